From an optimization exercise on the open Yosys and OpenROAD flow, aimed at small area; shortcuts taken in it are not production practice.
Where RTL was checked, it was by simulation tests only, not by an equivalence proof against the original.
The runs stand in the order in which they began. Some may have run side by side, so a run need not build on the results above it, and the first need not be the original design.
The series may have gaps, and a smaller design here may also do less where the tests do not look.
Only the layout flow was run in runs 1, 23 to 25, 27 and 28; the RTL was not checked for function there.

<file path="config.mk">
export PLATFORM = sky130hd
export DESIGN_NAME = FIR_filter
export DESIGN_NICKNAME = FIR_filter
export VERILOG_FILES = /design/flow/design.v
export SDC_FILE = /design/flow/constraint.sdc
export NUM_CORES = 4
export LEC_CHECK = 0
export CAP_MARGIN = 20
export CORE_MARGIN = 2
export CORE_UTILIZATION = 40
export SLEW_MARGIN = 20
</file>
<file path="constraint.sdc">
create_clock -name core_clock -period 8.0 [get_ports {CLK}]
set_input_delay 1.6000 -clock core_clock [delete_from_list [all_inputs] [get_ports {CLK}]]
set_output_delay 1.6000 -clock core_clock [all_outputs]
set_load 0.01 [all_outputs]
</file>
<file path="design.v">
`timescale 1ns / 1ps
module FIR_filter(data_in,data_out,reset,CLK,music);
input wire signed [15:0]data_in;
output reg signed [31:0]data_out;
input reset;
input music;
input CLK;
parameter word_width = 16;
parameter      order =15;
wire signed [15:0] coef [0:15];
reg signed [15:0] delay_pipeline[0:15];          
          assign coef[0]=-58;
          assign coef[1]=15;
          assign coef[2]=601;
          assign coef[3]=223;
          assign coef[4]=-2831;
          assign coef[5]=-2447;
          assign coef[6]=10325;
          assign coef[7]=26941;
          assign coef[8]=26941;
          assign coef[9]=10325;
          assign coef[10]=-2447;
          assign coef[11]=-2831;
          assign coef[12]=223;
          assign coef[13]=601;
          assign coef[14]=15;
          assign coef[15]=-58;
reg signed [31:0]product[0:15];
reg signed [31:0]sum;
reg signed [15:0]data_in_buf;
always@(posedge CLK or negedge reset)
begin 
  if (!reset)
   begin
    data_in_buf<=0;
   end
  else begin
    data_in_buf<=data_in;
   end
end
always@(posedge CLK or negedge reset)
  begin 
    if(!reset) begin
        delay_pipeline[0]<=0;
        delay_pipeline[1]<=0;
        delay_pipeline[2]<=0;
        delay_pipeline[3]<=0;
        delay_pipeline[4]<=0;
        delay_pipeline[5]<=0;
        delay_pipeline[6]<=0;
        delay_pipeline[7]<=0;
        delay_pipeline[8]<=0;
        delay_pipeline[9]<=0;
        delay_pipeline[10]<=0;
        delay_pipeline[11]<=0;
        delay_pipeline[12]<=0;
        delay_pipeline[13]<=0;
        delay_pipeline[14]<=0;
        delay_pipeline[15]<=0;
      end
      else begin
      delay_pipeline[0]<=data_in_buf;
      delay_pipeline[1]<=delay_pipeline[0];
      delay_pipeline[2]<=delay_pipeline[1];
      delay_pipeline[3]<=delay_pipeline[2];
      delay_pipeline[4]<=delay_pipeline[3];
      delay_pipeline[5]<=delay_pipeline[4];
      delay_pipeline[6]<=delay_pipeline[5];
      delay_pipeline[7]<=delay_pipeline[6];
      delay_pipeline[8]<=delay_pipeline[7];
      delay_pipeline[9]<=delay_pipeline[8];
      delay_pipeline[10]<=delay_pipeline[9];
      delay_pipeline[11]<=delay_pipeline[10];
      delay_pipeline[12]<=delay_pipeline[11];
      delay_pipeline[13]<=delay_pipeline[12];
      delay_pipeline[14]<=delay_pipeline[13];
      delay_pipeline[15]<=delay_pipeline[14];
      end 
    end 
always@(posedge CLK or negedge reset)
begin
  if (!reset)begin
  product[0]<=0;
  product[1]<=0;
  product[2]<=0;
  product[3]<=0;
  product[4]<=0;
  product[5]<=0;
  product[6]<=0;
  product[7]<=0;
  product[8]<=0;
  product[9]<=0;
  product[10]<=0;
  product[11]<=0;
  product[12]<=0;
  product[13]<=0;
  product[14]<=0;
  product[15]<=0;
  end
  else begin
  product[0]<=coef[0]*delay_pipeline[0];
  product[1]<=coef[1]*delay_pipeline[1];
  product[2]<=coef[2]*delay_pipeline[2];
  product[3]<=coef[3]*delay_pipeline[3];
  product[4]<=coef[4]*delay_pipeline[4];
  product[5]<=coef[5]*delay_pipeline[5];
  product[6]<=coef[6]*delay_pipeline[6];
  product[7]<=coef[7]*delay_pipeline[7];
  product[8]<=coef[8]*delay_pipeline[8];
  product[9]<=coef[9]*delay_pipeline[9];
  product[10]<=coef[10]*delay_pipeline[10];
  product[11]<=coef[11]*delay_pipeline[11];
  product[12]<=coef[12]*delay_pipeline[12];
  product[13]<=coef[13]*delay_pipeline[13];
  product[14]<=coef[14]*delay_pipeline[14];
  product[15]<=coef[15]*delay_pipeline[15];
  end
end
always@(posedge CLK or negedge reset)
begin
  if(!reset)
  begin
  sum<=0;
  end
  else begin
  sum<=product[0]+product[1]+product[2]+product[3]+product[4]+product[5]+product[6]+product[7]+product[8]+product[9]+product[10]+product[11]+product[12]+product[13]+product[14]+product[15];
  end
end
always@(posedge CLK or negedge reset)
begin
  if(!reset)
  begin
  data_out<=0;
  end
  else begin
  data_out <= sum;
  end
end
endmodule
</file>
<file path="run.sh">
#!/bin/bash
# synth_recipe.tcl (not shown) runs the flow's synth.tcl, then flattens the netlist and writes it again
# the make line also repeats each setting of config.mk as NAME=value (left out here)
make -C /OpenROAD-flow-scripts/flow DESIGN_CONFIG=/design/flow/config.mk WORK_HOME=/design/flow/orfs CLKGATE_MAP_FILE= SYNTH_SCRIPT=/design/flow/synth_recipe.tcl finish
</file>
==> results of run 1 <==
logic make-up after synthesis:
kind of cell / after synthesis / synth area share (%)
fa+ha+maj: 2745 / 52.31
buf+inv: 2382 / 10.65
compound gates: 784 / 6.104
flops: 733 / 21.84
simple gates: 678 / 3.844
xor+xnor: 448 / 4.689
mux: 45 / 0.5677
per-layer routing:
metal  wire length (µm)  up-vias  track usage (%)
li1                   -    24350                -
met1              92040    26560            27.44
met4               5587        6            5.304
met3               5668      182            1.631
met5                 41        -                0
met2              96100      684            32.90
final cells by class:
| class | instances | share of cell area, % |
|---|---|---|
| Multi-Input combinational cell | 4700 | 62.14 |
| Clock inverter | 54 | 0.8640 |
| Clock buffer | 105 | 2.538 |
| Sequential cell | 733 | 20.11 |
| Inverter | 2370 | 9.751 |
| Timing Repair Buffer | 69 | 0.7351 |
| Tap cell | 2805 | 3.847 |
| Antenna cell | 7 | 0.01920 |
placed cells by master (no fill, tap or decap), types with 26 or more instances in the layout:
cell	count
a211oi_1	43
a21o_1	116
a21oi_1	230
clkbuf_16	88
clkdlybuf4s50_1	48
dfrtp_1	733
fa_1	1276
ha_1	1469
inv_1	2369
nand2_1	131
nand2b_1	30
nand3_1	58
nor2_1	232
nor2b_1	26
nor3_1	66
o21a_1	48
o21ai_0	132
o21bai_1	50
xnor2_1	336
xor2_1	111
registers in the layout, summed over array words and instances, names as in the netlist:
signal and cells:
delay_pipeline 256, sum 32, data_in_buf 16, product 397, data_out 32
cell usage after synthesis, types with 21 or more instances:
cell,instances,area (µm²)
nor3_1,66,330.3
xor2_1,111,972.2
o21bai_1,50,375.4
nand2_1,131,491.7
a21oi_1,230,1151
fa_1,1276,25540
a211oi_1,43,322.8
ha_1,1469,18380
a31oi_1,23,143.9
nand2b_1,30,187.7
inv_1,2369,8892
and2_1,23,143.9
and3_1,25,156.4
nand3_1,58,290.3
o21a_1,48,360.4
nor2b_1,26,162.7
xnor2_1,336,2943
mux2_2,21,236.5
o21ai_0,132,660.6
nor2_1,232,870.8
mux2i_1,24,240.2
dfrtp_1,733,18340
a21o_1,116,870.8
stage by stage:
step,instances,setup slack (ps),utilization [%],instance area [µm²]
after CTS,10840,844.0,43.61,91220
after global routing,10840,589.6,43.62,91220
after global placement,10680,927.0,42.13,88110
final,10840,830.7,43.62,91230
after floorplan,7815,2006,-,83980
after detailed placement,10680,864.1,42.13,88110
worst paths after layout:
check / depth (start not counted) / endpoint / from / slack, ps
max: 20 / sum[31]$_DFF_PN0_ / delay_pipeline[11][2]$_DFF_PN0_ / 830
min: 0 / delay_pipeline[0][10]$_DFF_PN0_ / data_in_buf[10]$_DFF_PN0_ / 350
max reg2reg: 20 / sum[31]$_DFF_PN0_ / delay_pipeline[11][2]$_DFF_PN0_ / 830
min reg2reg: 0 / delay_pipeline[0][10]$_DFF_PN0_ / data_in_buf[10]$_DFF_PN0_ / 350
max in group asynchronous: 2 / product[6][26]$_DFF_PN0_ / reset / 5550
min in group asynchronous: 1 / delay_pipeline[0][6]$_DFF_PN0_ / reset / 880
worst register-to-register path: stages (launching register included):
cell and delay [ps]:
dfrtp_1 550, inv_1 240, fa_1 520, fa_1 520, inv_1 60, fa_1 510, fa_1 580, fa_1 440
fa_1 500, ha_1 230, fa_1 270, a211oi_1 100, nor2_1 260, o21ai_0 160, buf_4 180, o31ai_1 660
a211oi_1 320, o41a_1 550, o21bai_1 180, a21oi_1 110, xnor2_1 130
==> qor.yml, run 1 <==
floorplan:
  ioPinCount: 51
  core_um2: 209200
  start_util_pct: 40.15
  rows: 168
  die_x_um: 462.2
  die_h_um: 462.2
  die_area_um2: 213600
logic_synthesis:
  avgSynthCellArea_um2: 10.75
  synth_cell_type_count: 72
  netlist_area_um2: 83980
  synth-edff-count: 0
  synth_warnings: 3
  ys_ff_latch: 733
  syn-num-nets: 10580
  ys.flop_type: "dfrtp_1"
  synthArstFlopShare_pct: 100.0
  synth-seq-area-share_pct: 21.84
  postSynthCellCount: 7815
timing:
  relSlewSlack_pct: 32.23
  holdWs_ps: 345.8
  setup_viol: 0
  min_period_ps: 7169
  period_share_pct: 89.62
  fmaxAchievable_mhz: 139.5
  worstMarginPinSlew_ps: 1009
  slew_violations: 0
  skew_ps: 25.87
  hold_viol: 0
  setup_tns_ps: 0
  rsz0062_at_grt: "false"
finish:
  fill_cells: 19620
  multi_input_area_um2: 56690
  area_delta_synth_final_pct: 8.642
  drive_gt1_share_pct: 2.864
  nets: 10730
  seq_area_um2: 18340
clocking:
  cts_buffers: 87
  cts-root-buf: "clkbuf_16"
  cts.path.max_buffers: 3
  clock_latency_ps: 720
  cts_hold_buf: 0
  clock-sinks: 733
  ctsResizeCount: 0
  cts_tree: "done"
  clk_pin_slew_ps: 60
  htreeDepth: 3
  cts_setup_buffers: 0
global_route:
  antenna_found_initial: 10
  overflow: 0
  track_usage_pct: 19.67
  grt_pass1_wl_mm: 322.8
  grt_pass1_vias: 56550
  grt_max_degree: 165
setup_path:
  crit_type: "reg2reg"
  required_ps: 8600
  cp_top_family: "adder cells"
  cp-start-kind: "register"
  cp_cell_sequence: "inv_1 > fa_1 > fa_1 > inv_1 > fa_1 > fa_1 > fa_1 > fa_1 > ha_1 > fa_1 > a211oi_1 > nor2_1 > o21ai_0 > buf_4 > o31ai_1 > a211oi_1 > o41a_1 > o21bai_1 > a21oi_1 > xnor2_1"
  worstPathMaxFanout: 7
  slowest_delay_ps: 660
  crit_top_cell: "fa_1"
  critPathBufInv: 3
  slowest_stage: "o31ai_1"
  cp-end-kind: "register"
  cp.arrival_ps: 7770
place:
  hpwl_mm: 169.4
  port_buffers: 49
  gp_congestion: 0.8864
detailed_routing:
  num_vias: 51780
  drt_wl_total_mm: 199.4
  wl_per_cell_um: 18.39
  drc: 0
  avgViaCountPerCell: 4.775
  drt_first_iter_violations: 2677
  drt_first_pass_iters: 6
  ant_nets: 0
outcome:
  status: "complete, no violations"
flow_run:
  cap_viol_max_count: 0
worst_hold_path:
  hold_path_class: "reg2reg"
Power of run 1 is left out: the tool's default activity adds up to more than one toggle a clock period on the data nets, which glitch-free logic cannot reach.
## Run 2: large edit since run 1, in outline
design.v: 139 -> 1764 lines; modules unchanged: 0
  FIR_filter: edited, 138 -> 1764 lines, shown in part
  code outside the modules changed too, not shown
==> module FIR_filter as of run 2, first 82 of 1764 lines <==
module FIR_filter(data_in,data_out,reset,CLK,music);
input wire signed [15:0] data_in;
output wire signed [31:0] data_out;
input reset;
input music;
input CLK;
reg [15:0] r0;
reg [15:0] r1;
reg [15:0] r2;
reg [15:0] r3;
reg [15:0] r4;
reg [15:0] r5;
reg [15:0] r6;
reg [15:0] r7;
reg [15:0] r8;
reg [15:0] r9;
reg [15:0] r10;
reg [15:0] r11;
reg [15:0] r12;
reg [15:0] r13;
reg [15:0] r14;
reg [15:0] r15;
reg [15:0] r16;
reg [15:0] r17;
reg [15:0] r18;
always @(posedge CLK or negedge reset)
  if (!reset) begin
    r0 <= 16'd0;
    r1 <= 16'd0;
    r2 <= 16'd0;
    r3 <= 16'd0;
    r4 <= 16'd0;
    r5 <= 16'd0;
    r6 <= 16'd0;
    r7 <= 16'd0;
    r8 <= 16'd0;
    r9 <= 16'd0;
    r10 <= 16'd0;
    r11 <= 16'd0;
    r12 <= 16'd0;
    r13 <= 16'd0;
    r14 <= 16'd0;
    r15 <= 16'd0;
    r16 <= 16'd0;
    r17 <= 16'd0;
    r18 <= 16'd0;
  end else begin
    r0 <= data_in;
    r1 <= r0;
    r2 <= r1;
    r3 <= r2;
    r4 <= r3;
    r5 <= r4;
    r6 <= r5;
    r7 <= r6;
    r8 <= r7;
    r9 <= r8;
    r10 <= r9;
    r11 <= r10;
    r12 <= r11;
    r13 <= r12;
    r14 <= r13;
    r15 <= r14;
    r16 <= r15;
    r17 <= r16;
    r18 <= r17;
  end
wire s1 = r3[0] ^ r18[0];
wire c2 = r3[0] & r18[0];
wire s3 = r3[1] ^ r18[1] ^ c2;
wire c4 = (r3[1] & r18[1]) | (r3[1] & c2) | (r18[1] & c2);
wire s5 = r3[2] ^ r18[2] ^ c4;
wire c6 = (r3[2] & r18[2]) | (r3[2] & c4) | (r18[2] & c4);
wire s7 = r3[3] ^ r18[3] ^ c6;
wire c8 = (r3[3] & r18[3]) | (r3[3] & c6) | (r18[3] & c6);
wire s9 = r3[4] ^ r18[4] ^ c8;
wire c10 = (r3[4] & r18[4]) | (r3[4] & c8) | (r18[4] & c8);
wire s11 = r3[5] ^ r18[5] ^ c10;
wire c12 = (r3[5] & r18[5]) | (r3[5] & c10) | (r18[5] & c10);
wire s13 = r3[6] ^ r18[6] ^ c12;
wire c14 = (r3[6] & r18[6]) | (r3[6] & c12) | (r18[6] & c12);
wire s15 = r3[7] ^ r18[7] ^ c14;
==> qor.yml, run 2 <==
clocking:
  cts_tree: "done"
  cts.path.max_buffers: 3  # unchanged
  cts_hold_buf: 0  # unchanged
  cts_buffers: 39  # -55%
  clock-sinks: 369  # -50%
  clk_pin_slew_ps: 60  # about the same
  clock_latency_ps: 560  # -160 ps
  htreeDepth: 2  # -1
  cts-root-buf: "clkbuf_16"
timing:
  period_share_pct: 96.40  # +6.8 points
  fmaxAchievable_mhz: 129.7  # -7.0%
  slew_violations: 0  # unchanged
  skew_ps: 11.37  # -14.50 ps
  rsz0062_at_grt: "false"
  hold_viol: 0  # unchanged
  worstMarginPinSlew_ps: 962.0  # -47.29 ps
  setup_tns_ps: 0  # unchanged
  setup_viol: 0  # unchanged
  min_period_ps: 7712  # +542.8 ps
  relSlewSlack_pct: 35.86  # +3.6 points
finish:
  top_register: "cs"
  final_cell_mix: "inv_1 (950), fa_1 (705), dfrtp_1 (369), ha_1 (55), clkdlybuf4s50_1 (48)"
  area_delta_synth_final_pct: 10.59
  largest_register_ff_count: 65  # -84%
  final_common_cell: "inv_1"
  drive_gt1_share_pct: 5.069  # +2.2 points
  fill_cells: 6423  # -67%
  antenna_cells: 0  # -7
  nets: 3065  # -71%
logic_synthesis:
  avgSynthCellArea_um2: 13.04  # +21%
  synth-seq-area-share_pct: 32.47  # +11 points
  synth_cell_type_count: 26  # -64%
  synth_warnings: 1  # -2
  ys_ff_latch: 369  # -50%
  synth_most_common_cell: "inv_1"
  synth-edff-count: 0  # unchanged
  synthArstFlopShare_pct: 100.0  # unchanged
  synth_top_area_share_pct: 50.05  # +20 points
  syn-num-nets: 2966  # -72%
  synth_commonest_cells: "inv_1 (950), fa_1 (711), dfrtp_1 (369), ha_1 (55), buf_4 (32)"
  synth_top_cell_by_area: "fa_1"
  netlist_area_um2: 28440  # -66%
  ys.flop_type: "dfrtp_1"
  synthTopCellsByArea: "fa_1 (50%), dfrtp_1 (32%), inv_1 (13%)"
  postSynthCellCount: 2181  # -72%
setup_path:
  crit_type: "reg2reg"
  required_ps: 8430  # -170 ps
  r2r_setup_slack_ps: 290  # -540 ps
  ff2ff_path_depth: 21  # +5.0%
  cp-end-kind: "register"
  cp-start-kind: "register"
  cp.arrival_ps: 8150  # +380 ps
  worstPathMaxFanout: 2  # -5
place:
  gp_congestion: 0.9023  # +1.8%
  port_buffers: 49  # unchanged
  hpwl_mm: 54.72  # -68%
flow_run:
  cap_viol_max_count: 0  # unchanged
floorplan:
  ioPinCount: 51  # unchanged
  die_area_um2: 73250  # -66%
  rows: 97  # -42%
  die_x_um: 270.6  # -41%
  start_util_pct: 40.47  # +0.32 points
  die_h_um: 270.6  # -41%
  core_um2: 70270  # -66%
global_route:
  grt_pass1_wl_mm: 102.6  # -68%
  grt_pass1_vias: 17980  # -68%
  track_usage_pct: 19.01  # -0.66 points
  antenna_found_initial: 0  # -10
  grt_max_degree: 171  # +3.6%
  overflow: 0  # unchanged
detailed_routing:
  ant_nets: 0  # unchanged
  num_vias: 13940  # -73%
  drt_first_iter_violations: 760  # -72%
  avgViaCountPerCell: 4.291  # -10%
  drt_first_pass_iters: 4  # -2
  drc: 0  # unchanged
  wl_per_cell_um: 19.40  # +5.5%
  drt_wl_total_mm: 63.03  # -68%
worst_hold_path:
  hold_path_class: "reg2reg"
  min_path_cells: 0  # unchanged
outcome:
  status: "complete, no violations"
==> run 2: cell count changes after synthesis, sizes merged, moves of 49 or more <==
cell and change:
xor2 -101, xnor2 -319, nor3 -65, ha -1414
fa -565, a21oi -228, inv -1419, o21bai -49
nand3 -57, dfrtp -364, a21o -114, nor2 -226
o21ai -127, nand2 -124
==> run 2: per-layer routing <==
| metal | up-vias | track usage [%] | part of all wire [%] |
|---|---|---|---|
| li1 | 5883 | - | - |
| met1 | 7820 | 25.26 | 43 |
| met2 | 163 | 33.66 | 53 |
| met3 | 70 | 2.476 | 3.0 |
| met4 | 0 | 3.722 | 1.9 |
| met5 | - | 0 | 0 |
==> run 2: per-stage QoR <==
| stage | std cells | setup WS (ps) | hold slack [ps] | cell area [µm²] | util, % |
|---|---|---|---|---|---|
| after floorplan | 2181 | 296.5 | 331.2 | 28440 | - |
| after global placement | 3178 | 117.7 | 332.7 | 30190 | 42.96 |
| after detailed placement | 3178 | 50.11 | 334.7 | 30190 | 42.96 |
| after CTS | 3247 | 29.37 | 347.2 | 31430 | 44.72 |
| after global routing | 3248 | 17.72 | 349.0 | 31450 | 44.76 |
| final | 3248 | 288.0 | 344.5 | 31450 | 44.76 |
==> run 2: cell families after synthesis <==
kind of cell | synth area share, %
fa+ha+maj | 52.50
xor+xnor | 0.8315
flops | 32.47
compound gates | 0.3431
buf+inv | 13.40
simple gates | 0.4532
==> run 2: final timing paths <==
kind / endpoint / start
max: cs[11]$_DFF_PN0_ / r12[0]$_DFF_PN0_
min: r2[10]$_DFF_PN0_ / r1[10]$_DFF_PN0_
max reg2reg: cs[11]$_DFF_PN0_ / r12[0]$_DFF_PN0_
min reg2reg: r2[10]$_DFF_PN0_ / r1[10]$_DFF_PN0_
max in group asynchronous: r0[15]$_DFF_PN0_ / reset
min in group asynchronous: r17[2]$_DFF_PN0_ / reset
==> run 2: critical path, stage by stage (launching register included) <==
cell and delay, ps:
dfrtp_1 390, ha_1 200, fa_1 410, fa_1 370, inv_1 80, fa_1 450, inv_1 130, fa_1 460
fa_2 420, fa_1 440, fa_1 520, fa_2 430, fa_1 470, fa_2 400, fa_1 510, fa_1 530
ha_1 160, inv_1 60, fa_1 440, fa_1 420, inv_1 70, ha_1 220
==> run 2: cell type report <==
| class | count | area [µm²] | area share, % |
|---|---|---|---|
| repair buffers | 91 | 827.0 | 2.629 |
| clock buffers | 51 | 1082 | 3.441 |
| flip-flops and latches | 369 | 9234 | 29.36 |
| inverters | 950 | 3566 | 11.34 |
| well taps | 940 | 1176 | 3.739 |
| clock inverters | 18 | 157.7 | 0.5012 |
| multi-input cells | 829 | 15410 | 48.99 |
==> run 2: repair_timing <==
item | CTS | global route
setup endpoints to repair | 0 | 3
resized for setup | 0 | 6
buffers inserted | 0 | 1
Power of run 2 is left out for the same reason.
==> run 3, diff against run 2 <==
==> flow/run.sh (new file) <==
#!/bin/bash
# Standard ORFS synthesis, then a netlist pass that re-chooses the polarity
# of the full-adder cells (a full adder is self-dual) to drop the inverters
# Yosys' extract_fa leaves between adders, then the standard layout.
set -euo pipefail
W=$(pwd)
R=$W/orfs/results/$FLOW_PLATFORM/FIR_filter/base
bash standard.sh synth > $W/synth.log 2>&1
cp $R/1_2_yosys.v $W/1_2_yosys.std.v
python3 $W/flow/polar.py $W/1_2_yosys.std.v $W/1_2_yosys.pol.v > $W/polar.log 2>&1
cp $W/1_2_yosys.pol.v $R/1_2_yosys.v
rm -f $R/1_synth.odb $R/1_synth.sdc
bash standard.sh finish > $W/layout.log 2>&1
==> flow/polar.py (new file) <==
#!/usr/bin/env python3
"""Re-choose the polarity of full-adder cells in a flat Yosys netlist.

A full adder is self-dual: FA(~a,~b,~c) = (~sum, ~cout).  Yosys' extract_fa
picks each adder's polarity locally, which leaves many inverters between
adders.  This script flips adders (inverting all three inputs and both
outputs) to minimise the number of inverters needed, then rewrites the
netlist with one shared inverter per signal that needs its complement.
The logic function of every net that is used by a non-adder cell, a
register or a port is unchanged.

usage: polar.py in.v out.v
"""
import re, sys, random

INV_TYPES = ('sky130_fd_sc_hd__inv_', 'sky130_fd_sc_hd__clkinv_')
FA_TYPE = 'sky130_fd_sc_hd__fa_'
OUT_PINS = {'X', 'Y', 'Q', 'Q_N', 'SUM', 'COUT', 'HI', 'LO'}

src = open(sys.argv[1]).read()
cell_re = re.compile(r'^(\s*)(sky130_fd_sc_hd__\w+)\s+(\\\S+\s|\S+)\s*\((.*?)\);\n', re.S | re.M)
pin_re = re.compile(r'\.(\w+)\(\s*(\\\S+\s|[^()\s]+)\s*\)')


def norm(n):
    return n.strip()


cells = []   # dict(type,name,pins{pin:net}, span)
for m in cell_re.finditer(src):
    pins = {p: norm(n) for p, n in pin_re.findall(m.group(4))}
    cells.append(dict(type=m.group(2), name=m.group(3).strip(), pins=pins, span=m.span(), indent=m.group(1)))

# ports
ports = set()
mod = re.search(r'module\s+\w+\s*\((.*?)\);', src, re.S)
decl = {}
for kind, rng, names in re.findall(r'^\s*(input|output)\s*(\[[^\]]*\])?\s*([^;]+);', src, re.M):
    for nm in names.split(','):
        nm = nm.strip()
        if rng:
            hi, lo = [int(x) for x in rng[1:-1].split(':')]
            for i in range(min(hi, lo), max(hi, lo) + 1):
                ports.add('%s[%d]' % (nm, i))
        ports.add(nm)

driver = {}
for c in cells:
    for p, n in c['pins'].items():
        if p in OUT_PINS:
            driver[n] = c

is_inv = lambda c: c['type'].startswith(INV_TYPES)
is_fa = lambda c: c['type'].startswith(FA_TYPE)


def root(n):
    par = 0
    seen = 0
    while n in driver and is_inv(driver[n]) and n not in ports:
        n = driver[n]['pins']['A']
        par ^= 1
        seen += 1
        if seen > 50: raise Exception('loop')
    return n, par


# inverters whose output is a port stay as they are (treated as ordinary cells)
removable = [c for c in cells if is_inv(c) and c['pins']['Y'] not in ports]
keep_cells = [c for c in cells if not (is_inv(c) and c['pins']['Y'] not in ports)]

fas = [c for c in keep_cells if is_fa(c)]
fa_idx = {id(c): i for i, c in enumerate(fas)}
# fixed FAs: drive a port directly
fixed = set()
for i, c in enumerate(fas):
    if c['pins']['SUM'] in ports or c['pins']['COUT'] in ports:
        fixed.add(i)

# consumers: (root, parity_needed_relative_to_root_value, fa_index or None, cell, pin)
uses = {}   # root -> list of (fa or -1, parity)
consumers = []
for c in keep_cells:
    for p, n in c['pins'].items():
        if p in OUT_PINS: continue
        if p == 'CLK' or p == 'RESET_B' or p == 'SET_B':
            r, par = root(n)
            consumers.append((c, p, r, par, -1))
            uses.setdefault(r, []).append((-1, par))
            continue
        r, par = root(n)
        f = fa_idx.get(id(c), -1)
        consumers.append((c, p, r, par, f))
        uses.setdefault(r, []).append((f, par))

drv_fa = {}
for i, c in enumerate(fas):
    drv_fa[c['pins']['SUM']] = i
    drv_fa[c['pins']['COUT']] = i

flip = [0] * len(fas)


def root_cost(r):
    d = drv_fa.get(r, -1)
    av = flip[d] if d >= 0 else 0
    for f, par in uses.get(r, []):
        need = par ^ (flip[f] if f >= 0 else 0)
        if need != av:
            return 1
    return 0


fa_roots = []
for i, c in enumerate(fas):
    rs = set()
    rs.add(c['pins']['SUM']); rs.add(c['pins']['COUT'])
    for p in ('A', 'B', 'CIN'):
        rs.add(root(c['pins'][p])[0])
    fa_roots.append(rs)


def total():
    return sum(root_cost(r) for r in uses)


before_inv = len(removable)
best = total()
improved = True
it = 0
while improved and it < 100:
    improved = False
    it += 1
    order = list(range(len(fas)))
    random.Random(it).shuffle(order)
    for i in order:
        if i in fixed: continue
        rs = fa_roots[i]
        c0 = sum(root_cost(r) for r in rs)
        flip[i] ^= 1
        c1 = sum(root_cost(r) for r in rs)
        if c1 < c0:
            improved = True
        elif c1 == c0 and random.Random(i * 7 + it).random() < 0.3:
            pass
        else:
            flip[i] ^= 1
after = total()

# rewrite
inv_net = {}
new_cells = []
ninv = 0


def inv_of(r):
    global ninv
    if r not in inv_net:
        ninv += 1
        nm = 'pol_n%d' % ninv
        inv_net[r] = nm
        new_cells.append('  sky130_fd_sc_hd__inv_1 pol_i%d (\n    .A(%s),\n    .Y(%s)\n  );\n' % (ninv, esc(r), nm))
    return inv_net[r]


def esc(n):
    return n + ' ' if n.startswith('\\') else n


newpins = {}
for (c, p, r, par, f) in consumers:
    d = drv_fa.get(r, -1)
    av = flip[d] if d >= 0 else 0
    need = par ^ (flip[f] if f >= 0 else 0)
    newpins[(id(c), p)] = r if need == av else inv_of(r)

out = []
pos = 0
for c in cells:
    s, e = c['span']
    out.append(src[pos:s])
    pos = e
    if is_inv(c) and c['pins']['Y'] not in ports:
        continue
    pins = []
    for p, n in c['pins'].items():
        if (id(c), p) in newpins:
            n = newpins[(id(c), p)]
        pins.append('    .%s(%s)' % (p, esc(n)))
    out.append('%s%s %s (\n%s\n  );\n' % (c['indent'], c['type'], esc(c['name']), ',\n'.join(pins)))
tail = src[pos:]
i = tail.rfind('endmodule')
decls = ''.join('  wire %s;\n' % nm for nm in inv_net.values())
out.append(tail[:i] + decls + ''.join(new_cells) + tail[i:])
open(sys.argv[2], 'w').write(''.join(out))
print('fa %d fixed %d; inverters %d -> %d (model %d -> %d)' % (len(fas), len(fixed), before_inv, ninv, best, after))
==> standard.sh (new file) <==
#!/bin/bash
# synth_recipe.tcl (not shown) runs the flow's synth.tcl, then flattens the netlist and writes it again
# the make line also repeats each setting of config.mk as NAME=value (left out here)
make -C /OpenROAD-flow-scripts/flow DESIGN_CONFIG=/design/flow/config.mk WORK_HOME=/design/flow/orfs CLKGATE_MAP_FILE= SYNTH_SCRIPT=/design/flow/synth_recipe.tcl "${@:-finish}"
removed: run.sh
==> qor.yml, run 3 <==
floorplan:
  die_x_um: 258.8  # -4.4%
  die_area_um2: 66950  # -8.6%
  start_util_pct: 40.34  # -0.13 points
  core_um2: 64350  # -8.4%
  die_h_um: 258.8  # -4.4%
  ioPinCount: 51  # unchanged
  rows: 93  # -4.1%
clocking:
  cts-root-buf: "clkbuf_16"
  cts_tree: "done"
  cts_buffers: 40  # +2.6%
  clk_pin_slew_ps: 60  # about the same
  clock_latency_ps: 570  # about the same
  htreeDepth: 2  # unchanged
  cts_hold_buf: 0  # unchanged
  cts_setup_buffers: 0  # unchanged
  clock-sinks: 369  # unchanged
  cts.path.max_buffers: 3  # unchanged
detailed_routing:
  drt_first_iter_violations: 839  # +10%
  drt_first_pass_iters: 5  # +1
  drc: 0  # unchanged
  ant_nets: 0  # unchanged
  drt_wl_total_mm: 59.00  # -6.4%
  avgViaCountPerCell: 4.585  # +6.9%
  num_vias: 11520  # -17%
  wl_per_cell_um: 23.48  # +21%
setup_path:
  crit_start: "r7[0]$_DFF_PN0_"
  r2r_start: "r7[0]$_DFF_PN0_"
  r2r_setup_slack_ps: 230  # -60 ps
  slowest_delay_ps: 580  # +50 ps
  crit_top_cell: "fa_1"
  cp-end-kind: "register"
  worstPathMaxFanout: 2  # unchanged
  worst_r2r_endpoint: "cs[11]$_DFF_PN0_"
  cp_cell_sequence: "ha_1 > fa_1 > fa_1 > fa_1 > fa_2 > fa_1 > fa_1 > fa_2 > fa_1 > inv_1 > fa_1 > fa_1 > fa_1 > inv_1 > fa_1 > ha_1 > fa_1 > fa_1 > ha_1"
  cp-start-kind: "register"
  crit_type: "reg2reg"
  ff2ff_path_depth: 19  # -9.5%
  cp.arrival_ps: 8220  # +70 ps
  slowest_stage: "fa_2"
  required_ps: 8450  # +20 ps
  endpoint: "cs[11]$_DFF_PN0_"
global_route:
  grt_max_degree: 169  # -1.2%
  grt_pass1_wl_mm: 91.08  # -11%
  overflow: 0  # unchanged
  grt_pass1_vias: 14690  # -18%
  track_usage_pct: 19.14  # +0.14 points
  antenna_found_initial: 0  # unchanged
timing:
  fmaxAchievable_mhz: 128.7  # -0.72%
  slew_violations: 0  # unchanged
  relSlewSlack_pct: 28.53  # -7.3 points
  rsz0062_at_grt: "false"
  min_period_ps: 7768  # +56.22 ps
  worstMarginPinSlew_ps: 1072  # +109.9 ps
  skew_ps: 18.65  # +7.281 ps
  setup_tns_ps: 0  # unchanged
  period_share_pct: 97.10  # +0.70 points
  hold_viol: 0  # unchanged
  setup_viol: 0  # unchanged
finish:
  drive_gt1_share_pct: 7.901  # +2.8 points
  area_delta_synth_final_pct: 12.24
  final_common_cell: "fa_1"
  largest_register_ff_count: 65  # unchanged
  antenna_cells: 0  # unchanged
  final_cell_mix: "fa_1 (705), dfrtp_1 (369), inv_1 (289), ha_1 (55), clkdlybuf4s50_1 (48)"
  nets: 2412  # -21%
  top_register: "cs"
logic_synthesis:
  postSynthCellCount: 1520  # -30%
  avgSynthCellArea_um2: 17.08  # +31%
  syn-num-nets: 2305  # -22%
  synth_warnings: 1  # unchanged
  netlist_area_um2: 25960  # -8.7%
flow_run:
  cap_viol_max_count: 0  # unchanged
outcome:
  status: "complete, no violations"
place:
  hpwl_mm: 51.55  # -5.8%
  port_buffers: 49  # unchanged
  gp_congestion: 0.8874  # -1.7%
worst_hold_path:
  hold_path_class: "reg2reg"
  worst_hold_startpoint: "r1[13]$_DFF_PN0_"
  min_path_cells: 0  # unchanged
-- run 3: cell type report --
type / instances / area [µm²]
Clock buffer: 55 / 1190
Clock inverter: 18 / 269.0
Fill cell: 5581 / 35210
Inverter: 289 / 1085
Multi-Input combinational cell: 829 / 15410
Sequential cell: 369 / 9234
Tap cell: 855 / 1070
Timing Repair Buffer: 98 / 879.6
-- run 3: critical path: cells and delay by family (launching register included) --
family                     cells  cell delay [ps]
DFF                            1              390
adders and majority gates     17             7110
buffers and inverters          2              140
-- run 3: through the flow --
| stage | util (%) | cells | worst slack [ps] | hold WS (ps) | instance area [µm²] |
|---|---|---|---|---|---|
| after floorplan | - | 1520 | 262.0 | 331.2 | 25960 |
| after global placement | 42.98 | 2440 | -0.9734 | 333.3 | 27660 |
| after detailed placement | 42.98 | 2440 | -9.829 | 334.7 | 27660 |
| after CTS | 45.26 | 2513 | 59.33 | 348.9 | 29120 |
| after global routing | 45.28 | 2513 | 21.91 | 351.0 | 29140 |
| final | 45.28 | 2513 | 231.7 | 342.8 | 29140 |
-- run 3: worst min path at each step --
stage	slack, ps	to
after floorplan	330	r1[0]$_DFF_PN0_
after global placement	330	r2[14]$_DFF_PN0_
after detailed placement	330	r3[12]$_DFF_PN0_
after CTS	350	r2[13]$_DFF_PN0_
after global routing	350	r3[15]$_DFF_PN0_
final	340	r2[13]$_DFF_PN0_
-- run 3: routing by layer --
layer / vias to the layer above / track usage (%) / wire (µm)
li1: 4582 / - / -
met1: 6621 / 26.76 / 24700
met2: 250 / 31.53 / 30240
met3: 68 / 3.208 / 2790
met4: 0 / 4.801 / 1260
met5: - / 0 / 0
-- run 3: repair_timing --
item	in CTS	in global routing
pin swaps	0	2
gates resized for setup	2	4
endpoints found under the setup margin	1	1
Power of run 3 is left out for the same reason.
==> run 4, diff against run 3 <==
--- a/flow/polar.py
+++ b/flow/polar.py
@@ -11,7 +11,7 @@
 
 usage: polar.py in.v out.v
 """
-import re, sys, random
+import re, sys, random, os
 
 INV_TYPES = ('sky130_fd_sc_hd__inv_', 'sky130_fd_sc_hd__clkinv_')
 FA_TYPE = 'sky130_fd_sc_hd__fa_'
@@ -126,25 +126,40 @@
 
 before_inv = len(removable)
 best = total()
+import math
+rng = random.Random(12345)
+cur = best
+best_flip = flip[:]
+free = [i for i in range(len(fas)) if i not in fixed]
+NIT = int(os.environ.get('POLAR_ITERS', '400000'))
+T0 = 1.0
+for it in range(NIT):
+    T = T0 * (1 - it / NIT) + 0.01
+    i = free[rng.randrange(len(free))]
+    rs = fa_roots[i]
+    c0 = sum(root_cost(r) for r in rs)
+    flip[i] ^= 1
+    c1 = sum(root_cost(r) for r in rs)
+    d = c1 - c0
+    if d <= 0 or rng.random() < math.exp(-d / T):
+        cur += d
+        if cur < best:
+            best = cur
+            best_flip = flip[:]
+    else:
+        flip[i] ^= 1
+flip[:] = best_flip
+# final greedy polish
 improved = True
-it = 0
-while improved and it < 100:
+while improved:
     improved = False
-    it += 1
-    order = list(range(len(fas)))
-    random.Random(it).shuffle(order)
-    for i in order:
-        if i in fixed: continue
+    for i in free:
         rs = fa_roots[i]
         c0 = sum(root_cost(r) for r in rs)
         flip[i] ^= 1
         c1 = sum(root_cost(r) for r in rs)
-        if c1 < c0:
-            improved = True
-        elif c1 == c0 and random.Random(i * 7 + it).random() < 0.3:
-            pass
-        else:
-            flip[i] ^= 1
+        if c1 < c0: improved = True
+        else: flip[i] ^= 1
 after = total()
 
 # rewrite
--- a/config.mk
+++ b/config.mk
@@ -8,4 +8,5 @@
 export CAP_MARGIN = 20
 export CORE_MARGIN = 2
 export CORE_UTILIZATION = 40
+export CTS_BUF_LIST = sky130_fd_sc_hd__clkbuf_4
 export SLEW_MARGIN = 20
==> qor.yml, run 4 <==
timing:
  hold_viol: 0  # unchanged
  relSlewSlack_pct: 31.83  # +3.3 points
  setup_slack_ps: 282.8  # +51.06 ps
  skew_ps: 61.06  # +42.41 ps
  min_period_ps: 7717  # -51.06 ps
  slew_violations: 0  # unchanged
  fmaxAchievable_mhz: 129.6  # +0.66%
  period_share_pct: 96.46  # -0.64 points
  worstMarginPinSlew_ps: 1023  # -49.39 ps
  setup_viol: 0  # unchanged
  rsz0062_at_grt: "false"
detailed_routing:
  drt_wl_total_mm: 58.70  # -0.50%
  ant_nets: 0  # unchanged
  avgViaCountPerCell: 4.691  # +2.3%
  wl_per_cell_um: 23.62  # +0.62%
  num_vias: 11660  # +1.2%
  drt_first_pass_iters: 4  # -1
  drt_first_iter_violations: 628  # -25%
  drc: 0  # unchanged
finish:
  drive_gt1_share_pct: 12.58  # +4.7 points
  top_register: "cs"
  largest_register_ff_count: 65  # unchanged
  final_common_cell: "fa_1"
  final_cell_mix: "fa_1 (704), dfrtp_1 (369), inv_1 (185), clkbuf_4 (140), ha_1 (55)"
  area_delta_synth_final_pct: 11.30
  nets: 2357  # -2.3%
worst_hold_path:
  worst_hold_startpoint: "r2[12]$_DFF_PN0_"
  hold_path_class: "reg2reg"
global_route:
  antenna_found_initial: 1  # +1
  grt_max_degree: 168  # -0.59%
  overflow: 0  # unchanged
  grt_pass1_vias: 14880  # +1.3%
  track_usage_pct: 19.47  # +0.32 points
  grt_pass1_wl_mm: 91.09  # about the same
logic_synthesis:
  postSynthCellCount: 1416  # -6.8%
  syn-num-nets: 2201  # -4.5%
  synth_warnings: 1  # unchanged
  netlist_area_um2: 25570  # -1.5%
  avgSynthCellArea_um2: 18.06  # +5.7%
place:
  port_buffers: 49  # unchanged
  place_ws_ps: -29.16  # -19.33 ps
  hpwl_mm: 51.14  # -0.78%
  gp_congestion: 0.8735  # -1.6%
floorplan:
  die_h_um: 256.8  # -0.74%
  rows: 92  # -1.1%
  ioPinCount: 51  # unchanged
  die_area_um2: 65960  # -1.5%
  start_util_pct: 40.53  # +0.19 points
  die_x_um: 256.8  # -0.74%
  core_um2: 63080  # -2.0%
setup_path:
  cp_cell_sequence: "ha_1 > fa_2 > fa_1 > fa_2 > fa_2 > fa_1 > fa_1 > fa_2 > fa_2 > fa_1 > fa_1 > fa_2 > fa_1 > ha_1 > fa_1 > fa_1 > ha_1"
  r2r_start: "r5[0]$_DFF_PN0_"
  cp_top_family: "adder cells"
  cp-start-kind: "register"
  crit_type: "reg2reg"
  slowest_delay_ps: 590  # about the same
  critPathBufInv: 0  # -2
  cp.arrival_ps: 8430  # +210 ps
  cp-end-kind: "register"
  worstPathMaxFanout: 2  # unchanged
  slowest_stage: "fa_2"
  crit_top_cell: "fa_1"
  required_ps: 8710  # +260 ps
  crit_start: "r5[0]$_DFF_PN0_"
flow_run:
  cap_viol_max_count: 0  # unchanged
clocking:
  clock_latency_ps: 850  # +280 ps
  cts.path.max_buffers: 3  # unchanged
  htreeDepth: 3  # +1
  cts-root-buf: "clkbuf_4"
  cts_tree: "done"
  clk_pin_slew_ps: 60  # about the same
  cts_buffers: 95  # +140%
  clock-sinks: 369  # unchanged
outcome:
  status: "complete, no violations"
==> run 4: changes by cell type in the layout (fill, tap and decap cells not counted), sizes merged <==
cell      change
buf           -6
bufinv        -4
clkbuf       +85
clkinv       +10
clkinvlp      -2
diode         +1
inv         -103
==> run 4: cell type report <==
| cell class | count | area [µm²] |
|---|---|---|
| antenna | 1 | 2.502 |
| tap | 846 | 1059 |
| timing repair buffer | 92 | 847.1 |
| clock inverter | 23 | 158.9 |
| multi-input combinational | 829 | 15410 |
| inverter | 185 | 694.4 |
| fill | 5666 | 34620 |
| clock buffer | 140 | 1051 |
| sequential | 369 | 9234 |
==> run 4: what timing repair did <==
item                       CTS  global route
pin swaps                    0             1
gates cloned                 0             0
setup endpoints to repair    1             5
setup buffers                0             1
hold buffers                 0             0
resized for setup            3             4
==> run 4: worst paths after layout <==
kind                       cells after the start  slack (ps)                to
min                                            0         300  r3[12]$_DFF_PN0_
max reg2reg                                   17         280  cs[11]$_DFF_PN0_
max in group asynchronous                      2        5680  r18[8]$_DFF_PN0_
min reg2reg                                    0         300  r3[12]$_DFF_PN0_
min in group asynchronous                      1         830  r18[5]$_DFF_PN0_
max                                           17         280  cs[11]$_DFF_PN0_
==> run 4: worst reg2reg max path, stage by stage, from the launching register on <==
cell and delay [ps]:
dfrtp_1 390, ha_1 230, fa_2 590, fa_1 470, fa_2 390, fa_2 430, fa_1 400, fa_1 440
fa_2 490, fa_2 440, fa_1 520, fa_1 470, fa_2 440, fa_1 490, ha_1 210, fa_1 450
fa_1 430, ha_1 300
==> run 4: metrics by stage <==
| step | instances | area [µm²] | util (%) | setup TNS, ps | hold slack, ps |
|---|---|---|---|---|---|
| floorplan | 1416 | 25570 | - | 0 | 331.2 |
| global placement | 2320 | 27200 | 43.13 | 0 | 332.0 |
| detailed placement | 2320 | 27200 | 43.13 | -29.16 | 334.7 |
| CTS | 2483 | 28420 | 45.06 | 0 | 285.9 |
| global route | 2485 | 28460 | 45.11 | 0 | 304.7 |
| finish | 2485 | 28460 | 45.11 | 0 | 297.3 |
==> run 4: metal layers <==
| metal | vias up | track usage, % | share of wire (%) |
|---|---|---|---|
| met3 | 78 | 5.249 | 5.7 |
| li1 | 4535 | - | - |
| met5 | - | 0 | 0 |
| met2 | 287 | 31.85 | 52 |
| met4 | 0 | 5.749 | 2.2 |
| met1 | 6756 | 25.68 | 40 |
Power of run 4 is left out for the same reason.
==> run 5, diff against run 4 <==
--- a/config.mk
+++ b/config.mk
@@ -8,5 +8,5 @@
 export CAP_MARGIN = 20
 export CORE_MARGIN = 2
 export CORE_UTILIZATION = 40
-export CTS_BUF_LIST = sky130_fd_sc_hd__clkbuf_4
+export CTS_BUF_LIST = sky130_fd_sc_hd__clkbuf_8
 export SLEW_MARGIN = 20
==> qor.yml, run 5 <==
setup_path:
  cp-end-kind: "register"
  r2r_start: "r9[0]$_DFF_PN0_"
  crit_type: "reg2reg"
  worstPathMaxFanout: 2  # unchanged
  cp.arrival_ps: 8250  # -180 ps
  required_ps: 8520  # -190 ps
  endpoint: "cs[11]$_DFF_PN0_"
  worst_r2r_endpoint: "cs[11]$_DFF_PN0_"
  crit_start: "r9[0]$_DFF_PN0_"
  r2r_setup_slack_ps: 270  # about the same
  ff2ff_path_depth: 17  # unchanged
  cp-start-kind: "register"
detailed_routing:
  drt_wl_total_mm: 58.42  # -0.49%
  drt_first_iter_violations: 783  # +25%
  avgViaCountPerCell: 4.667  # -0.51%
  drc: 0  # unchanged
  wl_per_cell_um: 24.07  # +1.9%
  drt_first_pass_iters: 4  # unchanged
  num_vias: 11330  # -2.8%
  ant_nets: 0  # unchanged
floorplan:
  die_area_um2: 65960  # unchanged
  ioPinCount: 51  # unchanged
  die_h_um: 256.8  # unchanged
  die_x_um: 256.8  # unchanged
  start_util_pct: 40.53  # unchanged
  rows: 92  # unchanged
  core_um2: 63080  # unchanged
clocking:
  cts_buffers: 60  # -37%
  clock-sinks: 369  # unchanged
  cts-root-buf: "clkbuf_8"
  clk_pin_slew_ps: 60  # about the same
  clock_latency_ps: 680  # -170 ps
  cts.path.max_buffers: 3  # unchanged
  htreeDepth: 2  # -1
  cts_tree: "done"
logic_synthesis:
  syn-num-nets: 2201  # unchanged
  netlist_area_um2: 25570  # unchanged
  postSynthCellCount: 1416  # unchanged
  avgSynthCellArea_um2: 18.06  # unchanged
  synth_warnings: 1  # unchanged
finish:
  largest_register_ff_count: 65  # unchanged
  top_register: "cs"
  nets: 2321  # -1.5%
  drive_gt1_share_pct: 9.430  # -3.1 points
  final_cell_mix: "fa_1 (703), dfrtp_1 (369), inv_1 (199), clkbuf_8 (75), ha_1 (55)"
  area_delta_synth_final_pct: 11.51
  fin_area_um2: 28510  # +0.18%
  final_common_cell: "fa_1"
timing:
  period_share_pct: 96.62  # +0.15 points
  worstMarginPinSlew_ps: 930.4  # -92.15 ps
  setup_tns_ps: 0  # unchanged
  setup_viol: 0  # unchanged
  slew_violations: 0  # unchanged
  skew_ps: 55.46  # -5.595 ps
  min_period_ps: 7729  # +12.28 ps
  fmaxAchievable_mhz: 129.4  # -0.16%
  relSlewSlack_pct: 37.97  # +6.1 points
  holdWs_ps: 319.6  # +22.29 ps
  hold_viol: 0  # unchanged
global_route:
  track_usage_pct: 19.24  # -0.22 points
  antenna_found_initial: 1  # unchanged
  overflow: 0  # unchanged
  grt_pass1_vias: 14550  # -2.2%
  grt_max_degree: 168  # unchanged
  grt_pass1_wl_mm: 90.41  # -0.74%
place:
  postPlaceCellArea_um2: 27200  # unchanged
  port_buffers: 49  # unchanged
  gp_congestion: 0.8735  # unchanged
  hpwl_mm: 51.14  # unchanged
outcome:
  status: "complete, no violations"
flow_run:
  cap_viol_max_count: 0  # unchanged
worst_hold_path:
  hold_path_class: "reg2reg"
## run 5: worst min-delay path by stage
stage                           from               end  slack [ps]  cells past startpoint
floorplan            r0[0]$_DFF_PN0_   r1[0]$_DFF_PN0_         330                      0
global placement    r1[12]$_DFF_PN0_  r2[12]$_DFF_PN0_         330                      0
detailed placement   r0[8]$_DFF_PN0_   r1[8]$_DFF_PN0_         330                      0
CTS                 r2[12]$_DFF_PN0_  r3[12]$_DFF_PN0_         320                      0
global route        r2[12]$_DFF_PN0_  r3[12]$_DFF_PN0_         330                      0
finish              r2[12]$_DFF_PN0_  r3[12]$_DFF_PN0_         320                      0
## run 5: timing repair
action | CTS | global route
setup endpoints to repair | 1 | 2
buffers inserted | 0 | 0
hold buffers | 0 | 0
gates resized for setup | 2 | 6
pin swaps | 0 | 0
## run 5: critical path, cell delays in order (launching register included)
cell and delay [ps]:
dfrtp_1 390, ha_1 220, fa_1 400, fa_1 410, fa_1 560, fa_1 470
fa_1 460, fa_1 440, fa_2 490, fa_2 440, fa_1 520, fa_1 480
fa_2 440, fa_1 490, ha_1 210, fa_1 450, fa_1 430, ha_1 300
## run 5: per-stage QoR
step	worst slack, ps	utilization, %	instances
after floorplan	230.1	-	1416
after global placement	25.24	43.13	2320
after detailed placement	-29.16	43.13	2320
after CTS	71.60	45.16	2426
after global routing	-6.506	45.20	2427
final	270.5	45.20	2427
## run 5: layout make-up
cell class | instances | area (µm²)
Clock buffer | 75 | 1032
Clock inverter | 31 | 247.7
Antenna cell | 1 | 2.502
Inverter | 185 | 694.4
Fill cell | 5624 | 34570
Timing Repair Buffer | 91 | 827.0
Sequential cell | 369 | 9234
Tap cell | 846 | 1059
Multi-Input combinational cell | 829 | 15410
## run 5: layer usage
layer,vias up,GRT usage [%],part of all wire [%]
met5,-,0,0
met1,6586,26.05,41
met2,258,31.74,52
met3,73,4.478,5.6
li1,4409,-,-
met4,0,4.732,2.1
Power of run 5 is left out for the same reason.
--- run 6: outline of the changes from run 5 ---
design.v: 1764 -> 1758 lines; modules unchanged: 0
  FIR_filter: edited, 1764 -> 1758 lines, shown in part
==> module FIR_filter, changes in run 6, first 43 of 2815 lines <==
@@ -79,10 +79,10 @@
 wire c12 = (r3[5] & r18[5]) | (r3[5] & c10) | (r18[5] & c10);
 wire s13 = r3[6] ^ r18[6] ^ c12;
 wire c14 = (r3[6] & r18[6]) | (r3[6] & c12) | (r18[6] & c12);
-wire s15 = r3[7] ^ r18[7] ^ c14;
-wire c16 = (r3[7] & r18[7]) | (r3[7] & c14) | (r18[7] & c14);
-wire s17 = r3[8] ^ r18[8];
-wire c18 = r3[8] & r18[8];
+wire s15 = r3[7] ^ r18[7];
+wire c16 = r3[7] & r18[7];
+wire s17 = r3[8] ^ r18[8] ^ c16;
+wire c18 = (r3[8] & r18[8]) | (r3[8] & c16) | (r18[8] & c16);
 wire s19 = r3[9] ^ r18[9] ^ c18;
 wire c20 = (r3[9] & r18[9]) | (r3[9] & c18) | (r18[9] & c18);
 wire s21 = r3[10] ^ r18[10] ^ c20;
@@ -111,10 +111,10 @@
 wire c44 = (r4[5] & r17[5]) | (r4[5] & c42) | (r17[5] & c42);
 wire s45 = r4[6] ^ r17[6] ^ c44;
 wire c46 = (r4[6] & r17[6]) | (r4[6] & c44) | (r17[6] & c44);
-wire s47 = r4[7] ^ r17[7] ^ c46;
-wire c48 = (r4[7] & r17[7]) | (r4[7] & c46) | (r17[7] & c46);
-wire s49 = r4[8] ^ r17[8];
-wire c50 = r4[8] & r17[8];
+wire s47 = r4[7] ^ r17[7];
+wire c48 = r4[7] & r17[7];
+wire s49 = r4[8] ^ r17[8] ^ c48;
+wire c50 = (r4[8] & r17[8]) | (r4[8] & c48) | (r17[8] & c48);
 wire s51 = r4[9] ^ r17[9] ^ c50;
 wire c52 = (r4[9] & r17[9]) | (r4[9] & c50) | (r17[9] & c50);
 wire s53 = r4[10] ^ r17[10] ^ c52;
@@ -143,10 +143,10 @@
 wire c76 = (r5[5] & r16[5]) | (r5[5] & c74) | (r16[5] & c74);
 wire s77 = r5[6] ^ r16[6] ^ c76;
 wire c78 = (r5[6] & r16[6]) | (r5[6] & c76) | (r16[6] & c76);
-wire s79 = r5[7] ^ r16[7] ^ c78;
-wire c80 = (r5[7] & r16[7]) | (r5[7] & c78) | (r16[7] & c78);
-wire s81 = r5[8] ^ r16[8];
-wire c82 = r5[8] & r16[8];
+wire s79 = r5[7] ^ r16[7];
+wire c80 = r5[7] & r16[7];
+wire s81 = r5[8] ^ r16[8] ^ c80;
+wire c82 = (r5[8] & r16[8]) | (r5[8] & c80) | (r16[8] & c80);
 wire s83 = r5[9] ^ r16[9] ^ c82;
--- a/config.mk
+++ b/config.mk
@@ -8,5 +8,7 @@
 export CAP_MARGIN = 20
 export CORE_MARGIN = 2
 export CORE_UTILIZATION = 40
-export CTS_BUF_LIST = sky130_fd_sc_hd__clkbuf_8
+export CTS_BUF_LIST = sky130_fd_sc_hd__clkbuf_16
+export CTS_CLUSTER_DIAMETER = 60
+export CTS_CLUSTER_SIZE = 25
 export SLEW_MARGIN = 20
==> qor.yml, run 6 <==
clocking:
  ctsResizeCount: 0  # -2
  cts-root-buf: "clkbuf_16"
  cts_buffers: 25  # -58%
  htreeDepth: 1  # -1
  clk_pin_slew_ps: 90  # +30 ps
  cts_tree: "done"
  clock_latency_ps: 600  # -80 ps
  cts.path.max_buffers: 3  # unchanged
  cts_setup_buffers: 0  # unchanged
  clock-sinks: 354  # -4.1%
  cts_hold_buf: 0  # unchanged
detailed_routing:
  drt_first_pass_iters: 4  # unchanged
  drt_first_iter_violations: 647  # -17%
  drc: 0  # unchanged
  num_vias: 11010  # -2.8%
  avgViaCountPerCell: 4.739  # +1.6%
  drt_wl_total_mm: 58.86  # +0.76%
  ant_nets: 0  # unchanged
  wl_per_cell_um: 25.35  # +5.3%
finish:
  final_common_cell: "fa_1"
  fill_cells: 5472  # -2.7%
  area_delta_synth_final_pct: 9.859
  drive_gt1_share_pct: 5.791  # -3.6 points
  final_cell_mix: "fa_1 (716), dfrtp_1 (354), inv_1 (184), ha_1 (50), clkdlybuf4s50_1 (48)"
  antenna_cells: 0  # -1
  top_register: "cs"
  largest_register_ff_count: 50  # -23%
  nets: 2251  # -3.0%
setup_path:
  crit_type: "reg2reg"
  worst_r2r_endpoint: "cs[28]$_DFF_PN0_"
  worstPathMaxFanout: 6  # +4
  cp-start-kind: "register"
  cp-end-kind: "register"
  ff2ff_path_depth: 15  # -2
  cp.arrival_ps: 8170  # -80 ps
  r2r_setup_slack_ps: 280  # about the same
  r2r_start: "r10[0]$_DFF_PN0_"
  required_ps: 8450  # -70 ps
timing:
  fmaxAchievable_mhz: 129.5  # about the same
  rsz0062_at_grt: "false"
  setup_viol: 0  # unchanged
  relSlewSlack_pct: 39.64  # +1.7 points
  slew_violations: 0  # unchanged
  skew_ps: 30.63  # -24.83 ps
  hold_viol: 0  # unchanged
  min_period_ps: 7724  # -5.835 ps
  worstMarginPinSlew_ps: 905.4  # -25.00 ps
  period_share_pct: 96.55  # about the same
  holdWs_ps: 347.1  # +27.56 ps
  setup_tns_ps: 0  # unchanged
place:
  port_buffers: 49  # unchanged
  gp_congestion: 0.9031  # +3.4%
  hpwl_mm: 52.61  # +2.9%
worst_hold_path:
  worst_hold_startpoint: "r2[6]$_DFF_PN0_"
  hold_path_class: "reg2reg"
  min_path_cells: 0  # unchanged
  worstHoldEndpoint: "r3[6]$_DFF_PN0_"
floorplan:
  core_um2: 61940  # -1.8%
  start_util_pct: 40.55  # about the same
  die_h_um: 254.6  # -0.88%
  ioPinCount: 51  # unchanged
  rows: 91  # -1.1%
  die_x_um: 254.6  # -0.88%
  die_area_um2: 64810  # -1.7%
global_route:
  antenna_found_initial: 0  # -1
  grt_max_degree: 167  # -0.60%
  grt_pass1_wl_mm: 88.53  # -2.1%
  track_usage_pct: 19.63  # +0.38 points
  grt_pass1_vias: 13800  # -5.2%
  overflow: 0  # unchanged
logic_synthesis:
  netlist_area_um2: 25110  # -1.8%
  syn-num-nets: 2170  # -1.4%
  postSynthCellCount: 1385  # -2.2%
  avgSynthCellArea_um2: 18.13  # +0.42%
  synth_warnings: 1  # unchanged
flow_run:
  cap_viol_max_count: 0  # unchanged
outcome:
  status: "complete, no violations"
## run 6: how the worst max path moves through the flow
stage | cells past startpoint | endpoint | start | slack (ps)
after CTS | 15 | cs[28]$_DFF_PN0_ | r10[0]$_DFF_PN0_ | 250
after floorplan | 15 | cs[24]$_DFF_PN0_ | r10[0]$_DFF_PN0_ | 740
final | 15 | cs[28]$_DFF_PN0_ | r10[0]$_DFF_PN0_ | 280
after detailed placement | 15 | cs[28]$_DFF_PN0_ | r10[0]$_DFF_PN0_ | 290
after global routing | 15 | cs[28]$_DFF_PN0_ | r10[0]$_DFF_PN0_ | 110
after global placement | 15 | cs[28]$_DFF_PN0_ | r10[0]$_DFF_PN0_ | 290
## run 6: metal layers
metal	up-vias	wire [µm]	global-route usage (%)
met5	-	0	0
met4	0	1228	3.943
met3	58	2621	3.511
met2	209	29870	32.62
met1	6512	25140	27.46
li1	4226	-	-
## run 6: metrics by stage
step	util, %	cell area [µm²]	setup slack, ps	cells
2_1_floorplan	-	25110	740.1	1385
3_3_place_gp	43.12	26710	288.2	2276
3_5_place_dp	43.12	26710	289.1	2276
4_1_cts	44.54	27590	247.3	2322
5_1_grt	44.54	27590	107.7	2322
6_report	44.54	27590	276.4	2322
## run 6: worst max-delay path, stage by stage (launching register included)
cell and delay [ps]:
dfrtp_1 390, ha_1 210, fa_1 420, fa_1 440
fa_1 430, fa_1 470, fa_1 970, inv_1 310
fa_1 470, fa_1 570, fa_1 460, fa_1 510
fa_1 560, fa_1 450, fa_1 510, fa_1 410
## run 6: cell type report
type	instances	area (µm²)	area share [%]
clock buffer	25	625.6	2.267
clock inverter	21	250.2	0.9070
inverter	182	683.2	2.476
multi-input combinational	816	15330	55.56
sequential	354	8859	32.11
tap	837	1047	3.796
timing repair buffer	87	797.0	2.889
Power of run 6 is left out for the same reason.
==> run 7, diff against run 6 <==
--- a/config.mk
+++ b/config.mk
@@ -8,7 +8,7 @@
 export CAP_MARGIN = 20
 export CORE_MARGIN = 2
 export CORE_UTILIZATION = 40
-export CTS_BUF_LIST = sky130_fd_sc_hd__clkbuf_16
-export CTS_CLUSTER_DIAMETER = 60
-export CTS_CLUSTER_SIZE = 25
+export CTS_BUF_LIST = sky130_fd_sc_hd__clkbuf_8
+export CTS_CLUSTER_DIAMETER = 50
+export CTS_CLUSTER_SIZE = 18
 export SLEW_MARGIN = 20
==> qor.yml, run 7 <==
finish:
  drive_gt1_share_pct: 6.853  # +1.1 points
  largest_register_ff_count: 50  # unchanged
  multi_input_area_um2: 15330  # unchanged
  top_register: "cs"
  seq_area_um2: 8859  # unchanged
  final_cell_mix: "fa_1 (716), dfrtp_1 (354), inv_1 (187), ha_1 (50), clkdlybuf4s50_1 (48)"
  fill_cells: 5500  # +0.51%
  nets: 2262  # +0.49%
  final_common_cell: "fa_1"
  area_delta_synth_final_pct: 9.466
floorplan:
  die_x_um: 254.6  # unchanged
  start_util_pct: 40.55  # unchanged
  die_area_um2: 64810  # unchanged
  core_um2: 61940  # unchanged
  ioPinCount: 51  # unchanged
  rows: 91  # unchanged
  die_h_um: 254.6  # unchanged
place:
  port_buffers: 49  # unchanged
  gp_congestion: 0.9031  # unchanged
  hpwl_mm: 52.61  # unchanged
clocking:
  ctsResizeCount: 0  # unchanged
  clock_latency_ps: 630  # +30 ps
  cts_tree: "done"
  cts_hold_buf: 0  # unchanged
  cts_buffers: 36  # +44%
  clock-sinks: 354  # unchanged
  cts-root-buf: "clkbuf_8"
  clk_pin_slew_ps: 100  # about the same
  cts.path.max_buffers: 3  # unchanged
  cts_setup_buffers: 0  # unchanged
  htreeDepth: 2  # +1
global_route:
  track_usage_pct: 19.85  # +0.22 points
  grt_max_degree: 167  # unchanged
  grt_pass1_vias: 13880  # +0.59%
  antenna_found_initial: 1  # +1
  grt_pass1_wl_mm: 89.06  # +0.59%
  overflow: 0  # unchanged
timing:
  min_period_ps: 7717  # -6.747 ps
  setup_tns_ps: 0  # unchanged
  relSlewSlack_pct: 40.53  # +0.89 points
  skew_ps: 24.92  # -5.707 ps
  period_share_pct: 96.46  # about the same
  fmaxAchievable_mhz: 129.6  # about the same
  slew_violations: 0  # unchanged
  setup_viol: 0  # unchanged
  worstMarginPinSlew_ps: 892.0  # -13.42 ps
  hold_viol: 0  # unchanged
  rsz0062_at_grt: "false"
logic_synthesis:
  netlist_area_um2: 25110  # unchanged
  synth_warnings: 1  # unchanged
  syn-num-nets: 2170  # unchanged
  postSynthCellCount: 1385  # unchanged
  avgSynthCellArea_um2: 18.13  # unchanged
outcome:
  status: "complete, no violations"
detailed_routing:
  drt_wl_total_mm: 59.17  # +0.53%
  ant_nets: 0  # unchanged
  avgViaCountPerCell: 4.736  # about the same
  num_vias: 11090  # +0.75%
  drt_first_iter_violations: 757  # +17%
  wl_per_cell_um: 25.28  # -0.29%
  drt_first_pass_iters: 5  # +1
  drc: 0  # unchanged
setup_path:
  endpoint: "cs[28]$_DFF_PN0_"
  crit_start: "r10[0]$_DFF_PN0_"
  cp-end-kind: "register"
  cp.arrival_ps: 8210  # +40 ps
  required_ps: 8490  # +40 ps
  r2r_start: "r10[0]$_DFF_PN0_"
  worst_r2r_endpoint: "cs[28]$_DFF_PN0_"
  ff2ff_path_depth: 15  # unchanged
  cp-start-kind: "register"
  worstPathMaxFanout: 6  # unchanged
  r2r_setup_slack_ps: 280  # about the same
  crit_type: "reg2reg"
worst_hold_path:
  hold_path_class: "reg2reg"
flow_run:
  cap_viol_max_count: 0  # unchanged
==> run 7: how the worst min path moves through the flow <==
| stage | from | to | slack, ps | depth (start not counted) |
|---|---|---|---|---|
| after floorplan | r0[0]$_DFF_PN0_ | r1[0]$_DFF_PN0_ | 330 | 0 |
| after global placement | r0[15]$_DFF_PN0_ | r1[15]$_DFF_PN0_ | 330 | 0 |
| after detailed placement | r1[9]$_DFF_PN0_ | r2[9]$_DFF_PN0_ | 330 | 0 |
| after CTS | r2[0]$_DFF_PN0_ | r3[0]$_DFF_PN0_ | 350 | 0 |
| after global routing | r2[0]$_DFF_PN0_ | r3[0]$_DFF_PN0_ | 360 | 0 |
| final | r2[0]$_DFF_PN0_ | r3[0]$_DFF_PN0_ | 340 | 0 |
==> run 7: per-stage QoR <==
stage	instance area, µm²	utilization [%]	worst slack, ps	cells	hold WS (ps)
final	27490	44.38	283.1	2341	341.7
after global routing	27490	44.38	113.7	2341	357.3
after CTS	27490	44.37	269.4	2340	348.3
after detailed placement	26710	43.12	289.1	2276	334.7
after global placement	26710	43.12	288.2	2276	331.5
after floorplan	25110	-	740.1	1385	331.2
==> run 7: worst max-delay path, cell delays in order, from the launching register on <==
cell     delay, ps
dfrtp_1        390
ha_1           210
fa_1           420
fa_1           440
fa_1           430
fa_1           480
fa_1           970
inv_1          300
fa_1           470
fa_1           570
fa_1           470
fa_1           510
fa_1           560
fa_1           450
fa_1           510
fa_1           410
==> run 7: area by class of cell <==
cell class / count / share of cell area [%]
diodes: 1 / 0.009102
clock buffers: 37 / 1.852
clock inverters: 27 / 0.9649
inverters: 182 / 2.485
multi-input cells: 816 / 55.76
flip-flops and latches: 354 / 32.22
well taps: 837 / 3.809
repair buffers: 87 / 2.899
==> run 7: layer usage <==
| layer | routed length, µm | share of wire [%] | vias to the layer above | GRT usage (%) |
|---|---|---|---|---|
| met5 | 0 | 0 | - | 0 |
| met2 | 29890 | 51 | 232 | 32.51 |
| li1 | - | - | 4245 | - |
| met1 | 25210 | 43 | 6540 | 27.71 |
| met4 | 1256 | 2.1 | 0 | 4.845 |
| met3 | 2811 | 4.8 | 70 | 3.746 |
Power of run 7 is left out for the same reason.
==> run 8, diff against run 7 <==
--- a/flow/run.sh
+++ b/flow/run.sh
@@ -10,4 +10,5 @@
 python3 $W/flow/polar.py $W/1_2_yosys.std.v $W/1_2_yosys.pol.v > $W/polar.log 2>&1
 cp $W/1_2_yosys.pol.v $R/1_2_yosys.v
 rm -f $R/1_synth.odb $R/1_synth.sdc
+export BUFFER_PORTS_ARGS="-buffer_cell sky130_fd_sc_hd__buf_1"
 bash standard.sh finish > $W/layout.log 2>&1
==> qor.yml, run 8 <==
outcome:
  status: "complete, no violations"
detailed_routing:
  drt_wl_total_mm: 59.40  # +0.39%
  num_vias: 10970  # -1.0%
  wl_per_cell_um: 25.39  # +0.44%
  ant_nets: 0  # unchanged
  drt_first_pass_iters: 5  # unchanged
  avgViaCountPerCell: 4.689  # -0.99%
  drt_first_iter_violations: 730  # -3.6%
  drc: 0  # unchanged
setup_path:
  cp-start-kind: "register"
  r2r_setup_slack_ps: 390  # +110 ps
  required_ps: 8480  # about the same
  cp-end-kind: "register"
  worstPathMaxFanout: 6  # unchanged
  crit_type: "reg2reg"
  cp.arrival_ps: 8090  # -120 ps
clocking:
  cts_setup_buffers: 0  # unchanged
  cts.path.max_buffers: 3  # unchanged
  cts_hold_buf: 0  # unchanged
  clock-sinks: 354  # unchanged
  cts-root-buf: "clkbuf_8"
  cts_tree: "done"
  htreeDepth: 2  # unchanged
  clock_latency_ps: 620  # about the same
  ctsResizeCount: 0  # unchanged
  cts_buffers: 36  # unchanged
  clk_pin_slew_ps: 100  # about the same
finish:
  final_cell_mix: "fa_1 (716), dfrtp_1 (354), inv_1 (185), ha_1 (50), buf_1 (48)"
  area_delta_synth_final_pct: 8.310
  top_register: "cs"
  final_common_cell: "fa_1"
  drive_gt1_share_pct: 6.924  # +0.071 points
  largest_register_ff_count: 50  # unchanged
  final_util_pct: 43.92  # -0.47 points
  fin_area_um2: 27200  # -1.1%
  nets: 2261  # -0.044%
timing:
  min_period_ps: 7609  # -107.8 ps
  slew_violations: 0  # unchanged
  period_share_pct: 95.11  # -1.3 points
  hold_viol: 0  # unchanged
  rsz0062_at_grt: "false"
  setup_viol: 0  # unchanged
  fmaxAchievable_mhz: 131.4  # +1.4%
  relSlewSlack_pct: 36.52  # -4.0 points
  skew_ps: 25.53  # +0.6056 ps
  worstMarginPinSlew_ps: 952.2  # +60.15 ps
  setup_tns_ps: 0  # unchanged
floorplan:
  rows: 91  # unchanged
  die_area_um2: 64810  # unchanged
  ioPinCount: 51  # unchanged
  die_x_um: 254.6  # unchanged
  die_h_um: 254.6  # unchanged
  start_util_pct: 40.55  # unchanged
  core_um2: 61940  # unchanged
global_route:
  grt_pass1_wl_mm: 89.82  # +0.86%
  antenna_found_initial: 1  # unchanged
  grt_max_degree: 168  # +0.60%
  grt_pass1_vias: 13970  # +0.63%
  overflow: 0  # unchanged
  track_usage_pct: 19.97  # +0.12 points
flow_run:
  cap_viol_max_count: 0  # unchanged
logic_synthesis:
  avgSynthCellArea_um2: 18.13  # unchanged
  synth_warnings: 1  # unchanged
  netlist_area_um2: 25110  # unchanged
  postSynthCellCount: 1385  # unchanged
  syn-num-nets: 2170  # unchanged
place:
  hpwl_mm: 53.00  # +0.73%
  postPlaceCellArea_um2: 26410  # -1.1%
  gp_congestion: 0.9195  # +1.8%
  port_buffers: 49  # unchanged
worst_hold_path:
  hold_path_class: "reg2reg"
-- run 8: through the flow --
step | instances | setup slack, ps | hold slack, ps
2_1_floorplan | 1385 | 740.1 | 331.2
3_3_place_gp | 2275 | 343.1 | 333.6
3_5_place_dp | 2275 | 325.9 | 334.7
4_1_cts | 2339 | 311.9 | 347.7
5_1_grt | 2340 | 139.2 | 343.6
6_report | 2340 | 390.9 | 347.0
-- run 8: layout make-up --
type                            instances  area (µm²)
Tap cell                              837        1047
Clock inverter                         27       281.5
Inverter                              182       683.2
Antenna cell                            1       2.502
Fill cell                            5517       34740
Multi-Input combinational cell        816       15330
Sequential cell                       354        8859
Clock buffer                           37       509.2
Timing Repair Buffer                   86       490.5
-- run 8: routing by layer --
layer  GRT usage [%]  wire (µm)  vias to the layer above
li1                -          -                     4249
met1           28.26      25490                     6424
met2           32.95      30070                      234
met3           3.195       2696                       65
met4           4.378       1141                        0
met5               0          0                        -
-- run 8: worst paths after layout --
kind / start / end / cells after the start
max: r10[0]$_DFF_PN0_ / cs[28]$_DFF_PN0_ / 15
min: r1[9]$_DFF_PN0_ / r2[9]$_DFF_PN0_ / 0
max reg2reg: r10[0]$_DFF_PN0_ / cs[28]$_DFF_PN0_ / 15
min reg2reg: r1[9]$_DFF_PN0_ / r2[9]$_DFF_PN0_ / 0
max in group asynchronous: reset / r0[9]$_DFF_PN0_ / 2
min in group asynchronous: reset / r0[6]$_DFF_PN0_ / 1
-- run 8: critical path, stage by stage, from the launching register on --
cell	delay, ps
dfrtp_1	400
ha_1	210
fa_1	410
fa_1	440
fa_1	420
fa_1	450
fa_1	940
inv_1	290
fa_1	470
fa_1	580
fa_1	460
fa_1	500
fa_1	560
fa_1	460
fa_1	500
fa_1	410
Power of run 8 is left out for the same reason.
==> run 9, diff against run 8 <==
--- a/flow/run.sh
+++ b/flow/run.sh
@@ -10,5 +10,4 @@
 python3 $W/flow/polar.py $W/1_2_yosys.std.v $W/1_2_yosys.pol.v > $W/polar.log 2>&1
 cp $W/1_2_yosys.pol.v $R/1_2_yosys.v
 rm -f $R/1_synth.odb $R/1_synth.sdc
-export BUFFER_PORTS_ARGS="-buffer_cell sky130_fd_sc_hd__buf_1"
 bash standard.sh finish > $W/layout.log 2>&1
--- a/config.mk
+++ b/config.mk
@@ -7,7 +7,7 @@
 export LEC_CHECK = 0
 export CAP_MARGIN = 20
 export CORE_MARGIN = 2
-export CORE_UTILIZATION = 40
+export CORE_UTILIZATION = 65
 export CTS_BUF_LIST = sky130_fd_sc_hd__clkbuf_8
 export CTS_CLUSTER_DIAMETER = 50
 export CTS_CLUSTER_SIZE = 18
==> qor.yml, run 9 <==
outcome:
  status: "complete, no violations"
setup_path:
  crit_start: "r11[0]$_DFF_PN0_"
  cp-end-kind: "register"
  cp_cell_sequence: "ha_1 > fa_1 > fa_1 > fa_1 > fa_1 > fa_1 > fa_1 > fa_1 > fa_1 > fa_1 > fa_1 > fa_1 > fa_1 > fa_1 > fa_1"
  cp-start-kind: "register"
  cp_top_family: "adder cells"
  crit_top_cell: "fa_1"
  cp.arrival_ps: 8300  # +210 ps
  worstPathMaxFanout: 6  # unchanged
  slowest_stage: "fa_1"
  r2r_start: "r11[0]$_DFF_PN0_"
  critPathBufInv: 0  # -1
  slowest_delay_ps: 970  # +30 ps
  crit_type: "reg2reg"
  required_ps: 8560  # +80 ps
finish:
  nets: 2251  # -0.44%
  antenna_cells: 0  # -1
  drive_gt1_share_pct: 6.179  # -0.75 points
  top_register: "cs"
  area_delta_synth_final_pct: 7.598
  final_cell_mix: "fa_1 (716), dfrtp_1 (354), inv_1 (184), ha_1 (50), clkdlybuf4s50_1 (48)"
  fill_cells: 2542  # -54%
  largest_register_ff_count: 50  # unchanged
  final_common_cell: "fa_1"
floorplan:
  ioPinCount: 51  # unchanged
  start_util_pct: 65.44  # +25 points
  die_h_um: 200.6  # -21%
  die_area_um2: 40230  # -38%
  rows: 72  # -21%
  core_um2: 38380  # -38%
  die_x_um: 200.6  # -21%
timing:
  skew_ps: 30.87  # +5.340 ps
  fmaxAchievable_mhz: 129.1  # -1.8%
  period_share_pct: 96.83  # +1.7 points
  worstMarginPinSlew_ps: 967.3  # +15.15 ps
  relSlewSlack_pct: 35.51  # -1.0 points
  hold_viol: 0  # unchanged
  setup_tns_ps: 0  # unchanged
  rsz0062_at_grt: "false"
  min_period_ps: 7746  # +136.9 ps
  setup_viol: 0  # unchanged
  slew_violations: 0  # unchanged
clocking:
  cts_setup_buffers: 0  # unchanged
  cts_buffers: 34  # -5.6%
  clk_pin_slew_ps: 100  # about the same
  htreeDepth: 2  # unchanged
  cts.path.max_buffers: 3  # unchanged
  cts_hold_buf: 0  # unchanged
  cts_tree: "done"
  clock-sinks: 354  # unchanged
  clock_latency_ps: 630  # about the same
  ctsResizeCount: 0  # unchanged
  cts-root-buf: "clkbuf_8"
global_route:
  overflow: 0  # unchanged
  track_usage_pct: 31.01  # +11 points
  grt_pass1_wl_mm: 85.86  # -4.4%
  grt_max_degree: 177  # +5.4%
  grt_pass1_vias: 13910  # -0.41%
  antenna_found_initial: 0  # -1
detailed_routing:
  avgViaCountPerCell: 5.524  # +18%
  num_vias: 11090  # +1.0%
  ant_nets: 0  # unchanged
  drt_first_pass_iters: 5  # unchanged
  drt_first_iter_violations: 691  # -5.3%
  drc: 0  # unchanged
  drt_wl_total_mm: 56.31  # -5.2%
  wl_per_cell_um: 28.06  # +11%
place:
  port_buffers: 49  # unchanged
  gp_congestion: 0.9596  # +4.4%
  hpwl_mm: 49.85  # -5.9%
worst_hold_path:
  worst_hold_startpoint: "r2[0]$_DFF_PN0_"
  hold_path_class: "reg2reg"
logic_synthesis:
  netlist_area_um2: 25110  # unchanged
  avgSynthCellArea_um2: 18.13  # unchanged
  synth_warnings: 1  # unchanged
  syn-num-nets: 2170  # unchanged
  postSynthCellCount: 1385  # unchanged
flow_run:
  cap_viol_max_count: 0  # unchanged
[run 9: layout make-up]
cell class | count | area (µm²) | share of cell area (%)
clock inverters | 25 | 306.5 | 1.134
flip-flops and latches | 354 | 8859 | 32.78
inverters | 182 | 683.2 | 2.528
repair buffers | 78 | 729.5 | 2.699
well taps | 518 | 648.1 | 2.398
multi-input cells | 816 | 15330 | 56.73
clock buffers | 34 | 467.9 | 1.732
[run 9: layer usage]
layer  wire length [µm]  part of all wire [%]  vias up  GRT usage [%]
met5                  0                     0        -              0
met4               1567                   2.8        0          8.783
met3               3799                   6.7       83          7.029
met2              29310                    52      349          50.66
met1              21630                    38     6432          43.43
li1                   -                     -     4223              -
[run 9: worst paths after layout]
check,cells past startpoint,end,slack (ps)
setup / recovery,15,cs[22]$_DFF_PN0_,250
hold / removal,0,r3[0]$_DFF_PN0_,330
setup reg to reg,15,cs[22]$_DFF_PN0_,250
hold reg to reg,0,r3[0]$_DFF_PN0_,330
max in group asynchronous,2,r17[10]$_DFF_PN0_,5620
min in group asynchronous,1,r3[6]$_DFF_PN0_,1000
[run 9: through the flow]
stage / setup slack, ps / util, % / hold WS, ps / cell area [µm²] / instances
after floorplan: 740.1 / - / 331.2 / 25110 / 1385
after global placement: 299.2 / 68.38 / 332.1 / 26240 / 1948
after detailed placement: 275.9 / 68.38 / 334.7 / 26240 / 1948
after CTS: 248.6 / 70.40 / 338.0 / 27020 / 2007
after global routing: 50.82 / 70.41 / 342.9 / 27020 / 2007
final: 253.9 / 70.41 / 332.3 / 27020 / 2007
Power of run 9 is left out for the same reason.
==> run 10, diff against run 9 <==
--- a/flow/run.sh
+++ b/flow/run.sh
@@ -10,4 +10,5 @@
 python3 $W/flow/polar.py $W/1_2_yosys.std.v $W/1_2_yosys.pol.v > $W/polar.log 2>&1
 cp $W/1_2_yosys.pol.v $R/1_2_yosys.v
 rm -f $R/1_synth.odb $R/1_synth.sdc
+export BUFFER_PORTS_ARGS="-buffer_cell sky130_fd_sc_hd__buf_1"
 bash standard.sh finish > $W/layout.log 2>&1
--- a/config.mk
+++ b/config.mk
@@ -7,8 +7,9 @@
 export LEC_CHECK = 0
 export CAP_MARGIN = 20
 export CORE_MARGIN = 2
-export CORE_UTILIZATION = 65
+export CORE_UTILIZATION = 40
 export CTS_BUF_LIST = sky130_fd_sc_hd__clkbuf_8
 export CTS_CLUSTER_DIAMETER = 50
 export CTS_CLUSTER_SIZE = 18
+export GPL_TIMING_DRIVEN = 0
 export SLEW_MARGIN = 20
==> qor.yml, run 10 <==
timing:
  min_period_ps: 7710  # -35.91 ps
  rsz0062_at_grt: "false"
  worstMarginPinSlew_ps: 726.1  # -241.2 ps
  period_share_pct: 96.38  # -0.45 points
  hold_viol: 0  # unchanged
  relSlewSlack_pct: 51.45  # +16 points
  fmaxAchievable_mhz: 129.7  # +0.47%
  slew_violations: 0  # unchanged
  setup_viol: 0  # unchanged
  skew_ps: 42.87  # +12.00 ps
detailed_routing:
  num_vias: 10960  # -1.1%
  drc: 0  # unchanged
  wl_per_cell_um: 24.79  # -12%
  ant_nets: 0  # unchanged
  drt_first_pass_iters: 4  # -1
  drt_first_iter_violations: 714  # +3.3%
  drt_wl_total_mm: 58.41  # +3.7%
  avgViaCountPerCell: 4.652  # -16%
clocking:
  cts.path.max_buffers: 3  # unchanged
  clock-sinks: 354  # unchanged
  cts-root-buf: "clkbuf_8"
  clk_pin_slew_ps: 100  # about the same
  cts_tree: "done"
  clock_latency_ps: 660  # +30 ps
  cts_setup_buffers: 0  # unchanged
  cts_buffers: 39  # +15%
  htreeDepth: 2  # unchanged
setup_path:
  worstPathMaxFanout: 6  # unchanged
  crit_type: "reg2reg"
  cp-start-kind: "register"
  required_ps: 8510  # -50 ps
  cp-end-kind: "register"
  cp.arrival_ps: 8220  # -80 ps
logic_synthesis:
  syn-num-nets: 2170  # unchanged
  synth_warnings: 1  # unchanged
  avgSynthCellArea_um2: 18.13  # unchanged
  postSynthCellCount: 1385  # unchanged
  netlist_area_um2: 25110  # unchanged
finish:
  nets: 2271  # +0.89%
  final_common_cell: "fa_1"
  largest_register_ff_count: 50  # unchanged
  top_register: "cs"
  fill_cells: 5512  # +120%
  drive_gt1_share_pct: 8.240  # +2.1 points
  area_delta_synth_final_pct: 9.830
  final_cell_mix: "fa_1 (713), dfrtp_1 (354), inv_1 (182), ha_1 (49), buf_1 (48)"
  final_util_pct: 44.53  # -26 points
outcome:
  status: "complete, no violations"
floorplan:
  die_x_um: 254.6  # +27%
  die_h_um: 254.6  # +27%
  core_um2: 61940  # +61%
  start_util_pct: 40.55  # -25 points
  ioPinCount: 51  # unchanged
  rows: 91  # +26%
  die_area_um2: 64810  # +61%
worst_hold_path:
  hold_path_class: "reg2reg"
flow_run:
  cap_viol_max_count: 0  # unchanged
place:
  port_buffers: 49  # unchanged
  gp_congestion: 0.8852  # -7.8%
  hpwl_mm: 52.07  # +4.4%
global_route:
  grt_max_degree: 37  # -79%
  grt_pass1_wl_mm: 89.60  # +4.4%
  overflow: 0  # unchanged
  track_usage_pct: 19.79  # -11 points
  grt_pass1_vias: 14170  # +1.9%
  antenna_found_initial: 1  # +1
-- run 10: timing repair --
action,4_1_cts,5_1_grt
gates resized for setup,0,4
setup endpoints to repair,0,5
hold buffers,0,0
-- run 10: metrics by stage --
stage	cells	hold WS, ps	setup slack, ps	TNS [ps]	cell area [µm²]
detailed placement	2282	334.7	139.0	0	26570
CTS	2354	341.4	91.48	0	27570
finish	2356	333.8	289.8	0	27580
floorplan	1385	331.2	740.1	0	25110
global placement	2271	332.3	-11930	-4187910	26350
global route	2356	361.1	20.16	0	27580
-- run 10: critical path, cell delays in order (launching register included) --
cell	delay, ps
dfrtp_1	400
ha_1	220
fa_1	860
fa_1	550
fa_1	590
fa_1	460
fa_1	490
fa_1	480
fa_1	650
ha_1	270
xnor2_1	200
fa_1	490
fa_1	580
fa_1	450
fa_1	450
fa_1	460
-- run 10: layout make-up --
type | count | area (µm²) | share of cell area, %
multi-input combinational | 816 | 15340 | 55.61
sequential | 354 | 8859 | 32.12
tap | 837 | 1047 | 3.797
inverter | 182 | 683.2 | 2.477
clock buffer | 41 | 564.3 | 2.046
clock inverter | 31 | 436.7 | 1.583
timing repair buffer | 60 | 405.4 | 1.470
buffer | 33 | 244.0 | 0.8846
antenna | 2 | 5.005 | 0.01814
-- run 10: path summary, 6_finish.rpt --
path,startpoint,end,slack (ps),cells past startpoint
min in group asynchronous,reset,r1[6]$_DFF_PN0_,980,1
max reg2reg,r9[7]$_DFF_PN0_,cs[22]$_DFF_PN0_,290,15
max,r9[7]$_DFF_PN0_,cs[22]$_DFF_PN0_,290,15
min reg2reg,r2[12]$_DFF_PN0_,r3[12]$_DFF_PN0_,330,0
min,r2[12]$_DFF_PN0_,r3[12]$_DFF_PN0_,330,0
max in group asynchronous,reset,r4[7]$_DFF_PN0_,5420,6
-- run 10: routing by layer --
metal	vias up	share of wire, %	global-route usage, %
li1	4273	-	-
met1	6376	41	27.47
met2	256	51	32.86
met3	55	6.4	3.695
met4	0	1.6	4.294
met5	-	0	0
Power of run 10 is left out for the same reason.
==> run 11, diff against run 10 <==
--- a/flow/run.sh
+++ b/flow/run.sh
@@ -11,4 +11,5 @@
 cp $W/1_2_yosys.pol.v $R/1_2_yosys.v
 rm -f $R/1_synth.odb $R/1_synth.sdc
 export BUFFER_PORTS_ARGS="-buffer_cell sky130_fd_sc_hd__buf_1"
+export CTS_ARGS="-sink_clustering_enable -repair_clock_nets -dont_use_dummy_load -buf_list sky130_fd_sc_hd__clkbuf_8 -sink_clustering_size 18 -sink_clustering_max_diameter 50"
 bash standard.sh finish > $W/layout.log 2>&1
--- a/config.mk
+++ b/config.mk
@@ -11,5 +11,4 @@
 export CTS_BUF_LIST = sky130_fd_sc_hd__clkbuf_8
 export CTS_CLUSTER_DIAMETER = 50
 export CTS_CLUSTER_SIZE = 18
-export GPL_TIMING_DRIVEN = 0
 export SLEW_MARGIN = 20
==> qor.yml, run 11 <==
clocking:
  cts_setup_buffers: 0  # unchanged
  cts_buffers: 36  # -7.7%
  clock_latency_ps: 630  # -30 ps
  clk_pin_slew_ps: 100  # about the same
  cts.path.max_buffers: 3  # unchanged
  htreeDepth: 2  # unchanged
  clock-sinks: 354  # unchanged
  cts_hold_buf: 0  # unchanged
  cts-root-buf: "clkbuf_8"
  cts_tree: "done"
  ctsResizeCount: 0  # unchanged
place:
  hpwl_mm: 53.00  # +1.8%
  place_ws_ps: 325.9  # +186.9 ps
  gp_congestion: 0.9195  # +3.9%
  port_buffers: 49  # unchanged
logic_synthesis:
  postSynthCellCount: 1385  # unchanged
  synth_warnings: 1  # unchanged
  netlist_area_um2: 25110  # unchanged
  syn-num-nets: 2170  # unchanged
  avgSynthCellArea_um2: 18.13  # unchanged
setup_path:
  cp.arrival_ps: 8110  # -110 ps
  cp_cell_sequence: "ha_1 > inv_1 > ha_1 > inv_1 > fa_1 > fa_1 > fa_1 > fa_1 > fa_1 > fa_1 > fa_1 > fa_1 > fa_1 > fa_1 > fa_1 > fa_1"
  cp-start-kind: "register"
  slowest_delay_ps: 630  # -230 ps
  slowest_stage: "fa_1"
  critPathBufInv: 2  # +2
  required_ps: 8440  # -70 ps
  crit_type: "reg2reg"
  crit_top_cell: "fa_1"
  cp-end-kind: "register"
  cp_top_family: "adder cells"
  worstPathMaxFanout: 3  # -3
global_route:
  overflow: 0  # unchanged
  track_usage_pct: 19.90  # +0.11 points
  antenna_found_initial: 1  # unchanged
  grt_pass1_wl_mm: 89.45  # -0.17%
  grt_pass1_vias: 13890  # -2.0%
  grt_max_degree: 168  # +350%
finish:
  nets: 2261  # -0.44%
  largest_register_ff_count: 50  # unchanged
  fill_cells: 5529  # +0.31%
  area_delta_synth_final_pct: 7.134
  final_cell_mix: "fa_1 (716), dfrtp_1 (354), inv_1 (182), ha_1 (50), buf_1 (48)"
  final_common_cell: "fa_1"
  drive_gt1_share_pct: 5.360  # -2.9 points
  top_register: "cs"
timing:
  relSlewSlack_pct: 37.76  # -14 points
  setup_tns_ps: 0  # unchanged
  setup_slack_ps: 333.1  # +43.27 ps
  hold_viol: 0  # unchanged
  setup_viol: 0  # unchanged
  fmaxAchievable_mhz: 130.4  # +0.56%
  min_period_ps: 7667  # -43.27 ps
  period_share_pct: 95.84  # -0.54 points
  worstMarginPinSlew_ps: 933.6  # +207.5 ps
  rsz0062_at_grt: "false"
  slew_violations: 0  # unchanged
  holdWs_ps: 305.6  # -28.21 ps
  skew_ps: 62.99  # +20.12 ps
worst_hold_path:
  hold_path_class: "reg2reg"
detailed_routing:
  ant_nets: 0  # unchanged
  drt_first_iter_violations: 742  # +3.9%
  wl_per_cell_um: 25.60  # +3.3%
  num_vias: 10830  # -1.2%
  drc: 0  # unchanged
  avgViaCountPerCell: 4.686  # +0.72%
  drt_wl_total_mm: 59.18  # +1.3%
  drt_first_pass_iters: 5  # +1
floorplan:
  core_um2: 61940  # unchanged
  die_x_um: 254.6  # unchanged
  rows: 91  # unchanged
  die_h_um: 254.6  # unchanged
  start_util_pct: 40.55  # unchanged
  die_area_um2: 64810  # unchanged
  ioPinCount: 51  # unchanged
outcome:
  status: "complete, no violations"
flow_run:
  cap_viol_max_count: 0  # unchanged
-- run 11: cell count changes in the layout (fill, tap and decap cells not counted), moves of 4 or more --
| cell | previous run | this run |
|---|---|---|
| buf_12 | 11 | 2 |
| clkinv_8 | 7 | 0 |
| bufinv_16 | 4 | 0 |
| inv_12 | 5 | 0 |
| inv_6 | 5 | 0 |
| clkbuf_8 | 41 | 36 |
-- run 11: layer usage --
layer,vias up,wire [µm],global-route usage [%]
met2,197,29900,32.85
met3,62,2405,3.154
li1,4209,-,-
met1,6365,25740,28.18
met4,0,1145,4.294
met5,-,0,0
-- run 11: final timing paths --
kind	depth (start not counted)	to	start	slack (ps)
max	16	cs[24]$_DFF_PN0_	r7[7]$_DFF_PN0_	330
min	0	r2[9]$_DFF_PN0_	r1[9]$_DFF_PN0_	310
max reg2reg	16	cs[24]$_DFF_PN0_	r7[7]$_DFF_PN0_	330
min reg2reg	0	r2[9]$_DFF_PN0_	r1[9]$_DFF_PN0_	310
max in group asynchronous	2	r0[9]$_DFF_PN0_	reset	5540
min in group asynchronous	1	cs[28]$_DFF_PN0_	reset	1090
-- run 11: through the flow --
| step | instance area [µm²] | util [%] | instances |
|---|---|---|---|
| floorplan | 25110 | - | 1385 |
| global placement | 26410 | 42.63 | 2275 |
| detailed placement | 26410 | 42.63 | 2275 |
| CTS | 26900 | 43.43 | 2311 |
| global route | 26910 | 43.44 | 2312 |
| finish | 26910 | 43.44 | 2312 |
-- run 11: area by class of cell --
class	instances	area, µm²	area share (%)
clock buffers	36	495.5	1.842
inverters	182	683.2	2.539
diodes	1	2.502	0.009301
multi-input cells	816	15330	56.97
repair buffers	86	490.5	1.823
well taps	837	1047	3.892
flip-flops and latches	354	8859	32.92
Power of run 11 is left out for the same reason.
==> run 12, diff against run 11 <==
--- a/config.mk
+++ b/config.mk
@@ -7,7 +7,7 @@
 export LEC_CHECK = 0
 export CAP_MARGIN = 20
 export CORE_MARGIN = 2
-export CORE_UTILIZATION = 40
+export CORE_UTILIZATION = 65
 export CTS_BUF_LIST = sky130_fd_sc_hd__clkbuf_8
 export CTS_CLUSTER_DIAMETER = 50
 export CTS_CLUSTER_SIZE = 18
==> qor.yml, run 12 <==
outcome:
  status: "complete, no violations"
detailed_routing:
  drt_first_pass_iters: 5  # unchanged
  num_vias: 11090  # +2.4%
  drc: 0  # unchanged
  ant_nets: 0  # unchanged
  avgViaCountPerCell: 5.611  # +20%
  drt_first_iter_violations: 824  # +11%
  drt_wl_total_mm: 56.54  # -4.5%
  wl_per_cell_um: 28.60  # +12%
finish:
  final_cell_mix: "fa_1 (716), dfrtp_1 (354), inv_1 (182), ha_1 (50), buf_1 (48)"
  area_delta_synth_final_pct: 4.962
  drive_gt1_share_pct: 4.387  # -0.97 points
  nets: 2246  # -0.66%
  top_register: "cs"
  antenna_cells: 0  # -1
  largest_register_ff_count: 50  # unchanged
  final_common_cell: "fa_1"
logic_synthesis:
  syn-num-nets: 2170  # unchanged
  netlist_area_um2: 25110  # unchanged
  avgSynthCellArea_um2: 18.13  # unchanged
  synth_warnings: 1  # unchanged
  postSynthCellCount: 1385  # unchanged
timing:
  slew_violations: 0  # unchanged
  hold_viol: 0  # unchanged
  setup_slack_ps: 149.0  # -184.1 ps
  min_period_ps: 7851  # +184.1 ps
  setup_tns_ps: 0  # unchanged
  rsz0062_at_grt: "false"
  worstMarginPinSlew_ps: 1006  # +72.32 ps
  relSlewSlack_pct: 32.94  # -4.8 points
  skew_ps: 81.92  # +18.93 ps
  period_share_pct: 98.14  # +2.3 points
  fmaxAchievable_mhz: 127.4  # -2.3%
  setup_viol: 0  # unchanged
clocking:
  cts_tree: "done"
  cts_hold_buf: 0  # unchanged
  clk_pin_slew_ps: 90  # about the same
  clock-sinks: 354  # unchanged
  clock_latency_ps: 680  # +50 ps
  cts_buffers: 31  # -14%
  cts.path.max_buffers: 3  # unchanged
  cts-root-buf: "clkbuf_8"
  htreeDepth: 1  # -1
  cts_setup_buffers: 0  # unchanged
  ctsResizeCount: 0  # unchanged
setup_path:
  crit_start: "r10[0]$_DFF_PN0_"
  worstPathMaxFanout: 6  # +3
  r2r_start: "r10[0]$_DFF_PN0_"
  cp.arrival_ps: 8330  # +220 ps
  cp-end-kind: "register"
  required_ps: 8480  # +40 ps
  cp-start-kind: "register"
  crit_type: "reg2reg"
global_route:
  antenna_found_initial: 0  # -1
  grt_max_degree: 170  # +1.2%
  track_usage_pct: 30.81  # +11 points
  grt_pass1_wl_mm: 85.68  # -4.2%
  grt_pass1_vias: 13760  # -0.95%
  overflow: 0  # unchanged
floorplan:
  die_x_um: 200.6  # -21%
  ioPinCount: 51  # unchanged
  rows: 72  # -21%
  die_area_um2: 40230  # -38%
  start_util_pct: 65.44  # +25 points
  die_h_um: 200.6  # -21%
  core_um2: 38380  # -38%
worst_hold_path:
  hold_path_class: "reg2reg"
  worst_hold_startpoint: "r11[0]$_DFF_PN0_"
flow_run:
  cap_viol_max_count: 0  # unchanged
place:
  gp_congestion: 0.9669  # +5.2%
  port_buffers: 49  # unchanged
  hpwl_mm: 50.26  # -5.2%
  place_ws_ps: 262.6  # -63.31 ps
-- run 12: critical path, cell delays in order (launching register included) --
cell     delay (ps)
dfrtp_1         370
ha_1            220
fa_1            470
fa_1            450
fa_1            430
fa_1            490
fa_1           1010
inv_1           290
fa_1            490
fa_1            580
fa_1            470
fa_1            510
fa_1            550
fa_1            450
fa_1            510
fa_1            410
-- run 12: layout make-up --
class	instances	area, µm²
inverters	182	683.2
fillers	2631	12020
clock buffers	31	426.7
repair buffers	76	415.4
multi-input cells	816	15330
well taps	518	648.1
flip-flops and latches	354	8859
-- run 12: path summary, 6_finish.rpt --
check,to,slack (ps),cells past startpoint
max,cs[28]$_DFF_PN0_,150,15
min,r12[0]$_DFF_PN0_,330,0
max reg2reg,cs[28]$_DFF_PN0_,150,15
min reg2reg,r12[0]$_DFF_PN0_,330,0
max in group asynchronous,r18[13]$_DFF_PN0_,5760,2
min in group asynchronous,r0[5]$_DFF_PN0_,930,1
-- run 12: per-layer routing --
layer | track usage [%] | part of all wire [%]
met1 | 44.46 | 39
met3 | 4.935 | 5.9
met2 | 50.33 | 52
met5 | 0 | 0
met4 | 9.365 | 3.2
-- run 12: through the flow --
| stage | instance area (µm²) | hold WS [ps] | util, % | instances |
|---|---|---|---|---|
| 5_1_grt | 26360 | 343.2 | 68.69 | 1977 |
| 6_report | 26360 | 331.9 | 68.69 | 1977 |
| 4_1_cts | 26360 | 328.3 | 68.69 | 1977 |
| 3_5_place_dp | 25930 | 335.5 | 67.58 | 1946 |
| 2_1_floorplan | 25110 | 331.2 | - | 1385 |
| 3_3_place_gp | 25930 | 332.0 | 67.58 | 1946 |
Power of run 12 is left out for the same reason.
==> run 13, diff against run 12 <==
==> config.mk (replaced) <==
export PLATFORM = sky130hd
export DESIGN_NAME = FIR_filter
export DESIGN_NICKNAME = FIR_filter
export VERILOG_FILES = /design/flow/design.v
export SDC_FILE = /design/flow/constraint.sdc
export NUM_CORES = 4
export LEC_CHECK = 0
export CAP_MARGIN = 5
export CORE_MARGIN = 2
export CORE_UTILIZATION = 65
export SLEW_MARGIN = 5
==> qor.yml, run 13 <==
timing:
  min_period_ps: 7851  # unchanged
  skew_ps: 81.92  # unchanged
  slew_violations: 0  # unchanged
  fmaxAchievable_mhz: 127.4  # unchanged
  setup_viol: 0  # unchanged
  rsz0062_at_grt: "false"
  worstMarginPinSlew_ps: 1006  # unchanged
  setup_tns_ps: 0  # unchanged
  holdWs_ps: 331.9  # unchanged
  period_share_pct: 98.14  # unchanged
  hold_viol: 0  # unchanged
  relSlewSlack_pct: 32.94  # unchanged
setup_path:
  ff2ff_path_depth: 15  # unchanged
  slowest_stage: "fa_1"
  required_ps: 8480  # about the same
  worst_r2r_endpoint: "cs[28]$_DFF_PN0_"
  crit_top_cell: "fa_1"
  endpoint: "cs[28]$_DFF_PN0_"
  crit_type: "reg2reg"
  cp.arrival_ps: 8330  # about the same
  slowest_delay_ps: 1010  # about the same
  cp_cell_sequence: "ha_1 > fa_1 > fa_1 > fa_1 > fa_1 > fa_1 > inv_1 > fa_1 > fa_1 > fa_1 > fa_1 > fa_1 > fa_1 > fa_1 > fa_1"
  r2r_setup_slack_ps: 150  # about the same
  cp-end-kind: "register"
  crit_start: "r10[0]$_DFF_PN0_"
  worstPathMaxFanout: 6  # unchanged
  cp-start-kind: "register"
  r2r_start: "r10[0]$_DFF_PN0_"
outcome:
  status: "complete, no violations"
finish:
  final_common_cell: "fa_1"
  area_delta_synth_final_pct: 4.962  # unchanged
  largest_register_ff_count: 50  # unchanged
  nets: 2246  # unchanged
  antenna_cells: 0  # unchanged
  drive_gt1_share_pct: 4.387  # unchanged
  final_cell_mix: "fa_1 (716), dfrtp_1 (354), inv_1 (182), ha_1 (50), buf_1 (48)"
  top_register: "cs"
  fin_area_um2: 26360  # unchanged
  fill_cells: 2631  # unchanged
clocking:
  htreeDepth: 1  # unchanged
  cts_tree: "done"
  ctsResizeCount: 0  # unchanged
  cts_setup_buffers: 0  # unchanged
  clock_latency_ps: 680  # about the same
  clk_pin_slew_ps: 90  # about the same
  cts_buffers: 31  # unchanged
  clock-sinks: 354  # unchanged
  cts_hold_buf: 0  # unchanged
  cts.path.max_buffers: 3  # unchanged
  cts-root-buf: "clkbuf_8"
flow_run:
  cap_viol_max_count: 0  # unchanged
floorplan:
  ioPinCount: 51  # unchanged
  die_x_um: 200.6  # unchanged
  start_util_pct: 65.44  # unchanged
  core_um2: 38380  # unchanged
  die_area_um2: 40230  # unchanged
  die_h_um: 200.6  # unchanged
  rows: 72  # unchanged
global_route:
  grt_pass1_wl_mm: 85.68  # unchanged
  track_usage_pct: 30.81  # unchanged
  overflow: 0  # unchanged
  grt_max_degree: 170  # unchanged
  grt_pass1_vias: 13760  # unchanged
  antenna_found_initial: 0  # unchanged
detailed_routing:
  avgViaCountPerCell: 5.611  # unchanged
  drt_first_iter_violations: 824  # unchanged
  wl_per_cell_um: 28.60  # unchanged
  num_vias: 11090  # unchanged
  drc: 0  # unchanged
  ant_nets: 0  # unchanged
  drt_wl_total_mm: 56.54  # unchanged
  drt_first_pass_iters: 5  # unchanged
worst_hold_path:
  hold_path_class: "reg2reg"
  worst_hold_startpoint: "r11[0]$_DFF_PN0_"
logic_synthesis:
  synth_warnings: 1  # unchanged
  postSynthCellCount: 1385  # unchanged
  syn-num-nets: 2170  # unchanged
  netlist_area_um2: 25110  # unchanged
  avgSynthCellArea_um2: 18.13  # unchanged
place:
  gp_congestion: 0.9669  # unchanged
  hpwl_mm: 50.26  # unchanged
  postPlaceCellArea_um2: 25930  # unchanged
  port_buffers: 49  # unchanged
==> run 13: worst max-delay path, delay by kind of cell, from the launching register on <==
family	cells	cell delay, ps
adder cells (fa/ha/maj)	14	7040
flip-flops	1	370
buffers and inverters	1	290
==> run 13: stage by stage <==
step | setup WS [ps] | util [%] | cells
final | 149.0 | 68.69 | 1977
after global routing | 1.655 | 68.69 | 1977
after CTS | 223.9 | 68.69 | 1977
after detailed placement | 262.6 | 67.58 | 1946
after global placement | 280.6 | 67.58 | 1946
after floorplan | 740.1 | - | 1385
==> run 13: worst min-delay path by stage <==
| stage | to | slack (ps) | cells after the start |
|---|---|---|---|
| global placement | r1[2]$_DFF_PN0_ | 330 | 0 |
| global route | r12[0]$_DFF_PN0_ | 340 | 0 |
| finish | r12[0]$_DFF_PN0_ | 330 | 0 |
| detailed placement | r1[0]$_DFF_PN0_ | 340 | 0 |
| CTS | r12[0]$_DFF_PN0_ | 330 | 0 |
| floorplan | r1[0]$_DFF_PN0_ | 330 | 0 |
==> run 13: area by class of cell <==
class | count | area, µm² | area share [%]
Tap cell | 518 | 648.1 | 2.459
Clock buffer | 31 | 426.7 | 1.619
Timing Repair Buffer | 76 | 415.4 | 1.576
Sequential cell | 354 | 8859 | 33.61
Inverter | 182 | 683.2 | 2.592
Multi-Input combinational cell | 816 | 15330 | 58.15
==> run 13: metal layers <==
metal / track usage (%) / wire [µm] / part of all wire (%)
met3: 4.935 / 3360 / 5.9
met5: 0 / 0 / 0
met2: 50.33 / 29340 / 52
met4: 9.365 / 1825 / 3.2
met1: 44.46 / 22010 / 39
Power of run 13 is left out for the same reason.
==> run 14: too many edits to list; what changed since run 13 <==
design.v: 1758 -> 1590 lines; modules unchanged: 0
  FIR_filter: edited, 1758 -> 1590 lines, shown in part
==> module FIR_filter, changes in run 14, first 75 of 2695 lines <==
@@ -321,60 +321,60 @@
 wire c254 = (r10[14] & r11[14]) | (r10[14] & c252) | (r11[14] & c252);
 wire s255 = ~r10[15] ^ ~r11[15] ^ c254;
 wire c256 = (~r10[15] & ~r11[15]) | (~r10[15] & c254) | (~r11[15] & c254);
-wire n257 = ~s1;
-wire n258 = ~s3;
-wire n259 = ~s5;
-wire n260 = ~s7;
-wire n261 = ~s9;
-wire n262 = ~s11;
-wire n263 = ~s13;
-wire n264 = ~c14;
-wire n265 = ~s15;
-wire n266 = ~s17;
-wire n267 = ~s19;
-wire n268 = ~s21;
-wire n269 = ~s23;
-wire n270 = ~s25;
-wire n271 = ~s27;
-wire n272 = ~s29;
-wire n273 = ~s31;
-wire n274 = ~c32;
-wire n275 = ~s33;
-wire n276 = ~s35;
-wire n277 = ~s37;
-wire n278 = ~s39;
-wire n279 = ~s41;
-wire n280 = ~s43;
-wire n281 = ~s45;
-wire n282 = ~c46;
-wire n283 = ~s47;
-wire n284 = ~s49;
-wire n285 = ~s51;
-wire n286 = ~s53;
-wire n287 = ~s55;
-wire n288 = ~s57;
-wire n289 = ~s59;
-wire n290 = ~s61;
-wire n291 = ~s63;
-wire n292 = ~c64;
-wire n293 = ~s65;
-wire n294 = ~s67;
-wire n295 = ~s69;
-wire n296 = ~s71;
-wire n297 = ~s73;
-wire n298 = ~s75;
-wire n299 = ~s77;
-wire n300 = ~c78;
-wire n301 = ~s79;
-wire n302 = ~s81;
-wire n303 = ~s83;
-wire n304 = ~s85;
-wire n305 = ~s87;
-wire n306 = ~s89;
-wire n307 = ~s91;
-wire n308 = ~s93;
-wire n309 = ~s95;
-wire n310 = ~c96;
+wire n257 = ~s65;
+wire n258 = ~s67;
+wire n259 = ~s69;
+wire n260 = ~s71;
+wire n261 = ~s73;
+wire n262 = ~s75;
+wire n263 = ~s77;
+wire n264 = ~c78;
+wire s265 = s1 ^ n257 ^ 1'b1;
+wire c266 = (s1 & n257) | (s1 & 1'b1) | (n257 & 1'b1);
+wire s267 = s3 ^ n258 ^ c266;
+wire c268 = (s3 & n258) | (s3 & c266) | (n258 & c266);
+wire s269 = s5 ^ n259 ^ c268;
+wire c270 = (s5 & n259) | (s5 & c268) | (n259 & c268);
+wire s271 = s7 ^ n260 ^ c270;
+wire c272 = (s7 & n260) | (s7 & c270) | (n260 & c270);
+wire s273 = s9 ^ n261 ^ c272;
--- a/config.mk
+++ b/config.mk
@@ -5,7 +5,7 @@
 export SDC_FILE = /design/flow/constraint.sdc
 export NUM_CORES = 4
 export LEC_CHECK = 0
-export CAP_MARGIN = 5
+export CAP_MARGIN = 20
 export CORE_MARGIN = 2
-export CORE_UTILIZATION = 65
-export SLEW_MARGIN = 5
+export CORE_UTILIZATION = 40
+export SLEW_MARGIN = 20
==> qor.yml, run 14 <==
clocking:
  clk_pin_slew_ps: 100  # about the same
  cts-root-buf: "clkbuf_8"
  cts.path.max_buffers: 3  # unchanged
  clock_latency_ps: 620  # -60 ps
  cts_buffers: 36  # +16%
  cts_hold_buf: 0  # unchanged
  clock-sinks: 352  # -0.56%
  htreeDepth: 2  # +1
  cts_tree: "done"
finish:
  final_common_cell: "fa_1"
  nets: 2100  # -6.5%
  drive_gt1_share_pct: 8.216  # +3.8 points
  fill_cells: 5011  # +90%
  area_delta_synth_final_pct: 8.219
  final_cell_mix: "fa_1 (573), dfrtp_1 (352), inv_1 (209), ha_1 (65), buf_4 (58)"
  top_register: "cs"
  antenna_cells: 0  # unchanged
  largest_register_ff_count: 48  # -4.0%
  fin_area_um2: 24790  # -5.9%
place:
  hpwl_mm: 42.17  # -16%
  gp_congestion: 0.8698  # -10%
  postPlaceCellArea_um2: 24230  # -6.6%
  port_buffers: 49  # unchanged
floorplan:
  rows: 87  # +21%
  ioPinCount: 51  # unchanged
  die_h_um: 243.3  # +21%
  core_um2: 56500  # +47%
  die_x_um: 243.3  # +21%
  die_area_um2: 59210  # +47%
  start_util_pct: 40.55  # -25 points
setup_path:
  cp-start-kind: "register"
  required_ps: 8450  # -30 ps
  cp.arrival_ps: 8240  # -90 ps
  crit_type: "reg2reg"
  r2r_setup_slack_ps: 210  # +60 ps
  cp-end-kind: "register"
  worstPathMaxFanout: 3  # -3
flow_run:
  cap_viol_max_count: 0  # unchanged
timing:
  fmaxAchievable_mhz: 128.4  # +0.80%
  slew_violations: 0  # unchanged
  setup_tns_ps: 0  # unchanged
  rsz0062_at_grt: "false"
  hold_viol: 0  # unchanged
  skew_ps: 75.07  # -6.851 ps
  min_period_ps: 7789  # -62.23 ps
  worstMarginPinSlew_ps: 979.8  # -26.16 ps
  setup_viol: 0  # unchanged
  relSlewSlack_pct: 33.99  # +1.1 points
  period_share_pct: 97.36  # -0.78 points
detailed_routing:
  wl_per_cell_um: 22.11  # -23%
  avgViaCountPerCell: 4.617  # -18%
  drt_first_iter_violations: 550  # -33%
  num_vias: 10060  # -9.3%
  ant_nets: 0  # unchanged
  drt_first_pass_iters: 4  # -1
  drc: 0  # unchanged
  drt_wl_total_mm: 48.20  # -15%
global_route:
  grt_max_degree: 141  # -17%
  track_usage_pct: 17.73  # -13 points
  grt_pass1_wl_mm: 76.06  # -11%
  overflow: 0  # unchanged
  grt_pass1_vias: 12750  # -7.3%
  antenna_found_initial: 0  # unchanged
logic_synthesis:
  syn-num-nets: 1987  # -8.4%
  synth_warnings: 1  # unchanged
  postSynthCellCount: 1313  # -5.2%
  avgSynthCellArea_um2: 17.45  # -3.8%
  netlist_area_um2: 22910  # -8.8%
outcome:
  status: "complete, no violations"
worst_hold_path:
  hold_path_class: "reg2reg"
run 14: per-layer routing:
metal	routed length (µm)	part of all wire [%]	track usage (%)
met5	0	0	0
met1	20760	43	25.51
met3	2386	5.0	3.283
met2	24250	50	28.39
met4	810	1.7	3.970
run 14: final cells by class:
class                   count  area (µm²)  share of cell area (%)
multi-input cells         718       13110                   52.89
flip-flops and latches    352        8808                   35.53
well taps                 756       945.9                   3.815
inverters                 210       788.3                   3.179
repair buffers            108       643.1                   2.594
clock buffers              36       495.5                   1.998
run 14: what timing repair did:
action / in CTS / in global routing
endpoints found under the setup margin: 1 / 5
buffers inserted: 0 / 3
gates resized for setup: 3 / 15
pin swaps: 1 / 8
run 14: critical path: stages, from the launching register on:
cell and delay [ps]:
dfrtp_1 400, ha_1 210, fa_1 520, inv_1 80, fa_1 420, fa_2 430
fa_1 460, fa_2 430, fa_2 420, fa_2 680, fa_1 470, fa_1 500
fa_1 410, fa_1 420, fa_1 380, fa_1 470, fa_1 390, fa_1 490
inv_1 40
run 14: through the flow:
| step | worst slack, ps | instances | hold WS (ps) | util [%] |
|---|---|---|---|---|
| after floorplan | 339.2 | 1313 | 331.2 | - |
| after global placement | 51.57 | 2141 | 331.6 | 42.89 |
| after detailed placement | 6.431 | 2141 | 334.7 | 42.89 |
| after CTS | 15.36 | 2177 | 341.0 | 43.78 |
| after global routing | 1.104 | 2180 | 352.3 | 43.89 |
| final | 211.3 | 2180 | 342.3 | 43.89 |
run 14: worst paths after layout:
path / end / cells past startpoint / startpoint
max: cs[33]$_DFF_PN0_ / 18 / r10[0]$_DFF_PN0_
min: r18[2]$_DFF_PN0_ / 0 / r17[2]$_DFF_PN0_
max reg2reg: cs[33]$_DFF_PN0_ / 18 / r10[0]$_DFF_PN0_
min reg2reg: r18[2]$_DFF_PN0_ / 0 / r17[2]$_DFF_PN0_
max in group asynchronous: r16[2]$_DFF_PN0_ / 2 / reset
min in group asynchronous: r17[4]$_DFF_PN0_ / 1 / reset
Power of run 14 is left out for the same reason.
==> run 15, diff against run 14 <==
--- a/config.mk
+++ b/config.mk
@@ -7,5 +7,8 @@
 export LEC_CHECK = 0
 export CAP_MARGIN = 20
 export CORE_MARGIN = 2
-export CORE_UTILIZATION = 40
+export CORE_UTILIZATION = 65
+export CTS_BUF_LIST = sky130_fd_sc_hd__clkbuf_8
+export CTS_CLUSTER_DIAMETER = 50
+export CTS_CLUSTER_SIZE = 18
 export SLEW_MARGIN = 20
==> qor.yml, run 15 <==
timing:
  relSlewSlack_pct: 31.36  # -2.6 points
  hold_viol: 0  # unchanged
  setup_tns_ps: 0  # unchanged
  fmaxAchievable_mhz: 128.4  # about the same
  rsz0062_at_grt: "false"
  period_share_pct: 97.36  # about the same
  setup_viol: 0  # unchanged
  skew_ps: 53.89  # -21.18 ps
  slew_violations: 0  # unchanged
  min_period_ps: 7789  # -0.1720 ps
  worstMarginPinSlew_ps: 1019  # +39.10 ps
setup_path:
  critPathBufInv: 1  # -1
  required_ps: 8450  # about the same
  cp.arrival_ps: 8240  # about the same
  worst_r2r_endpoint: "cs[33]$_DFF_PN0_"
  ff2ff_path_depth: 17  # -1
  cp-start-kind: "register"
  r2r_setup_slack_ps: 210  # about the same
  crit_type: "reg2reg"
  crit_top_cell: "fa_1"
  endpoint: "cs[33]$_DFF_PN0_"
  cp-end-kind: "register"
  r2r_start: "r13[0]$_DFF_PN0_"
  path_depth: 17  # -1
  slowest_delay_ps: 560  # -120 ps
  worstPathMaxFanout: 3  # unchanged
  cp_top_family: "adder cells"
  cp_cell_sequence: "ha_1 > fa_1 > fa_1 > fa_1 > fa_1 > fa_1 > fa_2 > fa_1 > fa_1 > fa_1 > fa_1 > fa_1 > fa_1 > fa_1 > fa_1 > fa_1 > inv_1"
  crit_start: "r13[0]$_DFF_PN0_"
  slowest_stage: "fa_2"
place:
  gp_congestion: 0.9012  # +3.6%
  port_buffers: 49  # unchanged
  hpwl_mm: 40.40  # -4.2%
floorplan:
  die_x_um: 191.7  # -21%
  start_util_pct: 66.16  # +26 points
  rows: 68  # -22%
  core_um2: 34630  # -39%
  ioPinCount: 51  # unchanged
  die_h_um: 191.7  # -21%
  die_area_um2: 36760  # -38%
clocking:
  htreeDepth: 2  # unchanged
  clock-sinks: 352  # unchanged
  clock_latency_ps: 580  # -40 ps
  cts.path.max_buffers: 3  # unchanged
  clk_pin_slew_ps: 100  # about the same
  cts_tree: "done"
  cts_hold_buf: 0  # unchanged
  cts_buffers: 35  # -2.8%
  cts-root-buf: "clkbuf_8"
detailed_routing:
  num_vias: 10140  # +0.78%
  drt_first_pass_iters: 5  # +1
  avgViaCountPerCell: 5.444  # +18%
  drt_wl_total_mm: 45.93  # -4.7%
  ant_nets: 0  # unchanged
  drt_first_iter_violations: 634  # +15%
  drc: 0  # unchanged
  wl_per_cell_um: 24.65  # +11%
global_route:
  antenna_found_initial: 0  # unchanged
  grt_pass1_vias: 12420  # -2.6%
  grt_pass1_wl_mm: 71.98  # -5.4%
  overflow: 0  # unchanged
  track_usage_pct: 28.33  # +11 points
  grt_max_degree: 154  # +9.2%
logic_synthesis:
  postSynthCellCount: 1313  # unchanged
  syn-num-nets: 1987  # unchanged
  synth_warnings: 1  # unchanged
  netlist_area_um2: 22910  # unchanged
  avgSynthCellArea_um2: 17.45  # unchanged
finish:
  largest_register_ff_count: 48  # unchanged
  final_common_cell: "fa_1"
  final_cell_mix: "fa_1 (572), dfrtp_1 (352), inv_1 (210), ha_1 (65), buf_1 (48)"
  top_register: "cs"
  antenna_cells: 0  # unchanged
  drive_gt1_share_pct: 7.173  # -1.0 points
  nets: 2084  # -0.76%
  area_delta_synth_final_pct: 6.089
  fill_cells: 2286  # -54%
outcome:
  status: "complete, no violations"
worst_hold_path:
  hold_path_class: "reg2reg"
  worst_hold_startpoint: "r10[7]$_DFF_PN0_"
flow_run:
  cap_viol_max_count: 0  # unchanged
-- run 15: cell types whose count changed in the layout (fill, tap and decap cells not counted), sizes merged --
cell / previous run / this run
buf: 107 / 92
clkbuf: 37 / 36
-- run 15: cell type report --
class	count	area [µm²]	area share, %
clock buffers	35	481.7	1.982
inverters	210	788.3	3.243
well taps	455	569.3	2.342
flip-flops and latches	352	8808	36.24
repair buffers	93	543.0	2.234
multi-input cells	718	13120	53.96
-- run 15: per-layer routing --
| layer | track usage [%] | wire length (µm) | up-vias |
|---|---|---|---|
| li1 | - | - | 4040 |
| met1 | 40.28 | 18290 | 5785 |
| met2 | 46.97 | 24100 | 243 |
| met3 | 4.221 | 2343 | 75 |
| met4 | 8.166 | 1193 | 0 |
| met5 | 0 | 0 | - |
-- run 15: worst register-to-register path, delay by kind of cell, from the launching register on --
family                     cells  cell delay [ps]
buffers and inverters          1               40
adders and majority gates     16             7200
DFF                            1              420
-- run 15: worst min path at each step --
stage	to	slack, ps	cells after the start
6_report	r11[7]$_DFF_PN0_	340	0
3_3_place_gp	r1[1]$_DFF_PN0_	330	0
5_1_grt	r11[7]$_DFF_PN0_	350	0
4_1_cts	r11[7]$_DFF_PN0_	350	0
3_5_place_dp	r2[1]$_DFF_PN0_	330	0
2_1_floorplan	r1[0]$_DFF_PN0_	330	0
-- run 15: metrics by stage --
stage | utilization [%] | instance area [µm²] | hold slack, ps | setup slack (ps) | instances
2_1_floorplan | - | 22910 | 331.2 | 339.2 | 1313
3_3_place_gp | 68.67 | 23780 | 331.5 | 91.56 | 1828
3_5_place_dp | 68.67 | 23780 | 334.7 | 27.24 | 1828
4_1_cts | 70.07 | 24260 | 345.2 | 33.97 | 1863
5_1_grt | 70.19 | 24310 | 347.4 | 7.410 | 1863
6_report | 70.19 | 24310 | 341.4 | 211.4 | 1863
-- run 15: timing repair --
| action | in CTS | in global routing |
|---|---|---|
| buffers inserted | 0 | 0 |
| cloned | 0 | 0 |
| setup endpoints to repair | 1 | 9 |
| endpoints found under the hold margin | 0 | 0 |
| pin swaps | 0 | 7 |
| gates resized for setup | 1 | 17 |
Power of run 15 is left out for the same reason.
## Run 16: large edit since run 15, in outline
design.v: 1590 -> 1550 lines; modules unchanged: 0
  FIR_filter: edited, 1590 -> 1550 lines, shown in part
==> module FIR_filter, changes in run 16, first 43 of 2594 lines <==
@@ -79,10 +79,10 @@
 wire c12 = (r3[5] & r18[5]) | (r3[5] & c10) | (r18[5] & c10);
 wire s13 = r3[6] ^ r18[6] ^ c12;
 wire c14 = (r3[6] & r18[6]) | (r3[6] & c12) | (r18[6] & c12);
-wire s15 = r3[7] ^ r18[7];
-wire c16 = r3[7] & r18[7];
-wire s17 = r3[8] ^ r18[8] ^ c16;
-wire c18 = (r3[8] & r18[8]) | (r3[8] & c16) | (r18[8] & c16);
+wire s15 = r3[7] ^ r18[7] ^ c14;
+wire c16 = (r3[7] & r18[7]) | (r3[7] & c14) | (r18[7] & c14);
+wire s17 = r3[8] ^ r18[8];
+wire c18 = r3[8] & r18[8];
 wire s19 = r3[9] ^ r18[9] ^ c18;
 wire c20 = (r3[9] & r18[9]) | (r3[9] & c18) | (r18[9] & c18);
 wire s21 = r3[10] ^ r18[10] ^ c20;
@@ -111,10 +111,10 @@
 wire c44 = (r4[5] & r17[5]) | (r4[5] & c42) | (r17[5] & c42);
 wire s45 = r4[6] ^ r17[6] ^ c44;
 wire c46 = (r4[6] & r17[6]) | (r4[6] & c44) | (r17[6] & c44);
-wire s47 = r4[7] ^ r17[7];
-wire c48 = r4[7] & r17[7];
-wire s49 = r4[8] ^ r17[8] ^ c48;
-wire c50 = (r4[8] & r17[8]) | (r4[8] & c48) | (r17[8] & c48);
+wire s47 = r4[7] ^ r17[7] ^ c46;
+wire c48 = (r4[7] & r17[7]) | (r4[7] & c46) | (r17[7] & c46);
+wire s49 = r4[8] ^ r17[8];
+wire c50 = r4[8] & r17[8];
 wire s51 = r4[9] ^ r17[9] ^ c50;
 wire c52 = (r4[9] & r17[9]) | (r4[9] & c50) | (r17[9] & c50);
 wire s53 = r4[10] ^ r17[10] ^ c52;
@@ -143,10 +143,10 @@
 wire c76 = (r5[5] & r16[5]) | (r5[5] & c74) | (r16[5] & c74);
 wire s77 = r5[6] ^ r16[6] ^ c76;
 wire c78 = (r5[6] & r16[6]) | (r5[6] & c76) | (r16[6] & c76);
-wire s79 = r5[7] ^ r16[7];
-wire c80 = r5[7] & r16[7];
-wire s81 = r5[8] ^ r16[8] ^ c80;
-wire c82 = (r5[8] & r16[8]) | (r5[8] & c80) | (r16[8] & c80);
+wire s79 = r5[7] ^ r16[7] ^ c78;
+wire c80 = (r5[7] & r16[7]) | (r5[7] & c78) | (r16[7] & c78);
+wire s81 = r5[8] ^ r16[8];
+wire c82 = r5[8] & r16[8];
 wire s83 = r5[9] ^ r16[9] ^ c82;
==> qor.yml, run 16 <==
global_route:
  overflow: 0  # unchanged
  use_met3_pct: 5.098  # +0.88 points
  antenna_found_initial: 0  # unchanged
  grt_pass1_wl_mm: 69.59  # -3.3%
  track_usage_pct: 27.56  # -0.78 points
  grt_pass1_vias: 12100  # -2.6%
  grt.met1_usage_pct: 39.56  # -0.73 points
  grt_max_degree: 178  # +16%
  grt-busiest-layer: "met2"
  grt_use_met2_pct: 44.58  # -2.4 points
place:
  postPlaceCellArea_um2: 23380  # -1.7%
  port_buffers: 49  # unchanged
  hpwl_mm: 38.49  # -4.7%
  gp_congestion: 0.9003  # about the same
floorplan:
  core_um2: 34460  # -0.49%
  rows: 68  # unchanged
  ioPinCount: 51  # unchanged
  die_x_um: 190.9  # -0.45%
  die_h_um: 190.9  # -0.45%
  die_area_um2: 36440  # -0.89%
  start_util_pct: 65.88  # -0.28 points
worst_hold_path:
  min_path_cells: 0  # unchanged
  worstHoldEndpoint: "r2[15]$_DFF_PN0_"
  hold_path_class: "reg2reg"
  worst_hold_startpoint: "r1[15]$_DFF_PN0_"
setup_path:
  cp_cell_sequence: "ha_1 > fa_1 > fa_1 > fa_1 > fa_1 > fa_1 > fa_1 > fa_1 > fa_1 > fa_1 > fa_1 > fa_1 > fa_1 > fa_1 > ha_1 > fa_1"
  r2r_setup_slack_ps: 240  # +30 ps
  cp-start-kind: "register"
  required_ps: 8510  # +60 ps
  worstPathMaxFanout: 3  # unchanged
  crit_type: "reg2reg"
  r2r_start: "r5[0]$_DFF_PN0_"
  critPathBufInv: 0  # -1
  slowest_delay_ps: 680  # +120 ps
  ff2ff_path_depth: 16  # -1
  cp_top_family: "adder cells"
  cp-end-kind: "register"
  worst_r2r_endpoint: "cs[10]$_DFF_PN0_"
  cp.arrival_ps: 8270  # +30 ps
  crit_top_cell: "fa_1"
  slowest_stage: "fa_1"
clocking:
  cts.path.max_buffers: 3  # unchanged
  cts_setup_buffers: 0  # unchanged
  cts_hold_buf: 0  # unchanged
  clk_pin_slew_ps: 80  # -20 ps
  cts-root-buf: "clkbuf_8"
  ctsResizeCount: 0  # -1
  clock-sinks: 352  # unchanged
  clock_latency_ps: 630  # +50 ps
  htreeDepth: 2  # unchanged
  cts_buffers: 38  # +8.6%
  cts_tree: "done"
timing:
  rsz0062_at_grt: "false"
  slew_violations: 0  # unchanged
  setup_tns_ps: 0  # unchanged
  skew_ps: 68.15  # +14.26 ps
  min_period_ps: 7762  # -26.82 ps
  fmaxAchievable_mhz: 128.8  # +0.35%
  relSlewSlack_pct: 32.82  # +1.5 points
  hold_viol: 0  # unchanged
  worstMarginPinSlew_ps: 1008  # -11.11 ps
  period_share_pct: 97.02  # -0.34 points
  setup_viol: 0  # unchanged
detailed_routing:
  ant_nets: 0  # unchanged
  wl_per_cell_um: 24.72  # +0.29%
  drc: 0  # unchanged
  avgViaCountPerCell: 5.374  # -1.3%
  drt_first_pass_iters: 4  # -1
  drt_first_iter_violations: 597  # -5.8%
  drt_wl_total_mm: 44.28  # -3.6%
  num_vias: 9625  # -5.1%
finish:
  area_delta_synth_final_pct: 5.297
  nets: 2014  # -3.4%
  fill_cells: 2365  # +3.5%
  largest_register_ff_count: 48  # unchanged
  final_cell_mix: "fa_1 (591), dfrtp_1 (352), inv_1 (187), ha_1 (65), buf_1 (48)"
  top_register: "cs"
  drive_gt1_share_pct: 4.716  # -2.5 points
  final_common_cell: "fa_1"
  antenna_cells: 0  # unchanged
  fin_area_um2: 23900  # -1.7%
logic_synthesis:
  postSynthCellCount: 1263  # -3.8%
  netlist_area_um2: 22700  # -0.91%
  synth_warnings: 1  # unchanged
  avgSynthCellArea_um2: 17.97  # +3.0%
  syn-num-nets: 1939  # -2.4%
outcome:
  status: "complete, no violations"
flow_run:
  cap_viol_max_count: 0  # unchanged
-- run 16: layer usage --
| metal | wire length [µm] | share of wire [%] |
|---|---|---|
| met5 | 0 | 0 |
| met4 | 1284 | 2.9 |
| met3 | 1962 | 4.4 |
| met2 | 23000 | 52 |
| met1 | 18030 | 41 |
-- run 16: how the worst max path moves through the flow --
stage	startpoint	to	slack, ps	depth (start not counted)
6_report	r5[0]$_DFF_PN0_	cs[10]$_DFF_PN0_	240	16
5_1_grt	r16[0]$_DFF_PN0_	cs[10]$_DFF_PN0_	20	16
4_1_cts	r16[0]$_DFF_PN0_	cs[10]$_DFF_PN0_	200	16
3_5_place_dp	r5[0]$_DFF_PN0_	cs[10]$_DFF_PN0_	200	16
3_3_place_gp	r5[0]$_DFF_PN0_	cs[10]$_DFF_PN0_	250	16
2_1_floorplan	r9[8]$_DFF_PN0_	cs[22]$_DFF_PN0_	610	15
-- run 16: cell type report --
class / count / area [µm²] / share of cell area (%)
clock buffers: 38 / 523.0 / 2.188
inverters: 187 / 701.9 / 2.936
multi-input cells: 692 / 12950 / 54.19
flip-flops and latches: 352 / 8808 / 36.85
well taps: 455 / 569.3 / 2.382
repair buffers: 67 / 347.8 / 1.455
-- run 16: stage by stage --
stage               utilization (%)  setup WS [ps]  cells  hold slack [ps]
CTS                           69.36          198.5   1791            334.3
global route                  69.37          22.25   1791            348.1
floorplan                         -          613.2   1263            331.2
global placement              67.85          254.5   1753            332.2
finish                        69.37          238.3   1791            329.2
detailed placement            67.85          197.6   1753            334.7
Power of run 16 is left out for the same reason.
==> run 17, diff against run 16 <==
--- a/flow/run.sh
+++ b/flow/run.sh
@@ -11,5 +11,5 @@
 cp $W/1_2_yosys.pol.v $R/1_2_yosys.v
 rm -f $R/1_synth.odb $R/1_synth.sdc
 export BUFFER_PORTS_ARGS="-buffer_cell sky130_fd_sc_hd__buf_1"
-export CTS_ARGS="-sink_clustering_enable -repair_clock_nets -dont_use_dummy_load -buf_list sky130_fd_sc_hd__clkbuf_8 -sink_clustering_size 18 -sink_clustering_max_diameter 50"
+export CTS_ARGS="-sink_clustering_enable -repair_clock_nets -dont_use_dummy_load -buf_list sky130_fd_sc_hd__clkbuf_16 -sink_clustering_size 30 -sink_clustering_max_diameter 50"
 bash standard.sh finish > $W/layout.log 2>&1
==> qor.yml, run 17 <==
timing:
  slew_violations: 0  # unchanged
  rsz0062_at_grt: "false"
  min_period_ps: 7804  # +42.76 ps
  setup_viol: 0  # unchanged
  hold_viol: 0  # unchanged
  worstMarginPinSlew_ps: 1011  # +2.933 ps
  fmaxAchievable_mhz: 128.1  # -0.55%
  relSlewSlack_pct: 32.62  # -0.20 points
  setup_tns_ps: 0  # unchanged
  skew_ps: 54.38  # -13.77 ps
  period_share_pct: 97.56  # +0.53 points
global_route:
  grt_pass1_vias: 12160  # +0.48%
  antenna_found_initial: 0  # unchanged
  grt_max_degree: 178  # unchanged
  track_usage_pct: 27.78  # +0.22 points
  overflow: 0  # unchanged
  grt_pass1_wl_mm: 70.18  # +0.84%
setup_path:
  crit_type: "reg2reg"
  cp.arrival_ps: 8240  # -30 ps
  cp-end-kind: "register"
  required_ps: 8430  # -80 ps
  cp-start-kind: "register"
  worstPathMaxFanout: 3  # unchanged
  r2r_setup_slack_ps: 200  # -40 ps
finish:
  final_common_cell: "fa_1"
  drive_gt1_share_pct: 4.426  # -0.29 points
  area_delta_synth_final_pct: 6.840
  largest_register_ff_count: 48  # unchanged
  final_cell_mix: "fa_1 (592), dfrtp_1 (352), inv_1 (187), ha_1 (65), buf_1 (48)"
  antenna_cells: 0  # unchanged
  nets: 2011  # -0.15%
  top_register: "cs"
detailed_routing:
  drt_wl_total_mm: 44.41  # +0.30%
  drc: 0  # unchanged
  ant_nets: 0  # unchanged
  avgViaCountPerCell: 5.426  # +0.96%
  drt_first_iter_violations: 549  # -8.0%
  num_vias: 9701  # +0.79%
  drt_first_pass_iters: 5  # +1
  wl_per_cell_um: 24.84  # +0.47%
clocking:
  ctsResizeCount: 0  # unchanged
  htreeDepth: 2  # unchanged
  cts_buffers: 35  # -7.9%
  cts-root-buf: "clkbuf_16"
  cts_setup_buffers: 0  # unchanged
  cts_hold_buf: 0  # unchanged
  clock-sinks: 352  # unchanged
  clock_latency_ps: 560  # -70 ps
  cts_tree: "done"
  clk_pin_slew_ps: 80  # about the same
  cts.path.max_buffers: 3  # unchanged
place:
  gp_congestion: 0.9003  # unchanged
  hpwl_mm: 38.49  # unchanged
  port_buffers: 49  # unchanged
flow_run:
  cap_viol_max_count: 0  # unchanged
logic_synthesis:
  syn-num-nets: 1939  # unchanged
  postSynthCellCount: 1263  # unchanged
  netlist_area_um2: 22700  # unchanged
  avgSynthCellArea_um2: 17.97  # unchanged
  synth_warnings: 1  # unchanged
worst_hold_path:
  hold_path_class: "reg2reg"
floorplan:
  die_x_um: 190.9  # unchanged
  start_util_pct: 65.88  # unchanged
  die_h_um: 190.9  # unchanged
  core_um2: 34460  # unchanged
  rows: 68  # unchanged
  ioPinCount: 51  # unchanged
  die_area_um2: 36440  # unchanged
outcome:
  status: "complete, no violations"
run 17: cell types whose count changed in the layout (fill, tap and decap cells not counted):
cell / previous run / this run
fa_1: 591 / 592
clkbuf_16: 0 / 35
fa_2: 1 / 0
clkbuf_8: 38 / 0
run 17: critical path, stage by stage (launching register included):
cell and delay, ps:
dfrtp_1 390, ha_1 210, fa_1 570, fa_1 450, fa_1 470, fa_1 490, fa_1 470, fa_1 480
fa_1 490, fa_1 710, fa_1 500, fa_1 420, fa_1 430, fa_1 520, fa_1 420, ha_1 220
fa_1 440
run 17: per-stage QoR:
step                      setup WS (ps)  area (µm²)  cells  utilization, %  hold slack (ps)
after detailed placement          197.6       23380   1753           67.85            334.7
final                             195.5       24250   1788           70.39            330.5
after global routing              15.69       24250   1788           70.39            353.5
after CTS                         169.9       24250   1788           70.39            335.2
after global placement            254.5       23380   1753           67.85            332.2
after floorplan                   613.2       22700   1263               -            331.2
run 17: worst paths after layout:
check                                  from          endpoint  depth (start not counted)
setup reg to reg            r5[0]$_DFF_PN0_  cs[10]$_DFF_PN0_                         16
hold / removal             r1[15]$_DFF_PN0_  r2[15]$_DFF_PN0_                          0
min in group asynchronous             reset   r3[7]$_DFF_PN0_                          1
max in group asynchronous             reset  r11[0]$_DFF_PN0_                          2
setup / recovery            r5[0]$_DFF_PN0_  cs[10]$_DFF_PN0_                         16
hold reg to reg            r1[15]$_DFF_PN0_  r2[15]$_DFF_PN0_                          0
run 17: cell type report:
cell class                      instances  area, µm²
Multi-Input combinational cell        692      12950
Fill cell                            2322      10200
Sequential cell                       352       8808
Clock buffer                           35      875.8
Inverter                              187      701.9
Tap cell                              455      569.3
Timing Repair Buffer                   67      347.8
run 17: metal layers:
layer  wire length [µm]  GRT usage (%)  vias to the layer above  share of wire, %
li1                   -              -                     3830                 -
met1              17830          40.03                     5576                40
met2              23160          45.09                      220                52
met3               2159          4.932                       75               4.9
met4               1258          7.662                        0               2.8
met5                  0              0                        -                 0
Power of run 17 is left out for the same reason.
==> run 18, diff against run 17 <==
--- a/flow/run.sh
+++ b/flow/run.sh
@@ -11,5 +11,5 @@
 cp $W/1_2_yosys.pol.v $R/1_2_yosys.v
 rm -f $R/1_synth.odb $R/1_synth.sdc
 export BUFFER_PORTS_ARGS="-buffer_cell sky130_fd_sc_hd__buf_1"
-export CTS_ARGS="-sink_clustering_enable -repair_clock_nets -dont_use_dummy_load -buf_list sky130_fd_sc_hd__clkbuf_16 -sink_clustering_size 30 -sink_clustering_max_diameter 50"
+export CTS_ARGS="-sink_clustering_enable -repair_clock_nets -dont_use_dummy_load -buf_list {sky130_fd_sc_hd__clkbuf_4 sky130_fd_sc_hd__clkbuf_8} -sink_clustering_size 12 -sink_clustering_max_diameter 40"
 bash standard.sh finish > $W/layout.log 2>&1
==> qor.yml, run 18 <==
outcome:
  status: "complete, no violations"
global_route:
  track_usage_pct: 27.71  # -0.070 points
  grt_max_degree: 178  # unchanged
  grt_pass1_wl_mm: 70.01  # -0.24%
  grt_pass1_vias: 12180  # +0.21%
  overflow: 0  # unchanged
  antenna_found_initial: 0  # unchanged
logic_synthesis:
  syn-num-nets: 1939  # unchanged
  netlist_area_um2: 22700  # unchanged
  postSynthCellCount: 1263  # unchanged
  avgSynthCellArea_um2: 17.97  # unchanged
  synth_warnings: 1  # unchanged
finish:
  nets: 2022  # +0.55%
  stdcell_count: 1799  # +0.62%
  antenna_cells: 0  # unchanged
  final_common_cell: "fa_1"
  top_register: "cs"
  area_delta_synth_final_pct: 5.793
  largest_register_ff_count: 48  # unchanged
  final_cell_mix: "fa_1 (590), dfrtp_1 (352), inv_1 (187), ha_1 (65), buf_1 (48)"
  drive_gt1_share_pct: 5.357  # +0.93 points
  fill_cells: 2353  # +1.3%
detailed_routing:
  drt_wl_total_mm: 44.29  # -0.27%
  num_vias: 9688  # -0.13%
  drc: 0  # unchanged
  drt_first_iter_violations: 575  # +4.7%
  drt_first_pass_iters: 5  # unchanged
  ant_nets: 0  # unchanged
  wl_per_cell_um: 24.62  # -0.88%
  avgViaCountPerCell: 5.385  # -0.74%
setup_path:
  cp-end-kind: "register"
  cp-start-kind: "register"
  worstPathMaxFanout: 3  # unchanged
  cp.arrival_ps: 8260  # +20 ps
  crit_type: "reg2reg"
  required_ps: 8480  # +50 ps
clocking:
  clock_latency_ps: 610  # +50 ps
  cts_buffers: 46  # +31%
  htreeDepth: 2  # unchanged
  cts_tree: "done"
  cts.path.max_buffers: 3  # unchanged
  clk_pin_slew_ps: 70  # about the same
  cts-root-buf: "clkbuf_8"
  clock-sinks: 352  # unchanged
timing:
  slew_violations: 0  # unchanged
  hold_viol: 0  # unchanged
  rsz0062_at_grt: "false"
  holdWs_ps: 336.1  # +5.601 ps
  min_period_ps: 7781  # -23.32 ps
  fmaxAchievable_mhz: 128.5  # +0.30%
  setup_tns_ps: 0  # unchanged
  setup_slack_ps: 218.8  # +23.32 ps
  relSlewSlack_pct: 33.55  # +0.93 points
  skew_ps: 56.26  # +1.885 ps
  setup_viol: 0  # unchanged
  period_share_pct: 97.26  # -0.29 points
  worstMarginPinSlew_ps: 996.8  # -13.88 ps
floorplan:
  die_h_um: 190.9  # unchanged
  core_um2: 34460  # unchanged
  rows: 68  # unchanged
  ioPinCount: 51  # unchanged
  die_x_um: 190.9  # unchanged
  die_area_um2: 36440  # unchanged
  start_util_pct: 65.88  # unchanged
place:
  gp_congestion: 0.9003  # unchanged
  port_buffers: 49  # unchanged
  hpwl_mm: 38.49  # unchanged
  place_ws_ps: 197.6  # unchanged
  placedCellCount: 1753  # unchanged
flow_run:
  cap_viol_max_count: 0  # unchanged
worst_hold_path:
  hold_path_class: "reg2reg"
## run 18: per-stage QoR
step	instance area (µm²)	utilization, %
2_1_floorplan	22700	-
4_1_cts	24010	69.68
3_5_place_dp	23380	67.85
5_1_grt	24020	69.70
3_3_place_gp	23380	67.85
6_report	24020	69.70
## run 18: timing repair
action / in CTS / in global routing
hold buffers: 0 / 0
setup buffers: 0 / 0
endpoints found under the setup margin: 0 / 2
gates resized for setup: 0 / 2
## run 18: path summary, 6_finish.rpt
path	slack (ps)	start	endpoint	cells past startpoint
max	220	r16[0]$_DFF_PN0_	cs[10]$_DFF_PN0_	16
max reg2reg	220	r16[0]$_DFF_PN0_	cs[10]$_DFF_PN0_	16
min reg2reg	340	r1[14]$_DFF_PN0_	r2[14]$_DFF_PN0_	0
min in group asynchronous	840	reset	r0[5]$_DFF_PN0_	1
min	340	r1[14]$_DFF_PN0_	r2[14]$_DFF_PN0_	0
max in group asynchronous	5960	reset	r18[14]$_DFF_PN0_	2
## run 18: final cells by class
type	instances	area [µm²]	share of cell area [%]
clock buffers	46	633.1	2.636
multi-input cells	692	12960	53.95
flip-flops and latches	352	8808	36.68
repair buffers	67	347.8	1.448
well taps	455	569.3	2.370
inverters	187	701.9	2.923
## run 18: metal layers
metal	GRT usage (%)	vias to the layer above	part of all wire (%)
met5	0	-	0
met3	4.914	73	4.7
met4	7.841	0	2.7
met1	39.87	5564	41
met2	44.96	205	52
li1	-	3846	-
## run 18: critical path, cell delays in order (launching register included)
cell and delay [ps]:
dfrtp_1 390, ha_1 200, fa_1 570, fa_1 450, fa_1 480, fa_1 480
fa_1 470, fa_1 480, fa_1 480, fa_1 710, fa_1 490, fa_1 400
fa_1 430, fa_1 520, fa_1 420, ha_1 220, fa_1 440
Power of run 18 is left out for the same reason.
==> run 19, diff against run 18 <==
--- a/flow/run.sh
+++ b/flow/run.sh
@@ -11,5 +11,5 @@
 cp $W/1_2_yosys.pol.v $R/1_2_yosys.v
 rm -f $R/1_synth.odb $R/1_synth.sdc
 export BUFFER_PORTS_ARGS="-buffer_cell sky130_fd_sc_hd__buf_1"
-export CTS_ARGS="-sink_clustering_enable -repair_clock_nets -dont_use_dummy_load -buf_list {sky130_fd_sc_hd__clkbuf_4 sky130_fd_sc_hd__clkbuf_8} -sink_clustering_size 12 -sink_clustering_max_diameter 40"
+export CTS_ARGS="-sink_clustering_enable -repair_clock_nets -dont_use_dummy_load -buf_list sky130_fd_sc_hd__clkbuf_8 -sink_clustering_size 18 -sink_clustering_max_diameter 80"
 bash standard.sh finish > $W/layout.log 2>&1
==> qor.yml, run 19 <==
floorplan:
  die_h_um: 190.9  # unchanged
  die_area_um2: 36440  # unchanged
  die_x_um: 190.9  # unchanged
  ioPinCount: 51  # unchanged
  start_util_pct: 65.88  # unchanged
  core_um2: 34460  # unchanged
  rows: 68  # unchanged
setup_path:
  cp-start-kind: "register"
  crit_type: "reg2reg"
  required_ps: 8500  # +20 ps
  cp-end-kind: "register"
  worstPathMaxFanout: 3  # unchanged
  worst_r2r_endpoint: "cs[10]$_DFF_PN0_"
  cp.arrival_ps: 8280  # +20 ps
  ff2ff_path_depth: 16  # unchanged
  slowest_delay_ps: 680  # -30 ps
  slowest_stage: "fa_1"
  cp_cell_sequence: "ha_1 > fa_1 > fa_1 > fa_1 > fa_1 > fa_1 > fa_1 > fa_1 > fa_1 > fa_1 > fa_1 > fa_1 > fa_1 > fa_1 > ha_1 > fa_1"
  r2r_setup_slack_ps: 220  # about the same
  crit_top_cell: "fa_1"
  r2r_start: "r5[0]$_DFF_PN0_"
worst_hold_path:
  worst_hold_startpoint: "r2[15]$_DFF_PN0_"
  hold_path_class: "reg2reg"
  worstHoldEndpoint: "r3[15]$_DFF_PN0_"
  min_path_cells: 0  # unchanged
global_route:
  grt_pass1_vias: 11990  # -1.6%
  grt_pass1_wl_mm: 69.11  # -1.3%
  overflow: 0  # unchanged
  grt_max_degree: 178  # unchanged
  antenna_found_initial: 0  # unchanged
  track_usage_pct: 27.14  # -0.57 points
clocking:
  cts-root-buf: "clkbuf_8"
  cts_buffers: 25  # -46%
  clock_latency_ps: 630  # +20 ps
  clock-sinks: 352  # unchanged
  htreeDepth: 1  # -1
  cts_tree: "done"
  cts_hold_buf: 0  # unchanged
  ctsResizeCount: 0  # unchanged
  clk_pin_slew_ps: 110  # +40 ps
  cts.path.max_buffers: 3  # unchanged
  cts_setup_buffers: 0  # unchanged
logic_synthesis:
  avgSynthCellArea_um2: 17.97  # unchanged
  synth_warnings: 1  # unchanged
  syn-num-nets: 1939  # unchanged
  netlist_area_um2: 22700  # unchanged
  postSynthCellCount: 1263  # unchanged
detailed_routing:
  num_vias: 9559  # -1.3%
  drc: 0  # unchanged
  drt_first_pass_iters: 4  # -1
  drt_first_iter_violations: 563  # -2.1%
  avgViaCountPerCell: 5.376  # -0.17%
  wl_per_cell_um: 24.61  # about the same
  drt_wl_total_mm: 43.76  # -1.2%
  ant_nets: 0  # unchanged
timing:
  setup_viol: 0  # unchanged
  period_share_pct: 97.28  # about the same
  worstMarginPinSlew_ps: 1016  # +19.65 ps
  relSlewSlack_pct: 32.24  # -1.3 points
  hold_viol: 0  # unchanged
  fmaxAchievable_mhz: 128.5  # about the same
  min_period_ps: 7782  # +1.200 ps
  skew_ps: 42.49  # -13.77 ps
  setup_slack_ps: 217.6  # -1.200 ps
  holdWs_ps: 306.2  # -29.93 ps
  rsz0062_at_grt: "false"
  slew_violations: 0  # unchanged
  setup_tns_ps: 0  # unchanged
finish:
  antenna_cells: 0  # unchanged
  fill_cells: 2371  # +0.76%
  final_cell_mix: "fa_1 (592), dfrtp_1 (352), inv_1 (187), ha_1 (65), buf_1 (48)"
  final_common_cell: "fa_1"
  top_register: "cs"
  area_delta_synth_final_pct: 4.498
  drive_gt1_share_pct: 3.704  # -1.7 points
  largest_register_ff_count: 48  # unchanged
  nets: 2001  # -1.0%
outcome:
  status: "complete, no violations"
place:
  place_ws_ps: 197.6  # unchanged
  hpwl_mm: 38.49  # unchanged
  gp_congestion: 0.9003  # unchanged
  port_buffers: 49  # unchanged
flow_run:
  cap_viol_max_count: 0  # unchanged
-- run 19: per-layer routing --
metal,GRT usage (%),wire (µm),vias to the layer above
met4,7.007,1268,0
met5,0,0,-
li1,-,-,3800
met1,39.87,17880,5528
met2,44.66,22980,170
met3,3.312,1635,61
-- run 19: worst max path at each step --
stage / from / endpoint / slack, ps / depth (start not counted)
floorplan: r9[8]$_DFF_PN0_ / cs[22]$_DFF_PN0_ / 610 / 15
global placement: r5[0]$_DFF_PN0_ / cs[10]$_DFF_PN0_ / 250 / 16
detailed placement: r5[0]$_DFF_PN0_ / cs[10]$_DFF_PN0_ / 200 / 16
CTS: r5[0]$_DFF_PN0_ / cs[10]$_DFF_PN0_ / 180 / 16
global route: r5[0]$_DFF_PN0_ / cs[10]$_DFF_PN0_ / 8 / 16
finish: r5[0]$_DFF_PN0_ / cs[10]$_DFF_PN0_ / 220 / 16
-- run 19: through the flow --
step / cell area (µm²) / util [%] / std cells
after global placement: 23380 / 67.85 / 1753
after detailed placement: 23380 / 67.85 / 1753
after CTS: 23720 / 68.85 / 1778
final: 23720 / 68.85 / 1778
after global routing: 23720 / 68.85 / 1778
after floorplan: 22700 / - / 1263
-- run 19: worst max-delay path, delay by kind of cell, from the launching register on --
family,cells,cell delay [ps]
DFF,1,400
adders and majority gates,16,7260
-- run 19: area by class of cell --
cell class,count,area [µm²],area share [%]
flip-flops and latches,352,8808,37.13
inverters,187,701.9,2.959
multi-input cells,692,12950,54.59
well taps,455,569.3,2.400
clock buffers,25,344.1,1.450
repair buffers,67,347.8,1.466
Power of run 19 is left out for the same reason.
==> run 20, diff against run 19 <==
--- a/flow/run.sh
+++ b/flow/run.sh
@@ -11,5 +11,5 @@
 cp $W/1_2_yosys.pol.v $R/1_2_yosys.v
 rm -f $R/1_synth.odb $R/1_synth.sdc
 export BUFFER_PORTS_ARGS="-buffer_cell sky130_fd_sc_hd__buf_1"
-export CTS_ARGS="-sink_clustering_enable -repair_clock_nets -dont_use_dummy_load -buf_list sky130_fd_sc_hd__clkbuf_8 -sink_clustering_size 18 -sink_clustering_max_diameter 80"
+export CTS_ARGS="-sink_clustering_enable -repair_clock_nets -dont_use_dummy_load -buf_list sky130_fd_sc_hd__clkbuf_8 -sink_clustering_size 20 -sink_clustering_max_diameter 70"
 bash standard.sh finish > $W/layout.log 2>&1
==> qor.yml, run 20 <==
finish:
  antenna_cells: 0  # unchanged
  drive_gt1_share_pct: 4.000  # +0.30 points
  top_register: "cs"
  nets: 2003  # +0.10%
  final_cell_mix: "fa_1 (590), dfrtp_1 (352), inv_1 (187), ha_1 (65), buf_1 (48)"
  area_delta_synth_final_pct: 4.641
  largest_register_ff_count: 48  # unchanged
  final_common_cell: "fa_1"
place:
  place_ws_ps: 197.6  # unchanged
  port_buffers: 49  # unchanged
  gp_congestion: 0.9003  # unchanged
  hpwl_mm: 38.49  # unchanged
global_route:
  grt_pass1_vias: 12010  # +0.24%
  grt_pass1_wl_mm: 69.23  # +0.17%
  antenna_found_initial: 0  # unchanged
  track_usage_pct: 27.18  # +0.039 points
  overflow: 0  # unchanged
  grt_max_degree: 178  # unchanged
worst_hold_path:
  worst_hold_startpoint: "r11[5]$_DFF_PN0_"
  worstHoldEndpoint: "r12[5]$_DFF_PN0_"
  hold_path_class: "reg2reg"
  min_path_cells: 0  # unchanged
timing:
  fmaxAchievable_mhz: 128.4  # about the same
  hold_viol: 0  # unchanged
  setup_viol: 0  # unchanged
  relSlewSlack_pct: 34.36  # +2.1 points
  skew_ps: 85.29  # +42.80 ps
  worstMarginPinSlew_ps: 984.6  # -31.83 ps
  period_share_pct: 97.35  # about the same
  setup_slack_ps: 211.9  # -5.730 ps
  setup_tns_ps: 0  # unchanged
  rsz0062_at_grt: "false"
  min_period_ps: 7788  # +5.730 ps
  slew_violations: 0  # unchanged
clocking:
  clock_latency_ps: 650  # +20 ps
  cts.path.max_buffers: 3  # unchanged
  cts-root-buf: "clkbuf_8"
  clock-sinks: 352  # unchanged
  cts_setup_buffers: 0  # unchanged
  cts_tree: "done"
  htreeDepth: 1  # unchanged
  cts_buffers: 27  # +8.0%
  clk_pin_slew_ps: 110  # about the same
detailed_routing:
  drt_wl_total_mm: 43.95  # +0.43%
  drt_first_pass_iters: 4  # unchanged
  drc: 0  # unchanged
  num_vias: 9546  # -0.14%
  ant_nets: 0  # unchanged
  wl_per_cell_um: 24.69  # +0.31%
  avgViaCountPerCell: 5.363  # -0.25%
  drt_first_iter_violations: 547  # -2.8%
outcome:
  status: "complete, no violations"
setup_path:
  cp.arrival_ps: 8260  # -20 ps
  crit_type: "reg2reg"
  r2r_start: "r8[0]$_DFF_PN0_"
  required_ps: 8470  # -30 ps
  r2r_setup_slack_ps: 210  # about the same
  worstPathMaxFanout: 3  # unchanged
  cp-start-kind: "register"
  worst_r2r_endpoint: "cs[26]$_DFF_PN0_"
  cp-end-kind: "register"
  ff2ff_path_depth: 16  # unchanged
floorplan:
  die_area_um2: 36440  # unchanged
  start_util_pct: 65.88  # unchanged
  die_x_um: 190.9  # unchanged
  core_um2: 34460  # unchanged
  ioPinCount: 51  # unchanged
  rows: 68  # unchanged
  die_h_um: 190.9  # unchanged
logic_synthesis:
  syn-num-nets: 1939  # unchanged
  netlist_area_um2: 22700  # unchanged
  avgSynthCellArea_um2: 17.97  # unchanged
  postSynthCellCount: 1263  # unchanged
  synth_warnings: 1  # unchanged
flow_run:
  cap_viol_max_count: 0  # unchanged
-- run 20: layer usage --
layer  up-vias  global-route usage (%)  part of all wire [%]
met5         -                       0                     0
met4         0                   7.096                   3.0
met3        76                   3.589                   3.8
met2       175                   44.59                    52
met1      5489                   39.82                    41
li1       3806                       -                     -
-- run 20: worst max path at each step --
stage | startpoint | endpoint | slack (ps) | cells after the start
after floorplan | r9[8]$_DFF_PN0_ | cs[22]$_DFF_PN0_ | 610 | 15
after global placement | r5[0]$_DFF_PN0_ | cs[10]$_DFF_PN0_ | 250 | 16
after detailed placement | r5[0]$_DFF_PN0_ | cs[10]$_DFF_PN0_ | 200 | 16
after CTS | r5[0]$_DFF_PN0_ | cs[10]$_DFF_PN0_ | 170 | 16
after global routing | r8[0]$_DFF_PN0_ | cs[26]$_DFF_PN0_ | 30 | 16
final | r8[0]$_DFF_PN0_ | cs[26]$_DFF_PN0_ | 210 | 16
-- run 20: stage by stage --
stage	instances	hold slack (ps)	util [%]	instance area (µm²)
after global placement	1753	332.2	67.85	23380
after CTS	1780	354.3	68.93	23750
final	1780	338.5	68.94	23760
after floorplan	1263	331.2	-	22700
after detailed placement	1753	334.7	67.85	23380
after global routing	1780	359.9	68.94	23760
-- run 20: critical path, stage by stage, from the launching register on --
cell	delay, ps
dfrtp_1	420
ha_1	380
ha_1	410
inv_1	150
fa_1	450
fa_1	510
fa_1	480
fa_1	440
fa_1	470
fa_1	530
fa_1	460
fa_1	470
fa_1	470
fa_1	460
fa_1	510
fa_1	580
fa_1	420
-- run 20: cell type report --
type,count,area [µm²]
Multi-Input combinational cell,692,12960
Fill cell,2379,10700
Sequential cell,352,8808
Inverter,187,701.9
Tap cell,455,569.3
Clock buffer,27,371.6
Timing Repair Buffer,67,347.8
-- run 20: repair_timing --
item | in CTS | in global routing
resized for setup | 0 | 2
setup endpoints to repair | 0 | 3
hold buffers | 0 | 0
Power of run 20 is left out for the same reason.
==> run 21, diff against run 20 <==
==> config.mk (replaced) <==
export PLATFORM = sky130hd
export DESIGN_NAME = FIR_filter
export DESIGN_NICKNAME = FIR_filter
export VERILOG_FILES = /design/flow/design.v
export SDC_FILE = /design/flow/constraint.sdc
export NUM_CORES = 4
export LEC_CHECK = 0
export ABC_AREA = 1
export CAP_MARGIN = 20
export CORE_MARGIN = 2
export CORE_UTILIZATION = 65
export SLEW_MARGIN = 20
==> qor.yml, run 21 <==
outcome:
  status: "complete, no violations"
floorplan:
  start_util_pct: 65.87  # about the same
  die_h_um: 191.1  # +0.11%
  ioPinCount: 51  # unchanged
  die_area_um2: 36520  # +0.23%
  core_um2: 34540  # +0.25%
  die_x_um: 191.1  # +0.11%
  rows: 68  # unchanged
place:
  port_buffers: 49  # unchanged
  hpwl_mm: 38.78  # +0.76%
  gp_congestion: 0.8987  # -0.18%
worst_hold_path:
  hold_path_class: "reg2reg"
  min_path_cells: 0  # unchanged
global_route:
  grt_max_degree: 168  # -5.6%
  grt_pass1_wl_mm: 69.55  # +0.47%
  track_usage_pct: 27.31  # +0.13 points
  overflow: 0  # unchanged
  antenna_found_initial: 1  # +1
  grt_pass1_vias: 11940  # -0.63%
timing:
  relSlewSlack_pct: 36.01  # +1.7 points
  slew_violations: 0  # unchanged
  skew_ps: 85.98  # +0.6873 ps
  fmaxAchievable_mhz: 128.9  # +0.37%
  worstMarginPinSlew_ps: 959.9  # -24.77 ps
  setup_tns_ps: 0  # unchanged
  setup_viol: 0  # unchanged
  rsz0062_at_grt: "false"
  hold_viol: 0  # unchanged
  min_period_ps: 7759  # -28.73 ps
  period_share_pct: 96.99  # -0.36 points
finish:
  final_common_cell: "fa_1"
  top_register: "cs"
  multi_input_area_um2: 12970  # about the same
  seq_area_um2: 8808  # unchanged
  final_cell_mix: "fa_1 (592), dfrtp_1 (352), inv_1 (197), ha_1 (65), buf_1 (48)"
  fill_cells: 2374  # -0.21%
  largest_register_ff_count: 48  # unchanged
  antenna_cells: 0  # unchanged
  drive_gt1_share_pct: 3.476  # -0.52 points
  nets: 2030  # +1.3%
  area_delta_synth_final_pct: 4.482
detailed_routing:
  num_vias: 9692  # +1.5%
  drt_first_iter_violations: 464  # -15%
  drt_first_pass_iters: 5  # +1
  drt_wl_total_mm: 44.31  # +0.82%
  drc: 0  # unchanged
  wl_per_cell_um: 24.52  # -0.68%
  avgViaCountPerCell: 5.364  # about the same
  ant_nets: 0  # unchanged
clocking:
  cts_tree: "done"
  cts.path.max_buffers: 3  # unchanged
  clk_pin_slew_ps: 110  # about the same
  ctsResizeCount: 0  # unchanged
  cts-root-buf: "clkbuf_8"
  cts_hold_buf: 0  # unchanged
  cts_setup_buffers: 0  # unchanged
  clock-sinks: 352  # unchanged
  htreeDepth: 1  # unchanged
  cts_buffers: 26  # -3.7%
  clock_latency_ps: 630  # -20 ps
setup_path:
  cp.arrival_ps: 8260  # about the same
  crit_type: "reg2reg"
  required_ps: 8500  # +30 ps
  worstPathMaxFanout: 3  # unchanged
  cp-start-kind: "register"
  cp-end-kind: "register"
  ff2ff_path_depth: 16  # unchanged
logic_synthesis:
  syn-num-nets: 1969  # +1.5%
  netlist_area_um2: 22750  # +0.23%
  avgSynthCellArea_um2: 17.60  # -2.1%
  synth_warnings: 1  # unchanged
  postSynthCellCount: 1293  # +2.4%
flow_run:
  cap_viol_max_count: 0  # unchanged
run 21: layout make-up:
cell class	count	area share, %
clock buffer	26	1.505
inverter	197	3.110
multi-input combinational	712	54.54
sequential	352	37.05
tap	455	2.395
timing repair buffer	65	1.400
run 21: per-layer routing:
layer	vias up	global-route usage [%]	share of wire, %
li1	3879	-	-
met1	5552	39.69	41
met2	196	45.18	52
met3	61	3.984	4.3
met4	4	6.538	2.3
met5	-	0	0.061
run 21: final timing paths:
check	slack, ps	from	endpoint
max reg2reg	240	r9[0]$_DFF_PN0_	cs[10]$_DFF_PN0_
min	320	r17[11]$_DFF_PN0_	r18[11]$_DFF_PN0_
min in group asynchronous	920	reset	r2[6]$_DFF_PN0_
min reg2reg	320	r17[11]$_DFF_PN0_	r18[11]$_DFF_PN0_
max in group asynchronous	5770	reset	r17[11]$_DFF_PN0_
max	240	r9[0]$_DFF_PN0_	cs[10]$_DFF_PN0_
run 21: stage by stage:
stage          hold slack, ps  instance area (µm²)  instances  util [%]  setup WS, ps
6_report                323.9                23770       1807     68.82         240.6
5_1_grt                 323.9                23770       1807     68.82         33.44
4_1_cts                 324.7                23770       1807     68.82         195.2
3_5_place_dp            334.7                23420       1781     67.79         214.9
3_3_place_gp            331.4                23420       1781     67.79         248.7
2_1_floorplan           331.2                22750       1293         -         607.0
run 21: critical path, stage by stage, from the launching register on:
cell and delay [ps]:
dfrtp_1 410, ha_1 220, fa_1 540, fa_1 460, fa_1 470, fa_1 480, fa_1 470, fa_1 480
fa_1 480, fa_1 460, fa_1 680, fa_1 480, fa_1 410, fa_1 520, fa_1 420, ha_1 220
fa_1 430
Power of run 21 is left out for the same reason.
==> run 22, diff against run 21 <==
--- a/config.mk
+++ b/config.mk
@@ -5,8 +5,7 @@
 export SDC_FILE = /design/flow/constraint.sdc
 export NUM_CORES = 4
 export LEC_CHECK = 0
-export ABC_AREA = 1
 export CAP_MARGIN = 20
 export CORE_MARGIN = 2
-export CORE_UTILIZATION = 65
+export CORE_UTILIZATION = 70
 export SLEW_MARGIN = 20
==> qor.yml, run 22 <==
setup_path:
  crit_type: "reg2reg"
  cp.arrival_ps: 8250  # about the same
  worstPathMaxFanout: 3  # unchanged
  cp_top_family: "adder cells"
  critPathBufInv: 0  # unchanged
  slowest_stage: "fa_1"
  crit_start: "r5[0]$_DFF_PN0_"
  cp-end-kind: "register"
  r2r_setup_slack_ps: 230  # about the same
  required_ps: 8480  # -20 ps
  cp-start-kind: "register"
  ff2ff_path_depth: 16  # unchanged
  worst_r2r_endpoint: "cs[10]$_DFF_PN0_"
  slowest_delay_ps: 700  # +20 ps
  crit_top_cell: "fa_1"
  r2r_start: "r5[0]$_DFF_PN0_"
  cp_cell_sequence: "ha_1 > fa_1 > fa_1 > fa_1 > fa_1 > fa_1 > fa_1 > fa_1 > fa_1 > fa_1 > fa_1 > fa_1 > fa_1 > fa_1 > ha_1 > fa_1"
timing:
  min_period_ps: 7774  # +14.81 ps
  relSlewSlack_pct: 44.87  # +8.9 points
  skew_ps: 49.11  # -36.87 ps
  period_share_pct: 97.18  # +0.19 points
  setup_viol: 0  # unchanged
  rsz0062_at_grt: "false"
  holdWs_ps: 352.7  # +28.72 ps
  setup_tns_ps: 0  # unchanged
  hold_viol: 0  # unchanged
  worstMarginPinSlew_ps: 827.0  # -132.9 ps
  fmaxAchievable_mhz: 128.6  # -0.19%
  slew_violations: 0  # unchanged
global_route:
  grt_pass1_wl_mm: 68.68  # -1.3%
  grt_use_met2_pct: 47.95  # +2.8 points
  overflow: 0  # unchanged
  grt-busiest-layer: "met2"
  grt.met1_usage_pct: 42.15  # +2.5 points
  track_usage_pct: 29.01  # +1.7 points
  use_met3_pct: 4.398  # +0.41 points
  antenna_found_initial: 0  # -1
  grt_pass1_vias: 12110  # +1.4%
  grt_max_degree: 190  # +13%
detailed_routing:
  drc: 0  # unchanged
  drt_first_iter_violations: 505  # +8.8%
  avgViaCountPerCell: 5.568  # +3.8%
  num_vias: 9605  # -0.90%
  wl_per_cell_um: 24.94  # +1.7%
  drt_wl_total_mm: 43.01  # -2.9%
  ant_nets: 0  # unchanged
  drt_first_pass_iters: 5  # unchanged
logic_synthesis:
  netlist_area_um2: 22700  # -0.23%
  synth_warnings: 1  # unchanged
  avgSynthCellArea_um2: 17.97  # +2.1%
  postSynthCellCount: 1263  # -2.3%
  syn-num-nets: 1939  # -1.5%
clocking:
  cts.path.max_buffers: 3  # unchanged
  cts-root-buf: "clkbuf_8"
  clock-sinks: 352  # unchanged
  cts_setup_buffers: 0  # unchanged
  clk_pin_slew_ps: 110  # about the same
  cts_tree: "done"
  htreeDepth: 1  # unchanged
  clock_latency_ps: 610  # -20 ps
  cts_buffers: 26  # unchanged
floorplan:
  die_area_um2: 33890  # -7.2%
  rows: 65  # -4.4%
  start_util_pct: 71.57  # +5.7 points
  ioPinCount: 51  # unchanged
  core_um2: 31720  # -8.2%
  die_h_um: 184.1  # -3.7%
  die_x_um: 184.1  # -3.7%
worst_hold_path:
  worst_hold_startpoint: "r11[6]$_DFF_PN0_"
  min_path_cells: 0  # unchanged
  worstHoldEndpoint: "r12[6]$_DFF_PN0_"
  hold_path_class: "reg2reg"
outcome:
  status: "complete, no violations"
finish:
  largest_register_ff_count: 48  # unchanged
  final_common_cell: "fa_1"
  top_register: "cs"
  final_util_pct: 74.66  # +5.8 points
  fill_cells: 1961  # -17%
  nets: 2001  # -1.4%
  drive_gt1_share_pct: 3.930  # +0.45 points
  area_delta_synth_final_pct: 4.316
  final_cell_mix: "fa_1 (589), dfrtp_1 (352), inv_1 (187), ha_1 (65), buf_1 (48)"
  antenna_cells: 0  # unchanged
flow_run:
  cap_viol_max_count: 0  # unchanged
place:
  gp_congestion: 0.9185  # +2.2%
  port_buffers: 49  # unchanged
  hpwl_mm: 37.79  # -2.5%
-- run 22: worst register-to-register path, cell delays in order, from the launching register on --
cell	delay (ps)
dfrtp_1	400
ha_1	220
fa_1	570
fa_1	450
fa_1	470
fa_1	480
fa_1	470
fa_1	480
fa_1	480
fa_1	470
fa_1	700
fa_1	500
fa_1	400
fa_1	520
fa_1	420
ha_1	220
fa_1	420
-- run 22: layout make-up --
cell class	instances	area (µm²)	area share, %
inverter	187	701.9	2.964
timing repair buffer	66	351.6	1.485
multi-input combinational	692	12960	54.72
clock buffer	26	357.8	1.511
sequential	352	8808	37.20
tap	402	503.0	2.124
-- run 22: timing repair --
item / in CTS / in global routing
resized for setup: 0 / 3
hold buffers: 0 / 0
setup endpoints to repair: 0 / 2
-- run 22: worst max path at each step --
stage                       end  slack, ps  cells after the start
2_1_floorplan  cs[22]$_DFF_PN0_        610                     15
6_report       cs[10]$_DFF_PN0_        230                     16
3_3_place_gp   cs[10]$_DFF_PN0_        270                     16
4_1_cts        cs[22]$_DFF_PN0_        120                     15
3_5_place_dp   cs[22]$_DFF_PN0_        170                     15
5_1_grt        cs[22]$_DFF_PN0_          2                     15
-- run 22: layer usage --
layer,routed length [µm],vias to the layer above
li1,-,3807
met1,17120,5496
met2,22500,237
met3,2083,65
met4,1303,0
met5,0,-
-- run 22: through the flow --
stage | instance area, µm² | worst slack (ps) | std cells
after floorplan | 22700 | 613.2 | 1263
after global placement | 23280 | 271.1 | 1698
after detailed placement | 23280 | 173.4 | 1698
after CTS | 23640 | 120.5 | 1724
after global routing | 23680 | 1.638 | 1725
final | 23680 | 225.8 | 1725
Power of run 22 is left out for the same reason.
==> run 23, diff against run 22 <==
--- a/design.v
+++ b/design.v
@@ -1223,264 +1223,264 @@
 wire c1156 = (c1108 & s1151) | (c1108 & c1110) | (s1151 & c1110);
 wire s1157 = s1153 ^ c1112 ^ s1155;
 wire c1158 = (s1153 & c1112) | (s1153 & s1155) | (c1112 & s1155);
-wire s1159 = s437 ^ n559 ^ s85;
-wire c1160 = (s437 & n559) | (s437 & s85) | (n559 & s85);
-wire s1161 = s1159 ^ n503 ^ c1118;
-wire c1162 = (s1159 & n503) | (s1159 & c1118) | (n503 & c1118);
-wire s1163 = n561 ^ s185 ^ c1120;
-wire c1164 = (n561 & s185) | (n561 & c1120) | (s185 & c1120);
-wire s1165 = s371 ^ c1122 ^ s1161;
-wire c1166 = (s371 & c1122) | (s371 & s1161) | (c1122 & s1161);
-wire s1167 = s235 ^ c1124 ^ s1163;
-wire c1168 = (s235 & c1124) | (s235 & s1163) | (c1124 & s1163);
-wire s1169 = s1165 ^ s339 ^ c1126;
-wire c1170 = (s1165 & s339) | (s1165 & c1126) | (s339 & c1126);
-wire s1171 = n488 ^ s1167 ^ n524;
-wire c1172 = (n488 & s1167) | (n488 & n524) | (s1167 & n524);
-wire s1173 = c1128 ^ c96 ^ s63;
-wire c1174 = (c1128 & c96) | (c1128 & s63) | (c96 & s63);
-wire s1175 = s431 ^ c1130 ^ s1169;
-wire c1176 = (s431 & c1130) | (s431 & s1169) | (c1130 & s1169);
-wire s1177 = c1132 ^ s1171 ^ c1134;
-wire c1178 = (c1132 & s1171) | (c1132 & c1134) | (s1171 & c1134);
-wire s1179 = s343 ^ c1136 ^ s1173;
-wire c1180 = (s343 & c1136) | (s343 & s1173) | (c1136 & s1173);
-wire s1181 = n566 ^ c1138 ^ s1175;
-wire c1182 = (n566 & c1138) | (n566 & s1175) | (c1138 & s1175);
-wire s1183 = c1140 ^ s1177 ^ s435;
-wire c1184 = (c1140 & s1177) | (c1140 & s435) | (s1177 & s435);
-wire s1185 = c1142 ^ s1179 ^ n557;
-wire c1186 = (c1142 & s1179) | (c1142 & n557) | (s1179 & n557);
-wire s1187 = c1144 ^ s1181 ^ c1146;
-wire c1188 = (c1144 & s1181) | (c1144 & c1146) | (s1181 & c1146);
-wire s1189 = s1183 ^ c1148 ^ s1185;
-wire c1190 = (s1183 & c1148) | (s1183 & s1185) | (c1148 & s1185);
-wire s1191 = c1150 ^ s1187 ^ c1152;
-wire c1192 = (c1150 & s1187) | (c1150 & c1152) | (s1187 & c1152);
-wire s1193 = s1189 ^ c1154 ^ s1191;
-wire c1194 = (s1189 & c1154) | (s1189 & s1191) | (c1154 & s1191);
-wire s1195 = c1156 ^ s1193 ^ c1158;
-wire c1196 = (c1156 & s1193) | (c1156 & c1158) | (s1193 & c1158);
-wire s1197 = 1'b1 ^ s439 ^ n560;
-wire c1198 = (1'b1 & s439) | (1'b1 & n560) | (s439 & n560);
-wire s1199 = s87 ^ c1160 ^ s1197;
-wire c1200 = (s87 & c1160) | (s87 & s1197) | (c1160 & s1197);
-wire s1201 = n504 ^ c1162 ^ n562;
-wire c1202 = (n504 & c1162) | (n504 & n562) | (c1162 & n562);
-wire s1203 = s1199 ^ s187 ^ c1164;
-wire c1204 = (s1199 & s187) | (s1199 & c1164) | (s187 & c1164);
-wire s1205 = s373 ^ c1166 ^ s1201;
-wire c1206 = (s373 & c1166) | (s373 & s1201) | (c1166 & s1201);
-wire s1207 = s237 ^ c1168 ^ s1203;
-wire c1208 = (s237 & c1168) | (s237 & s1203) | (c1168 & s1203);
-wire s1209 = s1205 ^ c64 ^ s341;
-wire c1210 = (s1205 & c64) | (s1205 & s341) | (c64 & s341);
-wire s1211 = c1170 ^ n489 ^ s1207;
-wire c1212 = (c1170 & n489) | (c1170 & s1207) | (n489 & s1207);
-wire s1213 = n525 ^ c1172 ^ c1174;
-wire c1214 = (n525 & c1172) | (n525 & c1174) | (c1172 & c1174);
-wire s1215 = s433 ^ c1176 ^ s1209;
-wire c1216 = (s433 & c1176) | (s433 & s1209) | (c1176 & s1209);
-wire s1217 = s1211 ^ c1178 ^ c436;
-wire c1218 = (s1211 & c1178) | (s1211 & c436) | (c1178 & c436);
-wire s1219 = s345 ^ s1213 ^ c1180;
-wire c1220 = (s345 & s1213) | (s345 & c1180) | (s1213 & c1180);
-wire s1221 = n558 ^ n567 ^ s1215;
-wire c1222 = (n558 & n567) | (n558 & s1215) | (n567 & s1215);
-wire s1223 = c1182 ^ c1184 ^ s1217;
-wire c1224 = (c1182 & c1184) | (c1182 & s1217) | (c1184 & s1217);
-wire s1225 = s1219 ^ c1186 ^ s1221;
-wire c1226 = (s1219 & c1186) | (s1219 & s1221) | (c1186 & s1221);
-wire s1227 = c1188 ^ s1223 ^ c1190;
-wire c1228 = (c1188 & s1223) | (c1188 & c1190) | (s1223 & c1190);
-wire s1229 = s1225 ^ c1192 ^ s1227;
-wire c1230 = (s1225 & c1192) | (s1225 & s1227) | (c1192 & s1227);
-wire s1231 = s437 ^ s441 ^ c1198;
-wire c1232 = (s437 & s441) | (s437 & c1198) | (s441 & c1198);
-wire s1233 = n561 ^ s89 ^ c1200;
-wire c1234 = (n561 & s89) | (n561 & c1200) | (s89 & c1200);
-wire s1235 = s1231 ^ n505 ^ n563;
-wire c1236 = (s1231 & n505) | (s1231 & n563) | (n505 & n563);
-wire s1237 = c1202 ^ s1233 ^ s189;
-wire c1238 = (c1202 & s1233) | (c1202 & s189) | (s1233 & s189);
-wire s1239 = c1204 ^ s375 ^ c1206;
-wire c1240 = (c1204 & s375) | (c1204 & c1206) | (s375 & c1206);
-wire s1241 = s1235 ^ s239 ^ n490;
-wire c1242 = (s1235 & s239) | (s1235 & n490) | (s239 & n490);
-wire s1243 = c1208 ^ s1237 ^ s1239;
-wire c1244 = (c1208 & s1237) | (c1208 & s1239) | (s1237 & s1239);
-wire s1245 = s343 ^ c1210 ^ s1241;
-wire c1246 = (s343 & c1210) | (s343 & s1241) | (c1210 & s1241);
-wire s1247 = c1212 ^ n526 ^ s1243;
-wire c1248 = (c1212 & n526) | (c1212 & s1243) | (n526 & s1243);
-wire s1249 = c346 ^ c1214 ^ s435;
-wire c1250 = (c346 & c1214) | (c346 & s435) | (c1214 & s435);
-wire s1251 = n568 ^ c1216 ^ s1245;
-wire c1252 = (n568 & c1216) | (n568 & s1245) | (c1216 & s1245);
-wire s1253 = s1247 ^ c1218 ^ c1220;
-wire c1254 = (s1247 & c1218) | (s1247 & c1220) | (c1218 & c1220);
-wire s1255 = s1249 ^ c1222 ^ s1251;
-wire c1256 = (s1249 & c1222) | (s1249 & s1251) | (c1222 & s1251);
-wire s1257 = c1224 ^ s1253 ^ c1226;
-wire c1258 = (c1224 & s1253) | (c1224 & c1226) | (s1253 & c1226);
-wire s1259 = s1255 ^ c1228 ^ s1257;
-wire c1260 = (s1255 & c1228) | (s1255 & s1257) | (c1228 & s1257);
-wire s1261 = 1'b1 ^ s241 ^ s439;
-wire c1262 = (1'b1 & s241) | (1'b1 & s439) | (s241 & s439);
-wire s1263 = s1261 ^ s443 ^ c1232;
-wire c1264 = (s1261 & s443) | (s1261 & c1232) | (s443 & c1232);
-wire s1265 = n562 ^ s91 ^ c1234;
-wire c1266 = (n562 & s91) | (n562 & c1234) | (s91 & c1234);
-wire s1267 = s1263 ^ n506 ^ n564;
-wire c1268 = (s1263 & n506) | (s1263 & n564) | (n506 & n564);
-wire s1269 = c1236 ^ s1265 ^ c240;
-wire c1270 = (c1236 & s1265) | (c1236 & c240) | (s1265 & c240);
-wire s1271 = s191 ^ c1238 ^ s377;
-wire c1272 = (s191 & c1238) | (s191 & s377) | (c1238 & s377);
-wire s1273 = c1240 ^ s1267 ^ s1269;
-wire c1274 = (c1240 & s1267) | (c1240 & s1269) | (s1267 & s1269);
-wire s1275 = c1242 ^ s1271 ^ c1244;
-wire c1276 = (c1242 & s1271) | (c1242 & c1244) | (s1271 & c1244);
-wire s1277 = c436 ^ s345 ^ s1273;
-wire c1278 = (c436 & s345) | (c436 & s1273) | (s345 & s1273);
-wire s1279 = c1246 ^ n527 ^ c1248;
-wire c1280 = (c1246 & n527) | (c1246 & c1248) | (n527 & c1248);
-wire s1281 = s1275 ^ c1250 ^ s1277;
-wire c1282 = (s1275 & c1250) | (s1275 & s1277) | (c1250 & s1277);
-wire s1283 = c1252 ^ s1279 ^ c1254;
-wire c1284 = (c1252 & s1279) | (c1252 & c1254) | (s1279 & c1254);
-wire s1285 = s1281 ^ c1256 ^ s1283;
-wire c1286 = (s1281 & c1256) | (s1281 & s1283) | (c1256 & s1283);
-wire s1287 = c1258 ^ s1285 ^ c1260;
-wire c1288 = (c1258 & s1285) | (c1258 & c1260) | (s1285 & c1260);
-wire s1289 = 1'b1 ^ s243 ^ c1262;
-wire c1290 = (1'b1 & s243) | (1'b1 & c1262) | (s243 & c1262);
-wire s1291 = s441 ^ s1289 ^ s445;
-wire c1292 = (s441 & s1289) | (s441 & s445) | (s1289 & s445);
-wire s1293 = c1264 ^ n563 ^ s93;
-wire c1294 = (c1264 & n563) | (c1264 & s93) | (n563 & s93);
-wire s1295 = s1291 ^ c1266 ^ c192;
-wire c1296 = (s1291 & c1266) | (s1291 & c192) | (c1266 & c192);
-wire s1297 = s1293 ^ n507 ^ n565;
-wire c1298 = (s1293 & n507) | (s1293 & n565) | (n507 & n565);
-wire s1299 = c1268 ^ c1270 ^ s1295;
-wire c1300 = (c1268 & c1270) | (c1268 & s1295) | (c1270 & s1295);
-wire s1301 = s379 ^ c1272 ^ s1297;
-wire c1302 = (s379 & c1272) | (s379 & s1297) | (c1272 & s1297);
-wire s1303 = c346 ^ c1274 ^ s1299;
-wire c1304 = (c346 & c1274) | (c346 & s1299) | (c1274 & s1299);
-wire s1305 = n528 ^ s1301 ^ c1276;
-wire c1306 = (n528 & s1301) | (n528 & c1276) | (s1301 & c1276);
-wire s1307 = c1278 ^ s1303 ^ c1280;
-wire c1308 = (c1278 & s1303) | (c1278 & c1280) | (s1303 & c1280);
-wire s1309 = s1305 ^ c1282 ^ s1307;
-wire c1310 = (s1305 & c1282) | (s1305 & s1307) | (c1282 & s1307);
-wire s1311 = c1284 ^ s1309 ^ c1286;
-wire c1312 = (c1284 & s1309) | (c1284 & c1286) | (s1309 & c1286);
-wire s1313 = s245 ^ c1290 ^ s443;
-wire c1314 = (s245 & c1290) | (s245 & s443) | (c1290 & s443);
-wire s1315 = s1313 ^ s447 ^ c1292;
-wire c1316 = (s1313 & s447) | (s1313 & c1292) | (s447 & c1292);
-wire s1317 = n564 ^ s95 ^ c1294;
-wire c1318 = (n564 & s95) | (n564 & c1294) | (s95 & c1294);
-wire s1319 = n508 ^ s1315 ^ c1296;
-wire c1320 = (n508 & s1315) | (n508 & c1296) | (s1315 & c1296);
-wire s1321 = s1317 ^ n566 ^ c1298;
-wire c1322 = (s1317 & n566) | (s1317 & c1298) | (n566 & c1298);
-wire s1323 = c1300 ^ s1319 ^ s381;
-wire c1324 = (c1300 & s1319) | (c1300 & s381) | (s1319 & s381);
-wire s1325 = s1321 ^ c1302 ^ c1304;
-wire c1326 = (s1321 & c1302) | (s1321 & c1304) | (c1302 & c1304);
-wire s1327 = s1323 ^ c1306 ^ s1325;
-wire c1328 = (s1323 & c1306) | (s1323 & s1325) | (c1306 & s1325);
-wire s1329 = c1308 ^ s1327 ^ c1310;
-wire c1330 = (c1308 & s1327) | (c1308 & c1310) | (s1327 & c1310);
-wire s1331 = s247 ^ s445 ^ c1314;
-wire c1332 = (s247 & s445) | (s247 & c1314) | (s445 & c1314);
-wire s1333 = s1331 ^ c96 ^ s449;
-wire c1334 = (s1331 & c96) | (s1331 & s449) | (c96 & s449);
-wire s1335 = c1316 ^ n565 ^ c1318;
-wire c1336 = (c1316 & n565) | (c1316 & c1318) | (n565 & c1318);
-wire s1337 = s1333 ^ c1320 ^ c382;
-wire c1338 = (s1333 & c1320) | (s1333 & c382) | (c1320 & c382);
-wire s1339 = s1335 ^ n567 ^ c1322;
-wire c1340 = (s1335 & n567) | (s1335 & c1322) | (n567 & c1322);
-wire s1341 = c1324 ^ s1337 ^ s1339;
-wire c1342 = (c1324 & s1337) | (c1324 & s1339) | (s1337 & s1339);
-wire s1343 = c1326 ^ s1341 ^ c1328;
-wire c1344 = (c1326 & s1341) | (c1326 & c1328) | (s1341 & c1328);
-wire s1345 = 1'b1 ^ s249 ^ s447;
-wire c1346 = (1'b1 & s249) | (1'b1 & s447) | (s249 & s447);
-wire s1347 = c1332 ^ s1345 ^ s451;
-wire c1348 = (c1332 & s1345) | (c1332 & s451) | (s1345 & s451);
-wire s1349 = c1334 ^ n566 ^ c1336;
-wire c1350 = (c1334 & n566) | (c1334 & c1336) | (n566 & c1336);
-wire s1351 = n568 ^ s1347 ^ c1338;
-wire c1352 = (n568 & s1347) | (n568 & c1338) | (s1347 & c1338);
-wire s1353 = s1349 ^ c1340 ^ s1351;
-wire c1354 = (s1349 & c1340) | (s1349 & s1351) | (c1340 & s1351);
-wire s1355 = c1342 ^ s1353 ^ c1344;
-wire c1356 = (c1342 & s1353) | (c1342 & c1344) | (s1353 & c1344);
-wire s1357 = s251 ^ s449 ^ c1346;
-wire c1358 = (s251 & s449) | (s251 & c1346) | (s449 & c1346);
-wire s1359 = s1357 ^ s453 ^ c1348;
-wire c1360 = (s1357 & s453) | (s1357 & c1348) | (s453 & c1348);
-wire s1361 = n567 ^ c1350 ^ s1359;
-wire c1362 = (n567 & c1350) | (n567 & s1359) | (c1350 & s1359);
-wire s1363 = c1352 ^ s1361 ^ c1354;
-wire c1364 = (c1352 & s1361) | (c1352 & c1354) | (s1361 & c1354);
-wire s1365 = 1'b1 ^ s253 ^ s451;
-wire c1366 = (1'b1 & s253) | (1'b1 & s451) | (s253 & s451);
-wire s1367 = c1358 ^ c454 ^ n568;
-wire c1368 = (c1358 & c454) | (c1358 & n568) | (c454 & n568);
-wire s1369 = s1365 ^ c1360 ^ s1367;
-wire c1370 = (s1365 & c1360) | (s1365 & s1367) | (c1360 & s1367);
-wire s1371 = c1362 ^ s1369 ^ c1364;
-wire c1372 = (c1362 & s1369) | (c1362 & c1364) | (s1369 & c1364);
-wire s1373 = s255 ^ s453 ^ c1366;
-wire c1374 = (s255 & s453) | (s255 & c1366) | (s453 & c1366);
-wire s1375 = c1368 ^ s1373 ^ c1370;
-wire c1376 = (c1368 & s1373) | (c1368 & c1370) | (s1373 & c1370);
-wire s1377 = 1'b1 ^ c256 ^ c454;
-wire c1378 = (1'b1 & c256) | (1'b1 & c454) | (c256 & c454);
-wire s1379 = s1377 ^ c1374 ^ c1376;
-wire c1380 = (s1377 & c1374) | (s1377 & c1376) | (c1374 & c1376);
-wire s1381 = n529 ^ s569;
-wire c1382 = n529 & s569;
-wire s1383 = s575 ^ c1382;
-wire c1384 = s575 & c1382;
-wire s1385 = s581 ^ s583 ^ c1384;
-wire c1386 = (s581 & s583) | (s581 & c1384) | (s583 & c1384);
-wire s1387 = s591 ^ s593 ^ c1386;
-wire c1388 = (s591 & s593) | (s591 & c1386) | (s593 & c1386);
-wire s1389 = s609 ^ c1388;
-wire c1390 = s609 & c1388;
-wire s1391 = s629 ^ c1390;
-wire c1392 = s629 & c1390;
-wire s1393 = s653 ^ c1392;
-wire c1394 = s653 & c1392;
-wire s1395 = s679 ^ c1394;
-wire c1396 = s679 & c1394;
-wire s1397 = s713 ^ c1396;
-wire c1398 = s713 & c1396;
-wire s1399 = s753 ^ c1398;
-wire c1400 = s753 & c1398;
-wire s1401 = c754 ^ s793 ^ c1400;
-wire c1402 = (c754 & s793) | (c754 & c1400) | (s793 & c1400);
-reg [47:0] cs;
+wire s1159 = c1114 ^ s1157 ^ c1116;
+wire c1160 = (c1114 & s1157) | (c1114 & c1116) | (s1157 & c1116);
+wire s1161 = s437 ^ n559 ^ s85;
+wire c1162 = (s437 & n559) | (s437 & s85) | (n559 & s85);
+wire s1163 = s1161 ^ n503 ^ c1118;
+wire c1164 = (s1161 & n503) | (s1161 & c1118) | (n503 & c1118);
+wire s1165 = n561 ^ s185 ^ c1120;
+wire c1166 = (n561 & s185) | (n561 & c1120) | (s185 & c1120);
+wire s1167 = s371 ^ c1122 ^ s1163;
+wire c1168 = (s371 & c1122) | (s371 & s1163) | (c1122 & s1163);
+wire s1169 = s235 ^ c1124 ^ s1165;
+wire c1170 = (s235 & c1124) | (s235 & s1165) | (c1124 & s1165);
+wire s1171 = s1167 ^ s339 ^ c1126;
+wire c1172 = (s1167 & s339) | (s1167 & c1126) | (s339 & c1126);
+wire s1173 = n488 ^ s1169 ^ n524;
+wire c1174 = (n488 & s1169) | (n488 & n524) | (s1169 & n524);
+wire s1175 = c1128 ^ c96 ^ s63;
+wire c1176 = (c1128 & c96) | (c1128 & s63) | (c96 & s63);
+wire s1177 = s431 ^ c1130 ^ s1171;
+wire c1178 = (s431 & c1130) | (s431 & s1171) | (c1130 & s1171);
+wire s1179 = c1132 ^ s1173 ^ c1134;
+wire c1180 = (c1132 & s1173) | (c1132 & c1134) | (s1173 & c1134);
+wire s1181 = s343 ^ c1136 ^ s1175;
+wire c1182 = (s343 & c1136) | (s343 & s1175) | (c1136 & s1175);
+wire s1183 = n566 ^ c1138 ^ s1177;
+wire c1184 = (n566 & c1138) | (n566 & s1177) | (c1138 & s1177);
+wire s1185 = c1140 ^ s1179 ^ s435;
+wire c1186 = (c1140 & s1179) | (c1140 & s435) | (s1179 & s435);
+wire s1187 = c1142 ^ s1181 ^ n557;
+wire c1188 = (c1142 & s1181) | (c1142 & n557) | (s1181 & n557);
+wire s1189 = c1144 ^ s1183 ^ c1146;
+wire c1190 = (c1144 & s1183) | (c1144 & c1146) | (s1183 & c1146);
+wire s1191 = s1185 ^ c1148 ^ s1187;
+wire c1192 = (s1185 & c1148) | (s1185 & s1187) | (c1148 & s1187);
+wire s1193 = c1150 ^ s1189 ^ c1152;
+wire c1194 = (c1150 & s1189) | (c1150 & c1152) | (s1189 & c1152);
+wire s1195 = s1191 ^ c1154 ^ s1193;
+wire c1196 = (s1191 & c1154) | (s1191 & s1193) | (c1154 & s1193);
+wire s1197 = c1156 ^ s1195 ^ c1158;
+wire c1198 = (c1156 & s1195) | (c1156 & c1158) | (s1195 & c1158);
+wire s1199 = 1'b1 ^ s439 ^ n560;
+wire c1200 = (1'b1 & s439) | (1'b1 & n560) | (s439 & n560);
+wire s1201 = s87 ^ c1162 ^ s1199;
+wire c1202 = (s87 & c1162) | (s87 & s1199) | (c1162 & s1199);
+wire s1203 = n504 ^ c1164 ^ n562;
+wire c1204 = (n504 & c1164) | (n504 & n562) | (c1164 & n562);
+wire s1205 = s1201 ^ s187 ^ c1166;
+wire c1206 = (s1201 & s187) | (s1201 & c1166) | (s187 & c1166);
+wire s1207 = s373 ^ c1168 ^ s1203;
+wire c1208 = (s373 & c1168) | (s373 & s1203) | (c1168 & s1203);
+wire s1209 = s237 ^ c1170 ^ s1205;
+wire c1210 = (s237 & c1170) | (s237 & s1205) | (c1170 & s1205);
+wire s1211 = s1207 ^ c64 ^ s341;
+wire c1212 = (s1207 & c64) | (s1207 & s341) | (c64 & s341);
+wire s1213 = c1172 ^ n489 ^ s1209;
+wire c1214 = (c1172 & n489) | (c1172 & s1209) | (n489 & s1209);
+wire s1215 = n525 ^ c1174 ^ c1176;
+wire c1216 = (n525 & c1174) | (n525 & c1176) | (c1174 & c1176);
+wire s1217 = s433 ^ c1178 ^ s1211;
+wire c1218 = (s433 & c1178) | (s433 & s1211) | (c1178 & s1211);
+wire s1219 = s1213 ^ c1180 ^ c436;
+wire c1220 = (s1213 & c1180) | (s1213 & c436) | (c1180 & c436);
+wire s1221 = s345 ^ s1215 ^ c1182;
+wire c1222 = (s345 & s1215) | (s345 & c1182) | (s1215 & c1182);
+wire s1223 = n558 ^ n567 ^ s1217;
+wire c1224 = (n558 & n567) | (n558 & s1217) | (n567 & s1217);
+wire s1225 = c1184 ^ c1186 ^ s1219;
+wire c1226 = (c1184 & c1186) | (c1184 & s1219) | (c1186 & s1219);
+wire s1227 = s1221 ^ c1188 ^ s1223;
+wire c1228 = (s1221 & c1188) | (s1221 & s1223) | (c1188 & s1223);
+wire s1229 = c1190 ^ s1225 ^ c1192;
+wire c1230 = (c1190 & s1225) | (c1190 & c1192) | (s1225 & c1192);
+wire s1231 = s1227 ^ c1194 ^ s1229;
+wire c1232 = (s1227 & c1194) | (s1227 & s1229) | (c1194 & s1229);
+wire s1233 = c1196 ^ s1231 ^ c1198;
+wire c1234 = (c1196 & s1231) | (c1196 & c1198) | (s1231 & c1198);
+wire s1235 = s437 ^ s441 ^ c1200;
+wire c1236 = (s437 & s441) | (s437 & c1200) | (s441 & c1200);
+wire s1237 = n561 ^ s89 ^ c1202;
+wire c1238 = (n561 & s89) | (n561 & c1202) | (s89 & c1202);
+wire s1239 = s1235 ^ n505 ^ n563;
+wire c1240 = (s1235 & n505) | (s1235 & n563) | (n505 & n563);
+wire s1241 = c1204 ^ s1237 ^ s189;
+wire c1242 = (c1204 & s1237) | (c1204 & s189) | (s1237 & s189);
+wire s1243 = c1206 ^ s375 ^ c1208;
+wire c1244 = (c1206 & s375) | (c1206 & c1208) | (s375 & c1208);
+wire s1245 = s1239 ^ s239 ^ n490;
+wire c1246 = (s1239 & s239) | (s1239 & n490) | (s239 & n490);
+wire s1247 = c1210 ^ s1241 ^ s1243;
+wire c1248 = (c1210 & s1241) | (c1210 & s1243) | (s1241 & s1243);
+wire s1249 = s343 ^ c1212 ^ s1245;
+wire c1250 = (s343 & c1212) | (s343 & s1245) | (c1212 & s1245);
+wire s1251 = c1214 ^ n526 ^ s1247;
+wire c1252 = (c1214 & n526) | (c1214 & s1247) | (n526 & s1247);
+wire s1253 = c346 ^ c1216 ^ s435;
+wire c1254 = (c346 & c1216) | (c346 & s435) | (c1216 & s435);
+wire s1255 = n568 ^ c1218 ^ s1249;
+wire c1256 = (n568 & c1218) | (n568 & s1249) | (c1218 & s1249);
+wire s1257 = s1251 ^ c1220 ^ c1222;
+wire c1258 = (s1251 & c1220) | (s1251 & c1222) | (c1220 & c1222);
+wire s1259 = s1253 ^ c1224 ^ s1255;
+wire c1260 = (s1253 & c1224) | (s1253 & s1255) | (c1224 & s1255);
+wire s1261 = c1226 ^ s1257 ^ c1228;
+wire c1262 = (c1226 & s1257) | (c1226 & c1228) | (s1257 & c1228);
+wire s1263 = s1259 ^ c1230 ^ s1261;
+wire c1264 = (s1259 & c1230) | (s1259 & s1261) | (c1230 & s1261);
+wire s1265 = 1'b1 ^ s241 ^ s439;
+wire c1266 = (1'b1 & s241) | (1'b1 & s439) | (s241 & s439);
+wire s1267 = s1265 ^ s443 ^ c1236;
+wire c1268 = (s1265 & s443) | (s1265 & c1236) | (s443 & c1236);
+wire s1269 = n562 ^ s91 ^ c1238;
+wire c1270 = (n562 & s91) | (n562 & c1238) | (s91 & c1238);
+wire s1271 = s1267 ^ n506 ^ n564;
+wire c1272 = (s1267 & n506) | (s1267 & n564) | (n506 & n564);
+wire s1273 = c1240 ^ s1269 ^ c240;
+wire c1274 = (c1240 & s1269) | (c1240 & c240) | (s1269 & c240);
+wire s1275 = s191 ^ c1242 ^ s377;
+wire c1276 = (s191 & c1242) | (s191 & s377) | (c1242 & s377);
+wire s1277 = c1244 ^ s1271 ^ s1273;
+wire c1278 = (c1244 & s1271) | (c1244 & s1273) | (s1271 & s1273);
+wire s1279 = c1246 ^ s1275 ^ c1248;
+wire c1280 = (c1246 & s1275) | (c1246 & c1248) | (s1275 & c1248);
+wire s1281 = c436 ^ s345 ^ s1277;
+wire c1282 = (c436 & s345) | (c436 & s1277) | (s345 & s1277);
+wire s1283 = c1250 ^ n527 ^ c1252;
+wire c1284 = (c1250 & n527) | (c1250 & c1252) | (n527 & c1252);
+wire s1285 = s1279 ^ c1254 ^ s1281;
+wire c1286 = (s1279 & c1254) | (s1279 & s1281) | (c1254 & s1281);
+wire s1287 = c1256 ^ s1283 ^ c1258;
+wire c1288 = (c1256 & s1283) | (c1256 & c1258) | (s1283 & c1258);
+wire s1289 = s1285 ^ c1260 ^ s1287;
+wire c1290 = (s1285 & c1260) | (s1285 & s1287) | (c1260 & s1287);
+wire s1291 = c1262 ^ s1289 ^ c1264;
+wire c1292 = (c1262 & s1289) | (c1262 & c1264) | (s1289 & c1264);
+wire s1293 = 1'b1 ^ s243 ^ c1266;
+wire c1294 = (1'b1 & s243) | (1'b1 & c1266) | (s243 & c1266);
+wire s1295 = s441 ^ s1293 ^ s445;
+wire c1296 = (s441 & s1293) | (s441 & s445) | (s1293 & s445);
+wire s1297 = c1268 ^ n563 ^ s93;
+wire c1298 = (c1268 & n563) | (c1268 & s93) | (n563 & s93);
+wire s1299 = s1295 ^ c1270 ^ c192;
+wire c1300 = (s1295 & c1270) | (s1295 & c192) | (c1270 & c192);
+wire s1301 = s1297 ^ n507 ^ n565;
+wire c1302 = (s1297 & n507) | (s1297 & n565) | (n507 & n565);
+wire s1303 = c1272 ^ c1274 ^ s1299;
+wire c1304 = (c1272 & c1274) | (c1272 & s1299) | (c1274 & s1299);
+wire s1305 = s379 ^ c1276 ^ s1301;
+wire c1306 = (s379 & c1276) | (s379 & s1301) | (c1276 & s1301);
+wire s1307 = c346 ^ c1278 ^ s1303;
+wire c1308 = (c346 & c1278) | (c346 & s1303) | (c1278 & s1303);
+wire s1309 = n528 ^ s1305 ^ c1280;
+wire c1310 = (n528 & s1305) | (n528 & c1280) | (s1305 & c1280);
+wire s1311 = c1282 ^ s1307 ^ c1284;
+wire c1312 = (c1282 & s1307) | (c1282 & c1284) | (s1307 & c1284);
+wire s1313 = s1309 ^ c1286 ^ s1311;
+wire c1314 = (s1309 & c1286) | (s1309 & s1311) | (c1286 & s1311);
+wire s1315 = c1288 ^ s1313 ^ c1290;
+wire c1316 = (c1288 & s1313) | (c1288 & c1290) | (s1313 & c1290);
+wire s1317 = s245 ^ c1294 ^ s443;
+wire c1318 = (s245 & c1294) | (s245 & s443) | (c1294 & s443);
+wire s1319 = s1317 ^ s447 ^ c1296;
+wire c1320 = (s1317 & s447) | (s1317 & c1296) | (s447 & c1296);
+wire s1321 = n564 ^ s95 ^ c1298;
+wire c1322 = (n564 & s95) | (n564 & c1298) | (s95 & c1298);
+wire s1323 = n508 ^ s1319 ^ c1300;
+wire c1324 = (n508 & s1319) | (n508 & c1300) | (s1319 & c1300);
+wire s1325 = s1321 ^ n566 ^ c1302;
+wire c1326 = (s1321 & n566) | (s1321 & c1302) | (n566 & c1302);
+wire s1327 = c1304 ^ s1323 ^ s381;
+wire c1328 = (c1304 & s1323) | (c1304 & s381) | (s1323 & s381);
+wire s1329 = s1325 ^ c1306 ^ c1308;
+wire c1330 = (s1325 & c1306) | (s1325 & c1308) | (c1306 & c1308);
+wire s1331 = s1327 ^ c1310 ^ s1329;
+wire c1332 = (s1327 & c1310) | (s1327 & s1329) | (c1310 & s1329);
+wire s1333 = c1312 ^ s1331 ^ c1314;
+wire c1334 = (c1312 & s1331) | (c1312 & c1314) | (s1331 & c1314);
+wire s1335 = s247 ^ s445 ^ c1318;
+wire c1336 = (s247 & s445) | (s247 & c1318) | (s445 & c1318);
+wire s1337 = s1335 ^ c96 ^ s449;
+wire c1338 = (s1335 & c96) | (s1335 & s449) | (c96 & s449);
+wire s1339 = c1320 ^ n565 ^ c1322;
+wire c1340 = (c1320 & n565) | (c1320 & c1322) | (n565 & c1322);
+wire s1341 = s1337 ^ c1324 ^ c382;
+wire c1342 = (s1337 & c1324) | (s1337 & c382) | (c1324 & c382);
+wire s1343 = s1339 ^ n567 ^ c1326;
+wire c1344 = (s1339 & n567) | (s1339 & c1326) | (n567 & c1326);
+wire s1345 = c1328 ^ s1341 ^ s1343;
+wire c1346 = (c1328 & s1341) | (c1328 & s1343) | (s1341 & s1343);
+wire s1347 = c1330 ^ s1345 ^ c1332;
+wire c1348 = (c1330 & s1345) | (c1330 & c1332) | (s1345 & c1332);
+wire s1349 = 1'b1 ^ s249 ^ s447;
+wire c1350 = (1'b1 & s249) | (1'b1 & s447) | (s249 & s447);
+wire s1351 = c1336 ^ s1349 ^ s451;
+wire c1352 = (c1336 & s1349) | (c1336 & s451) | (s1349 & s451);
+wire s1353 = c1338 ^ n566 ^ c1340;
+wire c1354 = (c1338 & n566) | (c1338 & c1340) | (n566 & c1340);
+wire s1355 = n568 ^ s1351 ^ c1342;
+wire c1356 = (n568 & s1351) | (n568 & c1342) | (s1351 & c1342);
+wire s1357 = s1353 ^ c1344 ^ s1355;
+wire c1358 = (s1353 & c1344) | (s1353 & s1355) | (c1344 & s1355);
+wire s1359 = c1346 ^ s1357 ^ c1348;
+wire c1360 = (c1346 & s1357) | (c1346 & c1348) | (s1357 & c1348);
+wire s1361 = s251 ^ s449 ^ c1350;
+wire c1362 = (s251 & s449) | (s251 & c1350) | (s449 & c1350);
+wire s1363 = s1361 ^ s453 ^ c1352;
+wire c1364 = (s1361 & s453) | (s1361 & c1352) | (s453 & c1352);
+wire s1365 = n567 ^ c1354 ^ s1363;
+wire c1366 = (n567 & c1354) | (n567 & s1363) | (c1354 & s1363);
+wire s1367 = c1356 ^ s1365 ^ c1358;
+wire c1368 = (c1356 & s1365) | (c1356 & c1358) | (s1365 & c1358);
+wire s1369 = 1'b1 ^ s253 ^ s451;
+wire c1370 = (1'b1 & s253) | (1'b1 & s451) | (s253 & s451);
+wire s1371 = c1362 ^ c454 ^ n568;
+wire c1372 = (c1362 & c454) | (c1362 & n568) | (c454 & n568);
+wire s1373 = s1369 ^ c1364 ^ s1371;
+wire c1374 = (s1369 & c1364) | (s1369 & s1371) | (c1364 & s1371);
+wire s1375 = c1366 ^ s1373 ^ c1368;
+wire c1376 = (c1366 & s1373) | (c1366 & c1368) | (s1373 & c1368);
+wire s1377 = s255 ^ s453 ^ c1370;
+wire c1378 = (s255 & s453) | (s255 & c1370) | (s453 & c1370);
+wire s1379 = c1372 ^ s1377 ^ c1374;
+wire c1380 = (c1372 & s1377) | (c1372 & c1374) | (s1377 & c1374);
+wire s1381 = 1'b1 ^ c256 ^ c454;
+wire c1382 = (1'b1 & c256) | (1'b1 & c454) | (c256 & c454);
+wire s1383 = s1381 ^ c1378 ^ c1380;
+wire c1384 = (s1381 & c1378) | (s1381 & c1380) | (c1378 & c1380);
+wire s1385 = n529 ^ s569;
+wire c1386 = n529 & s569;
+wire s1387 = s575 ^ c1386;
+wire c1388 = s575 & c1386;
+wire s1389 = s581 ^ s583 ^ c1388;
+wire c1390 = (s581 & s583) | (s581 & c1388) | (s583 & c1388);
+wire s1391 = s591 ^ s593 ^ c1390;
+wire c1392 = (s591 & s593) | (s591 & c1390) | (s593 & c1390);
+wire s1393 = s609 ^ c1392;
+wire c1394 = s609 & c1392;
+wire s1395 = s629 ^ c1394;
+wire c1396 = s629 & c1394;
+wire s1397 = s653 ^ c1396;
+wire c1398 = s653 & c1396;
+wire s1399 = s679 ^ c1398;
+wire c1400 = s679 & c1398;
+wire s1401 = s713 ^ c1400;
+wire c1402 = s713 & c1400;
+wire s1403 = s753 ^ c1402;
+wire c1404 = s753 & c1402;
+wire s1405 = c754 ^ s793 ^ c1404;
+wire c1406 = (c754 & s793) | (c754 & c1404) | (s793 & c1404);
+reg [45:0] cs;
 always @(posedge CLK or negedge reset)
-  if (!reset) cs <= 48'd0;
-  else cs <= {c1380,c1378,s1379,s1375,c1372,s1371,s1363,c1356,s1355,s1343,c1330,s1329,c1312,s1311,c1288,s1287,s1259,c1230,c1196,s1229,c1194,s1195,c1116,s1157,c1114,s1115,s1067,c1020,s1019,c972,s971,s923,c878,s877,c1402,s833,c794,s1401,s1399,s1397,s1395,s1393,s1391,s1389,s1387,s1385,s1383,s1381};
-wire s1405 = cs[11] ^ cs[12] ^ cs[13];
-wire c1406 = (cs[11] & cs[12]) | (cs[11] & cs[13]) | (cs[12] & cs[13]);
-wire s1407 = cs[23] ^ cs[24] ^ cs[25];
-wire c1408 = (cs[23] & cs[24]) | (cs[23] & cs[25]) | (cs[24] & cs[25]);
-wire s1409 = cs[27] ^ cs[28] ^ cs[29];
-wire c1410 = (cs[27] & cs[28]) | (cs[27] & cs[29]) | (cs[28] & cs[29]);
-wire s1411 = cs[30] ^ cs[31] ^ c1410;
-wire c1412 = (cs[30] & cs[31]) | (cs[30] & c1410) | (cs[31] & c1410);
-wire s1413 = cs[14] ^ c1406;
-wire c1414 = cs[14] & c1406;
+  if (!reset) cs <= 46'd0;
+  else cs <= {c1384,c1382,s1383,s1379,c1376,s1375,s1367,c1360,s1359,s1347,c1334,s1333,c1316,s1315,c1292,s1291,c1234,s1263,c1232,s1233,s1197,c1160,s1159,s1115,s1067,c1020,s1019,c972,s971,s923,c878,s877,c1406,s833,c794,s1405,s1403,s1401,s1399,s1397,s1395,s1393,s1391,s1389,s1387,s1385};
+wire s1409 = cs[11] ^ cs[12] ^ cs[13];
+wire c1410 = (cs[11] & cs[12]) | (cs[11] & cs[13]) | (cs[12] & cs[13]);
+wire s1411 = cs[27] ^ cs[28] ^ cs[29];
+wire c1412 = (cs[27] & cs[28]) | (cs[27] & cs[29]) | (cs[28] & cs[29]);
+wire s1413 = cs[14] ^ c1410;
+wire c1414 = cs[14] & c1410;
 wire s1415 = cs[15] ^ cs[16] ^ c1414;
 wire c1416 = (cs[15] & cs[16]) | (cs[15] & c1414) | (cs[16] & c1414);
 wire s1417 = cs[17] ^ c1416;
@@ -1491,22 +1491,22 @@
 wire c1422 = (cs[20] & cs[21]) | (cs[20] & c1420) | (cs[21] & c1420);
 wire s1423 = cs[22] ^ c1422;
 wire c1424 = cs[22] & c1422;
-wire s1425 = s1407 ^ c1424;
-wire c1426 = s1407 & c1424;
-wire s1427 = cs[26] ^ c1408 ^ c1426;
-wire c1428 = (cs[26] & c1408) | (cs[26] & c1426) | (c1408 & c1426);
-wire s1429 = cs[32] ^ c1412;
-wire c1430 = cs[32] & c1412;
-wire s1431 = cs[33] ^ cs[34] ^ c1430;
-wire c1432 = (cs[33] & cs[34]) | (cs[33] & c1430) | (cs[34] & c1430);
-wire s1433 = cs[35] ^ cs[36] ^ c1432;
-wire c1434 = (cs[35] & cs[36]) | (cs[35] & c1432) | (cs[36] & c1432);
-wire s1435 = cs[37] ^ cs[38] ^ c1434;
-wire c1436 = (cs[37] & cs[38]) | (cs[37] & c1434) | (cs[38] & c1434);
-wire y1437 = s1409 ^ c1428;
-wire t1438 = c1428 & s1409;
+wire s1425 = cs[23] ^ c1424;
+wire c1426 = cs[23] & c1424;
+wire s1427 = cs[24] ^ cs[25] ^ c1426;
+wire c1428 = (cs[24] & cs[25]) | (cs[24] & c1426) | (cs[25] & c1426);
+wire s1429 = cs[30] ^ c1412;
+wire c1430 = cs[30] & c1412;
+wire s1431 = cs[31] ^ cs[32] ^ c1430;
+wire c1432 = (cs[31] & cs[32]) | (cs[31] & c1430) | (cs[32] & c1430);
+wire s1433 = cs[33] ^ cs[34] ^ c1432;
+wire c1434 = (cs[33] & cs[34]) | (cs[33] & c1432) | (cs[34] & c1432);
+wire s1435 = cs[35] ^ cs[36] ^ c1434;
+wire c1436 = (cs[35] & cs[36]) | (cs[35] & c1434) | (cs[36] & c1434);
+wire y1437 = cs[26] ^ c1428;
+wire t1438 = c1428 & cs[26];
 wire y1439 = s1411 ^ t1438;
-wire p1440 = s1409 & s1411;
+wire p1440 = cs[26] & s1411;
 wire t1441 = c1428 & p1440;
 wire y1442 = s1429 ^ t1441;
 wire p1443 = p1440 & s1429;
@@ -1520,20 +1520,20 @@
 wire y1451 = s1435 ^ t1450;
 wire p1452 = p1449 & s1435;
 wire k1453 = c1436 | (c1428 & p1452);
-wire s1454 = cs[40] ^ cs[41];
-wire c1455 = cs[40] & cs[41];
-wire s1456 = cs[42] ^ c1455;
-wire c1457 = cs[42] & c1455;
-wire s1458 = cs[43] ^ cs[44] ^ c1457;
-wire c1459 = (cs[43] & cs[44]) | (cs[43] & c1457) | (cs[44] & c1457);
-wire s1460 = cs[45] ^ c1459;
-wire c1461 = cs[45] & c1459;
-wire s1462 = cs[46] ^ cs[47] ^ c1461;
-wire c1463 = (cs[46] & cs[47]) | (cs[46] & c1461) | (cs[47] & c1461);
-wire y1464 = cs[39] ^ k1453;
-wire t1465 = k1453 & cs[39];
+wire s1454 = cs[38] ^ cs[39];
+wire c1455 = cs[38] & cs[39];
+wire s1456 = cs[40] ^ c1455;
+wire c1457 = cs[40] & c1455;
+wire s1458 = cs[41] ^ cs[42] ^ c1457;
+wire c1459 = (cs[41] & cs[42]) | (cs[41] & c1457) | (cs[42] & c1457);
+wire s1460 = cs[43] ^ c1459;
+wire c1461 = cs[43] & c1459;
+wire s1462 = cs[44] ^ cs[45] ^ c1461;
+wire c1463 = (cs[44] & cs[45]) | (cs[44] & c1461) | (cs[45] & c1461);
+wire y1464 = cs[37] ^ k1453;
+wire t1465 = k1453 & cs[37];
 wire y1466 = s1454 ^ t1465;
-wire p1467 = cs[39] & s1454;
+wire p1467 = cs[37] & s1454;
 wire t1468 = k1453 & p1467;
 wire y1469 = s1456 ^ t1468;
 wire p1470 = p1467 & s1456;
@@ -1546,5 +1546,5 @@
 wire t1477 = k1453 & p1476;
 wire y1478 = s1462 ^ t1477;
 wire p1479 = p1476 & s1462;
-assign data_out = {y1478,y1475,y1472,y1469,y1466,y1464,y1451,y1448,y1445,y1442,y1439,y1437,s1427,s1425,s1423,s1421,s1419,s1417,s1415,s1413,s1405,cs[10],cs[9],cs[8],cs[7],cs[6],cs[5],cs[4],cs[3],cs[2],cs[1],cs[0]};
+assign data_out = {y1478,y1475,y1472,y1469,y1466,y1464,y1451,y1448,y1445,y1442,y1439,y1437,s1427,s1425,s1423,s1421,s1419,s1417,s1415,s1413,s1409,cs[10],cs[9],cs[8],cs[7],cs[6],cs[5],cs[4],cs[3],cs[2],cs[1],cs[0]};
 endmodule
--- a/config.mk
+++ b/config.mk
@@ -7,5 +7,8 @@
 export LEC_CHECK = 0
 export CAP_MARGIN = 20
 export CORE_MARGIN = 2
-export CORE_UTILIZATION = 70
+export CORE_UTILIZATION = 65
+export CTS_BUF_LIST = sky130_fd_sc_hd__clkbuf_8
+export CTS_CLUSTER_DIAMETER = 50
+export CTS_CLUSTER_SIZE = 18
 export SLEW_MARGIN = 20
==> qor.yml, run 23 <==
finish:
  area_delta_synth_final_pct: 8.389
  final_cell_mix: "fa_1 (533), dfrtp_1 (350), inv_1 (208), buf_4 (104), fa_2 (61)"
  fill_cells: 2231  # +14%
  top_register: "cs"
  drive_gt1_share_pct: 14.41  # +10 points
  final_common_cell: "fa_1"
  antenna_cells: 0  # unchanged
  nets: 2108  # +5.3%
  largest_register_ff_count: 46  # -4.2%
place:
  hpwl_mm: 40.02  # +5.9%
  port_buffers: 49  # unchanged
  gp_congestion: 0.9193  # about the same
global_route:
  grt_max_degree: 180  # -5.3%
  grt_pass1_wl_mm: 71.13  # +3.6%
  antenna_found_initial: 0  # unchanged
  track_usage_pct: 28.07  # -0.94 points
  overflow: 0  # unchanged
  grt_pass1_vias: 12310  # +1.7%
timing:
  hold_viol: 0  # unchanged
  period_share_pct: 97.45  # +0.28 points
  relSlewSlack_pct: 30.83  # -14 points
  min_period_ps: 7796  # +22.14 ps
  slew_violations: 0  # unchanged
  fmaxAchievable_mhz: 128.3  # -0.28%
  skew_ps: 66.53  # +17.42 ps
  holdWs_ps: 334.3  # -18.40 ps
  setup_viol: 0  # unchanged
  worstMarginPinSlew_ps: 1038  # +210.6 ps
outcome:
  status: "complete, no violations"
clocking:
  clk_pin_slew_ps: 110  # about the same
  htreeDepth: 1  # unchanged
  cts-root-buf: "clkbuf_8"
  cts_tree: "done"
  clock-sinks: 350  # -0.57%
  clock_latency_ps: 660  # +50 ps
  cts.path.max_buffers: 3  # unchanged
  cts_buffers: 28  # +7.7%
  cts_hold_buf: 0  # unchanged
logic_synthesis:
  netlist_area_um2: 22720  # about the same
  avgSynthCellArea_um2: 17.76  # -1.2%
  postSynthCellCount: 1279  # +1.3%
  syn-num-nets: 1955  # +0.83%
  synth_warnings: 1  # unchanged
setup_path:
  worstPathMaxFanout: 3  # unchanged
  r2r_setup_slack_ps: 200  # -20 ps
  critPathBufInv: 2  # +2
  cp-start-kind: "register"
  cp-end-kind: "register"
  crit_type: "reg2reg"
  crit_top_cell: "fa_1"
  required_ps: 8540  # +60 ps
  cp_cell_sequence: "ha_2 > fa_2 > inv_1 > fa_1 > fa_1 > fa_2 > fa_1 > fa_2 > fa_1 > fa_1 > fa_1 > inv_2 > fa_1 > fa_2 > fa_2 > fa_1 > fa_2 > fa_1"
  slowest_delay_ps: 590  # -110 ps
  cp.arrival_ps: 8340  # +90 ps
  cp_top_family: "adder cells"
  slowest_stage: "fa_2"
flow_run:
  cap_viol_max_count: 0  # unchanged
floorplan:
  die_area_um2: 36460  # +7.6%
  start_util_pct: 65.92  # -5.7 points
  rows: 68  # +4.6%
  die_h_um: 190.9  # +3.7%
  ioPinCount: 51  # unchanged
  core_um2: 34460  # +8.6%
  die_x_um: 190.9  # +3.7%
detailed_routing:
  avgViaCountPerCell: 5.287  # -5.0%
  wl_per_cell_um: 24.36  # -2.3%
  drc: 0  # unchanged
  drt_wl_total_mm: 45.93  # +6.8%
  ant_nets: 0  # unchanged
  num_vias: 9966  # +3.8%
  drt_first_iter_violations: 432  # -14%
  drt_first_pass_iters: 5  # unchanged
worst_hold_path:
  hold_path_class: "reg2reg"
## run 23: worst paths after layout
kind,from,to,cells past startpoint
worst max-delay path,r11[0]$_DFF_PN0_,cs[23]$_DFF_PN0_,18
worst min-delay path,r1[4]$_DFF_PN0_,r2[4]$_DFF_PN0_,0
worst max register to register,r11[0]$_DFF_PN0_,cs[23]$_DFF_PN0_,18
worst min register to register,r1[4]$_DFF_PN0_,r2[4]$_DFF_PN0_,0
max in group asynchronous,reset,r18[8]$_DFF_PN0_,2
min in group asynchronous,reset,cs[10]$_DFF_PN0_,1
## run 23: repair_timing
item | in CTS | in global routing
setup buffers | 0 | 2
resized for setup | 23 | 44
pin swaps | 4 | 18
endpoints found under the setup margin | 3 | 6
## run 23: final cells by class
class	count	area (µm²)	area share [%]
Clock buffer	28	385.4	1.565
Timing Repair Buffer	155	1008	4.096
Tap cell	455	569.3	2.312
Sequential cell	350	8758	35.57
Inverter	210	788.3	3.202
Multi-Input combinational cell	687	13110	53.25
## run 23: routing by layer
layer	track usage, %	vias up	share of wire (%)
li1	-	4005	-
met1	40.69	5679	41
met2	46.56	211	52
met3	3.965	71	4.1
met4	6.798	0	2.8
met5	0	-	0
## run 23: through the flow
step / area, µm² / setup slack, ps / cells / utilization [%] / TNS [ps]
floorplan: 22720 / 30.67 / 1279 / - / 0
global placement: 24040 / -244.6 / 1855 / 69.76 / -442.5
detailed placement: 24040 / -287.1 / 1855 / 69.76 / -575.2
CTS: 24490 / 1.009 / 1883 / 71.07 / 0
global route: 24620 / -5.280 / 1885 / 71.45 / -5.280
finish: 24620 / 203.7 / 1885 / 71.45 / 0
Power of run 23 is left out for the same reason.
==> run 24, diff against run 23 <==
--- a/design.v
+++ b/design.v
@@ -941,572 +941,572 @@
 wire c874 = (s867 & c828) | (s867 & s869) | (c828 & s869);
 wire s875 = s871 ^ c830 ^ s873;
 wire c876 = (s871 & c830) | (s871 & s873) | (c830 & s873);
-wire s877 = c832 ^ s875 ^ c834;
-wire c878 = (c832 & s875) | (c832 & c834) | (s875 & c834);
-wire s879 = 1'b1 ^ n482 ^ s419;
-wire c880 = (1'b1 & n482) | (1'b1 & s419) | (n482 & s419);
-wire s881 = s51 ^ c836 ^ s879;
-wire c882 = (s51 & c836) | (s51 & s879) | (c836 & s879);
-wire s883 = s85 ^ s331 ^ n560;
-wire c884 = (s85 & s331) | (s85 & n560) | (s331 & n560);
-wire s885 = c838 ^ s881 ^ s23;
-wire c886 = (c838 & s881) | (c838 & s23) | (s881 & s23);
-wire s887 = s215 ^ c840 ^ s423;
-wire c888 = (s215 & c840) | (s215 & s423) | (c840 & s423);
-wire s889 = n551 ^ s883 ^ c842;
-wire c890 = (n551 & s883) | (n551 & c842) | (s883 & c842);
-wire s891 = s73 ^ c844 ^ s885;
-wire c892 = (s73 & c844) | (s73 & s885) | (c844 & s885);
-wire s893 = s887 ^ s889 ^ n469;
-wire c894 = (s887 & s889) | (s887 & n469) | (s889 & n469);
-wire s895 = n496 ^ c846 ^ c848;
-wire c896 = (n496 & c846) | (n496 & c848) | (c846 & c848);
-wire s897 = s891 ^ n553 ^ s301;
-wire c898 = (s891 & n553) | (s891 & s301) | (n553 & s301);
-wire s899 = c850 ^ s173 ^ s339;
-wire c900 = (c850 & s173) | (c850 & s339) | (s173 & s339);
-wire s901 = s357 ^ s411 ^ c852;
-wire c902 = (s357 & s411) | (s357 & c852) | (s411 & c852);
-wire s903 = c854 ^ n544 ^ c856;
-wire c904 = (c854 & n544) | (c854 & c856) | (n544 & c856);
-wire s905 = s893 ^ s895 ^ s897;
-wire c906 = (s893 & s895) | (s893 & s897) | (s895 & s897);
-wire s907 = n481 ^ c858 ^ s899;
-wire c908 = (n481 & c858) | (n481 & s899) | (c858 & s899);
-wire s909 = s901 ^ c860 ^ s903;
-wire c910 = (s901 & c860) | (s901 & s903) | (c860 & s903);
-wire s911 = s905 ^ s325 ^ c862;
-wire c912 = (s905 & s325) | (s905 & c862) | (s325 & c862);
-wire s913 = c864 ^ s907 ^ n516;
-wire c914 = (c864 & s907) | (c864 & n516) | (s907 & n516);
-wire s915 = c866 ^ s909 ^ c328;
-wire c916 = (c866 & s909) | (c866 & c328) | (s909 & c328);
-wire s917 = n558 ^ s911 ^ c868;
-wire c918 = (n558 & s911) | (n558 & c868) | (s911 & c868);
-wire s919 = s913 ^ c870 ^ s915;
-wire c920 = (s913 & c870) | (s913 & s915) | (c870 & s915);
-wire s921 = c872 ^ s917 ^ c874;
-wire c922 = (c872 & s917) | (c872 & c874) | (s917 & c874);
-wire s923 = s919 ^ c876 ^ s921;
-wire c924 = (s919 & c876) | (s919 & s921) | (c876 & s921);
-wire s925 = 1'b1 ^ s225 ^ s329;
-wire c926 = (1'b1 & s225) | (1'b1 & s329) | (s225 & s329);
-wire s927 = n483 ^ n519 ^ c880;
-wire c928 = (n483 & n519) | (n483 & c880) | (n519 & c880);
-wire s929 = s925 ^ s53 ^ s421;
-wire c930 = (s925 & s53) | (s925 & s421) | (s53 & s421);
-wire s931 = c882 ^ s927 ^ s87;
-wire c932 = (c882 & s927) | (c882 & s87) | (s927 & s87);
-wire s933 = s333 ^ s929 ^ c884;
-wire c934 = (s333 & s929) | (s333 & c884) | (s929 & c884);
-wire s935 = n561 ^ s25 ^ s217;
-wire c936 = (n561 & s25) | (n561 & s217) | (s25 & s217);
-wire s937 = c886 ^ s931 ^ s425;
-wire c938 = (c886 & s931) | (c886 & s425) | (s931 & s425);
-wire s939 = c888 ^ n552 ^ s933;
-wire c940 = (c888 & n552) | (c888 & s933) | (n552 & s933);
-wire s941 = c890 ^ s75 ^ c892;
-wire c942 = (c890 & s75) | (c890 & c892) | (s75 & c892);
-wire s943 = s935 ^ s937 ^ s939;
-wire c944 = (s935 & s937) | (s935 & s939) | (s937 & s939);
-wire s945 = n470 ^ n497 ^ c894;
-wire c946 = (n470 & n497) | (n470 & c894) | (n497 & c894);
-wire s947 = c896 ^ s941 ^ n554;
-wire c948 = (c896 & s941) | (c896 & n554) | (s941 & n554);
-wire s949 = s303 ^ c898 ^ s943;
-wire c950 = (s303 & c898) | (s303 & s943) | (c898 & s943);
-wire s951 = s175 ^ s341 ^ s359;
-wire c952 = (s175 & s341) | (s175 & s359) | (s341 & s359);
-wire s953 = s413 ^ c900 ^ c902;
-wire c954 = (s413 & c900) | (s413 & c902) | (c900 & c902);
-wire s955 = n545 ^ c904 ^ s945;
-wire c956 = (n545 & c904) | (n545 & s945) | (c904 & s945);
-wire s957 = s947 ^ c906 ^ s949;
-wire c958 = (s947 & c906) | (s947 & s949) | (c906 & s949);
-wire s959 = c908 ^ s951 ^ s953;
-wire c960 = (c908 & s951) | (c908 & s953) | (s951 & s953);
-wire s961 = c910 ^ s955 ^ s957;
-wire c962 = (c910 & s955) | (c910 & s957) | (s955 & s957);
-wire s963 = s327 ^ c912 ^ s959;
-wire c964 = (s327 & c912) | (s327 & s959) | (c912 & s959);
-wire s965 = n517 ^ c914 ^ c916;
-wire c966 = (n517 & c914) | (n517 & c916) | (c914 & c916);
-wire s967 = s961 ^ c918 ^ s963;
-wire c968 = (s961 & c918) | (s961 & s963) | (c918 & s963);
-wire s969 = c920 ^ s965 ^ s967;
-wire c970 = (c920 & s965) | (c920 & s967) | (s965 & s967);
-wire s971 = c922 ^ s969 ^ c924;
-wire c972 = (c922 & s969) | (c922 & c924) | (s969 & c924);
-wire s973 = s177 ^ s227 ^ c926;
-wire c974 = (s177 & s227) | (s177 & c926) | (s227 & c926);
-wire s975 = s331 ^ n484 ^ n520;
-wire c976 = (s331 & n484) | (s331 & n520) | (n484 & n520);
-wire s977 = c928 ^ s973 ^ s55;
-wire c978 = (c928 & s973) | (c928 & s55) | (s973 & s55);
-wire s979 = c930 ^ s423 ^ s975;
-wire c980 = (c930 & s423) | (c930 & s975) | (s423 & s975);
-wire s981 = s89 ^ c932 ^ s977;
-wire c982 = (s89 & c932) | (s89 & s977) | (c932 & s977);
-wire s983 = s335 ^ c934 ^ n562;
-wire c984 = (s335 & c934) | (s335 & n562) | (c934 & n562);
-wire s985 = s979 ^ s27 ^ s219;
-wire c986 = (s979 & s27) | (s979 & s219) | (s27 & s219);
-wire s987 = c936 ^ s427 ^ c938;
-wire c988 = (c936 & s427) | (c936 & c938) | (s427 & c938);
-wire s989 = s981 ^ n553 ^ c940;
-wire c990 = (s981 & n553) | (s981 & c940) | (n553 & c940);
-wire s991 = s983 ^ s77 ^ c942;
-wire c992 = (s983 & s77) | (s983 & c942) | (s77 & c942);
-wire s993 = s985 ^ s987 ^ c944;
-wire c994 = (s985 & s987) | (s985 & c944) | (s987 & c944);
-wire s995 = s989 ^ c176 ^ n471;
-wire c996 = (s989 & c176) | (s989 & n471) | (c176 & n471);
-wire s997 = n498 ^ c946 ^ s991;
-wire c998 = (n498 & c946) | (n498 & s991) | (c946 & s991);
-wire s999 = n555 ^ c948 ^ s305;
-wire c1000 = (n555 & c948) | (n555 & s305) | (c948 & s305);
-wire s1001 = c950 ^ s993 ^ s343;
-wire c1002 = (c950 & s993) | (c950 & s343) | (s993 & s343);
-wire s1003 = s361 ^ s415 ^ c952;
-wire c1004 = (s361 & s415) | (s361 & c952) | (s415 & c952);
-wire s1005 = c954 ^ n546 ^ c956;
-wire c1006 = (c954 & n546) | (c954 & c956) | (n546 & c956);
-wire s1007 = s995 ^ s997 ^ s999;
-wire c1008 = (s995 & s997) | (s995 & s999) | (s997 & s999);
-wire s1009 = c958 ^ c328 ^ c960;
-wire c1010 = (c958 & c328) | (c958 & c960) | (c328 & c960);
-wire s1011 = s1001 ^ s1003 ^ n518;
-wire c1012 = (s1001 & s1003) | (s1001 & n518) | (s1003 & n518);
-wire s1013 = s1005 ^ s1007 ^ c962;
-wire c1014 = (s1005 & s1007) | (s1005 & c962) | (s1007 & c962);
-wire s1015 = c964 ^ s1009 ^ s1011;
-wire c1016 = (c964 & s1009) | (c964 & s1011) | (s1009 & s1011);
-wire s1017 = c966 ^ s1013 ^ c968;
-wire c1018 = (c966 & s1013) | (c966 & c968) | (s1013 & c968);
-wire s1019 = s1015 ^ c970 ^ s1017;
-wire c1020 = (s1015 & c970) | (s1015 & s1017) | (c970 & s1017);
-wire s1021 = 1'b1 ^ n500 ^ s365;
-wire c1022 = (1'b1 & n500) | (1'b1 & s365) | (n500 & s365);
-wire s1023 = s179 ^ s1021 ^ s229;
-wire c1024 = (s179 & s1021) | (s179 & s229) | (s1021 & s229);
-wire s1025 = c974 ^ s1023 ^ s333;
-wire c1026 = (c974 & s1023) | (c974 & s333) | (s1023 & s333);
-wire s1027 = n485 ^ n521 ^ c976;
-wire c1028 = (n485 & n521) | (n485 & c976) | (n521 & c976);
-wire s1029 = s57 ^ c978 ^ s425;
-wire c1030 = (s57 & c978) | (s57 & s425) | (c978 & s425);
-wire s1031 = s1025 ^ c980 ^ s1027;
-wire c1032 = (s1025 & c980) | (s1025 & s1027) | (c980 & s1027);
-wire s1033 = s91 ^ c982 ^ s337;
-wire c1034 = (s91 & c982) | (s91 & s337) | (c982 & s337);
-wire s1035 = s1029 ^ n563 ^ c984;
-wire c1036 = (s1029 & n563) | (s1029 & c984) | (n563 & c984);
-wire s1037 = s1031 ^ s29 ^ s221;
-wire c1038 = (s1031 & s29) | (s1031 & s221) | (s29 & s221);
-wire s1039 = c986 ^ s429 ^ c988;
-wire c1040 = (c986 & s429) | (c986 & c988) | (s429 & c988);
-wire s1041 = s1033 ^ n554 ^ c990;
-wire c1042 = (s1033 & n554) | (s1033 & c990) | (n554 & c990);
-wire s1043 = s1035 ^ s79 ^ n472;
-wire c1044 = (s1035 & s79) | (s1035 & n472) | (s79 & n472);
-wire s1045 = n499 ^ c992 ^ s1037;
-wire c1046 = (n499 & c992) | (n499 & s1037) | (c992 & s1037);
-wire s1047 = s1039 ^ c994 ^ s1041;
-wire c1048 = (s1039 & c994) | (s1039 & s1041) | (c994 & s1041);
-wire s1049 = c996 ^ s1043 ^ c998;
-wire c1050 = (c996 & s1043) | (c996 & c998) | (s1043 & c998);
-wire s1051 = s1045 ^ n556 ^ s307;
-wire c1052 = (s1045 & n556) | (s1045 & s307) | (n556 & s307);
-wire s1053 = c1000 ^ s1047 ^ s345;
-wire c1054 = (c1000 & s1047) | (c1000 & s345) | (s1047 & s345);
-wire s1055 = s363 ^ s417 ^ c1002;
-wire c1056 = (s363 & s417) | (s363 & c1002) | (s417 & c1002);
-wire s1057 = c1004 ^ n547 ^ c1006;
-wire c1058 = (c1004 & n547) | (c1004 & c1006) | (n547 & c1006);
-wire s1059 = s1049 ^ s1051 ^ c1008;
-wire c1060 = (s1049 & s1051) | (s1049 & c1008) | (s1051 & c1008);
-wire s1061 = s1053 ^ c1010 ^ s1055;
-wire c1062 = (s1053 & c1010) | (s1053 & s1055) | (c1010 & s1055);
-wire s1063 = c1012 ^ s1057 ^ s1059;
-wire c1064 = (c1012 & s1057) | (c1012 & s1059) | (s1057 & s1059);
-wire s1065 = c1014 ^ s1061 ^ c1016;
-wire c1066 = (c1014 & s1061) | (c1014 & c1016) | (s1061 & c1016);
-wire s1067 = s1063 ^ c1018 ^ s1065;
-wire c1068 = (s1063 & c1018) | (s1063 & s1065) | (c1018 & s1065);
-wire s1069 = s81 ^ n559 ^ n501;
-wire c1070 = (s81 & n559) | (s81 & n501) | (n559 & n501);
-wire s1071 = c1022 ^ s181 ^ s367;
-wire c1072 = (c1022 & s181) | (c1022 & s367) | (s181 & s367);
-wire s1073 = s1069 ^ s231 ^ c1024;
-wire c1074 = (s1069 & s231) | (s1069 & c1024) | (s231 & c1024);
-wire s1075 = s1071 ^ s335 ^ c1026;
-wire c1076 = (s1071 & s335) | (s1071 & c1026) | (s335 & c1026);
-wire s1077 = s1073 ^ n486 ^ n522;
-wire c1078 = (s1073 & n486) | (s1073 & n522) | (n486 & n522);
-wire s1079 = c1028 ^ s59 ^ s427;
-wire c1080 = (c1028 & s59) | (c1028 & s427) | (s59 & s427);
-wire s1081 = c1030 ^ s1075 ^ c1032;
-wire c1082 = (c1030 & s1075) | (c1030 & c1032) | (s1075 & c1032);
-wire s1083 = s1077 ^ s93 ^ s339;
-wire c1084 = (s1077 & s93) | (s1077 & s339) | (s93 & s339);
-wire s1085 = c1034 ^ s1079 ^ n564;
-wire c1086 = (c1034 & s1079) | (c1034 & n564) | (s1079 & n564);
-wire s1087 = c1036 ^ s1081 ^ c80;
-wire c1088 = (c1036 & s1081) | (c1036 & c80) | (s1081 & c80);
-wire s1089 = s31 ^ s223 ^ c1038;
-wire c1090 = (s31 & s223) | (s31 & c1038) | (s223 & c1038);
-wire s1091 = s431 ^ c1040 ^ s1083;
-wire c1092 = (s431 & c1040) | (s431 & s1083) | (c1040 & s1083);
-wire s1093 = n555 ^ c1042 ^ s1085;
-wire c1094 = (n555 & c1042) | (n555 & s1085) | (c1042 & s1085);
-wire s1095 = s1087 ^ c1044 ^ c1046;
-wire c1096 = (s1087 & c1044) | (s1087 & c1046) | (c1044 & c1046);
-wire s1097 = s1089 ^ s1091 ^ c1048;
-wire c1098 = (s1089 & s1091) | (s1089 & c1048) | (s1091 & c1048);
-wire s1099 = s1093 ^ c346 ^ c364;
-wire c1100 = (s1093 & c346) | (s1093 & c364) | (c346 & c364);
-wire s1101 = c418 ^ n548 ^ c1050;
-wire c1102 = (c418 & n548) | (c418 & c1050) | (n548 & c1050);
-wire s1103 = s1095 ^ n557 ^ s309;
-wire c1104 = (s1095 & n557) | (s1095 & s309) | (n557 & s309);
-wire s1105 = c1052 ^ s1097 ^ c1054;
-wire c1106 = (c1052 & s1097) | (c1052 & c1054) | (s1097 & c1054);
-wire s1107 = s1099 ^ c1056 ^ c1058;
-wire c1108 = (s1099 & c1056) | (s1099 & c1058) | (c1056 & c1058);
-wire s1109 = s1101 ^ s1103 ^ c1060;
-wire c1110 = (s1101 & s1103) | (s1101 & c1060) | (s1103 & c1060);
-wire s1111 = s1105 ^ c1062 ^ s1107;
-wire c1112 = (s1105 & c1062) | (s1105 & s1107) | (c1062 & s1107);
-wire s1113 = c1064 ^ s1109 ^ c1066;
-wire c1114 = (c1064 & s1109) | (c1064 & c1066) | (s1109 & c1066);
-wire s1115 = s1111 ^ c1068 ^ s1113;
-wire c1116 = (s1111 & c1068) | (s1111 & s1113) | (c1068 & s1113);
-wire s1117 = 1'b1 ^ s83 ^ n502;
-wire c1118 = (1'b1 & s83) | (1'b1 & n502) | (s83 & n502);
-wire s1119 = c1070 ^ n560 ^ s183;
-wire c1120 = (c1070 & n560) | (c1070 & s183) | (n560 & s183);
-wire s1121 = c1072 ^ s369 ^ s1117;
-wire c1122 = (c1072 & s369) | (c1072 & s1117) | (s369 & s1117);
-wire s1123 = s233 ^ c1074 ^ s1119;
-wire c1124 = (s233 & c1074) | (s233 & s1119) | (c1074 & s1119);
-wire s1125 = s1121 ^ s337 ^ c1076;
-wire c1126 = (s1121 & s337) | (s1121 & c1076) | (s337 & c1076);
-wire s1127 = n487 ^ s1123 ^ n523;
-wire c1128 = (n487 & s1123) | (n487 & n523) | (s1123 & n523);
-wire s1129 = c1078 ^ s61 ^ s429;
-wire c1130 = (c1078 & s61) | (c1078 & s429) | (s61 & s429);
-wire s1131 = c1080 ^ s1125 ^ c1082;
-wire c1132 = (c1080 & s1125) | (c1080 & c1082) | (s1125 & c1082);
-wire s1133 = s1127 ^ c32 ^ c224;
-wire c1134 = (s1127 & c32) | (s1127 & c224) | (c32 & c224);
-wire s1135 = s95 ^ s341 ^ c1084;
-wire c1136 = (s95 & s341) | (s95 & c1084) | (s341 & c1084);
-wire s1137 = s1129 ^ n565 ^ c1086;
-wire c1138 = (s1129 & n565) | (s1129 & c1086) | (n565 & c1086);
-wire s1139 = s1131 ^ c1088 ^ c1090;
-wire c1140 = (s1131 & c1088) | (s1131 & c1090) | (c1088 & c1090);
-wire s1141 = s1133 ^ s433 ^ c1092;
-wire c1142 = (s1133 & s433) | (s1133 & c1092) | (s433 & c1092);
-wire s1143 = s1135 ^ n556 ^ c1094;
-wire c1144 = (s1135 & n556) | (s1135 & c1094) | (n556 & c1094);
-wire s1145 = s1137 ^ s1139 ^ c1096;
-wire c1146 = (s1137 & s1139) | (s1137 & c1096) | (s1139 & c1096);
-wire s1147 = n558 ^ c310 ^ s1141;
-wire c1148 = (n558 & c310) | (n558 & s1141) | (c310 & s1141);
-wire s1149 = c1098 ^ s1143 ^ c1100;
-wire c1150 = (c1098 & s1143) | (c1098 & c1100) | (s1143 & c1100);
-wire s1151 = c1102 ^ s1145 ^ c1104;
-wire c1152 = (c1102 & s1145) | (c1102 & c1104) | (s1145 & c1104);
-wire s1153 = s1147 ^ c1106 ^ s1149;
-wire c1154 = (s1147 & c1106) | (s1147 & s1149) | (c1106 & s1149);
-wire s1155 = c1108 ^ s1151 ^ c1110;
-wire c1156 = (c1108 & s1151) | (c1108 & c1110) | (s1151 & c1110);
-wire s1157 = s1153 ^ c1112 ^ s1155;
-wire c1158 = (s1153 & c1112) | (s1153 & s1155) | (c1112 & s1155);
-wire s1159 = c1114 ^ s1157 ^ c1116;
-wire c1160 = (c1114 & s1157) | (c1114 & c1116) | (s1157 & c1116);
-wire s1161 = s437 ^ n559 ^ s85;
-wire c1162 = (s437 & n559) | (s437 & s85) | (n559 & s85);
-wire s1163 = s1161 ^ n503 ^ c1118;
-wire c1164 = (s1161 & n503) | (s1161 & c1118) | (n503 & c1118);
-wire s1165 = n561 ^ s185 ^ c1120;
-wire c1166 = (n561 & s185) | (n561 & c1120) | (s185 & c1120);
-wire s1167 = s371 ^ c1122 ^ s1163;
-wire c1168 = (s371 & c1122) | (s371 & s1163) | (c1122 & s1163);
-wire s1169 = s235 ^ c1124 ^ s1165;
-wire c1170 = (s235 & c1124) | (s235 & s1165) | (c1124 & s1165);
-wire s1171 = s1167 ^ s339 ^ c1126;
-wire c1172 = (s1167 & s339) | (s1167 & c1126) | (s339 & c1126);
-wire s1173 = n488 ^ s1169 ^ n524;
-wire c1174 = (n488 & s1169) | (n488 & n524) | (s1169 & n524);
-wire s1175 = c1128 ^ c96 ^ s63;
-wire c1176 = (c1128 & c96) | (c1128 & s63) | (c96 & s63);
-wire s1177 = s431 ^ c1130 ^ s1171;
-wire c1178 = (s431 & c1130) | (s431 & s1171) | (c1130 & s1171);
-wire s1179 = c1132 ^ s1173 ^ c1134;
-wire c1180 = (c1132 & s1173) | (c1132 & c1134) | (s1173 & c1134);
-wire s1181 = s343 ^ c1136 ^ s1175;
-wire c1182 = (s343 & c1136) | (s343 & s1175) | (c1136 & s1175);
-wire s1183 = n566 ^ c1138 ^ s1177;
-wire c1184 = (n566 & c1138) | (n566 & s1177) | (c1138 & s1177);
-wire s1185 = c1140 ^ s1179 ^ s435;
-wire c1186 = (c1140 & s1179) | (c1140 & s435) | (s1179 & s435);
-wire s1187 = c1142 ^ s1181 ^ n557;
-wire c1188 = (c1142 & s1181) | (c1142 & n557) | (s1181 & n557);
-wire s1189 = c1144 ^ s1183 ^ c1146;
-wire c1190 = (c1144 & s1183) | (c1144 & c1146) | (s1183 & c1146);
-wire s1191 = s1185 ^ c1148 ^ s1187;
-wire c1192 = (s1185 & c1148) | (s1185 & s1187) | (c1148 & s1187);
-wire s1193 = c1150 ^ s1189 ^ c1152;
-wire c1194 = (c1150 & s1189) | (c1150 & c1152) | (s1189 & c1152);
-wire s1195 = s1191 ^ c1154 ^ s1193;
-wire c1196 = (s1191 & c1154) | (s1191 & s1193) | (c1154 & s1193);
-wire s1197 = c1156 ^ s1195 ^ c1158;
-wire c1198 = (c1156 & s1195) | (c1156 & c1158) | (s1195 & c1158);
-wire s1199 = 1'b1 ^ s439 ^ n560;
-wire c1200 = (1'b1 & s439) | (1'b1 & n560) | (s439 & n560);
-wire s1201 = s87 ^ c1162 ^ s1199;
-wire c1202 = (s87 & c1162) | (s87 & s1199) | (c1162 & s1199);
-wire s1203 = n504 ^ c1164 ^ n562;
-wire c1204 = (n504 & c1164) | (n504 & n562) | (c1164 & n562);
-wire s1205 = s1201 ^ s187 ^ c1166;
-wire c1206 = (s1201 & s187) | (s1201 & c1166) | (s187 & c1166);
-wire s1207 = s373 ^ c1168 ^ s1203;
-wire c1208 = (s373 & c1168) | (s373 & s1203) | (c1168 & s1203);
-wire s1209 = s237 ^ c1170 ^ s1205;
-wire c1210 = (s237 & c1170) | (s237 & s1205) | (c1170 & s1205);
-wire s1211 = s1207 ^ c64 ^ s341;
-wire c1212 = (s1207 & c64) | (s1207 & s341) | (c64 & s341);
-wire s1213 = c1172 ^ n489 ^ s1209;
-wire c1214 = (c1172 & n489) | (c1172 & s1209) | (n489 & s1209);
-wire s1215 = n525 ^ c1174 ^ c1176;
-wire c1216 = (n525 & c1174) | (n525 & c1176) | (c1174 & c1176);
-wire s1217 = s433 ^ c1178 ^ s1211;
-wire c1218 = (s433 & c1178) | (s433 & s1211) | (c1178 & s1211);
-wire s1219 = s1213 ^ c1180 ^ c436;
-wire c1220 = (s1213 & c1180) | (s1213 & c436) | (c1180 & c436);
-wire s1221 = s345 ^ s1215 ^ c1182;
-wire c1222 = (s345 & s1215) | (s345 & c1182) | (s1215 & c1182);
-wire s1223 = n558 ^ n567 ^ s1217;
-wire c1224 = (n558 & n567) | (n558 & s1217) | (n567 & s1217);
-wire s1225 = c1184 ^ c1186 ^ s1219;
-wire c1226 = (c1184 & c1186) | (c1184 & s1219) | (c1186 & s1219);
-wire s1227 = s1221 ^ c1188 ^ s1223;
-wire c1228 = (s1221 & c1188) | (s1221 & s1223) | (c1188 & s1223);
-wire s1229 = c1190 ^ s1225 ^ c1192;
-wire c1230 = (c1190 & s1225) | (c1190 & c1192) | (s1225 & c1192);
-wire s1231 = s1227 ^ c1194 ^ s1229;
-wire c1232 = (s1227 & c1194) | (s1227 & s1229) | (c1194 & s1229);
-wire s1233 = c1196 ^ s1231 ^ c1198;
-wire c1234 = (c1196 & s1231) | (c1196 & c1198) | (s1231 & c1198);
-wire s1235 = s437 ^ s441 ^ c1200;
-wire c1236 = (s437 & s441) | (s437 & c1200) | (s441 & c1200);
-wire s1237 = n561 ^ s89 ^ c1202;
-wire c1238 = (n561 & s89) | (n561 & c1202) | (s89 & c1202);
-wire s1239 = s1235 ^ n505 ^ n563;
-wire c1240 = (s1235 & n505) | (s1235 & n563) | (n505 & n563);
-wire s1241 = c1204 ^ s1237 ^ s189;
-wire c1242 = (c1204 & s1237) | (c1204 & s189) | (s1237 & s189);
-wire s1243 = c1206 ^ s375 ^ c1208;
-wire c1244 = (c1206 & s375) | (c1206 & c1208) | (s375 & c1208);
-wire s1245 = s1239 ^ s239 ^ n490;
-wire c1246 = (s1239 & s239) | (s1239 & n490) | (s239 & n490);
-wire s1247 = c1210 ^ s1241 ^ s1243;
-wire c1248 = (c1210 & s1241) | (c1210 & s1243) | (s1241 & s1243);
-wire s1249 = s343 ^ c1212 ^ s1245;
-wire c1250 = (s343 & c1212) | (s343 & s1245) | (c1212 & s1245);
-wire s1251 = c1214 ^ n526 ^ s1247;
-wire c1252 = (c1214 & n526) | (c1214 & s1247) | (n526 & s1247);
-wire s1253 = c346 ^ c1216 ^ s435;
-wire c1254 = (c346 & c1216) | (c346 & s435) | (c1216 & s435);
-wire s1255 = n568 ^ c1218 ^ s1249;
-wire c1256 = (n568 & c1218) | (n568 & s1249) | (c1218 & s1249);
-wire s1257 = s1251 ^ c1220 ^ c1222;
-wire c1258 = (s1251 & c1220) | (s1251 & c1222) | (c1220 & c1222);
-wire s1259 = s1253 ^ c1224 ^ s1255;
-wire c1260 = (s1253 & c1224) | (s1253 & s1255) | (c1224 & s1255);
-wire s1261 = c1226 ^ s1257 ^ c1228;
-wire c1262 = (c1226 & s1257) | (c1226 & c1228) | (s1257 & c1228);
-wire s1263 = s1259 ^ c1230 ^ s1261;
-wire c1264 = (s1259 & c1230) | (s1259 & s1261) | (c1230 & s1261);
-wire s1265 = 1'b1 ^ s241 ^ s439;
-wire c1266 = (1'b1 & s241) | (1'b1 & s439) | (s241 & s439);
-wire s1267 = s1265 ^ s443 ^ c1236;
-wire c1268 = (s1265 & s443) | (s1265 & c1236) | (s443 & c1236);
-wire s1269 = n562 ^ s91 ^ c1238;
-wire c1270 = (n562 & s91) | (n562 & c1238) | (s91 & c1238);
-wire s1271 = s1267 ^ n506 ^ n564;
-wire c1272 = (s1267 & n506) | (s1267 & n564) | (n506 & n564);
-wire s1273 = c1240 ^ s1269 ^ c240;
-wire c1274 = (c1240 & s1269) | (c1240 & c240) | (s1269 & c240);
-wire s1275 = s191 ^ c1242 ^ s377;
-wire c1276 = (s191 & c1242) | (s191 & s377) | (c1242 & s377);
-wire s1277 = c1244 ^ s1271 ^ s1273;
-wire c1278 = (c1244 & s1271) | (c1244 & s1273) | (s1271 & s1273);
-wire s1279 = c1246 ^ s1275 ^ c1248;
-wire c1280 = (c1246 & s1275) | (c1246 & c1248) | (s1275 & c1248);
-wire s1281 = c436 ^ s345 ^ s1277;
-wire c1282 = (c436 & s345) | (c436 & s1277) | (s345 & s1277);
-wire s1283 = c1250 ^ n527 ^ c1252;
-wire c1284 = (c1250 & n527) | (c1250 & c1252) | (n527 & c1252);
-wire s1285 = s1279 ^ c1254 ^ s1281;
-wire c1286 = (s1279 & c1254) | (s1279 & s1281) | (c1254 & s1281);
-wire s1287 = c1256 ^ s1283 ^ c1258;
-wire c1288 = (c1256 & s1283) | (c1256 & c1258) | (s1283 & c1258);
-wire s1289 = s1285 ^ c1260 ^ s1287;
-wire c1290 = (s1285 & c1260) | (s1285 & s1287) | (c1260 & s1287);
-wire s1291 = c1262 ^ s1289 ^ c1264;
-wire c1292 = (c1262 & s1289) | (c1262 & c1264) | (s1289 & c1264);
-wire s1293 = 1'b1 ^ s243 ^ c1266;
-wire c1294 = (1'b1 & s243) | (1'b1 & c1266) | (s243 & c1266);
-wire s1295 = s441 ^ s1293 ^ s445;
-wire c1296 = (s441 & s1293) | (s441 & s445) | (s1293 & s445);
-wire s1297 = c1268 ^ n563 ^ s93;
-wire c1298 = (c1268 & n563) | (c1268 & s93) | (n563 & s93);
-wire s1299 = s1295 ^ c1270 ^ c192;
-wire c1300 = (s1295 & c1270) | (s1295 & c192) | (c1270 & c192);
-wire s1301 = s1297 ^ n507 ^ n565;
-wire c1302 = (s1297 & n507) | (s1297 & n565) | (n507 & n565);
-wire s1303 = c1272 ^ c1274 ^ s1299;
-wire c1304 = (c1272 & c1274) | (c1272 & s1299) | (c1274 & s1299);
-wire s1305 = s379 ^ c1276 ^ s1301;
-wire c1306 = (s379 & c1276) | (s379 & s1301) | (c1276 & s1301);
-wire s1307 = c346 ^ c1278 ^ s1303;
-wire c1308 = (c346 & c1278) | (c346 & s1303) | (c1278 & s1303);
-wire s1309 = n528 ^ s1305 ^ c1280;
-wire c1310 = (n528 & s1305) | (n528 & c1280) | (s1305 & c1280);
-wire s1311 = c1282 ^ s1307 ^ c1284;
-wire c1312 = (c1282 & s1307) | (c1282 & c1284) | (s1307 & c1284);
-wire s1313 = s1309 ^ c1286 ^ s1311;
-wire c1314 = (s1309 & c1286) | (s1309 & s1311) | (c1286 & s1311);
-wire s1315 = c1288 ^ s1313 ^ c1290;
-wire c1316 = (c1288 & s1313) | (c1288 & c1290) | (s1313 & c1290);
-wire s1317 = s245 ^ c1294 ^ s443;
-wire c1318 = (s245 & c1294) | (s245 & s443) | (c1294 & s443);
-wire s1319 = s1317 ^ s447 ^ c1296;
-wire c1320 = (s1317 & s447) | (s1317 & c1296) | (s447 & c1296);
-wire s1321 = n564 ^ s95 ^ c1298;
-wire c1322 = (n564 & s95) | (n564 & c1298) | (s95 & c1298);
-wire s1323 = n508 ^ s1319 ^ c1300;
-wire c1324 = (n508 & s1319) | (n508 & c1300) | (s1319 & c1300);
-wire s1325 = s1321 ^ n566 ^ c1302;
-wire c1326 = (s1321 & n566) | (s1321 & c1302) | (n566 & c1302);
-wire s1327 = c1304 ^ s1323 ^ s381;
-wire c1328 = (c1304 & s1323) | (c1304 & s381) | (s1323 & s381);
-wire s1329 = s1325 ^ c1306 ^ c1308;
-wire c1330 = (s1325 & c1306) | (s1325 & c1308) | (c1306 & c1308);
-wire s1331 = s1327 ^ c1310 ^ s1329;
-wire c1332 = (s1327 & c1310) | (s1327 & s1329) | (c1310 & s1329);
-wire s1333 = c1312 ^ s1331 ^ c1314;
-wire c1334 = (c1312 & s1331) | (c1312 & c1314) | (s1331 & c1314);
-wire s1335 = s247 ^ s445 ^ c1318;
-wire c1336 = (s247 & s445) | (s247 & c1318) | (s445 & c1318);
-wire s1337 = s1335 ^ c96 ^ s449;
-wire c1338 = (s1335 & c96) | (s1335 & s449) | (c96 & s449);
-wire s1339 = c1320 ^ n565 ^ c1322;
-wire c1340 = (c1320 & n565) | (c1320 & c1322) | (n565 & c1322);
-wire s1341 = s1337 ^ c1324 ^ c382;
-wire c1342 = (s1337 & c1324) | (s1337 & c382) | (c1324 & c382);
-wire s1343 = s1339 ^ n567 ^ c1326;
-wire c1344 = (s1339 & n567) | (s1339 & c1326) | (n567 & c1326);
-wire s1345 = c1328 ^ s1341 ^ s1343;
-wire c1346 = (c1328 & s1341) | (c1328 & s1343) | (s1341 & s1343);
-wire s1347 = c1330 ^ s1345 ^ c1332;
-wire c1348 = (c1330 & s1345) | (c1330 & c1332) | (s1345 & c1332);
-wire s1349 = 1'b1 ^ s249 ^ s447;
-wire c1350 = (1'b1 & s249) | (1'b1 & s447) | (s249 & s447);
-wire s1351 = c1336 ^ s1349 ^ s451;
-wire c1352 = (c1336 & s1349) | (c1336 & s451) | (s1349 & s451);
-wire s1353 = c1338 ^ n566 ^ c1340;
-wire c1354 = (c1338 & n566) | (c1338 & c1340) | (n566 & c1340);
-wire s1355 = n568 ^ s1351 ^ c1342;
-wire c1356 = (n568 & s1351) | (n568 & c1342) | (s1351 & c1342);
-wire s1357 = s1353 ^ c1344 ^ s1355;
-wire c1358 = (s1353 & c1344) | (s1353 & s1355) | (c1344 & s1355);
-wire s1359 = c1346 ^ s1357 ^ c1348;
-wire c1360 = (c1346 & s1357) | (c1346 & c1348) | (s1357 & c1348);
-wire s1361 = s251 ^ s449 ^ c1350;
-wire c1362 = (s251 & s449) | (s251 & c1350) | (s449 & c1350);
-wire s1363 = s1361 ^ s453 ^ c1352;
-wire c1364 = (s1361 & s453) | (s1361 & c1352) | (s453 & c1352);
-wire s1365 = n567 ^ c1354 ^ s1363;
-wire c1366 = (n567 & c1354) | (n567 & s1363) | (c1354 & s1363);
-wire s1367 = c1356 ^ s1365 ^ c1358;
-wire c1368 = (c1356 & s1365) | (c1356 & c1358) | (s1365 & c1358);
-wire s1369 = 1'b1 ^ s253 ^ s451;
-wire c1370 = (1'b1 & s253) | (1'b1 & s451) | (s253 & s451);
-wire s1371 = c1362 ^ c454 ^ n568;
-wire c1372 = (c1362 & c454) | (c1362 & n568) | (c454 & n568);
-wire s1373 = s1369 ^ c1364 ^ s1371;
-wire c1374 = (s1369 & c1364) | (s1369 & s1371) | (c1364 & s1371);
-wire s1375 = c1366 ^ s1373 ^ c1368;
-wire c1376 = (c1366 & s1373) | (c1366 & c1368) | (s1373 & c1368);
-wire s1377 = s255 ^ s453 ^ c1370;
-wire c1378 = (s255 & s453) | (s255 & c1370) | (s453 & c1370);
-wire s1379 = c1372 ^ s1377 ^ c1374;
-wire c1380 = (c1372 & s1377) | (c1372 & c1374) | (s1377 & c1374);
-wire s1381 = 1'b1 ^ c256 ^ c454;
-wire c1382 = (1'b1 & c256) | (1'b1 & c454) | (c256 & c454);
-wire s1383 = s1381 ^ c1378 ^ c1380;
-wire c1384 = (s1381 & c1378) | (s1381 & c1380) | (c1378 & c1380);
-wire s1385 = n529 ^ s569;
-wire c1386 = n529 & s569;
-wire s1387 = s575 ^ c1386;
-wire c1388 = s575 & c1386;
-wire s1389 = s581 ^ s583 ^ c1388;
-wire c1390 = (s581 & s583) | (s581 & c1388) | (s583 & c1388);
-wire s1391 = s591 ^ s593 ^ c1390;
-wire c1392 = (s591 & s593) | (s591 & c1390) | (s593 & c1390);
-wire s1393 = s609 ^ c1392;
-wire c1394 = s609 & c1392;
-wire s1395 = s629 ^ c1394;
-wire c1396 = s629 & c1394;
-wire s1397 = s653 ^ c1396;
-wire c1398 = s653 & c1396;
-wire s1399 = s679 ^ c1398;
-wire c1400 = s679 & c1398;
-wire s1401 = s713 ^ c1400;
-wire c1402 = s713 & c1400;
-wire s1403 = s753 ^ c1402;
-wire c1404 = s753 & c1402;
-wire s1405 = c754 ^ s793 ^ c1404;
-wire c1406 = (c754 & s793) | (c754 & c1404) | (s793 & c1404);
-reg [45:0] cs;
+wire s877 = 1'b1 ^ n482 ^ s419;
+wire c878 = (1'b1 & n482) | (1'b1 & s419) | (n482 & s419);
+wire s879 = s51 ^ c836 ^ s877;
+wire c880 = (s51 & c836) | (s51 & s877) | (c836 & s877);
+wire s881 = s85 ^ s331 ^ n560;
+wire c882 = (s85 & s331) | (s85 & n560) | (s331 & n560);
+wire s883 = c838 ^ s879 ^ s23;
+wire c884 = (c838 & s879) | (c838 & s23) | (s879 & s23);
+wire s885 = s215 ^ c840 ^ s423;
+wire c886 = (s215 & c840) | (s215 & s423) | (c840 & s423);
+wire s887 = n551 ^ s881 ^ c842;
+wire c888 = (n551 & s881) | (n551 & c842) | (s881 & c842);
+wire s889 = s73 ^ c844 ^ s883;
+wire c890 = (s73 & c844) | (s73 & s883) | (c844 & s883);
+wire s891 = s885 ^ s887 ^ n469;
+wire c892 = (s885 & s887) | (s885 & n469) | (s887 & n469);
+wire s893 = n496 ^ c846 ^ c848;
+wire c894 = (n496 & c846) | (n496 & c848) | (c846 & c848);
+wire s895 = s889 ^ n553 ^ s301;
+wire c896 = (s889 & n553) | (s889 & s301) | (n553 & s301);
+wire s897 = c850 ^ s173 ^ s339;
+wire c898 = (c850 & s173) | (c850 & s339) | (s173 & s339);
+wire s899 = s357 ^ s411 ^ c852;
+wire c900 = (s357 & s411) | (s357 & c852) | (s411 & c852);
+wire s901 = c854 ^ n544 ^ c856;
+wire c902 = (c854 & n544) | (c854 & c856) | (n544 & c856);
+wire s903 = s891 ^ s893 ^ s895;
+wire c904 = (s891 & s893) | (s891 & s895) | (s893 & s895);
+wire s905 = n481 ^ c858 ^ s897;
+wire c906 = (n481 & c858) | (n481 & s897) | (c858 & s897);
+wire s907 = s899 ^ c860 ^ s901;
+wire c908 = (s899 & c860) | (s899 & s901) | (c860 & s901);
+wire s909 = s903 ^ s325 ^ c862;
+wire c910 = (s903 & s325) | (s903 & c862) | (s325 & c862);
+wire s911 = c864 ^ s905 ^ n516;
+wire c912 = (c864 & s905) | (c864 & n516) | (s905 & n516);
+wire s913 = c866 ^ s907 ^ c328;
+wire c914 = (c866 & s907) | (c866 & c328) | (s907 & c328);
+wire s915 = n558 ^ s909 ^ c868;
+wire c916 = (n558 & s909) | (n558 & c868) | (s909 & c868);
+wire s917 = s911 ^ c870 ^ s913;
+wire c918 = (s911 & c870) | (s911 & s913) | (c870 & s913);
+wire s919 = c872 ^ s915 ^ c874;
+wire c920 = (c872 & s915) | (c872 & c874) | (s915 & c874);
+wire s921 = s917 ^ c876 ^ s919;
+wire c922 = (s917 & c876) | (s917 & s919) | (c876 & s919);
+wire s923 = 1'b1 ^ s225 ^ s329;
+wire c924 = (1'b1 & s225) | (1'b1 & s329) | (s225 & s329);
+wire s925 = n483 ^ n519 ^ c878;
+wire c926 = (n483 & n519) | (n483 & c878) | (n519 & c878);
+wire s927 = s923 ^ s53 ^ s421;
+wire c928 = (s923 & s53) | (s923 & s421) | (s53 & s421);
+wire s929 = c880 ^ s925 ^ s87;
+wire c930 = (c880 & s925) | (c880 & s87) | (s925 & s87);
+wire s931 = s333 ^ s927 ^ c882;
+wire c932 = (s333 & s927) | (s333 & c882) | (s927 & c882);
+wire s933 = n561 ^ s25 ^ s217;
+wire c934 = (n561 & s25) | (n561 & s217) | (s25 & s217);
+wire s935 = c884 ^ s929 ^ s425;
+wire c936 = (c884 & s929) | (c884 & s425) | (s929 & s425);
+wire s937 = c886 ^ n552 ^ s931;
+wire c938 = (c886 & n552) | (c886 & s931) | (n552 & s931);
+wire s939 = c888 ^ s75 ^ c890;
+wire c940 = (c888 & s75) | (c888 & c890) | (s75 & c890);
+wire s941 = s933 ^ s935 ^ s937;
+wire c942 = (s933 & s935) | (s933 & s937) | (s935 & s937);
+wire s943 = n470 ^ n497 ^ c892;
+wire c944 = (n470 & n497) | (n470 & c892) | (n497 & c892);
+wire s945 = c894 ^ s939 ^ n554;
+wire c946 = (c894 & s939) | (c894 & n554) | (s939 & n554);
+wire s947 = s303 ^ c896 ^ s941;
+wire c948 = (s303 & c896) | (s303 & s941) | (c896 & s941);
+wire s949 = s175 ^ s341 ^ s359;
+wire c950 = (s175 & s341) | (s175 & s359) | (s341 & s359);
+wire s951 = s413 ^ c898 ^ c900;
+wire c952 = (s413 & c898) | (s413 & c900) | (c898 & c900);
+wire s953 = n545 ^ c902 ^ s943;
+wire c954 = (n545 & c902) | (n545 & s943) | (c902 & s943);
+wire s955 = s945 ^ c904 ^ s947;
+wire c956 = (s945 & c904) | (s945 & s947) | (c904 & s947);
+wire s957 = c906 ^ s949 ^ s951;
+wire c958 = (c906 & s949) | (c906 & s951) | (s949 & s951);
+wire s959 = c908 ^ s953 ^ s955;
+wire c960 = (c908 & s953) | (c908 & s955) | (s953 & s955);
+wire s961 = s327 ^ c910 ^ s957;
+wire c962 = (s327 & c910) | (s327 & s957) | (c910 & s957);
+wire s963 = n517 ^ c912 ^ c914;
+wire c964 = (n517 & c912) | (n517 & c914) | (c912 & c914);
+wire s965 = s959 ^ c916 ^ s961;
+wire c966 = (s959 & c916) | (s959 & s961) | (c916 & s961);
+wire s967 = c918 ^ s963 ^ s965;
+wire c968 = (c918 & s963) | (c918 & s965) | (s963 & s965);
+wire s969 = s177 ^ s227 ^ c924;
+wire c970 = (s177 & s227) | (s177 & c924) | (s227 & c924);
+wire s971 = s331 ^ n484 ^ n520;
+wire c972 = (s331 & n484) | (s331 & n520) | (n484 & n520);
+wire s973 = c926 ^ s969 ^ s55;
+wire c974 = (c926 & s969) | (c926 & s55) | (s969 & s55);
+wire s975 = c928 ^ s423 ^ s971;
+wire c976 = (c928 & s423) | (c928 & s971) | (s423 & s971);
+wire s977 = s89 ^ c930 ^ s973;
+wire c978 = (s89 & c930) | (s89 & s973) | (c930 & s973);
+wire s979 = s335 ^ c932 ^ n562;
+wire c980 = (s335 & c932) | (s335 & n562) | (c932 & n562);
+wire s981 = s975 ^ s27 ^ s219;
+wire c982 = (s975 & s27) | (s975 & s219) | (s27 & s219);
+wire s983 = c934 ^ s427 ^ c936;
+wire c984 = (c934 & s427) | (c934 & c936) | (s427 & c936);
+wire s985 = s977 ^ n553 ^ c938;
+wire c986 = (s977 & n553) | (s977 & c938) | (n553 & c938);
+wire s987 = s979 ^ s77 ^ c940;
+wire c988 = (s979 & s77) | (s979 & c940) | (s77 & c940);
+wire s989 = s981 ^ s983 ^ c942;
+wire c990 = (s981 & s983) | (s981 & c942) | (s983 & c942);
+wire s991 = s985 ^ c176 ^ n471;
+wire c992 = (s985 & c176) | (s985 & n471) | (c176 & n471);
+wire s993 = n498 ^ c944 ^ s987;
+wire c994 = (n498 & c944) | (n498 & s987) | (c944 & s987);
+wire s995 = n555 ^ c946 ^ s305;
+wire c996 = (n555 & c946) | (n555 & s305) | (c946 & s305);
+wire s997 = c948 ^ s989 ^ s343;
+wire c998 = (c948 & s989) | (c948 & s343) | (s989 & s343);
+wire s999 = s361 ^ s415 ^ c950;
+wire c1000 = (s361 & s415) | (s361 & c950) | (s415 & c950);
+wire s1001 = c952 ^ n546 ^ c954;
+wire c1002 = (c952 & n546) | (c952 & c954) | (n546 & c954);
+wire s1003 = s991 ^ s993 ^ s995;
+wire c1004 = (s991 & s993) | (s991 & s995) | (s993 & s995);
+wire s1005 = c956 ^ c328 ^ c958;
+wire c1006 = (c956 & c328) | (c956 & c958) | (c328 & c958);
+wire s1007 = s997 ^ s999 ^ n518;
+wire c1008 = (s997 & s999) | (s997 & n518) | (s999 & n518);
+wire s1009 = s1001 ^ s1003 ^ c960;
+wire c1010 = (s1001 & s1003) | (s1001 & c960) | (s1003 & c960);
+wire s1011 = c962 ^ s1005 ^ s1007;
+wire c1012 = (c962 & s1005) | (c962 & s1007) | (s1005 & s1007);
+wire s1013 = c964 ^ s1009 ^ c966;
+wire c1014 = (c964 & s1009) | (c964 & c966) | (s1009 & c966);
+wire s1015 = s1011 ^ c968 ^ s1013;
+wire c1016 = (s1011 & c968) | (s1011 & s1013) | (c968 & s1013);
+wire s1017 = 1'b1 ^ n500 ^ s365;
+wire c1018 = (1'b1 & n500) | (1'b1 & s365) | (n500 & s365);
+wire s1019 = s179 ^ s1017 ^ s229;
+wire c1020 = (s179 & s1017) | (s179 & s229) | (s1017 & s229);
+wire s1021 = c970 ^ s1019 ^ s333;
+wire c1022 = (c970 & s1019) | (c970 & s333) | (s1019 & s333);
+wire s1023 = n485 ^ n521 ^ c972;
+wire c1024 = (n485 & n521) | (n485 & c972) | (n521 & c972);
+wire s1025 = s57 ^ c974 ^ s425;
+wire c1026 = (s57 & c974) | (s57 & s425) | (c974 & s425);
+wire s1027 = s1021 ^ c976 ^ s1023;
+wire c1028 = (s1021 & c976) | (s1021 & s1023) | (c976 & s1023);
+wire s1029 = s91 ^ c978 ^ s337;
+wire c1030 = (s91 & c978) | (s91 & s337) | (c978 & s337);
+wire s1031 = s1025 ^ n563 ^ c980;
+wire c1032 = (s1025 & n563) | (s1025 & c980) | (n563 & c980);
+wire s1033 = s1027 ^ s29 ^ s221;
+wire c1034 = (s1027 & s29) | (s1027 & s221) | (s29 & s221);
+wire s1035 = c982 ^ s429 ^ c984;
+wire c1036 = (c982 & s429) | (c982 & c984) | (s429 & c984);
+wire s1037 = s1029 ^ n554 ^ c986;
+wire c1038 = (s1029 & n554) | (s1029 & c986) | (n554 & c986);
+wire s1039 = s1031 ^ s79 ^ n472;
+wire c1040 = (s1031 & s79) | (s1031 & n472) | (s79 & n472);
+wire s1041 = n499 ^ c988 ^ s1033;
+wire c1042 = (n499 & c988) | (n499 & s1033) | (c988 & s1033);
+wire s1043 = s1035 ^ c990 ^ s1037;
+wire c1044 = (s1035 & c990) | (s1035 & s1037) | (c990 & s1037);
+wire s1045 = c992 ^ s1039 ^ c994;
+wire c1046 = (c992 & s1039) | (c992 & c994) | (s1039 & c994);
+wire s1047 = s1041 ^ n556 ^ s307;
+wire c1048 = (s1041 & n556) | (s1041 & s307) | (n556 & s307);
+wire s1049 = c996 ^ s1043 ^ s345;
+wire c1050 = (c996 & s1043) | (c996 & s345) | (s1043 & s345);
+wire s1051 = s363 ^ s417 ^ c998;
+wire c1052 = (s363 & s417) | (s363 & c998) | (s417 & c998);
+wire s1053 = c1000 ^ n547 ^ c1002;
+wire c1054 = (c1000 & n547) | (c1000 & c1002) | (n547 & c1002);
+wire s1055 = s1045 ^ s1047 ^ c1004;
+wire c1056 = (s1045 & s1047) | (s1045 & c1004) | (s1047 & c1004);
+wire s1057 = s1049 ^ c1006 ^ s1051;
+wire c1058 = (s1049 & c1006) | (s1049 & s1051) | (c1006 & s1051);
+wire s1059 = c1008 ^ s1053 ^ s1055;
+wire c1060 = (c1008 & s1053) | (c1008 & s1055) | (s1053 & s1055);
+wire s1061 = c1010 ^ s1057 ^ c1012;
+wire c1062 = (c1010 & s1057) | (c1010 & c1012) | (s1057 & c1012);
+wire s1063 = s1059 ^ c1014 ^ s1061;
+wire c1064 = (s1059 & c1014) | (s1059 & s1061) | (c1014 & s1061);
+wire s1065 = s81 ^ n559 ^ n501;
+wire c1066 = (s81 & n559) | (s81 & n501) | (n559 & n501);
+wire s1067 = c1018 ^ s181 ^ s367;
+wire c1068 = (c1018 & s181) | (c1018 & s367) | (s181 & s367);
+wire s1069 = s1065 ^ s231 ^ c1020;
+wire c1070 = (s1065 & s231) | (s1065 & c1020) | (s231 & c1020);
+wire s1071 = s1067 ^ s335 ^ c1022;
+wire c1072 = (s1067 & s335) | (s1067 & c1022) | (s335 & c1022);
+wire s1073 = s1069 ^ n486 ^ n522;
+wire c1074 = (s1069 & n486) | (s1069 & n522) | (n486 & n522);
+wire s1075 = c1024 ^ s59 ^ s427;
+wire c1076 = (c1024 & s59) | (c1024 & s427) | (s59 & s427);
+wire s1077 = c1026 ^ s1071 ^ c1028;
+wire c1078 = (c1026 & s1071) | (c1026 & c1028) | (s1071 & c1028);
+wire s1079 = s1073 ^ s93 ^ s339;
+wire c1080 = (s1073 & s93) | (s1073 & s339) | (s93 & s339);
+wire s1081 = c1030 ^ s1075 ^ n564;
+wire c1082 = (c1030 & s1075) | (c1030 & n564) | (s1075 & n564);
+wire s1083 = c1032 ^ s1077 ^ c80;
+wire c1084 = (c1032 & s1077) | (c1032 & c80) | (s1077 & c80);
+wire s1085 = s31 ^ s223 ^ c1034;
+wire c1086 = (s31 & s223) | (s31 & c1034) | (s223 & c1034);
+wire s1087 = s431 ^ c1036 ^ s1079;
+wire c1088 = (s431 & c1036) | (s431 & s1079) | (c1036 & s1079);
+wire s1089 = n555 ^ c1038 ^ s1081;
+wire c1090 = (n555 & c1038) | (n555 & s1081) | (c1038 & s1081);
+wire s1091 = s1083 ^ c1040 ^ c1042;
+wire c1092 = (s1083 & c1040) | (s1083 & c1042) | (c1040 & c1042);
+wire s1093 = s1085 ^ s1087 ^ c1044;
+wire c1094 = (s1085 & s1087) | (s1085 & c1044) | (s1087 & c1044);
+wire s1095 = s1089 ^ c346 ^ c364;
+wire c1096 = (s1089 & c346) | (s1089 & c364) | (c346 & c364);
+wire s1097 = c418 ^ n548 ^ c1046;
+wire c1098 = (c418 & n548) | (c418 & c1046) | (n548 & c1046);
+wire s1099 = s1091 ^ n557 ^ s309;
+wire c1100 = (s1091 & n557) | (s1091 & s309) | (n557 & s309);
+wire s1101 = c1048 ^ s1093 ^ c1050;
+wire c1102 = (c1048 & s1093) | (c1048 & c1050) | (s1093 & c1050);
+wire s1103 = s1095 ^ c1052 ^ c1054;
+wire c1104 = (s1095 & c1052) | (s1095 & c1054) | (c1052 & c1054);
+wire s1105 = s1097 ^ s1099 ^ c1056;
+wire c1106 = (s1097 & s1099) | (s1097 & c1056) | (s1099 & c1056);
+wire s1107 = s1101 ^ c1058 ^ s1103;
+wire c1108 = (s1101 & c1058) | (s1101 & s1103) | (c1058 & s1103);
+wire s1109 = c1060 ^ s1105 ^ c1062;
+wire c1110 = (c1060 & s1105) | (c1060 & c1062) | (s1105 & c1062);
+wire s1111 = 1'b1 ^ s83 ^ n502;
+wire c1112 = (1'b1 & s83) | (1'b1 & n502) | (s83 & n502);
+wire s1113 = c1066 ^ n560 ^ s183;
+wire c1114 = (c1066 & n560) | (c1066 & s183) | (n560 & s183);
+wire s1115 = c1068 ^ s369 ^ s1111;
+wire c1116 = (c1068 & s369) | (c1068 & s1111) | (s369 & s1111);
+wire s1117 = s233 ^ c1070 ^ s1113;
+wire c1118 = (s233 & c1070) | (s233 & s1113) | (c1070 & s1113);
+wire s1119 = s1115 ^ s337 ^ c1072;
+wire c1120 = (s1115 & s337) | (s1115 & c1072) | (s337 & c1072);
+wire s1121 = n487 ^ s1117 ^ n523;
+wire c1122 = (n487 & s1117) | (n487 & n523) | (s1117 & n523);
+wire s1123 = c1074 ^ s61 ^ s429;
+wire c1124 = (c1074 & s61) | (c1074 & s429) | (s61 & s429);
+wire s1125 = c1076 ^ s1119 ^ c1078;
+wire c1126 = (c1076 & s1119) | (c1076 & c1078) | (s1119 & c1078);
+wire s1127 = s1121 ^ c32 ^ c224;
+wire c1128 = (s1121 & c32) | (s1121 & c224) | (c32 & c224);
+wire s1129 = s95 ^ s341 ^ c1080;
+wire c1130 = (s95 & s341) | (s95 & c1080) | (s341 & c1080);
+wire s1131 = s1123 ^ n565 ^ c1082;
+wire c1132 = (s1123 & n565) | (s1123 & c1082) | (n565 & c1082);
+wire s1133 = s1125 ^ c1084 ^ c1086;
+wire c1134 = (s1125 & c1084) | (s1125 & c1086) | (c1084 & c1086);
+wire s1135 = s1127 ^ s433 ^ c1088;
+wire c1136 = (s1127 & s433) | (s1127 & c1088) | (s433 & c1088);
+wire s1137 = s1129 ^ n556 ^ c1090;
+wire c1138 = (s1129 & n556) | (s1129 & c1090) | (n556 & c1090);
+wire s1139 = s1131 ^ s1133 ^ c1092;
+wire c1140 = (s1131 & s1133) | (s1131 & c1092) | (s1133 & c1092);
+wire s1141 = n558 ^ c310 ^ s1135;
+wire c1142 = (n558 & c310) | (n558 & s1135) | (c310 & s1135);
+wire s1143 = c1094 ^ s1137 ^ c1096;
+wire c1144 = (c1094 & s1137) | (c1094 & c1096) | (s1137 & c1096);
+wire s1145 = c1098 ^ s1139 ^ c1100;
+wire c1146 = (c1098 & s1139) | (c1098 & c1100) | (s1139 & c1100);
+wire s1147 = s1141 ^ c1102 ^ s1143;
+wire c1148 = (s1141 & c1102) | (s1141 & s1143) | (c1102 & s1143);
+wire s1149 = c1104 ^ s1145 ^ c1106;
+wire c1150 = (c1104 & s1145) | (c1104 & c1106) | (s1145 & c1106);
+wire s1151 = s1147 ^ c1108 ^ s1149;
+wire c1152 = (s1147 & c1108) | (s1147 & s1149) | (c1108 & s1149);
+wire s1153 = s437 ^ n559 ^ s85;
+wire c1154 = (s437 & n559) | (s437 & s85) | (n559 & s85);
+wire s1155 = s1153 ^ n503 ^ c1112;
+wire c1156 = (s1153 & n503) | (s1153 & c1112) | (n503 & c1112);
+wire s1157 = n561 ^ s185 ^ c1114;
+wire c1158 = (n561 & s185) | (n561 & c1114) | (s185 & c1114);
+wire s1159 = s371 ^ c1116 ^ s1155;
+wire c1160 = (s371 & c1116) | (s371 & s1155) | (c1116 & s1155);
+wire s1161 = s235 ^ c1118 ^ s1157;
+wire c1162 = (s235 & c1118) | (s235 & s1157) | (c1118 & s1157);
+wire s1163 = s1159 ^ s339 ^ c1120;
+wire c1164 = (s1159 & s339) | (s1159 & c1120) | (s339 & c1120);
+wire s1165 = n488 ^ s1161 ^ n524;
+wire c1166 = (n488 & s1161) | (n488 & n524) | (s1161 & n524);
+wire s1167 = c1122 ^ c96 ^ s63;
+wire c1168 = (c1122 & c96) | (c1122 & s63) | (c96 & s63);
+wire s1169 = s431 ^ c1124 ^ s1163;
+wire c1170 = (s431 & c1124) | (s431 & s1163) | (c1124 & s1163);
+wire s1171 = c1126 ^ s1165 ^ c1128;
+wire c1172 = (c1126 & s1165) | (c1126 & c1128) | (s1165 & c1128);
+wire s1173 = s343 ^ c1130 ^ s1167;
+wire c1174 = (s343 & c1130) | (s343 & s1167) | (c1130 & s1167);
+wire s1175 = n566 ^ c1132 ^ s1169;
+wire c1176 = (n566 & c1132) | (n566 & s1169) | (c1132 & s1169);
+wire s1177 = c1134 ^ s1171 ^ s435;
+wire c1178 = (c1134 & s1171) | (c1134 & s435) | (s1171 & s435);
+wire s1179 = c1136 ^ s1173 ^ n557;
+wire c1180 = (c1136 & s1173) | (c1136 & n557) | (s1173 & n557);
+wire s1181 = c1138 ^ s1175 ^ c1140;
+wire c1182 = (c1138 & s1175) | (c1138 & c1140) | (s1175 & c1140);
+wire s1183 = s1177 ^ c1142 ^ s1179;
+wire c1184 = (s1177 & c1142) | (s1177 & s1179) | (c1142 & s1179);
+wire s1185 = c1144 ^ s1181 ^ c1146;
+wire c1186 = (c1144 & s1181) | (c1144 & c1146) | (s1181 & c1146);
+wire s1187 = s1183 ^ c1148 ^ s1185;
+wire c1188 = (s1183 & c1148) | (s1183 & s1185) | (c1148 & s1185);
+wire s1189 = 1'b1 ^ s439 ^ n560;
+wire c1190 = (1'b1 & s439) | (1'b1 & n560) | (s439 & n560);
+wire s1191 = s87 ^ c1154 ^ s1189;
+wire c1192 = (s87 & c1154) | (s87 & s1189) | (c1154 & s1189);
+wire s1193 = n504 ^ c1156 ^ n562;
+wire c1194 = (n504 & c1156) | (n504 & n562) | (c1156 & n562);
+wire s1195 = s1191 ^ s187 ^ c1158;
+wire c1196 = (s1191 & s187) | (s1191 & c1158) | (s187 & c1158);
+wire s1197 = s373 ^ c1160 ^ s1193;
+wire c1198 = (s373 & c1160) | (s373 & s1193) | (c1160 & s1193);
+wire s1199 = s237 ^ c1162 ^ s1195;
+wire c1200 = (s237 & c1162) | (s237 & s1195) | (c1162 & s1195);
+wire s1201 = s1197 ^ c64 ^ s341;
+wire c1202 = (s1197 & c64) | (s1197 & s341) | (c64 & s341);
+wire s1203 = c1164 ^ n489 ^ s1199;
+wire c1204 = (c1164 & n489) | (c1164 & s1199) | (n489 & s1199);
+wire s1205 = n525 ^ c1166 ^ c1168;
+wire c1206 = (n525 & c1166) | (n525 & c1168) | (c1166 & c1168);
+wire s1207 = s433 ^ c1170 ^ s1201;
+wire c1208 = (s433 & c1170) | (s433 & s1201) | (c1170 & s1201);
+wire s1209 = s1203 ^ c1172 ^ c436;
+wire c1210 = (s1203 & c1172) | (s1203 & c436) | (c1172 & c436);
+wire s1211 = s345 ^ s1205 ^ c1174;
+wire c1212 = (s345 & s1205) | (s345 & c1174) | (s1205 & c1174);
+wire s1213 = n558 ^ n567 ^ s1207;
+wire c1214 = (n558 & n567) | (n558 & s1207) | (n567 & s1207);
+wire s1215 = c1176 ^ c1178 ^ s1209;
+wire c1216 = (c1176 & c1178) | (c1176 & s1209) | (c1178 & s1209);
+wire s1217 = s1211 ^ c1180 ^ s1213;
+wire c1218 = (s1211 & c1180) | (s1211 & s1213) | (c1180 & s1213);
+wire s1219 = c1182 ^ s1215 ^ c1184;
+wire c1220 = (c1182 & s1215) | (c1182 & c1184) | (s1215 & c1184);
+wire s1221 = s1217 ^ c1186 ^ s1219;
+wire c1222 = (s1217 & c1186) | (s1217 & s1219) | (c1186 & s1219);
+wire s1223 = s437 ^ s441 ^ c1190;
+wire c1224 = (s437 & s441) | (s437 & c1190) | (s441 & c1190);
+wire s1225 = n561 ^ s89 ^ c1192;
+wire c1226 = (n561 & s89) | (n561 & c1192) | (s89 & c1192);
+wire s1227 = s1223 ^ n505 ^ n563;
+wire c1228 = (s1223 & n505) | (s1223 & n563) | (n505 & n563);
+wire s1229 = c1194 ^ s1225 ^ s189;
+wire c1230 = (c1194 & s1225) | (c1194 & s189) | (s1225 & s189);
+wire s1231 = c1196 ^ s375 ^ c1198;
+wire c1232 = (c1196 & s375) | (c1196 & c1198) | (s375 & c1198);
+wire s1233 = s1227 ^ s239 ^ n490;
+wire c1234 = (s1227 & s239) | (s1227 & n490) | (s239 & n490);
+wire s1235 = c1200 ^ s1229 ^ s1231;
+wire c1236 = (c1200 & s1229) | (c1200 & s1231) | (s1229 & s1231);
+wire s1237 = s343 ^ c1202 ^ s1233;
+wire c1238 = (s343 & c1202) | (s343 & s1233) | (c1202 & s1233);
+wire s1239 = c1204 ^ n526 ^ s1235;
+wire c1240 = (c1204 & n526) | (c1204 & s1235) | (n526 & s1235);
+wire s1241 = c346 ^ c1206 ^ s435;
+wire c1242 = (c346 & c1206) | (c346 & s435) | (c1206 & s435);
+wire s1243 = n568 ^ c1208 ^ s1237;
+wire c1244 = (n568 & c1208) | (n568 & s1237) | (c1208 & s1237);
+wire s1245 = s1239 ^ c1210 ^ c1212;
+wire c1246 = (s1239 & c1210) | (s1239 & c1212) | (c1210 & c1212);
+wire s1247 = s1241 ^ c1214 ^ s1243;
+wire c1248 = (s1241 & c1214) | (s1241 & s1243) | (c1214 & s1243);
+wire s1249 = c1216 ^ s1245 ^ c1218;
+wire c1250 = (c1216 & s1245) | (c1216 & c1218) | (s1245 & c1218);
+wire s1251 = s1247 ^ c1220 ^ s1249;
+wire c1252 = (s1247 & c1220) | (s1247 & s1249) | (c1220 & s1249);
+wire s1253 = 1'b1 ^ s241 ^ s439;
+wire c1254 = (1'b1 & s241) | (1'b1 & s439) | (s241 & s439);
+wire s1255 = s1253 ^ s443 ^ c1224;
+wire c1256 = (s1253 & s443) | (s1253 & c1224) | (s443 & c1224);
+wire s1257 = n562 ^ s91 ^ c1226;
+wire c1258 = (n562 & s91) | (n562 & c1226) | (s91 & c1226);
+wire s1259 = s1255 ^ n506 ^ n564;
+wire c1260 = (s1255 & n506) | (s1255 & n564) | (n506 & n564);
+wire s1261 = c1228 ^ s1257 ^ c240;
+wire c1262 = (c1228 & s1257) | (c1228 & c240) | (s1257 & c240);
+wire s1263 = s191 ^ c1230 ^ s377;
+wire c1264 = (s191 & c1230) | (s191 & s377) | (c1230 & s377);
+wire s1265 = c1232 ^ s1259 ^ s1261;
+wire c1266 = (c1232 & s1259) | (c1232 & s1261) | (s1259 & s1261);
+wire s1267 = c1234 ^ s1263 ^ c1236;
+wire c1268 = (c1234 & s1263) | (c1234 & c1236) | (s1263 & c1236);
+wire s1269 = c436 ^ s345 ^ s1265;
+wire c1270 = (c436 & s345) | (c436 & s1265) | (s345 & s1265);
+wire s1271 = c1238 ^ n527 ^ c1240;
+wire c1272 = (c1238 & n527) | (c1238 & c1240) | (n527 & c1240);
+wire s1273 = s1267 ^ c1242 ^ s1269;
+wire c1274 = (s1267 & c1242) | (s1267 & s1269) | (c1242 & s1269);
+wire s1275 = c1244 ^ s1271 ^ c1246;
+wire c1276 = (c1244 & s1271) | (c1244 & c1246) | (s1271 & c1246);
+wire s1277 = s1273 ^ c1248 ^ s1275;
+wire c1278 = (s1273 & c1248) | (s1273 & s1275) | (c1248 & s1275);
+wire s1279 = 1'b1 ^ s243 ^ c1254;
+wire c1280 = (1'b1 & s243) | (1'b1 & c1254) | (s243 & c1254);
+wire s1281 = s441 ^ s1279 ^ s445;
+wire c1282 = (s441 & s1279) | (s441 & s445) | (s1279 & s445);
+wire s1283 = c1256 ^ n563 ^ s93;
+wire c1284 = (c1256 & n563) | (c1256 & s93) | (n563 & s93);
+wire s1285 = s1281 ^ c1258 ^ c192;
+wire c1286 = (s1281 & c1258) | (s1281 & c192) | (c1258 & c192);
+wire s1287 = s1283 ^ n507 ^ n565;
+wire c1288 = (s1283 & n507) | (s1283 & n565) | (n507 & n565);
+wire s1289 = c1260 ^ c1262 ^ s1285;
+wire c1290 = (c1260 & c1262) | (c1260 & s1285) | (c1262 & s1285);
+wire s1291 = s379 ^ c1264 ^ s1287;
+wire c1292 = (s379 & c1264) | (s379 & s1287) | (c1264 & s1287);
+wire s1293 = c346 ^ c1266 ^ s1289;
+wire c1294 = (c346 & c1266) | (c346 & s1289) | (c1266 & s1289);
+wire s1295 = n528 ^ s1291 ^ c1268;
+wire c1296 = (n528 & s1291) | (n528 & c1268) | (s1291 & c1268);
+wire s1297 = c1270 ^ s1293 ^ c1272;
+wire c1298 = (c1270 & s1293) | (c1270 & c1272) | (s1293 & c1272);
+wire s1299 = s1295 ^ c1274 ^ s1297;
+wire c1300 = (s1295 & c1274) | (s1295 & s1297) | (c1274 & s1297);
+wire s1301 = s245 ^ c1280 ^ s443;
+wire c1302 = (s245 & c1280) | (s245 & s443) | (c1280 & s443);
+wire s1303 = s1301 ^ s447 ^ c1282;
+wire c1304 = (s1301 & s447) | (s1301 & c1282) | (s447 & c1282);
+wire s1305 = n564 ^ s95 ^ c1284;
+wire c1306 = (n564 & s95) | (n564 & c1284) | (s95 & c1284);
+wire s1307 = n508 ^ s1303 ^ c1286;
+wire c1308 = (n508 & s1303) | (n508 & c1286) | (s1303 & c1286);
+wire s1309 = s1305 ^ n566 ^ c1288;
+wire c1310 = (s1305 & n566) | (s1305 & c1288) | (n566 & c1288);
+wire s1311 = c1290 ^ s1307 ^ s381;
+wire c1312 = (c1290 & s1307) | (c1290 & s381) | (s1307 & s381);
+wire s1313 = s1309 ^ c1292 ^ c1294;
+wire c1314 = (s1309 & c1292) | (s1309 & c1294) | (c1292 & c1294);
+wire s1315 = s1311 ^ c1296 ^ s1313;
+wire c1316 = (s1311 & c1296) | (s1311 & s1313) | (c1296 & s1313);
+wire s1317 = s247 ^ s445 ^ c1302;
+wire c1318 = (s247 & s445) | (s247 & c1302) | (s445 & c1302);
+wire s1319 = s1317 ^ c96 ^ s449;
+wire c1320 = (s1317 & c96) | (s1317 & s449) | (c96 & s449);
+wire s1321 = c1304 ^ n565 ^ c1306;
+wire c1322 = (c1304 & n565) | (c1304 & c1306) | (n565 & c1306);
+wire s1323 = s1319 ^ c1308 ^ c382;
+wire c1324 = (s1319 & c1308) | (s1319 & c382) | (c1308 & c382);
+wire s1325 = s1321 ^ n567 ^ c1310;
+wire c1326 = (s1321 & n567) | (s1321 & c1310) | (n567 & c1310);
+wire s1327 = c1312 ^ s1323 ^ s1325;
+wire c1328 = (c1312 & s1323) | (c1312 & s1325) | (s1323 & s1325);
+wire s1329 = c1314 ^ s1327 ^ c1316;
+wire c1330 = (c1314 & s1327) | (c1314 & c1316) | (s1327 & c1316);
+wire s1331 = 1'b1 ^ s249 ^ s447;
+wire c1332 = (1'b1 & s249) | (1'b1 & s447) | (s249 & s447);
+wire s1333 = c1318 ^ s1331 ^ s451;
+wire c1334 = (c1318 & s1331) | (c1318 & s451) | (s1331 & s451);
+wire s1335 = c1320 ^ n566 ^ c1322;
+wire c1336 = (c1320 & n566) | (c1320 & c1322) | (n566 & c1322);
+wire s1337 = n568 ^ s1333 ^ c1324;
+wire c1338 = (n568 & s1333) | (n568 & c1324) | (s1333 & c1324);
+wire s1339 = s1335 ^ c1326 ^ s1337;
+wire c1340 = (s1335 & c1326) | (s1335 & s1337) | (c1326 & s1337);
+wire s1341 = s251 ^ s449 ^ c1332;
+wire c1342 = (s251 & s449) | (s251 & c1332) | (s449 & c1332);
+wire s1343 = s1341 ^ s453 ^ c1334;
+wire c1344 = (s1341 & s453) | (s1341 & c1334) | (s453 & c1334);
+wire s1345 = n567 ^ c1336 ^ s1343;
+wire c1346 = (n567 & c1336) | (n567 & s1343) | (c1336 & s1343);
+wire s1347 = c1338 ^ s1345 ^ c1340;
+wire c1348 = (c1338 & s1345) | (c1338 & c1340) | (s1345 & c1340);
+wire s1349 = 1'b1 ^ s253 ^ s451;
+wire c1350 = (1'b1 & s253) | (1'b1 & s451) | (s253 & s451);
+wire s1351 = c1342 ^ c454 ^ n568;
+wire c1352 = (c1342 & c454) | (c1342 & n568) | (c454 & n568);
+wire s1353 = s1349 ^ c1344 ^ s1351;
+wire c1354 = (s1349 & c1344) | (s1349 & s1351) | (c1344 & s1351);
+wire s1355 = s255 ^ s453 ^ c1350;
+wire c1356 = (s255 & s453) | (s255 & c1350) | (s453 & c1350);
+wire s1357 = c1352 ^ s1355 ^ c1354;
+wire c1358 = (c1352 & s1355) | (c1352 & c1354) | (s1355 & c1354);
+wire s1359 = 1'b1 ^ c256 ^ c454;
+wire c1360 = (1'b1 & c256) | (1'b1 & c454) | (c256 & c454);
+wire s1361 = s1359 ^ c1356 ^ c1358;
+wire c1362 = (s1359 & c1356) | (s1359 & c1358) | (c1356 & c1358);
+wire s1363 = n529 ^ s569;
+wire c1364 = n529 & s569;
+wire s1365 = s575 ^ c1364;
+wire c1366 = s575 & c1364;
+wire s1367 = s581 ^ s583 ^ c1366;
+wire c1368 = (s581 & s583) | (s581 & c1366) | (s583 & c1366);
+wire s1369 = s591 ^ s593 ^ c1368;
+wire c1370 = (s591 & s593) | (s591 & c1368) | (s593 & c1368);
+wire s1371 = s609 ^ c1370;
+wire c1372 = s609 & c1370;
+wire s1373 = s629 ^ c1372;
+wire c1374 = s629 & c1372;
+wire s1375 = s653 ^ c1374;
+wire c1376 = s653 & c1374;
+wire s1377 = s679 ^ c1376;
+wire c1378 = s679 & c1376;
+wire s1379 = s713 ^ c1378;
+wire c1380 = s713 & c1378;
+reg [57:0] cs;
 always @(posedge CLK or negedge reset)
-  if (!reset) cs <= 46'd0;
-  else cs <= {c1384,c1382,s1383,s1379,c1376,s1375,s1367,c1360,s1359,s1347,c1334,s1333,c1316,s1315,c1292,s1291,c1234,s1263,c1232,s1233,s1197,c1160,s1159,s1115,s1067,c1020,s1019,c972,s971,s923,c878,s877,c1406,s833,c794,s1405,s1403,s1401,s1399,s1397,s1395,s1393,s1391,s1389,s1387,s1385};
-wire s1409 = cs[11] ^ cs[12] ^ cs[13];
-wire c1410 = (cs[11] & cs[12]) | (cs[11] & cs[13]) | (cs[12] & cs[13]);
-wire s1411 = cs[27] ^ cs[28] ^ cs[29];
-wire c1412 = (cs[27] & cs[28]) | (cs[27] & cs[29]) | (cs[28] & cs[29]);
-wire s1413 = cs[14] ^ c1410;
-wire c1414 = cs[14] & c1410;
-wire s1415 = cs[15] ^ cs[16] ^ c1414;
-wire c1416 = (cs[15] & cs[16]) | (cs[15] & c1414) | (cs[16] & c1414);
-wire s1417 = cs[17] ^ c1416;
-wire c1418 = cs[17] & c1416;
-wire s1419 = cs[18] ^ cs[19] ^ c1418;
-wire c1420 = (cs[18] & cs[19]) | (cs[18] & c1418) | (cs[19] & c1418);
-wire s1421 = cs[20] ^ cs[21] ^ c1420;
-wire c1422 = (cs[20] & cs[21]) | (cs[20] & c1420) | (cs[21] & c1420);
-wire s1423 = cs[22] ^ c1422;
-wire c1424 = cs[22] & c1422;
-wire s1425 = cs[23] ^ c1424;
-wire c1426 = cs[23] & c1424;
-wire s1427 = cs[24] ^ cs[25] ^ c1426;
-wire c1428 = (cs[24] & cs[25]) | (cs[24] & c1426) | (cs[25] & c1426);
-wire s1429 = cs[30] ^ c1412;
-wire c1430 = cs[30] & c1412;
-wire s1431 = cs[31] ^ cs[32] ^ c1430;
-wire c1432 = (cs[31] & cs[32]) | (cs[31] & c1430) | (cs[32] & c1430);
-wire s1433 = cs[33] ^ cs[34] ^ c1432;
-wire c1434 = (cs[33] & cs[34]) | (cs[33] & c1432) | (cs[34] & c1432);
-wire s1435 = cs[35] ^ cs[36] ^ c1434;
-wire c1436 = (cs[35] & cs[36]) | (cs[35] & c1434) | (cs[36] & c1434);
-wire y1437 = cs[26] ^ c1428;
-wire t1438 = c1428 & cs[26];
-wire y1439 = s1411 ^ t1438;
-wire p1440 = cs[26] & s1411;
+  if (!reset) cs <= 58'd0;
+  else cs <= {c1362,c1360,s1361,s1357,c1348,s1353,c1346,s1347,c1330,s1339,c1328,s1329,c1300,s1315,c1298,c1278,s1299,c1276,c1252,s1277,c1250,s1251,c1222,s1221,c1188,c1152,s1187,c1150,s1151,c1110,s1109,c1064,s1107,s1063,c1016,s1015,c922,s967,c920,s921,c834,s875,c832,s833,c794,s793,c754,c1380,s753,s1379,s1377,s1375,s1373,s1371,s1369,s1367,s1365,s1363};
+wire s1383 = cs[15] ^ cs[16] ^ cs[17];
+wire c1384 = (cs[15] & cs[16]) | (cs[15] & cs[17]) | (cs[16] & cs[17]);
+wire s1385 = cs[19] ^ cs[20] ^ cs[21];
+wire c1386 = (cs[19] & cs[20]) | (cs[19] & cs[21]) | (cs[20] & cs[21]);
+wire s1387 = cs[25] ^ cs[26] ^ cs[27];
+wire c1388 = (cs[25] & cs[26]) | (cs[25] & cs[27]) | (cs[26] & cs[27]);
+wire s1389 = cs[28] ^ cs[29] ^ c1388;
+wire c1390 = (cs[28] & cs[29]) | (cs[28] & c1388) | (cs[29] & c1388);
+wire s1391 = cs[30] ^ cs[31] ^ cs[32];
+wire c1392 = (cs[30] & cs[31]) | (cs[30] & cs[32]) | (cs[31] & cs[32]);
+wire s1393 = cs[33] ^ cs[34] ^ c1392;
+wire c1394 = (cs[33] & cs[34]) | (cs[33] & c1392) | (cs[34] & c1392);
+wire s1395 = cs[35] ^ cs[36] ^ c1394;
+wire c1396 = (cs[35] & cs[36]) | (cs[35] & c1394) | (cs[36] & c1394);
+wire s1397 = cs[37] ^ cs[38] ^ cs[39];
+wire c1398 = (cs[37] & cs[38]) | (cs[37] & cs[39]) | (cs[38] & cs[39]);
+wire s1399 = cs[40] ^ cs[41] ^ cs[42];
+wire c1400 = (cs[40] & cs[41]) | (cs[40] & cs[42]) | (cs[41] & cs[42]);
+wire s1401 = cs[43] ^ cs[44] ^ cs[45];
+wire c1402 = (cs[43] & cs[44]) | (cs[43] & cs[45]) | (cs[44] & cs[45]);
+wire s1403 = cs[47] ^ cs[48] ^ cs[49];
+wire c1404 = (cs[47] & cs[48]) | (cs[47] & cs[49]) | (cs[48] & cs[49]);
+wire s1405 = cs[51] ^ cs[52] ^ cs[53];
+wire c1406 = (cs[51] & cs[52]) | (cs[51] & cs[53]) | (cs[52] & cs[53]);
+wire s1407 = cs[9] ^ cs[10];
+wire c1408 = cs[9] & cs[10];
+wire s1409 = cs[11] ^ cs[12] ^ c1408;
+wire c1410 = (cs[11] & cs[12]) | (cs[11] & c1408) | (cs[12] & c1408);
+wire s1411 = cs[13] ^ cs[14] ^ c1410;
+wire c1412 = (cs[13] & cs[14]) | (cs[13] & c1410) | (cs[14] & c1410);
+wire s1413 = s1383 ^ c1412;
+wire c1414 = s1383 & c1412;
+wire s1415 = cs[18] ^ c1384 ^ c1414;
+wire c1416 = (cs[18] & c1384) | (cs[18] & c1414) | (c1384 & c1414);
+wire s1417 = s1385 ^ c1416;
+wire c1418 = s1385 & c1416;
+wire s1419 = cs[22] ^ c1386 ^ c1418;
+wire c1420 = (cs[22] & c1386) | (cs[22] & c1418) | (c1386 & c1418);
+wire s1421 = cs[23] ^ cs[24] ^ c1420;
+wire c1422 = (cs[23] & cs[24]) | (cs[23] & c1420) | (cs[24] & c1420);
+wire s1423 = s1387 ^ c1422;
+wire c1424 = s1387 & c1422;
+wire s1425 = s1389 ^ c1424;
+wire c1426 = s1389 & c1424;
+wire s1427 = c1390 ^ s1391 ^ c1426;
+wire c1428 = (c1390 & s1391) | (c1390 & c1426) | (s1391 & c1426);
+wire s1429 = c1396 ^ s1397;
+wire c1430 = c1396 & s1397;
+wire s1431 = c1398 ^ s1399 ^ c1430;
+wire c1432 = (c1398 & s1399) | (c1398 & c1430) | (s1399 & c1430);
+wire s1433 = c1400 ^ s1401 ^ c1432;
+wire c1434 = (c1400 & s1401) | (c1400 & c1432) | (s1401 & c1432);
+wire s1435 = cs[46] ^ c1402 ^ c1434;
+wire c1436 = (cs[46] & c1402) | (cs[46] & c1434) | (c1402 & c1434);
+wire y1437 = s1393 ^ c1428;
+wire t1438 = c1428 & s1393;
+wire y1439 = s1395 ^ t1438;
+wire p1440 = s1393 & s1395;
 wire t1441 = c1428 & p1440;
 wire y1442 = s1429 ^ t1441;
 wire p1443 = p1440 & s1429;
@@ -1520,20 +1520,20 @@
 wire y1451 = s1435 ^ t1450;
 wire p1452 = p1449 & s1435;
 wire k1453 = c1436 | (c1428 & p1452);
-wire s1454 = cs[38] ^ cs[39];
-wire c1455 = cs[38] & cs[39];
-wire s1456 = cs[40] ^ c1455;
-wire c1457 = cs[40] & c1455;
-wire s1458 = cs[41] ^ cs[42] ^ c1457;
-wire c1459 = (cs[41] & cs[42]) | (cs[41] & c1457) | (cs[42] & c1457);
-wire s1460 = cs[43] ^ c1459;
-wire c1461 = cs[43] & c1459;
-wire s1462 = cs[44] ^ cs[45] ^ c1461;
-wire c1463 = (cs[44] & cs[45]) | (cs[44] & c1461) | (cs[45] & c1461);
-wire y1464 = cs[37] ^ k1453;
-wire t1465 = k1453 & cs[37];
+wire s1454 = cs[50] ^ c1404;
+wire c1455 = cs[50] & c1404;
+wire s1456 = s1405 ^ c1455;
+wire c1457 = s1405 & c1455;
+wire s1458 = cs[54] ^ c1406 ^ c1457;
+wire c1459 = (cs[54] & c1406) | (cs[54] & c1457) | (c1406 & c1457);
+wire s1460 = cs[55] ^ c1459;
+wire c1461 = cs[55] & c1459;
+wire s1462 = cs[56] ^ cs[57] ^ c1461;
+wire c1463 = (cs[56] & cs[57]) | (cs[56] & c1461) | (cs[57] & c1461);
+wire y1464 = s1403 ^ k1453;
+wire t1465 = k1453 & s1403;
 wire y1466 = s1454 ^ t1465;
-wire p1467 = cs[37] & s1454;
+wire p1467 = s1403 & s1454;
 wire t1468 = k1453 & p1467;
 wire y1469 = s1456 ^ t1468;
 wire p1470 = p1467 & s1456;
@@ -1546,5 +1546,5 @@
 wire t1477 = k1453 & p1476;
 wire y1478 = s1462 ^ t1477;
 wire p1479 = p1476 & s1462;
-assign data_out = {y1478,y1475,y1472,y1469,y1466,y1464,y1451,y1448,y1445,y1442,y1439,y1437,s1427,s1425,s1423,s1421,s1419,s1417,s1415,s1413,s1409,cs[10],cs[9],cs[8],cs[7],cs[6],cs[5],cs[4],cs[3],cs[2],cs[1],cs[0]};
+assign data_out = {y1478,y1475,y1472,y1469,y1466,y1464,y1451,y1448,y1445,y1442,y1439,y1437,s1427,s1425,s1423,s1421,s1419,s1417,s1415,s1413,s1411,s1409,s1407,cs[8],cs[7],cs[6],cs[5],cs[4],cs[3],cs[2],cs[1],cs[0]};
 endmodule
==> qor.yml, run 24 <==
place:
  hpwl_mm: 38.65  # -3.4%
  port_buffers: 49  # unchanged
  postPlaceCellArea_um2: 23530  # -2.1%
  placedCellCount: 1757  # -5.3%
  gp_congestion: 0.8852  # -3.7%
detailed_routing:
  num_vias: 9522  # -4.5%
  drt_first_iter_violations: 474  # +9.7%
  drt_wl_total_mm: 44.19  # -3.8%
  drt_first_pass_iters: 7  # +2
  top_layer: "met4"
  avgViaCountPerCell: 5.334  # +0.90%
  drc: 0  # unchanged
  wl_per_cell_um: 24.76  # +1.6%
  wl_met3_mm: 1.789  # -5.7%
  ant_nets: 0  # unchanged
  wl_met2_mm: 23.61  # -1.2%
  m1WireLength_mm: 17.97  # -4.7%
floorplan:
  start_util_pct: 66.32  # +0.40 points
  die_h_um: 192.0  # +0.54%
  die_x_um: 192.0  # +0.54%
  core_um2: 34630  # +0.49%
  rows: 68  # unchanged
  die_area_um2: 36850  # +1.1%
  ioPinCount: 51  # unchanged
setup_path:
  crit_top_cell: "fa_1"
  crit_type: "reg2reg"
  slowest_stage: "fa_1"
  required_ps: 8560  # +20 ps
  critPathBufInv: 0  # -2
  cp.arrival_ps: 7930  # -410 ps
  cp_top_family: "adder cells"
  cp-end-kind: "register"
  slowest_delay_ps: 630  # +40 ps
  cp_cell_sequence: "ha_1 > fa_1 > fa_1 > fa_1 > fa_1 > fa_1 > fa_1 > fa_1 > fa_1 > fa_1 > fa_1 > fa_1 > fa_1 > fa_1"
  cp-start-kind: "register"
  worstPathMaxFanout: 3  # unchanged
finish:
  seq_area_um2: 9059  # +3.4%
  antenna_cells: 0  # unchanged
  multi_input_area_um2: 12930  # -1.3%
  fin_area_um2: 23930  # -2.8%
  final_common_cell: "fa_1"
  nets: 2006  # -4.8%
  area_delta_synth_final_pct: 4.206
  top_register: "cs"
  fill_cells: 2314  # +3.7%
  largest_register_ff_count: 58  # +26%
  stdcell_count: 1785  # -5.3%
  final_util_pct: 69.11  # -2.3 points
  drive_gt1_share_pct: 2.782  # -12 points
  final_cell_mix: "fa_1 (592), dfrtp_1 (362), inv_1 (195), ha_1 (63), buf_1 (48)"
clocking:
  htreeDepth: 1  # unchanged
  cts.path.max_buffers: 3  # unchanged
  ctsResizeCount: 0  # -100%
  cts_tree: "done"
  cts_hold_buf: 0  # unchanged
  cts-root-buf: "clkbuf_8"
  clock_latency_ps: 630  # -30 ps
  cts_buffers: 27  # -3.6%
  clock-sinks: 362  # +3.4%
  cts_setup_buffers: 0  # unchanged
  clk_pin_slew_ps: 120  # about the same
global_route:
  overflow: 0  # unchanged
  antenna_found_initial: 0  # unchanged
  grt_max_degree: 136  # -24%
  track_usage_pct: 26.99  # -1.1 points
  grt_pass1_vias: 11940  # -3.0%
  grt_pass1_wl_mm: 69.17  # -2.8%
timing:
  hold_viol: 0  # unchanged
  fmaxAchievable_mhz: 135.7  # +5.8%
  setup_tns_ps: 0  # unchanged
  slew_violations: 0  # unchanged
  min_period_ps: 7367  # -429.5 ps
  worstMarginPinSlew_ps: 940.3  # -97.33 ps
  skew_ps: 43.91  # -22.62 ps
  relSlewSlack_pct: 37.31  # +6.5 points
  rsz0062_at_grt: "false"
  period_share_pct: 92.09  # -5.4 points
  setup_viol: 0  # unchanged
logic_synthesis:
  avgSynthCellArea_um2: 17.94  # +1.0%
  postSynthCellCount: 1280  # +0.078%
  netlist_area_um2: 22970  # +1.1%
  syn-num-nets: 1954  # -0.051%
  synth_warnings: 1  # unchanged
flow_run:
  cap_viol_max_count: 0  # unchanged
outcome:
  status: "complete, no violations"
worst_hold_path:
  hold_path_class: "reg2reg"
==> run 24: area by class of cell <==
cell class              count  area share (%)
clock buffers              27           1.553
multi-input cells         691           54.05
inverters                 195           3.059
well taps                 455           2.379
repair buffers             55           1.108
flip-flops and latches    362           37.85
==> run 24: worst register-to-register path, cell delays in order (launching register included) <==
cell	delay, ps
dfrtp_1	410
ha_1	220
fa_1	540
fa_1	460
fa_1	460
fa_1	470
fa_1	480
fa_1	630
fa_1	500
fa_1	550
fa_1	530
fa_1	530
fa_1	460
fa_1	520
fa_1	540
==> run 24: stage by stage <==
| stage | hold WS, ps | setup WS, ps |
|---|---|---|
| after CTS | 353.9 | 577.8 |
| after global placement | 332.2 | 640.1 |
| final | 350.4 | 633.2 |
| after global routing | 362.9 | 419.3 |
| after floorplan | 331.2 | 979.5 |
| after detailed placement | 334.7 | 616.9 |
==> run 24: routing by layer <==
metal / vias up / GRT usage (%)
met5: - / 0
met4: 0 / 5.592
met3: 45 / 3.636
met2: 165 / 45.47
met1: 5484 / 39.01
li1: 3828 / -
==> run 24: final timing paths <==
| path | from | end | slack [ps] | cells past startpoint |
|---|---|---|---|---|
| worst max-delay path | r9[8]$_DFF_PN0_ | cs[22]$_DFF_PN0_ | 630 | 14 |
| max in group asynchronous | reset | r11[2]$_DFF_PN0_ | 5360 | 3 |
| worst min-delay path | r1[13]$_DFF_PN0_ | r2[13]$_DFF_PN0_ | 350 | 0 |
| worst max register to register | r9[8]$_DFF_PN0_ | cs[22]$_DFF_PN0_ | 630 | 14 |
| min in group asynchronous | reset | r1[7]$_DFF_PN0_ | 1130 | 2 |
| worst min register to register | r1[13]$_DFF_PN0_ | r2[13]$_DFF_PN0_ | 350 | 0 |
Power of run 24 is left out for the same reason.
==> run 25, diff against run 24 <==
--- a/design.v
+++ b/design.v
@@ -1381,132 +1381,132 @@
 wire c1314 = (s1309 & c1292) | (s1309 & c1294) | (c1292 & c1294);
 wire s1315 = s1311 ^ c1296 ^ s1313;
 wire c1316 = (s1311 & c1296) | (s1311 & s1313) | (c1296 & s1313);
-wire s1317 = s247 ^ s445 ^ c1302;
-wire c1318 = (s247 & s445) | (s247 & c1302) | (s445 & c1302);
-wire s1319 = s1317 ^ c96 ^ s449;
-wire c1320 = (s1317 & c96) | (s1317 & s449) | (c96 & s449);
-wire s1321 = c1304 ^ n565 ^ c1306;
-wire c1322 = (c1304 & n565) | (c1304 & c1306) | (n565 & c1306);
-wire s1323 = s1319 ^ c1308 ^ c382;
-wire c1324 = (s1319 & c1308) | (s1319 & c382) | (c1308 & c382);
-wire s1325 = s1321 ^ n567 ^ c1310;
-wire c1326 = (s1321 & n567) | (s1321 & c1310) | (n567 & c1310);
-wire s1327 = c1312 ^ s1323 ^ s1325;
-wire c1328 = (c1312 & s1323) | (c1312 & s1325) | (s1323 & s1325);
-wire s1329 = c1314 ^ s1327 ^ c1316;
-wire c1330 = (c1314 & s1327) | (c1314 & c1316) | (s1327 & c1316);
-wire s1331 = 1'b1 ^ s249 ^ s447;
-wire c1332 = (1'b1 & s249) | (1'b1 & s447) | (s249 & s447);
-wire s1333 = c1318 ^ s1331 ^ s451;
-wire c1334 = (c1318 & s1331) | (c1318 & s451) | (s1331 & s451);
-wire s1335 = c1320 ^ n566 ^ c1322;
-wire c1336 = (c1320 & n566) | (c1320 & c1322) | (n566 & c1322);
-wire s1337 = n568 ^ s1333 ^ c1324;
-wire c1338 = (n568 & s1333) | (n568 & c1324) | (s1333 & c1324);
-wire s1339 = s1335 ^ c1326 ^ s1337;
-wire c1340 = (s1335 & c1326) | (s1335 & s1337) | (c1326 & s1337);
-wire s1341 = s251 ^ s449 ^ c1332;
-wire c1342 = (s251 & s449) | (s251 & c1332) | (s449 & c1332);
-wire s1343 = s1341 ^ s453 ^ c1334;
-wire c1344 = (s1341 & s453) | (s1341 & c1334) | (s453 & c1334);
-wire s1345 = n567 ^ c1336 ^ s1343;
-wire c1346 = (n567 & c1336) | (n567 & s1343) | (c1336 & s1343);
-wire s1347 = c1338 ^ s1345 ^ c1340;
-wire c1348 = (c1338 & s1345) | (c1338 & c1340) | (s1345 & c1340);
-wire s1349 = 1'b1 ^ s253 ^ s451;
-wire c1350 = (1'b1 & s253) | (1'b1 & s451) | (s253 & s451);
-wire s1351 = c1342 ^ c454 ^ n568;
-wire c1352 = (c1342 & c454) | (c1342 & n568) | (c454 & n568);
-wire s1353 = s1349 ^ c1344 ^ s1351;
-wire c1354 = (s1349 & c1344) | (s1349 & s1351) | (c1344 & s1351);
-wire s1355 = s255 ^ s453 ^ c1350;
-wire c1356 = (s255 & s453) | (s255 & c1350) | (s453 & c1350);
-wire s1357 = c1352 ^ s1355 ^ c1354;
-wire c1358 = (c1352 & s1355) | (c1352 & c1354) | (s1355 & c1354);
-wire s1359 = 1'b1 ^ c256 ^ c454;
-wire c1360 = (1'b1 & c256) | (1'b1 & c454) | (c256 & c454);
-wire s1361 = s1359 ^ c1356 ^ c1358;
-wire c1362 = (s1359 & c1356) | (s1359 & c1358) | (c1356 & c1358);
-wire s1363 = n529 ^ s569;
-wire c1364 = n529 & s569;
-wire s1365 = s575 ^ c1364;
-wire c1366 = s575 & c1364;
-wire s1367 = s581 ^ s583 ^ c1366;
-wire c1368 = (s581 & s583) | (s581 & c1366) | (s583 & c1366);
-wire s1369 = s591 ^ s593 ^ c1368;
-wire c1370 = (s591 & s593) | (s591 & c1368) | (s593 & c1368);
-wire s1371 = s609 ^ c1370;
-wire c1372 = s609 & c1370;
-wire s1373 = s629 ^ c1372;
-wire c1374 = s629 & c1372;
-wire s1375 = s653 ^ c1374;
-wire c1376 = s653 & c1374;
-wire s1377 = s679 ^ c1376;
-wire c1378 = s679 & c1376;
-wire s1379 = s713 ^ c1378;
-wire c1380 = s713 & c1378;
-reg [57:0] cs;
+wire s1317 = c1298 ^ s1315 ^ c1300;
+wire c1318 = (c1298 & s1315) | (c1298 & c1300) | (s1315 & c1300);
+wire s1319 = s247 ^ s445 ^ c1302;
+wire c1320 = (s247 & s445) | (s247 & c1302) | (s445 & c1302);
+wire s1321 = s1319 ^ c96 ^ s449;
+wire c1322 = (s1319 & c96) | (s1319 & s449) | (c96 & s449);
+wire s1323 = c1304 ^ n565 ^ c1306;
+wire c1324 = (c1304 & n565) | (c1304 & c1306) | (n565 & c1306);
+wire s1325 = s1321 ^ c1308 ^ c382;
+wire c1326 = (s1321 & c1308) | (s1321 & c382) | (c1308 & c382);
+wire s1327 = s1323 ^ n567 ^ c1310;
+wire c1328 = (s1323 & n567) | (s1323 & c1310) | (n567 & c1310);
+wire s1329 = c1312 ^ s1325 ^ s1327;
+wire c1330 = (c1312 & s1325) | (c1312 & s1327) | (s1325 & s1327);
+wire s1331 = c1314 ^ s1329 ^ c1316;
+wire c1332 = (c1314 & s1329) | (c1314 & c1316) | (s1329 & c1316);
+wire s1333 = 1'b1 ^ s249 ^ s447;
+wire c1334 = (1'b1 & s249) | (1'b1 & s447) | (s249 & s447);
+wire s1335 = c1320 ^ s1333 ^ s451;
+wire c1336 = (c1320 & s1333) | (c1320 & s451) | (s1333 & s451);
+wire s1337 = c1322 ^ n566 ^ c1324;
+wire c1338 = (c1322 & n566) | (c1322 & c1324) | (n566 & c1324);
+wire s1339 = n568 ^ s1335 ^ c1326;
+wire c1340 = (n568 & s1335) | (n568 & c1326) | (s1335 & c1326);
+wire s1341 = s1337 ^ c1328 ^ s1339;
+wire c1342 = (s1337 & c1328) | (s1337 & s1339) | (c1328 & s1339);
+wire s1343 = s251 ^ s449 ^ c1334;
+wire c1344 = (s251 & s449) | (s251 & c1334) | (s449 & c1334);
+wire s1345 = s1343 ^ s453 ^ c1336;
+wire c1346 = (s1343 & s453) | (s1343 & c1336) | (s453 & c1336);
+wire s1347 = n567 ^ c1338 ^ s1345;
+wire c1348 = (n567 & c1338) | (n567 & s1345) | (c1338 & s1345);
+wire s1349 = c1340 ^ s1347 ^ c1342;
+wire c1350 = (c1340 & s1347) | (c1340 & c1342) | (s1347 & c1342);
+wire s1351 = 1'b1 ^ s253 ^ s451;
+wire c1352 = (1'b1 & s253) | (1'b1 & s451) | (s253 & s451);
+wire s1353 = c1344 ^ c454 ^ n568;
+wire c1354 = (c1344 & c454) | (c1344 & n568) | (c454 & n568);
+wire s1355 = s1351 ^ c1346 ^ s1353;
+wire c1356 = (s1351 & c1346) | (s1351 & s1353) | (c1346 & s1353);
+wire s1357 = c1348 ^ s1355 ^ c1350;
+wire c1358 = (c1348 & s1355) | (c1348 & c1350) | (s1355 & c1350);
+wire s1359 = s255 ^ s453 ^ c1352;
+wire c1360 = (s255 & s453) | (s255 & c1352) | (s453 & c1352);
+wire s1361 = c1354 ^ s1359 ^ c1356;
+wire c1362 = (c1354 & s1359) | (c1354 & c1356) | (s1359 & c1356);
+wire s1363 = 1'b1 ^ c256 ^ c454;
+wire c1364 = (1'b1 & c256) | (1'b1 & c454) | (c256 & c454);
+wire s1365 = s1363 ^ c1360 ^ c1362;
+wire c1366 = (s1363 & c1360) | (s1363 & c1362) | (c1360 & c1362);
+wire s1367 = n529 ^ s569;
+wire c1368 = n529 & s569;
+wire s1369 = s575 ^ c1368;
+wire c1370 = s575 & c1368;
+wire s1371 = s581 ^ s583 ^ c1370;
+wire c1372 = (s581 & s583) | (s581 & c1370) | (s583 & c1370);
+wire s1373 = s591 ^ s593 ^ c1372;
+wire c1374 = (s591 & s593) | (s591 & c1372) | (s593 & c1372);
+wire s1375 = s609 ^ c1374;
+wire c1376 = s609 & c1374;
+wire s1377 = s629 ^ c1376;
+wire c1378 = s629 & c1376;
+wire s1379 = s653 ^ c1378;
+wire c1380 = s653 & c1378;
+wire s1381 = s679 ^ c1380;
+wire c1382 = s679 & c1380;
+wire s1383 = s713 ^ c1382;
+wire c1384 = s713 & c1382;
+wire s1385 = s753 ^ c1384;
+wire c1386 = s753 & c1384;
+reg [55:0] cs;
 always @(posedge CLK or negedge reset)
-  if (!reset) cs <= 58'd0;
-  else cs <= {c1362,c1360,s1361,s1357,c1348,s1353,c1346,s1347,c1330,s1339,c1328,s1329,c1300,s1315,c1298,c1278,s1299,c1276,c1252,s1277,c1250,s1251,c1222,s1221,c1188,c1152,s1187,c1150,s1151,c1110,s1109,c1064,s1107,s1063,c1016,s1015,c922,s967,c920,s921,c834,s875,c832,s833,c794,s793,c754,c1380,s753,s1379,s1377,s1375,s1373,s1371,s1369,s1367,s1365,s1363};
-wire s1383 = cs[15] ^ cs[16] ^ cs[17];
-wire c1384 = (cs[15] & cs[16]) | (cs[15] & cs[17]) | (cs[16] & cs[17]);
-wire s1385 = cs[19] ^ cs[20] ^ cs[21];
-wire c1386 = (cs[19] & cs[20]) | (cs[19] & cs[21]) | (cs[20] & cs[21]);
-wire s1387 = cs[25] ^ cs[26] ^ cs[27];
-wire c1388 = (cs[25] & cs[26]) | (cs[25] & cs[27]) | (cs[26] & cs[27]);
-wire s1389 = cs[28] ^ cs[29] ^ c1388;
-wire c1390 = (cs[28] & cs[29]) | (cs[28] & c1388) | (cs[29] & c1388);
-wire s1391 = cs[30] ^ cs[31] ^ cs[32];
-wire c1392 = (cs[30] & cs[31]) | (cs[30] & cs[32]) | (cs[31] & cs[32]);
-wire s1393 = cs[33] ^ cs[34] ^ c1392;
-wire c1394 = (cs[33] & cs[34]) | (cs[33] & c1392) | (cs[34] & c1392);
-wire s1395 = cs[35] ^ cs[36] ^ c1394;
-wire c1396 = (cs[35] & cs[36]) | (cs[35] & c1394) | (cs[36] & c1394);
-wire s1397 = cs[37] ^ cs[38] ^ cs[39];
-wire c1398 = (cs[37] & cs[38]) | (cs[37] & cs[39]) | (cs[38] & cs[39]);
-wire s1399 = cs[40] ^ cs[41] ^ cs[42];
-wire c1400 = (cs[40] & cs[41]) | (cs[40] & cs[42]) | (cs[41] & cs[42]);
-wire s1401 = cs[43] ^ cs[44] ^ cs[45];
-wire c1402 = (cs[43] & cs[44]) | (cs[43] & cs[45]) | (cs[44] & cs[45]);
-wire s1403 = cs[47] ^ cs[48] ^ cs[49];
-wire c1404 = (cs[47] & cs[48]) | (cs[47] & cs[49]) | (cs[48] & cs[49]);
-wire s1405 = cs[51] ^ cs[52] ^ cs[53];
-wire c1406 = (cs[51] & cs[52]) | (cs[51] & cs[53]) | (cs[52] & cs[53]);
-wire s1407 = cs[9] ^ cs[10];
-wire c1408 = cs[9] & cs[10];
-wire s1409 = cs[11] ^ cs[12] ^ c1408;
-wire c1410 = (cs[11] & cs[12]) | (cs[11] & c1408) | (cs[12] & c1408);
-wire s1411 = cs[13] ^ cs[14] ^ c1410;
-wire c1412 = (cs[13] & cs[14]) | (cs[13] & c1410) | (cs[14] & c1410);
-wire s1413 = s1383 ^ c1412;
-wire c1414 = s1383 & c1412;
-wire s1415 = cs[18] ^ c1384 ^ c1414;
-wire c1416 = (cs[18] & c1384) | (cs[18] & c1414) | (c1384 & c1414);
-wire s1417 = s1385 ^ c1416;
-wire c1418 = s1385 & c1416;
-wire s1419 = cs[22] ^ c1386 ^ c1418;
-wire c1420 = (cs[22] & c1386) | (cs[22] & c1418) | (c1386 & c1418);
+  if (!reset) cs <= 56'd0;
+  else cs <= {c1366,c1364,s1365,s1361,c1358,s1357,s1349,c1332,s1341,c1330,s1331,c1318,s1317,c1278,s1299,c1276,c1252,s1277,c1250,s1251,c1222,s1221,c1188,c1152,s1187,c1150,s1151,c1110,s1109,c1064,s1107,s1063,c1016,s1015,c922,s967,c920,s921,c834,s875,c832,s833,c794,c1386,s793,c754,s1385,s1383,s1381,s1379,s1377,s1375,s1373,s1371,s1369,s1367};
+wire s1389 = cs[10] ^ cs[11] ^ cs[12];
+wire c1390 = (cs[10] & cs[11]) | (cs[10] & cs[12]) | (cs[11] & cs[12]);
+wire s1391 = cs[13] ^ cs[14] ^ c1390;
+wire c1392 = (cs[13] & cs[14]) | (cs[13] & c1390) | (cs[14] & c1390);
+wire s1393 = cs[15] ^ cs[16] ^ cs[17];
+wire c1394 = (cs[15] & cs[16]) | (cs[15] & cs[17]) | (cs[16] & cs[17]);
+wire s1395 = cs[19] ^ cs[20] ^ cs[21];
+wire c1396 = (cs[19] & cs[20]) | (cs[19] & cs[21]) | (cs[20] & cs[21]);
+wire s1397 = cs[25] ^ cs[26] ^ cs[27];
+wire c1398 = (cs[25] & cs[26]) | (cs[25] & cs[27]) | (cs[26] & cs[27]);
+wire s1399 = cs[28] ^ cs[29] ^ c1398;
+wire c1400 = (cs[28] & cs[29]) | (cs[28] & c1398) | (cs[29] & c1398);
+wire s1401 = cs[30] ^ cs[31] ^ cs[32];
+wire c1402 = (cs[30] & cs[31]) | (cs[30] & cs[32]) | (cs[31] & cs[32]);
+wire s1403 = cs[33] ^ cs[34] ^ c1402;
+wire c1404 = (cs[33] & cs[34]) | (cs[33] & c1402) | (cs[34] & c1402);
+wire s1405 = cs[35] ^ cs[36] ^ c1404;
+wire c1406 = (cs[35] & cs[36]) | (cs[35] & c1404) | (cs[36] & c1404);
+wire s1407 = cs[37] ^ cs[38] ^ cs[39];
+wire c1408 = (cs[37] & cs[38]) | (cs[37] & cs[39]) | (cs[38] & cs[39]);
+wire s1409 = cs[40] ^ cs[41] ^ cs[42];
+wire c1410 = (cs[40] & cs[41]) | (cs[40] & cs[42]) | (cs[41] & cs[42]);
+wire s1411 = cs[46] ^ cs[47] ^ cs[48];
+wire c1412 = (cs[46] & cs[47]) | (cs[46] & cs[48]) | (cs[47] & cs[48]);
+wire s1413 = c1392 ^ s1393;
+wire c1414 = c1392 & s1393;
+wire s1415 = cs[18] ^ c1394 ^ c1414;
+wire c1416 = (cs[18] & c1394) | (cs[18] & c1414) | (c1394 & c1414);
+wire s1417 = s1395 ^ c1416;
+wire c1418 = s1395 & c1416;
+wire s1419 = cs[22] ^ c1396 ^ c1418;
+wire c1420 = (cs[22] & c1396) | (cs[22] & c1418) | (c1396 & c1418);
 wire s1421 = cs[23] ^ cs[24] ^ c1420;
 wire c1422 = (cs[23] & cs[24]) | (cs[23] & c1420) | (cs[24] & c1420);
-wire s1423 = s1387 ^ c1422;
-wire c1424 = s1387 & c1422;
-wire s1425 = s1389 ^ c1424;
-wire c1426 = s1389 & c1424;
-wire s1427 = c1390 ^ s1391 ^ c1426;
-wire c1428 = (c1390 & s1391) | (c1390 & c1426) | (s1391 & c1426);
-wire s1429 = c1396 ^ s1397;
-wire c1430 = c1396 & s1397;
-wire s1431 = c1398 ^ s1399 ^ c1430;
-wire c1432 = (c1398 & s1399) | (c1398 & c1430) | (s1399 & c1430);
-wire s1433 = c1400 ^ s1401 ^ c1432;
-wire c1434 = (c1400 & s1401) | (c1400 & c1432) | (s1401 & c1432);
-wire s1435 = cs[46] ^ c1402 ^ c1434;
-wire c1436 = (cs[46] & c1402) | (cs[46] & c1434) | (c1402 & c1434);
-wire y1437 = s1393 ^ c1428;
-wire t1438 = c1428 & s1393;
-wire y1439 = s1395 ^ t1438;
-wire p1440 = s1393 & s1395;
+wire s1423 = s1397 ^ c1422;
+wire c1424 = s1397 & c1422;
+wire s1425 = s1399 ^ c1424;
+wire c1426 = s1399 & c1424;
+wire s1427 = c1400 ^ s1401 ^ c1426;
+wire c1428 = (c1400 & s1401) | (c1400 & c1426) | (s1401 & c1426);
+wire s1429 = c1406 ^ s1407;
+wire c1430 = c1406 & s1407;
+wire s1431 = c1408 ^ s1409 ^ c1430;
+wire c1432 = (c1408 & s1409) | (c1408 & c1430) | (s1409 & c1430);
+wire s1433 = cs[43] ^ c1410 ^ c1432;
+wire c1434 = (cs[43] & c1410) | (cs[43] & c1432) | (c1410 & c1432);
+wire s1435 = cs[44] ^ cs[45] ^ c1434;
+wire c1436 = (cs[44] & cs[45]) | (cs[44] & c1434) | (cs[45] & c1434);
+wire y1437 = s1403 ^ c1428;
+wire t1438 = c1428 & s1403;
+wire y1439 = s1405 ^ t1438;
+wire p1440 = s1403 & s1405;
 wire t1441 = c1428 & p1440;
 wire y1442 = s1429 ^ t1441;
 wire p1443 = p1440 & s1429;
@@ -1520,20 +1520,20 @@
 wire y1451 = s1435 ^ t1450;
 wire p1452 = p1449 & s1435;
 wire k1453 = c1436 | (c1428 & p1452);
-wire s1454 = cs[50] ^ c1404;
-wire c1455 = cs[50] & c1404;
-wire s1456 = s1405 ^ c1455;
-wire c1457 = s1405 & c1455;
-wire s1458 = cs[54] ^ c1406 ^ c1457;
-wire c1459 = (cs[54] & c1406) | (cs[54] & c1457) | (c1406 & c1457);
-wire s1460 = cs[55] ^ c1459;
-wire c1461 = cs[55] & c1459;
-wire s1462 = cs[56] ^ cs[57] ^ c1461;
-wire c1463 = (cs[56] & cs[57]) | (cs[56] & c1461) | (cs[57] & c1461);
-wire y1464 = s1403 ^ k1453;
-wire t1465 = k1453 & s1403;
+wire s1454 = cs[49] ^ c1412;
+wire c1455 = cs[49] & c1412;
+wire s1456 = cs[50] ^ c1455;
+wire c1457 = cs[50] & c1455;
+wire s1458 = cs[51] ^ cs[52] ^ c1457;
+wire c1459 = (cs[51] & cs[52]) | (cs[51] & c1457) | (cs[52] & c1457);
+wire s1460 = cs[53] ^ c1459;
+wire c1461 = cs[53] & c1459;
+wire s1462 = cs[54] ^ cs[55] ^ c1461;
+wire c1463 = (cs[54] & cs[55]) | (cs[54] & c1461) | (cs[55] & c1461);
+wire y1464 = s1411 ^ k1453;
+wire t1465 = k1453 & s1411;
 wire y1466 = s1454 ^ t1465;
-wire p1467 = s1403 & s1454;
+wire p1467 = s1411 & s1454;
 wire t1468 = k1453 & p1467;
 wire y1469 = s1456 ^ t1468;
 wire p1470 = p1467 & s1456;
@@ -1546,5 +1546,5 @@
 wire t1477 = k1453 & p1476;
 wire y1478 = s1462 ^ t1477;
 wire p1479 = p1476 & s1462;
-assign data_out = {y1478,y1475,y1472,y1469,y1466,y1464,y1451,y1448,y1445,y1442,y1439,y1437,s1427,s1425,s1423,s1421,s1419,s1417,s1415,s1413,s1411,s1409,s1407,cs[8],cs[7],cs[6],cs[5],cs[4],cs[3],cs[2],cs[1],cs[0]};
+assign data_out = {y1478,y1475,y1472,y1469,y1466,y1464,y1451,y1448,y1445,y1442,y1439,y1437,s1427,s1425,s1423,s1421,s1419,s1417,s1415,s1413,s1391,s1389,cs[9],cs[8],cs[7],cs[6],cs[5],cs[4],cs[3],cs[2],cs[1],cs[0]};
 endmodule
==> qor.yml, run 25 <==
outcome:
  status: "complete, no violations"
clocking:
  clk_pin_slew_ps: 110  # about the same
  htreeDepth: 1  # unchanged
  clock-sinks: 360  # -0.55%
  cts-root-buf: "clkbuf_8"
  cts.path.max_buffers: 3  # unchanged
  cts_hold_buf: 0  # unchanged
  clock_latency_ps: 640  # about the same
  cts_setup_buffers: 0  # unchanged
  ctsResizeCount: 0  # unchanged
  cts_buffers: 28  # +3.7%
  cts_tree: "done"
timing:
  rsz0062_at_grt: "false"
  worstMarginPinSlew_ps: 1063  # +123.1 ps
  fmaxAchievable_mhz: 131.7  # -3.0%
  slew_violations: 0  # unchanged
  relSlewSlack_pct: 29.11  # -8.2 points
  holdWs_ps: 350.0  # -0.4070 ps
  setup_viol: 0  # unchanged
  period_share_pct: 94.93  # +2.8 points
  hold_viol: 0  # unchanged
  min_period_ps: 7595  # +227.7 ps
  skew_ps: 76.00  # +32.09 ps
  setup_tns_ps: 0  # unchanged
logic_synthesis:
  syn-num-nets: 1933  # -1.1%
  netlist_area_um2: 22860  # -0.48%
  postSynthCellCount: 1256  # -1.9%
  synth_warnings: 1  # unchanged
  avgSynthCellArea_um2: 18.20  # +1.4%
setup_path:
  required_ps: 8530  # -30 ps
  ff2ff_path_depth: 15  # +1
  slowest_delay_ps: 680  # +50 ps
  worstPathMaxFanout: 3  # unchanged
  r2r_start: "r9[0]$_DFF_PN0_"
  r2r_setup_slack_ps: 410  # -230 ps
  cp.arrival_ps: 8120  # +190 ps
  cp_cell_sequence: "ha_1 > fa_1 > fa_1 > fa_1 > fa_1 > fa_1 > fa_1 > fa_1 > fa_1 > fa_1 > fa_1 > fa_1 > fa_1 > fa_1 > ha_1"
  cp-end-kind: "register"
  cp-start-kind: "register"
  crit_top_cell: "fa_1"
  slowest_stage: "fa_1"
  worst_r2r_endpoint: "cs[9]$_DFF_PN0_"
  crit_type: "reg2reg"
detailed_routing:
  drc: 0  # unchanged
  ant_nets: 0  # unchanged
  avgViaCountPerCell: 5.357  # +0.42%
  drt_wl_total_mm: 43.58  # -1.4%
  wl_per_cell_um: 24.76  # about the same
  num_vias: 9428  # -0.99%
  drt_first_pass_iters: 5  # -2
  drt_first_iter_violations: 490  # +3.4%
place:
  port_buffers: 49  # unchanged
  placedCellCount: 1732  # -1.4%
  postPlaceCellArea_um2: 23420  # -0.50%
  hpwl_mm: 38.37  # -0.72%
  gp_congestion: 0.8998  # +1.6%
worst_hold_path:
  hold_path_class: "reg2reg"
  min_path_cells: 0  # unchanged
  worst_hold_startpoint: "r2[4]$_DFF_PN0_"
  worstHoldEndpoint: "r3[4]$_DFF_PN0_"
global_route:
  grt_max_degree: 176  # +29%
  grt_pass1_wl_mm: 68.75  # -0.60%
  overflow: 0  # unchanged
  track_usage_pct: 26.87  # -0.13 points
  antenna_found_initial: 0  # unchanged
  grt_pass1_vias: 11850  # -0.80%
finish:
  area_delta_synth_final_pct: 4.133  # about the same
  antenna_cells: 0  # unchanged
  top_register: "cs"
  largest_register_ff_count: 56  # -3.4%
  final_cell_mix: "fa_1 (596), dfrtp_1 (360), inv_1 (183), ha_1 (62), buf_1 (48)"
  stdcell_count: 1760  # -1.4%
  final_common_cell: "fa_1"
  fin_area_um2: 23800  # -0.55%
  nets: 1984  # -1.1%
  fill_cells: 2343  # +1.3%
  drive_gt1_share_pct: 2.835  # +0.053 points
floorplan:
  core_um2: 34540  # -0.25%
  ioPinCount: 51  # unchanged
  die_h_um: 191.5  # -0.23%
  start_util_pct: 66.17  # -0.16 points
  die_x_um: 191.5  # -0.23%
  die_area_um2: 36680  # -0.47%
  rows: 68  # unchanged
flow_run:
  cap_viol_max_count: 0  # unchanged
-- run 25: cell types whose count changed in the layout (fill, tap and decap cells not counted), sizes merged, moves of 2 or more --
cell	change
maj3	-3
buf	-2
nor2	-3
inv	-12
o21a	-2
nor3b	+2
xnor2	-6
dfrtp	-2
fa	+4
-- run 25: layout make-up --
class / count / area (µm²) / share of cell area, %
Sequential cell: 360 / 9009 / 37.85
Clock buffer: 28 / 385.4 / 1.619
Multi-Input combinational cell: 681 / 12920 / 54.28
Inverter: 183 / 686.9 / 2.886
Timing Repair Buffer: 53 / 230.2 / 0.9673
Tap cell: 455 / 569.3 / 2.392
-- run 25: per-stage QoR --
step                utilization (%)  setup slack [ps]
detailed placement            67.78             364.5
global placement              67.78             431.1
global route                  68.90             203.6
CTS                           68.90             331.5
floorplan                         -             824.2
finish                        68.90             405.4
-- run 25: worst max path at each step --
| stage | start | to | slack, ps | cells past startpoint |
|---|---|---|---|---|
| 5_1_grt | r9[0]$_DFF_PN0_ | cs[9]$_DFF_PN0_ | 200 | 15 |
| 4_1_cts | r9[0]$_DFF_PN0_ | cs[9]$_DFF_PN0_ | 330 | 15 |
| 6_report | r9[0]$_DFF_PN0_ | cs[9]$_DFF_PN0_ | 410 | 15 |
| 2_1_floorplan | r9[0]$_DFF_PN0_ | cs[9]$_DFF_PN0_ | 820 | 15 |
| 3_5_place_dp | r9[0]$_DFF_PN0_ | cs[9]$_DFF_PN0_ | 360 | 15 |
| 3_3_place_gp | r9[0]$_DFF_PN0_ | cs[9]$_DFF_PN0_ | 430 | 15 |
-- run 25: worst max-delay path: cells and delay by family, from the launching register on --
kind,cells,cell delay (ps)
adder cells (fa/ha/maj),15,7050
flip-flops,1,420
-- run 25: routing by layer --
metal | wire length, µm | vias to the layer above | global-route usage (%)
met5 | 0 | - | 0
met4 | 1192 | 0 | 6.479
met3 | 1659 | 63 | 3.451
met2 | 23040 | 151 | 44.64
met1 | 17690 | 5456 | 39.17
li1 | - | 3758 | -
Power of run 25 is left out for the same reason.
==> run 26, diff against run 25 <==
--- a/design.v
+++ b/design.v
@@ -941,572 +941,572 @@
 wire c874 = (s867 & c828) | (s867 & s869) | (c828 & s869);
 wire s875 = s871 ^ c830 ^ s873;
 wire c876 = (s871 & c830) | (s871 & s873) | (c830 & s873);
-wire s877 = 1'b1 ^ n482 ^ s419;
-wire c878 = (1'b1 & n482) | (1'b1 & s419) | (n482 & s419);
-wire s879 = s51 ^ c836 ^ s877;
-wire c880 = (s51 & c836) | (s51 & s877) | (c836 & s877);
-wire s881 = s85 ^ s331 ^ n560;
-wire c882 = (s85 & s331) | (s85 & n560) | (s331 & n560);
-wire s883 = c838 ^ s879 ^ s23;
-wire c884 = (c838 & s879) | (c838 & s23) | (s879 & s23);
-wire s885 = s215 ^ c840 ^ s423;
-wire c886 = (s215 & c840) | (s215 & s423) | (c840 & s423);
-wire s887 = n551 ^ s881 ^ c842;
-wire c888 = (n551 & s881) | (n551 & c842) | (s881 & c842);
-wire s889 = s73 ^ c844 ^ s883;
-wire c890 = (s73 & c844) | (s73 & s883) | (c844 & s883);
-wire s891 = s885 ^ s887 ^ n469;
-wire c892 = (s885 & s887) | (s885 & n469) | (s887 & n469);
-wire s893 = n496 ^ c846 ^ c848;
-wire c894 = (n496 & c846) | (n496 & c848) | (c846 & c848);
-wire s895 = s889 ^ n553 ^ s301;
-wire c896 = (s889 & n553) | (s889 & s301) | (n553 & s301);
-wire s897 = c850 ^ s173 ^ s339;
-wire c898 = (c850 & s173) | (c850 & s339) | (s173 & s339);
-wire s899 = s357 ^ s411 ^ c852;
-wire c900 = (s357 & s411) | (s357 & c852) | (s411 & c852);
-wire s901 = c854 ^ n544 ^ c856;
-wire c902 = (c854 & n544) | (c854 & c856) | (n544 & c856);
-wire s903 = s891 ^ s893 ^ s895;
-wire c904 = (s891 & s893) | (s891 & s895) | (s893 & s895);
-wire s905 = n481 ^ c858 ^ s897;
-wire c906 = (n481 & c858) | (n481 & s897) | (c858 & s897);
-wire s907 = s899 ^ c860 ^ s901;
-wire c908 = (s899 & c860) | (s899 & s901) | (c860 & s901);
-wire s909 = s903 ^ s325 ^ c862;
-wire c910 = (s903 & s325) | (s903 & c862) | (s325 & c862);
-wire s911 = c864 ^ s905 ^ n516;
-wire c912 = (c864 & s905) | (c864 & n516) | (s905 & n516);
-wire s913 = c866 ^ s907 ^ c328;
-wire c914 = (c866 & s907) | (c866 & c328) | (s907 & c328);
-wire s915 = n558 ^ s909 ^ c868;
-wire c916 = (n558 & s909) | (n558 & c868) | (s909 & c868);
-wire s917 = s911 ^ c870 ^ s913;
-wire c918 = (s911 & c870) | (s911 & s913) | (c870 & s913);
-wire s919 = c872 ^ s915 ^ c874;
-wire c920 = (c872 & s915) | (c872 & c874) | (s915 & c874);
-wire s921 = s917 ^ c876 ^ s919;
-wire c922 = (s917 & c876) | (s917 & s919) | (c876 & s919);
-wire s923 = 1'b1 ^ s225 ^ s329;
-wire c924 = (1'b1 & s225) | (1'b1 & s329) | (s225 & s329);
-wire s925 = n483 ^ n519 ^ c878;
-wire c926 = (n483 & n519) | (n483 & c878) | (n519 & c878);
-wire s927 = s923 ^ s53 ^ s421;
-wire c928 = (s923 & s53) | (s923 & s421) | (s53 & s421);
-wire s929 = c880 ^ s925 ^ s87;
-wire c930 = (c880 & s925) | (c880 & s87) | (s925 & s87);
-wire s931 = s333 ^ s927 ^ c882;
-wire c932 = (s333 & s927) | (s333 & c882) | (s927 & c882);
-wire s933 = n561 ^ s25 ^ s217;
-wire c934 = (n561 & s25) | (n561 & s217) | (s25 & s217);
-wire s935 = c884 ^ s929 ^ s425;
-wire c936 = (c884 & s929) | (c884 & s425) | (s929 & s425);
-wire s937 = c886 ^ n552 ^ s931;
-wire c938 = (c886 & n552) | (c886 & s931) | (n552 & s931);
-wire s939 = c888 ^ s75 ^ c890;
-wire c940 = (c888 & s75) | (c888 & c890) | (s75 & c890);
-wire s941 = s933 ^ s935 ^ s937;
-wire c942 = (s933 & s935) | (s933 & s937) | (s935 & s937);
-wire s943 = n470 ^ n497 ^ c892;
-wire c944 = (n470 & n497) | (n470 & c892) | (n497 & c892);
-wire s945 = c894 ^ s939 ^ n554;
-wire c946 = (c894 & s939) | (c894 & n554) | (s939 & n554);
-wire s947 = s303 ^ c896 ^ s941;
-wire c948 = (s303 & c896) | (s303 & s941) | (c896 & s941);
-wire s949 = s175 ^ s341 ^ s359;
-wire c950 = (s175 & s341) | (s175 & s359) | (s341 & s359);
-wire s951 = s413 ^ c898 ^ c900;
-wire c952 = (s413 & c898) | (s413 & c900) | (c898 & c900);
-wire s953 = n545 ^ c902 ^ s943;
-wire c954 = (n545 & c902) | (n545 & s943) | (c902 & s943);
-wire s955 = s945 ^ c904 ^ s947;
-wire c956 = (s945 & c904) | (s945 & s947) | (c904 & s947);
-wire s957 = c906 ^ s949 ^ s951;
-wire c958 = (c906 & s949) | (c906 & s951) | (s949 & s951);
-wire s959 = c908 ^ s953 ^ s955;
-wire c960 = (c908 & s953) | (c908 & s955) | (s953 & s955);
-wire s961 = s327 ^ c910 ^ s957;
-wire c962 = (s327 & c910) | (s327 & s957) | (c910 & s957);
-wire s963 = n517 ^ c912 ^ c914;
-wire c964 = (n517 & c912) | (n517 & c914) | (c912 & c914);
-wire s965 = s959 ^ c916 ^ s961;
-wire c966 = (s959 & c916) | (s959 & s961) | (c916 & s961);
-wire s967 = c918 ^ s963 ^ s965;
-wire c968 = (c918 & s963) | (c918 & s965) | (s963 & s965);
-wire s969 = s177 ^ s227 ^ c924;
-wire c970 = (s177 & s227) | (s177 & c924) | (s227 & c924);
-wire s971 = s331 ^ n484 ^ n520;
-wire c972 = (s331 & n484) | (s331 & n520) | (n484 & n520);
-wire s973 = c926 ^ s969 ^ s55;
-wire c974 = (c926 & s969) | (c926 & s55) | (s969 & s55);
-wire s975 = c928 ^ s423 ^ s971;
-wire c976 = (c928 & s423) | (c928 & s971) | (s423 & s971);
-wire s977 = s89 ^ c930 ^ s973;
-wire c978 = (s89 & c930) | (s89 & s973) | (c930 & s973);
-wire s979 = s335 ^ c932 ^ n562;
-wire c980 = (s335 & c932) | (s335 & n562) | (c932 & n562);
-wire s981 = s975 ^ s27 ^ s219;
-wire c982 = (s975 & s27) | (s975 & s219) | (s27 & s219);
-wire s983 = c934 ^ s427 ^ c936;
-wire c984 = (c934 & s427) | (c934 & c936) | (s427 & c936);
-wire s985 = s977 ^ n553 ^ c938;
-wire c986 = (s977 & n553) | (s977 & c938) | (n553 & c938);
-wire s987 = s979 ^ s77 ^ c940;
-wire c988 = (s979 & s77) | (s979 & c940) | (s77 & c940);
-wire s989 = s981 ^ s983 ^ c942;
-wire c990 = (s981 & s983) | (s981 & c942) | (s983 & c942);
-wire s991 = s985 ^ c176 ^ n471;
-wire c992 = (s985 & c176) | (s985 & n471) | (c176 & n471);
-wire s993 = n498 ^ c944 ^ s987;
-wire c994 = (n498 & c944) | (n498 & s987) | (c944 & s987);
-wire s995 = n555 ^ c946 ^ s305;
-wire c996 = (n555 & c946) | (n555 & s305) | (c946 & s305);
-wire s997 = c948 ^ s989 ^ s343;
-wire c998 = (c948 & s989) | (c948 & s343) | (s989 & s343);
-wire s999 = s361 ^ s415 ^ c950;
-wire c1000 = (s361 & s415) | (s361 & c950) | (s415 & c950);
-wire s1001 = c952 ^ n546 ^ c954;
-wire c1002 = (c952 & n546) | (c952 & c954) | (n546 & c954);
-wire s1003 = s991 ^ s993 ^ s995;
-wire c1004 = (s991 & s993) | (s991 & s995) | (s993 & s995);
-wire s1005 = c956 ^ c328 ^ c958;
-wire c1006 = (c956 & c328) | (c956 & c958) | (c328 & c958);
-wire s1007 = s997 ^ s999 ^ n518;
-wire c1008 = (s997 & s999) | (s997 & n518) | (s999 & n518);
-wire s1009 = s1001 ^ s1003 ^ c960;
-wire c1010 = (s1001 & s1003) | (s1001 & c960) | (s1003 & c960);
-wire s1011 = c962 ^ s1005 ^ s1007;
-wire c1012 = (c962 & s1005) | (c962 & s1007) | (s1005 & s1007);
-wire s1013 = c964 ^ s1009 ^ c966;
-wire c1014 = (c964 & s1009) | (c964 & c966) | (s1009 & c966);
-wire s1015 = s1011 ^ c968 ^ s1013;
-wire c1016 = (s1011 & c968) | (s1011 & s1013) | (c968 & s1013);
-wire s1017 = 1'b1 ^ n500 ^ s365;
-wire c1018 = (1'b1 & n500) | (1'b1 & s365) | (n500 & s365);
-wire s1019 = s179 ^ s1017 ^ s229;
-wire c1020 = (s179 & s1017) | (s179 & s229) | (s1017 & s229);
-wire s1021 = c970 ^ s1019 ^ s333;
-wire c1022 = (c970 & s1019) | (c970 & s333) | (s1019 & s333);
-wire s1023 = n485 ^ n521 ^ c972;
-wire c1024 = (n485 & n521) | (n485 & c972) | (n521 & c972);
-wire s1025 = s57 ^ c974 ^ s425;
-wire c1026 = (s57 & c974) | (s57 & s425) | (c974 & s425);
-wire s1027 = s1021 ^ c976 ^ s1023;
-wire c1028 = (s1021 & c976) | (s1021 & s1023) | (c976 & s1023);
-wire s1029 = s91 ^ c978 ^ s337;
-wire c1030 = (s91 & c978) | (s91 & s337) | (c978 & s337);
-wire s1031 = s1025 ^ n563 ^ c980;
-wire c1032 = (s1025 & n563) | (s1025 & c980) | (n563 & c980);
-wire s1033 = s1027 ^ s29 ^ s221;
-wire c1034 = (s1027 & s29) | (s1027 & s221) | (s29 & s221);
-wire s1035 = c982 ^ s429 ^ c984;
-wire c1036 = (c982 & s429) | (c982 & c984) | (s429 & c984);
-wire s1037 = s1029 ^ n554 ^ c986;
-wire c1038 = (s1029 & n554) | (s1029 & c986) | (n554 & c986);
-wire s1039 = s1031 ^ s79 ^ n472;
-wire c1040 = (s1031 & s79) | (s1031 & n472) | (s79 & n472);
-wire s1041 = n499 ^ c988 ^ s1033;
-wire c1042 = (n499 & c988) | (n499 & s1033) | (c988 & s1033);
-wire s1043 = s1035 ^ c990 ^ s1037;
-wire c1044 = (s1035 & c990) | (s1035 & s1037) | (c990 & s1037);
-wire s1045 = c992 ^ s1039 ^ c994;
-wire c1046 = (c992 & s1039) | (c992 & c994) | (s1039 & c994);
-wire s1047 = s1041 ^ n556 ^ s307;
-wire c1048 = (s1041 & n556) | (s1041 & s307) | (n556 & s307);
-wire s1049 = c996 ^ s1043 ^ s345;
-wire c1050 = (c996 & s1043) | (c996 & s345) | (s1043 & s345);
-wire s1051 = s363 ^ s417 ^ c998;
-wire c1052 = (s363 & s417) | (s363 & c998) | (s417 & c998);
-wire s1053 = c1000 ^ n547 ^ c1002;
-wire c1054 = (c1000 & n547) | (c1000 & c1002) | (n547 & c1002);
-wire s1055 = s1045 ^ s1047 ^ c1004;
-wire c1056 = (s1045 & s1047) | (s1045 & c1004) | (s1047 & c1004);
-wire s1057 = s1049 ^ c1006 ^ s1051;
-wire c1058 = (s1049 & c1006) | (s1049 & s1051) | (c1006 & s1051);
-wire s1059 = c1008 ^ s1053 ^ s1055;
-wire c1060 = (c1008 & s1053) | (c1008 & s1055) | (s1053 & s1055);
-wire s1061 = c1010 ^ s1057 ^ c1012;
-wire c1062 = (c1010 & s1057) | (c1010 & c1012) | (s1057 & c1012);
-wire s1063 = s1059 ^ c1014 ^ s1061;
-wire c1064 = (s1059 & c1014) | (s1059 & s1061) | (c1014 & s1061);
-wire s1065 = s81 ^ n559 ^ n501;
-wire c1066 = (s81 & n559) | (s81 & n501) | (n559 & n501);
-wire s1067 = c1018 ^ s181 ^ s367;
-wire c1068 = (c1018 & s181) | (c1018 & s367) | (s181 & s367);
-wire s1069 = s1065 ^ s231 ^ c1020;
-wire c1070 = (s1065 & s231) | (s1065 & c1020) | (s231 & c1020);
-wire s1071 = s1067 ^ s335 ^ c1022;
-wire c1072 = (s1067 & s335) | (s1067 & c1022) | (s335 & c1022);
-wire s1073 = s1069 ^ n486 ^ n522;
-wire c1074 = (s1069 & n486) | (s1069 & n522) | (n486 & n522);
-wire s1075 = c1024 ^ s59 ^ s427;
-wire c1076 = (c1024 & s59) | (c1024 & s427) | (s59 & s427);
-wire s1077 = c1026 ^ s1071 ^ c1028;
-wire c1078 = (c1026 & s1071) | (c1026 & c1028) | (s1071 & c1028);
-wire s1079 = s1073 ^ s93 ^ s339;
-wire c1080 = (s1073 & s93) | (s1073 & s339) | (s93 & s339);
-wire s1081 = c1030 ^ s1075 ^ n564;
-wire c1082 = (c1030 & s1075) | (c1030 & n564) | (s1075 & n564);
-wire s1083 = c1032 ^ s1077 ^ c80;
-wire c1084 = (c1032 & s1077) | (c1032 & c80) | (s1077 & c80);
-wire s1085 = s31 ^ s223 ^ c1034;
-wire c1086 = (s31 & s223) | (s31 & c1034) | (s223 & c1034);
-wire s1087 = s431 ^ c1036 ^ s1079;
-wire c1088 = (s431 & c1036) | (s431 & s1079) | (c1036 & s1079);
-wire s1089 = n555 ^ c1038 ^ s1081;
-wire c1090 = (n555 & c1038) | (n555 & s1081) | (c1038 & s1081);
-wire s1091 = s1083 ^ c1040 ^ c1042;
-wire c1092 = (s1083 & c1040) | (s1083 & c1042) | (c1040 & c1042);
-wire s1093 = s1085 ^ s1087 ^ c1044;
-wire c1094 = (s1085 & s1087) | (s1085 & c1044) | (s1087 & c1044);
-wire s1095 = s1089 ^ c346 ^ c364;
-wire c1096 = (s1089 & c346) | (s1089 & c364) | (c346 & c364);
-wire s1097 = c418 ^ n548 ^ c1046;
-wire c1098 = (c418 & n548) | (c418 & c1046) | (n548 & c1046);
-wire s1099 = s1091 ^ n557 ^ s309;
-wire c1100 = (s1091 & n557) | (s1091 & s309) | (n557 & s309);
-wire s1101 = c1048 ^ s1093 ^ c1050;
-wire c1102 = (c1048 & s1093) | (c1048 & c1050) | (s1093 & c1050);
-wire s1103 = s1095 ^ c1052 ^ c1054;
-wire c1104 = (s1095 & c1052) | (s1095 & c1054) | (c1052 & c1054);
-wire s1105 = s1097 ^ s1099 ^ c1056;
-wire c1106 = (s1097 & s1099) | (s1097 & c1056) | (s1099 & c1056);
-wire s1107 = s1101 ^ c1058 ^ s1103;
-wire c1108 = (s1101 & c1058) | (s1101 & s1103) | (c1058 & s1103);
-wire s1109 = c1060 ^ s1105 ^ c1062;
-wire c1110 = (c1060 & s1105) | (c1060 & c1062) | (s1105 & c1062);
-wire s1111 = 1'b1 ^ s83 ^ n502;
-wire c1112 = (1'b1 & s83) | (1'b1 & n502) | (s83 & n502);
-wire s1113 = c1066 ^ n560 ^ s183;
-wire c1114 = (c1066 & n560) | (c1066 & s183) | (n560 & s183);
-wire s1115 = c1068 ^ s369 ^ s1111;
-wire c1116 = (c1068 & s369) | (c1068 & s1111) | (s369 & s1111);
-wire s1117 = s233 ^ c1070 ^ s1113;
-wire c1118 = (s233 & c1070) | (s233 & s1113) | (c1070 & s1113);
-wire s1119 = s1115 ^ s337 ^ c1072;
-wire c1120 = (s1115 & s337) | (s1115 & c1072) | (s337 & c1072);
-wire s1121 = n487 ^ s1117 ^ n523;
-wire c1122 = (n487 & s1117) | (n487 & n523) | (s1117 & n523);
-wire s1123 = c1074 ^ s61 ^ s429;
-wire c1124 = (c1074 & s61) | (c1074 & s429) | (s61 & s429);
-wire s1125 = c1076 ^ s1119 ^ c1078;
-wire c1126 = (c1076 & s1119) | (c1076 & c1078) | (s1119 & c1078);
-wire s1127 = s1121 ^ c32 ^ c224;
-wire c1128 = (s1121 & c32) | (s1121 & c224) | (c32 & c224);
-wire s1129 = s95 ^ s341 ^ c1080;
-wire c1130 = (s95 & s341) | (s95 & c1080) | (s341 & c1080);
-wire s1131 = s1123 ^ n565 ^ c1082;
-wire c1132 = (s1123 & n565) | (s1123 & c1082) | (n565 & c1082);
-wire s1133 = s1125 ^ c1084 ^ c1086;
-wire c1134 = (s1125 & c1084) | (s1125 & c1086) | (c1084 & c1086);
-wire s1135 = s1127 ^ s433 ^ c1088;
-wire c1136 = (s1127 & s433) | (s1127 & c1088) | (s433 & c1088);
-wire s1137 = s1129 ^ n556 ^ c1090;
-wire c1138 = (s1129 & n556) | (s1129 & c1090) | (n556 & c1090);
-wire s1139 = s1131 ^ s1133 ^ c1092;
-wire c1140 = (s1131 & s1133) | (s1131 & c1092) | (s1133 & c1092);
-wire s1141 = n558 ^ c310 ^ s1135;
-wire c1142 = (n558 & c310) | (n558 & s1135) | (c310 & s1135);
-wire s1143 = c1094 ^ s1137 ^ c1096;
-wire c1144 = (c1094 & s1137) | (c1094 & c1096) | (s1137 & c1096);
-wire s1145 = c1098 ^ s1139 ^ c1100;
-wire c1146 = (c1098 & s1139) | (c1098 & c1100) | (s1139 & c1100);
-wire s1147 = s1141 ^ c1102 ^ s1143;
-wire c1148 = (s1141 & c1102) | (s1141 & s1143) | (c1102 & s1143);
-wire s1149 = c1104 ^ s1145 ^ c1106;
-wire c1150 = (c1104 & s1145) | (c1104 & c1106) | (s1145 & c1106);
-wire s1151 = s1147 ^ c1108 ^ s1149;
-wire c1152 = (s1147 & c1108) | (s1147 & s1149) | (c1108 & s1149);
-wire s1153 = s437 ^ n559 ^ s85;
-wire c1154 = (s437 & n559) | (s437 & s85) | (n559 & s85);
-wire s1155 = s1153 ^ n503 ^ c1112;
-wire c1156 = (s1153 & n503) | (s1153 & c1112) | (n503 & c1112);
-wire s1157 = n561 ^ s185 ^ c1114;
-wire c1158 = (n561 & s185) | (n561 & c1114) | (s185 & c1114);
-wire s1159 = s371 ^ c1116 ^ s1155;
-wire c1160 = (s371 & c1116) | (s371 & s1155) | (c1116 & s1155);
-wire s1161 = s235 ^ c1118 ^ s1157;
-wire c1162 = (s235 & c1118) | (s235 & s1157) | (c1118 & s1157);
-wire s1163 = s1159 ^ s339 ^ c1120;
-wire c1164 = (s1159 & s339) | (s1159 & c1120) | (s339 & c1120);
-wire s1165 = n488 ^ s1161 ^ n524;
-wire c1166 = (n488 & s1161) | (n488 & n524) | (s1161 & n524);
-wire s1167 = c1122 ^ c96 ^ s63;
-wire c1168 = (c1122 & c96) | (c1122 & s63) | (c96 & s63);
-wire s1169 = s431 ^ c1124 ^ s1163;
-wire c1170 = (s431 & c1124) | (s431 & s1163) | (c1124 & s1163);
-wire s1171 = c1126 ^ s1165 ^ c1128;
-wire c1172 = (c1126 & s1165) | (c1126 & c1128) | (s1165 & c1128);
-wire s1173 = s343 ^ c1130 ^ s1167;
-wire c1174 = (s343 & c1130) | (s343 & s1167) | (c1130 & s1167);
-wire s1175 = n566 ^ c1132 ^ s1169;
-wire c1176 = (n566 & c1132) | (n566 & s1169) | (c1132 & s1169);
-wire s1177 = c1134 ^ s1171 ^ s435;
-wire c1178 = (c1134 & s1171) | (c1134 & s435) | (s1171 & s435);
-wire s1179 = c1136 ^ s1173 ^ n557;
-wire c1180 = (c1136 & s1173) | (c1136 & n557) | (s1173 & n557);
-wire s1181 = c1138 ^ s1175 ^ c1140;
-wire c1182 = (c1138 & s1175) | (c1138 & c1140) | (s1175 & c1140);
-wire s1183 = s1177 ^ c1142 ^ s1179;
-wire c1184 = (s1177 & c1142) | (s1177 & s1179) | (c1142 & s1179);
-wire s1185 = c1144 ^ s1181 ^ c1146;
-wire c1186 = (c1144 & s1181) | (c1144 & c1146) | (s1181 & c1146);
-wire s1187 = s1183 ^ c1148 ^ s1185;
-wire c1188 = (s1183 & c1148) | (s1183 & s1185) | (c1148 & s1185);
-wire s1189 = 1'b1 ^ s439 ^ n560;
-wire c1190 = (1'b1 & s439) | (1'b1 & n560) | (s439 & n560);
-wire s1191 = s87 ^ c1154 ^ s1189;
-wire c1192 = (s87 & c1154) | (s87 & s1189) | (c1154 & s1189);
-wire s1193 = n504 ^ c1156 ^ n562;
-wire c1194 = (n504 & c1156) | (n504 & n562) | (c1156 & n562);
-wire s1195 = s1191 ^ s187 ^ c1158;
-wire c1196 = (s1191 & s187) | (s1191 & c1158) | (s187 & c1158);
-wire s1197 = s373 ^ c1160 ^ s1193;
-wire c1198 = (s373 & c1160) | (s373 & s1193) | (c1160 & s1193);
-wire s1199 = s237 ^ c1162 ^ s1195;
-wire c1200 = (s237 & c1162) | (s237 & s1195) | (c1162 & s1195);
-wire s1201 = s1197 ^ c64 ^ s341;
-wire c1202 = (s1197 & c64) | (s1197 & s341) | (c64 & s341);
-wire s1203 = c1164 ^ n489 ^ s1199;
-wire c1204 = (c1164 & n489) | (c1164 & s1199) | (n489 & s1199);
-wire s1205 = n525 ^ c1166 ^ c1168;
-wire c1206 = (n525 & c1166) | (n525 & c1168) | (c1166 & c1168);
-wire s1207 = s433 ^ c1170 ^ s1201;
-wire c1208 = (s433 & c1170) | (s433 & s1201) | (c1170 & s1201);
-wire s1209 = s1203 ^ c1172 ^ c436;
-wire c1210 = (s1203 & c1172) | (s1203 & c436) | (c1172 & c436);
-wire s1211 = s345 ^ s1205 ^ c1174;
-wire c1212 = (s345 & s1205) | (s345 & c1174) | (s1205 & c1174);
-wire s1213 = n558 ^ n567 ^ s1207;
-wire c1214 = (n558 & n567) | (n558 & s1207) | (n567 & s1207);
-wire s1215 = c1176 ^ c1178 ^ s1209;
-wire c1216 = (c1176 & c1178) | (c1176 & s1209) | (c1178 & s1209);
-wire s1217 = s1211 ^ c1180 ^ s1213;
-wire c1218 = (s1211 & c1180) | (s1211 & s1213) | (c1180 & s1213);
-wire s1219 = c1182 ^ s1215 ^ c1184;
-wire c1220 = (c1182 & s1215) | (c1182 & c1184) | (s1215 & c1184);
-wire s1221 = s1217 ^ c1186 ^ s1219;
-wire c1222 = (s1217 & c1186) | (s1217 & s1219) | (c1186 & s1219);
-wire s1223 = s437 ^ s441 ^ c1190;
-wire c1224 = (s437 & s441) | (s437 & c1190) | (s441 & c1190);
-wire s1225 = n561 ^ s89 ^ c1192;
-wire c1226 = (n561 & s89) | (n561 & c1192) | (s89 & c1192);
-wire s1227 = s1223 ^ n505 ^ n563;
-wire c1228 = (s1223 & n505) | (s1223 & n563) | (n505 & n563);
-wire s1229 = c1194 ^ s1225 ^ s189;
-wire c1230 = (c1194 & s1225) | (c1194 & s189) | (s1225 & s189);
-wire s1231 = c1196 ^ s375 ^ c1198;
-wire c1232 = (c1196 & s375) | (c1196 & c1198) | (s375 & c1198);
-wire s1233 = s1227 ^ s239 ^ n490;
-wire c1234 = (s1227 & s239) | (s1227 & n490) | (s239 & n490);
-wire s1235 = c1200 ^ s1229 ^ s1231;
-wire c1236 = (c1200 & s1229) | (c1200 & s1231) | (s1229 & s1231);
-wire s1237 = s343 ^ c1202 ^ s1233;
-wire c1238 = (s343 & c1202) | (s343 & s1233) | (c1202 & s1233);
-wire s1239 = c1204 ^ n526 ^ s1235;
-wire c1240 = (c1204 & n526) | (c1204 & s1235) | (n526 & s1235);
-wire s1241 = c346 ^ c1206 ^ s435;
-wire c1242 = (c346 & c1206) | (c346 & s435) | (c1206 & s435);
-wire s1243 = n568 ^ c1208 ^ s1237;
-wire c1244 = (n568 & c1208) | (n568 & s1237) | (c1208 & s1237);
-wire s1245 = s1239 ^ c1210 ^ c1212;
-wire c1246 = (s1239 & c1210) | (s1239 & c1212) | (c1210 & c1212);
-wire s1247 = s1241 ^ c1214 ^ s1243;
-wire c1248 = (s1241 & c1214) | (s1241 & s1243) | (c1214 & s1243);
-wire s1249 = c1216 ^ s1245 ^ c1218;
-wire c1250 = (c1216 & s1245) | (c1216 & c1218) | (s1245 & c1218);
-wire s1251 = s1247 ^ c1220 ^ s1249;
-wire c1252 = (s1247 & c1220) | (s1247 & s1249) | (c1220 & s1249);
-wire s1253 = 1'b1 ^ s241 ^ s439;
-wire c1254 = (1'b1 & s241) | (1'b1 & s439) | (s241 & s439);
-wire s1255 = s1253 ^ s443 ^ c1224;
-wire c1256 = (s1253 & s443) | (s1253 & c1224) | (s443 & c1224);
-wire s1257 = n562 ^ s91 ^ c1226;
-wire c1258 = (n562 & s91) | (n562 & c1226) | (s91 & c1226);
-wire s1259 = s1255 ^ n506 ^ n564;
-wire c1260 = (s1255 & n506) | (s1255 & n564) | (n506 & n564);
-wire s1261 = c1228 ^ s1257 ^ c240;
-wire c1262 = (c1228 & s1257) | (c1228 & c240) | (s1257 & c240);
-wire s1263 = s191 ^ c1230 ^ s377;
-wire c1264 = (s191 & c1230) | (s191 & s377) | (c1230 & s377);
-wire s1265 = c1232 ^ s1259 ^ s1261;
-wire c1266 = (c1232 & s1259) | (c1232 & s1261) | (s1259 & s1261);
-wire s1267 = c1234 ^ s1263 ^ c1236;
-wire c1268 = (c1234 & s1263) | (c1234 & c1236) | (s1263 & c1236);
-wire s1269 = c436 ^ s345 ^ s1265;
-wire c1270 = (c436 & s345) | (c436 & s1265) | (s345 & s1265);
-wire s1271 = c1238 ^ n527 ^ c1240;
-wire c1272 = (c1238 & n527) | (c1238 & c1240) | (n527 & c1240);
-wire s1273 = s1267 ^ c1242 ^ s1269;
-wire c1274 = (s1267 & c1242) | (s1267 & s1269) | (c1242 & s1269);
-wire s1275 = c1244 ^ s1271 ^ c1246;
-wire c1276 = (c1244 & s1271) | (c1244 & c1246) | (s1271 & c1246);
-wire s1277 = s1273 ^ c1248 ^ s1275;
-wire c1278 = (s1273 & c1248) | (s1273 & s1275) | (c1248 & s1275);
-wire s1279 = 1'b1 ^ s243 ^ c1254;
-wire c1280 = (1'b1 & s243) | (1'b1 & c1254) | (s243 & c1254);
-wire s1281 = s441 ^ s1279 ^ s445;
-wire c1282 = (s441 & s1279) | (s441 & s445) | (s1279 & s445);
-wire s1283 = c1256 ^ n563 ^ s93;
-wire c1284 = (c1256 & n563) | (c1256 & s93) | (n563 & s93);
-wire s1285 = s1281 ^ c1258 ^ c192;
-wire c1286 = (s1281 & c1258) | (s1281 & c192) | (c1258 & c192);
-wire s1287 = s1283 ^ n507 ^ n565;
-wire c1288 = (s1283 & n507) | (s1283 & n565) | (n507 & n565);
-wire s1289 = c1260 ^ c1262 ^ s1285;
-wire c1290 = (c1260 & c1262) | (c1260 & s1285) | (c1262 & s1285);
-wire s1291 = s379 ^ c1264 ^ s1287;
-wire c1292 = (s379 & c1264) | (s379 & s1287) | (c1264 & s1287);
-wire s1293 = c346 ^ c1266 ^ s1289;
-wire c1294 = (c346 & c1266) | (c346 & s1289) | (c1266 & s1289);
-wire s1295 = n528 ^ s1291 ^ c1268;
-wire c1296 = (n528 & s1291) | (n528 & c1268) | (s1291 & c1268);
-wire s1297 = c1270 ^ s1293 ^ c1272;
-wire c1298 = (c1270 & s1293) | (c1270 & c1272) | (s1293 & c1272);
-wire s1299 = s1295 ^ c1274 ^ s1297;
-wire c1300 = (s1295 & c1274) | (s1295 & s1297) | (c1274 & s1297);
-wire s1301 = s245 ^ c1280 ^ s443;
-wire c1302 = (s245 & c1280) | (s245 & s443) | (c1280 & s443);
-wire s1303 = s1301 ^ s447 ^ c1282;
-wire c1304 = (s1301 & s447) | (s1301 & c1282) | (s447 & c1282);
-wire s1305 = n564 ^ s95 ^ c1284;
-wire c1306 = (n564 & s95) | (n564 & c1284) | (s95 & c1284);
-wire s1307 = n508 ^ s1303 ^ c1286;
-wire c1308 = (n508 & s1303) | (n508 & c1286) | (s1303 & c1286);
-wire s1309 = s1305 ^ n566 ^ c1288;
-wire c1310 = (s1305 & n566) | (s1305 & c1288) | (n566 & c1288);
-wire s1311 = c1290 ^ s1307 ^ s381;
-wire c1312 = (c1290 & s1307) | (c1290 & s381) | (s1307 & s381);
-wire s1313 = s1309 ^ c1292 ^ c1294;
-wire c1314 = (s1309 & c1292) | (s1309 & c1294) | (c1292 & c1294);
-wire s1315 = s1311 ^ c1296 ^ s1313;
-wire c1316 = (s1311 & c1296) | (s1311 & s1313) | (c1296 & s1313);
-wire s1317 = c1298 ^ s1315 ^ c1300;
-wire c1318 = (c1298 & s1315) | (c1298 & c1300) | (s1315 & c1300);
-wire s1319 = s247 ^ s445 ^ c1302;
-wire c1320 = (s247 & s445) | (s247 & c1302) | (s445 & c1302);
-wire s1321 = s1319 ^ c96 ^ s449;
-wire c1322 = (s1319 & c96) | (s1319 & s449) | (c96 & s449);
-wire s1323 = c1304 ^ n565 ^ c1306;
-wire c1324 = (c1304 & n565) | (c1304 & c1306) | (n565 & c1306);
-wire s1325 = s1321 ^ c1308 ^ c382;
-wire c1326 = (s1321 & c1308) | (s1321 & c382) | (c1308 & c382);
-wire s1327 = s1323 ^ n567 ^ c1310;
-wire c1328 = (s1323 & n567) | (s1323 & c1310) | (n567 & c1310);
-wire s1329 = c1312 ^ s1325 ^ s1327;
-wire c1330 = (c1312 & s1325) | (c1312 & s1327) | (s1325 & s1327);
-wire s1331 = c1314 ^ s1329 ^ c1316;
-wire c1332 = (c1314 & s1329) | (c1314 & c1316) | (s1329 & c1316);
-wire s1333 = 1'b1 ^ s249 ^ s447;
-wire c1334 = (1'b1 & s249) | (1'b1 & s447) | (s249 & s447);
-wire s1335 = c1320 ^ s1333 ^ s451;
-wire c1336 = (c1320 & s1333) | (c1320 & s451) | (s1333 & s451);
-wire s1337 = c1322 ^ n566 ^ c1324;
-wire c1338 = (c1322 & n566) | (c1322 & c1324) | (n566 & c1324);
-wire s1339 = n568 ^ s1335 ^ c1326;
-wire c1340 = (n568 & s1335) | (n568 & c1326) | (s1335 & c1326);
-wire s1341 = s1337 ^ c1328 ^ s1339;
-wire c1342 = (s1337 & c1328) | (s1337 & s1339) | (c1328 & s1339);
-wire s1343 = s251 ^ s449 ^ c1334;
-wire c1344 = (s251 & s449) | (s251 & c1334) | (s449 & c1334);
-wire s1345 = s1343 ^ s453 ^ c1336;
-wire c1346 = (s1343 & s453) | (s1343 & c1336) | (s453 & c1336);
-wire s1347 = n567 ^ c1338 ^ s1345;
-wire c1348 = (n567 & c1338) | (n567 & s1345) | (c1338 & s1345);
-wire s1349 = c1340 ^ s1347 ^ c1342;
-wire c1350 = (c1340 & s1347) | (c1340 & c1342) | (s1347 & c1342);
-wire s1351 = 1'b1 ^ s253 ^ s451;
-wire c1352 = (1'b1 & s253) | (1'b1 & s451) | (s253 & s451);
-wire s1353 = c1344 ^ c454 ^ n568;
-wire c1354 = (c1344 & c454) | (c1344 & n568) | (c454 & n568);
-wire s1355 = s1351 ^ c1346 ^ s1353;
-wire c1356 = (s1351 & c1346) | (s1351 & s1353) | (c1346 & s1353);
-wire s1357 = c1348 ^ s1355 ^ c1350;
-wire c1358 = (c1348 & s1355) | (c1348 & c1350) | (s1355 & c1350);
-wire s1359 = s255 ^ s453 ^ c1352;
-wire c1360 = (s255 & s453) | (s255 & c1352) | (s453 & c1352);
-wire s1361 = c1354 ^ s1359 ^ c1356;
-wire c1362 = (c1354 & s1359) | (c1354 & c1356) | (s1359 & c1356);
-wire s1363 = 1'b1 ^ c256 ^ c454;
-wire c1364 = (1'b1 & c256) | (1'b1 & c454) | (c256 & c454);
-wire s1365 = s1363 ^ c1360 ^ c1362;
-wire c1366 = (s1363 & c1360) | (s1363 & c1362) | (c1360 & c1362);
-wire s1367 = n529 ^ s569;
-wire c1368 = n529 & s569;
-wire s1369 = s575 ^ c1368;
-wire c1370 = s575 & c1368;
-wire s1371 = s581 ^ s583 ^ c1370;
-wire c1372 = (s581 & s583) | (s581 & c1370) | (s583 & c1370);
-wire s1373 = s591 ^ s593 ^ c1372;
-wire c1374 = (s591 & s593) | (s591 & c1372) | (s593 & c1372);
-wire s1375 = s609 ^ c1374;
-wire c1376 = s609 & c1374;
-wire s1377 = s629 ^ c1376;
-wire c1378 = s629 & c1376;
-wire s1379 = s653 ^ c1378;
-wire c1380 = s653 & c1378;
-wire s1381 = s679 ^ c1380;
-wire c1382 = s679 & c1380;
-wire s1383 = s713 ^ c1382;
-wire c1384 = s713 & c1382;
-wire s1385 = s753 ^ c1384;
-wire c1386 = s753 & c1384;
-reg [55:0] cs;
+wire s877 = c832 ^ s875 ^ c834;
+wire c878 = (c832 & s875) | (c832 & c834) | (s875 & c834);
+wire s879 = 1'b1 ^ n482 ^ s419;
+wire c880 = (1'b1 & n482) | (1'b1 & s419) | (n482 & s419);
+wire s881 = s51 ^ c836 ^ s879;
+wire c882 = (s51 & c836) | (s51 & s879) | (c836 & s879);
+wire s883 = s85 ^ s331 ^ n560;
+wire c884 = (s85 & s331) | (s85 & n560) | (s331 & n560);
+wire s885 = c838 ^ s881 ^ s23;
+wire c886 = (c838 & s881) | (c838 & s23) | (s881 & s23);
+wire s887 = s215 ^ c840 ^ s423;
+wire c888 = (s215 & c840) | (s215 & s423) | (c840 & s423);
+wire s889 = n551 ^ s883 ^ c842;
+wire c890 = (n551 & s883) | (n551 & c842) | (s883 & c842);
+wire s891 = s73 ^ c844 ^ s885;
+wire c892 = (s73 & c844) | (s73 & s885) | (c844 & s885);
+wire s893 = s887 ^ s889 ^ n469;
+wire c894 = (s887 & s889) | (s887 & n469) | (s889 & n469);
+wire s895 = n496 ^ c846 ^ c848;
+wire c896 = (n496 & c846) | (n496 & c848) | (c846 & c848);
+wire s897 = s891 ^ n553 ^ s301;
+wire c898 = (s891 & n553) | (s891 & s301) | (n553 & s301);
+wire s899 = c850 ^ s173 ^ s339;
+wire c900 = (c850 & s173) | (c850 & s339) | (s173 & s339);
+wire s901 = s357 ^ s411 ^ c852;
+wire c902 = (s357 & s411) | (s357 & c852) | (s411 & c852);
+wire s903 = c854 ^ n544 ^ c856;
+wire c904 = (c854 & n544) | (c854 & c856) | (n544 & c856);
+wire s905 = s893 ^ s895 ^ s897;
+wire c906 = (s893 & s895) | (s893 & s897) | (s895 & s897);
+wire s907 = n481 ^ c858 ^ s899;
+wire c908 = (n481 & c858) | (n481 & s899) | (c858 & s899);
+wire s909 = s901 ^ c860 ^ s903;
+wire c910 = (s901 & c860) | (s901 & s903) | (c860 & s903);
+wire s911 = s905 ^ s325 ^ c862;
+wire c912 = (s905 & s325) | (s905 & c862) | (s325 & c862);
+wire s913 = c864 ^ s907 ^ n516;
+wire c914 = (c864 & s907) | (c864 & n516) | (s907 & n516);
+wire s915 = c866 ^ s909 ^ c328;
+wire c916 = (c866 & s909) | (c866 & c328) | (s909 & c328);
+wire s917 = n558 ^ s911 ^ c868;
+wire c918 = (n558 & s911) | (n558 & c868) | (s911 & c868);
+wire s919 = s913 ^ c870 ^ s915;
+wire c920 = (s913 & c870) | (s913 & s915) | (c870 & s915);
+wire s921 = c872 ^ s917 ^ c874;
+wire c922 = (c872 & s917) | (c872 & c874) | (s917 & c874);
+wire s923 = s919 ^ c876 ^ s921;
+wire c924 = (s919 & c876) | (s919 & s921) | (c876 & s921);
+wire s925 = 1'b1 ^ s225 ^ s329;
+wire c926 = (1'b1 & s225) | (1'b1 & s329) | (s225 & s329);
+wire s927 = n483 ^ n519 ^ c880;
+wire c928 = (n483 & n519) | (n483 & c880) | (n519 & c880);
+wire s929 = s925 ^ s53 ^ s421;
+wire c930 = (s925 & s53) | (s925 & s421) | (s53 & s421);
+wire s931 = c882 ^ s927 ^ s87;
+wire c932 = (c882 & s927) | (c882 & s87) | (s927 & s87);
+wire s933 = s333 ^ s929 ^ c884;
+wire c934 = (s333 & s929) | (s333 & c884) | (s929 & c884);
+wire s935 = n561 ^ s25 ^ s217;
+wire c936 = (n561 & s25) | (n561 & s217) | (s25 & s217);
+wire s937 = c886 ^ s931 ^ s425;
+wire c938 = (c886 & s931) | (c886 & s425) | (s931 & s425);
+wire s939 = c888 ^ n552 ^ s933;
+wire c940 = (c888 & n552) | (c888 & s933) | (n552 & s933);
+wire s941 = c890 ^ s75 ^ c892;
+wire c942 = (c890 & s75) | (c890 & c892) | (s75 & c892);
+wire s943 = s935 ^ s937 ^ s939;
+wire c944 = (s935 & s937) | (s935 & s939) | (s937 & s939);
+wire s945 = n470 ^ n497 ^ c894;
+wire c946 = (n470 & n497) | (n470 & c894) | (n497 & c894);
+wire s947 = c896 ^ s941 ^ n554;
+wire c948 = (c896 & s941) | (c896 & n554) | (s941 & n554);
+wire s949 = s303 ^ c898 ^ s943;
+wire c950 = (s303 & c898) | (s303 & s943) | (c898 & s943);
+wire s951 = s175 ^ s341 ^ s359;
+wire c952 = (s175 & s341) | (s175 & s359) | (s341 & s359);
+wire s953 = s413 ^ c900 ^ c902;
+wire c954 = (s413 & c900) | (s413 & c902) | (c900 & c902);
+wire s955 = n545 ^ c904 ^ s945;
+wire c956 = (n545 & c904) | (n545 & s945) | (c904 & s945);
+wire s957 = s947 ^ c906 ^ s949;
+wire c958 = (s947 & c906) | (s947 & s949) | (c906 & s949);
+wire s959 = c908 ^ s951 ^ s953;
+wire c960 = (c908 & s951) | (c908 & s953) | (s951 & s953);
+wire s961 = c910 ^ s955 ^ s957;
+wire c962 = (c910 & s955) | (c910 & s957) | (s955 & s957);
+wire s963 = s327 ^ c912 ^ s959;
+wire c964 = (s327 & c912) | (s327 & s959) | (c912 & s959);
+wire s965 = n517 ^ c914 ^ c916;
+wire c966 = (n517 & c914) | (n517 & c916) | (c914 & c916);
+wire s967 = s961 ^ c918 ^ s963;
+wire c968 = (s961 & c918) | (s961 & s963) | (c918 & s963);
+wire s969 = c920 ^ s965 ^ s967;
+wire c970 = (c920 & s965) | (c920 & s967) | (s965 & s967);
+wire s971 = c922 ^ s969 ^ c924;
+wire c972 = (c922 & s969) | (c922 & c924) | (s969 & c924);
+wire s973 = s177 ^ s227 ^ c926;
+wire c974 = (s177 & s227) | (s177 & c926) | (s227 & c926);
+wire s975 = s331 ^ n484 ^ n520;
+wire c976 = (s331 & n484) | (s331 & n520) | (n484 & n520);
+wire s977 = c928 ^ s973 ^ s55;
+wire c978 = (c928 & s973) | (c928 & s55) | (s973 & s55);
+wire s979 = c930 ^ s423 ^ s975;
+wire c980 = (c930 & s423) | (c930 & s975) | (s423 & s975);
+wire s981 = s89 ^ c932 ^ s977;
+wire c982 = (s89 & c932) | (s89 & s977) | (c932 & s977);
+wire s983 = s335 ^ c934 ^ n562;
+wire c984 = (s335 & c934) | (s335 & n562) | (c934 & n562);
+wire s985 = s979 ^ s27 ^ s219;
+wire c986 = (s979 & s27) | (s979 & s219) | (s27 & s219);
+wire s987 = c936 ^ s427 ^ c938;
+wire c988 = (c936 & s427) | (c936 & c938) | (s427 & c938);
+wire s989 = s981 ^ n553 ^ c940;
+wire c990 = (s981 & n553) | (s981 & c940) | (n553 & c940);
+wire s991 = s983 ^ s77 ^ c942;
+wire c992 = (s983 & s77) | (s983 & c942) | (s77 & c942);
+wire s993 = s985 ^ s987 ^ c944;
+wire c994 = (s985 & s987) | (s985 & c944) | (s987 & c944);
+wire s995 = s989 ^ c176 ^ n471;
+wire c996 = (s989 & c176) | (s989 & n471) | (c176 & n471);
+wire s997 = n498 ^ c946 ^ s991;
+wire c998 = (n498 & c946) | (n498 & s991) | (c946 & s991);
+wire s999 = n555 ^ c948 ^ s305;
+wire c1000 = (n555 & c948) | (n555 & s305) | (c948 & s305);
+wire s1001 = c950 ^ s993 ^ s343;
+wire c1002 = (c950 & s993) | (c950 & s343) | (s993 & s343);
+wire s1003 = s361 ^ s415 ^ c952;
+wire c1004 = (s361 & s415) | (s361 & c952) | (s415 & c952);
+wire s1005 = c954 ^ n546 ^ c956;
+wire c1006 = (c954 & n546) | (c954 & c956) | (n546 & c956);
+wire s1007 = s995 ^ s997 ^ s999;
+wire c1008 = (s995 & s997) | (s995 & s999) | (s997 & s999);
+wire s1009 = c958 ^ c328 ^ c960;
+wire c1010 = (c958 & c328) | (c958 & c960) | (c328 & c960);
+wire s1011 = s1001 ^ s1003 ^ n518;
+wire c1012 = (s1001 & s1003) | (s1001 & n518) | (s1003 & n518);
+wire s1013 = s1005 ^ s1007 ^ c962;
+wire c1014 = (s1005 & s1007) | (s1005 & c962) | (s1007 & c962);
+wire s1015 = c964 ^ s1009 ^ s1011;
+wire c1016 = (c964 & s1009) | (c964 & s1011) | (s1009 & s1011);
+wire s1017 = c966 ^ s1013 ^ c968;
+wire c1018 = (c966 & s1013) | (c966 & c968) | (s1013 & c968);
+wire s1019 = s1015 ^ c970 ^ s1017;
+wire c1020 = (s1015 & c970) | (s1015 & s1017) | (c970 & s1017);
+wire s1021 = 1'b1 ^ n500 ^ s365;
+wire c1022 = (1'b1 & n500) | (1'b1 & s365) | (n500 & s365);
+wire s1023 = s179 ^ s1021 ^ s229;
+wire c1024 = (s179 & s1021) | (s179 & s229) | (s1021 & s229);
+wire s1025 = c974 ^ s1023 ^ s333;
+wire c1026 = (c974 & s1023) | (c974 & s333) | (s1023 & s333);
+wire s1027 = n485 ^ n521 ^ c976;
+wire c1028 = (n485 & n521) | (n485 & c976) | (n521 & c976);
+wire s1029 = s57 ^ c978 ^ s425;
+wire c1030 = (s57 & c978) | (s57 & s425) | (c978 & s425);
+wire s1031 = s1025 ^ c980 ^ s1027;
+wire c1032 = (s1025 & c980) | (s1025 & s1027) | (c980 & s1027);
+wire s1033 = s91 ^ c982 ^ s337;
+wire c1034 = (s91 & c982) | (s91 & s337) | (c982 & s337);
+wire s1035 = s1029 ^ n563 ^ c984;
+wire c1036 = (s1029 & n563) | (s1029 & c984) | (n563 & c984);
+wire s1037 = s1031 ^ s29 ^ s221;
+wire c1038 = (s1031 & s29) | (s1031 & s221) | (s29 & s221);
+wire s1039 = c986 ^ s429 ^ c988;
+wire c1040 = (c986 & s429) | (c986 & c988) | (s429 & c988);
+wire s1041 = s1033 ^ n554 ^ c990;
+wire c1042 = (s1033 & n554) | (s1033 & c990) | (n554 & c990);
+wire s1043 = s1035 ^ s79 ^ n472;
+wire c1044 = (s1035 & s79) | (s1035 & n472) | (s79 & n472);
+wire s1045 = n499 ^ c992 ^ s1037;
+wire c1046 = (n499 & c992) | (n499 & s1037) | (c992 & s1037);
+wire s1047 = s1039 ^ c994 ^ s1041;
+wire c1048 = (s1039 & c994) | (s1039 & s1041) | (c994 & s1041);
+wire s1049 = c996 ^ s1043 ^ c998;
+wire c1050 = (c996 & s1043) | (c996 & c998) | (s1043 & c998);
+wire s1051 = s1045 ^ n556 ^ s307;
+wire c1052 = (s1045 & n556) | (s1045 & s307) | (n556 & s307);
+wire s1053 = c1000 ^ s1047 ^ s345;
+wire c1054 = (c1000 & s1047) | (c1000 & s345) | (s1047 & s345);
+wire s1055 = s363 ^ s417 ^ c1002;
+wire c1056 = (s363 & s417) | (s363 & c1002) | (s417 & c1002);
+wire s1057 = c1004 ^ n547 ^ c1006;
+wire c1058 = (c1004 & n547) | (c1004 & c1006) | (n547 & c1006);
+wire s1059 = s1049 ^ s1051 ^ c1008;
+wire c1060 = (s1049 & s1051) | (s1049 & c1008) | (s1051 & c1008);
+wire s1061 = s1053 ^ c1010 ^ s1055;
+wire c1062 = (s1053 & c1010) | (s1053 & s1055) | (c1010 & s1055);
+wire s1063 = c1012 ^ s1057 ^ s1059;
+wire c1064 = (c1012 & s1057) | (c1012 & s1059) | (s1057 & s1059);
+wire s1065 = c1014 ^ s1061 ^ c1016;
+wire c1066 = (c1014 & s1061) | (c1014 & c1016) | (s1061 & c1016);
+wire s1067 = s1063 ^ c1018 ^ s1065;
+wire c1068 = (s1063 & c1018) | (s1063 & s1065) | (c1018 & s1065);
+wire s1069 = s81 ^ n559 ^ n501;
+wire c1070 = (s81 & n559) | (s81 & n501) | (n559 & n501);
+wire s1071 = c1022 ^ s181 ^ s367;
+wire c1072 = (c1022 & s181) | (c1022 & s367) | (s181 & s367);
+wire s1073 = s1069 ^ s231 ^ c1024;
+wire c1074 = (s1069 & s231) | (s1069 & c1024) | (s231 & c1024);
+wire s1075 = s1071 ^ s335 ^ c1026;
+wire c1076 = (s1071 & s335) | (s1071 & c1026) | (s335 & c1026);
+wire s1077 = s1073 ^ n486 ^ n522;
+wire c1078 = (s1073 & n486) | (s1073 & n522) | (n486 & n522);
+wire s1079 = c1028 ^ s59 ^ s427;
+wire c1080 = (c1028 & s59) | (c1028 & s427) | (s59 & s427);
+wire s1081 = c1030 ^ s1075 ^ c1032;
+wire c1082 = (c1030 & s1075) | (c1030 & c1032) | (s1075 & c1032);
+wire s1083 = s1077 ^ s93 ^ s339;
+wire c1084 = (s1077 & s93) | (s1077 & s339) | (s93 & s339);
+wire s1085 = c1034 ^ s1079 ^ n564;
+wire c1086 = (c1034 & s1079) | (c1034 & n564) | (s1079 & n564);
+wire s1087 = c1036 ^ s1081 ^ c80;
+wire c1088 = (c1036 & s1081) | (c1036 & c80) | (s1081 & c80);
+wire s1089 = s31 ^ s223 ^ c1038;
+wire c1090 = (s31 & s223) | (s31 & c1038) | (s223 & c1038);
+wire s1091 = s431 ^ c1040 ^ s1083;
+wire c1092 = (s431 & c1040) | (s431 & s1083) | (c1040 & s1083);
+wire s1093 = n555 ^ c1042 ^ s1085;
+wire c1094 = (n555 & c1042) | (n555 & s1085) | (c1042 & s1085);
+wire s1095 = s1087 ^ c1044 ^ c1046;
+wire c1096 = (s1087 & c1044) | (s1087 & c1046) | (c1044 & c1046);
+wire s1097 = s1089 ^ s1091 ^ c1048;
+wire c1098 = (s1089 & s1091) | (s1089 & c1048) | (s1091 & c1048);
+wire s1099 = s1093 ^ c346 ^ c364;
+wire c1100 = (s1093 & c346) | (s1093 & c364) | (c346 & c364);
+wire s1101 = c418 ^ n548 ^ c1050;
+wire c1102 = (c418 & n548) | (c418 & c1050) | (n548 & c1050);
+wire s1103 = s1095 ^ n557 ^ s309;
+wire c1104 = (s1095 & n557) | (s1095 & s309) | (n557 & s309);
+wire s1105 = c1052 ^ s1097 ^ c1054;
+wire c1106 = (c1052 & s1097) | (c1052 & c1054) | (s1097 & c1054);
+wire s1107 = s1099 ^ c1056 ^ c1058;
+wire c1108 = (s1099 & c1056) | (s1099 & c1058) | (c1056 & c1058);
+wire s1109 = s1101 ^ s1103 ^ c1060;
+wire c1110 = (s1101 & s1103) | (s1101 & c1060) | (s1103 & c1060);
+wire s1111 = s1105 ^ c1062 ^ s1107;
+wire c1112 = (s1105 & c1062) | (s1105 & s1107) | (c1062 & s1107);
+wire s1113 = c1064 ^ s1109 ^ c1066;
+wire c1114 = (c1064 & s1109) | (c1064 & c1066) | (s1109 & c1066);
+wire s1115 = s1111 ^ c1068 ^ s1113;
+wire c1116 = (s1111 & c1068) | (s1111 & s1113) | (c1068 & s1113);
+wire s1117 = 1'b1 ^ s83 ^ n502;
+wire c1118 = (1'b1 & s83) | (1'b1 & n502) | (s83 & n502);
+wire s1119 = c1070 ^ n560 ^ s183;
+wire c1120 = (c1070 & n560) | (c1070 & s183) | (n560 & s183);
+wire s1121 = c1072 ^ s369 ^ s1117;
+wire c1122 = (c1072 & s369) | (c1072 & s1117) | (s369 & s1117);
+wire s1123 = s233 ^ c1074 ^ s1119;
+wire c1124 = (s233 & c1074) | (s233 & s1119) | (c1074 & s1119);
+wire s1125 = s1121 ^ s337 ^ c1076;
+wire c1126 = (s1121 & s337) | (s1121 & c1076) | (s337 & c1076);
+wire s1127 = n487 ^ s1123 ^ n523;
+wire c1128 = (n487 & s1123) | (n487 & n523) | (s1123 & n523);
+wire s1129 = c1078 ^ s61 ^ s429;
+wire c1130 = (c1078 & s61) | (c1078 & s429) | (s61 & s429);
+wire s1131 = c1080 ^ s1125 ^ c1082;
+wire c1132 = (c1080 & s1125) | (c1080 & c1082) | (s1125 & c1082);
+wire s1133 = s1127 ^ c32 ^ c224;
+wire c1134 = (s1127 & c32) | (s1127 & c224) | (c32 & c224);
+wire s1135 = s95 ^ s341 ^ c1084;
+wire c1136 = (s95 & s341) | (s95 & c1084) | (s341 & c1084);
+wire s1137 = s1129 ^ n565 ^ c1086;
+wire c1138 = (s1129 & n565) | (s1129 & c1086) | (n565 & c1086);
+wire s1139 = s1131 ^ c1088 ^ c1090;
+wire c1140 = (s1131 & c1088) | (s1131 & c1090) | (c1088 & c1090);
+wire s1141 = s1133 ^ s433 ^ c1092;
+wire c1142 = (s1133 & s433) | (s1133 & c1092) | (s433 & c1092);
+wire s1143 = s1135 ^ n556 ^ c1094;
+wire c1144 = (s1135 & n556) | (s1135 & c1094) | (n556 & c1094);
+wire s1145 = s1137 ^ s1139 ^ c1096;
+wire c1146 = (s1137 & s1139) | (s1137 & c1096) | (s1139 & c1096);
+wire s1147 = n558 ^ c310 ^ s1141;
+wire c1148 = (n558 & c310) | (n558 & s1141) | (c310 & s1141);
+wire s1149 = c1098 ^ s1143 ^ c1100;
+wire c1150 = (c1098 & s1143) | (c1098 & c1100) | (s1143 & c1100);
+wire s1151 = c1102 ^ s1145 ^ c1104;
+wire c1152 = (c1102 & s1145) | (c1102 & c1104) | (s1145 & c1104);
+wire s1153 = s1147 ^ c1106 ^ s1149;
+wire c1154 = (s1147 & c1106) | (s1147 & s1149) | (c1106 & s1149);
+wire s1155 = c1108 ^ s1151 ^ c1110;
+wire c1156 = (c1108 & s1151) | (c1108 & c1110) | (s1151 & c1110);
+wire s1157 = s1153 ^ c1112 ^ s1155;
+wire c1158 = (s1153 & c1112) | (s1153 & s1155) | (c1112 & s1155);
+wire s1159 = s437 ^ n559 ^ s85;
+wire c1160 = (s437 & n559) | (s437 & s85) | (n559 & s85);
+wire s1161 = s1159 ^ n503 ^ c1118;
+wire c1162 = (s1159 & n503) | (s1159 & c1118) | (n503 & c1118);
+wire s1163 = n561 ^ s185 ^ c1120;
+wire c1164 = (n561 & s185) | (n561 & c1120) | (s185 & c1120);
+wire s1165 = s371 ^ c1122 ^ s1161;
+wire c1166 = (s371 & c1122) | (s371 & s1161) | (c1122 & s1161);
+wire s1167 = s235 ^ c1124 ^ s1163;
+wire c1168 = (s235 & c1124) | (s235 & s1163) | (c1124 & s1163);
+wire s1169 = s1165 ^ s339 ^ c1126;
+wire c1170 = (s1165 & s339) | (s1165 & c1126) | (s339 & c1126);
+wire s1171 = n488 ^ s1167 ^ n524;
+wire c1172 = (n488 & s1167) | (n488 & n524) | (s1167 & n524);
+wire s1173 = c1128 ^ c96 ^ s63;
+wire c1174 = (c1128 & c96) | (c1128 & s63) | (c96 & s63);
+wire s1175 = s431 ^ c1130 ^ s1169;
+wire c1176 = (s431 & c1130) | (s431 & s1169) | (c1130 & s1169);
+wire s1177 = c1132 ^ s1171 ^ c1134;
+wire c1178 = (c1132 & s1171) | (c1132 & c1134) | (s1171 & c1134);
+wire s1179 = s343 ^ c1136 ^ s1173;
+wire c1180 = (s343 & c1136) | (s343 & s1173) | (c1136 & s1173);
+wire s1181 = n566 ^ c1138 ^ s1175;
+wire c1182 = (n566 & c1138) | (n566 & s1175) | (c1138 & s1175);
+wire s1183 = c1140 ^ s1177 ^ s435;
+wire c1184 = (c1140 & s1177) | (c1140 & s435) | (s1177 & s435);
+wire s1185 = c1142 ^ s1179 ^ n557;
+wire c1186 = (c1142 & s1179) | (c1142 & n557) | (s1179 & n557);
+wire s1187 = c1144 ^ s1181 ^ c1146;
+wire c1188 = (c1144 & s1181) | (c1144 & c1146) | (s1181 & c1146);
+wire s1189 = s1183 ^ c1148 ^ s1185;
+wire c1190 = (s1183 & c1148) | (s1183 & s1185) | (c1148 & s1185);
+wire s1191 = c1150 ^ s1187 ^ c1152;
+wire c1192 = (c1150 & s1187) | (c1150 & c1152) | (s1187 & c1152);
+wire s1193 = s1189 ^ c1154 ^ s1191;
+wire c1194 = (s1189 & c1154) | (s1189 & s1191) | (c1154 & s1191);
+wire s1195 = c1156 ^ s1193 ^ c1158;
+wire c1196 = (c1156 & s1193) | (c1156 & c1158) | (s1193 & c1158);
+wire s1197 = 1'b1 ^ s439 ^ n560;
+wire c1198 = (1'b1 & s439) | (1'b1 & n560) | (s439 & n560);
+wire s1199 = s87 ^ c1160 ^ s1197;
+wire c1200 = (s87 & c1160) | (s87 & s1197) | (c1160 & s1197);
+wire s1201 = n504 ^ c1162 ^ n562;
+wire c1202 = (n504 & c1162) | (n504 & n562) | (c1162 & n562);
+wire s1203 = s1199 ^ s187 ^ c1164;
+wire c1204 = (s1199 & s187) | (s1199 & c1164) | (s187 & c1164);
+wire s1205 = s373 ^ c1166 ^ s1201;
+wire c1206 = (s373 & c1166) | (s373 & s1201) | (c1166 & s1201);
+wire s1207 = s237 ^ c1168 ^ s1203;
+wire c1208 = (s237 & c1168) | (s237 & s1203) | (c1168 & s1203);
+wire s1209 = s1205 ^ c64 ^ s341;
+wire c1210 = (s1205 & c64) | (s1205 & s341) | (c64 & s341);
+wire s1211 = c1170 ^ n489 ^ s1207;
+wire c1212 = (c1170 & n489) | (c1170 & s1207) | (n489 & s1207);
+wire s1213 = n525 ^ c1172 ^ c1174;
+wire c1214 = (n525 & c1172) | (n525 & c1174) | (c1172 & c1174);
+wire s1215 = s433 ^ c1176 ^ s1209;
+wire c1216 = (s433 & c1176) | (s433 & s1209) | (c1176 & s1209);
+wire s1217 = s1211 ^ c1178 ^ c436;
+wire c1218 = (s1211 & c1178) | (s1211 & c436) | (c1178 & c436);
+wire s1219 = s345 ^ s1213 ^ c1180;
+wire c1220 = (s345 & s1213) | (s345 & c1180) | (s1213 & c1180);
+wire s1221 = n558 ^ n567 ^ s1215;
+wire c1222 = (n558 & n567) | (n558 & s1215) | (n567 & s1215);
+wire s1223 = c1182 ^ c1184 ^ s1217;
+wire c1224 = (c1182 & c1184) | (c1182 & s1217) | (c1184 & s1217);
+wire s1225 = s1219 ^ c1186 ^ s1221;
+wire c1226 = (s1219 & c1186) | (s1219 & s1221) | (c1186 & s1221);
+wire s1227 = c1188 ^ s1223 ^ c1190;
+wire c1228 = (c1188 & s1223) | (c1188 & c1190) | (s1223 & c1190);
+wire s1229 = s1225 ^ c1192 ^ s1227;
+wire c1230 = (s1225 & c1192) | (s1225 & s1227) | (c1192 & s1227);
+wire s1231 = s437 ^ s441 ^ c1198;
+wire c1232 = (s437 & s441) | (s437 & c1198) | (s441 & c1198);
+wire s1233 = n561 ^ s89 ^ c1200;
+wire c1234 = (n561 & s89) | (n561 & c1200) | (s89 & c1200);
+wire s1235 = s1231 ^ n505 ^ n563;
+wire c1236 = (s1231 & n505) | (s1231 & n563) | (n505 & n563);
+wire s1237 = c1202 ^ s1233 ^ s189;
+wire c1238 = (c1202 & s1233) | (c1202 & s189) | (s1233 & s189);
+wire s1239 = c1204 ^ s375 ^ c1206;
+wire c1240 = (c1204 & s375) | (c1204 & c1206) | (s375 & c1206);
+wire s1241 = s1235 ^ s239 ^ n490;
+wire c1242 = (s1235 & s239) | (s1235 & n490) | (s239 & n490);
+wire s1243 = c1208 ^ s1237 ^ s1239;
+wire c1244 = (c1208 & s1237) | (c1208 & s1239) | (s1237 & s1239);
+wire s1245 = s343 ^ c1210 ^ s1241;
+wire c1246 = (s343 & c1210) | (s343 & s1241) | (c1210 & s1241);
+wire s1247 = c1212 ^ n526 ^ s1243;
+wire c1248 = (c1212 & n526) | (c1212 & s1243) | (n526 & s1243);
+wire s1249 = c346 ^ c1214 ^ s435;
+wire c1250 = (c346 & c1214) | (c346 & s435) | (c1214 & s435);
+wire s1251 = n568 ^ c1216 ^ s1245;
+wire c1252 = (n568 & c1216) | (n568 & s1245) | (c1216 & s1245);
+wire s1253 = s1247 ^ c1218 ^ c1220;
+wire c1254 = (s1247 & c1218) | (s1247 & c1220) | (c1218 & c1220);
+wire s1255 = s1249 ^ c1222 ^ s1251;
+wire c1256 = (s1249 & c1222) | (s1249 & s1251) | (c1222 & s1251);
+wire s1257 = c1224 ^ s1253 ^ c1226;
+wire c1258 = (c1224 & s1253) | (c1224 & c1226) | (s1253 & c1226);
+wire s1259 = s1255 ^ c1228 ^ s1257;
+wire c1260 = (s1255 & c1228) | (s1255 & s1257) | (c1228 & s1257);
+wire s1261 = 1'b1 ^ s241 ^ s439;
+wire c1262 = (1'b1 & s241) | (1'b1 & s439) | (s241 & s439);
+wire s1263 = s1261 ^ s443 ^ c1232;
+wire c1264 = (s1261 & s443) | (s1261 & c1232) | (s443 & c1232);
+wire s1265 = n562 ^ s91 ^ c1234;
+wire c1266 = (n562 & s91) | (n562 & c1234) | (s91 & c1234);
+wire s1267 = s1263 ^ n506 ^ n564;
+wire c1268 = (s1263 & n506) | (s1263 & n564) | (n506 & n564);
+wire s1269 = c1236 ^ s1265 ^ c240;
+wire c1270 = (c1236 & s1265) | (c1236 & c240) | (s1265 & c240);
+wire s1271 = s191 ^ c1238 ^ s377;
+wire c1272 = (s191 & c1238) | (s191 & s377) | (c1238 & s377);
+wire s1273 = c1240 ^ s1267 ^ s1269;
+wire c1274 = (c1240 & s1267) | (c1240 & s1269) | (s1267 & s1269);
+wire s1275 = c1242 ^ s1271 ^ c1244;
+wire c1276 = (c1242 & s1271) | (c1242 & c1244) | (s1271 & c1244);
+wire s1277 = c436 ^ s345 ^ s1273;
+wire c1278 = (c436 & s345) | (c436 & s1273) | (s345 & s1273);
+wire s1279 = c1246 ^ n527 ^ c1248;
+wire c1280 = (c1246 & n527) | (c1246 & c1248) | (n527 & c1248);
+wire s1281 = s1275 ^ c1250 ^ s1277;
+wire c1282 = (s1275 & c1250) | (s1275 & s1277) | (c1250 & s1277);
+wire s1283 = c1252 ^ s1279 ^ c1254;
+wire c1284 = (c1252 & s1279) | (c1252 & c1254) | (s1279 & c1254);
+wire s1285 = s1281 ^ c1256 ^ s1283;
+wire c1286 = (s1281 & c1256) | (s1281 & s1283) | (c1256 & s1283);
+wire s1287 = c1258 ^ s1285 ^ c1260;
+wire c1288 = (c1258 & s1285) | (c1258 & c1260) | (s1285 & c1260);
+wire s1289 = 1'b1 ^ s243 ^ c1262;
+wire c1290 = (1'b1 & s243) | (1'b1 & c1262) | (s243 & c1262);
+wire s1291 = s441 ^ s1289 ^ s445;
+wire c1292 = (s441 & s1289) | (s441 & s445) | (s1289 & s445);
+wire s1293 = c1264 ^ n563 ^ s93;
+wire c1294 = (c1264 & n563) | (c1264 & s93) | (n563 & s93);
+wire s1295 = s1291 ^ c1266 ^ c192;
+wire c1296 = (s1291 & c1266) | (s1291 & c192) | (c1266 & c192);
+wire s1297 = s1293 ^ n507 ^ n565;
+wire c1298 = (s1293 & n507) | (s1293 & n565) | (n507 & n565);
+wire s1299 = c1268 ^ c1270 ^ s1295;
+wire c1300 = (c1268 & c1270) | (c1268 & s1295) | (c1270 & s1295);
+wire s1301 = s379 ^ c1272 ^ s1297;
+wire c1302 = (s379 & c1272) | (s379 & s1297) | (c1272 & s1297);
+wire s1303 = c346 ^ c1274 ^ s1299;
+wire c1304 = (c346 & c1274) | (c346 & s1299) | (c1274 & s1299);
+wire s1305 = n528 ^ s1301 ^ c1276;
+wire c1306 = (n528 & s1301) | (n528 & c1276) | (s1301 & c1276);
+wire s1307 = c1278 ^ s1303 ^ c1280;
+wire c1308 = (c1278 & s1303) | (c1278 & c1280) | (s1303 & c1280);
+wire s1309 = s1305 ^ c1282 ^ s1307;
+wire c1310 = (s1305 & c1282) | (s1305 & s1307) | (c1282 & s1307);
+wire s1311 = c1284 ^ s1309 ^ c1286;
+wire c1312 = (c1284 & s1309) | (c1284 & c1286) | (s1309 & c1286);
+wire s1313 = s245 ^ c1290 ^ s443;
+wire c1314 = (s245 & c1290) | (s245 & s443) | (c1290 & s443);
+wire s1315 = s1313 ^ s447 ^ c1292;
+wire c1316 = (s1313 & s447) | (s1313 & c1292) | (s447 & c1292);
+wire s1317 = n564 ^ s95 ^ c1294;
+wire c1318 = (n564 & s95) | (n564 & c1294) | (s95 & c1294);
+wire s1319 = n508 ^ s1315 ^ c1296;
+wire c1320 = (n508 & s1315) | (n508 & c1296) | (s1315 & c1296);
+wire s1321 = s1317 ^ n566 ^ c1298;
+wire c1322 = (s1317 & n566) | (s1317 & c1298) | (n566 & c1298);
+wire s1323 = c1300 ^ s1319 ^ s381;
+wire c1324 = (c1300 & s1319) | (c1300 & s381) | (s1319 & s381);
+wire s1325 = s1321 ^ c1302 ^ c1304;
+wire c1326 = (s1321 & c1302) | (s1321 & c1304) | (c1302 & c1304);
+wire s1327 = s1323 ^ c1306 ^ s1325;
+wire c1328 = (s1323 & c1306) | (s1323 & s1325) | (c1306 & s1325);
+wire s1329 = c1308 ^ s1327 ^ c1310;
+wire c1330 = (c1308 & s1327) | (c1308 & c1310) | (s1327 & c1310);
+wire s1331 = s247 ^ s445 ^ c1314;
+wire c1332 = (s247 & s445) | (s247 & c1314) | (s445 & c1314);
+wire s1333 = s1331 ^ c96 ^ s449;
+wire c1334 = (s1331 & c96) | (s1331 & s449) | (c96 & s449);
+wire s1335 = c1316 ^ n565 ^ c1318;
+wire c1336 = (c1316 & n565) | (c1316 & c1318) | (n565 & c1318);
+wire s1337 = s1333 ^ c1320 ^ c382;
+wire c1338 = (s1333 & c1320) | (s1333 & c382) | (c1320 & c382);
+wire s1339 = s1335 ^ n567 ^ c1322;
+wire c1340 = (s1335 & n567) | (s1335 & c1322) | (n567 & c1322);
+wire s1341 = c1324 ^ s1337 ^ s1339;
+wire c1342 = (c1324 & s1337) | (c1324 & s1339) | (s1337 & s1339);
+wire s1343 = c1326 ^ s1341 ^ c1328;
+wire c1344 = (c1326 & s1341) | (c1326 & c1328) | (s1341 & c1328);
+wire s1345 = 1'b1 ^ s249 ^ s447;
+wire c1346 = (1'b1 & s249) | (1'b1 & s447) | (s249 & s447);
+wire s1347 = c1332 ^ s1345 ^ s451;
+wire c1348 = (c1332 & s1345) | (c1332 & s451) | (s1345 & s451);
+wire s1349 = c1334 ^ n566 ^ c1336;
+wire c1350 = (c1334 & n566) | (c1334 & c1336) | (n566 & c1336);
+wire s1351 = n568 ^ s1347 ^ c1338;
+wire c1352 = (n568 & s1347) | (n568 & c1338) | (s1347 & c1338);
+wire s1353 = s1349 ^ c1340 ^ s1351;
+wire c1354 = (s1349 & c1340) | (s1349 & s1351) | (c1340 & s1351);
+wire s1355 = c1342 ^ s1353 ^ c1344;
+wire c1356 = (c1342 & s1353) | (c1342 & c1344) | (s1353 & c1344);
+wire s1357 = s251 ^ s449 ^ c1346;
+wire c1358 = (s251 & s449) | (s251 & c1346) | (s449 & c1346);
+wire s1359 = s1357 ^ s453 ^ c1348;
+wire c1360 = (s1357 & s453) | (s1357 & c1348) | (s453 & c1348);
+wire s1361 = n567 ^ c1350 ^ s1359;
+wire c1362 = (n567 & c1350) | (n567 & s1359) | (c1350 & s1359);
+wire s1363 = c1352 ^ s1361 ^ c1354;
+wire c1364 = (c1352 & s1361) | (c1352 & c1354) | (s1361 & c1354);
+wire s1365 = 1'b1 ^ s253 ^ s451;
+wire c1366 = (1'b1 & s253) | (1'b1 & s451) | (s253 & s451);
+wire s1367 = c1358 ^ c454 ^ n568;
+wire c1368 = (c1358 & c454) | (c1358 & n568) | (c454 & n568);
+wire s1369 = s1365 ^ c1360 ^ s1367;
+wire c1370 = (s1365 & c1360) | (s1365 & s1367) | (c1360 & s1367);
+wire s1371 = c1362 ^ s1369 ^ c1364;
+wire c1372 = (c1362 & s1369) | (c1362 & c1364) | (s1369 & c1364);
+wire s1373 = s255 ^ s453 ^ c1366;
+wire c1374 = (s255 & s453) | (s255 & c1366) | (s453 & c1366);
+wire s1375 = c1368 ^ s1373 ^ c1370;
+wire c1376 = (c1368 & s1373) | (c1368 & c1370) | (s1373 & c1370);
+wire s1377 = 1'b1 ^ c256 ^ c454;
+wire c1378 = (1'b1 & c256) | (1'b1 & c454) | (c256 & c454);
+wire s1379 = s1377 ^ c1374 ^ c1376;
+wire c1380 = (s1377 & c1374) | (s1377 & c1376) | (c1374 & c1376);
+wire s1381 = n529 ^ s569;
+wire c1382 = n529 & s569;
+wire s1383 = s575 ^ c1382;
+wire c1384 = s575 & c1382;
+wire s1385 = s581 ^ s583 ^ c1384;
+wire c1386 = (s581 & s583) | (s581 & c1384) | (s583 & c1384);
+wire s1387 = s591 ^ s593 ^ c1386;
+wire c1388 = (s591 & s593) | (s591 & c1386) | (s593 & c1386);
+wire s1389 = s609 ^ c1388;
+wire c1390 = s609 & c1388;
+wire s1391 = s629 ^ c1390;
+wire c1392 = s629 & c1390;
+wire s1393 = s653 ^ c1392;
+wire c1394 = s653 & c1392;
+wire s1395 = s679 ^ c1394;
+wire c1396 = s679 & c1394;
+wire s1397 = s713 ^ c1396;
+wire c1398 = s713 & c1396;
+wire s1399 = s753 ^ c1398;
+wire c1400 = s753 & c1398;
+reg [48:0] cs;
 always @(posedge CLK or negedge reset)
-  if (!reset) cs <= 56'd0;
-  else cs <= {c1366,c1364,s1365,s1361,c1358,s1357,s1349,c1332,s1341,c1330,s1331,c1318,s1317,c1278,s1299,c1276,c1252,s1277,c1250,s1251,c1222,s1221,c1188,c1152,s1187,c1150,s1151,c1110,s1109,c1064,s1107,s1063,c1016,s1015,c922,s967,c920,s921,c834,s875,c832,s833,c794,c1386,s793,c754,s1385,s1383,s1381,s1379,s1377,s1375,s1373,s1371,s1369,s1367};
-wire s1389 = cs[10] ^ cs[11] ^ cs[12];
-wire c1390 = (cs[10] & cs[11]) | (cs[10] & cs[12]) | (cs[11] & cs[12]);
-wire s1391 = cs[13] ^ cs[14] ^ c1390;
-wire c1392 = (cs[13] & cs[14]) | (cs[13] & c1390) | (cs[14] & c1390);
-wire s1393 = cs[15] ^ cs[16] ^ cs[17];
-wire c1394 = (cs[15] & cs[16]) | (cs[15] & cs[17]) | (cs[16] & cs[17]);
-wire s1395 = cs[19] ^ cs[20] ^ cs[21];
-wire c1396 = (cs[19] & cs[20]) | (cs[19] & cs[21]) | (cs[20] & cs[21]);
-wire s1397 = cs[25] ^ cs[26] ^ cs[27];
-wire c1398 = (cs[25] & cs[26]) | (cs[25] & cs[27]) | (cs[26] & cs[27]);
-wire s1399 = cs[28] ^ cs[29] ^ c1398;
-wire c1400 = (cs[28] & cs[29]) | (cs[28] & c1398) | (cs[29] & c1398);
-wire s1401 = cs[30] ^ cs[31] ^ cs[32];
-wire c1402 = (cs[30] & cs[31]) | (cs[30] & cs[32]) | (cs[31] & cs[32]);
-wire s1403 = cs[33] ^ cs[34] ^ c1402;
-wire c1404 = (cs[33] & cs[34]) | (cs[33] & c1402) | (cs[34] & c1402);
-wire s1405 = cs[35] ^ cs[36] ^ c1404;
-wire c1406 = (cs[35] & cs[36]) | (cs[35] & c1404) | (cs[36] & c1404);
-wire s1407 = cs[37] ^ cs[38] ^ cs[39];
-wire c1408 = (cs[37] & cs[38]) | (cs[37] & cs[39]) | (cs[38] & cs[39]);
-wire s1409 = cs[40] ^ cs[41] ^ cs[42];
-wire c1410 = (cs[40] & cs[41]) | (cs[40] & cs[42]) | (cs[41] & cs[42]);
-wire s1411 = cs[46] ^ cs[47] ^ cs[48];
-wire c1412 = (cs[46] & cs[47]) | (cs[46] & cs[48]) | (cs[47] & cs[48]);
-wire s1413 = c1392 ^ s1393;
-wire c1414 = c1392 & s1393;
-wire s1415 = cs[18] ^ c1394 ^ c1414;
-wire c1416 = (cs[18] & c1394) | (cs[18] & c1414) | (c1394 & c1414);
-wire s1417 = s1395 ^ c1416;
-wire c1418 = s1395 & c1416;
-wire s1419 = cs[22] ^ c1396 ^ c1418;
-wire c1420 = (cs[22] & c1396) | (cs[22] & c1418) | (c1396 & c1418);
-wire s1421 = cs[23] ^ cs[24] ^ c1420;
-wire c1422 = (cs[23] & cs[24]) | (cs[23] & c1420) | (cs[24] & c1420);
-wire s1423 = s1397 ^ c1422;
-wire c1424 = s1397 & c1422;
-wire s1425 = s1399 ^ c1424;
-wire c1426 = s1399 & c1424;
-wire s1427 = c1400 ^ s1401 ^ c1426;
-wire c1428 = (c1400 & s1401) | (c1400 & c1426) | (s1401 & c1426);
-wire s1429 = c1406 ^ s1407;
-wire c1430 = c1406 & s1407;
-wire s1431 = c1408 ^ s1409 ^ c1430;
-wire c1432 = (c1408 & s1409) | (c1408 & c1430) | (s1409 & c1430);
-wire s1433 = cs[43] ^ c1410 ^ c1432;
-wire c1434 = (cs[43] & c1410) | (cs[43] & c1432) | (c1410 & c1432);
-wire s1435 = cs[44] ^ cs[45] ^ c1434;
-wire c1436 = (cs[44] & cs[45]) | (cs[44] & c1434) | (cs[45] & c1434);
-wire y1437 = s1403 ^ c1428;
-wire t1438 = c1428 & s1403;
-wire y1439 = s1405 ^ t1438;
-wire p1440 = s1403 & s1405;
+  if (!reset) cs <= 49'd0;
+  else cs <= {c1380,c1378,s1379,s1375,c1372,s1371,s1363,c1356,s1355,s1343,c1330,s1329,c1312,s1311,c1288,s1287,s1259,c1230,c1196,s1229,c1194,s1195,c1116,s1157,c1114,s1115,s1067,c1020,s1019,c972,s971,s923,c878,s877,s833,c794,c1400,s793,c754,s1399,s1397,s1395,s1393,s1391,s1389,s1387,s1385,s1383,s1381};
+wire s1403 = cs[10] ^ cs[11] ^ cs[12];
+wire c1404 = (cs[10] & cs[11]) | (cs[10] & cs[12]) | (cs[11] & cs[12]);
+wire s1405 = cs[13] ^ cs[14] ^ c1404;
+wire c1406 = (cs[13] & cs[14]) | (cs[13] & c1404) | (cs[14] & c1404);
+wire s1407 = cs[24] ^ cs[25] ^ cs[26];
+wire c1408 = (cs[24] & cs[25]) | (cs[24] & cs[26]) | (cs[25] & cs[26]);
+wire s1409 = cs[28] ^ cs[29] ^ cs[30];
+wire c1410 = (cs[28] & cs[29]) | (cs[28] & cs[30]) | (cs[29] & cs[30]);
+wire s1411 = cs[31] ^ cs[32] ^ c1410;
+wire c1412 = (cs[31] & cs[32]) | (cs[31] & c1410) | (cs[32] & c1410);
+wire s1413 = cs[15] ^ c1406;
+wire c1414 = cs[15] & c1406;
+wire s1415 = cs[16] ^ cs[17] ^ c1414;
+wire c1416 = (cs[16] & cs[17]) | (cs[16] & c1414) | (cs[17] & c1414);
+wire s1417 = cs[18] ^ c1416;
+wire c1418 = cs[18] & c1416;
+wire s1419 = cs[19] ^ cs[20] ^ c1418;
+wire c1420 = (cs[19] & cs[20]) | (cs[19] & c1418) | (cs[20] & c1418);
+wire s1421 = cs[21] ^ cs[22] ^ c1420;
+wire c1422 = (cs[21] & cs[22]) | (cs[21] & c1420) | (cs[22] & c1420);
+wire s1423 = cs[23] ^ c1422;
+wire c1424 = cs[23] & c1422;
+wire s1425 = s1407 ^ c1424;
+wire c1426 = s1407 & c1424;
+wire s1427 = cs[27] ^ c1408 ^ c1426;
+wire c1428 = (cs[27] & c1408) | (cs[27] & c1426) | (c1408 & c1426);
+wire s1429 = cs[33] ^ c1412;
+wire c1430 = cs[33] & c1412;
+wire s1431 = cs[34] ^ cs[35] ^ c1430;
+wire c1432 = (cs[34] & cs[35]) | (cs[34] & c1430) | (cs[35] & c1430);
+wire s1433 = cs[36] ^ cs[37] ^ c1432;
+wire c1434 = (cs[36] & cs[37]) | (cs[36] & c1432) | (cs[37] & c1432);
+wire s1435 = cs[38] ^ cs[39] ^ c1434;
+wire c1436 = (cs[38] & cs[39]) | (cs[38] & c1434) | (cs[39] & c1434);
+wire y1437 = s1409 ^ c1428;
+wire t1438 = c1428 & s1409;
+wire y1439 = s1411 ^ t1438;
+wire p1440 = s1409 & s1411;
 wire t1441 = c1428 & p1440;
 wire y1442 = s1429 ^ t1441;
 wire p1443 = p1440 & s1429;
@@ -1520,20 +1520,20 @@
 wire y1451 = s1435 ^ t1450;
 wire p1452 = p1449 & s1435;
 wire k1453 = c1436 | (c1428 & p1452);
-wire s1454 = cs[49] ^ c1412;
-wire c1455 = cs[49] & c1412;
-wire s1456 = cs[50] ^ c1455;
-wire c1457 = cs[50] & c1455;
-wire s1458 = cs[51] ^ cs[52] ^ c1457;
-wire c1459 = (cs[51] & cs[52]) | (cs[51] & c1457) | (cs[52] & c1457);
-wire s1460 = cs[53] ^ c1459;
-wire c1461 = cs[53] & c1459;
-wire s1462 = cs[54] ^ cs[55] ^ c1461;
-wire c1463 = (cs[54] & cs[55]) | (cs[54] & c1461) | (cs[55] & c1461);
-wire y1464 = s1411 ^ k1453;
-wire t1465 = k1453 & s1411;
+wire s1454 = cs[41] ^ cs[42];
+wire c1455 = cs[41] & cs[42];
+wire s1456 = cs[43] ^ c1455;
+wire c1457 = cs[43] & c1455;
+wire s1458 = cs[44] ^ cs[45] ^ c1457;
+wire c1459 = (cs[44] & cs[45]) | (cs[44] & c1457) | (cs[45] & c1457);
+wire s1460 = cs[46] ^ c1459;
+wire c1461 = cs[46] & c1459;
+wire s1462 = cs[47] ^ cs[48] ^ c1461;
+wire c1463 = (cs[47] & cs[48]) | (cs[47] & c1461) | (cs[48] & c1461);
+wire y1464 = cs[40] ^ k1453;
+wire t1465 = k1453 & cs[40];
 wire y1466 = s1454 ^ t1465;
-wire p1467 = s1411 & s1454;
+wire p1467 = cs[40] & s1454;
 wire t1468 = k1453 & p1467;
 wire y1469 = s1456 ^ t1468;
 wire p1470 = p1467 & s1456;
@@ -1546,5 +1546,5 @@
 wire t1477 = k1453 & p1476;
 wire y1478 = s1462 ^ t1477;
 wire p1479 = p1476 & s1462;
-assign data_out = {y1478,y1475,y1472,y1469,y1466,y1464,y1451,y1448,y1445,y1442,y1439,y1437,s1427,s1425,s1423,s1421,s1419,s1417,s1415,s1413,s1391,s1389,cs[9],cs[8],cs[7],cs[6],cs[5],cs[4],cs[3],cs[2],cs[1],cs[0]};
+assign data_out = {y1478,y1475,y1472,y1469,y1466,y1464,y1451,y1448,y1445,y1442,y1439,y1437,s1427,s1425,s1423,s1421,s1419,s1417,s1415,s1413,s1405,s1403,cs[9],cs[8],cs[7],cs[6],cs[5],cs[4],cs[3],cs[2],cs[1],cs[0]};
 endmodule
==> qor.yml, run 26 <==
finish:
  final_common_cell: "fa_1"
  nets: 1985  # +0.050%
  top_register: "cs"
  stdcell_count: 1763  # +0.17%
  final_cell_mix: "fa_1 (593), dfrtp_1 (353), inv_1 (185), ha_1 (62), buf_1 (48)"
  drive_gt1_share_pct: 3.058  # +0.22 points
  multi_input_area_um2: 12930  # about the same
  largest_register_ff_count: 49  # -13%
  seq_area_um2: 8833  # -1.9%
  area_delta_synth_final_pct: 4.213  # about the same
  antenna_cells: 0  # unchanged
  fill_cells: 2329  # -0.60%
timing:
  rsz0062_at_grt: "false"
  skew_ps: 48.63  # -27.37 ps
  relSlewSlack_pct: 33.27  # +4.2 points
  holdWs_ps: 352.1  # +2.035 ps
  setup_tns_ps: 0  # unchanged
  setup_viol: 0  # unchanged
  worstMarginPinSlew_ps: 1001  # -62.44 ps
  hold_viol: 0  # unchanged
  period_share_pct: 96.54  # +1.6 points
  fmaxAchievable_mhz: 129.5  # -1.7%
  slew_violations: 0  # unchanged
  min_period_ps: 7723  # +128.4 ps
floorplan:
  die_h_um: 190.8  # -0.35%
  ioPinCount: 51  # unchanged
  core_um2: 34460  # -0.25%
  die_x_um: 190.8  # -0.35%
  rows: 68  # unchanged
  start_util_pct: 65.85  # -0.31 points
  die_area_um2: 36420  # -0.70%
logic_synthesis:
  avgSynthCellArea_um2: 18.05  # -0.80%
  synth_warnings: 1  # unchanged
  postSynthCellCount: 1257  # +0.080%
  netlist_area_um2: 22690  # -0.72%
  syn-num-nets: 1932  # -0.052%
setup_path:
  required_ps: 8440  # -90 ps
  r2r_setup_slack_ps: 280  # -130 ps
  ff2ff_path_depth: 15  # unchanged
  worstPathMaxFanout: 3  # unchanged
  crit_type: "reg2reg"
  cp.arrival_ps: 8170  # +50 ps
  cp-start-kind: "register"
  cp-end-kind: "register"
  worst_r2r_endpoint: "cs[23]$_DFF_PN0_"
  r2r_start: "r9[8]$_DFF_PN0_"
detailed_routing:
  drc: 0  # unchanged
  drt_wl_total_mm: 43.67  # +0.22%
  num_vias: 9455  # +0.29%
  avgViaCountPerCell: 5.363  # +0.12%
  wl_per_cell_um: 24.77  # about the same
  ant_nets: 0  # unchanged
  drt_first_pass_iters: 5  # unchanged
  drt_first_iter_violations: 534  # +9.0%
place:
  hpwl_mm: 38.23  # -0.37%
  placedCellCount: 1738  # +0.35%
  gp_congestion: 0.8823  # -1.9%
  port_buffers: 49  # unchanged
global_route:
  overflow: 0  # unchanged
  antenna_found_initial: 0  # unchanged
  grt_pass1_vias: 11730  # -1.0%
  track_usage_pct: 26.76  # -0.11 points
  grt_pass1_wl_mm: 68.03  # -1.1%
  grt_max_degree: 179  # +1.7%
clocking:
  clk_pin_slew_ps: 110  # about the same
  cts_setup_buffers: 0  # unchanged
  cts.path.max_buffers: 3  # unchanged
  cts_buffers: 25  # -11%
  cts-root-buf: "clkbuf_8"
  cts_hold_buf: 0  # unchanged
  clock-sinks: 353  # -1.9%
  clock_latency_ps: 610  # -30 ps
  cts_tree: "done"
  htreeDepth: 1  # unchanged
outcome:
  status: "complete, no violations"
flow_run:
  cap_viol_max_count: 0  # unchanged
worst_hold_path:
  worst_hold_startpoint: "r0[14]$_DFF_PN0_"
  worstHoldEndpoint: "r1[14]$_DFF_PN0_"
  hold_path_class: "reg2reg"
  min_path_cells: 0  # unchanged
run 26: worst max path at each step:
stage | from | to | slack [ps] | cells past startpoint
finish | r9[8]$_DFF_PN0_ | cs[23]$_DFF_PN0_ | 280 | 15
global route | r9[8]$_DFF_PN0_ | cs[23]$_DFF_PN0_ | 4 | 15
CTS | r10[0]$_DFF_PN0_ | cs[23]$_DFF_PN0_ | 180 | 15
global placement | r10[0]$_DFF_PN0_ | cs[23]$_DFF_PN0_ | 300 | 15
detailed placement | r10[0]$_DFF_PN0_ | cs[23]$_DFF_PN0_ | 250 | 15
floorplan | r9[8]$_DFF_PN0_ | cs[23]$_DFF_PN0_ | 640 | 15
run 26: cell type report:
type | instances | area share [%]
multi-input cells | 687 | 54.66
repair buffers | 58 | 1.185
inverters | 185 | 2.937
flip-flops and latches | 353 | 37.35
clock buffers | 25 | 1.455
well taps | 455 | 2.407
run 26: stage by stage:
stage,worst slack [ps],instance area (µm²),util [%]
after global placement,301.9,23300,67.62
after detailed placement,246.3,23300,67.62
after floorplan,637.6,22690,-
after CTS,179.9,23650,68.62
final,277.1,23650,68.63
after global routing,4.298,23650,68.63
run 26: routing by layer:
layer | GRT usage (%) | wire length (µm)
met5 | 0 | 0
met4 | 5.307 | 767
met3 | 3.349 | 1648
met2 | 45.05 | 23240
met1 | 38.96 | 18020
run 26: critical path, stage by stage, from the launching register on:
cell	delay [ps]
dfrtp_1	410
ha_1	220
fa_1	530
fa_1	460
fa_1	470
fa_1	470
fa_1	630
fa_1	490
fa_1	480
fa_1	550
fa_1	470
fa_1	450
fa_1	500
fa_1	460
fa_1	560
fa_1	410
run 26: what timing repair did:
action,CTS,global route
endpoints found under the hold margin,0,0
endpoints found under the setup margin,0,1
gates resized for setup,0,1
Power of run 26 is left out for the same reason.
==> run 27, diff against run 26 <==
--- a/design.v
+++ b/design.v
@@ -1179,308 +1179,308 @@
 wire c1112 = (s1105 & c1062) | (s1105 & s1107) | (c1062 & s1107);
 wire s1113 = c1064 ^ s1109 ^ c1066;
 wire c1114 = (c1064 & s1109) | (c1064 & c1066) | (s1109 & c1066);
-wire s1115 = s1111 ^ c1068 ^ s1113;
-wire c1116 = (s1111 & c1068) | (s1111 & s1113) | (c1068 & s1113);
-wire s1117 = 1'b1 ^ s83 ^ n502;
-wire c1118 = (1'b1 & s83) | (1'b1 & n502) | (s83 & n502);
-wire s1119 = c1070 ^ n560 ^ s183;
-wire c1120 = (c1070 & n560) | (c1070 & s183) | (n560 & s183);
-wire s1121 = c1072 ^ s369 ^ s1117;
-wire c1122 = (c1072 & s369) | (c1072 & s1117) | (s369 & s1117);
-wire s1123 = s233 ^ c1074 ^ s1119;
-wire c1124 = (s233 & c1074) | (s233 & s1119) | (c1074 & s1119);
-wire s1125 = s1121 ^ s337 ^ c1076;
-wire c1126 = (s1121 & s337) | (s1121 & c1076) | (s337 & c1076);
-wire s1127 = n487 ^ s1123 ^ n523;
-wire c1128 = (n487 & s1123) | (n487 & n523) | (s1123 & n523);
-wire s1129 = c1078 ^ s61 ^ s429;
-wire c1130 = (c1078 & s61) | (c1078 & s429) | (s61 & s429);
-wire s1131 = c1080 ^ s1125 ^ c1082;
-wire c1132 = (c1080 & s1125) | (c1080 & c1082) | (s1125 & c1082);
-wire s1133 = s1127 ^ c32 ^ c224;
-wire c1134 = (s1127 & c32) | (s1127 & c224) | (c32 & c224);
-wire s1135 = s95 ^ s341 ^ c1084;
-wire c1136 = (s95 & s341) | (s95 & c1084) | (s341 & c1084);
-wire s1137 = s1129 ^ n565 ^ c1086;
-wire c1138 = (s1129 & n565) | (s1129 & c1086) | (n565 & c1086);
-wire s1139 = s1131 ^ c1088 ^ c1090;
-wire c1140 = (s1131 & c1088) | (s1131 & c1090) | (c1088 & c1090);
-wire s1141 = s1133 ^ s433 ^ c1092;
-wire c1142 = (s1133 & s433) | (s1133 & c1092) | (s433 & c1092);
-wire s1143 = s1135 ^ n556 ^ c1094;
-wire c1144 = (s1135 & n556) | (s1135 & c1094) | (n556 & c1094);
-wire s1145 = s1137 ^ s1139 ^ c1096;
-wire c1146 = (s1137 & s1139) | (s1137 & c1096) | (s1139 & c1096);
-wire s1147 = n558 ^ c310 ^ s1141;
-wire c1148 = (n558 & c310) | (n558 & s1141) | (c310 & s1141);
-wire s1149 = c1098 ^ s1143 ^ c1100;
-wire c1150 = (c1098 & s1143) | (c1098 & c1100) | (s1143 & c1100);
-wire s1151 = c1102 ^ s1145 ^ c1104;
-wire c1152 = (c1102 & s1145) | (c1102 & c1104) | (s1145 & c1104);
-wire s1153 = s1147 ^ c1106 ^ s1149;
-wire c1154 = (s1147 & c1106) | (s1147 & s1149) | (c1106 & s1149);
-wire s1155 = c1108 ^ s1151 ^ c1110;
-wire c1156 = (c1108 & s1151) | (c1108 & c1110) | (s1151 & c1110);
-wire s1157 = s1153 ^ c1112 ^ s1155;
-wire c1158 = (s1153 & c1112) | (s1153 & s1155) | (c1112 & s1155);
-wire s1159 = s437 ^ n559 ^ s85;
-wire c1160 = (s437 & n559) | (s437 & s85) | (n559 & s85);
-wire s1161 = s1159 ^ n503 ^ c1118;
-wire c1162 = (s1159 & n503) | (s1159 & c1118) | (n503 & c1118);
-wire s1163 = n561 ^ s185 ^ c1120;
-wire c1164 = (n561 & s185) | (n561 & c1120) | (s185 & c1120);
-wire s1165 = s371 ^ c1122 ^ s1161;
-wire c1166 = (s371 & c1122) | (s371 & s1161) | (c1122 & s1161);
-wire s1167 = s235 ^ c1124 ^ s1163;
-wire c1168 = (s235 & c1124) | (s235 & s1163) | (c1124 & s1163);
-wire s1169 = s1165 ^ s339 ^ c1126;
-wire c1170 = (s1165 & s339) | (s1165 & c1126) | (s339 & c1126);
-wire s1171 = n488 ^ s1167 ^ n524;
-wire c1172 = (n488 & s1167) | (n488 & n524) | (s1167 & n524);
-wire s1173 = c1128 ^ c96 ^ s63;
-wire c1174 = (c1128 & c96) | (c1128 & s63) | (c96 & s63);
-wire s1175 = s431 ^ c1130 ^ s1169;
-wire c1176 = (s431 & c1130) | (s431 & s1169) | (c1130 & s1169);
-wire s1177 = c1132 ^ s1171 ^ c1134;
-wire c1178 = (c1132 & s1171) | (c1132 & c1134) | (s1171 & c1134);
-wire s1179 = s343 ^ c1136 ^ s1173;
-wire c1180 = (s343 & c1136) | (s343 & s1173) | (c1136 & s1173);
-wire s1181 = n566 ^ c1138 ^ s1175;
-wire c1182 = (n566 & c1138) | (n566 & s1175) | (c1138 & s1175);
-wire s1183 = c1140 ^ s1177 ^ s435;
-wire c1184 = (c1140 & s1177) | (c1140 & s435) | (s1177 & s435);
-wire s1185 = c1142 ^ s1179 ^ n557;
-wire c1186 = (c1142 & s1179) | (c1142 & n557) | (s1179 & n557);
-wire s1187 = c1144 ^ s1181 ^ c1146;
-wire c1188 = (c1144 & s1181) | (c1144 & c1146) | (s1181 & c1146);
-wire s1189 = s1183 ^ c1148 ^ s1185;
-wire c1190 = (s1183 & c1148) | (s1183 & s1185) | (c1148 & s1185);
-wire s1191 = c1150 ^ s1187 ^ c1152;
-wire c1192 = (c1150 & s1187) | (c1150 & c1152) | (s1187 & c1152);
-wire s1193 = s1189 ^ c1154 ^ s1191;
-wire c1194 = (s1189 & c1154) | (s1189 & s1191) | (c1154 & s1191);
-wire s1195 = c1156 ^ s1193 ^ c1158;
-wire c1196 = (c1156 & s1193) | (c1156 & c1158) | (s1193 & c1158);
-wire s1197 = 1'b1 ^ s439 ^ n560;
-wire c1198 = (1'b1 & s439) | (1'b1 & n560) | (s439 & n560);
-wire s1199 = s87 ^ c1160 ^ s1197;
-wire c1200 = (s87 & c1160) | (s87 & s1197) | (c1160 & s1197);
-wire s1201 = n504 ^ c1162 ^ n562;
-wire c1202 = (n504 & c1162) | (n504 & n562) | (c1162 & n562);
-wire s1203 = s1199 ^ s187 ^ c1164;
-wire c1204 = (s1199 & s187) | (s1199 & c1164) | (s187 & c1164);
-wire s1205 = s373 ^ c1166 ^ s1201;
-wire c1206 = (s373 & c1166) | (s373 & s1201) | (c1166 & s1201);
-wire s1207 = s237 ^ c1168 ^ s1203;
-wire c1208 = (s237 & c1168) | (s237 & s1203) | (c1168 & s1203);
-wire s1209 = s1205 ^ c64 ^ s341;
-wire c1210 = (s1205 & c64) | (s1205 & s341) | (c64 & s341);
-wire s1211 = c1170 ^ n489 ^ s1207;
-wire c1212 = (c1170 & n489) | (c1170 & s1207) | (n489 & s1207);
-wire s1213 = n525 ^ c1172 ^ c1174;
-wire c1214 = (n525 & c1172) | (n525 & c1174) | (c1172 & c1174);
-wire s1215 = s433 ^ c1176 ^ s1209;
-wire c1216 = (s433 & c1176) | (s433 & s1209) | (c1176 & s1209);
-wire s1217 = s1211 ^ c1178 ^ c436;
-wire c1218 = (s1211 & c1178) | (s1211 & c436) | (c1178 & c436);
-wire s1219 = s345 ^ s1213 ^ c1180;
-wire c1220 = (s345 & s1213) | (s345 & c1180) | (s1213 & c1180);
-wire s1221 = n558 ^ n567 ^ s1215;
-wire c1222 = (n558 & n567) | (n558 & s1215) | (n567 & s1215);
-wire s1223 = c1182 ^ c1184 ^ s1217;
-wire c1224 = (c1182 & c1184) | (c1182 & s1217) | (c1184 & s1217);
-wire s1225 = s1219 ^ c1186 ^ s1221;
-wire c1226 = (s1219 & c1186) | (s1219 & s1221) | (c1186 & s1221);
-wire s1227 = c1188 ^ s1223 ^ c1190;
-wire c1228 = (c1188 & s1223) | (c1188 & c1190) | (s1223 & c1190);
-wire s1229 = s1225 ^ c1192 ^ s1227;
-wire c1230 = (s1225 & c1192) | (s1225 & s1227) | (c1192 & s1227);
-wire s1231 = s437 ^ s441 ^ c1198;
-wire c1232 = (s437 & s441) | (s437 & c1198) | (s441 & c1198);
-wire s1233 = n561 ^ s89 ^ c1200;
-wire c1234 = (n561 & s89) | (n561 & c1200) | (s89 & c1200);
-wire s1235 = s1231 ^ n505 ^ n563;
-wire c1236 = (s1231 & n505) | (s1231 & n563) | (n505 & n563);
-wire s1237 = c1202 ^ s1233 ^ s189;
-wire c1238 = (c1202 & s1233) | (c1202 & s189) | (s1233 & s189);
-wire s1239 = c1204 ^ s375 ^ c1206;
-wire c1240 = (c1204 & s375) | (c1204 & c1206) | (s375 & c1206);
-wire s1241 = s1235 ^ s239 ^ n490;
-wire c1242 = (s1235 & s239) | (s1235 & n490) | (s239 & n490);
-wire s1243 = c1208 ^ s1237 ^ s1239;
-wire c1244 = (c1208 & s1237) | (c1208 & s1239) | (s1237 & s1239);
-wire s1245 = s343 ^ c1210 ^ s1241;
-wire c1246 = (s343 & c1210) | (s343 & s1241) | (c1210 & s1241);
-wire s1247 = c1212 ^ n526 ^ s1243;
-wire c1248 = (c1212 & n526) | (c1212 & s1243) | (n526 & s1243);
-wire s1249 = c346 ^ c1214 ^ s435;
-wire c1250 = (c346 & c1214) | (c346 & s435) | (c1214 & s435);
-wire s1251 = n568 ^ c1216 ^ s1245;
-wire c1252 = (n568 & c1216) | (n568 & s1245) | (c1216 & s1245);
-wire s1253 = s1247 ^ c1218 ^ c1220;
-wire c1254 = (s1247 & c1218) | (s1247 & c1220) | (c1218 & c1220);
-wire s1255 = s1249 ^ c1222 ^ s1251;
-wire c1256 = (s1249 & c1222) | (s1249 & s1251) | (c1222 & s1251);
-wire s1257 = c1224 ^ s1253 ^ c1226;
-wire c1258 = (c1224 & s1253) | (c1224 & c1226) | (s1253 & c1226);
-wire s1259 = s1255 ^ c1228 ^ s1257;
-wire c1260 = (s1255 & c1228) | (s1255 & s1257) | (c1228 & s1257);
-wire s1261 = 1'b1 ^ s241 ^ s439;
-wire c1262 = (1'b1 & s241) | (1'b1 & s439) | (s241 & s439);
-wire s1263 = s1261 ^ s443 ^ c1232;
-wire c1264 = (s1261 & s443) | (s1261 & c1232) | (s443 & c1232);
-wire s1265 = n562 ^ s91 ^ c1234;
-wire c1266 = (n562 & s91) | (n562 & c1234) | (s91 & c1234);
-wire s1267 = s1263 ^ n506 ^ n564;
-wire c1268 = (s1263 & n506) | (s1263 & n564) | (n506 & n564);
-wire s1269 = c1236 ^ s1265 ^ c240;
-wire c1270 = (c1236 & s1265) | (c1236 & c240) | (s1265 & c240);
-wire s1271 = s191 ^ c1238 ^ s377;
-wire c1272 = (s191 & c1238) | (s191 & s377) | (c1238 & s377);
-wire s1273 = c1240 ^ s1267 ^ s1269;
-wire c1274 = (c1240 & s1267) | (c1240 & s1269) | (s1267 & s1269);
-wire s1275 = c1242 ^ s1271 ^ c1244;
-wire c1276 = (c1242 & s1271) | (c1242 & c1244) | (s1271 & c1244);
-wire s1277 = c436 ^ s345 ^ s1273;
-wire c1278 = (c436 & s345) | (c436 & s1273) | (s345 & s1273);
-wire s1279 = c1246 ^ n527 ^ c1248;
-wire c1280 = (c1246 & n527) | (c1246 & c1248) | (n527 & c1248);
-wire s1281 = s1275 ^ c1250 ^ s1277;
-wire c1282 = (s1275 & c1250) | (s1275 & s1277) | (c1250 & s1277);
-wire s1283 = c1252 ^ s1279 ^ c1254;
-wire c1284 = (c1252 & s1279) | (c1252 & c1254) | (s1279 & c1254);
-wire s1285 = s1281 ^ c1256 ^ s1283;
-wire c1286 = (s1281 & c1256) | (s1281 & s1283) | (c1256 & s1283);
-wire s1287 = c1258 ^ s1285 ^ c1260;
-wire c1288 = (c1258 & s1285) | (c1258 & c1260) | (s1285 & c1260);
-wire s1289 = 1'b1 ^ s243 ^ c1262;
-wire c1290 = (1'b1 & s243) | (1'b1 & c1262) | (s243 & c1262);
-wire s1291 = s441 ^ s1289 ^ s445;
-wire c1292 = (s441 & s1289) | (s441 & s445) | (s1289 & s445);
-wire s1293 = c1264 ^ n563 ^ s93;
-wire c1294 = (c1264 & n563) | (c1264 & s93) | (n563 & s93);
-wire s1295 = s1291 ^ c1266 ^ c192;
-wire c1296 = (s1291 & c1266) | (s1291 & c192) | (c1266 & c192);
-wire s1297 = s1293 ^ n507 ^ n565;
-wire c1298 = (s1293 & n507) | (s1293 & n565) | (n507 & n565);
-wire s1299 = c1268 ^ c1270 ^ s1295;
-wire c1300 = (c1268 & c1270) | (c1268 & s1295) | (c1270 & s1295);
-wire s1301 = s379 ^ c1272 ^ s1297;
-wire c1302 = (s379 & c1272) | (s379 & s1297) | (c1272 & s1297);
-wire s1303 = c346 ^ c1274 ^ s1299;
-wire c1304 = (c346 & c1274) | (c346 & s1299) | (c1274 & s1299);
-wire s1305 = n528 ^ s1301 ^ c1276;
-wire c1306 = (n528 & s1301) | (n528 & c1276) | (s1301 & c1276);
-wire s1307 = c1278 ^ s1303 ^ c1280;
-wire c1308 = (c1278 & s1303) | (c1278 & c1280) | (s1303 & c1280);
-wire s1309 = s1305 ^ c1282 ^ s1307;
-wire c1310 = (s1305 & c1282) | (s1305 & s1307) | (c1282 & s1307);
-wire s1311 = c1284 ^ s1309 ^ c1286;
-wire c1312 = (c1284 & s1309) | (c1284 & c1286) | (s1309 & c1286);
-wire s1313 = s245 ^ c1290 ^ s443;
-wire c1314 = (s245 & c1290) | (s245 & s443) | (c1290 & s443);
-wire s1315 = s1313 ^ s447 ^ c1292;
-wire c1316 = (s1313 & s447) | (s1313 & c1292) | (s447 & c1292);
-wire s1317 = n564 ^ s95 ^ c1294;
-wire c1318 = (n564 & s95) | (n564 & c1294) | (s95 & c1294);
-wire s1319 = n508 ^ s1315 ^ c1296;
-wire c1320 = (n508 & s1315) | (n508 & c1296) | (s1315 & c1296);
-wire s1321 = s1317 ^ n566 ^ c1298;
-wire c1322 = (s1317 & n566) | (s1317 & c1298) | (n566 & c1298);
-wire s1323 = c1300 ^ s1319 ^ s381;
-wire c1324 = (c1300 & s1319) | (c1300 & s381) | (s1319 & s381);
-wire s1325 = s1321 ^ c1302 ^ c1304;
-wire c1326 = (s1321 & c1302) | (s1321 & c1304) | (c1302 & c1304);
-wire s1327 = s1323 ^ c1306 ^ s1325;
-wire c1328 = (s1323 & c1306) | (s1323 & s1325) | (c1306 & s1325);
-wire s1329 = c1308 ^ s1327 ^ c1310;
-wire c1330 = (c1308 & s1327) | (c1308 & c1310) | (s1327 & c1310);
-wire s1331 = s247 ^ s445 ^ c1314;
-wire c1332 = (s247 & s445) | (s247 & c1314) | (s445 & c1314);
-wire s1333 = s1331 ^ c96 ^ s449;
-wire c1334 = (s1331 & c96) | (s1331 & s449) | (c96 & s449);
-wire s1335 = c1316 ^ n565 ^ c1318;
-wire c1336 = (c1316 & n565) | (c1316 & c1318) | (n565 & c1318);
-wire s1337 = s1333 ^ c1320 ^ c382;
-wire c1338 = (s1333 & c1320) | (s1333 & c382) | (c1320 & c382);
-wire s1339 = s1335 ^ n567 ^ c1322;
-wire c1340 = (s1335 & n567) | (s1335 & c1322) | (n567 & c1322);
-wire s1341 = c1324 ^ s1337 ^ s1339;
-wire c1342 = (c1324 & s1337) | (c1324 & s1339) | (s1337 & s1339);
-wire s1343 = c1326 ^ s1341 ^ c1328;
-wire c1344 = (c1326 & s1341) | (c1326 & c1328) | (s1341 & c1328);
-wire s1345 = 1'b1 ^ s249 ^ s447;
-wire c1346 = (1'b1 & s249) | (1'b1 & s447) | (s249 & s447);
-wire s1347 = c1332 ^ s1345 ^ s451;
-wire c1348 = (c1332 & s1345) | (c1332 & s451) | (s1345 & s451);
-wire s1349 = c1334 ^ n566 ^ c1336;
-wire c1350 = (c1334 & n566) | (c1334 & c1336) | (n566 & c1336);
-wire s1351 = n568 ^ s1347 ^ c1338;
-wire c1352 = (n568 & s1347) | (n568 & c1338) | (s1347 & c1338);
-wire s1353 = s1349 ^ c1340 ^ s1351;
-wire c1354 = (s1349 & c1340) | (s1349 & s1351) | (c1340 & s1351);
-wire s1355 = c1342 ^ s1353 ^ c1344;
-wire c1356 = (c1342 & s1353) | (c1342 & c1344) | (s1353 & c1344);
-wire s1357 = s251 ^ s449 ^ c1346;
-wire c1358 = (s251 & s449) | (s251 & c1346) | (s449 & c1346);
-wire s1359 = s1357 ^ s453 ^ c1348;
-wire c1360 = (s1357 & s453) | (s1357 & c1348) | (s453 & c1348);
-wire s1361 = n567 ^ c1350 ^ s1359;
-wire c1362 = (n567 & c1350) | (n567 & s1359) | (c1350 & s1359);
-wire s1363 = c1352 ^ s1361 ^ c1354;
-wire c1364 = (c1352 & s1361) | (c1352 & c1354) | (s1361 & c1354);
-wire s1365 = 1'b1 ^ s253 ^ s451;
-wire c1366 = (1'b1 & s253) | (1'b1 & s451) | (s253 & s451);
-wire s1367 = c1358 ^ c454 ^ n568;
-wire c1368 = (c1358 & c454) | (c1358 & n568) | (c454 & n568);
-wire s1369 = s1365 ^ c1360 ^ s1367;
-wire c1370 = (s1365 & c1360) | (s1365 & s1367) | (c1360 & s1367);
-wire s1371 = c1362 ^ s1369 ^ c1364;
-wire c1372 = (c1362 & s1369) | (c1362 & c1364) | (s1369 & c1364);
-wire s1373 = s255 ^ s453 ^ c1366;
-wire c1374 = (s255 & s453) | (s255 & c1366) | (s453 & c1366);
-wire s1375 = c1368 ^ s1373 ^ c1370;
-wire c1376 = (c1368 & s1373) | (c1368 & c1370) | (s1373 & c1370);
-wire s1377 = 1'b1 ^ c256 ^ c454;
-wire c1378 = (1'b1 & c256) | (1'b1 & c454) | (c256 & c454);
-wire s1379 = s1377 ^ c1374 ^ c1376;
-wire c1380 = (s1377 & c1374) | (s1377 & c1376) | (c1374 & c1376);
-wire s1381 = n529 ^ s569;
-wire c1382 = n529 & s569;
-wire s1383 = s575 ^ c1382;
-wire c1384 = s575 & c1382;
-wire s1385 = s581 ^ s583 ^ c1384;
-wire c1386 = (s581 & s583) | (s581 & c1384) | (s583 & c1384);
-wire s1387 = s591 ^ s593 ^ c1386;
-wire c1388 = (s591 & s593) | (s591 & c1386) | (s593 & c1386);
-wire s1389 = s609 ^ c1388;
-wire c1390 = s609 & c1388;
-wire s1391 = s629 ^ c1390;
-wire c1392 = s629 & c1390;
-wire s1393 = s653 ^ c1392;
-wire c1394 = s653 & c1392;
-wire s1395 = s679 ^ c1394;
-wire c1396 = s679 & c1394;
-wire s1397 = s713 ^ c1396;
-wire c1398 = s713 & c1396;
-wire s1399 = s753 ^ c1398;
-wire c1400 = s753 & c1398;
-reg [48:0] cs;
+wire s1115 = 1'b1 ^ s83 ^ n502;
+wire c1116 = (1'b1 & s83) | (1'b1 & n502) | (s83 & n502);
+wire s1117 = c1070 ^ n560 ^ s183;
+wire c1118 = (c1070 & n560) | (c1070 & s183) | (n560 & s183);
+wire s1119 = c1072 ^ s369 ^ s1115;
+wire c1120 = (c1072 & s369) | (c1072 & s1115) | (s369 & s1115);
+wire s1121 = s233 ^ c1074 ^ s1117;
+wire c1122 = (s233 & c1074) | (s233 & s1117) | (c1074 & s1117);
+wire s1123 = s1119 ^ s337 ^ c1076;
+wire c1124 = (s1119 & s337) | (s1119 & c1076) | (s337 & c1076);
+wire s1125 = n487 ^ s1121 ^ n523;
+wire c1126 = (n487 & s1121) | (n487 & n523) | (s1121 & n523);
+wire s1127 = c1078 ^ s61 ^ s429;
+wire c1128 = (c1078 & s61) | (c1078 & s429) | (s61 & s429);
+wire s1129 = c1080 ^ s1123 ^ c1082;
+wire c1130 = (c1080 & s1123) | (c1080 & c1082) | (s1123 & c1082);
+wire s1131 = s1125 ^ c32 ^ c224;
+wire c1132 = (s1125 & c32) | (s1125 & c224) | (c32 & c224);
+wire s1133 = s95 ^ s341 ^ c1084;
+wire c1134 = (s95 & s341) | (s95 & c1084) | (s341 & c1084);
+wire s1135 = s1127 ^ n565 ^ c1086;
+wire c1136 = (s1127 & n565) | (s1127 & c1086) | (n565 & c1086);
+wire s1137 = s1129 ^ c1088 ^ c1090;
+wire c1138 = (s1129 & c1088) | (s1129 & c1090) | (c1088 & c1090);
+wire s1139 = s1131 ^ s433 ^ c1092;
+wire c1140 = (s1131 & s433) | (s1131 & c1092) | (s433 & c1092);
+wire s1141 = s1133 ^ n556 ^ c1094;
+wire c1142 = (s1133 & n556) | (s1133 & c1094) | (n556 & c1094);
+wire s1143 = s1135 ^ s1137 ^ c1096;
+wire c1144 = (s1135 & s1137) | (s1135 & c1096) | (s1137 & c1096);
+wire s1145 = n558 ^ c310 ^ s1139;
+wire c1146 = (n558 & c310) | (n558 & s1139) | (c310 & s1139);
+wire s1147 = c1098 ^ s1141 ^ c1100;
+wire c1148 = (c1098 & s1141) | (c1098 & c1100) | (s1141 & c1100);
+wire s1149 = c1102 ^ s1143 ^ c1104;
+wire c1150 = (c1102 & s1143) | (c1102 & c1104) | (s1143 & c1104);
+wire s1151 = s1145 ^ c1106 ^ s1147;
+wire c1152 = (s1145 & c1106) | (s1145 & s1147) | (c1106 & s1147);
+wire s1153 = c1108 ^ s1149 ^ c1110;
+wire c1154 = (c1108 & s1149) | (c1108 & c1110) | (s1149 & c1110);
+wire s1155 = s1151 ^ c1112 ^ s1153;
+wire c1156 = (s1151 & c1112) | (s1151 & s1153) | (c1112 & s1153);
+wire s1157 = s437 ^ n559 ^ s85;
+wire c1158 = (s437 & n559) | (s437 & s85) | (n559 & s85);
+wire s1159 = s1157 ^ n503 ^ c1116;
+wire c1160 = (s1157 & n503) | (s1157 & c1116) | (n503 & c1116);
+wire s1161 = n561 ^ s185 ^ c1118;
+wire c1162 = (n561 & s185) | (n561 & c1118) | (s185 & c1118);
+wire s1163 = s371 ^ c1120 ^ s1159;
+wire c1164 = (s371 & c1120) | (s371 & s1159) | (c1120 & s1159);
+wire s1165 = s235 ^ c1122 ^ s1161;
+wire c1166 = (s235 & c1122) | (s235 & s1161) | (c1122 & s1161);
+wire s1167 = s1163 ^ s339 ^ c1124;
+wire c1168 = (s1163 & s339) | (s1163 & c1124) | (s339 & c1124);
+wire s1169 = n488 ^ s1165 ^ n524;
+wire c1170 = (n488 & s1165) | (n488 & n524) | (s1165 & n524);
+wire s1171 = c1126 ^ c96 ^ s63;
+wire c1172 = (c1126 & c96) | (c1126 & s63) | (c96 & s63);
+wire s1173 = s431 ^ c1128 ^ s1167;
+wire c1174 = (s431 & c1128) | (s431 & s1167) | (c1128 & s1167);
+wire s1175 = c1130 ^ s1169 ^ c1132;
+wire c1176 = (c1130 & s1169) | (c1130 & c1132) | (s1169 & c1132);
+wire s1177 = s343 ^ c1134 ^ s1171;
+wire c1178 = (s343 & c1134) | (s343 & s1171) | (c1134 & s1171);
+wire s1179 = n566 ^ c1136 ^ s1173;
+wire c1180 = (n566 & c1136) | (n566 & s1173) | (c1136 & s1173);
+wire s1181 = c1138 ^ s1175 ^ s435;
+wire c1182 = (c1138 & s1175) | (c1138 & s435) | (s1175 & s435);
+wire s1183 = c1140 ^ s1177 ^ n557;
+wire c1184 = (c1140 & s1177) | (c1140 & n557) | (s1177 & n557);
+wire s1185 = c1142 ^ s1179 ^ c1144;
+wire c1186 = (c1142 & s1179) | (c1142 & c1144) | (s1179 & c1144);
+wire s1187 = s1181 ^ c1146 ^ s1183;
+wire c1188 = (s1181 & c1146) | (s1181 & s1183) | (c1146 & s1183);
+wire s1189 = c1148 ^ s1185 ^ c1150;
+wire c1190 = (c1148 & s1185) | (c1148 & c1150) | (s1185 & c1150);
+wire s1191 = s1187 ^ c1152 ^ s1189;
+wire c1192 = (s1187 & c1152) | (s1187 & s1189) | (c1152 & s1189);
+wire s1193 = 1'b1 ^ s439 ^ n560;
+wire c1194 = (1'b1 & s439) | (1'b1 & n560) | (s439 & n560);
+wire s1195 = s87 ^ c1158 ^ s1193;
+wire c1196 = (s87 & c1158) | (s87 & s1193) | (c1158 & s1193);
+wire s1197 = n504 ^ c1160 ^ n562;
+wire c1198 = (n504 & c1160) | (n504 & n562) | (c1160 & n562);
+wire s1199 = s1195 ^ s187 ^ c1162;
+wire c1200 = (s1195 & s187) | (s1195 & c1162) | (s187 & c1162);
+wire s1201 = s373 ^ c1164 ^ s1197;
+wire c1202 = (s373 & c1164) | (s373 & s1197) | (c1164 & s1197);
+wire s1203 = s237 ^ c1166 ^ s1199;
+wire c1204 = (s237 & c1166) | (s237 & s1199) | (c1166 & s1199);
+wire s1205 = s1201 ^ c64 ^ s341;
+wire c1206 = (s1201 & c64) | (s1201 & s341) | (c64 & s341);
+wire s1207 = c1168 ^ n489 ^ s1203;
+wire c1208 = (c1168 & n489) | (c1168 & s1203) | (n489 & s1203);
+wire s1209 = n525 ^ c1170 ^ c1172;
+wire c1210 = (n525 & c1170) | (n525 & c1172) | (c1170 & c1172);
+wire s1211 = s433 ^ c1174 ^ s1205;
+wire c1212 = (s433 & c1174) | (s433 & s1205) | (c1174 & s1205);
+wire s1213 = s1207 ^ c1176 ^ c436;
+wire c1214 = (s1207 & c1176) | (s1207 & c436) | (c1176 & c436);
+wire s1215 = s345 ^ s1209 ^ c1178;
+wire c1216 = (s345 & s1209) | (s345 & c1178) | (s1209 & c1178);
+wire s1217 = n558 ^ n567 ^ s1211;
+wire c1218 = (n558 & n567) | (n558 & s1211) | (n567 & s1211);
+wire s1219 = c1180 ^ c1182 ^ s1213;
+wire c1220 = (c1180 & c1182) | (c1180 & s1213) | (c1182 & s1213);
+wire s1221 = s1215 ^ c1184 ^ s1217;
+wire c1222 = (s1215 & c1184) | (s1215 & s1217) | (c1184 & s1217);
+wire s1223 = c1186 ^ s1219 ^ c1188;
+wire c1224 = (c1186 & s1219) | (c1186 & c1188) | (s1219 & c1188);
+wire s1225 = s1221 ^ c1190 ^ s1223;
+wire c1226 = (s1221 & c1190) | (s1221 & s1223) | (c1190 & s1223);
+wire s1227 = s437 ^ s441 ^ c1194;
+wire c1228 = (s437 & s441) | (s437 & c1194) | (s441 & c1194);
+wire s1229 = n561 ^ s89 ^ c1196;
+wire c1230 = (n561 & s89) | (n561 & c1196) | (s89 & c1196);
+wire s1231 = s1227 ^ n505 ^ n563;
+wire c1232 = (s1227 & n505) | (s1227 & n563) | (n505 & n563);
+wire s1233 = c1198 ^ s1229 ^ s189;
+wire c1234 = (c1198 & s1229) | (c1198 & s189) | (s1229 & s189);
+wire s1235 = c1200 ^ s375 ^ c1202;
+wire c1236 = (c1200 & s375) | (c1200 & c1202) | (s375 & c1202);
+wire s1237 = s1231 ^ s239 ^ n490;
+wire c1238 = (s1231 & s239) | (s1231 & n490) | (s239 & n490);
+wire s1239 = c1204 ^ s1233 ^ s1235;
+wire c1240 = (c1204 & s1233) | (c1204 & s1235) | (s1233 & s1235);
+wire s1241 = s343 ^ c1206 ^ s1237;
+wire c1242 = (s343 & c1206) | (s343 & s1237) | (c1206 & s1237);
+wire s1243 = c1208 ^ n526 ^ s1239;
+wire c1244 = (c1208 & n526) | (c1208 & s1239) | (n526 & s1239);
+wire s1245 = c346 ^ c1210 ^ s435;
+wire c1246 = (c346 & c1210) | (c346 & s435) | (c1210 & s435);
+wire s1247 = n568 ^ c1212 ^ s1241;
+wire c1248 = (n568 & c1212) | (n568 & s1241) | (c1212 & s1241);
+wire s1249 = s1243 ^ c1214 ^ c1216;
+wire c1250 = (s1243 & c1214) | (s1243 & c1216) | (c1214 & c1216);
+wire s1251 = s1245 ^ c1218 ^ s1247;
+wire c1252 = (s1245 & c1218) | (s1245 & s1247) | (c1218 & s1247);
+wire s1253 = c1220 ^ s1249 ^ c1222;
+wire c1254 = (c1220 & s1249) | (c1220 & c1222) | (s1249 & c1222);
+wire s1255 = s1251 ^ c1224 ^ s1253;
+wire c1256 = (s1251 & c1224) | (s1251 & s1253) | (c1224 & s1253);
+wire s1257 = 1'b1 ^ s241 ^ s439;
+wire c1258 = (1'b1 & s241) | (1'b1 & s439) | (s241 & s439);
+wire s1259 = s1257 ^ s443 ^ c1228;
+wire c1260 = (s1257 & s443) | (s1257 & c1228) | (s443 & c1228);
+wire s1261 = n562 ^ s91 ^ c1230;
+wire c1262 = (n562 & s91) | (n562 & c1230) | (s91 & c1230);
+wire s1263 = s1259 ^ n506 ^ n564;
+wire c1264 = (s1259 & n506) | (s1259 & n564) | (n506 & n564);
+wire s1265 = c1232 ^ s1261 ^ c240;
+wire c1266 = (c1232 & s1261) | (c1232 & c240) | (s1261 & c240);
+wire s1267 = s191 ^ c1234 ^ s377;
+wire c1268 = (s191 & c1234) | (s191 & s377) | (c1234 & s377);
+wire s1269 = c1236 ^ s1263 ^ s1265;
+wire c1270 = (c1236 & s1263) | (c1236 & s1265) | (s1263 & s1265);
+wire s1271 = c1238 ^ s1267 ^ c1240;
+wire c1272 = (c1238 & s1267) | (c1238 & c1240) | (s1267 & c1240);
+wire s1273 = c436 ^ s345 ^ s1269;
+wire c1274 = (c436 & s345) | (c436 & s1269) | (s345 & s1269);
+wire s1275 = c1242 ^ n527 ^ c1244;
+wire c1276 = (c1242 & n527) | (c1242 & c1244) | (n527 & c1244);
+wire s1277 = s1271 ^ c1246 ^ s1273;
+wire c1278 = (s1271 & c1246) | (s1271 & s1273) | (c1246 & s1273);
+wire s1279 = c1248 ^ s1275 ^ c1250;
+wire c1280 = (c1248 & s1275) | (c1248 & c1250) | (s1275 & c1250);
+wire s1281 = s1277 ^ c1252 ^ s1279;
+wire c1282 = (s1277 & c1252) | (s1277 & s1279) | (c1252 & s1279);
+wire s1283 = 1'b1 ^ s243 ^ c1258;
+wire c1284 = (1'b1 & s243) | (1'b1 & c1258) | (s243 & c1258);
+wire s1285 = s441 ^ s1283 ^ s445;
+wire c1286 = (s441 & s1283) | (s441 & s445) | (s1283 & s445);
+wire s1287 = c1260 ^ n563 ^ s93;
+wire c1288 = (c1260 & n563) | (c1260 & s93) | (n563 & s93);
+wire s1289 = s1285 ^ c1262 ^ c192;
+wire c1290 = (s1285 & c1262) | (s1285 & c192) | (c1262 & c192);
+wire s1291 = s1287 ^ n507 ^ n565;
+wire c1292 = (s1287 & n507) | (s1287 & n565) | (n507 & n565);
+wire s1293 = c1264 ^ c1266 ^ s1289;
+wire c1294 = (c1264 & c1266) | (c1264 & s1289) | (c1266 & s1289);
+wire s1295 = s379 ^ c1268 ^ s1291;
+wire c1296 = (s379 & c1268) | (s379 & s1291) | (c1268 & s1291);
+wire s1297 = c346 ^ c1270 ^ s1293;
+wire c1298 = (c346 & c1270) | (c346 & s1293) | (c1270 & s1293);
+wire s1299 = n528 ^ s1295 ^ c1272;
+wire c1300 = (n528 & s1295) | (n528 & c1272) | (s1295 & c1272);
+wire s1301 = c1274 ^ s1297 ^ c1276;
+wire c1302 = (c1274 & s1297) | (c1274 & c1276) | (s1297 & c1276);
+wire s1303 = s1299 ^ c1278 ^ s1301;
+wire c1304 = (s1299 & c1278) | (s1299 & s1301) | (c1278 & s1301);
+wire s1305 = c1280 ^ s1303 ^ c1282;
+wire c1306 = (c1280 & s1303) | (c1280 & c1282) | (s1303 & c1282);
+wire s1307 = s245 ^ c1284 ^ s443;
+wire c1308 = (s245 & c1284) | (s245 & s443) | (c1284 & s443);
+wire s1309 = s1307 ^ s447 ^ c1286;
+wire c1310 = (s1307 & s447) | (s1307 & c1286) | (s447 & c1286);
+wire s1311 = n564 ^ s95 ^ c1288;
+wire c1312 = (n564 & s95) | (n564 & c1288) | (s95 & c1288);
+wire s1313 = n508 ^ s1309 ^ c1290;
+wire c1314 = (n508 & s1309) | (n508 & c1290) | (s1309 & c1290);
+wire s1315 = s1311 ^ n566 ^ c1292;
+wire c1316 = (s1311 & n566) | (s1311 & c1292) | (n566 & c1292);
+wire s1317 = c1294 ^ s1313 ^ s381;
+wire c1318 = (c1294 & s1313) | (c1294 & s381) | (s1313 & s381);
+wire s1319 = s1315 ^ c1296 ^ c1298;
+wire c1320 = (s1315 & c1296) | (s1315 & c1298) | (c1296 & c1298);
+wire s1321 = s1317 ^ c1300 ^ s1319;
+wire c1322 = (s1317 & c1300) | (s1317 & s1319) | (c1300 & s1319);
+wire s1323 = c1302 ^ s1321 ^ c1304;
+wire c1324 = (c1302 & s1321) | (c1302 & c1304) | (s1321 & c1304);
+wire s1325 = s247 ^ s445 ^ c1308;
+wire c1326 = (s247 & s445) | (s247 & c1308) | (s445 & c1308);
+wire s1327 = s1325 ^ c96 ^ s449;
+wire c1328 = (s1325 & c96) | (s1325 & s449) | (c96 & s449);
+wire s1329 = c1310 ^ n565 ^ c1312;
+wire c1330 = (c1310 & n565) | (c1310 & c1312) | (n565 & c1312);
+wire s1331 = s1327 ^ c1314 ^ c382;
+wire c1332 = (s1327 & c1314) | (s1327 & c382) | (c1314 & c382);
+wire s1333 = s1329 ^ n567 ^ c1316;
+wire c1334 = (s1329 & n567) | (s1329 & c1316) | (n567 & c1316);
+wire s1335 = c1318 ^ s1331 ^ s1333;
+wire c1336 = (c1318 & s1331) | (c1318 & s1333) | (s1331 & s1333);
+wire s1337 = c1320 ^ s1335 ^ c1322;
+wire c1338 = (c1320 & s1335) | (c1320 & c1322) | (s1335 & c1322);
+wire s1339 = 1'b1 ^ s249 ^ s447;
+wire c1340 = (1'b1 & s249) | (1'b1 & s447) | (s249 & s447);
+wire s1341 = c1326 ^ s1339 ^ s451;
+wire c1342 = (c1326 & s1339) | (c1326 & s451) | (s1339 & s451);
+wire s1343 = c1328 ^ n566 ^ c1330;
+wire c1344 = (c1328 & n566) | (c1328 & c1330) | (n566 & c1330);
+wire s1345 = n568 ^ s1341 ^ c1332;
+wire c1346 = (n568 & s1341) | (n568 & c1332) | (s1341 & c1332);
+wire s1347 = s1343 ^ c1334 ^ s1345;
+wire c1348 = (s1343 & c1334) | (s1343 & s1345) | (c1334 & s1345);
+wire s1349 = c1336 ^ s1347 ^ c1338;
+wire c1350 = (c1336 & s1347) | (c1336 & c1338) | (s1347 & c1338);
+wire s1351 = s251 ^ s449 ^ c1340;
+wire c1352 = (s251 & s449) | (s251 & c1340) | (s449 & c1340);
+wire s1353 = s1351 ^ s453 ^ c1342;
+wire c1354 = (s1351 & s453) | (s1351 & c1342) | (s453 & c1342);
+wire s1355 = n567 ^ c1344 ^ s1353;
+wire c1356 = (n567 & c1344) | (n567 & s1353) | (c1344 & s1353);
+wire s1357 = c1346 ^ s1355 ^ c1348;
+wire c1358 = (c1346 & s1355) | (c1346 & c1348) | (s1355 & c1348);
+wire s1359 = 1'b1 ^ s253 ^ s451;
+wire c1360 = (1'b1 & s253) | (1'b1 & s451) | (s253 & s451);
+wire s1361 = c1352 ^ c454 ^ n568;
+wire c1362 = (c1352 & c454) | (c1352 & n568) | (c454 & n568);
+wire s1363 = s1359 ^ c1354 ^ s1361;
+wire c1364 = (s1359 & c1354) | (s1359 & s1361) | (c1354 & s1361);
+wire s1365 = c1356 ^ s1363 ^ c1358;
+wire c1366 = (c1356 & s1363) | (c1356 & c1358) | (s1363 & c1358);
+wire s1367 = s255 ^ s453 ^ c1360;
+wire c1368 = (s255 & s453) | (s255 & c1360) | (s453 & c1360);
+wire s1369 = c1362 ^ s1367 ^ c1364;
+wire c1370 = (c1362 & s1367) | (c1362 & c1364) | (s1367 & c1364);
+wire s1371 = 1'b1 ^ c256 ^ c454;
+wire c1372 = (1'b1 & c256) | (1'b1 & c454) | (c256 & c454);
+wire s1373 = s1371 ^ c1368 ^ c1370;
+wire c1374 = (s1371 & c1368) | (s1371 & c1370) | (c1368 & c1370);
+wire s1375 = n529 ^ s569;
+wire c1376 = n529 & s569;
+wire s1377 = s575 ^ c1376;
+wire c1378 = s575 & c1376;
+wire s1379 = s581 ^ s583 ^ c1378;
+wire c1380 = (s581 & s583) | (s581 & c1378) | (s583 & c1378);
+wire s1381 = s591 ^ s593 ^ c1380;
+wire c1382 = (s591 & s593) | (s591 & c1380) | (s593 & c1380);
+wire s1383 = s609 ^ c1382;
+wire c1384 = s609 & c1382;
+wire s1385 = s629 ^ c1384;
+wire c1386 = s629 & c1384;
+wire s1387 = s653 ^ c1386;
+wire c1388 = s653 & c1386;
+wire s1389 = s679 ^ c1388;
+wire c1390 = s679 & c1388;
+wire s1391 = s713 ^ c1390;
+wire c1392 = s713 & c1390;
+wire s1393 = s753 ^ c1392;
+wire c1394 = s753 & c1392;
+reg [51:0] cs;
 always @(posedge CLK or negedge reset)
-  if (!reset) cs <= 49'd0;
-  else cs <= {c1380,c1378,s1379,s1375,c1372,s1371,s1363,c1356,s1355,s1343,c1330,s1329,c1312,s1311,c1288,s1287,s1259,c1230,c1196,s1229,c1194,s1195,c1116,s1157,c1114,s1115,s1067,c1020,s1019,c972,s971,s923,c878,s877,s833,c794,c1400,s793,c754,s1399,s1397,s1395,s1393,s1391,s1389,s1387,s1385,s1383,s1381};
-wire s1403 = cs[10] ^ cs[11] ^ cs[12];
-wire c1404 = (cs[10] & cs[11]) | (cs[10] & cs[12]) | (cs[11] & cs[12]);
-wire s1405 = cs[13] ^ cs[14] ^ c1404;
-wire c1406 = (cs[13] & cs[14]) | (cs[13] & c1404) | (cs[14] & c1404);
-wire s1407 = cs[24] ^ cs[25] ^ cs[26];
-wire c1408 = (cs[24] & cs[25]) | (cs[24] & cs[26]) | (cs[25] & cs[26]);
-wire s1409 = cs[28] ^ cs[29] ^ cs[30];
-wire c1410 = (cs[28] & cs[29]) | (cs[28] & cs[30]) | (cs[29] & cs[30]);
-wire s1411 = cs[31] ^ cs[32] ^ c1410;
-wire c1412 = (cs[31] & cs[32]) | (cs[31] & c1410) | (cs[32] & c1410);
-wire s1413 = cs[15] ^ c1406;
-wire c1414 = cs[15] & c1406;
+  if (!reset) cs <= 52'd0;
+  else cs <= {c1374,c1372,s1373,s1369,c1366,s1365,s1357,c1350,s1349,s1337,c1324,s1323,c1306,s1305,c1256,s1281,c1254,s1255,c1226,s1225,c1192,c1156,s1191,c1154,s1155,c1114,s1113,c1068,s1111,s1067,c1020,s1019,c972,s971,s923,c878,s877,s833,c794,c1394,s793,c754,s1393,s1391,s1389,s1387,s1385,s1383,s1381,s1379,s1377,s1375};
+wire s1397 = cs[10] ^ cs[11] ^ cs[12];
+wire c1398 = (cs[10] & cs[11]) | (cs[10] & cs[12]) | (cs[11] & cs[12]);
+wire s1399 = cs[13] ^ cs[14] ^ c1398;
+wire c1400 = (cs[13] & cs[14]) | (cs[13] & c1398) | (cs[14] & c1398);
+wire s1401 = cs[23] ^ cs[24] ^ cs[25];
+wire c1402 = (cs[23] & cs[24]) | (cs[23] & cs[25]) | (cs[24] & cs[25]);
+wire s1403 = cs[26] ^ cs[27] ^ c1402;
+wire c1404 = (cs[26] & cs[27]) | (cs[26] & c1402) | (cs[27] & c1402);
+wire s1405 = cs[28] ^ cs[29] ^ cs[30];
+wire c1406 = (cs[28] & cs[29]) | (cs[28] & cs[30]) | (cs[29] & cs[30]);
+wire s1407 = cs[31] ^ cs[32] ^ c1406;
+wire c1408 = (cs[31] & cs[32]) | (cs[31] & c1406) | (cs[32] & c1406);
+wire s1409 = cs[33] ^ cs[34] ^ c1408;
+wire c1410 = (cs[33] & cs[34]) | (cs[33] & c1408) | (cs[34] & c1408);
+wire s1411 = cs[35] ^ cs[36] ^ cs[37];
+wire c1412 = (cs[35] & cs[36]) | (cs[35] & cs[37]) | (cs[36] & cs[37]);
+wire s1413 = cs[15] ^ c1400;
+wire c1414 = cs[15] & c1400;
 wire s1415 = cs[16] ^ cs[17] ^ c1414;
 wire c1416 = (cs[16] & cs[17]) | (cs[16] & c1414) | (cs[17] & c1414);
 wire s1417 = cs[18] ^ c1416;
@@ -1489,24 +1489,24 @@
 wire c1420 = (cs[19] & cs[20]) | (cs[19] & c1418) | (cs[20] & c1418);
 wire s1421 = cs[21] ^ cs[22] ^ c1420;
 wire c1422 = (cs[21] & cs[22]) | (cs[21] & c1420) | (cs[22] & c1420);
-wire s1423 = cs[23] ^ c1422;
-wire c1424 = cs[23] & c1422;
-wire s1425 = s1407 ^ c1424;
-wire c1426 = s1407 & c1424;
-wire s1427 = cs[27] ^ c1408 ^ c1426;
-wire c1428 = (cs[27] & c1408) | (cs[27] & c1426) | (c1408 & c1426);
-wire s1429 = cs[33] ^ c1412;
-wire c1430 = cs[33] & c1412;
-wire s1431 = cs[34] ^ cs[35] ^ c1430;
-wire c1432 = (cs[34] & cs[35]) | (cs[34] & c1430) | (cs[35] & c1430);
-wire s1433 = cs[36] ^ cs[37] ^ c1432;
-wire c1434 = (cs[36] & cs[37]) | (cs[36] & c1432) | (cs[37] & c1432);
-wire s1435 = cs[38] ^ cs[39] ^ c1434;
-wire c1436 = (cs[38] & cs[39]) | (cs[38] & c1434) | (cs[39] & c1434);
-wire y1437 = s1409 ^ c1428;
-wire t1438 = c1428 & s1409;
-wire y1439 = s1411 ^ t1438;
-wire p1440 = s1409 & s1411;
+wire s1423 = s1401 ^ c1422;
+wire c1424 = s1401 & c1422;
+wire s1425 = s1403 ^ c1424;
+wire c1426 = s1403 & c1424;
+wire s1427 = c1404 ^ s1405 ^ c1426;
+wire c1428 = (c1404 & s1405) | (c1404 & c1426) | (s1405 & c1426);
+wire s1429 = c1410 ^ s1411;
+wire c1430 = c1410 & s1411;
+wire s1431 = cs[38] ^ c1412 ^ c1430;
+wire c1432 = (cs[38] & c1412) | (cs[38] & c1430) | (c1412 & c1430);
+wire s1433 = cs[39] ^ cs[40] ^ c1432;
+wire c1434 = (cs[39] & cs[40]) | (cs[39] & c1432) | (cs[40] & c1432);
+wire s1435 = cs[41] ^ cs[42] ^ c1434;
+wire c1436 = (cs[41] & cs[42]) | (cs[41] & c1434) | (cs[42] & c1434);
+wire y1437 = s1407 ^ c1428;
+wire t1438 = c1428 & s1407;
+wire y1439 = s1409 ^ t1438;
+wire p1440 = s1407 & s1409;
 wire t1441 = c1428 & p1440;
 wire y1442 = s1429 ^ t1441;
 wire p1443 = p1440 & s1429;
@@ -1520,20 +1520,20 @@
 wire y1451 = s1435 ^ t1450;
 wire p1452 = p1449 & s1435;
 wire k1453 = c1436 | (c1428 & p1452);
-wire s1454 = cs[41] ^ cs[42];
-wire c1455 = cs[41] & cs[42];
-wire s1456 = cs[43] ^ c1455;
-wire c1457 = cs[43] & c1455;
-wire s1458 = cs[44] ^ cs[45] ^ c1457;
-wire c1459 = (cs[44] & cs[45]) | (cs[44] & c1457) | (cs[45] & c1457);
-wire s1460 = cs[46] ^ c1459;
-wire c1461 = cs[46] & c1459;
-wire s1462 = cs[47] ^ cs[48] ^ c1461;
-wire c1463 = (cs[47] & cs[48]) | (cs[47] & c1461) | (cs[48] & c1461);
-wire y1464 = cs[40] ^ k1453;
-wire t1465 = k1453 & cs[40];
+wire s1454 = cs[44] ^ cs[45];
+wire c1455 = cs[44] & cs[45];
+wire s1456 = cs[46] ^ c1455;
+wire c1457 = cs[46] & c1455;
+wire s1458 = cs[47] ^ cs[48] ^ c1457;
+wire c1459 = (cs[47] & cs[48]) | (cs[47] & c1457) | (cs[48] & c1457);
+wire s1460 = cs[49] ^ c1459;
+wire c1461 = cs[49] & c1459;
+wire s1462 = cs[50] ^ cs[51] ^ c1461;
+wire c1463 = (cs[50] & cs[51]) | (cs[50] & c1461) | (cs[51] & c1461);
+wire y1464 = cs[43] ^ k1453;
+wire t1465 = k1453 & cs[43];
 wire y1466 = s1454 ^ t1465;
-wire p1467 = cs[40] & s1454;
+wire p1467 = cs[43] & s1454;
 wire t1468 = k1453 & p1467;
 wire y1469 = s1456 ^ t1468;
 wire p1470 = p1467 & s1456;
@@ -1546,5 +1546,5 @@
 wire t1477 = k1453 & p1476;
 wire y1478 = s1462 ^ t1477;
 wire p1479 = p1476 & s1462;
-assign data_out = {y1478,y1475,y1472,y1469,y1466,y1464,y1451,y1448,y1445,y1442,y1439,y1437,s1427,s1425,s1423,s1421,s1419,s1417,s1415,s1413,s1405,s1403,cs[9],cs[8],cs[7],cs[6],cs[5],cs[4],cs[3],cs[2],cs[1],cs[0]};
+assign data_out = {y1478,y1475,y1472,y1469,y1466,y1464,y1451,y1448,y1445,y1442,y1439,y1437,s1427,s1425,s1423,s1421,s1419,s1417,s1415,s1413,s1399,s1397,cs[9],cs[8],cs[7],cs[6],cs[5],cs[4],cs[3],cs[2],cs[1],cs[0]};
 endmodule
==> qor.yml, run 27 <==
outcome:
  status: "complete, no violations"
logic_synthesis:
  syn-num-nets: 1934  # +0.10%
  avgSynthCellArea_um2: 18.04  # about the same
  postSynthCellCount: 1262  # +0.40%
  netlist_area_um2: 22770  # +0.34%
  synth_warnings: 1  # unchanged
clocking:
  cts_tree: "done"
  clock_latency_ps: 630  # +20 ps
  cts.path.max_buffers: 3  # unchanged
  cts-root-buf: "clkbuf_8"
  clock-sinks: 356  # +0.85%
  cts_buffers: 26  # +4.0%
  clk_pin_slew_ps: 110  # about the same
  cts_hold_buf: 0  # unchanged
  ctsResizeCount: 0  # unchanged
  cts_setup_buffers: 0  # unchanged
  htreeDepth: 1  # unchanged
finish:
  nets: 1982  # -0.15%
  largest_register_ff_count: 52  # +6.1%
  top_register: "cs"
  area_delta_synth_final_pct: 4.050
  final_common_cell: "fa_1"
  final_cell_mix: "fa_1 (594), dfrtp_1 (356), inv_1 (182), ha_1 (59), buf_1 (48)"
  antenna_cells: 0  # unchanged
  fill_cells: 2350  # +0.90%
  drive_gt1_share_pct: 2.676  # -0.38 points
place:
  place_ws_ps: 376.5  # +130.3 ps
  gp_congestion: 0.9075  # +2.9%
  port_buffers: 49  # unchanged
  hpwl_mm: 38.15  # -0.21%
worst_hold_path:
  hold_path_class: "reg2reg"
global_route:
  grt_pass1_wl_mm: 68.32  # +0.42%
  track_usage_pct: 26.76  # about the same
  antenna_found_initial: 0  # unchanged
  grt_pass1_vias: 11880  # +1.3%
  grt_max_degree: 180  # +0.56%
  overflow: 0  # unchanged
detailed_routing:
  drt_first_iter_violations: 479  # -10%
  ant_nets: 0  # unchanged
  avgViaCountPerCell: 5.358  # about the same
  drc: 0  # unchanged
  drt_wl_total_mm: 43.38  # -0.68%
  num_vias: 9446  # -0.095%
  wl_per_cell_um: 24.60  # -0.68%
  drt_first_pass_iters: 4  # -1
flow_run:
  cap_viol_max_count: 0  # unchanged
setup_path:
  cp-start-kind: "register"
  cp.arrival_ps: 8140  # -30 ps
  cp-end-kind: "register"
  required_ps: 8490  # +50 ps
  worstPathMaxFanout: 3  # unchanged
  crit_type: "reg2reg"
floorplan:
  die_x_um: 191.2  # +0.17%
  start_util_pct: 65.92  # about the same
  die_h_um: 191.2  # +0.17%
  ioPinCount: 51  # unchanged
  core_um2: 34540  # +0.25%
  die_area_um2: 36540  # +0.33%
  rows: 68  # unchanged
timing:
  fmaxAchievable_mhz: 130.7  # +0.92%
  setup_slack_ps: 347.8  # +70.74 ps
  skew_ps: 74.55  # +25.93 ps
  setup_tns_ps: 0  # unchanged
  slew_violations: 0  # unchanged
  hold_viol: 0  # unchanged
  min_period_ps: 7652  # -70.73 ps
  rsz0062_at_grt: "false"
  relSlewSlack_pct: 31.37  # -1.9 points
  worstMarginPinSlew_ps: 1029  # +28.49 ps
  period_share_pct: 95.65  # -0.88 points
  setup_viol: 0  # unchanged
[run 27: through the flow]
| step | instances | hold slack (ps) | area (µm²) | utilization, % |
|---|---|---|---|---|
| 3_5_place_dp | 1737 | 334.7 | 23330 | 67.55 |
| 3_3_place_gp | 1737 | 331.5 | 23330 | 67.55 |
| 5_1_grt | 1763 | 336.5 | 23690 | 68.59 |
| 2_1_floorplan | 1262 | 331.2 | 22770 | - |
| 6_report | 1763 | 338.7 | 23690 | 68.59 |
| 4_1_cts | 1763 | 344.4 | 23690 | 68.59 |
[run 27: layer usage]
metal	global-route usage, %	vias to the layer above	routed length (µm)
met3	3.470	58	2034
met2	45.21	174	23090
met5	0	-	0
met1	38.54	5440	17320
li1	-	3774	-
met4	5.917	0	933
[run 27: critical path, cell delays in order, from the launching register on]
cell	delay, ps
dfrtp_1	410
ha_1	220
fa_1	580
fa_1	470
fa_1	470
fa_1	480
fa_1	480
fa_1	480
fa_1	490
fa_1	480
fa_1	700
fa_1	490
fa_1	480
fa_1	580
fa_1	430
ha_1	280
[run 27: final cells by class]
| cell class | instances | area (µm²) | share of cell area (%) |
|---|---|---|---|
| Inverter | 182 | 683.2 | 2.884 |
| Clock buffer | 26 | 357.8 | 1.510 |
| Sequential cell | 356 | 8909 | 37.60 |
| Timing Repair Buffer | 52 | 235.2 | 0.9929 |
| Multi-Input combinational cell | 692 | 12940 | 54.61 |
| Tap cell | 455 | 569.3 | 2.403 |
[run 27: final timing paths]
path	start	endpoint	slack, ps	cells past startpoint
hold reg to reg	r2[15]$_DFF_PN0_	r3[15]$_DFF_PN0_	340	0
min in group asynchronous	reset	r1[5]$_DFF_PN0_	1090	2
max in group asynchronous	reset	r5[9]$_DFF_PN0_	5430	3
setup / recovery	r9[0]$_DFF_PN0_	cs[9]$_DFF_PN0_	350	15
setup reg to reg	r9[0]$_DFF_PN0_	cs[9]$_DFF_PN0_	350	15
hold / removal	r2[15]$_DFF_PN0_	r3[15]$_DFF_PN0_	340	0
Power of run 27 is left out for the same reason.
--- run 28: outline of the changes from run 27 ---
design.v: 1550 -> 1528 lines; modules unchanged: 0
  FIR_filter: edited, 1550 -> 1528 lines, shown in part
==> module FIR_filter, changes in run 28, first 45 of 1958 lines <==
@@ -65,8 +65,8 @@
     r17 <= r16;
     r18 <= r17;
   end
-wire s1 = r3[0] ^ r18[0];
-wire c2 = r3[0] & r18[0];
+wire s1 = r3[0] ^ r18[0] ^ 1'b1;
+wire c2 = (r3[0] & r18[0]) | (r3[0] & 1'b1) | (r18[0] & 1'b1);
 wire s3 = r3[1] ^ r18[1] ^ c2;
 wire c4 = (r3[1] & r18[1]) | (r3[1] & c2) | (r18[1] & c2);
 wire s5 = r3[2] ^ r18[2] ^ c4;
@@ -97,8 +97,8 @@
 wire c30 = (r3[14] & r18[14]) | (r3[14] & c28) | (r18[14] & c28);
 wire s31 = ~r3[15] ^ ~r18[15] ^ c30;
 wire c32 = (~r3[15] & ~r18[15]) | (~r3[15] & c30) | (~r18[15] & c30);
-wire s33 = r4[0] ^ r17[0];
-wire c34 = r4[0] & r17[0];
+wire s33 = r4[0] ^ r17[0] ^ 1'b1;
+wire c34 = (r4[0] & r17[0]) | (r4[0] & 1'b1) | (r17[0] & 1'b1);
 wire s35 = r4[1] ^ r17[1] ^ c34;
 wire c36 = (r4[1] & r17[1]) | (r4[1] & c34) | (r17[1] & c34);
 wire s37 = r4[2] ^ r17[2] ^ c36;
@@ -129,8 +129,8 @@
 wire c62 = (r4[14] & r17[14]) | (r4[14] & c60) | (r17[14] & c60);
 wire s63 = ~r4[15] ^ ~r17[15] ^ c62;
 wire c64 = (~r4[15] & ~r17[15]) | (~r4[15] & c62) | (~r17[15] & c62);
-wire s65 = r5[0] ^ r16[0];
-wire c66 = r5[0] & r16[0];
+wire s65 = r5[0] ^ r16[0] ^ 1'b1;
+wire c66 = (r5[0] & r16[0]) | (r5[0] & 1'b1) | (r16[0] & 1'b1);
 wire s67 = r5[1] ^ r16[1] ^ c66;
 wire c68 = (r5[1] & r16[1]) | (r5[1] & c66) | (r16[1] & c66);
 wire s69 = r5[2] ^ r16[2] ^ c68;
@@ -145,8 +145,8 @@
 wire c78 = (r5[6] & r16[6]) | (r5[6] & c76) | (r16[6] & c76);
 wire s79 = r5[7] ^ r16[7] ^ c78;
 wire c80 = (r5[7] & r16[7]) | (r5[7] & c78) | (r16[7] & c78);
-wire s81 = r5[8] ^ r16[8];
-wire c82 = r5[8] & r16[8];
+wire s81 = r5[8] ^ r16[8] ^ 1'b1;
+wire c82 = (r5[8] & r16[8]) | (r5[8] & 1'b1) | (r16[8] & 1'b1);
 wire s83 = r5[9] ^ r16[9] ^ c82;
 wire c84 = (r5[9] & r16[9]) | (r5[9] & c82) | (r16[9] & c82);
 wire s85 = r5[10] ^ r16[10] ^ c84;
@@ -177,8 +177,8 @@
==> qor.yml, run 28 <==
outcome:
  status: "complete, no violations"
clocking:
  cts.path.max_buffers: 3  # unchanged
  clock_latency_ps: 640  # about the same
  cts-root-buf: "clkbuf_8"
  cts_setup_buffers: 0  # unchanged
  cts_buffers: 27  # +3.8%
  clk_pin_slew_ps: 110  # about the same
  cts_tree: "done"
  clock-sinks: 355  # -0.28%
  htreeDepth: 1  # unchanged
finish:
  fill_cells: 2351  # +0.043%
  final_cell_mix: "fa_1 (592), dfrtp_1 (355), inv_1 (200), ha_1 (50), buf_1 (48)"
  top_register: "cs"
  multi_input_area_um2: 12770  # -1.3%
  seq_area_um2: 8884  # -0.28%
  largest_register_ff_count: 51  # -1.9%
  final_common_cell: "fa_1"
  area_delta_synth_final_pct: 4.411
  nets: 1977  # -0.25%
  drive_gt1_share_pct: 3.511  # +0.84 points
  antenna_cells: 0  # unchanged
timing:
  rsz0062_at_grt: "false"
  setup_viol: 0  # unchanged
  period_share_pct: 97.07  # +1.4 points
  skew_ps: 81.32  # +6.769 ps
  setup_tns_ps: 0  # unchanged
  fmaxAchievable_mhz: 128.8  # -1.5%
  relSlewSlack_pct: 36.54  # +5.2 points
  slew_violations: 0  # unchanged
  worstMarginPinSlew_ps: 951.9  # -77.54 ps
  min_period_ps: 7765  # +113.3 ps
  hold_viol: 0  # unchanged
logic_synthesis:
  synth_warnings: 1  # unchanged
  postSynthCellCount: 1256  # -0.48%
  avgSynthCellArea_um2: 18.02  # -0.12%
  netlist_area_um2: 22630  # -0.60%
  syn-num-nets: 1921  # -0.67%
setup_path:
  crit_type: "reg2reg"
  cp-end-kind: "register"
  cp.arrival_ps: 8230  # +90 ps
  worstPathMaxFanout: 3  # unchanged
  cp-start-kind: "register"
  required_ps: 8470  # -20 ps
  ff2ff_path_depth: 17  # +2
place:
  gp_congestion: 0.8885  # -2.1%
  hpwl_mm: 37.85  # -0.78%
  port_buffers: 49  # unchanged
detailed_routing:
  avgViaCountPerCell: 5.344  # -0.25%
  num_vias: 9433  # -0.14%
  drt_first_pass_iters: 4  # unchanged
  drc: 0  # unchanged
  ant_nets: 0  # unchanged
  drt_wl_total_mm: 43.35  # about the same
  drt_first_iter_violations: 494  # +3.1%
  wl_per_cell_um: 24.56  # -0.18%
global_route:
  grt_use_met2_pct: 44.06  # -1.2 points
  grt_pass1_wl_mm: 68.32  # unchanged
  grt_pass1_vias: 11690  # -1.6%
  antenna_found_initial: 0  # unchanged
  overflow: 0  # unchanged
  track_usage_pct: 26.81  # +0.053 points
  grt.met1_usage_pct: 40.12  # +1.6 points
  grt_max_degree: 165  # -8.3%
  grt-busiest-layer: "met2"
  use_met3_pct: 3.441  # -0.029 points
flow_run:
  cap_viol_max_count: 0  # unchanged
floorplan:
  die_h_um: 190.6  # -0.29%
  ioPinCount: 51  # unchanged
  start_util_pct: 65.68  # -0.23 points
  die_x_um: 190.6  # -0.29%
  core_um2: 34460  # -0.25%
  rows: 68  # unchanged
  die_area_um2: 36330  # -0.58%
worst_hold_path:
  hold_path_class: "reg2reg"
  min_path_cells: 0  # unchanged
-- run 28: what timing repair did --
action	in CTS	in global routing
resized for setup	0	4
hold buffers	0	0
endpoints found under the setup margin	0	2
-- run 28: final cells by class --
type                       instances  area share, %
multi-input combinational        669          54.03
clock buffer                      27          1.573
timing repair buffer              59          1.218
tap                              455          2.409
inverter                         200          3.177
sequential                       355          37.59
-- run 28: path summary, 6_finish.rpt --
path / startpoint / to / slack (ps)
worst max-delay path: r16[0]$_DFF_PN0_ / cs[10]$_DFF_PN0_ / 230
worst min-delay path: r0[1]$_DFF_PN0_ / r1[1]$_DFF_PN0_ / 330
worst max register to register: r16[0]$_DFF_PN0_ / cs[10]$_DFF_PN0_ / 230
worst min register to register: r0[1]$_DFF_PN0_ / r1[1]$_DFF_PN0_ / 330
max in group asynchronous: reset / r18[11]$_DFF_PN0_ / 5680
min in group asynchronous: reset / r1[5]$_DFF_PN0_ / 950
-- run 28: per-layer routing --
metal / vias up / part of all wire [%]
met3: 52 / 4.0
met5: - / 0
met2: 186 / 52
met1: 5459 / 41
met4: 0 / 2.2
li1: 3736 / -
-- run 28: metrics by stage --
step	area (µm²)	utilization (%)	instances	worst slack, ps	hold slack (ps)
global placement	23250	67.47	1738	222.3	331.3
finish	23630	68.58	1765	234.5	327.3
floorplan	22630	-	1256	627.8	331.2
CTS	23620	68.55	1765	91.77	327.2
global route	23630	68.58	1765	2.011	329.2
detailed placement	23250	67.47	1738	156.9	334.7
-- run 28: worst max-delay path, cell delays in order, from the launching register on --
cell	delay [ps]
dfrtp_1	400
inv_1	70
ha_1	140
inv_1	50
fa_1	580
fa_1	440
fa_1	490
fa_1	480
fa_1	480
fa_1	480
fa_1	700
fa_1	480
fa_1	470
fa_1	480
fa_1	460
fa_1	520
fa_1	450
fa_1	430
Power of run 28 is left out for the same reason.

re-timing with driven ports:
The flow's constraints put no driver on any port. The routed layouts listed below were extracted and timed again, unchanged, in two steps. Step 1 assumes that a clkbuf_16 drives the clock port and a buf_2 every other input. Step 2 also shifts input and output timing later by t, the mid clock arrival at the registers, as if the neighbouring blocks saw the same clock. Slacks: no drivers / after step 1 / after step 2; pairs: no drivers / after step 1.
run	t (ns)	setup WS [ns]	latest minus earliest clock arrival (ns)	slew at the worst register clock pin (ns)
run 1	0.792	0.831 / 0.831 / 0.831	0.026 / 0.026	0.07 / 0.07
run 2	0.613	0.288 / 0.288 / 0.288	0.013 / 0.013	0.06 / 0.06
run 3	0.621	0.232 / 0.232 / 0.232	0.019 / 0.019	0.06 / 0.06
run 4	0.879	0.283 / 0.283 / 0.283	0.070 / 0.070	0.07 / 0.07
run 5	0.706	0.271 / 0.271 / 0.271	0.060 / 0.060	0.09 / 0.09
run 6	0.637	0.276 / 0.276 / 0.276	0.031 / 0.031	0.10 / 0.10
run 7	0.664	0.283 / 0.283 / 0.283	0.032 / 0.032	0.10 / 0.10
run 8	0.658	0.391 / 0.391 / 0.391	0.032 / 0.032	0.11 / 0.11
run 9	0.665	0.254 / 0.254 / 0.254	0.035 / 0.035	0.10 / 0.10
run 10	0.681	0.290 / 0.290 / 0.290	0.059 / 0.059	0.10 / 0.10
run 11	0.639	0.333 / 0.333 / 0.333	0.087 / 0.087	0.11 / 0.11
run 12	0.688	0.149 / 0.149 / 0.149	0.091 / 0.091	0.11 / 0.11
run 13	0.688	0.149 / 0.149 / 0.149	0.091 / 0.091	0.11 / 0.11
run 14	0.639	0.211 / 0.211 / 0.211	0.075 / 0.075	0.10 / 0.10
run 15	0.616	0.211 / 0.211 / 0.211	0.070 / 0.070	0.10 / 0.10
run 16	0.645	0.238 / 0.238 / 0.238	0.068 / 0.068	0.10 / 0.10
run 17	0.582	0.196 / 0.196 / 0.196	0.054 / 0.054	0.08 / 0.08
run 18	0.641	0.219 / 0.219 / 0.219	0.075 / 0.075	0.08 / 0.08
run 19	0.659	0.218 / 0.218 / 0.218	0.049 / 0.049	0.12 / 0.12
run 20	0.653	0.212 / 0.212 / 0.212	0.085 / 0.086	0.12 / 0.12
run 21	0.638	0.241 / 0.241 / 0.241	0.096 / 0.096	0.12 / 0.12
run 22	0.625	0.226 / 0.226 / 0.226	0.057 / 0.057	0.11 / 0.11
run 23	0.668	0.204 / 0.204 / 0.204	0.077 / 0.076	0.11 / 0.11
run 24	0.657	0.633 / 0.633 / 0.633	0.051 / 0.051	0.12 / 0.12
run 25	0.655	0.405 / 0.405 / 0.405	0.083 / 0.082	0.11 / 0.11
run 26	0.635	0.277 / 0.277 / 0.277	0.059 / 0.059	0.12 / 0.12
run 27	0.645	0.348 / 0.348 / 0.348	0.075 / 0.075	0.12 / 0.12
run 28	0.649	0.235 / 0.235 / 0.235	0.085 / 0.085	0.12 / 0.12
After both steps every run listed still meets setup and hold.
